Background: an optimization exercise with open tools, aiming at small area and a short achievable clock period. Do not read the settings as production practice.
Where RTL was checked, it was by simulation tests only, not by an equivalence proof against the original.
Runs are listed by start time; runs that overlapped did not see each other's results, and the first one shown may already differ from the original design.
Not every run is shown, and edits may drop behaviour that the tests do not exercise.
No functional check of the RTL was part of runs 3 to 6, 12, 14, 16 to 18, 20, 23, 27, 31, 32, 34, 45 and 46.
No activity file was given, so power comes from the tool's default toggle rates.

==> design.v <==
module master_apb #(parameter ADDR_WIDTH=8, parameter DATA_WIDTH =8, parameter STATE=2 )(
input PCLK,
input PRESETn,
input [ADDR_WIDTH-1:0] apb_write_paddr,
input [DATA_WIDTH-1:0] apb_write_data,
input [ADDR_WIDTH-1:0] apb_read_paddr,
input READ_WRITE,
input PREADY,
input transfer,
input [DATA_WIDTH-1:0] PRDATA,
output PWRITE,
output reg PSEL,
output reg PENABLE,
output [ADDR_WIDTH-1:0] PADDR,
output reg[DATA_WIDTH-1:0] PWDATA,
output reg [DATA_WIDTH-1:0] apb_read_data_out
);
parameter IDLE=2'b00;
parameter SETUP=2'b01;
parameter ACCESS=2'b11;
reg [STATE-1:0] current_state,next_state;
wire [DATA_WIDTH-1:0] temp_read;
always @(posedge PCLK or negedge PRESETn)
begin
if(!PRESETn)
current_state<=IDLE;
else
current_state<=next_state;
end
always @(*)
begin
case (current_state)
IDLE: 
begin
if(transfer==1'b1)
next_state=SETUP;
else
next_state=IDLE;
end
SETUP:
begin
next_state=ACCESS;
end
ACCESS:
begin
if(PREADY==1'b1&&transfer==1'b1)
next_state=SETUP;
else if(PREADY==1'b1&&transfer==1'b0)
next_state=IDLE;
else
next_state=ACCESS;
end
default:
next_state=IDLE;
endcase
end
always@(*)
begin
PWDATA='b0;
case(current_state)
IDLE:
begin
PSEL=1'b0;
PENABLE=1'b0;
end
SETUP:
begin
PSEL=1'b1;
PENABLE=1'b0;
PWDATA=apb_write_data;
end
ACCESS:
begin
PSEL=1'b1;
PENABLE=1'b1;
PWDATA=apb_write_data;
end
default:
begin
PSEL=1'b0;
PENABLE=1'b0;
end
endcase
end
always @(posedge PCLK or negedge PRESETn)
begin
if(!PRESETn)
apb_read_data_out<='b0;
else if (current_state==ACCESS && PWRITE==1'b0)
apb_read_data_out<=PRDATA;
end
assign PWRITE=READ_WRITE;
assign PADDR= READ_WRITE?apb_write_paddr:apb_read_paddr;
endmodule
module RAM_slave #(parameter ADDRESS=8, parameter DATA=8, parameter LOCATION=64, parameter STATES=3)(
input PWRITE,PCLK,PRESETn,
input PSEL1,
input PENABLE,
input [ADDRESS-1:0] paddr,
input [DATA-1:0] pwdata,
output reg [DATA-1:0] prdata,
output reg PREADY
);
parameter IDLE=2'b00;
parameter TRANSFER=2'b01;
parameter WRITE=2'b11;
parameter READ=2'b10;
localparam AW=$clog2(LOCATION);
reg [STATES-1:0] current_state,next_state;
reg [DATA-1:0] memory [0:LOCATION-1];
integer i;
always @(posedge PCLK or negedge PRESETn )
begin
if(!PRESETn)
current_state<=IDLE;
else
current_state<=next_state;
end
always @(*)
begin
case (current_state)
IDLE: 
if(PSEL1==1'b1)
next_state=TRANSFER;
else 
next_state=IDLE;
TRANSFER:
next_state=IDLE;
default:
next_state=IDLE;
endcase
end
always @(*)
if(!PRESETn)
begin
prdata='b0;
PREADY=1'b0;
end
else
begin
    case(current_state)
    IDLE:
    begin
        prdata='b0;
        PREADY=1'b0;
    end
    TRANSFER:
    begin
        PREADY=1'b1;
	if(PWRITE==1'b0)
	if(paddr<LOCATION)
	prdata=memory[paddr[AW-1:0]];
	else
	prdata='b0;	
        else
	 prdata='b0;
    end
default:
begin
prdata='b0;
        PREADY=1'b0;
end
    endcase
end
always @(posedge PCLK or negedge PRESETn)
begin
if(!PRESETn)
begin
    for(i=0;i<LOCATION;i=i+1)
    memory[i]<='b0;
end
else if(current_state==TRANSFER&&PWRITE==1'b1&&paddr<LOCATION)
memory[paddr[AW-1:0]]<=pwdata;
end
endmodule
module apb_top #(parameter ADDRESS=8, parameter DATA =8, parameter LOCATION=64)(
input PCLK,PRESETn,transfer,READ_WRITE,
input [ADDRESS-1:0] apb_write_paddr,apb_read_paddr,
input [DATA-1:0] apb_write_data,
output [DATA-1:0] apb_read_data_out);
wire PWRITE;
wire PREADY;
wire PSEL1;
wire PENABLE;
wire [ADDRESS-1:0] paddr;
wire [DATA-1:0] pwdata,prdata;
master_apb #(.ADDR_WIDTH(ADDRESS),.DATA_WIDTH(DATA)) master(
.PCLK(PCLK),
.PRESETn(PRESETn),
.apb_write_paddr(apb_write_paddr),
.apb_write_data(apb_write_data),
.apb_read_paddr(apb_read_paddr),
.READ_WRITE(READ_WRITE),
.PREADY(PREADY),
.transfer(transfer),
.PRDATA(prdata),
.PWRITE(PWRITE),
.PSEL(PSEL1),
.PENABLE(PENABLE),
.PADDR(paddr),
.PWDATA(pwdata),
.apb_read_data_out(apb_read_data_out));
RAM_slave #(.ADDRESS(ADDRESS),.DATA(DATA), .LOCATION(LOCATION)) slave_dut (
.PWRITE(PWRITE),
.PCLK(PCLK),
.PRESETn(PRESETn),
.PSEL1(PSEL1),
.PENABLE(PENABLE),
.paddr(paddr),
.pwdata(pwdata),
.prdata(prdata),
.PREADY(PREADY)
);
endmodule
==> run.sh <==
#!/bin/bash
# synth_recipe.tcl (not shown) runs the flow's synth.tcl, then flattens the netlist and writes it again
# the make line also repeats each setting of config.mk as NAME=value (left out here)
make -C /OpenROAD-flow-scripts/flow DESIGN_CONFIG=/design/flow/config.mk WORK_HOME=/design/flow/orfs CLKGATE_MAP_FILE= SYNTH_SCRIPT=/design/flow/synth_recipe.tcl finish
==> config.mk <==
export PLATFORM = sky130hd
export DESIGN_NAME = apb_top
export DESIGN_NICKNAME = apb_top
export VERILOG_FILES = /design/flow/design.v
export SDC_FILE = /design/flow/constraint.sdc
export NUM_CORES = 4
export LEC_CHECK = 0
export CAP_MARGIN = 20
export CORE_MARGIN = 2
export CORE_UTILIZATION = 40
export PLACE_DENSITY = 0.6
export SLEW_MARGIN = 20
==> constraint.sdc <==
create_clock -name core_clock -period 5.0 [get_ports {PCLK}]
set_input_delay 1.0000 -clock core_clock [delete_from_list [all_inputs] [get_ports {PCLK}]]
set_output_delay 1.0000 -clock core_clock [all_outputs]
set_load 0.01 [all_outputs]
==> summary.txt, run 1 <==
outcome complete, no violations; CP max FO 23; synthesized area 0.02283 sq mm; FILL cells 5507; sequential share of the synthesized area 57.33%; Critical Path AT 4.96 ns; Leakage Power 11.09 nW; Least-Margin Pin Slew 1.149 ns; layout cell share with drive strength beyond 1 10.14%; num rows 87; cell family with most CP delay simple AND/OR/NAND/NOR gates; die width 242.9 um; synth top area cells dfrtp_1 57%, o21ai_0 12%, nand2_1 11%; largest net degree at the start of global routing 154; Clock Latency Late Sink 0.64 ns; Routed WL 103100 um; Max Cap Violations 0; IO Port Bufs 35; Initial Util 40.48%; Max Root-Sink Buffers 3; Worst path slowest cell clkdlybuf4s50_1; share of the synthesized area in the top cell type 57.33%; CP Capture Point master.apb_read_data_out[2]; Synth Register Bits 523; Fin. Hold Viols 0; post-route insts no fill 3253; grt ovf 0; Relative slew margins 23.43%; Worst path most repeated cell buf_4; htree depth 2; multi-input logic area 0.008944 sq mm; cell count of the worst reg-to-reg path 6; Max Slew Vio Count 0; GPL Wtd Cong 1.011; clock slew at the register clock pins of the worst setup and hold paths 0.06 ns; crit-path cells clkdlybuf4s50_1, buf_4, or3b_1, nand2_4, buf_12, buf_4, a22oi_1, o22ai_1, nor3_1, nand4_1, o41a_1; Critical path buffers and inverters 4; Post-Route Skew 0.01773 ns; Num CTS Buffers 57; Antenna Nets Post-Route 0; fmax 225.2 MHz; CTS tree yes; distinct cell type count after synthesis 67; CTS root buf clkbuf_16; final worst-path cycle share 88.80%; Pwr per Cell Area 378.0 mW/mm^2; drt wl/cell 31.70 um; Synth Instances 2427; reg-to-reg startpoint master.current_state[0]; first-pass detailed-route iteration total 6; Final #Nets 2479; DR iter-0 viols 2760; Area growth, synth to finish 15.45%; YS warnings 3; Post-Syn Area per Cell 9.405 sq um; via count 20340; RR Endpoint master.apb_read_data_out[5]; hold buffer count at cts 0; GR Util All Layers 35.05%; Crit. path cell count 11; Boundary Pins 36; die height 242.9 um; die area 0.05899 sq mm; dominant synthesized flop cell dfrtp_1; clock sinks 523; placed inst area 0.02442 sq mm; flip-flop and latch area 0.01309 sq mm; crit path time final 4.440 ns; Max VDD drop 0.5240 mV; count of final setup violators 0; setup bufs post-CTS 0; pre-CTS WS 0.07269 ns; Reg2Reg Setup Slack 1.50 ns; first-pass GRT wire length 147200 um; final instance area 0.02635 sq mm; CP startpoint kind input pin; placed insts 3147; initial antenna violation count 3; Critical Path End Type flop; CP startpoint READ_WRITE; DRC Markers 0; routed vias/inst 6.251; Resized cells post-CTS 0; critical path class in -> reg; DP Wirelength 71380 um; HP Class in -> async; number of synthesized flops with an enable pin 0; Yosys top cell by area dfrtp_1; RSZ-0062 raised after global routing false; setup TNS 0 ns; slack of the critical path 0.5602 ns; ys async rst share 100.0%; number of global-route vias before repair 19480; max incr delay on CP 0.63 ns; WP data required 5.52 ns; Core Area 0.05639 sq mm
## how the worst min path moves through the flow
stage	endpoint
after floorplan	master.current_state[0]
after global placement	slave_dut.memory[23][1]
after detailed placement	slave_dut.memory[0][4]
after CTS	slave_dut.memory[18][2]
after global routing	slave_dut.memory[18][2]
final	slave_dut.memory[18][2]
## registers in the layout, indices dropped and copies added, names as in the netlist
signal and count:
master.apb_read_data_out 8, slave_dut.current_state 1, master.current_state 2, slave_dut.memory 512
## layout make-up
cell class / count / area share, %
Sequential cell: 523 / 49.66
Multi-Input combinational cell: 1705 / 33.94
Clock buffer: 81 / 6.291
Timing Repair Buffer: 162 / 5.555
Tap cell: 756 / 3.589
Clock inverter: 21 / 0.9068
Inverter: 2 / 0.02849
Antenna cell: 3 / 0.02849
## stage by stage
step	total power [mW]	hold slack, ns	utilization [%]
finish	9.962	0.3418	46.74
global route	10.21	0.3771	46.72
CTS	9.944	0.3670	46.66
detailed placement	5.673	0.4680	43.30
global placement	5.659	0.4579	43.29
floorplan	4.977	0.4401	-
## metal layers
| metal | share of wire [%] | vias to the layer above | global-route usage, % | wire length [um] |
|---|---|---|---|---|
| li1 | - | 8731 | - | - |
| met1 | 40 | 10060 | 47.53 | 41730 |
| met4 | 6.8 | 2 | 19.88 | 6998 |
| met3 | 10 | 299 | 8.879 | 10410 |
| met2 | 43 | 1246 | 51.17 | 43970 |
| met5 | 0.017 | - | 0 | 18 |
## synth_stat cells, drive strengths merged, types with 3 or more instances
| master | n |
|---|---|
| a2111oi | 3 |
| a222oi | 12 |
| a21boi | 4 |
| a221o | 5 |
| a32o | 21 |
| a22oi | 127 |
| or3b | 7 |
| nand3b | 8 |
| and4 | 3 |
| clkbuf | 147 |
| nand4 | 32 |
| o211ai | 3 |
| a211oi | 3 |
| and3 | 10 |
| o21ai | 532 |
| and2 | 12 |
| a311oi | 6 |
| o2bb2ai | 7 |
| nor4 | 14 |
| o221ai | 5 |
| a32oi | 28 |
| or4 | 3 |
| nor2 | 28 |
| nor3 | 10 |
| o31a | 3 |
| nand3 | 57 |
| buf | 50 |
| a221oi | 8 |
| nand2 | 643 |
| a31oi | 3 |
| a22o | 23 |
| o21a | 3 |
| o22ai | 35 |
| dfrtp | 523 |
| a21oi | 24 |
| or3 | 4 |
## cells by family (layout without fill, tap and decap cells)
logic type	count (synthesis)	in the layout	synth area share (%)
buffers and inverters	199	266	3.645
other	0	3	0
AOI/OAI and AO/OA	868	868	23.38
DFF	523	523	57.33
and+or+nand+nor	837	837	15.64
## report_power, final
group | total (mW) | internal (mW) | switching, mW | leakage (nW)
Combinational | 1.15 | 0.191 | 0.954 | 2.87
Sequential | 4.50 | 4.36 | 0.138 | 7.28
Clock | 4.32 | 2.50 | 1.81 | 0.938
## placed cells by master (no fill, tap or decap), types with 28 or more instances in the layout
cell type,count
nand4_1,32
buf_4,114
o22ai_1,34
a22oi_1,125
a32oi_1,28
dfrtp_1,523
o21ai_0,528
clkbuf_16,58
clkdlybuf4s50_1,34
nand3_1,57
nand2_1,630
## worst register-to-register path: cells and delay by family, from the launching register on
family | cells | cell delay, ns
compound gates | 1 | 0.36
flops | 1 | 0.83
simple gates | 5 | 2.19
==> run 2: changes to the inputs <==
--- a/config.mk
+++ b/config.mk
@@ -9,4 +9,5 @@
 export CORE_MARGIN = 2
 export CORE_UTILIZATION = 40
 export PLACE_DENSITY = 0.6
+export SETUP_SLACK_MARGIN = 2.5
 export SLEW_MARGIN = 20
==> summary.txt, run 2 <==
post-route insts no fill 3426 (+5.3%); Max Slew Vio Count 0 (unchanged); Num CTS Buffers 57 (unchanged); num rows 87 (unchanged); critical path class in -> reg; CTS root buf clkbuf_16; Max VDD drop 0.3196 mV (-39%); sequential share of the synthesized area 57.33% (unchanged); drt wl/cell 33.71 um (+6.3%); Post-Syn Area per Cell 9.405 sq um (unchanged); RSZ-0062 raised after global routing true; first-pass GRT wire length 160900 um (+9.3%); dominant synthesized flop cell dfrtp_1; Relative slew margins 30.43% (+7.0 points); Critical Path AT 3.47 ns (-1.49 ns); Core Area 0.05639 sq mm (unchanged); Synth Register Bits 523 (unchanged); Largest Register slave_dut.memory; Boundary Pins 36 (unchanged); share of the synthesized area in the top cell type 57.33% (unchanged); Final #Nets 2655 (+7.1%); CP startpoint kind input pin; Post-Route Skew 0.02654 ns (+0.008802 ns); Least-Margin Pin Slew 1.044 ns (-0.1050 ns); largest net degree at the start of global routing 135 (-12%); GR Util All Layers 38.45% (+3.4 points); DP Wirelength 72850 um (+2.1%); layout cell share with drive strength beyond 1 26.11% (+16 points); most frequent cell after synthesis nand2_1; routed vias/inst 6.432 (+2.9%); crit path time final 2.947 ns (-1.493 ns); Area growth, synth to finish 33.52%; die width 242.9 um (unchanged); most frequent cells after synthesis 640 x nand2_1, 528 x o21ai_0, 523 x dfrtp_1, 146 x clkbuf_1, 125 x a22oi_1; first-pass detailed-route iteration total 8 (+2); clock sinks 523 (unchanged); fmax 339.4 MHz (+51%); HP Class in -> async; IO Port Bufs 35 (unchanged); GPL Wtd Cong 0.9973 (-1.3%); htree depth 2 (unchanged); Switching Fraction 29.55% (+0.39 points); die height 242.9 um (unchanged); Top Registers slave_dut.memory (512), master.apb_read_data_out (8), master.current_state (2); CTS tree yes; initial antenna violation count 5 (+2); Initial Util 40.48% (unchanged); CP startpoint apb_write_paddr[0]; Clock power frac 43.5% (+0.2 points); Power Internal 7.488 mW (+6.1%); clock slew at the register clock pins of the worst setup and hold paths 0.06 ns (about the same); grt ovf 0 (unchanged); DR iter-0 viols 3067 (+11%); die area 0.05899 sq mm (unchanged); sequential power share 42.3% (-2.9 points); final instance area 0.03048 sq mm (+16%); Pwr per Cell Area 348.7 mW/mm^2 (-7.7%); Synth Instances 2427 (unchanged); CP max FO 8 (-65%); synth top area cells dfrtp_1 57%, o21ai_0 12%, nand2_1 11%; Comb pwr share 14.2% (+2.7 points); reg-to-reg startpoint master.current_state[0]; Routed WL 115500 um (+12%); Leakage Power 13.01 nW (+17%); placed inst area 0.02470 sq mm (+1.2%); synthesized area 0.02283 sq mm (unchanged); WP data required 5.53 ns (about the same); commonest non-fill, non-tap cell in the layout nand2_1; most frequent cells in the layout 564 x nand2_1, 521 x dfrtp_1, 391 x o21ai_0; distinct cell type count after synthesis 67 (unchanged); number of global-route vias before repair 20720 (+6.3%); DRC Markers 0 (unchanged); Antenna Nets Post-Route 0 (unchanged); ys async rst share 100.0% (unchanged); Power Total 10.63 mW (+6.7%); final core occ 54.05% (+7.3 points); YS warnings 3 (unchanged); placed insts 3139 (-0.25%); outcome complete, no violations; final worst-path cycle share 58.94% (-30 points); Clock Latency Late Sink 0.65 ns (about the same); Max Root-Sink Buffers 3 (unchanged); number of synthesized flops with an enable pin 0 (unchanged); max reg flops 512 (unchanged); Critical Path End Type flop; Fin. Hold Viols 0 (unchanged); via count 22040 (+8.4%); switching power 3.141 mW (+8.1%); hold buffer count at cts 0 (unchanged); Max Cap Violations 0 (unchanged); count of final setup violators 0 (unchanged); Yosys top cell by area dfrtp_1
==> run 2: cells by family (layout without fill, tap and decap cells) <==
kind of cell           count (synthesis)  after routing  synth area share [%]
AO/OA/AOI/OAI                        868            870                 23.38
buffers and inverters                199            428                 3.645
flip-flops                           523            523                 57.33
AND/OR/NAND/NOR                      837            848                 15.64
other                                  0              1                     0
==> run 2: path summary, 6_finish.rpt <==
kind	depth (start not counted)	slack, ns	end
worst min-delay path	1	0.32	slave_dut.memory[57][3]
min in group core_clock	2	0.48	slave_dut.memory[27][7]
worst min register to register	2	0.48	slave_dut.memory[27][7]
worst max register to register	3	2.66	slave_dut.memory[32][5]
worst max-delay path	12	2.05	master.apb_read_data_out[3]
max in group asynchronous	3	3.01	slave_dut.memory[25][0]
==> run 2: per-stage QoR <==
step / setup TNS (ns) / hold slack, ns / setup slack, ns
CTS: 0 / 0.3555 / 2.131
global placement: -0.1622 / 0.4559 / -0.1460
global route: 0 / 0.3857 / 2.077
floorplan: 0 / 0.4401 / 2.072
detailed placement: -0.1739 / 0.4659 / -0.1688
finish: 0 / 0.3195 / 2.053
==> run 2: area by class of cell <==
cell class	count	area, sq um
Timing Repair Buffer	325	3298
Multi-Input combinational cell	1718	11130
Inverter	2	7.507
Sequential cell	523	13090
Fill cell	5100	25910
Clock buffer	77	1613
Clock inverter	24	391.6
Antenna cell	1	2.502
Tap cell	756	945.9
==> run 2: critical path, cell delays in order <==
cell and delay (ns):
buf_2 0.18, nand3b_1 0.19, buf_6 0.22, nand2_8 0.13, buf_4 0.22, buf_4 0.20, a21oi_1 0.16, nor2_1 0.08
a311oi_2 0.31, buf_4 0.21, nand4_1 0.12, o41a_1 0.43
==> run 2: per-layer routing <==
| metal | vias to the layer above | GRT usage [%] | wire length (um) | part of all wire [%] |
|---|---|---|---|---|
| met5 | - | 0 | 192 | 0.17 |
| met4 | 8 | 21.91 | 8710 | 7.5 |
| met3 | 438 | 13.21 | 14790 | 13 |
| met2 | 1562 | 54.52 | 47330 | 41 |
| met1 | 10860 | 51.18 | 44460 | 38 |
| li1 | 9172 | - | - | - |
==> run 2: power by group through the flow <==
stage	Sequential, mW	Combinational [mW]	Clock (mW)
floorplan	4.49	0.539	0
global placement	4.55	1.16	0
detailed placement	4.56	1.18	0
CTS	4.49	1.37	4.64
global route	4.50	1.54	4.84
finish	4.49	1.51	4.62
==> run 2: timing repair <==
item	4_1_cts	5_1_grt
setup buffers	112	52
setup endpoints to repair	528	350
endpoints found under the hold margin	0	0
gates cloned	15	6
resized for setup	360	162
pin swaps	76	79
==> run 3: changes to the inputs <==
==> design.v (replaced) <==
module master_apb #(parameter ADDR_WIDTH=8, parameter DATA_WIDTH =8)(
input PCLK,
input PRESETn,
input READ_WRITE,
input transfer,
input [DATA_WIDTH-1:0] PRDATA,
output reg PENABLE,
output reg [DATA_WIDTH-1:0] apb_read_data_out
);
reg setup_q;
always @(posedge PCLK or negedge PRESETn)
begin
if(!PRESETn)
begin
setup_q<=1'b0;
PENABLE<=1'b0;
end
else
begin
setup_q<=transfer&~setup_q;
PENABLE<=setup_q;
end
end
always @(posedge PCLK or negedge PRESETn)
begin
if(!PRESETn)
apb_read_data_out<='b0;
else if (PENABLE && !READ_WRITE)
apb_read_data_out<=PRDATA;
end
endmodule
module RAM_slave #(parameter ADDRESS=8, parameter DATA=8, parameter LOCATION=64)(
input PCLK,PRESETn,
input PENABLE,
input PWRITE,
input [ADDRESS-1:0] waddr,
input [ADDRESS-1:0] raddr,
input [DATA-1:0] pwdata,
output [DATA-1:0] prdata
);
localparam AW=$clog2(LOCATION);
reg [DATA-1:0] memory [0:LOCATION-1];
wire wr = PENABLE & PWRITE & (waddr < LOCATION);
genvar g;
generate
for (g=0; g<LOCATION; g=g+1) begin : loc
always @(posedge PCLK or negedge PRESETn)
begin
if(!PRESETn)
memory[g]<='b0;
else if(wr && waddr[AW-1:0]==g)
memory[g]<=pwdata;
end
end
endgenerate
assign prdata = (raddr < LOCATION) ? memory[raddr[AW-1:0]] : {DATA{1'b0}};
endmodule
module apb_top #(parameter ADDRESS=8, parameter DATA =8, parameter LOCATION=64)(
input PCLK,PRESETn,transfer,READ_WRITE,
input [ADDRESS-1:0] apb_write_paddr,apb_read_paddr,
input [DATA-1:0] apb_write_data,
output [DATA-1:0] apb_read_data_out);
wire PENABLE;
wire [DATA-1:0] prdata;
master_apb #(.ADDR_WIDTH(ADDRESS),.DATA_WIDTH(DATA)) master(
.PCLK(PCLK),
.PRESETn(PRESETn),
.READ_WRITE(READ_WRITE),
.transfer(transfer),
.PRDATA(prdata),
.PENABLE(PENABLE),
.apb_read_data_out(apb_read_data_out));
RAM_slave #(.ADDRESS(ADDRESS),.DATA(DATA), .LOCATION(LOCATION)) slave_dut (
.PCLK(PCLK),
.PRESETn(PRESETn),
.PENABLE(PENABLE),
.PWRITE(READ_WRITE),
.waddr(apb_write_paddr),
.raddr(apb_read_paddr),
.pwdata(apb_write_data),
.prdata(prdata)
);
endmodule
==> summary.txt, run 3 <==
die area 0.06184 sq mm (+4.8%); CTS tree yes; Clock power frac 47.2% (+3.7 points); GR Util All Layers 35.10% (-3.4 points); final instance area 0.03036 sq mm (-0.39%); number of synthesized flops with an enable pin 0 (unchanged); IO Port Bufs 35 (unchanged); ys async rst share 100.0% (unchanged); DP Wirelength 71570 um (-1.8%); via count 19210 (-13%); Power Internal 7.148 mW (-4.5%); Least-Margin Pin Slew 1.137 ns (+0.09380 ns); most frequent cells in the layout 515 x dfrtp_1, 488 x mux2_2, 153 x buf_4; Critical Path AT 3.14 ns (-0.33 ns); Max Slew Vio Count 0 (unchanged); Clock Latency Late Sink 0.64 ns (about the same); first-pass detailed-route iteration total 8 (unchanged); Leakage Power 14.87 nW (+14%); CP max FO 8 (unchanged); cell family with most CP delay simple AND/OR/NAND/NOR gates; switching power 2.347 mW (-25%); Boundary Pins 36 (unchanged); die width 248.7 um (+2.4%); Fin. Hold Viols 0 (unchanged); sequential power share 45.9% (+3.6 points); largest net degree at the start of global routing 101 (-25%); max incr delay on CP 0.38 ns (-0.05 ns); Initial Util 40.50% (about the same); Worst path most repeated cell buf_12; final worst-path cycle share 52.61% (-6.3 points); Num CTS Buffers 57 (unchanged); Synth Instances 1882 (-22%); FILL cells 5007 (-1.8%); synth top area cells dfrtp_1 55%, mux2_2 24%, nand3_1 2.8%; clock slew at the register clock pins of the worst setup and hold paths 0.07 ns (about the same); Largest Register slave_dut.memory; synthesized area 0.02395 sq mm (+4.9%); Area growth, synth to finish 26.78%; Routed WL 110200 um (-4.6%); DRC Markers 0 (unchanged); Max VDD drop 0.2755 mV (-14%); CTS root buf clkbuf_16; first-pass GRT wire length 152800 um (-5.1%); Critical Path End Type flop; outcome complete, no violations; sequential share of the synthesized area 54.55% (-2.8 points); CP startpoint kind input pin; Max Cap Violations 0 (unchanged); GPL Wtd Cong 1.012 (+1.5%); Worst path slowest cell nand4_1; Critical path buffers and inverters 6 (+1); die height 248.7 um (+2.4%); crit path time final 2.630 ns (-0.3165 ns); drt wl/cell 38.52 um (+14%); Max Root-Sink Buffers 3 (unchanged); count of final setup violators 0 (unchanged); DR iter-0 viols 2585 (-16%); grt ovf 0 (unchanged); Core Area 0.05913 sq mm (+4.9%); number of global-route vias before repair 18880 (-8.9%); distinct cell type count after synthesis 65 (-3.0%); Post-Route Skew 0.02945 ns (+0.002912 ns); share of the synthesized area in the top cell type 54.55% (-2.8 points); Switching Fraction 24.72% (-4.8 points); fmax 380.2 MHz (+12%); pre-CTS WS 0.2959 ns (+0.4647 ns); Comb pwr share 6.9% (-7.3 points); Relative slew margins 24.18% (-6.3 points); crit-path cells buf_12, buf_12, buf_12, buf_6, nand2_8, nor2_1, buf_4, a2111oi_4, buf_4, nand4_1, nor4_2, o21ai_1; Post-Syn Area per Cell 12.72 sq um (+35%); RSZ-0062 raised after global routing true; max reg flops 512 (unchanged); critical path class in -> reg; htree depth 2 (unchanged); slack of the critical path 2.370 ns (+0.3165 ns); placed inst area 0.02582 sq mm (+4.5%); most frequent cell after synthesis dfrtp_1; HP Class reg -> reg; num rows 89 (+2.3%); clock sinks 522 (-0.19%); routed vias/inst 6.713 (+4.4%); Pwr per Cell Area 312.8 mW/mm^2 (-10%); Yosys top cell by area dfrtp_1; WP data required 5.51 ns (-0.02 ns); dominant synthesized flop cell dfrtp_1; Final #Nets 2068 (-22%); Antenna Nets Post-Route 0 (unchanged); initial antenna violation count 3 (-2); Top Registers slave_dut.memory (512), master.apb_read_data_out (8); commonest non-fill, non-tap cell in the layout dfrtp_1; YS warnings 3 (unchanged); most frequent cells after synthesis 522 x dfrtp_1, 515 x mux2_2, 135 x nand3_1, 105 x clkbuf_1, 73 x a32oi_1; layout cell share with drive strength beyond 1 51.94% (+26 points); Synth Register Bits 522 (-0.19%)
## run 3: changes by cell type in the layout (fill, tap and decap cells not counted), moves of 20 or more
cell     before  now
a22oi_2      42   12
o21ai_0     391    9
mux2_4        0   27
mux2_2        0  488
and3_1        4   46
nand2_4      35   15
a22oi_1      84   33
nand2_1     564   32
a32oi_1      21   60
o21ai_1     134    3
nand3_4      24    1
buf_4       198  153
nand3_1      37  126
## run 3: layer usage
metal | GRT usage [%] | vias up | share of wire, %
met5 | 0 | - | 0.026
met4 | 22.65 | 4 | 8.2
met3 | 10.24 | 425 | 12
met2 | 50.59 | 1362 | 42
met1 | 46.16 | 10000 | 38
li1 | - | 7413 | -
## run 3: final timing paths
check	from	end	slack, ns	cells after the start
setup reg to reg	slave_dut.memory[30][1]	master.apb_read_data_out[1]	2.72	7
max in group asynchronous	PRESETn	slave_dut.memory[0][2]	3.28	2
hold reg to reg	master.setup_q	master.PENABLE	0.39	0
setup / recovery	apb_read_paddr[5]	master.apb_read_data_out[1]	2.37	12
min in group asynchronous	PRESETn	slave_dut.memory[7][5]	0.45	1
hold / removal	master.setup_q	master.PENABLE	0.39	0
## run 3: worst reg2reg max path: cells and delay by family (launching register included)
kind / cells / cell delay (ns)
multiplexers: 1 / 0.26
buffers and inverters: 1 / 0.17
AO/OA/AOI/OAI: 2 / 0.37
flip-flops: 1 / 0.39
AND/OR/NAND/NOR: 3 / 0.98
## run 3: cells by family (layout without fill, tap and decap cells)
logic type      count (synthesis)  count (layout)  synth area share, %
flops                         522             522                54.55
mux                           518             518                24.34
simple gates                  471             475                11.01
compound gates                210             210                7.138
buf+inv                       161             360                2.958
other cells                     0               3                    0
## run 3: stage by stage
step | hold slack [ns] | setup TNS (ns) | util (%) | total power, mW | std cells
2_1_floorplan | 0.3543 | 0 | - | 4.668 | 1882
3_3_place_gp | 0.3667 | -0.04636 | 43.66 | 4.951 | 2633
3_5_place_dp | 0.3845 | 0 | 43.67 | 4.960 | 2633
4_1_cts | 0.3934 | 0 | 49.99 | 9.476 | 2829
5_1_grt | 0.4040 | 0 | 51.33 | 9.727 | 2858
6_report | 0.3852 | 0 | 51.34 | 9.496 | 2861
## run 3: timing repair
action | CTS | global route
setup buffers | 85 | 28
hold buffers | 0 | 0
pin swaps | 33 | 36
gates resized for setup | 259 | 116
endpoints found under the setup margin | 514 | 304
gates cloned | 7 | 1
## run 3: final cells by class
type	count	area [sq um]	share of cell area (%)
multi-input cells	1203	11710	38.58
repair buffers	254	2623	8.639
clock buffers	82	1720	5.667
diodes	3	7.507	0.02473
flip-flops and latches	522	13070	43.06
inverters	2	7.507	0.02473
well taps	773	967.2	3.186
clock inverters	22	250.2	0.8243
## run 3: power by group through the flow
stage	registers, mW	logic (mW)	clock network [mW]
3_3_place_gp	4.43	0.522	0
5_1_grt	4.37	0.675	4.69
4_1_cts	4.36	0.613	4.51
2_1_floorplan	4.41	0.259	0
3_5_place_dp	4.43	0.529	0
6_report	4.36	0.652	4.48
==> run 4: changes to the inputs <==
--- a/design.v
+++ b/design.v
@@ -40,7 +40,21 @@
 );
 localparam AW=$clog2(LOCATION);
 reg [DATA-1:0] memory [0:LOCATION-1];
-wire wr = PENABLE & PWRITE & (waddr < LOCATION);
+reg wr_pend;
+reg [AW-1:0] wr_addr;
+reg [DATA-1:0] wr_data;
+always @(posedge PCLK or negedge PRESETn)
+begin
+if(!PRESETn)
+wr_pend<=1'b0;
+else
+wr_pend<=PENABLE & PWRITE & (waddr < LOCATION);
+end
+always @(posedge PCLK)
+begin
+wr_addr<=waddr[AW-1:0];
+wr_data<=pwdata;
+end
 genvar g;
 generate
 for (g=0; g<LOCATION; g=g+1) begin : loc
@@ -48,8 +62,8 @@
 begin
 if(!PRESETn)
 memory[g]<='b0;
-else if(wr && waddr[AW-1:0]==g)
-memory[g]<=pwdata;
+else if(wr_pend && wr_addr==g)
+memory[g]<=wr_data;
 end
 end
 endgenerate
==> summary.txt, run 4 <==
outcome complete, no violations; YS warnings 3 (unchanged); post-route insts no fill 2782 (-2.8%); Post-Route Skew 0.01969 ns (-0.009757 ns); placed insts 2600 (-1.3%); WHS Path Cells 0 (unchanged); grt ovf 0 (unchanged); number of synthesized flops with an enable pin 0 (unchanged); reg-to-reg startpoint slave_dut.wr_addr[1]; RSZ-0062 raised after global routing true; sequential power share 47.4% (+1.5 points); Clock power frac 46.5% (-0.7 points); first-pass detailed-route iteration total 6 (-2); Relative slew margins 21.72% (-2.5 points); Num CTS Buffers 58 (+1.8%); DR iter-0 viols 2450 (-5.2%); Clock Latency Late Sink 0.64 ns (about the same); sequential share of the synthesized area 56.09% (+1.5 points); crit path time final 2.621 ns (-0.009680 ns); cell count of the worst reg-to-reg path 4 (-3); routed vias/inst 6.644 (-1.0%); Worst path slowest cell or4_4; Boundary Pins 36 (unchanged); Critical Path AT 3.13 ns (about the same); CTS root buf clkbuf_16; most frequent cells in the layout 520 x dfrtp_1, 515 x mux2_2, 119 x buf_4; layout cell share with drive strength beyond 1 46.17% (-5.8 points); num rows 89 (unchanged); CTS tree yes; DRC Markers 0 (unchanged); htree depth 2 (unchanged); Switching Fraction 24.34% (-0.38 points); CP startpoint apb_read_paddr[1]; Routed WL 110400 um (+0.14%); die width 248.1 um (-0.23%); slack of the critical path 2.379 ns (+0.009680 ns); crit-path cells buf_12, buf_16, nand4b_1, nor2_4, a22oi_2, nand4_1, or4_4, o31a_1; Post-Syn Area per Cell 12.97 sq um (+1.9%); setup TNS 0 ns (unchanged); DP Wirelength 73670 um (+2.9%); most frequent cell after synthesis dfrtp_1; Fin. Hold Viols 0 (unchanged); Antenna Nets Post-Route 0 (unchanged); HP Class reg -> reg; number of global-route vias before repair 18230 (-3.5%); drt wl/cell 39.67 um (+3.0%); Synth Register Bits 537 (+2.9%); Area growth, synth to finish 21.61%; critical path class in -> reg; Top Registers slave_dut.memory (512), master.apb_read_data_out (8), slave_dut.wr_data (8); largest net degree at the start of global routing 92 (-8.9%); die area 0.06155 sq mm (-0.46%); Power Internal 7.195 mW (+0.66%); Final #Nets 1991 (-3.7%); die height 248.1 um (-0.23%); Core Area 0.05891 sq mm (-0.38%); Reg2Reg Setup Slack 2.44 ns (-0.28 ns); distinct cell type count after synthesis 56 (-14%); synth top area cells dfrtp_1 55%, mux2_2 24%, a22oi_1 3.0%; synthesized area 0.02383 sq mm (-0.47%); ys async rst share 97.39% (-2.6 points); commonest non-fill, non-tap cell in the layout dfrtp_1; CP startpoint kind input pin; share of the synthesized area in the top cell type 54.91% (+0.36 points); worst hold start master.setup_q; GR Util All Layers 36.30% (+1.2 points); Comb pwr share 6.1% (-0.8 points); most frequent cells after synthesis 523 x dfrtp_1, 515 x mux2_2, 97 x nand2_1, 94 x a22oi_1, 92 x clkbuf_1; worst hold margin 0.3625 ns (-0.02267 ns); max reg flops 512 (unchanged); Largest Register slave_dut.memory; Yosys top cell by area dfrtp_1; IO Port Bufs 35 (unchanged); via count 18480 (-3.8%); CP max FO 8 (unchanged); count of final setup violators 0 (unchanged); Pwr per Cell Area 328.1 mW/mm^2 (+4.9%); Least-Margin Pin Slew 1.173 ns (+0.03566 ns); Synth Instances 1838 (-2.3%); dominant synthesized flop cell dfrtp_1; GPL Wtd Cong 1.009 (-0.32%); first-pass GRT wire length 151900 um (-0.59%); Max VDD drop 0.2655 mV (-3.7%); initial antenna violation count 3 (unchanged); pre-CTS WS 0.3412 ns (+0.04529 ns); WP data required 5.51 ns (about the same); clock sinks 537 (+2.9%); final worst-path cycle share 52.41% (-0.19 points); Critical Path End Type flop; Max Slew Vio Count 0 (unchanged); Initial Util 40.46% (about the same); Max Root-Sink Buffers 3 (unchanged); fmax 381.6 MHz (+0.37%); switching power 2.314 mW (-1.4%); Leakage Power 14.00 nW (-5.9%); clock slew at the register clock pins of the worst setup and hold paths 0.06 ns (about the same); max incr delay on CP 0.49 ns (+0.11 ns); Max Cap Violations 0 (unchanged)
run 4: cell types whose count changed in the layout (fill, tap and decap cells not counted), moves of 10 or more:
cell / delta
a22oi_1: +48
a32o_1: -10
and3_1: -11
buf_12: -17
buf_4: -34
buf_6: -10
clkdlybuf4s50_1: +14
mux2_2: +27
mux2_4: -27
nand2_1: +51
nand2_4: -15
nand3_1: -46
nor2_1: +11
nor2_4: -10
run 4: worst paths after layout:
path                                               end
max in group asynchronous  master.apb_read_data_out[0]
hold / removal                          master.PENABLE
min in group asynchronous      slave_dut.memory[48][2]
setup / recovery           master.apb_read_data_out[3]
hold reg to reg                         master.PENABLE
setup reg to reg                slave_dut.memory[2][1]
run 4: through the flow:
step	utilization, %	power [mW]	area (sq um)
2_1_floorplan	-	4.751	23990
3_3_place_gp	43.24	5.045	25470
3_5_place_dp	43.27	5.054	25490
4_1_cts	48.81	9.521	28750
5_1_grt	49.20	9.747	28980
6_report	49.20	9.510	28980
run 4: layer usage:
metal	vias to the layer above	GRT usage (%)	routed length, um
met5	-	0	11
met3	297	7.283	10100
li1	7178	-	-
met2	1151	54.29	47770
met1	9855	49.19	44790
met4	2	20.97	7680
run 4: timing repair:
item	CTS	global route
gates cloned	9	0
pin swaps	44	23
endpoints found under the setup margin	126	61
setup buffers	58	9
hold buffers	0	0
gates resized for setup	196	38
run 4: cell type report:
class,instances,area (sq um)
diodes,1,2.502
repair buffers,194,2033
multi-input cells,1172,10670
clock inverters,21,221.5
clock buffers,84,1710
fillers,5145,29920
flip-flops and latches,537,13380
well taps,773,967.2
run 4: cell families (layout without fill, tap and decap cells):
logic type,count (synthesis),in the layout,synth area share [%]
multiplexers,520,520,24.54
other,0,1,0
AND/OR/NAND/NOR,423,424,9.481
AO/OA/AOI/OAI,228,228,7.623
flip-flops,537,537,56.09
buffers and inverters,130,299,2.263
run 4: critical path, delay by kind of cell:
family	cells	cell delay [ns]
buf+inv	2	0.27
compound gates	2	0.53
simple gates	4	1.30
run 4: power by group through the flow:
stage	Sequential [mW]	Combinational [mW]	Clock, mW
global route	4.51	0.602	4.64
finish	4.51	0.578	4.42
detailed placement	4.58	0.474	0
global placement	4.58	0.466	0
CTS	4.50	0.562	4.46
floorplan	4.54	0.211	0
==> run 5: changes to the inputs <==
--- a/config.mk
+++ b/config.mk
@@ -5,6 +5,7 @@
 export SDC_FILE = /design/flow/constraint.sdc
 export NUM_CORES = 4
 export LEC_CHECK = 0
+export ABC_CLOCK_PERIOD_IN_PS = 1500
 export CAP_MARGIN = 20
 export CORE_MARGIN = 2
 export CORE_UTILIZATION = 40
==> summary.txt, run 5 <==
outcome complete, no violations; Clock Latency Late Sink 0.64 ns (about the same); max reg flops 512 (unchanged); Least-Margin Pin Slew 1.173 ns (unchanged); Top Registers slave_dut.memory (512), master.apb_read_data_out (8), slave_dut.wr_data (8); htree depth 2 (unchanged); Core Area 0.05891 sq mm (unchanged); count of final setup violators 0 (unchanged); fmax 381.6 MHz (unchanged); Num CTS Buffers 58 (unchanged); cell count of the worst reg-to-reg path 4 (unchanged); hold buffer count at cts 0 (unchanged); Max Root-Sink Buffers 3 (unchanged); Pwr per Cell Area 328.1 mW/mm^2 (unchanged); distinct cell type count after synthesis 56 (unchanged); most frequent cells in the layout 520 x dfrtp_1, 515 x mux2_2, 119 x buf_4; GR Util All Layers 36.30% (unchanged); ys async rst share 97.39% (unchanged); max incr delay on CP 0.49 ns (about the same); reg-to-reg startpoint slave_dut.wr_addr[1]; first-pass GRT wire length 151900 um (unchanged); number of global-route vias before repair 18230 (unchanged); Switching Fraction 24.34% (unchanged); Metal-1 WL 44790 um (unchanged); CP startpoint kind input pin; routed vias/inst 6.644 (unchanged); RSZ-0062 raised after global routing true; Comb pwr share 6.1% (about the same); Max Slew Vio Count 0 (unchanged); IO Port Bufs 35 (unchanged); Routed WL 110400 um (unchanged); FILL cells 5145 (unchanged); Antenna Nets Post-Route 0 (unchanged); DR iter-0 viols 2450 (unchanged); synthesized area 0.02383 sq mm (unchanged); Yosys top cell by area dfrtp_1; Boundary Pins 36 (unchanged); Reg2Reg Setup Slack 2.44 ns (about the same); Clock power frac 46.5% (about the same); DRC Markers 0 (unchanged); dominant synthesized flop cell dfrtp_1; WHS Path Cells 0 (unchanged); initial antenna violation count 3 (unchanged); commonest non-fill, non-tap cell in the layout dfrtp_1; Initial Util 40.46% (unchanged); synth top area cells dfrtp_1 55%, mux2_2 24%, a22oi_1 3.0%; sequential share of the synthesized area 56.09% (unchanged); GPL Wtd Cong 1.009 (unchanged); CTS root buf clkbuf_16; Synth Register Bits 537 (unchanged); max layer used met5; RR Endpoint slave_dut.memory[2][1]; pre-CTS WS 0.3412 ns (unchanged); Synth Instances 1838 (unchanged); DP Wirelength 73670 um (unchanged); HP Class reg -> reg; sequential power share 47.4% (about the same); Worst path slowest cell or4_4; grt ovf 0 (unchanged); Worst Hold End master.PENABLE; Max Cap Violations 0 (unchanged); Post-Route Skew 0.01969 ns (unchanged); most frequent cell after synthesis dfrtp_1; Relative slew margins 21.72% (unchanged); final core occ 49.20% (unchanged); setup TNS 0 ns (unchanged); most frequent cells after synthesis 523 x dfrtp_1, 515 x mux2_2, 97 x nand2_1, 94 x a22oi_1, 92 x clkbuf_1; critical path class in -> reg; die area 0.06155 sq mm (unchanged); Max VDD drop 0.2655 mV (unchanged); crit-path cells buf_12, buf_16, nand4b_1, nor2_4, a22oi_2, nand4_1, or4_4, o31a_1; Largest Register slave_dut.memory; switching power 2.314 mW (unchanged); crit path time final 2.621 ns (unchanged); Power Internal 7.195 mW (unchanged); placed inst area 0.02549 sq mm (unchanged); via count 18480 (unchanged); Leakage Power 14.00 nW (unchanged); die width 248.1 um (unchanged); Fin. Hold Viols 0 (unchanged); drt wl/cell 39.67 um (unchanged); largest net degree at the start of global routing 92 (unchanged); clock sinks 537 (unchanged); number of synthesized flops with an enable pin 0 (unchanged); Post-Syn Area per Cell 12.97 sq um (unchanged); Area growth, synth to finish 21.61% (unchanged); Met3 Wirelength 10100 um (unchanged); share of the synthesized area in the top cell type 54.91% (unchanged); worst hold start master.setup_q; layout cell share with drive strength beyond 1 46.17% (unchanged); Critical Path End Type flop; slack of the critical path 2.379 ns (unchanged); CP max FO 8 (unchanged); Critical Path AT 3.13 ns (about the same); clock slew at the register clock pins of the worst setup and hold paths 0.06 ns (about the same); metal2 WL 47770 um (unchanged); CTS tree yes; die height 248.1 um (unchanged); final worst-path cycle share 52.41% (unchanged); Power Total 9.510 mW (unchanged); num rows 89 (unchanged); first-pass detailed-route iteration total 6 (unchanged); final instance area 0.02898 sq mm (unchanged); YS warnings 3 (unchanged); Final #Nets 1991 (unchanged); WP data required 5.51 ns (about the same)
[run 5: cell counts after synthesis]
No cell type changed its count.
[run 5: power by group through the flow]
stage | clock network [mW] | registers (mW) | logic [mW]
6_report | 4.42 | 4.51 | 0.578
5_1_grt | 4.64 | 4.51 | 0.602
4_1_cts | 4.46 | 4.50 | 0.562
3_5_place_dp | 0 | 4.58 | 0.474
3_3_place_gp | 0 | 4.58 | 0.466
2_1_floorplan | 0 | 4.54 | 0.211
[run 5: kinds of logic after synthesis]
kind of cell	after synthesis	synth area share [%]
multiplexers	520	24.54
AND/OR/NAND/NOR	423	9.481
buffers and inverters	130	2.263
AO/OA/AOI/OAI	228	7.623
flip-flops	537	56.09
[run 5: critical path: cells and delay by family]
family,cells,cell delay (ns)
compound gates,2,0.53
simple gates,4,1.30
buf+inv,2,0.27
[run 5: worst max-delay path by stage]
stage,from,endpoint,slack (ns)
floorplan,apb_read_paddr[3],master.apb_read_data_out[3],2.33
global placement,apb_read_paddr[5],master.apb_read_data_out[4],0.40
detailed placement,apb_read_paddr[5],master.apb_read_data_out[4],0.34
CTS,READ_WRITE,master.apb_read_data_out[4],2.38
global route,apb_read_paddr[1],master.apb_read_data_out[3],2.41
finish,apb_read_paddr[1],master.apb_read_data_out[3],2.38
[run 5: what timing repair did]
item	CTS	global route
setup endpoints to repair	126	61
buffers inserted	58	9
resized for setup	196	38
gates cloned	9	0
pin swaps	44	23
[run 5: metrics by stage]
stage               cells  hold WS [ns]
finish               2782        0.3625
global route         2781        0.3837
CTS                  2772        0.3644
detailed placement   2600        0.3656
global placement     2599        0.3622
floorplan            1838        0.3543
[run 5: layer usage]
metal	vias to the layer above	track usage, %
met1	9855	49.19
met4	2	20.97
met3	297	7.283
met5	-	0
li1	7178	-
met2	1151	54.29
[run 5: cell type report]
class	count	area (sq um)	share of cell area, %
Sequential cell	537	13380	46.17
Multi-Input combinational cell	1172	10670	36.81
Timing Repair Buffer	194	2033	7.015
Clock buffer	84	1710	5.901
Tap cell	773	967.2	3.337
Clock inverter	21	221.5	0.7641
Antenna cell	1	2.502	0.008634
==> run 6: changes to the inputs <==
--- a/config.mk
+++ b/config.mk
@@ -5,10 +5,9 @@
 export SDC_FILE = /design/flow/constraint.sdc
 export NUM_CORES = 4
 export LEC_CHECK = 0
-export ABC_CLOCK_PERIOD_IN_PS = 1500
 export CAP_MARGIN = 20
 export CORE_MARGIN = 2
 export CORE_UTILIZATION = 40
 export PLACE_DENSITY = 0.6
-export SETUP_SLACK_MARGIN = 2.5
+export SETUP_SLACK_MARGIN = 3.0
 export SLEW_MARGIN = 20
==> summary.txt, run 6 <==
CP startpoint apb_read_paddr[4]; max reg flops 512 (unchanged); Routed WL 105100 um (-4.8%); Area growth, synth to finish 23.76%; CP startpoint kind input pin; final worst-path cycle share 52.02% (-0.39 points); Antenna Nets Post-Route 0 (unchanged); fmax 384.5 MHz (+0.75%); Num CTS Buffers 57 (-1.7%); die height 248.1 um (unchanged); Max Root-Sink Buffers 3 (unchanged); Reg2Reg Setup Slack 2.97 ns (+0.53 ns); layout cell share with drive strength beyond 1 49.23% (+3.1 points); CP Capture Point master.apb_read_data_out[7]; Synth Instances 1838 (unchanged); Pwr per Cell Area 322.3 mW/mm^2 (-1.8%); Synth Register Bits 537 (unchanged); number of global-route vias before repair 18200 (-0.13%); Max VDD drop 0.3048 mV (+15%); grt ovf 0 (unchanged); Core Area 0.05891 sq mm (unchanged); clock slew at the register clock pins of the worst setup and hold paths 0.06 ns (about the same); Critical Path AT 3.09 ns (-0.04 ns); Yosys top cell by area dfrtp_1; FILL cells 5058 (-1.7%); die width 248.1 um (unchanged); largest net degree at the start of global routing 110 (+20%); Max Cap Violations 0 (unchanged); sequential power share 47.4% (about the same); GR Util All Layers 34.17% (-2.1 points); drt wl/cell 37.67 um (-5.0%); Relative slew margins 25.66% (+3.9 points); initial antenna violation count 3 (unchanged); DR iter-0 viols 2468 (+0.73%); first-pass detailed-route iteration total 6 (unchanged); commonest non-fill, non-tap cell in the layout dfrtp_1; dominant synthesized flop cell dfrtp_1; Fin. Hold Viols 0 (unchanged); synthesized area 0.02383 sq mm (unchanged); Boundary Pins 36 (unchanged); ys async rst share 97.39% (unchanged); Least-Margin Pin Slew 1.115 ns (-0.05781 ns); routed vias/inst 6.645 (about the same); RSZ-0062 raised after global routing true; DRC Markers 0 (unchanged); first-pass GRT wire length 144800 um (-4.7%); sequential share of the synthesized area 56.09% (unchanged); htree depth 2 (unchanged); Post-Route Skew 0.01913 ns (-0.0005544 ns); GPL Wtd Cong 1.041 (+3.1%); HP Class in -> async; Largest Register slave_dut.memory; pre-CTS WS 0.4912 ns (+0.1500 ns); Post-Syn Area per Cell 12.97 sq um (unchanged); reg-to-reg startpoint slave_dut.wr_addr[3]; RR Endpoint slave_dut.memory[61][7]; Switching Fraction 23.93% (-0.41 points); distinct cell type count after synthesis 56 (unchanged); Leakage Power 14.26 nW (+1.9%); crit path time final 2.601 ns (-0.01959 ns); num rows 89 (unchanged); count of final setup violators 0 (unchanged); DP Wirelength 67860 um (-7.9%); critical path class in -> reg; YS warnings 3 (unchanged); CP max FO 15 (+7); cell count of the worst reg-to-reg path 5 (+1); outcome complete, no violations; Clock power frac 46.7% (+0.2 points); die area 0.06155 sq mm (unchanged); Initial Util 40.46% (unchanged); Comb pwr share 5.9% (-0.2 points); most frequent cell after synthesis dfrtp_1; Max Slew Vio Count 0 (unchanged); via count 18540 (+0.31%); slack of the critical path 2.399 ns (+0.01959 ns); most frequent cells in the layout 518 x dfrtp_1, 515 x mux2_2, 103 x buf_4; CTS tree yes; Critical Path End Type flop; number of synthesized flops with an enable pin 0 (unchanged); synth top area cells dfrtp_1 55%, mux2_2 24%, a22oi_1 3.0%; setup TNS 0 ns (unchanged); Clock Latency Late Sink 0.63 ns (about the same); Final #Nets 1993 (+0.10%); share of the synthesized area in the top cell type 54.91% (unchanged); IO Port Bufs 35 (unchanged); switching power 2.274 mW (-1.7%); clock sinks 537 (unchanged); WP data required 5.49 ns (-0.02 ns); CTS root buf clkbuf_16; most frequent cells after synthesis 523 x dfrtp_1, 515 x mux2_2, 97 x nand2_1, 94 x a22oi_1, 92 x clkbuf_1; Power Internal 7.231 mW (+0.50%); Top Registers slave_dut.memory (512), master.apb_read_data_out (8), slave_dut.wr_data (8)
-- run 6: cell counts after synthesis --
Identical to the previous run, type by type.
-- run 6: cells by family (layout without fill, tap and decap cells) --
kind of cell	count (synthesis)	after routing	synth area share (%)
other cells	0	4	0
compound gates	228	228	7.623
simple gates	423	427	9.481
buf+inv	130	301	2.263
flops	537	537	56.09
mux	520	520	24.54
-- run 6: area by class of cell --
cell class | count | area (sq um) | area share (%)
sequential | 537 | 13400 | 45.42
antenna | 4 | 10.01 | 0.03394
clock buffer | 93 | 1774 | 6.015
tap | 773 | 967.2 | 3.279
timing repair buffer | 194 | 2128 | 7.216
multi-input combinational | 1175 | 11040 | 37.42
clock inverter | 14 | 182.7 | 0.6194
-- run 6: critical path, cell delays in order --
cell,delay [ns]
buf_12,0.10
buf_8,0.10
buf_4,0.11
nor2_4,0.04
buf_12,0.15
buf_4,0.22
and3_1,0.22
a2111o_1,0.44
nor4_2,0.38
and4b_1,0.26
o21ai_1,0.06
-- run 6: worst min path at each step --
stage / startpoint / depth (start not counted) / to / slack (ns)
final: PRESETn / 1 / master.setup_q / 0.39
after floorplan: master.setup_q / 0 / master.PENABLE / 0.35
after CTS: master.setup_q / 0 / master.PENABLE / 0.40
after global placement: master.setup_q / 0 / master.PENABLE / 0.38
after global routing: master.setup_q / 0 / master.PENABLE / 0.42
after detailed placement: master.setup_q / 0 / master.PENABLE / 0.38
-- run 6: power by group through the flow --
stage / Sequential (mW) / Clock [mW] / Combinational, mW
after floorplan: 4.54 / 0 / 0.213
after global placement: 4.57 / 0 / 0.458
after detailed placement: 4.57 / 0 / 0.466
after CTS: 4.50 / 4.47 / 0.532
after global routing: 4.51 / 4.67 / 0.586
final: 4.51 / 4.44 / 0.563
-- run 6: metrics by stage --
stage | hold slack, ns | cell area, sq um | power [mW] | util, % | instances
6_report | 0.3910 | 29490 | 9.506 | 50.07 | 2790
5_1_grt | 0.4216 | 29480 | 9.761 | 50.05 | 2786
4_1_cts | 0.4016 | 28810 | 9.496 | 48.90 | 2759
3_5_place_dp | 0.3836 | 25400 | 5.037 | 43.12 | 2586
3_3_place_gp | 0.3788 | 25380 | 5.029 | 43.09 | 2586
2_1_floorplan | 0.3543 | 24020 | 4.753 | - | 1838
-- run 6: routing by layer --
metal / track usage [%] / routed length [um] / share of wire [%]
met1: 44.67 / 40260 / 38
met2: 49.30 / 44290 / 42
met3: 11.05 / 12550 / 12
met4: 20.83 / 7979 / 7.6
met5: 0 / 10 / 0.0095
-- run 6: timing repair --
| item | in CTS | in global routing |
|---|---|---|
| endpoints found under the setup margin | 471 | 423 |
| hold endpoints to repair | 0 | 0 |
| pin swaps | 38 | 33 |
| gates resized for setup | 273 | 80 |
| buffers inserted | 62 | 25 |
| gates cloned | 4 | 2 |
| hold buffers | 0 | 0 |
==> run 7: changes to the inputs <==
--- a/design.v
+++ b/design.v
@@ -38,10 +38,9 @@
 input [DATA-1:0] pwdata,
 output [DATA-1:0] prdata
 );
-localparam AW=$clog2(LOCATION);
-reg [DATA-1:0] memory [0:LOCATION-1];
+reg [DATA-1:0] memory [0:63];
 reg wr_pend;
-reg [AW-1:0] wr_addr;
+reg [5:0] wr_addr;
 reg [DATA-1:0] wr_data;
 always @(posedge PCLK or negedge PRESETn)
 begin
@@ -52,22 +51,64 @@
 end
 always @(posedge PCLK)
 begin
-wr_addr<=waddr[AW-1:0];
+wr_addr<=waddr[5:0];
 wr_data<=pwdata;
 end
-genvar g;
+wire [7:0] w_row, w_bank;
+onehot8 w_row_dec (.en(wr_pend), .a(wr_addr[2:0]), .y(w_row));
+onehot8 w_bank_dec (.en(1'b1), .a(wr_addr[5:3]), .y(w_bank));
+wire [7:0] r_row, r_bank;
+onehot8 r_row_dec (.en(1'b1), .a(raddr[2:0]), .y(r_row));
+onehot8 r_bank_dec (.en(raddr[ADDRESS-1:6] == 0), .a(raddr[5:3]), .y(r_bank));
+genvar g, b;
 generate
-for (g=0; g<LOCATION; g=g+1) begin : loc
+for (g=0; g<64; g=g+1) begin : loc
+wire we = w_bank[g/8] & w_row[g%8];
+wire nwe = ~(w_bank[g/8] & w_row[g%8]);
+wire [DATA-1:0] d;
+for (b=0; b<DATA; b=b+1) begin : bc
+ram_bit_next nxt (.we(we), .nwe(nwe), .wd(wr_data[b]), .q(memory[g][b]), .d(d[b]));
+end
 always @(posedge PCLK or negedge PRESETn)
 begin
 if(!PRESETn)
 memory[g]<='b0;
-else if(wr_pend && wr_addr==g)
-memory[g]<=wr_data;
+else
+memory[g]<=d;
 end
 end
+for (b=0; b<DATA; b=b+1) begin : rbit
+wire [7:0] bank_data;
+for (g=0; g<8; g=g+1) begin : bank
+sel8 s (.sel(r_row), .d({memory[8*g+7][b], memory[8*g+6][b], memory[8*g+5][b], memory[8*g+4][b],
+                         memory[8*g+3][b], memory[8*g+2][b], memory[8*g+1][b], memory[8*g][b]}),
+        .y(bank_data[g]));
+end
+sel8 s (.sel(r_bank), .d(bank_data), .y(prdata[b]));
+end
 endgenerate
-assign prdata = (raddr < LOCATION) ? memory[raddr[AW-1:0]] : {DATA{1'b0}};
+endmodule
+module ram_bit_next (
+input we, nwe,
+input wd,
+input q,
+output d
+);
+assign d = (q & nwe) | (wd & we);
+endmodule
+module onehot8 (
+input en,
+input [2:0] a,
+output [7:0] y
+);
+assign y = en ? (8'b1 << a) : 8'b0;
+endmodule
+module sel8 (
+input [7:0] sel,
+input [7:0] d,
+output y
+);
+assign y = |(sel & d);
 endmodule
 module apb_top #(parameter ADDRESS=8, parameter DATA =8, parameter LOCATION=64)(
 input PCLK,PRESETn,transfer,READ_WRITE,
--- a/config.mk
+++ b/config.mk
@@ -8,6 +8,8 @@
 export CAP_MARGIN = 20
 export CORE_MARGIN = 2
 export CORE_UTILIZATION = 40
+export CTS_BUF_LIST = sky130_fd_sc_hd__clkbuf_4 sky130_fd_sc_hd__clkbuf_8
 export PLACE_DENSITY = 0.6
-export SETUP_SLACK_MARGIN = 3.0
+export SETUP_SLACK_MARGIN = 2.5
 export SLEW_MARGIN = 20
+export SYNTH_HIERARCHICAL = 1
==> summary.txt, run 7 <==
num rows 85 (-4.5%); Power Total 8.954 mW (-5.8%); main combinational cell family by area after synthesis compound AO/OA/AOI/OAI gates; share of the synthesized area in the top cell type 59.94% (+5.0 points); via count 17060 (-8.0%); CTS tree yes; ys async rst share 97.39% (unchanged); Least-Margin Pin Slew 1.081 ns (-0.03406 ns); die height 237.6 um (-4.2%); grt ovf 0 (unchanged); Max Root-Sink Buffers 3 (unchanged); Area growth, synth to finish 16.35%; flip-flop and latch area 0.01338 sq mm (-0.10%); YS warnings 10 (+7); Max VDD drop 0.1847 mV (-39%); Initial Util 40.49% (about the same); Final #Nets 1790 (-10%); Simple-Gate Fraction of Synth Area 6.894% (-2.6 points); Relative slew margins 27.93% (+2.3 points); Leakage Power 11.51 nW (-19%); Max Slew Vio Count 0 (unchanged); Synth Register Bits 537 (unchanged); number of synthesized flops with an enable pin 0 (unchanged); DRC Markers 0 (unchanged); Core Area 0.05392 sq mm (-8.5%); most frequent cells in the layout 519 x dfrtp_1, 512 x a22o_1, 269 x a22oi_1; final worst-path cycle share 51.10% (-0.92 points); Num CTS Buffers 90 (+58%); outcome complete, no violations; critical path class in -> reg; most frequent cell after synthesis dfrtp_1; final core occ 47.11% (-3.0 points); GPL Wtd Cong 0.8896 (-15%); CP max FO 35 (+20); post-route insts no fill 2523 (-9.6%); drt wl/cell 29.56 um (-22%); CP startpoint apb_read_paddr[1]; Max Cap Violations 0 (unchanged); Antenna Nets Post-Route 0 (unchanged); multi-input logic area 0.008559 sq mm (-22%); Post-Route Skew 0.03627 ns (+0.01713 ns); Clock Latency Late Sink 0.71 ns (+0.08 ns); Routed WL 74590 um (-29%); DP Wirelength 44160 um (-35%); CTS root buf clkbuf_8; DR iter-0 viols 2274 (-7.9%); dominant synthesized flop cell dfrtp_1; most frequent cells after synthesis 523 x dfrtp_1, 512 x a22o_1, 288 x a22oi_1, 72 x nand4_1; setup TNS 0 ns (unchanged); worst hold margin 0.3910 ns (-0.00004300 ns); distinct cell type count after synthesis 20 (-64%); XOR/XNOR share of the synthesized area 0% (unchanged); Top Registers slave_dut.memory (512), master.apb_read_data_out (8), slave_dut.wr_data (8); hold buffer count at cts 0 (unchanged); Yosys top cell by area dfrtp_1; adder-cell share of the synthesized area 0% (unchanged); HP Class reg -> reg; first-pass detailed-route iteration total 6 (unchanged); GR Util All Layers 26.44% (-7.7 points); clock slew at the register clock pins of the worst setup and hold paths 0.06 ns (about the same); FILL cells 4770 (-5.7%); die width 237.6 um (-4.2%); count of final setup violators 0 (unchanged); synthesized area 0.02183 sq mm (-8.4%); ANT cells 0 (-4); fmax 391.4 MHz (+1.8%); max reg flops 512 (unchanged); Synth Instances 1599 (-13%); largest net degree at the start of global routing 120 (+9.1%); Largest Register slave_dut.memory; initial antenna violation count 1 (-2); multiplexer share of the synthesized area 0.5501% (-24 points); Critical Path AT 3.13 ns (+0.04 ns); Pwr per Cell Area 352.5 mW/mm^2 (+9.4%); crit path time final 2.555 ns (-0.04591 ns); clock sinks 537 (unchanged); reg-to-reg startpoint slave_dut.wr_addr[1]; Boundary Pins 36 (unchanged); worst hold start master.setup_q; WP data required 5.57 ns (+0.08 ns); RSZ-0062 raised after global routing false; IO Port Bufs 35 (unchanged); compound-gate portion of the synthesized area 30.44% (+23 points); layout cell share with drive strength beyond 1 14.45% (-35 points); placed insts 2352 (-9.0%); synth top area cells dfrtp_1 60%, a22o_1 21%, a22oi_1 9.9%; Fin. Hold Viols 0 (unchanged); CP startpoint kind input pin; Post-Syn Area per Cell 13.66 sq um (+5.3%); commonest non-fill, non-tap cell in the layout dfrtp_1; Critical Path End Type flop; die area 0.05647 sq mm (-8.3%); number of global-route vias before repair 16880 (-7.3%); routed vias/inst 6.761 (+1.7%); htree depth 3 (+1); first-pass GRT wire length 112000 um (-23%); sequential share of the synthesized area 61.22% (+5.1 points)
==> run 7: cell types whose count changed in the layout (fill, tap and decap cells not counted), moves of 31 or more <==
| cell | delta |
|---|---|
| a32oi_1 | -66 |
| and2_1 | +62 |
| nor2_4 | -32 |
| nand2_2 | -31 |
| mux2_2 | -515 |
| buf_4 | -79 |
| clkbuf_4 | +31 |
| clkbuf_8 | +95 |
| and3_1 | -37 |
| a22o_1 | +506 |
| clkbuf_16 | -60 |
| nand3_1 | -80 |
| a22oi_1 | +186 |
| nand4_1 | +31 |
==> run 7: what timing repair did <==
| item | in CTS | in global routing |
|---|---|---|
| gates resized for setup | 55 | 10 |
| setup endpoints to repair | 16 | 7 |
| pin swaps | 8 | 3 |
| buffers inserted | 5 | 3 |
| cloned | 5 | 1 |
==> run 7: cells by family after synthesis <==
family,after synthesis
mux,8
buf+inv,17
other cells,1
flops,537
compound gates,800
simple gates,236
==> run 7: final cells by class <==
cell class	count	area share (%)
flip-flops and latches	537	52.68
multi-input cells	1066	33.69
clock buffers	143	6.984
well taps	696	3.428
repair buffers	67	2.694
clock inverters	14	0.5221
==> run 7: through the flow <==
step / setup WS [ns] / area [sq um]
2_1_floorplan: 1.641 / 21900
3_3_place_gp: 0.9771 / 23210
3_5_place_dp: 0.9418 / 23210
4_1_cts: 2.492 / 25300
5_1_grt: 2.496 / 25400
6_report: 2.445 / 25400
==> run 7: where the power goes <==
group          switching (mW)  leakage [nW]  internal, mW
clock network            1.84          1.01          2.30
logic                   0.246          3.09        0.0898
registers              0.0754          7.40          4.40
==> run 7: modules after synthesis (local to each module, per instance), a selection <==
module | times used | cells inside | flops+latches | cell area (sq um)
ram_bit_next | 512 | 1 | 0 | 8.758
onehot8 | 4 | 8 | 0 | 95.09
sel8 | 72 | 5 | 0 | 36.28
==> run 7: worst max-delay path, cell delays in order <==
cell and delay [ns]:
buf_4 0.24, and4b_4 0.34, buf_4 0.30, a22oi_1 0.26, nand4_1 0.16, a22oi_1 0.39
nand4_1 0.14, mux2_4 0.27
==> run 7: final timing paths <==
check | to | slack, ns | depth (start not counted)
setup / recovery | master.apb_read_data_out[4] | 2.44 | 8
hold / removal | master.PENABLE | 0.39 | 0
setup reg to reg | slave_dut.memory[2][5] | 2.72 | 3
hold reg to reg | master.PENABLE | 0.39 | 0
max in group asynchronous | slave_dut.memory[27][0] | 3.46 | 2
min in group asynchronous | slave_dut.memory[19][0] | 0.40 | 1
==> run 7: metal layers <==
metal	global-route usage, %	part of all wire [%]	up-vias
li1	-	-	7067
met1	38.04	43	8945
met2	38.45	44	888
met3	6.678	8.9	157
met4	10.14	3.7	0
met5	0	0	-
==> run 8: changes to the inputs <==
--- a/config.mk
+++ b/config.mk
@@ -8,7 +8,6 @@
 export CAP_MARGIN = 20
 export CORE_MARGIN = 2
 export CORE_UTILIZATION = 40
-export CTS_BUF_LIST = sky130_fd_sc_hd__clkbuf_4 sky130_fd_sc_hd__clkbuf_8
 export PLACE_DENSITY = 0.6
 export SETUP_SLACK_MARGIN = 2.5
 export SLEW_MARGIN = 20
==> summary.txt, run 8 <==
Core Area 0.05392 sq mm (unchanged); number of synthesized flops with an enable pin 0 (unchanged); Antenna Nets Post-Route 0 (unchanged); htree depth 2 (-1); GPL Wtd Cong 0.8896 (unchanged); most frequent cells after synthesis 523 x dfrtp_1, 512 x a22o_1, 288 x a22oi_1, 72 x nand4_1; routed vias/inst 6.799 (+0.57%); Post-Route Skew 0.03655 ns (+0.0002777 ns); Num CTS Buffers 57 (-37%); Max Cap Violations 0 (unchanged); grt ovf 0 (unchanged); Routed WL 73890 um (-0.95%); synthesized area 0.02183 sq mm (unchanged); setup TNS 0 ns (unchanged); Relative slew margins 28.13% (+0.21 points); Least-Margin Pin Slew 1.078 ns (-0.003100 ns); sequential power share 47.7% (-2.2 points); outcome complete, no violations; Most Used Layer, Global Route met2; GR Util All Layers 26.10% (-0.34 points); XOR/XNOR share of the synthesized area 0% (unchanged); sequential share of the synthesized area 61.22% (unchanged); met3 global-route usage 5.296% (-1.4 points); Initial Util 40.49% (unchanged); ys async rst share 97.39% (unchanged); Max Root-Sink Buffers 3 (unchanged); Final #Nets 1759 (-1.7%); ANT cells 0 (unchanged); HP Class reg -> reg; DRC Markers 0 (unchanged); Area growth, synth to finish 17.37%; multiplexer share of the synthesized area 0.5501% (unchanged); YS warnings 10 (unchanged); fmax 395.5 MHz (+1.0%); most frequent cells in the layout 519 x dfrtp_1, 512 x a22o_1, 256 x a22oi_1; CP max FO 48 (+37%); DR iter-0 viols 2339 (+2.9%); Synth Instances 1599 (unchanged); layout cell share with drive strength beyond 1 12.21% (-2.2 points); Largest Register slave_dut.memory; initial antenna violation count 1 (unchanged); flip-flop and latch area 0.01338 sq mm (unchanged); Boundary Pins 36 (unchanged); synth top area cells dfrtp_1 60%, a22o_1 21%, a22oi_1 9.9%; die width 237.6 um (unchanged); cell count of the worst reg-to-reg path 3 (unchanged); final worst-path cycle share 50.57% (-0.53 points); grt met2 use 38.35% (-0.098 points); CP Capture Point master.apb_read_data_out[1]; most frequent cell after synthesis dfrtp_1; first-pass GRT wire length 110800 um (-1.1%); CP startpoint kind input pin; Post-Syn Area per Cell 13.66 sq um (unchanged); M1 GR Usage 38.01% (about the same); switching power 2.129 mW (-1.6%); drt wl/cell 29.88 um (+1.1%); number of global-route vias before repair 16550 (-1.9%); adder-cell share of the synthesized area 0% (unchanged); via count 16810 (-1.4%); dominant synthesized flop cell dfrtp_1; worst hold margin 0.3903 ns (-0.0006730 ns); CTS tree yes; critical path class in -> reg; multi-input logic area 0.008625 sq mm (+0.76%); largest net degree at the start of global routing 120 (unchanged); Reg2Reg Setup Slack 2.72 ns (about the same); num rows 85 (unchanged); clock sinks 537 (unchanged); Clock Latency Late Sink 0.63 ns (-0.08 ns); Simple-Gate Fraction of Synth Area 6.894% (unchanged); WP data required 5.52 ns (-0.05 ns); main combinational cell family by area after synthesis compound AO/OA/AOI/OAI gates; die area 0.05647 sq mm (unchanged); Max Slew Vio Count 0 (unchanged); Fin. Hold Viols 0 (unchanged); Yosys top cell by area dfrtp_1; DP Wirelength 44160 um (unchanged); distinct cell type count after synthesis 20 (unchanged); reg-to-reg startpoint slave_dut.wr_addr[1]; FILL cells 4691 (-1.7%); CP startpoint apb_read_paddr[2]; Top Registers slave_dut.memory (512), master.apb_read_data_out (8), slave_dut.wr_data (8); first-pass detailed-route iteration total 6 (unchanged); crit path time final 2.529 ns (-0.02642 ns); Pwr per Cell Area 365.9 mW/mm^2 (+3.8%); Critical Path AT 3.05 ns (-0.08 ns); count of final setup violators 0 (unchanged); max reg flops 512 (unchanged); RSZ-0062 raised after global routing false; Clock power frac 48.7% (+2.4 points); die height 237.6 um (unchanged); Critical Path End Type flop; CTS root buf clkbuf_16; commonest non-fill, non-tap cell in the layout dfrtp_1; WHS Path Cells 0 (unchanged); share of the synthesized area in the top cell type 59.94% (unchanged); Comb pwr share 3.6% (-0.2 points); clock slew at the register clock pins of the worst setup and hold paths 0.06 ns (about the same); Switching Fraction 22.70% (-1.5 points); compound-gate portion of the synthesized area 30.44% (unchanged); Power Internal 7.247 mW (+6.7%); IO Port Bufs 35 (unchanged); Max VDD drop 0.3219 mV (+74%); RR Endpoint slave_dut.memory[2][5]; Synth Register Bits 537 (unchanged); Leakage Power 11.53 nW (+0.21%)
-- run 8: cell count changes in the layout (fill, tap and decap cells not counted), moves of 4 or more --
cell,delta
clkbuf_8,-97
clkbuf_1,+10
bufinv_16,+7
a22oi_1,-13
clkbuf_16,+58
clkinv_2,+4
clkbuf_4,-31
a22oi_2,+13
buf_6,+4
-- run 8: metrics by stage --
step / worst slack, ns / std cells / util, % / power, mW / cell area (sq um)
2_1_floorplan: 1.641 / 1614 / - / 4.628 / 21900
3_3_place_gp: 0.9771 / 2352 / 43.04 / 4.857 / 23210
3_5_place_dp: 0.9418 / 2352 / 43.04 / 4.864 / 23210
4_1_cts: 2.491 / 2470 / 47.32 / 9.432 / 25520
5_1_grt: 2.488 / 2473 / 47.53 / 9.647 / 25630
6_report: 2.471 / 2473 / 47.53 / 9.376 / 25630
-- run 8: metal layers --
layer | vias up | share of wire, %
li1 | 6985 | -
met3 | 164 | 8.1
met1 | 8778 | 44
met5 | - | 0
met2 | 887 | 44
met4 | 0 | 4.0
-- run 8: per-module statistics from Yosys (local to each module, per instance), a selection --
module | area, sq um | flops+latches | cells inside
onehot8 | 95.09 | 0 | 8
sel8 | 36.28 | 0 | 5
ram_bit_next | 8.758 | 0 | 1
-- run 8: final cells by class --
| class | instances | area share (%) |
|---|---|---|
| clock inverter | 22 | 1.338 |
| sequential | 537 | 52.22 |
| multi-input combinational | 1066 | 33.65 |
| clock buffer | 83 | 6.616 |
| timing repair buffer | 69 | 2.773 |
| tap | 696 | 3.398 |
-- run 8: cells by family after synthesis --
group	after synthesis
AO/OA/AOI/OAI	800
buffers and inverters	17
flip-flops	537
multiplexers	8
other	1
AND/OR/NAND/NOR	236
-- run 8: worst max-delay path, stage by stage --
cell	delay (ns)
buf_6	0.18
and4b_4	0.25
buf_6	0.22
a22oi_2	0.30
nand4_1	0.23
a22oi_2	0.38
nand4_1	0.14
mux2_4	0.27
-- run 8: worst min-delay path by stage --
stage | start | end | slack (ns)
2_1_floorplan | master.setup_q | master.PENABLE | 0.35
3_3_place_gp | master.setup_q | master.PENABLE | 0.37
3_5_place_dp | master.setup_q | master.PENABLE | 0.38
4_1_cts | master.setup_q | master.PENABLE | 0.40
5_1_grt | master.setup_q | master.PENABLE | 0.41
6_report | master.setup_q | master.PENABLE | 0.39
-- run 8: repair_timing --
item                       4_1_cts  5_1_grt
hold buffers                     0        0
resized for setup               62       17
buffers inserted                 7        3
cloned                           6        0
pin swaps                        7        3
setup endpoints to repair       16        8
-- run 8: power by group through the flow --
stage	clock [mW]	combinational, mW	sequential, mW
6_report	4.57	0.339	4.47
5_1_grt	4.81	0.366	4.47
2_1_floorplan	0	0.0926	4.54
3_3_place_gp	0	0.312	4.55
4_1_cts	4.63	0.336	4.47
3_5_place_dp	0	0.318	4.55
==> run 9: changes to the inputs <==
--- a/config.mk
+++ b/config.mk
@@ -9,6 +9,6 @@
 export CORE_MARGIN = 2
 export CORE_UTILIZATION = 40
 export PLACE_DENSITY = 0.6
-export SETUP_SLACK_MARGIN = 2.5
+export SETUP_SLACK_MARGIN = 2.8
 export SLEW_MARGIN = 20
 export SYNTH_HIERARCHICAL = 1
==> summary.txt, run 9 <==
htree depth 2 (unchanged); most frequent cells after synthesis 523 x dfrtp_1, 512 x a22o_1, 288 x a22oi_1, 72 x nand4_1; CP startpoint kind input pin; initial antenna violation count 1 (unchanged); Synth Register Bits 537 (unchanged); cell count of the worst reg-to-reg path 3 (unchanged); first-pass detailed-route iteration total 5 (-1); dominant synthesized flop cell dfrtp_1; number of synthesized flops with an enable pin 0 (unchanged); Worst Hold End master.PENABLE; Max Slew Vio Count 0 (unchanged); CTS tree yes; Critical Path AT 2.87 ns (-0.18 ns); Boundary Pins 36 (unchanged); Final #Nets 1800 (+2.3%); max reg flops 512 (unchanged); HP Class reg -> reg; fmax 426.0 MHz (+7.7%); crit path time final 2.347 ns (-0.1814 ns); Antenna Nets Post-Route 0 (unchanged); synth top area cells dfrtp_1 60%, a22o_1 21%, a22oi_1 9.9%; via count 17390 (+3.4%); GR Util All Layers 27.86% (+1.8 points); Post-Route Skew 0.03563 ns (-0.0009135 ns); setup TNS 0 ns (unchanged); Max VDD drop 0.3232 mV (+0.40%); Reg2Reg Setup Slack 2.86 ns (+0.14 ns); Clock Latency Late Sink 0.64 ns (about the same); share of the synthesized area in the top cell type 59.94% (unchanged); sequential share of the synthesized area 61.22% (unchanged); most frequent cell after synthesis dfrtp_1; DR iter-0 viols 2340 (+0.043%); outcome complete, no violations; WP data required 5.53 ns (about the same); die area 0.05647 sq mm (unchanged); DRC Markers 0 (unchanged); Leakage Power 11.92 nW (+3.4%); Synth Instances 1599 (unchanged); number of global-route vias before repair 17020 (+2.8%); Pwr per Cell Area 352.3 mW/mm^2 (-3.7%); Max Root-Sink Buffers 3 (unchanged); synthesized area 0.02183 sq mm (unchanged); Post-Syn Area per Cell 13.66 sq um (unchanged); Fin. Hold Viols 0 (unchanged); ANT cells 0 (unchanged); reg-to-reg startpoint slave_dut.wr_addr[4]; clock slew at the register clock pins of the worst setup and hold paths 0.07 ns (about the same); drt wl/cell 31.39 um (+5.1%); Yosys top cell by area dfrtp_1; IO Port Bufs 35 (unchanged); ys async rst share 97.39% (unchanged); YS warnings 10 (unchanged); CTS root buf clkbuf_16; placed inst area 0.02321 sq mm (unchanged); Core Area 0.05392 sq mm (unchanged); Max Cap Violations 0 (unchanged); clock sinks 537 (unchanged); layout cell share with drive strength beyond 1 18.26% (+6.1 points); Largest Register slave_dut.memory; RSZ-0062 raised after global routing true; RR Endpoint slave_dut.memory[16][5]; commonest non-fill, non-tap cell in the layout dfrtp_1; Initial Util 40.49% (unchanged); num rows 85 (unchanged); slack of the critical path 2.653 ns (+0.1814 ns); Routed WL 78910 um (+6.8%); die width 237.6 um (unchanged); grt ovf 0 (unchanged); Least-Margin Pin Slew 1.097 ns (+0.01936 ns); critical path class in -> reg; die height 237.6 um (unchanged); WHS Path Cells 0 (unchanged); final worst-path cycle share 46.95% (-3.6 points); largest net degree at the start of global routing 120 (unchanged); Relative slew margins 26.84% (-1.3 points); count of final setup violators 0 (unchanged); most frequent cells in the layout 519 x dfrtp_1, 512 x a22o_1, 195 x a22oi_1; pre-CTS WS 0.9418 ns (unchanged); Num CTS Buffers 57 (unchanged); final instance area 0.02686 sq mm (+4.8%); DP Wirelength 44160 um (unchanged); CP max FO 6 (-88%); GPL Wtd Cong 0.8896 (unchanged); Top Registers slave_dut.memory (512), master.apb_read_data_out (8), slave_dut.wr_data (8); worst hold start master.setup_q; FILL cells 4568 (-2.6%); first-pass GRT wire length 117300 um (+5.9%); distinct cell type count after synthesis 20 (unchanged); Critical Path End Type flop; Area growth, synth to finish 23.03%; routed vias/inst 6.916 (+1.7%)
==> run 9: Yosys stat by module, one instance, submodules excluded, excerpt <==
module        cells  area (sq um)
ram_bit_next      1         8.758
onehot8           8         95.09
sel8              5         36.28
==> run 9: cells by family after synthesis <==
logic type | after synthesis | synth area share [%]
compound gates | 800 | 30.44
buf+inv | 17 | 0.8767
flops | 537 | 61.22
mux | 8 | 0.5501
other cells | 1 | 0.01717
simple gates | 236 | 6.894
==> run 9: stage by stage <==
| stage | hold WS, ns | utilization (%) | instances | power (mW) |
|---|---|---|---|---|
| after floorplan | 0.3543 | - | 1614 | 4.628 |
| after global placement | 0.3666 | 43.04 | 2352 | 4.857 |
| after detailed placement | 0.3839 | 43.04 | 2352 | 4.864 |
| after CTS | 0.3959 | 49.56 | 2509 | 9.503 |
| after global routing | 0.4129 | 49.82 | 2514 | 9.722 |
| final | 0.3908 | 49.82 | 2514 | 9.463 |
==> run 9: area by class of cell <==
type / instances / area [sq um] / share of cell area (%)
clock inverters: 22 / 342.8 / 1.276
well taps: 696 / 870.8 / 3.242
repair buffers: 109 / 1608 / 5.985
clock buffers: 83 / 1695 / 6.311
multi-input cells: 1067 / 8964 / 33.37
flip-flops and latches: 537 / 13380 / 49.82
==> run 9: routing by layer <==
metal | part of all wire, % | vias up | global-route usage [%]
li1 | - | 7075 | -
met1 | 42 | 9115 | 39.90
met2 | 44 | 1017 | 41.44
met3 | 9.9 | 177 | 6.074
met4 | 4.1 | 2 | 10.75
met5 | 0.014 | - | 0
==> run 9: worst max-delay path: stages <==
cell and delay, ns:
buf_16 0.10, and4b_4 0.24, buf_12 0.17, buf_16 0.16, a22oi_2 0.21, nand4_1 0.20
a22oi_2 0.35, nand4_1 0.15, mux2_4 0.27
==> run 9: repair_timing <==
item,4_1_cts,5_1_grt
gates cloned,23,1
pin swaps,59,24
resized for setup,206,22
endpoints found under the setup margin,145,97
buffers inserted,29,4
hold buffers,0,0
==> run 9: power breakdown <==
part / total (mW) / internal, mW / switching [mW]
Sequential: 4.47 / 4.39 / 0.0771
Clock: 4.58 / 2.76 / 1.81
Combinational: 0.414 / 0.138 / 0.276
Total: 9.46 / 7.29 / 2.17
==> run 9: how the worst max path moves through the flow <==
| stage | startpoint | endpoint |
|---|---|---|
| 6_report | apb_read_paddr[2] | master.apb_read_data_out[5] |
| 4_1_cts | apb_read_paddr[1] | master.apb_read_data_out[5] |
| 2_1_floorplan | apb_read_paddr[0] | master.apb_read_data_out[0] |
| 3_3_place_gp | apb_read_paddr[2] | master.apb_read_data_out[1] |
| 5_1_grt | apb_read_paddr[1] | master.apb_read_data_out[5] |
| 3_5_place_dp | apb_read_paddr[2] | master.apb_read_data_out[1] |
==> run 10: changes to the inputs <==
--- a/config.mk
+++ b/config.mk
@@ -9,6 +9,6 @@
 export CORE_MARGIN = 2
 export CORE_UTILIZATION = 40
 export PLACE_DENSITY = 0.6
-export SETUP_SLACK_MARGIN = 2.8
+export SETUP_SLACK_MARGIN = 3.2
 export SLEW_MARGIN = 20
 export SYNTH_HIERARCHICAL = 1
==> summary.txt, run 10 <==
Max Root-Sink Buffers 3 (unchanged); layout cell share with drive strength beyond 1 17.33% (-0.93 points); GPL Wtd Cong 0.8896 (unchanged); Fin. Hold Viols 0 (unchanged); Routed WL 75650 um (-4.1%); FILL cells 4589 (+0.46%); commonest non-fill, non-tap cell in the layout dfrtp_1; distinct cell type count after synthesis 20 (unchanged); DRC Markers 0 (unchanged); switching power 2.148 mW (-0.95%); reg-to-reg startpoint slave_dut.wr_addr[2]; max incr delay on CP 0.34 ns (about the same); GR Util All Layers 26.76% (-1.1 points); initial antenna violation count 0 (-1); outcome complete, no violations; first-pass GRT wire length 113600 um (-3.2%); synthesized area 0.02183 sq mm (unchanged); Area growth, synth to finish 21.34%; most frequent cells in the layout 519 x dfrtp_1, 512 x a22o_1, 209 x a22oi_1; Clock power frac 48.6% (+0.2 points); largest net degree at the start of global routing 120 (unchanged); setup TNS 0 ns (unchanged); Post-Syn Area per Cell 13.66 sq um (unchanged); CTS tree yes; htree depth 2 (unchanged); Synth Instances 1599 (unchanged); die area 0.05647 sq mm (unchanged); ys async rst share 97.39% (unchanged); CP startpoint apb_read_paddr[1]; DP Wirelength 44160 um (unchanged); Worst path slowest cell a22oi_2; IO Port Bufs 35 (unchanged); Critical Path AT 2.90 ns (+0.03 ns); Power Internal 7.271 mW (-0.32%); crit-path cells buf_16, and4b_4, buf_16, a22oi_2, nand4_1, a22oi_2, nand4_1, mux2_4; Max Slew Vio Count 0 (unchanged); routed vias/inst 6.845 (-1.0%); Least-Margin Pin Slew 1.059 ns (-0.03821 ns); share of the synthesized area in the top cell type 59.94% (unchanged); dominant synthesized flop cell dfrtp_1; clock slew at the register clock pins of the worst setup and hold paths 0.06 ns (about the same); number of global-route vias before repair 16810 (-1.2%); Boundary Pins 36 (unchanged); Max Cap Violations 0 (unchanged); Synth Register Bits 537 (unchanged); Critical Path End Type flop; Power Total 9.419 mW (-0.46%); max reg flops 512 (unchanged); fmax 420.5 MHz (-1.3%); sequential power share 47.5% (+0.2 points); Final #Nets 1788 (-0.67%); sequential share of the synthesized area 61.22% (unchanged); critical path class in -> reg; synth top area cells dfrtp_1 60%, a22o_1 21%, a22oi_1 9.9%; YS warnings 10 (unchanged); final instance area 0.02649 sq mm (-1.4%); most frequent cells after synthesis 523 x dfrtp_1, 512 x a22o_1, 288 x a22oi_1, 72 x nand4_1; count of final setup violators 0 (unchanged); Top Registers slave_dut.memory (512), master.apb_read_data_out (8), slave_dut.wr_data (8); CP Capture Point master.apb_read_data_out[5]; clock sinks 537 (unchanged); Max VDD drop 0.3220 mV (-0.39%); RSZ-0062 raised after global routing true; HP Class in -> async; cell count of the worst reg-to-reg path 3 (unchanged); Largest Register slave_dut.memory; Reg2Reg Setup Slack 3.19 ns (+0.33 ns); Num CTS Buffers 57 (unchanged); number of synthesized flops with an enable pin 0 (unchanged); CTS root buf clkbuf_16; Initial Util 40.49% (unchanged); num rows 85 (unchanged); crit path time final 2.378 ns (+0.03090 ns); placed inst area 0.02321 sq mm (unchanged); Comb pwr share 4.0% (-0.4 points); CP max FO 12 (+6); WP data required 5.52 ns (about the same); die width 237.6 um (unchanged); first-pass detailed-route iteration total 6 (+1); Core Area 0.05392 sq mm (unchanged); Leakage Power 11.77 nW (-1.3%); drt wl/cell 30.21 um (-3.8%); final core occ 49.14% (-0.68 points); RR Endpoint slave_dut.memory[13][3]; Yosys top cell by area dfrtp_1; Antenna Nets Post-Route 0 (unchanged); via count 17140 (-1.4%); Pwr per Cell Area 355.5 mW/mm^2 (+0.92%); DR iter-0 viols 2518 (+7.6%); most frequent cell after synthesis dfrtp_1; Switching Fraction 22.80% (-0.11 points); grt ovf 0 (unchanged); die height 237.6 um (unchanged); CP startpoint kind input pin; Clock Latency Late Sink 0.63 ns (about the same); Relative slew margins 29.39% (+2.5 points); Post-Route Skew 0.03278 ns (-0.002855 ns); final worst-path cycle share 47.56% (+0.62 points)
## run 10: cell counts after synthesis
No cell type changed its count.
## run 10: power groups by stage
stage,combinational (mW),sequential [mW],clock [mW]
after detailed placement,0.318,4.55,0
after global placement,0.312,4.55,0
after global routing,0.402,4.47,4.81
after CTS,0.371,4.47,4.63
final,0.375,4.47,4.57
after floorplan,0.0926,4.54,0
## run 10: worst min-delay path by stage
| stage | end | slack (ns) | depth (start not counted) |
|---|---|---|---|
| 2_1_floorplan | master.PENABLE | 0.35 | 0 |
| 3_3_place_gp | master.PENABLE | 0.37 | 0 |
| 3_5_place_dp | master.PENABLE | 0.38 | 0 |
| 4_1_cts | master.PENABLE | 0.40 | 0 |
| 5_1_grt | slave_dut.memory[19][0] | 0.40 | 1 |
| 6_report | slave_dut.memory[19][0] | 0.34 | 1 |
## run 10: timing repair
action	CTS	global route
gates cloned	12	0
endpoints found under the setup margin	528	341
pin swaps	42	23
buffers inserted	24	9
hold buffers	0	0
resized for setup	198	23
## run 10: cell families (layout without fill, tap and decap cells)
family / Yosys count / in the layout / synth area share, %
other: 1 / 18 / 0.01717
flip-flops: 537 / 537 / 61.22
multiplexers: 8 / 8 / 0.5501
buffers and inverters: 17 / 202 / 0.8767
AND/OR/NAND/NOR: 236 / 243 / 6.894
AO/OA/AOI/OAI: 800 / 800 / 30.44
## run 10: critical path, delay by kind of cell
kind | cells | cell delay, ns
and+or+nand+nor | 3 | 0.68
AOI/OAI and AO/OA | 2 | 0.57
buffers and inverters | 2 | 0.33
muxes | 1 | 0.27
## run 10: stage by stage
stage                     hold slack (ns)  instances  worst slack (ns)
after floorplan                    0.3543       1614             1.641
after global placement             0.3666       2352            0.9771
after detailed placement           0.3839       2352            0.9418
after CTS                          0.3959       2493             2.707
after global routing               0.4002       2502             2.639
final                              0.3374       2504             2.622
## run 10: routing by layer
layer	part of all wire, %	global-route usage (%)	vias up
met3	8.1	5.145	153
met1	44	38.69	8991
li1	-	-	7052
met4	3.5	10.04	0
met2	45	40.03	944
met5	0	0	-
## run 10: modules after synthesis (local to each module, per instance), a selection
module	cells inside	cell area, sq um	flops+latches
sel8	5	36.28	0
ram_bit_next	1	8.758	0
onehot8	8	95.09	0
## run 10: final cells by class
| class | instances | area (sq um) | area share [%] |
|---|---|---|---|
| Clock inverter | 22 | 342.8 | 1.294 |
| Tap cell | 696 | 870.8 | 3.287 |
| Multi-Input combinational cell | 1067 | 8926 | 33.69 |
| Clock buffer | 83 | 1695 | 6.399 |
| Timing Repair Buffer | 97 | 1255 | 4.737 |
| Antenna cell | 2 | 5.005 | 0.01889 |
| Sequential cell | 537 | 13400 | 50.57 |
==> run 11: changes to the inputs <==
--- a/config.mk
+++ b/config.mk
@@ -8,7 +8,9 @@
 export CAP_MARGIN = 20
 export CORE_MARGIN = 2
 export CORE_UTILIZATION = 40
+export CTS_CLUSTER_DIAMETER = 100
+export CTS_CLUSTER_SIZE = 30
 export PLACE_DENSITY = 0.6
-export SETUP_SLACK_MARGIN = 3.2
+export SETUP_SLACK_MARGIN = 2.8
 export SLEW_MARGIN = 20
 export SYNTH_HIERARCHICAL = 1
==> summary.txt, run 11 <==
outcome complete, no violations; Clock power frac 32.4% (-16 points); Top Registers slave_dut.memory (512), master.apb_read_data_out (8), slave_dut.wr_data (8); RSZ-0062 raised after global routing true; Max Root-Sink Buffers 3 (unchanged); CP max FO 6 (-6); Post-Route Skew 0.02727 ns (-0.005511 ns); CP startpoint kind input pin; YS warnings 10 (unchanged); Area growth, synth to finish 15.61%; CTS root buf clkbuf_16; most frequent cells after synthesis 523 x dfrtp_1, 512 x a22o_1, 288 x a22oi_1, 72 x nand4_1; IO Port Bufs 35 (unchanged); Pwr per Cell Area 284.4 mW/mm^2 (-20%); number of synthesized flops with an enable pin 0 (unchanged); critical path class in -> reg; layout cell share with drive strength beyond 1 14.74% (-2.6 points); DP Wirelength 44160 um (unchanged); cell family with most CP delay compound AO/OA/AOI/OAI gates; final core occ 46.82% (-2.3 points); share of the synthesized area in the top cell type 59.94% (unchanged); worst hold margin 0.4012 ns (+0.06384 ns); clock slew at the register clock pins of the worst setup and hold paths 0.11 ns (+0.05 ns); DR iter-0 viols 2411 (-4.2%); drt wl/cell 31.01 um (+2.6%); DRC Markers 0 (unchanged); setup TNS 0 ns (unchanged); Critical path buffers and inverters 4 (+2); htree depth 1 (-1); grt ovf 0 (unchanged); Comb pwr share 5.4% (+1.4 points); die width 237.6 um (unchanged); Critical Path End Type flop; die area 0.05647 sq mm (unchanged); distinct cell type count after synthesis 20 (unchanged); sequential power share 62.2% (+15 points); CTS tree yes; Switching Fraction 24.83% (+2.0 points); metal2 WL 33370 um (-1.0%); Critical Path AT 2.90 ns (about the same); most frequent cells in the layout 519 x dfrtp_1, 512 x a22o_1, 196 x a22oi_1; initial antenna violation count 1 (+1); number of global-route vias before repair 16340 (-2.8%); cell count of the worst reg-to-reg path 3 (unchanged); via count 16950 (-1.1%); Power Internal 5.397 mW (-26%); Final #Nets 1757 (-1.7%); first-pass GRT wire length 112800 um (-0.73%); switching power 1.783 mW (-17%); ys async rst share 97.39% (unchanged); Fin. Hold Viols 0 (unchanged); count of final setup violators 0 (unchanged); synth top area cells dfrtp_1 60%, a22o_1 21%, a22oi_1 9.9%; synthesized area 0.02183 sq mm (unchanged); Metal-1 WL 33500 um (+1.1%); Initial Util 40.49% (unchanged); commonest non-fill, non-tap cell in the layout dfrtp_1; Clock Latency Late Sink 0.60 ns (-0.03 ns); largest net degree at the start of global routing 120 (unchanged); Largest Register slave_dut.memory; Relative slew margins 27.71% (-1.7 points); Routed WL 75470 um (-0.24%); crit path time final 2.420 ns (+0.04166 ns); final worst-path cycle share 48.40% (+0.83 points); dominant synthesized flop cell dfrtp_1; fmax 413.2 MHz (-1.7%); Post-Syn Area per Cell 13.66 sq um (unchanged); HP Class reg -> reg; max incr delay on CP 0.29 ns (-0.05 ns); Leakage Power 11.13 nW (-5.4%); Synth Instances 1599 (unchanged); WP data required 5.48 ns (-0.04 ns); num rows 85 (unchanged); first-pass detailed-route iteration total 5 (-1); Max Slew Vio Count 0 (unchanged); Yosys top cell by area dfrtp_1; Boundary Pins 36 (unchanged); routed vias/inst 6.963 (+1.7%); GR Util All Layers 26.49% (-0.27 points); most frequent cell after synthesis dfrtp_1; Antenna Nets Post-Route 0 (unchanged); Synth Register Bits 537 (unchanged); clock sinks 537 (unchanged); max layer used met4; Core Area 0.05392 sq mm (unchanged); Max Cap Violations 0 (unchanged); max reg flops 512 (unchanged); Num CTS Buffers 23 (-60%); Worst path slowest cell a22oi_2; sequential share of the synthesized area 61.22% (unchanged); WHS Path Cells 0; Max VDD drop 0.2147 mV (-33%); die height 237.6 um (unchanged); Least-Margin Pin Slew 1.084 ns (+0.02523 ns); Crit. path cell count 10 (+2); crit-path cells buf_16, and4b_4, buf_12, buf_12, buf_16, a22oi_2, nand4_1, a22oi_2, nand4_1, mux2_4; Met3 Wirelength 5930 um (-3.3%); GPL Wtd Cong 0.8896 (unchanged)
run 11: cell families after synthesis:
group | synth area share, %
compound gates | 30.44
flops | 61.22
simple gates | 6.894
buf+inv | 0.8767
mux | 0.5501
other cells | 0.01717
run 11: per-layer routing:
| metal | vias to the layer above | track usage, % |
|---|---|---|
| li1 | 6941 | - |
| met1 | 9026 | 39.79 |
| met2 | 851 | 40.27 |
| met3 | 130 | 3.437 |
| met4 | 0 | 7.604 |
| met5 | - | 0 |
run 11: worst reg2reg max path: cells and delay by family (launching register included):
family	cells	cell delay, ns
flip-flops	1	0.52
AO/OA/AOI/OAI	1	0.31
AND/OR/NAND/NOR	2	1.19
run 11: Yosys stat by module (local to each module, per instance), excerpt:
module	times used	cell area, sq um	cells inside	flops+latches
onehot8	4	95.09	8	0
ram_bit_next	512	8.758	1	0
sel8	72	36.28	5	0
run 11: per-stage QoR:
| stage | area (sq um) | worst slack [ns] | std cells | total power, mW |
|---|---|---|---|---|
| 6_report | 25240 | 2.580 | 2434 | 7.180 |
| 2_1_floorplan | 21900 | 1.641 | 1614 | 4.628 |
| 5_1_grt | 25240 | 2.586 | 2433 | 7.392 |
| 3_5_place_dp | 23210 | 0.9418 | 2352 | 4.864 |
| 3_3_place_gp | 23210 | 0.9771 | 2352 | 4.857 |
| 4_1_cts | 25040 | 2.641 | 2428 | 7.195 |
run 11: power groups by stage:
stage	registers, mW	clock network (mW)	logic (mW)
after floorplan	4.54	0	0.0926
after global placement	4.55	0	0.312
after detailed placement	4.55	0	0.318
after CTS	4.46	2.35	0.380
after global routing	4.47	2.50	0.417
final	4.47	2.32	0.390
run 11: repair_timing:
item | 4_1_cts | 5_1_grt
hold buffers | 0 | 0
endpoints found under the hold margin | 0 | 0
buffers inserted | 27 | 3
resized for setup | 196 | 25
cloned | 16 | 2
pin swaps | 56 | 24
endpoints found under the setup margin | 175 | 126
run 11: worst paths after layout:
kind / from / end / slack [ns]
hold reg to reg: master.setup_q / master.PENABLE / 0.40
hold / removal: master.setup_q / master.PENABLE / 0.40
min in group asynchronous: PRESETn / slave_dut.memory[19][0] / 0.45
max in group asynchronous: PRESETn / slave_dut.memory[58][6] / 3.36
setup / recovery: apb_read_paddr[1] / master.apb_read_data_out[4] / 2.58
setup reg to reg: slave_dut.wr_addr[5] / slave_dut.memory[2][2] / 2.89
run 11: final cells by class:
cell class,count,area [sq um]
diodes,1,2.502
multi-input cells,1066,8947
flip-flops and latches,537,13380
clock inverters,6,81.33
fillers,4743,28680
well taps,696,870.8
repair buffers,101,1368
clock buffers,27,590.6
==> run 12: changes to the inputs <==
--- a/design.v
+++ b/design.v
@@ -39,26 +39,18 @@
 output [DATA-1:0] prdata
 );
 reg [DATA-1:0] memory [0:63];
-reg wr_pend;
-reg [5:0] wr_addr;
-reg [DATA-1:0] wr_data;
-always @(posedge PCLK or negedge PRESETn)
-begin
-if(!PRESETn)
-wr_pend<=1'b0;
-else
-wr_pend<=PENABLE & PWRITE & (waddr < LOCATION);
+wire wr = PENABLE & PWRITE & (waddr < LOCATION);
+wire [7:0] w_row, w_bank;
+onehot8 w_row_dec (.en(wr), .a(waddr[2:0]), .y(w_row));
+onehot8 w_bank_dec (.en(1'b1), .a(waddr[5:3]), .y(w_bank));
+wire [7:0] r_row [0:DATA/2-1];
+wire [7:0] r_bank;
+genvar k;
+generate
+for (k=0; k<DATA/2; k=k+1) begin : rdec
+onehot8 r_row_dec (.en(1'b1), .a(raddr[2:0]), .y(r_row[k]));
 end
-always @(posedge PCLK)
-begin
-wr_addr<=waddr[5:0];
-wr_data<=pwdata;
-end
-wire [7:0] w_row, w_bank;
-onehot8 w_row_dec (.en(wr_pend), .a(wr_addr[2:0]), .y(w_row));
-onehot8 w_bank_dec (.en(1'b1), .a(wr_addr[5:3]), .y(w_bank));
-wire [7:0] r_row, r_bank;
-onehot8 r_row_dec (.en(1'b1), .a(raddr[2:0]), .y(r_row));
+endgenerate
 onehot8 r_bank_dec (.en(raddr[ADDRESS-1:6] == 0), .a(raddr[5:3]), .y(r_bank));
 genvar g, b;
 generate
@@ -67,7 +59,7 @@
 wire nwe = ~(w_bank[g/8] & w_row[g%8]);
 wire [DATA-1:0] d;
 for (b=0; b<DATA; b=b+1) begin : bc
-ram_bit_next nxt (.we(we), .nwe(nwe), .wd(wr_data[b]), .q(memory[g][b]), .d(d[b]));
+ram_bit_next nxt (.we(we), .nwe(nwe), .wd(pwdata[b]), .q(memory[g][b]), .d(d[b]));
 end
 always @(posedge PCLK or negedge PRESETn)
 begin
@@ -80,7 +72,7 @@
 for (b=0; b<DATA; b=b+1) begin : rbit
 wire [7:0] bank_data;
 for (g=0; g<8; g=g+1) begin : bank
-sel8 s (.sel(r_row), .d({memory[8*g+7][b], memory[8*g+6][b], memory[8*g+5][b], memory[8*g+4][b],
+sel8 s (.sel(r_row[b/2]), .d({memory[8*g+7][b], memory[8*g+6][b], memory[8*g+5][b], memory[8*g+4][b],
                          memory[8*g+3][b], memory[8*g+2][b], memory[8*g+1][b], memory[8*g][b]}),
         .y(bank_data[g]));
 end
--- a/config.mk
+++ b/config.mk
@@ -8,8 +8,6 @@
 export CAP_MARGIN = 20
 export CORE_MARGIN = 2
 export CORE_UTILIZATION = 40
-export CTS_CLUSTER_DIAMETER = 100
-export CTS_CLUSTER_SIZE = 30
 export PLACE_DENSITY = 0.6
 export SETUP_SLACK_MARGIN = 2.8
 export SLEW_MARGIN = 20
==> summary.txt, run 12 <==
Relative slew margins 22.83% (-4.9 points); XOR/XNOR share of the synthesized area 0% (unchanged); Simple-Gate Fraction of Synth Area 8.208% (+1.3 points); Core Area 0.05392 sq mm (unchanged); most frequent cell after synthesis dfrtp_1; Synth Instances 1608 (+0.56%); Area growth, synth to finish 26.38%; multiplexer share of the synthesized area 0.5506% (about the same); first-pass GRT wire length 128100 um (+14%); synth top area cells dfrtp_1 60%, a22o_1 21%, a22oi_1 9.9%; Leakage Power 12.53 nW (+13%); flip-flop and latch area 0.01307 sq mm (-2.4%); final worst-path cycle share 48.12% (-0.28 points); distinct cell type count after synthesis 19 (-5.0%); RSZ-0062 raised after global routing true; clock sinks 522 (-2.8%); DRC Markers 0 (unchanged); compound-gate portion of the synthesized area 30.47% (about the same); Boundary Pins 36 (unchanged); multi-input logic area 0.009733 sq mm (+8.8%); Clock Latency Late Sink 0.63 ns (+0.03 ns); largest net degree at the start of global routing 102 (-15%); hold buffer count at cts 0 (unchanged); dominant synthesized flop cell dfrtp_1; most frequent cells in the layout 519 x dfrtp_1, 512 x a22o_1, 202 x a22oi_1; Post-Route Skew 0.01975 ns (-0.007515 ns); commonest non-fill, non-tap cell in the layout dfrtp_1; drt wl/cell 34.20 um (+10%); Post-Syn Area per Cell 13.57 sq um (-0.65%); crit path time final 2.406 ns (-0.01407 ns); DR iter-0 viols 2623 (+8.8%); routed vias/inst 7.097 (+1.9%); via count 18460 (+8.9%); Critical Path AT 2.91 ns (about the same); CTS tree yes; CP startpoint kind input pin; synthesized area 0.02181 sq mm (about the same); HP Class reg -> reg; grt ovf 0 (unchanged); die width 237.5 um (about the same); number of synthesized flops with an enable pin 0 (unchanged); CTS root buf clkbuf_16; setup TNS 0 ns (unchanged); share of the synthesized area in the top cell type 59.88% (about the same); Final #Nets 1888 (+7.5%); Initial Util 40.46% (about the same); initial antenna violation count 5 (+4); main combinational cell family by area after synthesis compound AO/OA/AOI/OAI gates; WP data required 5.51 ns (+0.03 ns); critical path class in -> reg; Least-Margin Pin Slew 1.157 ns (+0.07311 ns); GR Util All Layers 30.98% (+4.5 points); Max Root-Sink Buffers 3 (unchanged); fmax 415.7 MHz (+0.59%); outcome complete, no violations; IO Port Bufs 35 (unchanged); layout cell share with drive strength beyond 1 25.59% (+11 points); most frequent cells after synthesis 522 x dfrtp_1, 512 x a22o_1, 288 x a22oi_1, 72 x nand4_1; DP Wirelength 49660 um (+12%); Antenna Nets Post-Route 0 (unchanged); die height 237.5 um (about the same); Pwr per Cell Area 321.6 mW/mm^2 (+13%); placed insts 2388 (+1.5%); Max Slew Vio Count 0 (unchanged); clock slew at the register clock pins of the worst setup and hold paths 0.06 ns (-0.05 ns); max reg flops 512 (unchanged); Largest Register slave_dut.memory; num rows 85 (unchanged); FILL cells 4560 (-3.9%); Top Registers slave_dut.memory (512), master.apb_read_data_out (8); YS warnings 10 (unchanged); sequential share of the synthesized area 59.88% (-1.3 points); number of global-route vias before repair 18130 (+11%); count of final setup violators 0 (unchanged); CP max FO 36 (+30); Routed WL 88960 um (+18%); Synth Register Bits 522 (-2.8%); Max Cap Violations 0 (unchanged); ys async rst share 100.0% (+2.6 points); Max VDD drop 0.2559 mV (+19%); post-route insts no fill 2601 (+6.9%); adder-cell share of the synthesized area 0% (unchanged); Critical Path End Type flop; Yosys top cell by area dfrtp_1; Num CTS Buffers 54 (+130%); die area 0.05642 sq mm (about the same); first-pass detailed-route iteration total 6 (+1); GPL Wtd Cong 0.8782 (-1.3%); htree depth 2 (+1); Fin. Hold Viols 0 (unchanged)
## run 12: cell count changes in the layout (fill, tap and decap cells not counted), sizes merged, moves of 3 or more
cell / previous run / this run
and4b: 14 / 23
and4bb: 16 / 26
clkbuf: 29 / 87
nor4b: 4 / 7
dlygate4sd2: 3 / 6
conb: 16 / 40
clkinv: 4 / 10
buf: 76 / 152
clkdlybuf4s50: 20 / 3
and4: 4 / 7
dlymetal6s2s: 0 / 3
dfxtp: 14 / 0
## run 12: cell families after synthesis
| family | after synthesis |
|---|---|
| flops | 522 |
| mux | 8 |
| other cells | 1 |
| simple gates | 260 |
| compound gates | 800 |
| buf+inv | 17 |
## run 12: final cells by class
class | count | share of cell area [%]
multi-input cells | 1115 | 35.30
clock inverters | 14 | 0.3812
clock buffers | 85 | 5.909
flip-flops and latches | 522 | 47.40
well taps | 696 | 3.159
diodes | 2 | 0.01815
repair buffers | 167 | 7.833
## run 12: where the power goes
group,leakage [nW],internal (mW),switching [mW]
clock,0.860,2.28,1.75
sequential,7.27,4.27,0.0307
combinational,4.40,0.157,0.378
total,12.5,6.70,2.16
## run 12: routing by layer
metal / vias up / global-route usage [%] / share of wire, %
li1: 7289 / - / -
met1: 9698 / 43.75 / 41
met2: 1226 / 44.85 / 43
met3: 243 / 8.245 / 11
met4: 4 / 13.59 / 4.7
met5: - / 0 / 0.030
## run 12: through the flow
step	setup slack, ns	power [mW]	utilization (%)	hold WS, ns	area [sq um]
CTS	2.649	8.842	50.39	0.3866	27170
floorplan	2.700	4.476	-	0.3543	22210
finish	2.594	8.866	51.13	0.3811	27570
detailed placement	0.6420	4.791	43.52	0.3677	23470
global placement	0.7616	4.782	43.52	0.3622	23470
global route	2.584	9.074	51.12	0.4094	27570
## run 12: worst max-delay path, stage by stage
cell and delay [ns]:
buf_16 0.16, buf_8 0.16, and4bb_4 0.28, a22oi_1 0.19, nand4_1 0.22, a22oi_2 0.39
nand4_1 0.20, mux2_4 0.29
## run 12: worst paths after layout
path	startpoint	to	cells after the start	slack [ns]
max	apb_read_paddr[2]	master.apb_read_data_out[5]	8	2.59
min	master.setup_q	master.PENABLE	0	0.38
max reg2reg	master.PENABLE	slave_dut.memory[4][6]	8	3.10
min reg2reg	master.setup_q	master.PENABLE	0	0.38
max in group asynchronous	PRESETn	master.apb_read_data_out[6]	2	3.39
min in group asynchronous	PRESETn	slave_dut.memory[16][6]	1	0.43
## run 12: repair_timing
| item | 4_1_cts | 5_1_grt |
|---|---|---|
| setup endpoints to repair | 528 | 350 |
| setup buffers | 85 | 14 |
| cloned | 11 | 2 |
| resized for setup | 253 | 52 |
| pin swaps | 72 | 35 |
## run 12: Yosys stat by module (local to each module, per instance), a selection
| module | cells inside | cell area [sq um] |
|---|---|---|
| ram_bit_next | 1 | 8.758 |
| sel8 | 5 | 36.28 |
| onehot8 | 8 | 95.09 |
==> run 13: changes to the inputs <==
--- a/design.v
+++ b/design.v
@@ -39,18 +39,26 @@
 output [DATA-1:0] prdata
 );
 reg [DATA-1:0] memory [0:63];
-wire wr = PENABLE & PWRITE & (waddr < LOCATION);
+reg wr_pend;
+reg [5:0] wr_addr;
+reg [DATA-1:0] wr_data;
+always @(posedge PCLK or negedge PRESETn)
+begin
+if(!PRESETn)
+wr_pend<=1'b0;
+else
+wr_pend<=PENABLE & PWRITE & (waddr < LOCATION);
+end
+always @(posedge PCLK)
+begin
+wr_addr<=waddr[5:0];
+wr_data<=pwdata;
+end
 wire [7:0] w_row, w_bank;
-onehot8 w_row_dec (.en(wr), .a(waddr[2:0]), .y(w_row));
-onehot8 w_bank_dec (.en(1'b1), .a(waddr[5:3]), .y(w_bank));
-wire [7:0] r_row [0:DATA/2-1];
-wire [7:0] r_bank;
-genvar k;
-generate
-for (k=0; k<DATA/2; k=k+1) begin : rdec
-onehot8 r_row_dec (.en(1'b1), .a(raddr[2:0]), .y(r_row[k]));
-end
-endgenerate
+onehot8 w_row_dec (.en(wr_pend), .a(wr_addr[2:0]), .y(w_row));
+onehot8 w_bank_dec (.en(1'b1), .a(wr_addr[5:3]), .y(w_bank));
+wire [7:0] r_row, r_bank;
+onehot8 r_row_dec (.en(1'b1), .a(raddr[2:0]), .y(r_row));
 onehot8 r_bank_dec (.en(raddr[ADDRESS-1:6] == 0), .a(raddr[5:3]), .y(r_bank));
 genvar g, b;
 generate
@@ -59,7 +67,7 @@
 wire nwe = ~(w_bank[g/8] & w_row[g%8]);
 wire [DATA-1:0] d;
 for (b=0; b<DATA; b=b+1) begin : bc
-ram_bit_next nxt (.we(we), .nwe(nwe), .wd(pwdata[b]), .q(memory[g][b]), .d(d[b]));
+ram_bit_next nxt (.we(we), .nwe(nwe), .wd(wr_data[b]), .q(memory[g][b]), .d(d[b]));
 end
 always @(posedge PCLK or negedge PRESETn)
 begin
@@ -72,7 +80,7 @@
 for (b=0; b<DATA; b=b+1) begin : rbit
 wire [7:0] bank_data;
 for (g=0; g<8; g=g+1) begin : bank
-sel8 s (.sel(r_row[b/2]), .d({memory[8*g+7][b], memory[8*g+6][b], memory[8*g+5][b], memory[8*g+4][b],
+sel8 s (.sel(r_row), .d({memory[8*g+7][b], memory[8*g+6][b], memory[8*g+5][b], memory[8*g+4][b],
                          memory[8*g+3][b], memory[8*g+2][b], memory[8*g+1][b], memory[8*g][b]}),
         .y(bank_data[g]));
 end
==> flow/run.sh (new file) <==
#!/bin/bash
# The standard layout (standard.sh, synthesis unchanged) with three changes
# to how the layout is made:
#  - the resizer may pick any size of a cell, not only cells of the same footprint
#  - ports are buffered with buf_2 instead of the delay buffer buffer_ports picks
#  - larger clock-sink clusters and no CTS dummy loads
# Each tool's output stays in orfs/logs/; make's output goes to standard.log.
set -e
bash standard.sh \
  MATCH_CELL_FOOTPRINT=0 \
  "BUFFER_PORTS_ARGS=-buffer_cell sky130_fd_sc_hd__buf_2" \
  "CTS_ARGS=-sink_clustering_enable -repair_clock_nets -sink_clustering_size 25 -sink_clustering_max_diameter 100 -dont_use_dummy_load" \
  finish > standard.log 2>&1
==> standard.sh (new file) <==
#!/bin/bash
# synth_recipe.tcl (not shown) runs the flow's synth.tcl, then flattens the netlist and writes it again
# the make line also repeats each setting of config.mk as NAME=value (left out here)
make -C /OpenROAD-flow-scripts/flow DESIGN_CONFIG=/design/flow/config.mk WORK_HOME=/design/flow/orfs CLKGATE_MAP_FILE= SYNTH_SCRIPT=/design/flow/synth_recipe.tcl "${@:-finish}"
removed: run.sh
==> summary.txt, run 13 <==
num rows 85 (unchanged); Critical Path AT 2.89 ns (-0.02 ns); CP startpoint kind input pin; clock slew at the register clock pins of the worst setup and hold paths 0.10 ns (+0.04 ns); Critical Path End Type flop; Synth Register Bits 537 (+2.9%); Pwr per Cell Area 284.3 mW/mm^2 (-12%); Top Registers slave_dut.memory (512), master.apb_read_data_out (8), slave_dut.wr_data (8); Max Root-Sink Buffers 3 (unchanged); GPL Wtd Cong 0.9163 (+4.3%); Initial Util 40.49% (about the same); IO Port Bufs 35 (unchanged); Least-Margin Pin Slew 1.182 ns (+0.02433 ns); count of final setup violators 0 (unchanged); worst hold start master.setup_q; first-pass GRT wire length 116500 um (-9.0%); grt ovf 0 (unchanged); FILL cells 4757 (+4.3%); critical path class in -> reg; max reg flops 512 (unchanged); Num CTS Buffers 25 (-54%); DP Wirelength 44460 um (-10%); XOR/XNOR share of the synthesized area 0% (unchanged); Power Total 7.116 mW (-20%); YS warnings 10 (unchanged); adder-cell share of the synthesized area 0% (unchanged); DR iter-0 viols 2489 (-5.1%); main combinational cell family by area after synthesis compound AO/OA/AOI/OAI gates; first-pass detailed-route iteration total 6 (unchanged); number of synthesized flops with an enable pin 0 (unchanged); multiplexer share of the synthesized area 0.5501% (about the same); CTS tree yes; Clock Latency Late Sink 0.59 ns (-0.04 ns); most frequent cells in the layout 522 x dfrtp_1, 512 x a22o_1, 192 x a22oi_1; compound-gate portion of the synthesized area 30.44% (about the same); fmax 415.8 MHz (about the same); crit path time final 2.405 ns (-0.0006700 ns); Core Area 0.05392 sq mm (unchanged); Post-Route Skew 0.05278 ns (+0.03303 ns); htree depth 1 (-1); layout cell share with drive strength beyond 1 15.83% (-9.8 points); flip-flop and latch area 0.01338 sq mm (+2.4%); die height 237.6 um (about the same); DRC Markers 0 (unchanged); Max VDD drop 0.2580 mV (+0.81%); reg-to-reg startpoint slave_dut.wr_addr[2]; Simple-Gate Fraction of Synth Area 6.894% (-1.3 points); GR Util All Layers 27.41% (-3.6 points); dominant synthesized flop cell dfrtp_1; commonest non-fill, non-tap cell in the layout dfrtp_1; HP Class reg -> reg; distinct cell type count after synthesis 20 (+1); synthesized area 0.02183 sq mm (about the same); final instance area 0.02503 sq mm (-9.2%); Relative slew margins 21.21% (-1.6 points); Max Slew Vio Count 0 (unchanged); die area 0.05647 sq mm (about the same); multi-input logic area 0.009047 sq mm (-7.0%); Antenna Nets Post-Route 0 (unchanged); synth top area cells dfrtp_1 60%, a22o_1 21%, a22oi_1 9.9%; die width 237.6 um (about the same); Area growth, synth to finish 14.64%; CP max FO 6 (-83%); RSZ-0062 raised after global routing true; setup TNS 0 ns (unchanged); routed vias/inst 7.052 (-0.63%); Leakage Power 11.10 nW (-11%); number of global-route vias before repair 16890 (-6.8%); ys async rst share 97.39% (-2.6 points); CP startpoint apb_read_paddr[1]; drt wl/cell 32.16 um (-6.0%); Final #Nets 1761 (-6.7%); WP data required 5.48 ns (-0.03 ns); Post-Syn Area per Cell 13.66 sq um (+0.66%); most frequent cells after synthesis 523 x dfrtp_1, 512 x a22o_1, 288 x a22oi_1, 72 x nand4_1; Routed WL 78080 um (-12%); clock sinks 537 (+2.9%); placed inst area 0.02302 sq mm (-1.9%); Largest Register slave_dut.memory; Boundary Pins 36 (unchanged); most frequent cell after synthesis dfrtp_1; sequential share of the synthesized area 61.22% (+1.3 points); Max Cap Violations 0 (unchanged); share of the synthesized area in the top cell type 59.94% (about the same); CTS root buf clkbuf_16; Yosys top cell by area dfrtp_1; worst hold margin 0.3994 ns (+0.01838 ns); initial antenna violation count 2 (-3); largest net degree at the start of global routing 117 (+15%); outcome complete, no violations; final core occ 46.42% (-4.7 points); Synth Instances 1599 (-0.56%); via count 17120 (-7.2%); final worst-path cycle share 48.10% (about the same); Fin. Hold Viols 0 (unchanged)
## run 13: cell count changes in the layout (fill, tap and decap cells not counted), sizes merged, moves of 3 or more
cell           change
and4bb             -7
dlygate4sd2        -6
dlymetal6s2s       -3
buf               -66
clkbuf            -52
conb              -24
clkinv            -10
clkdlybuf4s50      -3
nor4b              -3
dfxtp             +14
and4b              -6
## run 13: modules after synthesis, one instance, submodules excluded, excerpt
module	cell area [sq um]	cells inside	flops+latches	times used
onehot8	95.09	8	0	4
ram_bit_next	8.758	1	0	512
sel8	36.28	5	0	72
## run 13: cells by family after synthesis
group,Yosys count
AND/OR/NAND/NOR,236
multiplexers,8
buffers and inverters,17
flip-flops,537
other,1
AO/OA/AOI/OAI,800
## run 13: final cells by class
class,instances,share of cell area [%]
sequential,537,53.45
clock buffer,25,2.499
timing repair buffer,96,4.414
tap,696,3.479
antenna,1,0.009997
multi-input combinational,1073,36.15
## run 13: report_power, final
group | internal (mW) | switching, mW
Combinational | 0.113 | 0.275
Clock | 0.897 | 1.37
Sequential | 4.39 | 0.0776
## run 13: final timing paths
| check | endpoint | slack [ns] | cells past startpoint |
|---|---|---|---|
| max in group asynchronous | slave_dut.memory[60][2] | 3.27 | 2 |
| min in group asynchronous | slave_dut.memory[18][5] | 0.45 | 1 |
| worst max-delay path | master.apb_read_data_out[3] | 2.59 | 8 |
| worst min-delay path | master.PENABLE | 0.40 | 0 |
| worst min register to register | master.PENABLE | 0.40 | 0 |
| worst max register to register | slave_dut.memory[20][0] | 2.85 | 3 |
## run 13: per-stage QoR
stage,worst slack (ns),cells
final,2.595,2428
after global placement,1.365,2351
after floorplan,1.641,1614
after detailed placement,1.308,2351
after global routing,2.653,2428
after CTS,2.702,2420
## run 13: worst max-delay path, cell delays in order
cell and delay (ns):
buf_16 0.13, and4b_4 0.29, clkbuf_16 0.20, a22oi_1 0.20, nand4_1 0.14, a22oi_1 0.47, nand4_1 0.16, mux2_4 0.28
## run 13: what timing repair did
action                     in CTS  in global routing
hold buffers                    0                  0
pin swaps                      55                 43
gates cloned                   27                  2
gates resized for setup       141                 24
setup endpoints to repair     208                 97
setup buffers                  17                  5
## run 13: layer usage
metal / GRT usage, % / share of wire, % / vias to the layer above
li1: - / - / 6964
met1: 40.55 / 44 / 9090
met2: 41.07 / 44 / 924
met3: 5.551 / 8.7 / 143
met4: 7.338 / 3.2 / 2
met5: 0 / 0.017 / -
==> run 14: changes to the inputs <==
==> design.v (replaced) <==
module master_apb (
input PCLK,
input PRESETn,
input transfer,
output reg PENABLE
);
reg setup_q;
always @(posedge PCLK or negedge PRESETn)
begin
if(!PRESETn)
begin
setup_q<=1'b0;
PENABLE<=1'b0;
end
else
begin
setup_q<=transfer&~setup_q;
PENABLE<=setup_q;
end
end
endmodule
module RAM_slave #(parameter ADDRESS=8, parameter DATA=8, parameter LOCATION=64)(
input PCLK,PRESETn,
input PENABLE,
input PWRITE,
input [ADDRESS-1:0] waddr,
input [ADDRESS-1:0] raddr,
input [DATA-1:0] pwdata,
output reg [DATA-1:0] rdata
);
reg [DATA-1:0] memory [0:63];
reg wr_pend;
reg [5:0] wr_addr;
reg [DATA-1:0] wr_data_n;   
always @(posedge PCLK or negedge PRESETn)
begin
if(!PRESETn)
wr_pend<=1'b0;
else
wr_pend<=PENABLE & PWRITE & (waddr < LOCATION);
end
always @(posedge PCLK)
begin
wr_addr<=waddr[5:0];
wr_data_n<=~pwdata;
end
wire [7:0] w_row, w_bank;
onehot8 w_row_dec (.en(wr_pend), .a(wr_addr[2:0]), .y(w_row));
dec8 w_bank_dec (.a(wr_addr[5:3]), .y(w_bank));
wire rd = PENABLE & ~PWRITE;
wire [7:0] r_row [0:DATA/2-1];
wire [7:0] r_bank;
onehot8 r_bank_dec (.en(rd & (raddr < LOCATION)), .a(raddr[5:3]), .y(r_bank));
genvar g, b;
generate
for (b=0; b<DATA/2; b=b+1) begin : rdec
dec8 r_row_dec (.a(raddr[2:0]), .y(r_row[b]));
end
for (g=0; g<64; g=g+1) begin : loc
wire nwe = ~(w_bank[g/8] & w_row[g%8]);
wire [DATA-1:0] d;
for (b=0; b<DATA; b=b+1) begin : bc
ram_bit_next nxt (.nwe(nwe), .wd_n(wr_data_n[b]), .q(memory[g][b]), .d(d[b]));
end
always @(posedge PCLK or negedge PRESETn)
begin
if(!PRESETn)
memory[g]<='b0;
else
memory[g]<=d;
end
end
for (b=0; b<DATA; b=b+1) begin : rbit
wire [7:0] bank_data;
wire rnext;
for (g=0; g<8; g=g+1) begin : bank
sel8 s (.sel(r_row[b/2]), .d({memory[8*g+7][b], memory[8*g+6][b], memory[8*g+5][b], memory[8*g+4][b],
                         memory[8*g+3][b], memory[8*g+2][b], memory[8*g+1][b], memory[8*g][b]}),
        .y(bank_data[g]));
end
sel8_hold s (.sel(r_bank), .d(bank_data), .hold(~rd), .q(rdata[b]), .y(rnext));
always @(posedge PCLK or negedge PRESETn)
begin
if(!PRESETn)
rdata[b]<=1'b0;
else
rdata[b]<=rnext;
end
end
endgenerate
endmodule
module ram_bit_next (
input nwe,
input wd_n,
input q,
output d
);
assign d = ~((wd_n | nwe) & ~(q & nwe));
endmodule
module onehot8 (
input en,
input [2:0] a,
output [7:0] y
);
assign y = en ? (8'b1 << a) : 8'b0;
endmodule
module dec8 (
input [2:0] a,
output [7:0] y
);
assign y = 8'b1 << a;
endmodule
module sel8 (
input [7:0] sel,
input [7:0] d,
output y
);
assign y = |(sel & d);
endmodule
module sel8_hold (
input [7:0] sel,
input [7:0] d,
input hold,
input q,
output y
);
assign y = |(sel & d) | (hold & q);
endmodule
module apb_top #(parameter ADDRESS=8, parameter DATA =8, parameter LOCATION=64)(
input PCLK,PRESETn,transfer,READ_WRITE,
input [ADDRESS-1:0] apb_write_paddr,apb_read_paddr,
input [DATA-1:0] apb_write_data,
output [DATA-1:0] apb_read_data_out);
wire PENABLE;
master_apb master(
.PCLK(PCLK),
.PRESETn(PRESETn),
.transfer(transfer),
.PENABLE(PENABLE));
RAM_slave #(.ADDRESS(ADDRESS),.DATA(DATA), .LOCATION(LOCATION)) slave_dut (
.PCLK(PCLK),
.PRESETn(PRESETn),
.PENABLE(PENABLE),
.PWRITE(READ_WRITE),
.waddr(apb_write_paddr),
.raddr(apb_read_paddr),
.pwdata(apb_write_data),
.rdata(apb_read_data_out)
);
endmodule
==> summary.txt, run 14 <==
FILL cells 4970 (+4.5%); WP data required 5.42 ns (-0.06 ns); CTS root buf clkbuf_16; first-pass GRT wire length 112500 um (-3.5%); share of the synthesized area in the top cell type 60.99% (+1.1 points); cell family with most CP delay simple AND/OR/NAND/NOR gates; Fin. Hold Viols 0 (unchanged); max reg flops 512 (unchanged); Max Slew Vio Count 0 (unchanged); crit-path cells nor3b_2, nand2_1, nand2_1, o21ai_1; Leakage Power 10.48 nW (-5.6%); Largest Register slave_dut.memory; YS warnings 10 (unchanged); Critical Path AT 2.91 ns (+0.02 ns); Final #Nets 2222 (+26%); initial antenna violation count 2 (unchanged); Routed WL 77090 um (-1.3%); outcome complete, no violations; largest net degree at the start of global routing 118 (+0.85%); layout cell share with drive strength beyond 1 11.31% (-4.5 points); commonest non-fill, non-tap cell in the layout nand2_1; GR Util All Layers 27.06% (-0.35 points); RR Endpoint slave_dut.memory[33][3]; IO Port Bufs 35 (unchanged); final core occ 46.20% (-0.22 points); Critical path buffers and inverters 0 (-2); CP startpoint kind flop; slack of the critical path 2.501 ns (-0.09402 ns); routed vias/inst 6.160 (-13%); final instance area 0.02437 sq mm (-2.6%); most frequent cell after synthesis nand2_1; Boundary Pins 36 (unchanged); critical path class reg -> reg; Top Registers slave_dut.memory (512), slave_dut.rdata (8), slave_dut.wr_data_n (8); reg-to-reg startpoint slave_dut.wr_addr[5]; ys async rst share 97.39% (unchanged); grt ovf 0 (unchanged); dominant synthesized flop cell dfrtp_1; distinct cell type count after synthesis 24 (+20%); Synth Register Bits 537 (unchanged); Worst path slowest cell dfxtp_1; Worst path most repeated cell nand2_1; clock slew at the register clock pins of the worst setup and hold paths 0.10 ns (about the same); crit path time final 2.499 ns (+0.09402 ns); DRC Markers 0 (unchanged); number of synthesized flops with an enable pin 0 (unchanged); Critical Path End Type flop; Antenna Nets Post-Route 0 (unchanged); pre-CTS WS 1.557 ns (+0.2486 ns); GPL Wtd Cong 0.9621 (+5.0%); DR iter-0 viols 2290 (-8.0%); DP Wirelength 48860 um (+9.9%); Initial Util 40.67% (+0.18 points); number of global-route vias before repair 16550 (-2.0%); setup TNS 0 ns (unchanged); Num CTS Buffers 25 (unchanged); CP startpoint slave_dut.wr_addr[5]; Relative slew margins 37.00% (+16 points); Clock Latency Late Sink 0.60 ns (about the same); synthesized area 0.02146 sq mm (-1.7%); htree depth 1 (unchanged); RSZ-0062 raised after global routing true; die width 235.6 um (-0.85%); Synth Instances 2069 (+29%); count of final setup violators 0 (unchanged); Max VDD drop 0.2647 mV (+2.6%); die area 0.05551 sq mm (-1.7%); ANT cells 0 (-1); CTS tree yes; fmax 400.1 MHz (-3.8%); clock sinks 537 (unchanged); drt wl/cell 26.77 um (-17%); die height 235.6 um (-0.85%); final worst-path cycle share 49.98% (+1.9 points); Yosys top cell by area dfrtp_1; max incr delay on CP 0.72 ns (+0.25 ns); Pwr per Cell Area 298.0 mW/mm^2 (+4.8%); most frequent cells in the layout 561 x nand2_1, 519 x dfrtp_1, 512 x o21ai_1; CP max FO 16 (+10); first-pass detailed-route iteration total 6 (unchanged); Reg2Reg Setup Slack 2.50 ns (-0.35 ns); sequential share of the synthesized area 62.30% (+1.1 points); num rows 84 (-1.2%); via count 17740 (+3.6%); placed inst area 0.02286 sq mm (-0.68%); Max Cap Violations 0 (unchanged); HP Class in -> async; Area growth, synth to finish 13.59%; Least-Margin Pin Slew 0.9450 ns (-0.2368 ns); Post-Route Skew 0.04895 ns (-0.003838 ns); Post-Syn Area per Cell 10.37 sq um (-24%); synth top area cells dfrtp_1 61%, o21ai_1 12%, nand2_1 10%; Max Root-Sink Buffers 3 (unchanged); Core Area 0.05276 sq mm (-2.2%); cell count of the worst reg-to-reg path 4 (+1); most frequent cells after synthesis 576 x nand2_1, 523 x dfrtp_1, 512 x o21ai_1, 264 x a22oi_1, 64 x nand4_1
run 14: changes by cell type in the layout (fill, tap and decap cells not counted), sizes merged, moves of 16 or more:
cell / previous run / this run
and3b: 0 / 17
o21ai: 0 / 512
and2: 64 / 0
a22o: 512 / 8
nand2: 64 / 576
conb: 16 / 0
buf: 86 / 107
a22oi: 288 / 264
run 14: area by class of cell:
cell class                 count  area [sq um]  area share, %
inverter                       8         30.03         0.1232
sequential                   537         13380          54.90
multi-input combinational   1510          8404          34.48
tap                          688         860.8          3.532
timing repair buffer         112          1071          4.394
clock buffer                  25         625.6          2.567
run 14: metrics by stage:
step	power [mW]	hold slack [ns]	instances
final	7.263	0.3418	2880
after global routing	7.501	0.3722	2880
after CTS	7.261	0.3437	2854
after detailed placement	5.006	0.4757	2809
after global placement	4.993	0.4669	2806
after floorplan	4.713	0.4091	2069
run 14: per-module statistics from Yosys (local to each module, per instance), a selection:
module	cells inside	copies in the design
onehot8	8	2
dec8	8	5
master_apb	3	1
ram_bit_next	2	512
sel8	5	64
sel8_hold	5	8
run 14: cell families (layout without fill, tap and decap cells):
group	Yosys count	in the layout	synth area share, %
buf+inv	24	145	0.5131
compound gates	800	800	22.44
flops	537	537	62.30
simple gates	708	710	14.75
run 14: layer usage:
metal / vias up / GRT usage, % / share of wire [%]
met5: - / 0 / 0.029
met2: 951 / 38.45 / 42
met4: 4 / 11.45 / 4.5
met3: 175 / 5.417 / 10
li1: 7956 / - / -
met1: 8655 / 40.14 / 43
run 14: worst reg2reg max path, delay by kind of cell (launching register included):
kind | cells | cell delay (ns)
simple gates | 3 | 1.50
compound gates | 1 | 0.09
flops | 1 | 0.72
run 14: timing repair:
| item | 4_1_cts | 5_1_grt |
|---|---|---|
| pin swaps | 8 | 21 |
| endpoints found under the setup margin | 236 | 315 |
| resized for setup | 61 | 50 |
| hold buffers | 0 | 0 |
| gates cloned | 1 | 6 |
| setup buffers | 19 | 20 |
run 14: worst max-delay path by stage:
stage	slack, ns	depth (start not counted)	to
4_1_cts	2.67	4	slave_dut.memory[19][3]
5_1_grt	2.46	4	slave_dut.memory[19][6]
3_5_place_dp	1.56	6	slave_dut.rdata[1]
6_report	2.50	4	slave_dut.memory[33][3]
3_3_place_gp	1.39	7	slave_dut.rdata[7]
2_1_floorplan	2.83	6	slave_dut.rdata[0]
run 14: report_power, final:
part | total, mW | internal [mW] | switching [mW] | leakage [nW]
clock | 2.27 | 0.897 | 1.37 | 0.308
sequential | 4.49 | 4.42 | 0.0703 | 7.39
combinational | 0.500 | 0.130 | 0.370 | 2.78
==> run 15: changes to the inputs <==
==> design.v (replaced) <==
module master_apb #(parameter ADDR_WIDTH=8, parameter DATA_WIDTH =8)(
input PCLK,
input PRESETn,
input READ_WRITE,
input transfer,
input [DATA_WIDTH-1:0] PRDATA,
output reg PENABLE,
output reg [DATA_WIDTH-1:0] apb_read_data_out
);
reg setup_q;
always @(posedge PCLK or negedge PRESETn)
begin
if(!PRESETn)
begin
setup_q<=1'b0;
PENABLE<=1'b0;
end
else
begin
setup_q<=transfer&~setup_q;
PENABLE<=setup_q;
end
end
always @(posedge PCLK or negedge PRESETn)
begin
if(!PRESETn)
apb_read_data_out<='b0;
else if (PENABLE && !READ_WRITE)
apb_read_data_out<=PRDATA;
end
endmodule
module RAM_slave #(parameter ADDRESS=8, parameter DATA=8, parameter LOCATION=64)(
input PCLK,PRESETn,
input PENABLE,
input PWRITE,
input [ADDRESS-1:0] waddr,
input [ADDRESS-1:0] raddr,
input [DATA-1:0] pwdata,
output [DATA-1:0] prdata
);
reg [DATA-1:0] memory [0:63];
reg wr_pend;
reg [5:0] wr_addr;
reg [DATA-1:0] wr_data_n;   
always @(posedge PCLK or negedge PRESETn)
begin
if(!PRESETn)
wr_pend<=1'b0;
else
wr_pend<=PENABLE & PWRITE & (waddr < LOCATION);
end
always @(posedge PCLK)
begin
wr_addr<=waddr[5:0];
wr_data_n<=~pwdata;
end
wire [7:0] w_row, w_bank;
onehot8 w_row_dec (.en(wr_pend), .a(wr_addr[2:0]), .y(w_row));
dec8 w_bank_dec (.a(wr_addr[5:3]), .y(w_bank));
wire [7:0] r_row, r_bank;
dec8 r_row_dec (.a(raddr[2:0]), .y(r_row));
onehot8 r_bank_dec (.en(raddr[ADDRESS-1:6] == 0), .a(raddr[5:3]), .y(r_bank));
genvar g, b;
generate
for (g=0; g<64; g=g+1) begin : loc
wire nwe = ~(w_bank[g/8] & w_row[g%8]);
wire [DATA-1:0] d;
for (b=0; b<DATA; b=b+1) begin : bc
ram_bit_next nxt (.nwe(nwe), .wd_n(wr_data_n[b]), .q(memory[g][b]), .d(d[b]));
end
always @(posedge PCLK or negedge PRESETn)
begin
if(!PRESETn)
memory[g]<='b0;
else
memory[g]<=d;
end
end
for (b=0; b<DATA; b=b+1) begin : rbit
wire [7:0] bank_data;
for (g=0; g<8; g=g+1) begin : bank
sel8 s (.sel(r_row), .d({memory[8*g+7][b], memory[8*g+6][b], memory[8*g+5][b], memory[8*g+4][b],
                         memory[8*g+3][b], memory[8*g+2][b], memory[8*g+1][b], memory[8*g][b]}),
        .y(bank_data[g]));
end
sel8 s (.sel(r_bank), .d(bank_data), .y(prdata[b]));
end
endgenerate
endmodule
module ram_bit_next (
input nwe,
input wd_n,
input q,
output d
);
assign d = ~((wd_n | nwe) & ~(q & nwe));
endmodule
module onehot8 (
input en,
input [2:0] a,
output [7:0] y
);
assign y = en ? (8'b1 << a) : 8'b0;
endmodule
module dec8 (
input [2:0] a,
output [7:0] y
);
assign y = 8'b1 << a;
endmodule
module sel8 (
input [7:0] sel,
input [7:0] d,
output y
);
assign y = |(sel & d);
endmodule
module apb_top #(parameter ADDRESS=8, parameter DATA =8, parameter LOCATION=64)(
input PCLK,PRESETn,transfer,READ_WRITE,
input [ADDRESS-1:0] apb_write_paddr,apb_read_paddr,
input [DATA-1:0] apb_write_data,
output [DATA-1:0] apb_read_data_out);
wire PENABLE;
wire [DATA-1:0] prdata;
master_apb #(.ADDR_WIDTH(ADDRESS),.DATA_WIDTH(DATA)) master(
.PCLK(PCLK),
.PRESETn(PRESETn),
.READ_WRITE(READ_WRITE),
.transfer(transfer),
.PRDATA(prdata),
.PENABLE(PENABLE),
.apb_read_data_out(apb_read_data_out));
RAM_slave #(.ADDRESS(ADDRESS),.DATA(DATA), .LOCATION(LOCATION)) slave_dut (
.PCLK(PCLK),
.PRESETn(PRESETn),
.PENABLE(PENABLE),
.PWRITE(READ_WRITE),
.waddr(apb_write_paddr),
.raddr(apb_read_paddr),
.pwdata(apb_write_data),
.prdata(prdata)
);
endmodule
==> summary.txt, run 15 <==
outcome complete, no violations; Fin. Hold Viols 0 (unchanged); first-pass detailed-route iteration total 6 (unchanged); Reg2Reg Setup Slack 2.83 ns (+0.33 ns); worst hold margin 0.4104 ns (+0.06867 ns); Top Registers slave_dut.memory (512), master.apb_read_data_out (8), slave_dut.wr_data_n (8); Area growth, synth to finish 15.53%; placed insts 2784 (-0.89%); post-route insts no fill 2863 (-0.59%); most frequent cells in the layout 570 x nand2_1, 522 x dfrtp_1, 512 x o21ai_1; Initial Util 40.46% (-0.21 points); worst hold start master.setup_q; pre-CTS WS 1.425 ns (-0.1314 ns); max reg flops 512 (unchanged); initial antenna violation count 3 (+1); max incr delay on CP 0.38 ns (-0.34 ns); num rows 84 (unchanged); Routed WL 73090 um (-5.2%); final worst-path cycle share 48.08% (-1.9 points); share of the synthesized area in the top cell type 61.44% (+0.44 points); Largest Register slave_dut.memory; CTS tree yes; Post-Syn Area per Cell 10.37 sq um (about the same); count of final setup violators 0 (unchanged); via count 17400 (-1.9%); IO Port Bufs 35 (unchanged); CP Capture Point master.apb_read_data_out[7]; Num CTS Buffers 25 (unchanged); slack of the critical path 2.596 ns (+0.09514 ns); clock sinks 537 (unchanged); sequential share of the synthesized area 62.75% (+0.45 points); critical path class in -> reg; most frequent cell after synthesis nand2_1; Post-Route Skew 0.02096 ns (-0.02799 ns); GR Util All Layers 26.10% (-0.96 points); first-pass GRT wire length 109700 um (-2.5%); RSZ-0062 raised after global routing true; crit-path cells buf_16, nor3b_4, buf_12, clkbuf_16, a22oi_2, nand4_1, a22oi_2, nand4_1, mux2_4; die height 234.8 um (-0.36%); fmax 416.0 MHz (+4.0%); placed inst area 0.02260 sq mm (-1.1%); final instance area 0.02461 sq mm (+0.97%); Antenna Nets Post-Route 0 (unchanged); ys async rst share 97.39% (unchanged); synthesized area 0.02130 sq mm (-0.72%); htree depth 1 (unchanged); drt wl/cell 25.53 um (-4.6%); Least-Margin Pin Slew 0.9490 ns (+0.003977 ns); routed vias/inst 6.078 (-1.3%); CTS root buf clkbuf_16; DP Wirelength 38580 um (-21%); Critical Path End Type flop; distinct cell type count after synthesis 23 (-4.2%); DR iter-0 viols 2287 (-0.13%); Core Area 0.05266 sq mm (-0.20%); final core occ 46.74% (+0.54 points); Worst path slowest cell a22oi_2; number of global-route vias before repair 16360 (-1.1%); cell count of the worst reg-to-reg path 4 (unchanged); DRC Markers 0 (unchanged); layout cell share with drive strength beyond 1 12.46% (+1.1 points); Synth Instances 2054 (-0.72%); crit path time final 2.404 ns (-0.09514 ns); Critical Path AT 2.89 ns (-0.02 ns); setup TNS 0 ns (unchanged); Synth Register Bits 537 (unchanged); number of synthesized flops with an enable pin 0 (unchanged); Leakage Power 10.42 nW (-0.52%); Max VDD drop 0.2289 mV (-14%); YS warnings 10 (unchanged); reg-to-reg startpoint slave_dut.wr_addr[1]; Clock Latency Late Sink 0.59 ns (about the same); CP max FO 8 (-8); dominant synthesized flop cell dfrtp_1; largest net degree at the start of global routing 114 (-3.4%); Relative slew margins 36.73% (-0.27 points); WP data required 5.48 ns (+0.06 ns); clock slew at the register clock pins of the worst setup and hold paths 0.10 ns (about the same); ANT cells 0 (unchanged); hold buffer count at cts 0 (unchanged); die width 234.8 um (-0.36%); CP startpoint kind input pin; Yosys top cell by area dfrtp_1; Max Slew Vio Count 0 (unchanged); Boundary Pins 36 (unchanged); Power Total 7.232 mW (-0.43%); Max Root-Sink Buffers 3 (unchanged); Pwr per Cell Area 293.8 mW/mm^2 (-1.4%); Final #Nets 2205 (-0.77%); commonest non-fill, non-tap cell in the layout nand2_1; HP Class reg -> reg; die area 0.05512 sq mm (-0.71%); most frequent cells after synthesis 576 x nand2_1, 523 x dfrtp_1, 512 x o21ai_1, 288 x a22oi_1, 72 x nand4_1; CP startpoint apb_read_paddr[0]; RR Endpoint slave_dut.memory[50][3]; grt ovf 0 (unchanged); Max Cap Violations 0 (unchanged); GPL Wtd Cong 0.8441 (-12%); synth top area cells dfrtp_1 61%, o21ai_1 12%, a22oi_1 10%
==> run 15: changes by cell type after synthesis, sizes merged, moves of 3 or more <==
cell,previous run,this run
a22oi,264,288
and3b,15,6
nor3b,15,6
a221oi,8,0
a222oi,8,0
a22o,8,0
mux2,0,8
nand3,8,0
nand4,64,72
and3,5,2
nor3,5,2
==> run 15: logic make-up (layout without fill, tap and decap cells) <==
group	Yosys count	after routing	synth area share, %
simple gates	684	698	13.94
flops	537	537	62.75
compound gates	800	800	22.18
mux	8	8	0.5639
buf+inv	25	132	0.5697
==> run 15: how the worst min path moves through the flow <==
stage                     end  slack, ns  depth (start not counted)
3_5_place_dp   master.PENABLE       0.38                          0
5_1_grt        master.PENABLE       0.42                          0
2_1_floorplan  master.PENABLE       0.35                          0
4_1_cts        master.PENABLE       0.41                          0
3_3_place_gp   master.PENABLE       0.37                          0
6_report       master.PENABLE       0.41                          0
==> run 15: report_power, final <==
part	internal, mW	switching (mW)
registers	4.42	0.0576
logic	0.137	0.373
clock network	0.896	1.34
total	5.46	1.77
==> run 15: final cells by class <==
type	count	area, sq um
Fill cell	4876	28040
Sequential cell	537	13380
Multi-Input combinational cell	1506	8491
Timing Repair Buffer	99	1225
Tap cell	688	860.8
Clock buffer	25	625.6
Inverter	8	30.03
==> run 15: what timing repair did <==
item | CTS | global route
gates cloned | 25 | 2
setup endpoints to repair | 331 | 159
buffers inserted | 20 | 7
pin swaps | 52 | 18
resized for setup | 148 | 24
==> run 15: Yosys stat by module (local to each module, per instance), a selection <==
module | area, sq um | cells inside | flip-flops and latches | times used
onehot8 | 95.09 | 8 | 0 | 2
dec8 | 65.06 | 8 | 0 | 2
sel8 | 36.28 | 5 | 0 | 72
ram_bit_next | 8.758 | 2 | 0 | 512
==> run 15: worst max-delay path: cells and delay by family <==
family	cells	cell delay, ns
buf+inv	3	0.46
simple gates	3	0.53
mux	1	0.28
compound gates	2	0.59
==> run 15: routing by layer <==
| layer | part of all wire (%) | routed length, um | vias to the layer above | GRT usage, % |
|---|---|---|---|---|
| met5 | 0.047 | 34 | - | 0 |
| met4 | 3.6 | 2626 | 6 | 8.688 |
| met3 | 7.4 | 5419 | 136 | 3.607 |
| met2 | 45 | 32900 | 758 | 39.69 |
| met1 | 44 | 32110 | 8637 | 38.57 |
| li1 | - | - | 7865 | - |
==> run 16: changes to the inputs <==
==> design.v (replaced) <==
module master_apb (
input PCLK,
input PRESETn,
input transfer,
output reg PENABLE
);
reg setup_q;
always @(posedge PCLK or negedge PRESETn)
begin
if(!PRESETn)
begin
setup_q<=1'b0;
PENABLE<=1'b0;
end
else
begin
setup_q<=transfer&~setup_q;
PENABLE<=setup_q;
end
end
endmodule
module RAM_slave #(parameter ADDRESS=8, parameter DATA=8, parameter LOCATION=64)(
input PCLK,PRESETn,
input PENABLE,
input PWRITE,
input [ADDRESS-1:0] waddr,
input [ADDRESS-1:0] raddr,
input [DATA-1:0] pwdata,
output reg [DATA-1:0] rdata
);
reg [DATA-1:0] memory [0:63];
reg wr_pend;
reg [5:0] wr_addr;
reg [DATA-1:0] wr_data_n;   
always @(posedge PCLK or negedge PRESETn)
begin
if(!PRESETn)
wr_pend<=1'b0;
else
wr_pend<=PENABLE & PWRITE & (waddr < LOCATION);
end
always @(posedge PCLK)
begin
wr_addr<=waddr[5:0];
wr_data_n<=~pwdata;
end
wire [7:0] w_row, w_bank;
onehot8 w_row_dec (.en(wr_pend), .a(wr_addr[2:0]), .y(w_row));
dec8 w_bank_dec (.a(wr_addr[5:3]), .y(w_bank));
wire rd = PENABLE & ~PWRITE;
wire [7:0] r_row [0:DATA/2-1];
wire [7:0] r_bank;
onehot8 r_bank_dec (.en(rd & (raddr < LOCATION)), .a(raddr[5:3]), .y(r_bank));
genvar g, b;
generate
for (b=0; b<DATA/2; b=b+1) begin : rdec
dec8 r_row_dec (.a(raddr[2:0]), .y(r_row[b]));
end
for (g=0; g<64; g=g+1) begin : loc
wire [DATA-1:0] d;
ram_row_next #(.DATA(DATA)) nxt (.bank(w_bank[g/8]), .row(w_row[g%8]), .wd_n(wr_data_n), .q(memory[g]), .d(d));
always @(posedge PCLK or negedge PRESETn)
begin
if(!PRESETn)
memory[g]<='b0;
else
memory[g]<=d;
end
end
for (b=0; b<DATA; b=b+1) begin : rbit
wire [7:0] bank_data;
wire rnext;
for (g=0; g<8; g=g+1) begin : bank
sel8 s (.sel(r_row[b/2]), .d({memory[8*g+7][b], memory[8*g+6][b], memory[8*g+5][b], memory[8*g+4][b],
                         memory[8*g+3][b], memory[8*g+2][b], memory[8*g+1][b], memory[8*g][b]}),
        .y(bank_data[g]));
end
sel8_hold s (.sel(r_bank), .d(bank_data), .hold(~rd), .q(rdata[b]), .y(rnext));
always @(posedge PCLK or negedge PRESETn)
begin
if(!PRESETn)
rdata[b]<=1'b0;
else
rdata[b]<=rnext;
end
end
endgenerate
endmodule
module ram_row_next #(parameter DATA=8)(
input bank, row,
input [DATA-1:0] wd_n,
input [DATA-1:0] q,
output [DATA-1:0] d
);
wire nwe = ~(bank & row);
genvar b;
generate
for (b=0; b<DATA; b=b+1) begin : bc
ram_bit_next nxt (.nwe(nwe), .wd_n(wd_n[b]), .q(q[b]), .d(d[b]));
end
endgenerate
endmodule
module ram_bit_next (
input nwe,
input wd_n,
input q,
output d
);
assign d = ~((wd_n | nwe) & ~(q & nwe));
endmodule
module onehot8 (
input en,
input [2:0] a,
output [7:0] y
);
assign y = en ? (8'b1 << a) : 8'b0;
endmodule
module dec8 (
input [2:0] a,
output [7:0] y
);
assign y = 8'b1 << a;
endmodule
module sel8 (
input [7:0] sel,
input [7:0] d,
output y
);
assign y = |(sel & d);
endmodule
module sel8_hold (
input [7:0] sel,
input [7:0] d,
input hold,
input q,
output y
);
assign y = |(sel & d) | (hold & q);
endmodule
module apb_top #(parameter ADDRESS=8, parameter DATA =8, parameter LOCATION=64)(
input PCLK,PRESETn,transfer,READ_WRITE,
input [ADDRESS-1:0] apb_write_paddr,apb_read_paddr,
input [DATA-1:0] apb_write_data,
output [DATA-1:0] apb_read_data_out);
wire PENABLE;
master_apb master(
.PCLK(PCLK),
.PRESETn(PRESETn),
.transfer(transfer),
.PENABLE(PENABLE));
RAM_slave #(.ADDRESS(ADDRESS),.DATA(DATA), .LOCATION(LOCATION)) slave_dut (
.PCLK(PCLK),
.PRESETn(PRESETn),
.PENABLE(PENABLE),
.PWRITE(READ_WRITE),
.waddr(apb_write_paddr),
.raddr(apb_read_paddr),
.pwdata(apb_write_data),
.rdata(apb_read_data_out)
);
endmodule
--- a/config.mk
+++ b/config.mk
@@ -9,6 +9,6 @@
 export CORE_MARGIN = 2
 export CORE_UTILIZATION = 40
 export PLACE_DENSITY = 0.6
-export SETUP_SLACK_MARGIN = 2.8
+export SETUP_SLACK_MARGIN = 3.0
 export SLEW_MARGIN = 20
 export SYNTH_HIERARCHICAL = 1
==> summary.txt, run 16 <==
outcome complete, no violations; clock sinks 537 (unchanged); Reg2Reg Setup Slack 3.01 ns (+0.18 ns); Pwr per Cell Area 287.1 mW/mm^2 (-2.3%); final instance area 0.02540 sq mm (+3.2%); sequential share of the synthesized area 62.53% (-0.22 points); Core Area 0.05266 sq mm (unchanged); initial antenna violation count 4 (+1); post-route insts no fill 2938 (+2.6%); distinct cell type count after synthesis 23 (unchanged); Post-Route Skew 0.03868 ns (+0.01773 ns); Yosys top cell by area dfrtp_1; cell count of the worst reg-to-reg path 4 (unchanged); die height 235.2 um (+0.17%); YS warnings 10 (unchanged); GPL Wtd Cong 0.9144 (+8.3%); Power Total 7.291 mW (+0.82%); most frequent cells after synthesis 576 x nand2_1, 523 x dfrtp_1, 512 x o21ai_1, 264 x a22oi_1, 64 x nand4_1; critical path class in -> reg; Boundary Pins 36 (unchanged); die width 235.2 um (+0.17%); layout cell share with drive strength beyond 1 17.98% (+5.5 points); reg-to-reg startpoint slave_dut.wr_pend; GR Util All Layers 27.51% (+1.4 points); number of synthesized flops with an enable pin 0 (unchanged); DP Wirelength 47820 um (+24%); most frequent cells in the layout 516 x dfrtp_1, 512 x nand2_1, 512 x o21ai_1; Max Slew Vio Count 0 (unchanged); RSZ-0062 raised after global routing true; Max Cap Violations 0 (unchanged); most frequent cell after synthesis nand2_1; largest net degree at the start of global routing 119 (+4.4%); Fin. Hold Viols 0 (unchanged); RR Endpoint slave_dut.memory[9][1]; Area growth, synth to finish 18.80%; Antenna Nets Post-Route 0 (unchanged); placed inst area 0.02282 sq mm (+0.99%); htree depth 1 (unchanged); Critical Path AT 2.75 ns (-0.14 ns); Largest Register slave_dut.memory; CTS tree yes; setup TNS 0 ns (unchanged); num rows 84 (unchanged); final core occ 48.23% (+1.5 points); DRC Markers 0 (unchanged); Relative slew margins 39.69% (+3.0 points); share of the synthesized area in the top cell type 61.22% (-0.22 points); first-pass detailed-route iteration total 6 (unchanged); commonest non-fill, non-tap cell in the layout dfrtp_1; max reg flops 512 (unchanged); ys async rst share 97.39% (unchanged); Initial Util 40.60% (+0.14 points); die area 0.05531 sq mm (+0.35%); dominant synthesized flop cell dfrtp_1; Worst path slowest cell nand4_1; HP Class in -> async; max incr delay on CP 0.53 ns (+0.15 ns); fmax 436.8 MHz (+5.0%); IO Port Bufs 35 (unchanged); Least-Margin Pin Slew 0.9047 ns (-0.04436 ns); Leakage Power 10.87 nW (+4.3%); Routed WL 77080 um (+5.5%); WP data required 5.46 ns (-0.02 ns); clock slew at the register clock pins of the worst setup and hold paths 0.10 ns (about the same); crit path time final 2.290 ns (-0.1145 ns); slack of the critical path 2.710 ns (+0.1145 ns); final worst-path cycle share 45.79% (-2.3 points); placed insts 2802 (+0.65%); Max Root-Sink Buffers 3 (unchanged); CTS root buf clkbuf_16; Top Registers slave_dut.memory (512), slave_dut.rdata (8), slave_dut.wr_data_n (8); Synth Register Bits 537 (unchanged); number of global-route vias before repair 17420 (+6.5%); crit-path cells clkbuf_16, nor3b_2, buf_6, a22oi_2, nand4_1, a221oi_2, nand3_1; Clock Latency Late Sink 0.59 ns (about the same); pre-CTS WS 1.402 ns (-0.02373 ns); synthesized area 0.02138 sq mm (+0.35%); Final #Nets 2277 (+3.3%); Critical Path End Type flop; count of final setup violators 0 (unchanged); via count 17900 (+2.9%); drt wl/cell 26.23 um (+2.8%); Max VDD drop 0.2442 mV (+6.7%); Num CTS Buffers 25 (unchanged); routed vias/inst 6.093 (+0.24%); CP startpoint kind input pin; DR iter-0 viols 1924 (-16%); grt ovf 0 (unchanged); Post-Syn Area per Cell 10.41 sq um (+0.40%); worst hold margin 0.3510 ns (-0.05949 ns); CP max FO 7 (-1); synth top area cells dfrtp_1 61%, o21ai_1 12%, nand2_1 10%; Synth Instances 2053 (-0.049%); first-pass GRT wire length 115200 um (+5.0%)
run 16: cell count changes in the layout (fill, tap and decap cells not counted), moves of 8 or more:
| cell | delta |
|---|---|
| a22oi_2 | -15 |
| a22oi_1 | -9 |
| nand2_1 | -58 |
| nand3_1 | +8 |
| buf_4 | +63 |
| buf_6 | +15 |
| nand4_1 | -8 |
| nand2_2 | +58 |
| mux2_4 | -8 |
| a222oi_1 | +8 |
run 16: area by class of cell:
cell class / count / area [sq um]
Antenna cell: 3 / 7.507
Clock buffer: 25 / 625.6
Fill cell: 4772 / 27260
Inverter: 8 / 30.03
Multi-Input combinational cell: 1511 / 8793
Sequential cell: 537 / 13390
Tap cell: 688 / 860.8
Timing Repair Buffer: 166 / 1689
run 16: worst max-delay path, delay by kind of cell:
family / cells / cell delay [ns]
AO/OA/AOI/OAI: 2 / 0.61
AND/OR/NAND/NOR: 3 / 0.82
buffers and inverters: 2 / 0.30
run 16: report_power, final:
group | switching [mW] | total (mW) | internal, mW
logic | 0.383 | 0.550 | 0.167
clock network | 1.35 | 2.25 | 0.897
registers | 0.0661 | 4.49 | 4.42
total | 1.80 | 7.29 | 5.49
run 16: cells by family (layout without fill, tap and decap cells):
group                  after synthesis  in the layout  synth area share, %
DFF                                537            537                62.53
AOI/OAI and AO/OA                  800            800                22.52
other                                0              3                    0
buffers and inverters                8            199               0.1405
and+or+nand+nor                    708            711                14.81
run 16: routing by layer:
layer	global-route usage (%)	routed length (um)
met4	11.37	3668
met2	40.04	32880
met5	0	8
met1	37.81	31920
met3	9.017	8594
run 16: repair_timing:
| action | 4_1_cts | 5_1_grt |
|---|---|---|
| endpoints found under the setup margin | 368 | 405 |
| pin swaps | 51 | 49 |
| cloned | 9 | 2 |
| hold buffers | 0 | 0 |
| setup buffers | 87 | 10 |
| resized for setup | 152 | 73 |
run 16: Yosys stat by module (local to each module, per instance), a selection:
module / cell area [sq um] / flops+latches / copies in the design
sel8_hold: 46.29 / 0 / 8
sel8: 36.28 / 0 / 64
master_apb: 63.81 / 2 / 1
ram_bit_next: 8.758 / 0 / 512
dec8: 65.06 / 0 / 5
onehot8: 95.09 / 0 / 2
run 16: worst max-delay path by stage:
stage | start | endpoint | slack, ns | cells after the start
detailed placement | apb_read_paddr[2] | slave_dut.rdata[0] | 1.40 | 6
finish | apb_read_paddr[2] | slave_dut.rdata[1] | 2.71 | 7
floorplan | apb_read_paddr[0] | slave_dut.rdata[0] | 2.85 | 6
global placement | apb_read_paddr[1] | slave_dut.rdata[2] | 1.46 | 6
CTS | slave_dut.rdata[0] | apb_read_data_out[0] | 2.74 | 1
global route | apb_read_paddr[1] | slave_dut.rdata[0] | 2.73 | 7
==> run 17: changes to the inputs <==
--- a/config.mk
+++ b/config.mk
@@ -9,6 +9,6 @@
 export CORE_MARGIN = 2
 export CORE_UTILIZATION = 40
 export PLACE_DENSITY = 0.6
-export SETUP_SLACK_MARGIN = 3.0
+export SETUP_SLACK_MARGIN = 2.8
 export SLEW_MARGIN = 20
 export SYNTH_HIERARCHICAL = 1
==> summary.txt, run 17 <==
outcome complete, no violations; Worst path slowest cell dfxtp_1; routed vias/inst 6.041 (-0.84%); die width 235.2 um (unchanged); Clock Latency Late Sink 0.60 ns (about the same); compound-gate portion of the synthesized area 22.52% (unchanged); Initial Util 40.60% (unchanged); sequential share of the synthesized area 62.53% (unchanged); Critical Path AT 2.73 ns (-0.02 ns); die height 235.2 um (unchanged); Pwr per Cell Area 295.2 mW/mm^2 (+2.8%); clock sinks 537 (unchanged); placed inst area 0.02282 sq mm (about the same); FILL cells 4918 (+3.1%); HP Class in -> async; Critical path buffers and inverters 0 (-2); number of synthesized flops with an enable pin 0 (unchanged); Core Area 0.05266 sq mm (unchanged); Top Registers slave_dut.memory (512), slave_dut.rdata (8), slave_dut.wr_data_n (8); Worst path most repeated cell nand2_1; first-pass detailed-route iteration total 6 (unchanged); Critical Path End Type flop; Max Cap Violations 0 (unchanged); YS warnings 10 (unchanged); most frequent cells in the layout 560 x nand2_1, 519 x dfrtp_1, 512 x o21ai_1; cell family with most CP delay simple AND/OR/NAND/NOR gates; crit path time final 2.301 ns (+0.01119 ns); Leakage Power 10.44 nW (-4.0%); layout cell share with drive strength beyond 1 11.05% (-6.9 points); count of final setup violators 0 (unchanged); fmax 434.7 MHz (-0.49%); initial antenna violation count 1 (-3); RSZ-0062 raised after global routing true; Simple-Gate Fraction of Synth Area 14.81% (unchanged); final instance area 0.02444 sq mm (-3.8%); DR iter-0 viols 1945 (+1.1%); final core occ 46.41% (-1.8 points); synth top area cells dfrtp_1 61%, o21ai_1 12%, nand2_1 10%; flip-flop and latch area 0.01338 sq mm (about the same); critical path class reg -> reg; Fin. Hold Viols 0 (unchanged); final worst-path cycle share 46.01% (+0.22 points); num rows 84 (unchanged); DP Wirelength 45500 um (-4.8%); adder-cell share of the synthesized area 0% (unchanged); commonest non-fill, non-tap cell in the layout nand2_1; WP data required 5.43 ns (-0.03 ns); GR Util All Layers 25.58% (-1.9 points); multi-input logic area 0.008396 sq mm (-4.5%); main combinational cell family by area after synthesis compound AO/OA/AOI/OAI gates; Largest Register slave_dut.memory; Synth Register Bits 537 (unchanged); Max Slew Vio Count 0 (unchanged); ys async rst share 97.39% (unchanged); Relative slew margins 39.12% (-0.57 points); Final #Nets 2211 (-2.9%); setup TNS 0 ns (unchanged); Yosys top cell by area dfrtp_1; dominant synthesized flop cell dfrtp_1; share of the synthesized area in the top cell type 61.22% (unchanged); Post-Syn Area per Cell 10.41 sq um (unchanged); most frequent cells after synthesis 576 x nand2_1, 523 x dfrtp_1, 512 x o21ai_1, 264 x a22oi_1, 64 x nand4_1; first-pass GRT wire length 107500 um (-6.6%); CTS tree yes; Synth Instances 2053 (unchanged); crit-path cells nor3b_2, nand2_1, nand2_1, o21ai_1; largest net degree at the start of global routing 129 (+8.4%); multiplexer share of the synthesized area 0% (unchanged); drt wl/cell 25.00 um (-4.7%); CTS root buf clkbuf_16; synthesized area 0.02138 sq mm (unchanged); XOR/XNOR share of the synthesized area 0% (unchanged); Post-Route Skew 0.02991 ns (-0.008773 ns); Least-Margin Pin Slew 0.9132 ns (+0.008583 ns); via count 17330 (-3.2%); Routed WL 71740 um (-6.9%); IO Port Bufs 35 (unchanged); clock slew at the register clock pins of the worst setup and hold paths 0.10 ns (about the same); Power Total 7.215 mW (-1.0%); htree depth 1 (unchanged); Num CTS Buffers 25 (unchanged); Area growth, synth to finish 14.30%; die area 0.05531 sq mm (unchanged); number of global-route vias before repair 16570 (-4.9%); most frequent cell after synthesis nand2_1; max incr delay on CP 0.69 ns (+0.16 ns); DRC Markers 0 (unchanged); GPL Wtd Cong 0.8581 (-6.2%); Max VDD drop 0.2197 mV (-10%); Boundary Pins 36 (unchanged); grt ovf 0 (unchanged); Antenna Nets Post-Route 0 (unchanged); CP startpoint kind flop; max reg flops 512 (unchanged); distinct cell type count after synthesis 23 (unchanged); Max Root-Sink Buffers 3 (unchanged); CP max FO 16 (+9); ANT cells 0 (-3)
-- run 17: cell counts after synthesis --
Identical to the previous run, type by type.
-- run 17: routing by layer --
| metal | up-vias | routed length [um] | GRT usage (%) |
|---|---|---|---|
| met4 | 0 | 2556 | 9.014 |
| met5 | - | 0 | 0 |
| met3 | 122 | 6086 | 4.796 |
| met1 | 8633 | 31610 | 37.15 |
| met2 | 677 | 31490 | 38.38 |
| li1 | 7901 | - | - |
-- run 17: cells by family after synthesis --
family | count (synthesis)
AOI/OAI and AO/OA | 800
buffers and inverters | 8
DFF | 537
and+or+nand+nor | 708
-- run 17: what timing repair did --
item / CTS / global route
hold buffers: 0 / 0
pin swaps: 4 / 14
endpoints found under the setup margin: 236 / 185
resized for setup: 68 / 43
cloned: 0 / 5
buffers inserted: 9 / 20
-- run 17: metrics by stage --
step / hold slack [ns] / worst slack, ns / cells
6_report: 0.3282 / 2.699 / 2869
5_1_grt: 0.3289 / 2.646 / 2869
4_1_cts: 0.4482 / 2.713 / 2843
3_5_place_dp: 0.4258 / 1.657 / 2809
3_3_place_gp: 0.4172 / 1.513 / 2808
2_1_floorplan: 0.4091 / 2.830 / 2053
-- run 17: power by group --
part / internal (mW) / switching [mW]
combinational: 0.130 / 0.352
sequential: 4.42 / 0.0604
clock: 0.897 / 1.35
total: 5.45 / 1.76
-- run 17: per-module statistics from Yosys (local to each module, per instance), a selection --
module | cells | copies in the design
sel8_hold | 5 | 8
ram_bit_next | 2 | 512
dec8 | 8 | 5
sel8 | 5 | 64
master_apb | 3 | 1
onehot8 | 8 | 2
-- run 17: area by class of cell --
type,count,area share [%]
flip-flops and latches,537,54.77
multi-input cells,1508,34.36
repair buffers,103,4.670
well taps,688,3.523
clock buffers,25,2.560
inverters,8,0.1229
-- run 17: path summary, 6_finish.rpt --
kind | cells after the start | from | endpoint | slack [ns]
worst max-delay path | 4 | slave_dut.wr_addr[5] | slave_dut.memory[36][6] | 2.70
worst min-delay path | 1 | PRESETn | slave_dut.memory[23][0] | 0.33
worst max register to register | 4 | slave_dut.wr_addr[5] | slave_dut.memory[36][6] | 2.70
worst min register to register | 0 | master.setup_q | master.PENABLE | 0.45
max in group asynchronous | 3 | PRESETn | slave_dut.memory[62][4] | 3.45
min in group core_clock | 0 | master.setup_q | master.PENABLE | 0.45
==> run 18: changes to the inputs <==
--- a/config.mk
+++ b/config.mk
@@ -12,3 +12,4 @@
 export SETUP_SLACK_MARGIN = 2.8
 export SLEW_MARGIN = 20
 export SYNTH_HIERARCHICAL = 1
+export TNS_END_PERCENT = 10
==> summary.txt, run 18 <==
outcome complete, no violations; CP max FO 16 (unchanged); Area growth, synth to finish 11.73%; most frequent cells in the layout 571 x nand2_1, 523 x dfrtp_1, 512 x o21ai_1; count of final setup violators 0 (unchanged); share of the synthesized area in the top cell type 61.22% (unchanged); GPL Wtd Cong 0.8581 (unchanged); DR iter-0 viols 1988 (+2.2%); Clock Latency Late Sink 0.59 ns (about the same); compound-gate portion of the synthesized area 22.52% (unchanged); Yosys top cell by area dfrtp_1; fmax 425.8 MHz (-2.0%); first-pass GRT wire length 107500 um (about the same); Simple-Gate Fraction of Synth Area 14.81% (unchanged); Max Cap Violations 0 (unchanged); Antenna Nets Post-Route 0 (unchanged); YS warnings 10 (unchanged); IO Port Bufs 35 (unchanged); Leakage Power 10.22 nW (-2.0%); Synth Register Bits 537 (unchanged); cell count of the worst reg-to-reg path 4 (unchanged); Reg2Reg Setup Slack 2.65 ns (-0.05 ns); max reg flops 512 (unchanged); DP Wirelength 45500 um (unchanged); Critical Path End Type flop; drt wl/cell 24.99 um (about the same); Max VDD drop 0.2207 mV (+0.46%); Synth Instances 2053 (unchanged); via count 17290 (-0.27%); initial antenna violation count 1 (unchanged); die height 235.2 um (unchanged); Pwr per Cell Area 300.7 mW/mm^2 (+1.9%); synth top area cells dfrtp_1 61%, o21ai_1 12%, nand2_1 10%; die area 0.05531 sq mm (unchanged); Largest Register slave_dut.memory; clock slew at the register clock pins of the worst setup and hold paths 0.10 ns (about the same); crit path time final 2.348 ns (+0.04770 ns); Routed WL 71080 um (-0.92%); RSZ-0062 raised after global routing true; HP Class in -> async; Least-Margin Pin Slew 0.9069 ns (-0.006365 ns); CP startpoint kind flop; Boundary Pins 36 (unchanged); Initial Util 40.60% (unchanged); layout cell share with drive strength beyond 1 8.720% (-2.3 points); dominant synthesized flop cell dfrtp_1; Fin. Hold Viols 0 (unchanged); most frequent cell after synthesis nand2_1; routed vias/inst 6.078 (+0.61%); Core Area 0.05266 sq mm (unchanged); Relative slew margins 39.54% (+0.42 points); Num CTS Buffers 25 (unchanged); CTS root buf clkbuf_16; XOR/XNOR share of the synthesized area 0% (unchanged); ANT cells 0 (unchanged); ys async rst share 97.39% (unchanged); final worst-path cycle share 46.97% (+0.95 points); clock sinks 537 (unchanged); reg-to-reg startpoint slave_dut.wr_addr[2]; synthesized area 0.02138 sq mm (unchanged); critical path class reg -> reg; multiplexer share of the synthesized area 0% (unchanged); most frequent cells after synthesis 576 x nand2_1, 523 x dfrtp_1, 512 x o21ai_1, 264 x a22oi_1, 64 x nand4_1; CTS tree yes; number of global-route vias before repair 16570 (+0.012%); Post-Syn Area per Cell 10.41 sq um (unchanged); Critical Path AT 2.77 ns (+0.04 ns); sequential share of the synthesized area 62.53% (unchanged); largest net degree at the start of global routing 129 (unchanged); first-pass detailed-route iteration total 9 (+3); adder-cell share of the synthesized area 0% (unchanged); distinct cell type count after synthesis 23 (unchanged); die width 235.2 um (unchanged); Final #Nets 2186 (-1.1%); main combinational cell family by area after synthesis compound AO/OA/AOI/OAI gates; grt ovf 0 (unchanged); RR Endpoint slave_dut.memory[4][0]; num rows 84 (unchanged); htree depth 1 (unchanged); number of synthesized flops with an enable pin 0 (unchanged); commonest non-fill, non-tap cell in the layout nand2_1; Top Registers slave_dut.memory (512), slave_dut.rdata (8), slave_dut.wr_data_n (8); Post-Route Skew 0.02606 ns (-0.003849 ns); DRC Markers 0 (unchanged); final core occ 45.36% (-1.0 points); setup TNS 0 ns (unchanged); WP data required 5.42 ns (about the same); Max Root-Sink Buffers 3 (unchanged); GR Util All Layers 25.58% (unchanged); Max Slew Vio Count 0 (unchanged)
## run 18: cell families after synthesis
kind of cell / count (synthesis)
flops: 537
compound gates: 800
simple gates: 708
buf+inv: 8
## run 18: what timing repair did
item,in CTS,in global routing
hold buffers,0,0
cloned,0,0
pin swaps,4,2
endpoints found under the setup margin,236,218
buffers inserted,9,0
resized for setup,57,7
## run 18: worst max-delay path, stage by stage, from the launching register on
cell	delay, ns
dfxtp_1	0.52
and4bb_1	0.66
nand2_1	0.68
nand2_1	0.23
o21ai_1	0.09
## run 18: worst max-delay path by stage
stage | from | end | slack (ns)
after global routing | apb_read_paddr[1] | slave_dut.rdata[3] | 2.64
after global placement | apb_read_paddr[1] | slave_dut.rdata[6] | 1.51
after detailed placement | apb_read_paddr[2] | slave_dut.rdata[3] | 1.66
after floorplan | apb_read_paddr[1] | slave_dut.rdata[0] | 2.83
after CTS | slave_dut.wr_addr[4] | slave_dut.memory[19][5] | 2.59
final | slave_dut.wr_addr[2] | slave_dut.memory[4][0] | 2.65
## run 18: modules after synthesis (local to each module, per instance), excerpt
| module | times used | flops+latches |
|---|---|---|
| ram_bit_next | 512 | 0 |
| onehot8 | 2 | 0 |
| sel8_hold | 8 | 0 |
| dec8 | 5 | 0 |
| sel8 | 64 | 0 |
| master_apb | 1 | 2 |
## run 18: power breakdown
group / leakage, nW / switching (mW) / internal, mW
Clock: 0.308 / 1.35 / 0.897
Sequential: 7.39 / 0.0597 / 4.42
Combinational: 2.52 / 0.345 / 0.104
## run 18: through the flow
stage / setup WS [ns] / instances / total power, mW / cell area [sq um] / hold WS [ns]
finish: 2.652 / 2844 / 7.183 / 23890 / 0.3236
global route: 2.636 / 2844 / 7.449 / 23890 / 0.3293
CTS: 2.587 / 2843 / 7.230 / 23830 / 0.4482
floorplan: 2.830 / 2053 / 4.711 / 21470 / 0.4091
global placement: 1.513 / 2808 / 4.975 / 22800 / 0.4172
detailed placement: 1.657 / 2809 / 4.988 / 22820 / 0.4258
## run 18: area by class of cell
class | count | area (sq um)
Fill cell | 4984 | 28770
Multi-Input combinational cell | 1508 | 8294
Tap cell | 688 | 860.8
Clock buffer | 25 | 625.6
Sequential cell | 537 | 13380
Timing Repair Buffer | 78 | 698.2
Inverter | 8 | 30.03
## run 18: layer usage
metal  up-vias  GRT usage, %  routed length, um
met4         0         9.110               2812
met2       727         38.32              30960
met3       142         4.784               6009
met1      8572         37.17              31300
li1       7845             -                  -
met5         -             0                  0
==> run 19: changes to the inputs <==
--- a/design.v
+++ b/design.v
@@ -29,24 +29,23 @@
 output reg [DATA-1:0] rdata
 );
 reg [DATA-1:0] memory [0:63];
-reg wr_pend;
-reg [5:0] wr_addr;
+reg [7:0] w_row, w_bank;    
 reg [DATA-1:0] wr_data_n;   
+wire [7:0] w_row_d, w_bank_d;
+onehot8 w_row_dec (.en(PENABLE & PWRITE & (waddr < LOCATION)), .a(waddr[2:0]), .y(w_row_d));
+dec8 w_bank_dec (.a(waddr[5:3]), .y(w_bank_d));
 always @(posedge PCLK or negedge PRESETn)
 begin
 if(!PRESETn)
-wr_pend<=1'b0;
+w_row<=8'b0;
 else
-wr_pend<=PENABLE & PWRITE & (waddr < LOCATION);
+w_row<=w_row_d;
 end
 always @(posedge PCLK)
 begin
-wr_addr<=waddr[5:0];
+w_bank<=w_bank_d;
 wr_data_n<=~pwdata;
 end
-wire [7:0] w_row, w_bank;
-onehot8 w_row_dec (.en(wr_pend), .a(wr_addr[2:0]), .y(w_row));
-dec8 w_bank_dec (.a(wr_addr[5:3]), .y(w_bank));
 wire rd = PENABLE & ~PWRITE;
 wire [7:0] r_row [0:DATA/2-1];
 wire [7:0] r_bank;
--- a/config.mk
+++ b/config.mk
@@ -12,4 +12,3 @@
 export SETUP_SLACK_MARGIN = 2.8
 export SLEW_MARGIN = 20
 export SYNTH_HIERARCHICAL = 1
-export TNS_END_PERCENT = 10
==> summary.txt, run 19 <==
outcome complete, no violations; CTS tree yes; HP Class in -> async; Area growth, synth to finish 10.96%; ys async rst share 97.07% (-0.32 points); layout cell share with drive strength beyond 1 8.194% (-0.53 points); number of global-route vias before repair 16540 (-0.19%); commonest non-fill, non-tap cell in the layout nand2_1; CP max FO 33 (+17); CP startpoint kind input pin; Fin. Hold Viols 0 (unchanged); count of final setup violators 0 (unchanged); Max Slew Vio Count 0 (unchanged); placed inst area 0.02301 sq mm (+0.83%); htree depth 1 (unchanged); most frequent cells in the layout 576 x nand2_1, 525 x dfrtp_1, 512 x o21ai_1; first-pass GRT wire length 107800 um (+0.28%); Synth Register Bits 546 (+1.7%); Relative slew margins 37.23% (-2.3 points); Worst path slowest cell a22oi_1; dominant synthesized flop cell dfrtp_1; largest net degree at the start of global routing 145 (+12%); Post-Route Skew 0.02350 ns (-0.002560 ns); clock slew at the register clock pins of the worst setup and hold paths 0.10 ns (about the same); Post-Syn Area per Cell 10.47 sq um (+0.57%); YS warnings 10 (unchanged); Final #Nets 2190 (+0.18%); Antenna Nets Post-Route 0 (unchanged); GPL Wtd Cong 0.8987 (+4.7%); fmax 444.3 MHz (+4.4%); grt ovf 0 (unchanged); crit-path cells buf_12, and3b_1, a22oi_1, nand4_1, a221oi_2, nand3_1; Routed WL 71050 um (about the same); RSZ-0062 raised after global routing true; final instance area 0.02396 sq mm (+0.30%); DR iter-0 viols 1974 (-0.70%); via count 17250 (-0.22%); max reg flops 512 (unchanged); sequential share of the synthesized area 62.90% (+0.37 points); Power Total 7.249 mW (+0.92%); DRC Markers 0 (unchanged); die height 236.3 um (+0.49%); CTS root buf clkbuf_16; synth top area cells dfrtp_1 61%, o21ai_1 12%, nand2_1 10%; distinct cell type count after synthesis 23 (unchanged); num rows 85 (+1.2%); Largest Register slave_dut.memory; Boundary Pins 36 (unchanged); clock sinks 546 (+1.7%); Synth Instances 2062 (+0.44%); DP Wirelength 47370 um (+4.1%); final worst-path cycle share 45.01% (-2.0 points); max incr delay on CP 0.48 ns (-0.20 ns); IO Port Bufs 35 (unchanged); Critical Path End Type flop; GR Util All Layers 25.56% (about the same); Least-Margin Pin Slew 0.9393 ns (+0.03244 ns); die width 236.3 um (+0.49%); setup TNS 0 ns (unchanged); Clock Latency Late Sink 0.59 ns (about the same); most frequent cells after synthesis 576 x nand2_1, 530 x dfrtp_1, 512 x o21ai_1, 264 x a22oi_1, 64 x nand4_1; WP data required 5.44 ns (+0.02 ns); Critical Path AT 2.69 ns (-0.08 ns); initial antenna violation count 1 (unchanged); die area 0.05586 sq mm (+0.99%); first-pass detailed-route iteration total 8 (-1); drt wl/cell 24.87 um (-0.49%); hold buffer count at cts 0 (unchanged); Core Area 0.05360 sq mm (+1.8%); Yosys top cell by area dfrtp_1; routed vias/inst 6.037 (-0.67%); most frequent cell after synthesis nand2_1; Max Cap Violations 0 (unchanged); Pwr per Cell Area 302.6 mW/mm^2 (+0.61%); Leakage Power 10.25 nW (+0.31%); crit path time final 2.251 ns (-0.09790 ns); synthesized area 0.02159 sq mm (+1.0%); critical path class in -> reg; Initial Util 40.28% (-0.31 points); number of synthesized flops with an enable pin 0 (unchanged); Max Root-Sink Buffers 3 (unchanged); FILL cells 5122 (+2.8%); Num CTS Buffers 25 (unchanged); share of the synthesized area in the top cell type 61.42% (+0.20 points); Max VDD drop 0.2514 mV (+14%)
[run 19: cell count changes after synthesis]
cell	previous run	this run
dfrtp_1	523	530
dfxtp_1	14	16
[run 19: per-layer routing]
layer / wire, um / vias to the layer above / part of all wire [%] / GRT usage (%)
met3: 6515 / 113 / 9.2 / 6.331
met2: 30980 / 746 / 44 / 38.30
li1: - / 7878 / - / -
met4: 2058 / 0 / 2.9 / 6.406
met5: 0 / - / 0 / 0
met1: 31500 / 8511 / 44 / 37.22
[run 19: layout make-up]
type                    instances  area [sq um]  share of cell area [%]
well taps                     696         870.8                   3.635
flip-flops and latches        546         13600                   56.76
clock buffers                  25         625.6                   2.611
diodes                          1         2.502                 0.01044
inverters                       8         30.03                  0.1253
multi-input cells            1509          8227                   34.34
repair buffers                 72         604.3                   2.522
[run 19: final timing paths]
| check | from | to | slack (ns) | cells after the start |
|---|---|---|---|---|
| max reg2reg | master.PENABLE | slave_dut.rdata[1] | 3.04 | 4 |
| min | PRESETn | slave_dut.memory[54][0] | 0.40 | 1 |
| max | apb_read_paddr[0] | slave_dut.rdata[1] | 2.75 | 6 |
| max in group asynchronous | PRESETn | slave_dut.memory[35][3] | 3.36 | 2 |
| min in group core_clock | master.setup_q | master.PENABLE | 0.46 | 0 |
| min reg2reg | master.setup_q | master.PENABLE | 0.46 | 0 |
[run 19: where the power goes]
part / leakage, nW / internal (mW) / total [mW] / switching, mW
Sequential: 7.50 / 4.50 / 4.56 / 0.0604
Combinational: 2.45 / 0.0961 / 0.418 / 0.322
Clock: 0.308 / 0.898 / 2.27 / 1.38
Total: 10.3 / 5.49 / 7.25 / 1.76
[run 19: modules after synthesis, one instance, submodules excluded, a selection]
module / cells inside / times used
dec8: 8 / 5
master_apb: 3 / 1
onehot8: 8 / 2
ram_bit_next: 2 / 512
sel8: 5 / 64
sel8_hold: 5 / 8
[run 19: repair_timing]
action	4_1_cts	5_1_grt
buffers inserted	7	0
gates resized for setup	43	19
hold endpoints to repair	0	0
cloned	1	0
endpoints found under the setup margin	13	15
pin swaps	3	5
[run 19: kinds of logic (layout without fill, tap and decap cells)]
| group | after synthesis | after routing | synth area share [%] |
|---|---|---|---|
| buffers and inverters | 8 | 105 | 0.1391 |
| other | 0 | 1 | 0 |
| AND/OR/NAND/NOR | 708 | 709 | 14.66 |
| AO/OA/AOI/OAI | 800 | 800 | 22.30 |
| flip-flops | 546 | 546 | 62.90 |
[run 19: critical path, delay by kind of cell]
kind	cells	cell delay (ns)
buffers and inverters	1	0.18
and+or+nand+nor	3	0.69
AOI/OAI and AO/OA	2	0.81
[run 19: metrics by stage]
step,setup WS (ns),instances,utilization [%],hold WS [ns]
2_1_floorplan,2.830,2062,-,0.4091
3_3_place_gp,1.724,2823,42.93,0.4157
3_5_place_dp,1.704,2823,42.93,0.4377
4_1_cts,2.765,2856,44.51,0.3968
5_1_grt,2.750,2856,44.69,0.4181
6_report,2.750,2857,44.70,0.3997
==> run 20: changes to the inputs <==
--- a/design.v
+++ b/design.v
@@ -29,23 +29,10 @@
 output reg [DATA-1:0] rdata
 );
 reg [DATA-1:0] memory [0:63];
-reg [7:0] w_row, w_bank;    
-reg [DATA-1:0] wr_data_n;   
-wire [7:0] w_row_d, w_bank_d;
-onehot8 w_row_dec (.en(PENABLE & PWRITE & (waddr < LOCATION)), .a(waddr[2:0]), .y(w_row_d));
-dec8 w_bank_dec (.a(waddr[5:3]), .y(w_bank_d));
-always @(posedge PCLK or negedge PRESETn)
-begin
-if(!PRESETn)
-w_row<=8'b0;
-else
-w_row<=w_row_d;
-end
-always @(posedge PCLK)
-begin
-w_bank<=w_bank_d;
-wr_data_n<=~pwdata;
-end
+wire [DATA-1:0] wd_n = ~pwdata;   
+wire [7:0] w_row, w_bank;
+onehot8 w_row_dec (.en(PENABLE & PWRITE & (waddr < LOCATION)), .a(waddr[2:0]), .y(w_row));
+dec8 w_bank_dec (.a(waddr[5:3]), .y(w_bank));
 wire rd = PENABLE & ~PWRITE;
 wire [7:0] r_row [0:DATA/2-1];
 wire [7:0] r_bank;
@@ -57,7 +44,7 @@
 end
 for (g=0; g<64; g=g+1) begin : loc
 wire [DATA-1:0] d;
-ram_row_next #(.DATA(DATA)) nxt (.bank(w_bank[g/8]), .row(w_row[g%8]), .wd_n(wr_data_n), .q(memory[g]), .d(d));
+ram_row_next #(.DATA(DATA)) nxt (.bank(w_bank[g/8]), .row(w_row[g%8]), .wd_n(wd_n), .q(memory[g]), .d(d));
 always @(posedge PCLK or negedge PRESETn)
 begin
 if(!PRESETn)
--- a/config.mk
+++ b/config.mk
@@ -12,3 +12,4 @@
 export SETUP_SLACK_MARGIN = 2.8
 export SLEW_MARGIN = 20
 export SYNTH_HIERARCHICAL = 1
+export TNS_END_PERCENT = 10
==> summary.txt, run 20 <==
first-pass detailed-route iteration total 6 (-2); slack of the critical path 2.598 ns (-0.1516 ns); clock sinks 522 (-4.4%); number of global-route vias before repair 16380 (-0.97%); WHS Path Cells 1; layout cell share with drive strength beyond 1 13.12% (+4.9 points); initial antenna violation count 0 (-1); max incr delay on CP 0.50 ns (+0.02 ns); setup TNS 0 ns (unchanged); sequential power share 61.4% (-1.5 points); synth top area cells dfrtp_1 62%, o21ai_1 12%, nand2_1 10%; share of the synthesized area in the top cell type 61.99% (+0.57 points); Post-Route Skew 0.04562 ns (+0.02212 ns); Power Total 7.078 mW (-2.4%); Post-Syn Area per Cell 10.34 sq um (-1.3%); num rows 84 (-1.2%); CP max FO 16 (-52%); Core Area 0.05234 sq mm (-2.4%); routed vias/inst 6.020 (-0.28%); ys async rst share 100.0% (+2.9 points); Largest Register slave_dut.memory; outcome complete, no violations; DR iter-0 viols 2257 (+14%); Switching Fraction 24.81% (+0.54 points); final worst-path cycle share 48.04% (+3.0 points); IO Port Bufs 35 (unchanged); dominant synthesized flop cell dfrtp_1; clock slew at the register clock pins of the worst setup and hold paths 0.10 ns (about the same); most frequent cells in the layout 527 x nand2_1, 522 x dfrtp_1, 512 x o21ai_1; Initial Util 40.26% (about the same); DRC Markers 0 (unchanged); Area growth, synth to finish 14.52%; CP startpoint kind input pin; CTS tree yes; WP data required 5.46 ns (+0.02 ns); Max Cap Violations 0 (unchanged); critical path class in -> reg; Critical path buffers and inverters 1 (unchanged); Top Registers slave_dut.memory (512), slave_dut.rdata (8); Relative slew margins 33.92% (-3.3 points); Max Slew Vio Count 0 (unchanged); crit path time final 2.402 ns (+0.1516 ns); Clock power frac 31.5% (about the same); ANT cells 0 (-1); CP startpoint apb_write_paddr[7]; reg-to-reg startpoint master.PENABLE; CTS root buf clkbuf_16; via count 17220 (-0.17%); hold buffer count at cts 0 (unchanged); distinct cell type count after synthesis 22 (-4.3%); pre-CTS WS 1.481 ns (-0.2236 ns); Pwr per Cell Area 293.3 mW/mm^2 (-3.1%); commonest non-fill, non-tap cell in the layout nand2_1; Comb pwr share 7.1% (+1.3 points); die height 233.5 um (-1.2%); Routed WL 72520 um (+2.1%); fmax 416.3 MHz (-6.3%); first-pass GRT wire length 107500 um (-0.31%); RSZ-0062 raised after global routing true; Worst path slowest cell and4bb_2; Worst Hold End master.setup_q; sequential share of the synthesized area 61.99% (-0.92 points); Antenna Nets Post-Route 0 (unchanged); count of final setup violators 0 (unchanged); drt wl/cell 25.36 um (+2.0%); GR Util All Layers 26.48% (+0.92 points); Max Root-Sink Buffers 3 (unchanged); Power Internal 5.322 mW (-3.1%); Synth Instances 2038 (-1.2%); Yosys top cell by area dfrtp_1; Leakage Power 10.34 nW (+0.82%); final instance area 0.02413 sq mm (+0.72%); placed inst area 0.02252 sq mm (-2.1%); Critical Path AT 2.86 ns (+0.17 ns); DP Wirelength 45620 um (-3.7%); YS warnings 10 (unchanged); HP Class reg -> reg; die area 0.05453 sq mm (-2.4%); number of synthesized flops with an enable pin 0 (unchanged); die width 233.5 um (-1.2%); htree depth 1 (unchanged); Clock Latency Late Sink 0.60 ns (about the same); Num CTS Buffers 25 (unchanged); Max VDD drop 0.2313 mV (-8.0%); Final #Nets 2202 (+0.55%); cell count of the worst reg-to-reg path 5 (+1); Synth Register Bits 522 (-4.4%); max reg flops 512 (unchanged); RR Endpoint slave_dut.memory[9][7]; Critical Path End Type flop; Least-Margin Pin Slew 0.9912 ns (+0.05191 ns); Boundary Pins 36 (unchanged); most frequent cell after synthesis nand2_1; switching power 1.756 mW (-0.18%); Reg2Reg Setup Slack 2.80 ns (-0.24 ns); cell family with most CP delay simple AND/OR/NAND/NOR gates; worst hold start master.setup_q; synthesized area 0.02107 sq mm (-2.4%); Fin. Hold Viols 0 (unchanged); crit-path cells buf_2, and4bb_2, and4bb_2, nand2_1, nand2_1, o21ai_1; grt ovf 0 (unchanged); most frequent cells after synthesis 576 x nand2_1, 522 x dfrtp_1, 512 x o21ai_1, 264 x a22oi_1, 64 x nand4_1; GPL Wtd Cong 0.8726 (-2.9%); largest net degree at the start of global routing 117 (-19%)
## run 20: changes by cell type after synthesis, sizes merged
| cell | before | now |
|---|---|---|
| dfxtp | 16 | 0 |
| dfrtp | 530 | 522 |
## run 20: kinds of logic (layout without fill, tap and decap cells)
group                  after synthesis  in the layout  share of synthesized area, %
AO/OA/AOI/OAI                      800            800                         22.85
AND/OR/NAND/NOR                    708            710                         15.02
flip-flops                         522            522                         61.99
buffers and inverters                8            140                        0.1425
## run 20: worst max-delay path by stage
stage | end | slack (ns) | depth (start not counted)
after floorplan | slave_dut.memory[16][0] | 2.60 | 5
after global placement | slave_dut.memory[48][3] | 1.52 | 6
after detailed placement | slave_dut.memory[48][2] | 1.48 | 6
after CTS | slave_dut.memory[17][7] | 2.68 | 6
after global routing | slave_dut.memory[53][7] | 2.59 | 6
final | slave_dut.memory[9][7] | 2.60 | 6
## run 20: cell type report
type / count / area, sq um
multi-input combinational: 1510 / 8514
clock buffer: 25 / 625.6
tap: 688 / 860.8
fill: 4924 / 28210
timing repair buffer: 107 / 1039
inverter: 8 / 30.03
sequential: 522 / 13060
## run 20: metrics by stage
| step | hold slack, ns | instances | util, % |
|---|---|---|---|
| floorplan | 0.4091 | 2038 | - |
| global placement | 0.4286 | 2794 | 43.02 |
| detailed placement | 0.4354 | 2794 | 43.02 |
| CTS | 0.4803 | 2832 | 44.99 |
| global route | 0.4987 | 2860 | 46.11 |
| finish | 0.4763 | 2860 | 46.11 |
## run 20: metal layers
layer	vias up	part of all wire [%]	GRT usage, %
met2	679	44	39.77
met1	8517	44	38.62
met4	0	3.1	9.731
li1	7886	-	-
met3	136	8.1	4.272
met5	-	0	0
## run 20: modules after synthesis, one instance, submodules excluded, a selection
module	cell area (sq um)	cells
dec8	65.06	8
onehot8	95.09	8
ram_bit_next	8.758	2
master_apb	63.81	3
sel8	36.28	5
sel8_hold	46.29	5
## run 20: what timing repair did
action / in CTS / in global routing
endpoints found under the setup margin: 525 / 462
setup buffers: 11 / 24
cloned: 2 / 4
gates resized for setup: 84 / 64
pin swaps: 11 / 26
## run 20: power by group through the flow
stage	clock network (mW)	registers, mW	logic, mW
finish	2.23	4.35	0.504
global route	2.41	4.36	0.545
CTS	2.28	4.34	0.464
detailed placement	0	4.43	0.439
global placement	0	4.42	0.428
floorplan	0	4.41	0.168
==> run 21: changes to the inputs <==
--- a/design.v
+++ b/design.v
@@ -29,10 +29,23 @@
 output reg [DATA-1:0] rdata
 );
 reg [DATA-1:0] memory [0:63];
-wire [DATA-1:0] wd_n = ~pwdata;   
-wire [7:0] w_row, w_bank;
-onehot8 w_row_dec (.en(PENABLE & PWRITE & (waddr < LOCATION)), .a(waddr[2:0]), .y(w_row));
-dec8 w_bank_dec (.a(waddr[5:3]), .y(w_bank));
+reg [7:0] w_row, w_bank;    
+reg [DATA-1:0] wr_data_n;   
+wire [7:0] w_row_d, w_bank_d;
+onehot8 w_row_dec (.en(PENABLE & PWRITE & (waddr < LOCATION)), .a(waddr[2:0]), .y(w_row_d));
+dec8 w_bank_dec (.a(waddr[5:3]), .y(w_bank_d));
+always @(posedge PCLK or negedge PRESETn)
+begin
+if(!PRESETn)
+w_row<=8'b0;
+else
+w_row<=w_row_d;
+end
+always @(posedge PCLK)
+begin
+w_bank<=w_bank_d;
+wr_data_n<=~pwdata;
+end
 wire rd = PENABLE & ~PWRITE;
 wire [7:0] r_row [0:DATA/2-1];
 wire [7:0] r_bank;
@@ -44,7 +57,7 @@
 end
 for (g=0; g<64; g=g+1) begin : loc
 wire [DATA-1:0] d;
-ram_row_next #(.DATA(DATA)) nxt (.bank(w_bank[g/8]), .row(w_row[g%8]), .wd_n(wd_n), .q(memory[g]), .d(d));
+ram_row_next #(.DATA(DATA)) nxt (.bank(w_bank[g/8]), .row(w_row[g%8]), .wd_n(wr_data_n), .q(memory[g]), .d(d));
 always @(posedge PCLK or negedge PRESETn)
 begin
 if(!PRESETn)
==> summary.txt, run 21 <==
ANT cells 0 (unchanged); switching power 1.759 mW (+0.20%); die area 0.05586 sq mm (+2.4%); number of synthesized flops with an enable pin 0 (unchanged); worst hold margin 0.3990 ns (-0.07732 ns); Critical Path AT 2.72 ns (-0.14 ns); RR Endpoint slave_dut.rdata[3]; die height 236.3 um (+1.2%); Max Cap Violations 0 (unchanged); critical path class in -> reg; Switching Fraction 24.28% (-0.53 points); layout cell share with drive strength beyond 1 7.885% (-5.2 points); IO Port Bufs 35 (unchanged); multiplexer share of the synthesized area 0% (unchanged); count of final setup violators 0 (unchanged); Post-Route Skew 0.01964 ns (-0.02598 ns); YS warnings 10 (unchanged); Relative slew margins 37.76% (+3.8 points); Area growth, synth to finish 10.48%; Comb pwr share 5.7% (-1.4 points); Antenna Nets Post-Route 0 (unchanged); compound-gate portion of the synthesized area 22.30% (-0.55 points); Max Slew Vio Count 0 (unchanged); share of the synthesized area in the top cell type 61.42% (-0.57 points); ys async rst share 97.07% (-2.9 points); synthesized area 0.02159 sq mm (+2.5%); Boundary Pins 36 (unchanged); Least-Margin Pin Slew 0.9314 ns (-0.05988 ns); sequential power share 62.9% (+1.5 points); Largest Register slave_dut.memory; CP max FO 32 (+16); CTS root buf clkbuf_16; crit path time final 2.254 ns (-0.1479 ns); clock slew at the register clock pins of the worst setup and hold paths 0.10 ns (about the same); reg-to-reg startpoint master.PENABLE; initial antenna violation count 1 (+1); number of global-route vias before repair 16470 (+0.57%); DR iter-0 viols 1861 (-18%); Initial Util 40.28% (about the same); WP data required 5.46 ns (about the same); Max VDD drop 0.2512 mV (+8.6%); most frequent cells after synthesis 576 x nand2_1, 530 x dfrtp_1, 512 x o21ai_1, 264 x a22oi_1, 64 x nand4_1; synth top area cells dfrtp_1 61%, o21ai_1 12%, nand2_1 10%; Clock Latency Late Sink 0.59 ns (about the same); Num CTS Buffers 25 (unchanged); DRC Markers 0 (unchanged); drt wl/cell 24.84 um (-2.0%); Routed WL 70850 um (-2.3%); via count 17220 (-0.017%); GPL Wtd Cong 0.8987 (+3.0%); most frequent cells in the layout 576 x nand2_1, 525 x dfrtp_1, 512 x o21ai_1; die width 236.3 um (+1.2%); outcome complete, no violations; dominant synthesized flop cell dfrtp_1; Synth Register Bits 546 (+4.6%); CTS tree yes; GR Util All Layers 25.50% (-0.98 points); hold buffer count at cts 0 (unchanged); htree depth 1 (unchanged); first-pass detailed-route iteration total 7 (+1); fmax 443.6 MHz (+6.6%); Power Total 7.246 mW (+2.4%); DP Wirelength 47370 um (+3.9%); CP startpoint kind input pin; commonest non-fill, non-tap cell in the layout nand2_1; Synth Instances 2062 (+1.2%); Leakage Power 10.22 nW (-1.1%); Power Internal 5.487 mW (+3.1%); XOR/XNOR share of the synthesized area 0% (unchanged); Core Area 0.05360 sq mm (+2.4%); adder-cell share of the synthesized area 0% (unchanged); Clock power frac 31.4% (about the same); RSZ-0062 raised after global routing true; Pwr per Cell Area 303.8 mW/mm^2 (+3.6%); sequential share of the synthesized area 62.90% (+0.92 points); Final #Nets 2186 (-0.73%); distinct cell type count after synthesis 23 (+4.5%); Post-Syn Area per Cell 10.47 sq um (+1.3%); clock sinks 546 (+4.6%); grt ovf 0 (unchanged); largest net degree at the start of global routing 145 (+24%); main combinational cell family by area after synthesis compound AO/OA/AOI/OAI gates; Fin. Hold Viols 0 (unchanged); most frequent cell after synthesis nand2_1; Max Root-Sink Buffers 3 (unchanged); HP Class in -> async; Simple-Gate Fraction of Synth Area 14.66% (-0.36 points); setup TNS 0 ns (unchanged); Reg2Reg Setup Slack 2.99 ns (+0.19 ns); cell count of the worst reg-to-reg path 5 (unchanged); first-pass GRT wire length 107600 um (+0.10%); Critical Path End Type flop; num rows 85 (+1.2%); final worst-path cycle share 45.08% (-3.0 points); Yosys top cell by area dfrtp_1; max reg flops 512 (unchanged); routed vias/inst 6.036 (+0.26%)
[run 21: changes by cell type in the layout (fill, tap and decap cells not counted), sizes merged]
cell	change
dfxtp	+16
clkbuf	-3
dfrtp	+8
buf	-35
and3b	-2
[run 21: what timing repair did]
item / in CTS / in global routing
buffers inserted: 1 / 3
endpoints found under the setup margin: 13 / 15
resized for setup: 25 / 24
pin swaps: 1 / 5
[run 21: cell type report]
| type | instances | area, sq um |
|---|---|---|
| multi-input cells | 1508 | 8190 |
| clock buffers | 25 | 625.6 |
| repair buffers | 69 | 539.3 |
| fillers | 5147 | 29750 |
| inverters | 8 | 30.03 |
| flip-flops and latches | 546 | 13600 |
| well taps | 696 | 870.8 |
[run 21: power by group through the flow]
stage	registers (mW)	clock network [mW]	logic, mW
final	4.56	2.28	0.413
after global routing	4.57	2.48	0.457
after CTS	4.55	2.33	0.410
after detailed placement	4.64	0	0.404
after global placement	4.64	0	0.391
after floorplan	4.66	0	0.123
[run 21: layer usage]
layer  GRT usage [%]  vias up  share of wire, %
met5               0        -                 0
met4           6.176        0               2.6
met3           6.027       95               9.3
met2           38.35      723                44
met1           37.29     8518                44
li1                -     7879                 -
[run 21: cells by family after synthesis]
kind of cell           after synthesis
flip-flops                         546
AND/OR/NAND/NOR                    708
AO/OA/AOI/OAI                      800
buffers and inverters                8
[run 21: worst max path at each step]
stage,start,to,slack [ns]
final,apb_read_paddr[2],slave_dut.rdata[2],2.75
after global placement,apb_read_paddr[1],slave_dut.rdata[4],1.72
after floorplan,apb_read_paddr[1],slave_dut.rdata[0],2.83
after global routing,slave_dut.rdata[7],apb_read_data_out[7],2.75
after CTS,apb_read_paddr[1],slave_dut.rdata[1],2.72
after detailed placement,apb_read_paddr[1],slave_dut.rdata[4],1.70
[run 21: Yosys stat by module (local to each module, per instance), a selection]
module	flops+latches	copies in the design
onehot8	0	2
dec8	0	5
master_apb	2	1
sel8_hold	0	8
sel8	0	64
ram_bit_next	0	512
[run 21: metrics by stage]
step,area [sq um],setup slack [ns],util (%),cells
2_1_floorplan,21680,2.830,-,2062
3_3_place_gp,23010,1.724,42.93,2823
3_5_place_dp,23010,1.704,42.93,2823
4_1_cts,23730,2.725,44.28,2849
5_1_grt,23860,2.750,44.51,2852
6_report,23860,2.746,44.51,2852
[run 21: critical path, cell delays in order]
cell      delay, ns
buf_8          0.16
and3_2         0.44
a22oi_1        0.25
nand4_1        0.12
a22o_1         0.29
a221oi_2       0.31
nand3_1        0.12
==> run 22: changes to the inputs <==
--- a/config.mk
+++ b/config.mk
@@ -10,6 +10,6 @@
 export CORE_UTILIZATION = 40
 export PLACE_DENSITY = 0.6
 export SETUP_SLACK_MARGIN = 2.8
-export SLEW_MARGIN = 20
+export SLEW_MARGIN = 75
 export SYNTH_HIERARCHICAL = 1
 export TNS_END_PERCENT = 10
==> summary.txt, run 22 <==
outcome complete, no violations; largest net degree at the start of global routing 47 (-68%); sequential power share 62.1% (-0.8 points); most frequent cells after synthesis 576 x nand2_1, 530 x dfrtp_1, 512 x o21ai_1, 264 x a22oi_1, 64 x nand4_1; first-pass GRT wire length 109200 um (+1.5%); commonest non-fill, non-tap cell in the layout dfrtp_1; Fin. Hold Viols 0 (unchanged); Synth Instances 2062 (unchanged); Max Slew Vio Count 0 (unchanged); Boundary Pins 36 (unchanged); first-pass detailed-route iteration total 6 (-1); YS warnings 10 (unchanged); crit-path cells buf_6; initial antenna violation count 2 (+1); Crit. path cell count 1 (-6); flip-flop and latch area 0.01366 sq mm (+0.43%); Core Area 0.05360 sq mm (unchanged); CTS tree yes; CP startpoint kind flop; Antenna Nets Post-Route 0 (unchanged); distinct cell type count after synthesis 23 (unchanged); Worst path slowest cell dfrtp_2; Comb pwr share 6.6% (+0.9 points); Relative slew margins 73.27% (+36 points); GR Util All Layers 25.98% (+0.48 points); Area growth, synth to finish 16.68%; Critical Path End Type primary output; via count 17380 (+0.98%); Routed WL 72090 um (+1.8%); DP Wirelength 50120 um (+5.8%); FILL cells 4955 (-3.7%); ys async rst share 97.07% (unchanged); die area 0.05586 sq mm (unchanged); ANT cells 0 (unchanged); Max Cap Violations 0 (unchanged); layout cell share with drive strength beyond 1 13.19% (+5.3 points); max reg flops 512 (unchanged); routed vias/inst 6.005 (-0.52%); die width 236.3 um (unchanged); critical path class reg -> out; cell family with most CP delay flip-flops; switching power 1.786 mW (+1.5%); setup TNS 0 ns (unchanged); synth top area cells dfrtp_1 61%, o21ai_1 12%, nand2_1 10%; Pwr per Cell Area 292.0 mW/mm^2 (-3.9%); Num CTS Buffers 26 (+4.0%); drt wl/cell 24.90 um (+0.24%); num rows 85 (unchanged); fmax 445.8 MHz (+0.49%); Final #Nets 2229 (+2.0%); Largest Register slave_dut.memory; GPL Wtd Cong 0.8987 (unchanged); share of the synthesized area in the top cell type 61.42% (unchanged); crit path time final 2.243 ns (-0.01100 ns); dominant synthesized flop cell dfrtp_1; number of global-route vias before repair 16730 (+1.6%); synthesized area 0.02159 sq mm (unchanged); Yosys top cell by area dfrtp_1; Initial Util 40.28% (unchanged); CTS root buf clkbuf_16; sequential share of the synthesized area 62.90% (unchanged); most frequent cell after synthesis nand2_1; Power Internal 5.570 mW (+1.5%); final worst-path cycle share 44.86% (-0.22 points); count of final setup violators 0 (unchanged); IO Port Bufs 35 (unchanged); Max Root-Sink Buffers 3 (unchanged); DR iter-0 viols 1967 (+5.7%); RSZ-0062 raised after global routing true; clock slew at the register clock pins of the worst setup and hold paths 0.10 ns (about the same); Critical path buffers and inverters 1 (unchanged); number of synthesized flops with an enable pin 0 (unchanged); multi-input logic area 0.008711 sq mm (+6.4%); Critical Path AT 1.24 ns (-1.48 ns); CP max FO 2 (-94%); HP Class in -> async; WP data required 4.00 ns (-1.46 ns); Max VDD drop 0.2505 mV (-0.26%); Clock Latency Late Sink 0.60 ns (about the same); Switching Fraction 24.28% (about the same); die height 236.3 um (unchanged); Post-Syn Area per Cell 10.47 sq um (unchanged); most frequent cells in the layout 518 x dfrtp_1, 512 x nand2_1, 512 x o21ai_1; Least-Margin Pin Slew 0.4009 ns (-0.5305 ns); Synth Register Bits 546 (unchanged); grt ovf 0 (unchanged); DRC Markers 0 (unchanged); cell count of the worst reg-to-reg path 8 (+3); htree depth 1 (unchanged); Post-Route Skew 0.03280 ns (+0.01316 ns); clock sinks 546 (unchanged); max incr delay on CP 0.49 ns (+0.05 ns); Leakage Power 11.50 nW (+13%); Power Total 7.356 mW (+1.5%); Clock power frac 31.4% (about the same); worst hold margin 0.2276 ns (-0.1715 ns)
[run 22: power by group through the flow]
stage	Combinational (mW)	Sequential [mW]	Clock [mW]
3_5_place_dp	0.475	4.65	0
3_3_place_gp	0.391	4.64	0
4_1_cts	0.476	4.56	2.36
2_1_floorplan	0.123	4.66	0
6_report	0.482	4.57	2.31
5_1_grt	0.529	4.58	2.53
[run 22: per-layer routing]
metal	vias to the layer above	track usage [%]	routed length, um
met5	-	0	13
met4	2	7.576	2222
met3	108	7.408	6917
met2	748	38.59	31630
met1	8554	37.06	31310
li1	7972	-	-
[run 22: per-module statistics from Yosys, one instance, submodules excluded, excerpt]
module | times used | flip-flops and latches
onehot8 | 2 | 0
master_apb | 1 | 2
sel8 | 64 | 0
sel8_hold | 8 | 0
dec8 | 5 | 0
ram_bit_next | 512 | 0
[run 22: timing repair]
item / in CTS / in global routing
gates resized for setup: 7 / 18
pin swaps: 0 / 3
hold buffers: 0 / 0
hold endpoints to repair: 0 / 0
endpoints found under the setup margin: 12 / 15
setup buffers: 0 / 2
[run 22: kinds of logic after synthesis]
logic type | Yosys count | synth area share, %
simple gates | 708 | 14.66
buf+inv | 8 | 0.1391
compound gates | 800 | 22.30
flops | 546 | 62.90
[run 22: layout make-up]
| type | instances | share of cell area, % |
|---|---|---|
| sequential | 546 | 54.21 |
| multi-input combinational | 1508 | 34.57 |
| timing repair buffer | 111 | 5.060 |
| tap | 696 | 3.456 |
| clock buffer | 26 | 2.582 |
| inverter | 8 | 0.1192 |
[run 22: path summary, 6_finish.rpt]
check | end | from | slack, ns
max in group asynchronous | slave_dut.memory[13][4] | PRESETn | 3.27
worst min register to register | master.PENABLE | master.setup_q | 0.45
min in group core_clock | master.PENABLE | master.setup_q | 0.45
worst max register to register | slave_dut.rdata[1] | master.PENABLE | 3.01
worst max-delay path | apb_read_data_out[7] | slave_dut.rdata[7] | 2.76
worst min-delay path | slave_dut.memory[50][0] | PRESETn | 0.23
[run 22: per-stage QoR]
step | std cells | worst slack [ns] | cell area, sq um | util, %
6_report | 2895 | 2.757 | 25200 | 47.01
5_1_grt | 2895 | 2.750 | 25200 | 47.01
4_1_cts | 2886 | 2.754 | 24970 | 46.58
3_5_place_dp | 2860 | 2.057 | 24290 | 45.32
3_3_place_gp | 2823 | 1.724 | 23010 | 42.93
2_1_floorplan | 2062 | 2.830 | 21680 | -
==> run 23: changes to the inputs <==
--- a/design.v
+++ b/design.v
@@ -29,23 +29,10 @@
 output reg [DATA-1:0] rdata
 );
 reg [DATA-1:0] memory [0:63];
-reg [7:0] w_row, w_bank;    
-reg [DATA-1:0] wr_data_n;   
-wire [7:0] w_row_d, w_bank_d;
-onehot8 w_row_dec (.en(PENABLE & PWRITE & (waddr < LOCATION)), .a(waddr[2:0]), .y(w_row_d));
-dec8 w_bank_dec (.a(waddr[5:3]), .y(w_bank_d));
-always @(posedge PCLK or negedge PRESETn)
-begin
-if(!PRESETn)
-w_row<=8'b0;
-else
-w_row<=w_row_d;
-end
-always @(posedge PCLK)
-begin
-w_bank<=w_bank_d;
-wr_data_n<=~pwdata;
-end
+wire [DATA-1:0] wd_n = ~pwdata;   
+wire [7:0] w_row, w_bank;
+onehot8 w_row_dec (.en(PENABLE & PWRITE & (waddr < LOCATION)), .a(waddr[2:0]), .y(w_row));
+dec8 w_bank_dec (.a(waddr[5:3]), .y(w_bank));
 wire rd = PENABLE & ~PWRITE;
 wire [7:0] r_row [0:DATA/2-1];
 wire [7:0] r_bank;
@@ -57,7 +44,7 @@
 end
 for (g=0; g<64; g=g+1) begin : loc
 wire [DATA-1:0] d;
-ram_row_next #(.DATA(DATA)) nxt (.bank(w_bank[g/8]), .row(w_row[g%8]), .wd_n(wr_data_n), .q(memory[g]), .d(d));
+ram_row_next #(.DATA(DATA)) nxt (.bank(w_bank[g/8]), .row(w_row[g%8]), .wd_n(wd_n), .q(memory[g]), .d(d));
 always @(posedge PCLK or negedge PRESETn)
 begin
 if(!PRESETn)
==> summary.txt, run 23 <==
Post-Route Skew 0.02769 ns (-0.005111 ns); YS warnings 10 (unchanged); Num CTS Buffers 25 (-3.8%); Final #Nets 2271 (+1.9%); Post-Syn Area per Cell 10.34 sq um (-1.3%); Critical Path End Type flop; Power Internal 5.371 mW (-3.6%); share of the synthesized area in the top cell type 61.99% (+0.57 points); switching power 1.756 mW (-1.7%); Antenna Nets Post-Route 0 (unchanged); flip-flop and latch area 0.01306 sq mm (-4.4%); Largest Register slave_dut.memory; GPL Wtd Cong 0.8726 (-2.9%); fmax 443.3 MHz (-0.56%); dominant synthesized flop cell dfrtp_1; XOR/XNOR share of the synthesized area 0% (unchanged); Max Slew Vio Count 0 (unchanged); Synth Instances 2038 (-1.2%); Simple-Gate Fraction of Synth Area 15.02% (+0.36 points); distinct cell type count after synthesis 22 (-4.3%); number of global-route vias before repair 16800 (+0.41%); Relative slew margins 73.48% (+0.21 points); DRC Markers 0 (unchanged); Top Registers slave_dut.memory (512), slave_dut.rdata (8); Pwr per Cell Area 281.5 mW/mm^2 (-3.6%); count of final setup violators 0 (unchanged); most frequent cell after synthesis nand2_1; most frequent cells after synthesis 576 x nand2_1, 522 x dfrtp_1, 512 x o21ai_1, 264 x a22oi_1, 64 x nand4_1; Routed WL 72800 um (+0.99%); drt wl/cell 24.86 um (-0.19%); die width 233.5 um (-1.2%); CP startpoint kind input pin; Worst path most repeated cell buf_2; number of synthesized flops with an enable pin 0 (unchanged); GR Util All Layers 26.73% (+0.74 points); hold buffer count at cts 0 (unchanged); grt ovf 0 (unchanged); Clock power frac 31.0% (-0.4 points); Max Root-Sink Buffers 3 (unchanged); Critical path buffers and inverters 4 (+3); Area growth, synth to finish 20.16%; sequential share of the synthesized area 61.99% (-0.92 points); synth top area cells dfrtp_1 62%, o21ai_1 12%, nand2_1 10%; ys async rst share 100.0% (+2.9 points); CTS root buf clkbuf_16; max reg flops 512 (unchanged); RSZ-0062 raised after global routing true; Max VDD drop 0.2230 mV (-11%); DP Wirelength 48910 um (-2.4%); Comb pwr share 8.0% (+1.4 points); WP data required 5.46 ns (+1.46 ns); via count 17710 (+1.9%); die area 0.05453 sq mm (-2.4%); adder-cell share of the synthesized area 0% (unchanged); HP Class in -> async; most frequent cells in the layout 522 x dfrtp_1, 512 x nand2_1, 512 x o21ai_1; IO Port Bufs 35 (unchanged); Synth Register Bits 522 (-4.4%); sequential power share 61.0% (-1.1 points); Core Area 0.05234 sq mm (-2.4%); commonest non-fill, non-tap cell in the layout dfrtp_1; final worst-path cycle share 45.12% (+0.25 points); max incr delay on CP 0.46 ns (-0.03 ns); final core occ 48.38% (+1.4 points); initial antenna violation count 0 (-2); compound-gate portion of the synthesized area 22.85% (+0.55 points); crit path time final 2.256 ns (+0.01256 ns); crit-path cells buf_16, nor3b_4, buf_6, a22oi_1, buf_2, nand4_1, a222oi_1, buf_2, nand3_1; Initial Util 40.26% (about the same); CP max FO 14 (+12); clock sinks 522 (-4.4%); routed vias/inst 6.047 (+0.70%); htree depth 1 (unchanged); outcome complete, no violations; largest net degree at the start of global routing 59 (+26%); Worst path slowest cell a222oi_1; synthesized area 0.02107 sq mm (-2.4%); Boundary Pins 36 (unchanged); multiplexer share of the synthesized area 0% (unchanged); FILL cells 4828 (-2.6%); clock slew at the register clock pins of the worst setup and hold paths 0.10 ns (about the same); CTS tree yes; Critical Path AT 2.71 ns (+1.47 ns); Leakage Power 11.55 nW (+0.40%); Clock Latency Late Sink 0.58 ns (-0.02 ns); Yosys top cell by area dfrtp_1; ANT cells 0 (unchanged); critical path class in -> reg; Fin. Hold Viols 0 (unchanged); Least-Margin Pin Slew 0.3978 ns (-0.003082 ns); Switching Fraction 24.64% (+0.36 points); die height 233.5 um (-1.2%); first-pass detailed-route iteration total 9 (+3); cell family with most CP delay buffers and inverters; Max Cap Violations 0 (unchanged); main combinational cell family by area after synthesis compound AO/OA/AOI/OAI gates; DR iter-0 viols 2185 (+11%); first-pass GRT wire length 109100 um (about the same); setup TNS 0 ns (unchanged); num rows 84 (-1.2%); layout cell share with drive strength beyond 1 15.84% (+2.7 points); multi-input logic area 0.008891 sq mm (+2.1%)
-- run 23: cell types whose count changed after synthesis, sizes merged --
cell | previous run | this run
dfxtp | 16 | 0
dfrtp | 530 | 522
-- run 23: cells by family (layout without fill, tap and decap cells) --
family / Yosys count / after routing
AOI/OAI and AO/OA: 800 / 800
buffers and inverters: 8 / 209
DFF: 522 / 522
and+or+nand+nor: 708 / 710
-- run 23: per-stage QoR --
stage               worst slack, ns  hold WS, ns  total power, mW  area (sq um)  cells
floorplan                     2.605       0.4091            4.583         21170   2038
global placement              1.523       0.4286            4.853         22520   2794
detailed placement            1.504       0.4251            4.948         23860   2869
CTS                           2.779       0.2031            7.162         24820   2907
global route                  2.729       0.2108            7.370         25320   2929
finish                        2.744       0.2229            7.127         25320   2929
-- run 23: repair_timing --
item                       4_1_cts  5_1_grt
setup buffers                    9        9
resized for setup               62       50
pin swaps                       14       25
setup endpoints to repair       98       96
gates cloned                     4        1
-- run 23: power groups by stage --
stage / Clock (mW) / Sequential [mW] / Combinational [mW]
after floorplan: 0 / 4.41 / 0.168
after global placement: 0 / 4.42 / 0.428
after detailed placement: 0 / 4.43 / 0.521
after CTS: 2.27 / 4.34 / 0.542
after global routing: 2.40 / 4.36 / 0.612
final: 2.21 / 4.35 / 0.571
-- run 23: worst paths after layout --
path	to	startpoint	slack, ns	cells past startpoint
min	slave_dut.memory[17][5]	PRESETn	0.22	1
min in group core_clock	master.PENABLE	master.setup_q	0.45	0
min reg2reg	master.PENABLE	master.setup_q	0.45	0
max	slave_dut.rdata[0]	apb_read_paddr[2]	2.74	9
max reg2reg	slave_dut.rdata[4]	master.PENABLE	2.93	9
max in group asynchronous	slave_dut.memory[44][2]	PRESETn	3.29	7
-- run 23: metal layers --
layer | vias up | share of wire (%) | wire length, um | GRT usage, %
met5 | - | 0 | 0 | 0
met4 | 0 | 2.8 | 2065 | 8.703
met3 | 129 | 8.2 | 5939 | 4.309
met2 | 800 | 45 | 32880 | 40.71
met1 | 8760 | 44 | 31910 | 38.95
li1 | 8022 | - | - | -
-- run 23: area by class of cell --
cell class	count	area share, %
multi-input cells	1510	35.11
well taps	688	3.400
repair buffers	176	7.239
inverters	8	0.1878
clock buffers	25	2.471
flip-flops and latches	522	51.59
-- run 23: Yosys stat by module, one instance, submodules excluded, excerpt --
| module | copies in the design | area [sq um] | cells inside |
|---|---|---|---|
| ram_bit_next | 512 | 8.758 | 2 |
| sel8 | 64 | 36.28 | 5 |
| sel8_hold | 8 | 46.29 | 5 |
| onehot8 | 2 | 95.09 | 8 |
| master_apb | 1 | 63.81 | 3 |
| dec8 | 5 | 65.06 | 8 |
==> run 24: changes to the inputs <==
--- a/design.v
+++ b/design.v
@@ -29,10 +29,23 @@
 output reg [DATA-1:0] rdata
 );
 reg [DATA-1:0] memory [0:63];
-wire [DATA-1:0] wd_n = ~pwdata;   
-wire [7:0] w_row, w_bank;
-onehot8 w_row_dec (.en(PENABLE & PWRITE & (waddr < LOCATION)), .a(waddr[2:0]), .y(w_row));
-dec8 w_bank_dec (.a(waddr[5:3]), .y(w_bank));
+reg [7:0] w_row, w_bank;    
+reg [DATA-1:0] wr_data_n;   
+wire [7:0] w_row_d, w_bank_d;
+onehot8 w_row_dec (.en(PENABLE & PWRITE & (waddr < LOCATION)), .a(waddr[2:0]), .y(w_row_d));
+dec8 w_bank_dec (.a(waddr[5:3]), .y(w_bank_d));
+always @(posedge PCLK or negedge PRESETn)
+begin
+if(!PRESETn)
+w_row<=8'b0;
+else
+w_row<=w_row_d;
+end
+always @(posedge PCLK)
+begin
+w_bank<=w_bank_d;
+wr_data_n<=~pwdata;
+end
 wire rd = PENABLE & ~PWRITE;
 wire [7:0] r_row [0:DATA/2-1];
 wire [7:0] r_bank;
@@ -44,7 +57,7 @@
 end
 for (g=0; g<64; g=g+1) begin : loc
 wire [DATA-1:0] d;
-ram_row_next #(.DATA(DATA)) nxt (.bank(w_bank[g/8]), .row(w_row[g%8]), .wd_n(wd_n), .q(memory[g]), .d(d));
+ram_row_next #(.DATA(DATA)) nxt (.bank(w_bank[g/8]), .row(w_row[g%8]), .wd_n(wr_data_n), .q(memory[g]), .d(d));
 always @(posedge PCLK or negedge PRESETn)
 begin
 if(!PRESETn)
--- a/config.mk
+++ b/config.mk
@@ -9,7 +9,7 @@
 export CORE_MARGIN = 2
 export CORE_UTILIZATION = 40
 export PLACE_DENSITY = 0.6
-export SETUP_SLACK_MARGIN = 2.8
-export SLEW_MARGIN = 75
+export SETUP_SLACK_MARGIN = 3.0
+export SLEW_MARGIN = 20
 export SYNTH_HIERARCHICAL = 1
 export TNS_END_PERCENT = 10
==> summary.txt, run 24 <==
outcome complete, no violations; DP Wirelength 48820 um (-0.19%); slack of the critical path 2.728 ns (-0.01592 ns); clock slew at the register clock pins of the worst setup and hold paths 0.10 ns (about the same); Num CTS Buffers 26 (+4.0%); Area growth, synth to finish 13.62%; Leakage Power 10.56 nW (-8.6%); first-pass detailed-route iteration total 7 (-2); CTS root buf clkbuf_16; commonest non-fill, non-tap cell in the layout nand2_1; sequential share of the synthesized area 62.90% (+0.92 points); YS warnings 10 (unchanged); DRC Markers 0 (unchanged); synthesized area 0.02159 sq mm (+2.5%); via count 17810 (+0.53%); max incr delay on CP 0.43 ns (-0.03 ns); placed inst area 0.02306 sq mm (-3.3%); Max Cap Violations 0 (unchanged); Power Total 7.386 mW (+3.6%); crit-path cells buf_16, nor3b_4, buf_6, buf_12, a22oi_1, nand4_1, a222oi_1, nand3_1; HP Class reg -> reg; most frequent cells after synthesis 576 x nand2_1, 530 x dfrtp_1, 512 x o21ai_1, 264 x a22oi_1, 64 x nand4_1; Antenna Nets Post-Route 0 (unchanged); Critical Path AT 2.73 ns (+0.02 ns); WP data required 5.46 ns (about the same); IO Port Bufs 35 (unchanged); cell family with most CP delay simple AND/OR/NAND/NOR gates; Critical Path End Type flop; Max Slew Vio Count 0 (unchanged); initial antenna violation count 2 (+2); die width 236.3 um (+1.2%); worst hold margin 0.4460 ns (+0.2232 ns); Pwr per Cell Area 301.1 mW/mm^2 (+7.0%); Synth Register Bits 546 (+4.6%); die height 236.3 um (+1.2%); Largest Register slave_dut.memory; DR iter-0 viols 2308 (+5.6%); CTS tree yes; layout cell share with drive strength beyond 1 10.47% (-5.4 points); final worst-path cycle share 45.43% (+0.32 points); htree depth 1 (unchanged); crit path time final 2.272 ns (+0.01592 ns); distinct cell type count after synthesis 23 (+4.5%); final instance area 0.02453 sq mm (-3.1%); Relative slew margins 38.57% (-35 points); routed vias/inst 6.155 (+1.8%); most frequent cells in the layout 576 x nand2_1, 525 x dfrtp_1, 512 x o21ai_1; Core Area 0.05360 sq mm (+2.4%); synth top area cells dfrtp_1 61%, o21ai_1 12%, nand2_1 10%; Least-Margin Pin Slew 0.9214 ns (+0.5236 ns); number of global-route vias before repair 16670 (-0.80%); critical path class in -> reg; count of final setup violators 0 (unchanged); drt wl/cell 26.57 um (+6.9%); Initial Util 40.28% (about the same); number of synthesized flops with an enable pin 0 (unchanged); first-pass GRT wire length 111900 um (+2.6%); Max VDD drop 0.2384 mV (+6.9%); Max Root-Sink Buffers 3 (unchanged); Synth Instances 2062 (+1.2%); Yosys top cell by area dfrtp_1; num rows 85 (+1.2%); CP startpoint kind input pin; setup TNS 0 ns (unchanged); ANT cells 0 (unchanged); GR Util All Layers 26.89% (+0.16 points); share of the synthesized area in the top cell type 61.42% (-0.57 points); Post-Syn Area per Cell 10.47 sq um (+1.3%); most frequent cell after synthesis nand2_1; largest net degree at the start of global routing 113 (+92%); Worst path slowest cell a222oi_1; Critical path buffers and inverters 3 (-1); fmax 440.2 MHz (-0.70%); Fin. Hold Viols 0 (unchanged); Routed WL 76870 um (+5.6%); die area 0.05586 sq mm (+2.4%); hold buffer count at cts 0 (unchanged); dominant synthesized flop cell dfrtp_1; max reg flops 512 (unchanged); CP max FO 17 (+3); Post-Route Skew 0.03652 ns (+0.008835 ns); pre-CTS WS 1.474 ns (-0.02955 ns); Clock Latency Late Sink 0.60 ns (+0.02 ns); Final #Nets 2227 (-1.9%); RSZ-0062 raised after global routing true; grt ovf 0 (unchanged); Boundary Pins 36 (unchanged); ys async rst share 97.07% (-2.9 points); clock sinks 546 (+4.6%); GPL Wtd Cong 0.9293 (+6.5%)
## run 24: Yosys stat by module, one instance, submodules excluded, a selection
module,flip-flops and latches,copies in the design
dec8,0,5
master_apb,2,1
onehot8,0,2
ram_bit_next,0,512
sel8,0,64
sel8_hold,0,8
## run 24: cells by family (layout without fill, tap and decap cells)
kind of cell	count (synthesis)	after routing	synth area share (%)
flip-flops	546	546	62.90
AND/OR/NAND/NOR	708	711	14.66
AO/OA/AOI/OAI	800	800	22.30
buffers and inverters	8	140	0.1391
## run 24: repair_timing
item | CTS | global route
setup buffers | 18 | 23
pin swaps | 2 | 21
setup endpoints to repair | 16 | 37
gates resized for setup | 32 | 49
gates cloned | 0 | 6
## run 24: final timing paths
path	from	endpoint	slack [ns]	depth (start not counted)
max in group asynchronous	PRESETn	slave_dut.memory[30][6]	3.31	2
worst min-delay path	master.setup_q	master.PENABLE	0.45	0
worst max-delay path	apb_read_paddr[2]	slave_dut.rdata[1]	2.73	8
worst min register to register	master.setup_q	master.PENABLE	0.45	0
worst max register to register	slave_dut.w_row[4]	slave_dut.memory[20][6]	2.93	3
min in group asynchronous	PRESETn	slave_dut.memory[61][0]	0.46	1
## run 24: area by class of cell
| class | count | area [sq um] |
|---|---|---|
| Fill cell | 5091 | 29070 |
| Clock buffer | 26 | 650.6 |
| Inverter | 8 | 30.03 |
| Tap cell | 696 | 870.8 |
| Timing Repair Buffer | 106 | 1021 |
| Sequential cell | 546 | 13600 |
| Multi-Input combinational cell | 1511 | 8362 |
## run 24: power by group
group          internal (mW)  switching, mW  total (mW)
Sequential              4.50         0.0635        4.56
Clock                  0.931           1.40        2.33
Combinational          0.127          0.368       0.495
Total                   5.55           1.83        7.39
## run 24: metrics by stage
step,cells,utilization [%]
6_report,2893,45.77
5_1_grt,2893,45.77
4_1_cts,2864,44.85
3_5_place_dp,2820,43.03
3_3_place_gp,2819,42.99
2_1_floorplan,2062,-
## run 24: routing by layer
metal / vias to the layer above / share of wire [%] / track usage [%]
met2: 895 / 43 / 40.15
li1: 7964 / - / -
met5: - / 0.030 / 0
met1: 8774 / 43 / 38.77
met4: 4 / 4.3 / 10.51
met3: 168 / 9.1 / 5.114
==> run 25: changes to the inputs <==
--- a/config.mk
+++ b/config.mk
@@ -9,7 +9,7 @@
 export CORE_MARGIN = 2
 export CORE_UTILIZATION = 40
 export PLACE_DENSITY = 0.6
-export SETUP_SLACK_MARGIN = 3.0
+export SETUP_SLACK_MARGIN = 2.6
 export SLEW_MARGIN = 20
 export SYNTH_HIERARCHICAL = 1
 export TNS_END_PERCENT = 10
==> summary.txt, run 25 <==
outcome complete, no violations; DR iter-0 viols 2301 (-0.30%); Relative slew margins 37.40% (-1.2 points); Initial Util 40.28% (unchanged); FILL cells 5142 (+1.0%); DP Wirelength 49930 um (+2.3%); Fin. Hold Viols 0 (unchanged); synth top area cells dfrtp_1 61%, o21ai_1 12%, nand2_1 10%; IO Port Bufs 35 (unchanged); most frequent cells in the layout 576 x nand2_1, 530 x dfrtp_1, 512 x o21ai_1; dominant synthesized flop cell dfrtp_1; cell count of the worst reg-to-reg path 4 (+1); Pwr per Cell Area 307.0 mW/mm^2 (+2.0%); layout cell share with drive strength beyond 1 7.678% (-2.8 points); Area growth, synth to finish 10.77%; GPL Wtd Cong 0.9945 (+7.0%); Switching Fraction 24.78% (about the same); num rows 85 (unchanged); placed inst area 0.02305 sq mm (about the same); DRC Markers 0 (unchanged); ANT cells 0 (unchanged); commonest non-fill, non-tap cell in the layout nand2_1; routed vias/inst 6.189 (+0.55%); sequential share of the synthesized area 62.90% (unchanged); Boundary Pins 36 (unchanged); htree depth 1 (unchanged); Reg2Reg Setup Slack 2.75 ns (-0.18 ns); Final #Nets 2192 (-1.6%); Critical Path End Type flop; drt wl/cell 26.68 um (+0.40%); largest net degree at the start of global routing 131 (+16%); Least-Margin Pin Slew 0.9390 ns (+0.01758 ns); switching power 1.820 mW (-0.67%); first-pass GRT wire length 112800 um (+0.76%); Yosys top cell by area dfrtp_1; ys async rst share 97.07% (unchanged); setup TNS 0 ns (unchanged); Max Root-Sink Buffers 3 (unchanged); Leakage Power 10.31 nW (-2.3%); Clock Latency Late Sink 0.62 ns (+0.02 ns); synthesized area 0.02159 sq mm (unchanged); via count 17690 (-0.66%); RSZ-0062 raised after global routing true; final instance area 0.02392 sq mm (-2.5%); Max Cap Violations 0 (unchanged); pre-CTS WS 1.345 ns (-0.1295 ns); Clock power frac 31.7% (about the same); reg-to-reg startpoint master.PENABLE; sequential power share 62.2% (+0.5 points); HP Class in -> async; GR Util All Layers 27.21% (+0.32 points); Post-Route Skew 0.02935 ns (-0.007171 ns); Antenna Nets Post-Route 0 (unchanged); number of global-route vias before repair 16560 (-0.64%); Power Total 7.342 mW (-0.60%); grt ovf 0 (unchanged); Worst path slowest cell a222oi_1; die width 236.3 um (unchanged); Power Internal 5.523 mW (-0.58%); CTS root buf clkbuf_16; CP max FO 32 (+15); Synth Instances 2062 (unchanged); die area 0.05586 sq mm (unchanged); share of the synthesized area in the top cell type 61.42% (unchanged); Critical path buffers and inverters 1 (-2); die height 236.3 um (unchanged); clock sinks 546 (unchanged); clock slew at the register clock pins of the worst setup and hold paths 0.10 ns (about the same); Max VDD drop 0.2694 mV (+13%); Num CTS Buffers 26 (unchanged); CP startpoint kind input pin; Comb pwr share 6.1% (-0.6 points); placed insts 2825 (+0.18%); number of synthesized flops with an enable pin 0 (unchanged); CTS tree yes; Max Slew Vio Count 0 (unchanged); final worst-path cycle share 49.71% (+4.3 points); worst hold margin 0.3323 ns (-0.1137 ns); WP data required 5.46 ns (about the same); cell family with most CP delay compound AO/OA/AOI/OAI gates; Post-Syn Area per Cell 10.47 sq um (unchanged); Core Area 0.05360 sq mm (unchanged); distinct cell type count after synthesis 23 (unchanged); initial antenna violation count 0 (-2); count of final setup violators 0 (unchanged); max incr delay on CP 0.53 ns (+0.10 ns); hold buffer count at cts 0 (unchanged); Critical Path AT 2.95 ns (+0.22 ns); slack of the critical path 2.514 ns (-0.2140 ns); final core occ 44.62% (-1.1 points); Largest Register slave_dut.memory; most frequent cells after synthesis 576 x nand2_1, 530 x dfrtp_1, 512 x o21ai_1, 264 x a22oi_1, 64 x nand4_1; YS warnings 10 (unchanged); post-route insts no fill 2858 (-1.2%); RR Endpoint slave_dut.rdata[2]; max reg flops 512 (unchanged); crit path time final 2.486 ns (+0.2140 ns); first-pass detailed-route iteration total 6 (-1); Synth Register Bits 546 (unchanged); fmax 402.3 MHz (-8.6%); critical path class in -> reg; most frequent cell after synthesis nand2_1; crit-path cells buf_8, and3b_4, a22oi_1, nand4_1, a222oi_1, nand3_1; Routed WL 76250 um (-0.81%)
## run 25: worst max-delay path by stage
| stage | start | end | slack [ns] | cells after the start |
|---|---|---|---|---|
| after floorplan | apb_read_paddr[1] | slave_dut.rdata[2] | 2.45 | 6 |
| after global placement | apb_read_paddr[2] | slave_dut.rdata[4] | 1.31 | 7 |
| after detailed placement | apb_read_paddr[0] | slave_dut.rdata[0] | 1.34 | 8 |
| after CTS | apb_read_paddr[2] | slave_dut.rdata[0] | 2.58 | 8 |
| after global routing | apb_read_paddr[0] | slave_dut.rdata[2] | 2.59 | 7 |
| final | apb_read_paddr[2] | slave_dut.rdata[1] | 2.51 | 6 |
## run 25: logic make-up after synthesis
| family | share of synthesized area [%] |
|---|---|
| compound gates | 22.30 |
| simple gates | 14.66 |
| flops | 62.90 |
| buf+inv | 0.1391 |
## run 25: final cells by class
type	count	area (sq um)	area share, %
clock buffer	26	650.6	2.720
inverter	8	30.03	0.1255
tap	696	870.8	3.641
sequential	546	13590	56.83
timing repair buffer	74	585.6	2.448
multi-input combinational	1508	8189	34.24
## run 25: Yosys stat by module (local to each module, per instance), a selection
module        flip-flops and latches  area [sq um]
sel8                               0         36.28
dec8                               0         65.06
onehot8                            0         95.09
master_apb                         2         63.81
sel8_hold                          0         46.29
ram_bit_next                       0         8.758
## run 25: repair_timing
action                                  CTS  global route
gates resized for setup                  26             8
pin swaps                                 1             3
endpoints found under the setup margin    8             8
setup buffers                             2             5
## run 25: metal layers
layer	routed length, um	up-vias	global-route usage (%)
met3	9042	154	9.912
met4	2793	2	8.439
met2	31830	942	38.92
met1	32510	8693	38.38
li1	-	7896	-
met5	77	-	1.039
## run 25: power groups by stage
stage / Clock, mW / Combinational [mW] / Sequential [mW]
finish: 2.33 / 0.450 / 4.57
global route: 2.54 / 0.488 / 4.57
CTS: 2.37 / 0.439 / 4.56
floorplan: 0 / 0.122 / 4.66
detailed placement: 0 / 0.430 / 4.65
global placement: 0 / 0.412 / 4.65
==> run 26: changes to the inputs <==
--- a/config.mk
+++ b/config.mk
@@ -7,9 +7,9 @@
 export LEC_CHECK = 0
 export CAP_MARGIN = 20
 export CORE_MARGIN = 2
-export CORE_UTILIZATION = 40
-export PLACE_DENSITY = 0.6
-export SETUP_SLACK_MARGIN = 2.6
+export CORE_UTILIZATION = 60
+export PLACE_DENSITY = 0.75
+export SETUP_SLACK_MARGIN = 2.8
 export SLEW_MARGIN = 20
 export SYNTH_HIERARCHICAL = 1
 export TNS_END_PERCENT = 10
==> summary.txt, run 26 <==
CP max FO 8 (-75%); Antenna Nets Post-Route 0 (unchanged); placed insts 2587 (-8.4%); crit path time final 2.275 ns (-0.2105 ns); RR Endpoint slave_dut.rdata[6]; Most Used Layer, Global Route met1; Area growth, synth to finish 10.40%; share of the synthesized area in the top cell type 61.42% (unchanged); most frequent cells after synthesis 576 x nand2_1, 530 x dfrtp_1, 512 x o21ai_1, 264 x a22oi_1, 64 x nand4_1; most frequent cell after synthesis nand2_1; Largest Register slave_dut.memory; Crit. path cell count 6 (unchanged); CTS tree yes; met3 global-route usage 12.73% (+2.8 points); distinct cell type count after synthesis 23 (unchanged); ys async rst share 97.07% (unchanged); Relative slew margins 37.78% (+0.38 points); GR Util All Layers 37.71% (+11 points); Post-Syn Area per Cell 10.47 sq um (unchanged); Final #Nets 2209 (+0.78%); Max Slew Vio Count 0 (unchanged); fmax 439.5 MHz (+9.3%); routed vias/inst 6.871 (+11%); YS warnings 10 (unchanged); cell count of the worst reg-to-reg path 5 (+1); Num CTS Buffers 25 (-3.8%); number of synthesized flops with an enable pin 0 (unchanged); first-pass GRT wire length 107100 um (-5.0%); via count 18140 (+2.6%); num rows 69 (-19%); htree depth 1 (unchanged); Initial Util 60.86% (+21 points); dominant synthesized flop cell dfrtp_1; Fin. Hold Viols 0 (unchanged); DR iter-0 viols 2523 (+9.6%); Core Area 0.03548 sq mm (-34%); Leakage Power 10.41 nW (+1.0%); crit-path cells buf_2, nor4b_4, and4_2, a22o_1, a221oi_2, nand3_1; Routed WL 71190 um (-6.6%); max incr delay on CP 0.61 ns (+0.08 ns); Least-Margin Pin Slew 0.9333 ns (-0.005677 ns); Max VDD drop 0.3856 mV (+43%); Clock Latency Late Sink 0.58 ns (-0.04 ns); Max Root-Sink Buffers 3 (unchanged); hold buffer count at cts 0 (unchanged); synthesized area 0.02159 sq mm (unchanged); largest net degree at the start of global routing 113 (-14%); WP data required 5.51 ns (+0.05 ns); clock slew at the register clock pins of the worst setup and hold paths 0.10 ns (about the same); die height 193.7 um (-18%); CP Capture Point slave_dut.rdata[6]; CP startpoint kind input pin; Post-Route Skew 0.01576 ns (-0.01359 ns); FILL cells 2685 (-48%); die width 193.7 um (-18%); clock sinks 546 (unchanged); final core occ 67.18% (+23 points); critical path class in -> reg; outcome complete, no violations; Pwr per Cell Area 304.7 mW/mm^2 (-0.73%); Yosys top cell by area dfrtp_1; Max Cap Violations 0 (unchanged); Boundary Pins 36 (unchanged); Critical Path AT 2.79 ns (-0.16 ns); Synth Instances 2062 (unchanged); die area 0.03752 sq mm (-33%); max reg flops 512 (unchanged); Critical Path End Type flop; Critical path buffers and inverters 1 (unchanged); IO Port Bufs 35 (unchanged); setup TNS 0 ns (unchanged); first-pass detailed-route iteration total 8 (+2); reg-to-reg startpoint master.PENABLE; GPL Wtd Cong 0.9798 (-1.5%); drt wl/cell 26.96 um (+1.1%); count of final setup violators 0 (unchanged); commonest non-fill, non-tap cell in the layout nand2_1; sequential share of the synthesized area 62.90% (unchanged); DRC Markers 0 (unchanged); CP startpoint READ_WRITE; initial antenna violation count 1 (+1); ANT cells 0 (unchanged); post-route insts no fill 2640 (-7.6%); M1 GR Usage 55.29% (+17 points); Synth Register Bits 546 (unchanged); final worst-path cycle share 45.50% (-4.2 points); most frequent cells in the layout 576 x nand2_1, 528 x dfrtp_1, 512 x o21ai_1; CTS root buf clkbuf_16; HP Class reg -> reg; grt met2 use 53.41% (+14 points); number of global-route vias before repair 16990 (+2.6%); synth top area cells dfrtp_1 61%, o21ai_1 12%, nand2_1 10%; DP Wirelength 45940 um (-8.0%); layout cell share with drive strength beyond 1 8.582% (+0.90 points); Reg2Reg Setup Slack 2.77 ns (+0.02 ns); cell family with most CP delay simple AND/OR/NAND/NOR gates; Worst path slowest cell nor4b_4; grt ovf 0 (unchanged); RSZ-0062 raised after global routing true
==> run 26: cell counts after synthesis <==
No cell type changed its count.
==> run 26: cells by family (layout without fill, tap and decap cells) <==
| kind of cell | after synthesis | count (layout) | share of synthesized area, % |
|---|---|---|---|
| buffers and inverters | 8 | 123 | 0.1391 |
| AOI/OAI and AO/OA | 800 | 800 | 22.30 |
| DFF | 546 | 546 | 62.90 |
| and+or+nand+nor | 708 | 710 | 14.66 |
==> run 26: worst reg2reg max path: stages, from the launching register on <==
cell and delay [ns]:
dfrtp_1 0.57, nor4b_4 0.59, and4_2 0.54, a22o_1 0.27, a221oi_2 0.07, nand3_1 0.12
==> run 26: cell type report <==
class	count	area (sq um)	share of cell area (%)
multi-input combinational	1510	8223	34.49
tap	461	576.8	2.420
timing repair buffer	90	788.3	3.307
sequential	546	13600	57.03
inverter	8	30.03	0.1260
clock buffer	25	625.6	2.624
==> run 26: layer usage <==
layer	up-vias	part of all wire (%)
met2	1253	42
li1	7897	-
met5	-	0
met1	8801	39
met4	0	3.9
met3	188	15
==> run 26: how the worst min path moves through the flow <==
| stage | start | endpoint | slack, ns | cells past startpoint |
|---|---|---|---|---|
| CTS | master.setup_q | master.PENABLE | 0.45 | 0 |
| global route | master.setup_q | master.PENABLE | 0.47 | 0 |
| detailed placement | master.setup_q | master.PENABLE | 0.42 | 0 |
| global placement | master.setup_q | master.PENABLE | 0.42 | 0 |
| floorplan | master.setup_q | master.PENABLE | 0.41 | 0 |
| finish | master.setup_q | master.PENABLE | 0.45 | 0 |
==> run 26: report_power, final <==
group | leakage, nW | internal (mW) | total, mW | switching (mW)
clock | 0.308 | 0.896 | 2.24 | 1.34
combinational | 2.60 | 0.111 | 0.457 | 0.346
sequential | 7.50 | 4.50 | 4.57 | 0.0724
total | 10.4 | 5.50 | 7.26 | 1.76
==> run 26: Yosys stat by module (local to each module, per instance), a selection <==
module        cells  copies in the design  flops+latches  area [sq um]
onehot8           8                     2              0         95.09
sel8_hold         5                     8              0         46.29
dec8              8                     5              0         65.06
sel8              5                    64              0         36.28
ram_bit_next      2                   512              0         8.758
master_apb        3                     1              2         63.81
==> run 26: timing repair <==
action / CTS / global route
buffers inserted: 10 / 14
cloned: 0 / 4
resized for setup: 39 / 12
pin swaps: 2 / 11
endpoints found under the setup margin: 9 / 13
==> run 26: stage by stage <==
| step | total power [mW] | hold WS, ns | setup WS (ns) | instance area (sq um) |
|---|---|---|---|---|
| 2_1_floorplan | 4.782 | 0.4091 | 2.830 | 21680 |
| 3_3_place_gp | 5.042 | 0.4205 | 1.569 | 22720 |
| 3_5_place_dp | 5.060 | 0.4236 | 1.527 | 22740 |
| 4_1_cts | 7.241 | 0.4492 | 2.789 | 23590 |
| 5_1_grt | 7.473 | 0.4671 | 2.775 | 23840 |
| 6_report | 7.264 | 0.4453 | 2.725 | 23840 |
==> run 27: changes to the inputs <==
--- a/design.v
+++ b/design.v
@@ -74,7 +74,9 @@
                          memory[8*g+3][b], memory[8*g+2][b], memory[8*g+1][b], memory[8*g][b]}),
         .y(bank_data[g]));
 end
-sel8_hold s (.sel(r_bank), .d(bank_data), .hold(~rd), .q(rdata[b]), .y(rnext));
+wire rsel;
+sel8 s (.sel(r_bank), .d(bank_data), .y(rsel));
+or_hold h (.a(rsel), .hold(~rd), .q(rdata[b]), .y(rnext));
 always @(posedge PCLK or negedge PRESETn)
 begin
 if(!PRESETn)
@@ -127,14 +129,13 @@
 );
 assign y = |(sel & d);
 endmodule
-module sel8_hold (
-input [7:0] sel,
-input [7:0] d,
+module or_hold (
+input a,
 input hold,
 input q,
 output y
 );
-assign y = |(sel & d) | (hold & q);
+assign y = a | (hold & q);
 endmodule
 module apb_top #(parameter ADDRESS=8, parameter DATA =8, parameter LOCATION=64)(
 input PCLK,PRESETn,transfer,READ_WRITE,
--- a/config.mk
+++ b/config.mk
@@ -7,8 +7,8 @@
 export LEC_CHECK = 0
 export CAP_MARGIN = 20
 export CORE_MARGIN = 2
-export CORE_UTILIZATION = 60
-export PLACE_DENSITY = 0.75
+export CORE_UTILIZATION = 40
+export PLACE_DENSITY = 0.6
 export SETUP_SLACK_MARGIN = 2.8
 export SLEW_MARGIN = 20
 export SYNTH_HIERARCHICAL = 1
==> summary.txt, run 27 <==
outcome complete, no violations; routed vias/inst 6.019 (-12%); count of final setup violators 0 (unchanged); crit path time final 2.265 ns (-0.01033 ns); Max Root-Sink Buffers 3 (unchanged); Least-Margin Pin Slew 0.9294 ns (-0.003924 ns); crit-path cells buf_12, nor3b_4, buf_12, a22oi_1, nand4_1, a22oi_2, nand4_1, a21o_1; distinct cell type count after synthesis 20 (-13%); Final #Nets 2206 (-0.14%); XOR/XNOR share of the synthesized area 0% (unchanged); max incr delay on CP 0.38 ns (-0.23 ns); initial antenna violation count 0 (-1); Max Cap Violations 0 (unchanged); worst hold margin 0.3852 ns (-0.06005 ns); Post-Route Skew 0.09151 ns (+0.07575 ns); Yosys top cell by area dfrtp_1; most frequent cells in the layout 576 x nand2_1, 528 x dfrtp_1, 512 x o21ai_1; first-pass detailed-route iteration total 7 (-1); slack of the critical path 2.735 ns (+0.01033 ns); num rows 85 (+23%); Synth Instances 2070 (+0.39%); critical path class in -> reg; most frequent cell after synthesis nand2_1; cell family with most CP delay compound AO/OA/AOI/OAI gates; reg-to-reg startpoint slave_dut.w_row[2]; CTS root buf clkbuf_16; IO Port Bufs 35 (unchanged); main combinational cell family by area after synthesis compound AO/OA/AOI/OAI gates; die height 236.2 um (+22%); Boundary Pins 36 (unchanged); via count 17290 (-4.7%); DR iter-0 viols 2233 (-11%); CP startpoint apb_read_paddr[2]; Synth Register Bits 546 (unchanged); compound-gate portion of the synthesized area 22.18% (-0.12 points); Fin. Hold Viols 0 (unchanged); fmax 441.5 MHz (+0.46%); commonest non-fill, non-tap cell in the layout nand2_1; placed insts 2831 (+9.4%); CTS tree yes; max reg flops 512 (unchanged); Area growth, synth to finish 11.84%; synthesized area 0.02157 sq mm (about the same); CP max FO 32 (+24); Max Slew Vio Count 0 (unchanged); clock slew at the register clock pins of the worst setup and hold paths 0.10 ns (about the same); drt wl/cell 25.58 um (-5.1%); Initial Util 40.25% (-21 points); Critical Path AT 2.74 ns (-0.05 ns); post-route insts no fill 2872 (+8.8%); Worst path slowest cell a22oi_1; ANT cells 0 (unchanged); Critical path buffers and inverters 2 (+1); Relative slew margins 38.04% (+0.26 points); Core Area 0.05360 sq mm (+51%); GR Util All Layers 26.42% (-11 points); WP data required 5.48 ns (-0.03 ns); Post-Syn Area per Cell 10.42 sq um (-0.48%); Critical Path End Type flop; GPL Wtd Cong 0.9110 (-7.0%); number of global-route vias before repair 16300 (-4.1%); setup TNS 0 ns (unchanged); pre-CTS WS 1.295 ns (-0.2314 ns); dominant synthesized flop cell dfrtp_1; layout cell share with drive strength beyond 1 9.007% (+0.43 points); Max VDD drop 0.2685 mV (-30%); grt ovf 0 (unchanged); first-pass GRT wire length 110300 um (+3.0%); multiplexer share of the synthesized area 0% (unchanged); Antenna Nets Post-Route 0 (unchanged); adder-cell share of the synthesized area 0% (unchanged); sequential share of the synthesized area 62.96% (about the same); number of synthesized flops with an enable pin 0 (unchanged); clock sinks 546 (unchanged); Leakage Power 10.37 nW (-0.41%); DP Wirelength 47760 um (+4.0%); Largest Register slave_dut.memory; Simple-Gate Fraction of Synth Area 14.72% (+0.060 points); most frequent cells after synthesis 576 x nand2_1, 530 x dfrtp_1, 512 x o21ai_1, 288 x a22oi_1, 72 x nand4_1; Pwr per Cell Area 302.9 mW/mm^2 (-0.59%); Num CTS Buffers 26 (+4.0%); htree depth 1 (unchanged); YS warnings 10 (unchanged); HP Class in -> async; synth top area cells dfrtp_1 61%, o21ai_1 12%, a22oi_1 10%; largest net degree at the start of global routing 116 (+2.7%); RSZ-0062 raised after global routing true; CP startpoint kind input pin; DRC Markers 0 (unchanged); Clock Latency Late Sink 0.62 ns (+0.04 ns); share of the synthesized area in the top cell type 61.48% (about the same); die area 0.05581 sq mm (+49%); final worst-path cycle share 45.30% (-0.21 points); Routed WL 73460 um (+3.2%); die width 236.2 um (+22%); ys async rst share 97.07% (unchanged)
-- run 27: cell count changes after synthesis, sizes merged --
cell	delta
a221oi	-8
a21o	+8
a22o	-8
a22oi	+24
nand4	+8
nand3	-8
a222oi	-8
-- run 27: layout make-up --
type / instances / area, sq um
fill: 5116 / 29470
clock buffer: 26 / 650.6
sequential: 546 / 13600
inverter: 8 / 30.03
tap: 696 / 870.8
timing repair buffer: 80 / 663.1
multi-input combinational: 1516 / 8317
-- run 27: timing repair --
action,CTS,global route
hold endpoints to repair,0,0
setup endpoints to repair,15,15
buffers inserted,7,8
gates cloned,0,0
hold buffers,0,0
resized for setup,53,21
pin swaps,4,6
-- run 27: cell families (layout without fill, tap and decap cells) --
| family | after synthesis | after routing |
|---|---|---|
| AO/OA/AOI/OAI | 808 | 808 |
| buffers and inverters | 8 | 114 |
| flip-flops | 546 | 546 |
| AND/OR/NAND/NOR | 708 | 708 |
-- run 27: per-stage QoR --
step | util [%] | total power [mW] | area (sq um)
CTS | 44.73 | 7.356 | 23980
global placement | 42.87 | 5.048 | 22980
floorplan | - | 4.782 | 21670
finish | 45.01 | 7.308 | 24130
detailed placement | 42.99 | 5.064 | 23040
global route | 45.01 | 7.551 | 24130
-- run 27: path summary, 6_finish.rpt --
check,end,slack [ns],cells past startpoint
worst min register to register,master.PENABLE,0.45,0
min in group core_clock,master.PENABLE,0.45,0
worst max register to register,slave_dut.memory[26][6],2.98,3
max in group asynchronous,slave_dut.memory[5][6],3.36,2
worst min-delay path,slave_dut.memory[56][1],0.39,1
worst max-delay path,slave_dut.rdata[2],2.74,8
-- run 27: report_power, final --
part           internal, mW  switching, mW
Sequential             4.50         0.0601
Clock                 0.929           1.38
Combinational         0.103          0.344
Total                  5.53           1.78
-- run 27: per-layer routing --
layer	vias to the layer above	share of wire, %	track usage (%)
met4	0	3.8	9.513
met3	132	7.8	3.792
met1	8493	44	38.90
met2	743	44	39.91
li1	7920	-	-
met5	-	0	0
-- run 27: modules after synthesis (local to each module, per instance), a selection --
module / cells inside / flops+latches / times used / area [sq um]
dec8: 8 / 0 / 5 / 65.06
onehot8: 8 / 0 / 2 / 95.09
ram_bit_next: 2 / 0 / 512 / 8.758
or_hold: 1 / 0 / 8 / 7.507
sel8: 5 / 0 / 72 / 36.28
master_apb: 3 / 2 / 1 / 63.81
==> run 28: changes to the inputs <==
--- a/design.v
+++ b/design.v
@@ -74,9 +74,7 @@
                          memory[8*g+3][b], memory[8*g+2][b], memory[8*g+1][b], memory[8*g][b]}),
         .y(bank_data[g]));
 end
-wire rsel;
-sel8 s (.sel(r_bank), .d(bank_data), .y(rsel));
-or_hold h (.a(rsel), .hold(~rd), .q(rdata[b]), .y(rnext));
+sel8_hold s (.sel(r_bank), .d(bank_data), .hold(~rd), .q(rdata[b]), .y(rnext));
 always @(posedge PCLK or negedge PRESETn)
 begin
 if(!PRESETn)
@@ -129,13 +127,14 @@
 );
 assign y = |(sel & d);
 endmodule
-module or_hold (
-input a,
+module sel8_hold (
+input [7:0] sel,
+input [7:0] d,
 input hold,
 input q,
 output y
 );
-assign y = a | (hold & q);
+assign y = |(sel & d) | (hold & q);
 endmodule
 module apb_top #(parameter ADDRESS=8, parameter DATA =8, parameter LOCATION=64)(
 input PCLK,PRESETn,transfer,READ_WRITE,
--- a/config.mk
+++ b/config.mk
@@ -8,7 +8,7 @@
 export CAP_MARGIN = 20
 export CORE_MARGIN = 2
 export CORE_UTILIZATION = 40
-export PLACE_DENSITY = 0.6
+export PLACE_DENSITY = 0.7
 export SETUP_SLACK_MARGIN = 2.8
 export SLEW_MARGIN = 20
 export SYNTH_HIERARCHICAL = 1
==> summary.txt, run 28 <==
Final #Nets 2229 (+1.0%); initial antenna violation count 1 (+1); fmax 422.6 MHz (-4.3%); IO Port Bufs 35 (unchanged); Area growth, synth to finish 13.08%; share of the synthesized area in the top cell type 61.42% (about the same); crit-path cells clkbuf_16, and3b_1, a22oi_1, nand4_1, a222oi_1, nand3_1; final worst-path cycle share 47.33% (+2.0 points); Boundary Pins 36 (unchanged); DRC Markers 0 (unchanged); layout cell share with drive strength beyond 1 9.868% (+0.86 points); RR Endpoint slave_dut.memory[54][3]; Core Area 0.05360 sq mm (unchanged); Max VDD drop 0.2336 mV (-13%); worst hold start master.setup_q; Pwr per Cell Area 298.7 mW/mm^2 (-1.4%); Leakage Power 10.55 nW (+1.7%); Clock Latency Late Sink 0.59 ns (-0.03 ns); synthesized area 0.02159 sq mm (about the same); dominant synthesized flop cell dfrtp_1; Initial Util 40.28% (about the same); RSZ-0062 raised after global routing true; Post-Syn Area per Cell 10.47 sq um (+0.48%); die area 0.05586 sq mm (about the same); WP data required 5.43 ns (-0.05 ns); die width 236.3 um (about the same); Critical Path End Type flop; GR Util All Layers 25.67% (-0.76 points); num rows 85 (unchanged); Post-Route Skew 0.03503 ns (-0.05648 ns); Max Cap Violations 0 (unchanged); CTS tree yes; synth top area cells dfrtp_1 61%, o21ai_1 12%, nand2_1 10%; Least-Margin Pin Slew 0.8887 ns (-0.04069 ns); Antenna Nets Post-Route 0 (unchanged); commonest non-fill, non-tap cell in the layout nand2_1; CTS root buf clkbuf_16; die height 236.3 um (about the same); ys async rst share 97.07% (unchanged); routed vias/inst 6.244 (+3.7%); outcome complete, no violations; first-pass detailed-route iteration total 8 (+1); sequential share of the synthesized area 62.90% (about the same); count of final setup violators 0 (unchanged); critical path class in -> reg; GPL Wtd Cong 0.9460 (+3.8%); drt wl/cell 25.06 um (-2.0%); reg-to-reg startpoint slave_dut.w_row[6]; distinct cell type count after synthesis 23 (+15%); most frequent cells in the layout 576 x nand2_1, 530 x dfrtp_1, 512 x o21ai_1; Synth Instances 2062 (-0.39%); WHS Path Cells 0; grt ovf 0 (unchanged); max incr delay on CP 0.58 ns (+0.20 ns); Synth Register Bits 546 (unchanged); Num CTS Buffers 25 (-3.8%); Critical Path AT 2.79 ns (+0.05 ns); placed inst area 0.02302 sq mm (about the same); CP startpoint kind input pin; Max Slew Vio Count 0 (unchanged); YS warnings 10 (unchanged); Relative slew margins 40.76% (+2.7 points); setup TNS 0 ns (unchanged); most frequent cells after synthesis 576 x nand2_1, 530 x dfrtp_1, 512 x o21ai_1, 264 x a22oi_1, 64 x nand4_1; Critical path buffers and inverters 1 (-1); hold buffer count at cts 0 (unchanged); largest net degree at the start of global routing 102 (-12%); CP max FO 17 (-47%); Routed WL 72560 um (-1.2%); clock sinks 546 (unchanged); via count 18080 (+4.6%); DR iter-0 viols 2424 (+8.6%); htree depth 1 (unchanged); clock slew at the register clock pins of the worst setup and hold paths 0.10 ns (about the same); worst hold margin 0.4455 ns (+0.06029 ns); cell count of the worst reg-to-reg path 3 (unchanged); Fin. Hold Viols 0 (unchanged); final instance area 0.02442 sq mm (+1.2%); crit path time final 2.366 ns (+0.1014 ns); most frequent cell after synthesis nand2_1; DP Wirelength 45940 um (-3.8%); HP Class reg -> reg; CP startpoint apb_read_paddr[2]; max reg flops 512 (unchanged); cell family with most CP delay compound AO/OA/AOI/OAI gates; Yosys top cell by area dfrtp_1; Worst path slowest cell a222oi_1; Reg2Reg Setup Slack 2.90 ns (-0.08 ns); number of global-route vias before repair 16970 (+4.1%); Worst Hold End master.PENABLE; first-pass GRT wire length 109200 um (-1.0%); Largest Register slave_dut.memory; ANT cells 0 (unchanged); Max Root-Sink Buffers 3 (unchanged); number of synthesized flops with an enable pin 0 (unchanged)
## run 28: through the flow
step	total power, mW	cells	utilization [%]	setup slack (ns)
2_1_floorplan	4.782	2062	-	2.830
3_3_place_gp	5.036	2819	42.90	1.495
3_5_place_dp	5.054	2819	42.96	1.489
4_1_cts	7.292	2873	45.01	2.758
5_1_grt	7.531	2895	45.56	2.696
6_report	7.294	2895	45.56	2.634
## run 28: cell families after synthesis
kind of cell,count (synthesis),share of synthesized area [%]
buffers and inverters,8,0.1391
DFF,546,62.90
and+or+nand+nor,708,14.66
AOI/OAI and AO/OA,800,22.30
## run 28: timing repair
item	4_1_cts	5_1_grt
buffers inserted	23	18
gates resized for setup	45	19
hold endpoints to repair	0	0
pin swaps	8	20
cloned	6	4
endpoints found under the setup margin	10	14
## run 28: report_power, final
| part | total (mW) | switching, mW | internal [mW] |
|---|---|---|---|
| clock | 2.25 | 1.36 | 0.897 |
| sequential | 4.56 | 0.0611 | 4.50 |
| combinational | 0.484 | 0.357 | 0.128 |
## run 28: worst max-delay path by stage
| stage | end | slack [ns] | cells past startpoint |
|---|---|---|---|
| after detailed placement | slave_dut.rdata[0] | 1.49 | 6 |
| final | slave_dut.rdata[1] | 2.63 | 6 |
| after CTS | slave_dut.rdata[1] | 2.76 | 7 |
| after global placement | slave_dut.rdata[6] | 1.50 | 7 |
| after floorplan | slave_dut.rdata[0] | 2.83 | 6 |
| after global routing | slave_dut.rdata[2] | 2.70 | 8 |
## run 28: routing by layer
layer  GRT usage (%)  part of all wire, %  vias to the layer above
met2           37.70                   43                     1050
met1           36.28                   41                     8881
met5               0                0.018                        -
li1                -                    -                     7947
met3           6.752                   12                      196
met4           10.13                  4.6                        2
## run 28: final cells by class
class                      instances  area (sq um)
fill                            4985         29180
inverter                           8         30.03
timing repair buffer             109          1021
tap                              696         870.8
clock buffer                      25         625.6
multi-input combinational       1511          8278
sequential                       546         13590
## run 28: modules after synthesis (local to each module, per instance), excerpt
| module | cells inside | copies in the design |
|---|---|---|
| onehot8 | 8 | 2 |
| dec8 | 8 | 5 |
| master_apb | 3 | 1 |
| sel8_hold | 5 | 8 |
| sel8 | 5 | 64 |
| ram_bit_next | 2 | 512 |
==> run 29: changes to the inputs <==
--- a/config.mk
+++ b/config.mk
@@ -8,7 +8,7 @@
 export CAP_MARGIN = 20
 export CORE_MARGIN = 2
 export CORE_UTILIZATION = 40
-export PLACE_DENSITY = 0.7
+export PLACE_DENSITY = 0.5
 export SETUP_SLACK_MARGIN = 2.8
 export SLEW_MARGIN = 20
 export SYNTH_HIERARCHICAL = 1
==> summary.txt, run 29 <==
DR iter-0 viols 1804 (-26%); synthesized area 0.02159 sq mm (unchanged); Initial Util 40.28% (unchanged); max reg flops 512 (unchanged); clock slew at the register clock pins of the worst setup and hold paths 0.10 ns (about the same); first-pass GRT wire length 113100 um (+3.6%); critical path class in -> reg; most frequent cells in the layout 576 x nand2_1, 529 x dfrtp_1, 512 x o21ai_1; num rows 85 (unchanged); CP startpoint apb_read_paddr[0]; DRC Markers 0 (unchanged); outcome complete, no violations; Relative slew margins 38.64% (-2.1 points); initial antenna violation count 1 (unchanged); Final #Nets 2211 (-0.81%); HP Class in -> async; Routed WL 76310 um (+5.2%); Least-Margin Pin Slew 0.9204 ns (+0.03175 ns); GR Util All Layers 27.31% (+1.6 points); placed insts 2821 (+0.071%); Max Cap Violations 0 (unchanged); htree depth 1 (unchanged); Boundary Pins 36 (unchanged); final core occ 45.29% (-0.26 points); Critical path buffers and inverters 2 (+1); grt ovf 0 (unchanged); setup TNS 0 ns (unchanged); routed vias/inst 5.916 (-5.3%); YS warnings 10 (unchanged); crit path time final 2.287 ns (-0.07934 ns); GPL Wtd Cong 0.8524 (-9.9%); synth top area cells dfrtp_1 61%, o21ai_1 12%, nand2_1 10%; most frequent cells after synthesis 576 x nand2_1, 530 x dfrtp_1, 512 x o21ai_1, 264 x a22oi_1, 64 x nand4_1; Max Root-Sink Buffers 3 (unchanged); Max VDD drop 0.2527 mV (+8.2%); Worst path slowest cell a222oi_1; CP startpoint kind input pin; hold buffer count at cts 0 (unchanged); Yosys top cell by area dfrtp_1; CP max FO 33 (+16); Num CTS Buffers 26 (+4.0%); commonest non-fill, non-tap cell in the layout nand2_1; CTS root buf clkbuf_16; post-route insts no fill 2877 (-0.62%); Core Area 0.05360 sq mm (unchanged); Leakage Power 10.45 nW (-0.91%); Max Slew Vio Count 0 (unchanged); final instance area 0.02428 sq mm (-0.58%); Pwr per Cell Area 302.5 mW/mm^2 (+1.3%); number of synthesized flops with an enable pin 0 (unchanged); Fin. Hold Viols 0 (unchanged); Area growth, synth to finish 12.43%; WP data required 5.45 ns (+0.02 ns); share of the synthesized area in the top cell type 61.42% (unchanged); layout cell share with drive strength beyond 1 8.941% (-0.93 points); RSZ-0062 raised after global routing true; Largest Register slave_dut.memory; dominant synthesized flop cell dfrtp_1; final worst-path cycle share 45.74% (-1.6 points); placed inst area 0.02307 sq mm (+0.18%); die width 236.3 um (unchanged); most frequent cell after synthesis nand2_1; max incr delay on CP 0.61 ns (+0.03 ns); cell family with most CP delay compound AO/OA/AOI/OAI gates; fmax 437.3 MHz (+3.5%); Synth Register Bits 546 (unchanged); IO Port Bufs 35 (unchanged); crit-path cells buf_16, nor3b_2, buf_6, a22oi_1, nand4_1, a222oi_1, nand3_1; DP Wirelength 51170 um (+11%); ANT cells 0 (unchanged); reg-to-reg startpoint master.PENABLE; Synth Instances 2062 (unchanged); Power Total 7.343 mW (+0.68%); ys async rst share 97.07% (unchanged); die area 0.05586 sq mm (unchanged); Post-Syn Area per Cell 10.47 sq um (unchanged); sequential share of the synthesized area 62.90% (unchanged); via count 17020 (-5.8%); drt wl/cell 26.52 um (+5.8%); count of final setup violators 0 (unchanged); Clock Latency Late Sink 0.60 ns (about the same); die height 236.3 um (unchanged); Post-Route Skew 0.02234 ns (-0.01269 ns); Critical Path End Type flop; first-pass detailed-route iteration total 6 (-2); number of global-route vias before repair 16260 (-4.2%); clock sinks 546 (unchanged); Antenna Nets Post-Route 0 (unchanged); Critical Path AT 2.74 ns (-0.05 ns); CTS tree yes; distinct cell type count after synthesis 23 (unchanged); largest net degree at the start of global routing 98 (-3.9%)
## run 29: kinds of logic after synthesis
kind of cell           count (synthesis)  synth area share [%]
DFF                                  546                 62.90
buffers and inverters                  8                0.1391
and+or+nand+nor                      708                 14.66
AOI/OAI and AO/OA                    800                 22.30
## run 29: worst paths after layout
check | end | slack [ns] | cells past startpoint
min in group core_clock | slave_dut.memory[50][1] | 0.49 | 2
max in group asynchronous | slave_dut.memory[56][1] | 3.42 | 2
hold reg to reg | slave_dut.memory[50][1] | 0.49 | 2
hold / removal | slave_dut.memory[6][3] | 0.44 | 1
setup / recovery | slave_dut.rdata[5] | 2.71 | 7
setup reg to reg | slave_dut.rdata[7] | 2.96 | 5
## run 29: per-module statistics from Yosys, one instance, submodules excluded, a selection
module	flops+latches	cells	times used	area (sq um)
onehot8	0	8	2	95.09
dec8	0	8	5	65.06
master_apb	2	3	1	63.81
sel8_hold	0	5	8	46.29
sel8	0	5	64	36.28
ram_bit_next	0	2	512	8.758
## run 29: where the power goes
group | total, mW | switching, mW | internal (mW)
Clock | 2.33 | 1.40 | 0.931
Sequential | 4.56 | 0.0648 | 4.50
Combinational | 0.456 | 0.341 | 0.115
Total | 7.34 | 1.80 | 5.54
## run 29: area by class of cell
| class | instances | area [sq um] |
|---|---|---|
| Sequential cell | 546 | 13590 |
| Timing Repair Buffer | 92 | 863.3 |
| Fill cell | 5213 | 29320 |
| Inverter | 8 | 30.03 |
| Tap cell | 696 | 870.8 |
| Clock buffer | 26 | 650.6 |
| Multi-Input combinational cell | 1509 | 8268 |
## run 29: per-layer routing
| layer | vias to the layer above | GRT usage [%] | routed length (um) | part of all wire, % |
|---|---|---|---|---|
| li1 | 7930 | - | - | - |
| met1 | 8490 | 41.79 | 35880 | 47 |
| met2 | 515 | 41.15 | 33710 | 44 |
| met3 | 85 | 4.272 | 5117 | 6.7 |
| met4 | 0 | 5.351 | 1606 | 2.1 |
| met5 | - | 0 | 0 | 0 |
## run 29: timing repair
action	CTS	global route
pin swaps	7	10
buffers inserted	10	17
resized for setup	43	15
setup endpoints to repair	14	15
cloned	0	3
## run 29: stage by stage
stage / setup slack, ns / hold slack, ns
floorplan: 2.830 / 0.4091
finish: 2.713 / 0.4366
global route: 2.714 / 0.4965
global placement: 1.327 / 0.4663
detailed placement: 1.395 / 0.4751
CTS: 2.729 / 0.4844
==> run 30: changes to the inputs <==
--- a/flow/run.sh
+++ b/flow/run.sh
@@ -10,4 +10,5 @@
   MATCH_CELL_FOOTPRINT=0 \
   "BUFFER_PORTS_ARGS=-buffer_cell sky130_fd_sc_hd__buf_2" \
   "CTS_ARGS=-sink_clustering_enable -repair_clock_nets -sink_clustering_size 25 -sink_clustering_max_diameter 100 -dont_use_dummy_load" \
+  "SETUP_MOVE_SEQUENCE=sizeup,swap,buffer,clone,split" \
   finish > standard.log 2>&1
--- a/config.mk
+++ b/config.mk
@@ -8,7 +8,7 @@
 export CAP_MARGIN = 20
 export CORE_MARGIN = 2
 export CORE_UTILIZATION = 40
-export PLACE_DENSITY = 0.5
+export PLACE_DENSITY = 0.6
 export SETUP_SLACK_MARGIN = 2.8
 export SLEW_MARGIN = 20
 export SYNTH_HIERARCHICAL = 1
==> summary.txt, run 30 <==
die area 0.05586 sq mm (unchanged); met3 global-route usage 6.027% (+1.8 points); FILL cells 5147 (-1.3%); M1 GR Usage 37.29% (-4.5 points); Final #Nets 2186 (-1.1%); hold buffer count at cts 0 (unchanged); htree depth 1 (unchanged); HP Class in -> async; synthesized area 0.02159 sq mm (unchanged); synth top area cells dfrtp_1 61%, o21ai_1 12%, nand2_1 10%; Num CTS Buffers 25 (-3.8%); Most Used Layer, Global Route met2; crit path time final 2.254 ns (-0.03271 ns); DP Wirelength 47370 um (-7.4%); count of final setup violators 0 (unchanged); Clock Latency Late Sink 0.59 ns (about the same); Leakage Power 10.22 nW (-2.2%); Fin. Hold Viols 0 (unchanged); CTS root buf clkbuf_16; IO Port Bufs 35 (unchanged); number of synthesized flops with an enable pin 0 (unchanged); Least-Margin Pin Slew 0.9314 ns (+0.01094 ns); Post-Syn Area per Cell 10.47 sq um (unchanged); num rows 85 (unchanged); Max VDD drop 0.2512 mV (-0.58%); Critical Path AT 2.72 ns (-0.02 ns); max reg flops 512 (unchanged); compound-gate portion of the synthesized area 22.30% (unchanged); number of global-route vias before repair 16470 (+1.3%); sequential power share 62.9% (+0.8 points); CP startpoint apb_read_paddr[2]; DR iter-0 viols 1861 (+3.2%); GPL Wtd Cong 0.8987 (+5.4%); most frequent cells in the layout 576 x nand2_1, 525 x dfrtp_1, 512 x o21ai_1; via count 17220 (+1.1%); Max Cap Violations 0 (unchanged); Switching Fraction 24.28% (-0.26 points); Yosys top cell by area dfrtp_1; die height 236.3 um (unchanged); switching power 1.759 mW (-2.4%); Max Slew Vio Count 0 (unchanged); WP data required 5.46 ns (about the same); Critical Path End Type flop; DRC Markers 0 (unchanged); first-pass detailed-route iteration total 7 (+1); RSZ-0062 raised after global routing true; most frequent cell after synthesis nand2_1; clock slew at the register clock pins of the worst setup and hold paths 0.10 ns (about the same); die width 236.3 um (unchanged); largest net degree at the start of global routing 145 (+48%); Max Root-Sink Buffers 3 (unchanged); critical path class in -> reg; Routed WL 70850 um (-7.2%); CTS tree yes; ANT cells 0 (unchanged); Core Area 0.05360 sq mm (unchanged); CP max FO 32 (-3.0%); most frequent cells after synthesis 576 x nand2_1, 530 x dfrtp_1, 512 x o21ai_1, 264 x a22oi_1, 64 x nand4_1; CP startpoint kind input pin; Area growth, synth to finish 10.48%; Largest Register slave_dut.memory; commonest non-fill, non-tap cell in the layout nand2_1; XOR/XNOR share of the synthesized area 0% (unchanged); ys async rst share 97.07% (unchanged); drt wl/cell 24.84 um (-6.3%); grt met2 use 38.35% (-2.8 points); first-pass GRT wire length 107600 um (-4.8%); dominant synthesized flop cell dfrtp_1; YS warnings 10 (unchanged); multi-input logic area 0.008190 sq mm (-0.94%); layout cell share with drive strength beyond 1 7.885% (-1.1 points); Comb pwr share 5.7% (-0.5 points); routed vias/inst 6.036 (+2.0%); flip-flop and latch area 0.01360 sq mm (about the same); final instance area 0.02386 sq mm (-1.7%); outcome complete, no violations; grt ovf 0 (unchanged); Pwr per Cell Area 303.8 mW/mm^2 (+0.42%); reg-to-reg startpoint master.PENABLE; clock sinks 546 (unchanged); setup TNS 0 ns (unchanged); share of the synthesized area in the top cell type 61.42% (unchanged); multiplexer share of the synthesized area 0% (unchanged); Post-Route Skew 0.01964 ns (-0.002703 ns); initial antenna violation count 1 (unchanged); Relative slew margins 37.76% (-0.88 points); Clock power frac 31.4% (-0.3 points); Synth Register Bits 546 (unchanged); distinct cell type count after synthesis 23 (unchanged); Initial Util 40.28% (unchanged); sequential share of the synthesized area 62.90% (unchanged); main combinational cell family by area after synthesis compound AO/OA/AOI/OAI gates; Boundary Pins 36 (unchanged); Power Internal 5.487 mW (-0.99%); placed inst area 0.02301 sq mm (-0.24%); GR Util All Layers 25.50% (-1.8 points); Synth Instances 2062 (unchanged); adder-cell share of the synthesized area 0% (unchanged); final worst-path cycle share 45.08% (-0.65 points); Simple-Gate Fraction of Synth Area 14.66% (unchanged); Antenna Nets Post-Route 0 (unchanged); fmax 443.6 MHz (+1.5%)
## run 30: cell types whose count changed in the layout (fill, tap and decap cells not counted), sizes merged
| cell | previous run | this run |
|---|---|---|
| clkbuf | 28 | 25 |
| and3b | 16 | 15 |
| buf | 90 | 69 |
## run 30: power groups by stage
stage | logic, mW | registers, mW | clock network [mW]
3_5_place_dp | 0.404 | 4.64 | 0
2_1_floorplan | 0.123 | 4.66 | 0
4_1_cts | 0.410 | 4.55 | 2.33
5_1_grt | 0.457 | 4.57 | 2.48
3_3_place_gp | 0.391 | 4.64 | 0
6_report | 0.413 | 4.56 | 2.28
## run 30: cells by family (layout without fill, tap and decap cells)
logic type             count (synthesis)  in the layout
AO/OA/AOI/OAI                        800            800
buffers and inverters                  8            102
flip-flops                           546            546
AND/OR/NAND/NOR                      708            708
## run 30: stage by stage
stage	worst slack [ns]	hold slack, ns	power, mW	utilization (%)	instances
2_1_floorplan	2.830	0.4091	4.782	-	2062
4_1_cts	2.725	0.3968	7.295	44.28	2849
6_report	2.746	0.3990	7.246	44.51	2852
3_3_place_gp	1.724	0.4157	5.030	42.93	2823
5_1_grt	2.750	0.4190	7.506	44.51	2852
3_5_place_dp	1.704	0.4377	5.044	42.93	2823
## run 30: routing by layer
metal	up-vias	part of all wire (%)
met5	-	0
met4	0	2.6
met3	95	9.3
met2	723	44
met1	8518	44
li1	7879	-
## run 30: worst paths after layout
path | depth (start not counted) | end | slack (ns)
worst min-delay path | 1 | slave_dut.memory[54][0] | 0.40
min in group core_clock | 0 | master.PENABLE | 0.45
max in group asynchronous | 2 | slave_dut.memory[38][4] | 3.35
worst max-delay path | 7 | slave_dut.rdata[2] | 2.75
worst min register to register | 0 | master.PENABLE | 0.45
worst max register to register | 5 | slave_dut.rdata[3] | 2.99
## run 30: timing repair
item,4_1_cts,5_1_grt
resized for setup,25,24
pin swaps,1,5
setup buffers,1,3
endpoints found under the setup margin,13,15
## run 30: area by class of cell
| class | count | share of cell area, % |
|---|---|---|
| Multi-Input combinational cell | 1508 | 34.33 |
| Tap cell | 696 | 3.650 |
| Inverter | 8 | 0.1259 |
| Clock buffer | 25 | 2.622 |
| Sequential cell | 546 | 57.01 |
| Timing Repair Buffer | 69 | 2.261 |
## run 30: modules after synthesis (local to each module, per instance), a selection
module / cells inside / cell area (sq um)
onehot8: 8 / 95.09
dec8: 8 / 65.06
master_apb: 3 / 63.81
sel8_hold: 5 / 46.29
sel8: 5 / 36.28
ram_bit_next: 2 / 8.758
## run 30: worst max-delay path: stages
cell,delay (ns)
buf_8,0.16
and3_2,0.44
a22oi_1,0.25
nand4_1,0.12
a22o_1,0.29
a221oi_2,0.31
nand3_1,0.12
==> run 31: changes to the inputs <==
--- a/design.v
+++ b/design.v
@@ -47,12 +47,12 @@
 wr_data_n<=~pwdata;
 end
 wire rd = PENABLE & ~PWRITE;
-wire [7:0] r_row [0:DATA/2-1];
+wire [7:0] r_row [0:DATA-1];
 wire [7:0] r_bank;
 onehot8 r_bank_dec (.en(rd & (raddr < LOCATION)), .a(raddr[5:3]), .y(r_bank));
 genvar g, b;
 generate
-for (b=0; b<DATA/2; b=b+1) begin : rdec
+for (b=0; b<DATA; b=b+1) begin : rdec
 dec8 r_row_dec (.a(raddr[2:0]), .y(r_row[b]));
 end
 for (g=0; g<64; g=g+1) begin : loc
@@ -70,7 +70,7 @@
 wire [7:0] bank_data;
 wire rnext;
 for (g=0; g<8; g=g+1) begin : bank
-sel8 s (.sel(r_row[b/2]), .d({memory[8*g+7][b], memory[8*g+6][b], memory[8*g+5][b], memory[8*g+4][b],
+sel8 s (.sel(r_row[b]), .d({memory[8*g+7][b], memory[8*g+6][b], memory[8*g+5][b], memory[8*g+4][b],
                          memory[8*g+3][b], memory[8*g+2][b], memory[8*g+1][b], memory[8*g][b]}),
         .y(bank_data[g]));
 end
--- a/flow/run.sh
+++ b/flow/run.sh
@@ -10,5 +10,4 @@
   MATCH_CELL_FOOTPRINT=0 \
   "BUFFER_PORTS_ARGS=-buffer_cell sky130_fd_sc_hd__buf_2" \
   "CTS_ARGS=-sink_clustering_enable -repair_clock_nets -sink_clustering_size 25 -sink_clustering_max_diameter 100 -dont_use_dummy_load" \
-  "SETUP_MOVE_SEQUENCE=sizeup,swap,buffer,clone,split" \
   finish > standard.log 2>&1
==> summary.txt, run 31 <==
outcome complete, no violations; Max Cap Violations 0 (unchanged); final core occ 45.87% (+1.4 points); Largest Register slave_dut.memory; FILL cells 5047 (-1.9%); Num CTS Buffers 26 (+4.0%); synth top area cells dfrtp_1 61%, o21ai_1 12%, nand2_1 9.9%; CTS tree yes; Relative slew margins 31.43% (-6.3 points); synthesized area 0.02185 sq mm (+1.2%); first-pass GRT wire length 124800 um (+16%); worst hold margin 0.4290 ns (+0.02996 ns); most frequent cell after synthesis nand2_1; CP startpoint kind input pin; RSZ-0062 raised after global routing true; die height 237.7 um (+0.59%); drt wl/cell 29.78 um (+20%); Post-Route Skew 0.05066 ns (+0.03102 ns); first-pass detailed-route iteration total 8 (+1); CP max FO 8 (-75%); htree depth 1 (unchanged); HP Class in -> async; Synth Register Bits 546 (unchanged); Worst path most repeated cell nor4b_4; Core Area 0.05392 sq mm (+0.60%); via count 18270 (+6.1%); Post-Syn Area per Cell 10.44 sq um (-0.34%); Max Root-Sink Buffers 3 (unchanged); count of final setup violators 0 (unchanged); share of the synthesized area in the top cell type 60.69% (-0.73 points); dominant synthesized flop cell dfrtp_1; CTS root buf clkbuf_16; Clock Latency Late Sink 0.62 ns (+0.03 ns); Worst path slowest cell nor4b_4; cell family with most CP delay simple AND/OR/NAND/NOR gates; clock slew at the register clock pins of the worst setup and hold paths 0.10 ns (about the same); critical path class in -> reg; Max VDD drop 0.2440 mV (-2.9%); Critical path buffers and inverters 1 (unchanged); clock sinks 546 (unchanged); Leakage Power 10.57 nW (+3.4%); number of global-route vias before repair 17140 (+4.1%); crit-path cells buf_2, nor4b_4, nor4b_4, a222oi_1, nand3_1; WP data required 5.51 ns (+0.05 ns); initial antenna violation count 1 (unchanged); largest net degree at the start of global routing 98 (-32%); hold buffer count at cts 0 (unchanged); setup TNS 0 ns (unchanged); Critical Path End Type flop; Synth Instances 2094 (+1.6%); slack of the critical path 2.670 ns (-0.07550 ns); YS warnings 10 (unchanged); Reg2Reg Setup Slack 2.94 ns (-0.05 ns); GR Util All Layers 30.60% (+5.1 points); GPL Wtd Cong 1.047 (+17%); grt ovf 0 (unchanged); fmax 429.2 MHz (-3.2%); Pwr per Cell Area 299.9 mW/mm^2 (-1.3%); ys async rst share 97.07% (unchanged); Yosys top cell by area dfrtp_1; Boundary Pins 36 (unchanged); Antenna Nets Post-Route 0 (unchanged); Routed WL 86570 um (+22%); IO Port Bufs 35 (unchanged); final worst-path cycle share 46.59% (+1.5 points); distinct cell type count after synthesis 23 (unchanged); number of synthesized flops with an enable pin 0 (unchanged); DP Wirelength 60960 um (+29%); die area 0.05652 sq mm (+1.2%); Fin. Hold Viols 0 (unchanged); Area growth, synth to finish 13.18%; most frequent cells after synthesis 576 x nand2_1, 530 x dfrtp_1, 512 x o21ai_1, 264 x a22oi_1, 64 x nand4_1; DR iter-0 viols 2368 (+27%); Critical Path AT 2.84 ns (+0.12 ns); num rows 85 (unchanged); layout cell share with drive strength beyond 1 12.04% (+4.2 points); Max Slew Vio Count 0 (unchanged); Least-Margin Pin Slew 1.021 ns (+0.08930 ns); crit path time final 2.330 ns (+0.07550 ns); DRC Markers 0 (unchanged); max reg flops 512 (unchanged); sequential share of the synthesized area 62.16% (-0.75 points); most frequent cells in the layout 576 x nand2_1, 529 x dfrtp_1, 512 x o21ai_1; Final #Nets 2240 (+2.5%); routed vias/inst 6.283 (+4.1%); max incr delay on CP 0.70 ns (+0.26 ns); commonest non-fill, non-tap cell in the layout nand2_1; Initial Util 40.53% (+0.24 points); pre-CTS WS 1.337 ns (-0.3673 ns); die width 237.7 um (+0.59%)
==> run 31: changes by cell type in the layout (fill, tap and decap cells not counted), moves of 5 or more <==
cell / delta
a22oi_1: -62
a22oi_2: +62
and3_2: +5
and3b_2: +17
and3b_4: -5
buf_4: +11
clkbuf_16: +7
nor3b_1: +12
==> run 31: worst paths after layout <==
check                                        from                 endpoint  cells after the start
max in group asynchronous                 PRESETn  slave_dut.memory[34][0]                      2
worst min register to register     master.setup_q           master.PENABLE                      0
worst max-delay path            apb_read_paddr[6]       slave_dut.rdata[0]                      5
min in group core_clock            master.setup_q           master.PENABLE                      0
worst min-delay path                      PRESETn   slave_dut.memory[4][5]                      1
worst max register to register     master.PENABLE       slave_dut.rdata[0]                      4
==> run 31: cell type report <==
| type | instances | area (sq um) | share of cell area, % |
|---|---|---|---|
| timing repair buffer | 90 | 857.1 | 3.465 |
| multi-input combinational | 1540 | 8728 | 35.29 |
| sequential | 546 | 13590 | 54.96 |
| antenna | 1 | 2.502 | 0.01012 |
| inverter | 8 | 30.03 | 0.1214 |
| clock buffer | 26 | 650.6 | 2.631 |
| tap | 696 | 870.8 | 3.521 |
==> run 31: metrics by stage <==
step	instance area, sq um	total power [mW]	std cells
CTS	24430	7.435	2893
global placement	23230	5.083	2858
floorplan	21860	4.788	2094
global route	24730	7.678	2906
finish	24730	7.418	2907
detailed placement	23330	5.099	2864
==> run 31: per-module statistics from Yosys, one instance, submodules excluded, excerpt <==
module        cell area, sq um  cells inside  flops+latches  copies in the design
sel8                     36.28             5              0                    64
ram_bit_next             8.758             2              0                   512
master_apb               63.81             3              2                     1
onehot8                  95.09             8              0                     2
sel8_hold                46.29             5              0                     8
dec8                     65.06             8              0                     9
==> run 31: report_power, final <==
part	internal [mW]	switching, mW	total [mW]	leakage [nW]
Clock	0.931	1.41	2.35	0.320
Sequential	4.50	0.0756	4.57	7.51
Combinational	0.125	0.376	0.501	2.74
==> run 31: logic make-up after synthesis <==
family,after synthesis,synth area share [%]
AOI/OAI and AO/OA,800,22.03
and+or+nand+nor,740,15.68
DFF,546,62.16
buffers and inverters,8,0.1374
==> run 31: layer usage <==
metal / up-vias / track usage (%) / part of all wire, %
met5: - / 0 / 0
met4: 0 / 17.80 / 7.4
met3: 226 / 4.947 / 8.9
met2: 952 / 46.04 / 44
met1: 9030 / 42.06 / 40
li1: 8057 / - / -
==> run 31: what timing repair did <==
action                     4_1_cts  5_1_grt
cloned                           2        4
setup endpoints to repair       14       15
pin swaps                        8       19
buffers inserted                 1        9
hold endpoints to repair         0        0
gates resized for setup         89       31
==> run 32: changes to the inputs <==
--- a/flow/run.sh
+++ b/flow/run.sh
@@ -9,5 +9,5 @@
 bash standard.sh \
   MATCH_CELL_FOOTPRINT=0 \
   "BUFFER_PORTS_ARGS=-buffer_cell sky130_fd_sc_hd__buf_2" \
-  "CTS_ARGS=-sink_clustering_enable -repair_clock_nets -sink_clustering_size 25 -sink_clustering_max_diameter 100 -dont_use_dummy_load" \
+  "CTS_ARGS=-sink_clustering_enable -repair_clock_nets -sink_clustering_size 30 -sink_clustering_max_diameter 100 -dont_use_dummy_load" \
   finish > standard.log 2>&1
==> summary.txt, run 32 <==
Power Internal 5.490 mW (-1.1%); grt ovf 0 (unchanged); placed inst area 0.02333 sq mm (unchanged); count of final setup violators 0 (unchanged); flip-flop and latch area 0.01359 sq mm (unchanged); drt wl/cell 29.91 um (+0.44%); synth top area cells dfrtp_1 61%, o21ai_1 12%, nand2_1 9.9%; synthesized area 0.02185 sq mm (unchanged); clock sinks 546 (unchanged); DR iter-0 viols 2359 (-0.38%); DRC Markers 0 (unchanged); Boundary Pins 36 (unchanged); CTS tree yes; initial antenna violation count 1 (unchanged); fmax 433.3 MHz (+0.95%); Least-Margin Pin Slew 0.9675 ns (-0.05315 ns); Clock power frac 30.8% (-0.8 points); final core occ 45.94% (+0.070 points); Comb pwr share 6.9% (about the same); slack of the critical path 2.692 ns (+0.02195 ns); Routed WL 86800 um (+0.27%); first-pass GRT wire length 125800 um (+0.84%); dominant synthesized flop cell dfrtp_1; crit path time final 2.308 ns (-0.02195 ns); Synth Instances 2094 (unchanged); Critical Path End Type flop; Max VDD drop 0.2321 mV (-4.9%); Critical Path AT 2.84 ns (about the same); Relative slew margins 35.50% (+4.1 points); distinct cell type count after synthesis 23 (unchanged); sequential share of the synthesized area 62.16% (unchanged); Synth Register Bits 546 (unchanged); Post-Syn Area per Cell 10.44 sq um (unchanged); sequential power share 62.3% (+0.7 points); critical path class in -> reg; RSZ-0062 raised after global routing true; die area 0.05652 sq mm (unchanged); pre-CTS WS 1.337 ns (unchanged); Area growth, synth to finish 13.35%; first-pass detailed-route iteration total 6 (-2); post-route insts no fill 2902 (-0.17%); Fin. Hold Viols 0 (unchanged); DP Wirelength 60960 um (unchanged); Num CTS Buffers 24 (-7.7%); YS warnings 10 (unchanged); most frequent cells after synthesis 576 x nand2_1, 530 x dfrtp_1, 512 x o21ai_1, 264 x a22oi_1, 64 x nand4_1; final instance area 0.02477 sq mm (+0.15%); Core Area 0.05392 sq mm (unchanged); number of global-route vias before repair 17260 (+0.66%); die height 237.7 um (unchanged); Post-Route Skew 0.06047 ns (+0.009809 ns); layout cell share with drive strength beyond 1 12.28% (+0.25 points); clock slew at the register clock pins of the worst setup and hold paths 0.12 ns (+0.02 ns); Switching Fraction 25.25% (+0.11 points); switching power 1.855 mW (-0.57%); Yosys top cell by area dfrtp_1; Clock Latency Late Sink 0.61 ns (about the same); Max Slew Vio Count 0 (unchanged); outcome complete, no violations; CTS root buf clkbuf_16; WP data required 5.53 ns (+0.02 ns); FILL cells 5032 (-0.30%); commonest non-fill, non-tap cell in the layout nand2_1; setup TNS 0 ns (unchanged); Largest Register slave_dut.memory; Antenna Nets Post-Route 0 (unchanged); hold buffer count at cts 0 (unchanged); via count 18160 (-0.56%); share of the synthesized area in the top cell type 60.69% (unchanged); HP Class in -> async; Max Root-Sink Buffers 3 (unchanged); die width 237.7 um (unchanged); placed insts 2864 (unchanged); htree depth 1 (unchanged); num rows 85 (unchanged); ys async rst share 97.07% (unchanged); Pwr per Cell Area 296.5 mW/mm^2 (-1.1%); multi-input logic area 0.008796 sq mm (+0.77%); CP max FO 8 (unchanged); IO Port Bufs 35 (unchanged); largest net degree at the start of global routing 98 (unchanged); max reg flops 512 (unchanged); most frequent cells in the layout 576 x nand2_1, 529 x dfrtp_1, 512 x o21ai_1; Max Cap Violations 0 (unchanged); routed vias/inst 6.258 (-0.39%); number of synthesized flops with an enable pin 0 (unchanged); Final #Nets 2236 (-0.18%); ANT cells 0 (-1); Initial Util 40.53% (unchanged); final worst-path cycle share 46.16% (-0.44 points); Leakage Power 10.55 nW (-0.18%); GR Util All Layers 30.78% (+0.18 points); most frequent cell after synthesis nand2_1; GPL Wtd Cong 1.047 (unchanged); CP startpoint kind input pin
run 32: worst max-delay path, stage by stage:
cell and delay, ns:
buf_2 0.19, nor4b_4 0.58, and4_2 0.55, a22o_1 0.31, a221oi_2 0.08, nand3_1 0.10
run 32: power groups by stage:
stage               clock network, mW  logic (mW)  registers [mW]
floorplan                           0       0.129            4.66
CTS                              2.30       0.486            4.57
global route                     2.46       0.546            4.58
global placement                    0       0.432            4.65
finish                           2.26       0.507            4.57
detailed placement                  0       0.447            4.65
run 32: cell type report:
cell class                      instances  share of cell area, %
Sequential cell                       546                  54.88
Multi-Input combinational cell       1540                  35.51
Timing Repair Buffer                   88                  3.551
Tap cell                              696                  3.515
Clock buffer                           24                  2.424
Inverter                                8                 0.1212
run 32: what timing repair did:
item / CTS / global route
cloned: 5 / 3
setup endpoints to repair: 12 / 13
resized for setup: 104 / 29
buffers inserted: 3 / 3
pin swaps: 13 / 19
run 32: per-module statistics from Yosys, one instance, submodules excluded, excerpt:
module | flops+latches | area [sq um] | cells inside
dec8 | 0 | 65.06 | 8
master_apb | 2 | 63.81 | 3
onehot8 | 0 | 95.09 | 8
ram_bit_next | 0 | 8.758 | 2
sel8 | 0 | 36.28 | 5
sel8_hold | 0 | 46.29 | 5
run 32: path summary, 6_finish.rpt:
path / from / end / slack [ns] / cells after the start
worst max-delay path: apb_read_paddr[6] / slave_dut.rdata[5] / 2.69 / 6
worst min-delay path: PRESETn / slave_dut.memory[3][2] / 0.41 / 1
worst max register to register: master.PENABLE / slave_dut.rdata[5] / 2.97 / 5
worst min register to register: master.setup_q / master.PENABLE / 0.48 / 0
max in group asynchronous: PRESETn / slave_dut.memory[34][2] / 3.40 / 2
min in group core_clock: master.setup_q / master.PENABLE / 0.48 / 0
run 32: cell families after synthesis:
group           share of synthesized area, %
buf+inv                               0.1374
flops                                  62.16
compound gates                         22.03
simple gates                           15.68
run 32: per-stage QoR:
| step | total power [mW] | hold slack, ns |
|---|---|---|
| after floorplan | 4.788 | 0.4091 |
| after global placement | 5.083 | 0.4179 |
| after detailed placement | 5.099 | 0.4335 |
| after CTS | 7.354 | 0.4628 |
| after global routing | 7.584 | 0.4847 |
| final | 7.345 | 0.4144 |
run 32: per-layer routing:
layer | vias to the layer above | GRT usage, % | wire [um]
met3 | 221 | 5.237 | 7454
met4 | 0 | 18.64 | 6271
met1 | 8950 | 41.75 | 35000
li1 | 8055 | - | -
met2 | 936 | 46.40 | 38080
met5 | - | 0 | 0
==> run 33: changes to the inputs <==
--- a/design.v
+++ b/design.v
@@ -47,12 +47,12 @@
 wr_data_n<=~pwdata;
 end
 wire rd = PENABLE & ~PWRITE;
-wire [7:0] r_row [0:DATA-1];
+wire [7:0] r_row [0:DATA/2-1];
 wire [7:0] r_bank;
 onehot8 r_bank_dec (.en(rd & (raddr < LOCATION)), .a(raddr[5:3]), .y(r_bank));
 genvar g, b;
 generate
-for (b=0; b<DATA; b=b+1) begin : rdec
+for (b=0; b<DATA/2; b=b+1) begin : rdec
 dec8 r_row_dec (.a(raddr[2:0]), .y(r_row[b]));
 end
 for (g=0; g<64; g=g+1) begin : loc
@@ -70,7 +70,7 @@
 wire [7:0] bank_data;
 wire rnext;
 for (g=0; g<8; g=g+1) begin : bank
-sel8 s (.sel(r_row[b]), .d({memory[8*g+7][b], memory[8*g+6][b], memory[8*g+5][b], memory[8*g+4][b],
+sel8 s (.sel(r_row[b/2]), .d({memory[8*g+7][b], memory[8*g+6][b], memory[8*g+5][b], memory[8*g+4][b],
                          memory[8*g+3][b], memory[8*g+2][b], memory[8*g+1][b], memory[8*g][b]}),
         .y(bank_data[g]));
 end
==> summary.txt, run 33 <==
cell count of the worst reg-to-reg path 5 (unchanged); Critical Path End Type primary output; clock slew at the register clock pins of the worst setup and hold paths 0.12 ns (about the same); fmax 445.6 MHz (+2.8%); Crit. path cell count 1 (-5); CTS root buf clkbuf_16; Critical Path AT 1.24 ns (-1.60 ns); multi-input logic area 0.008172 sq mm (-7.1%); RSZ-0062 raised after global routing true; htree depth 1 (unchanged); distinct cell type count after synthesis 23 (unchanged); YS warnings 10 (unchanged); DR iter-0 viols 1953 (-17%); Post-Route Skew 0.04654 ns (-0.01392 ns); Area growth, synth to finish 10.20%; layout cell share with drive strength beyond 1 7.614% (-4.7 points); share of the synthesized area in the top cell type 61.42% (+0.73 points); critical path class reg -> out; Max VDD drop 0.2289 mV (-1.4%); Yosys top cell by area dfrtp_1; first-pass GRT wire length 107300 um (-15%); synthesized area 0.02159 sq mm (-1.2%); synth top area cells dfrtp_1 61%, o21ai_1 12%, nand2_1 10%; Power Total 7.203 mW (-1.9%); crit-path cells buf_6; DRC Markers 0 (unchanged); Clock Latency Late Sink 0.60 ns (about the same); most frequent cells after synthesis 576 x nand2_1, 530 x dfrtp_1, 512 x o21ai_1, 264 x a22oi_1, 64 x nand4_1; pre-CTS WS 1.704 ns (+0.3673 ns); Synth Register Bits 546 (unchanged); crit path time final 2.244 ns (-0.06381 ns); flip-flop and latch area 0.01360 sq mm (about the same); CP startpoint slave_dut.rdata[7]; number of synthesized flops with an enable pin 0 (unchanged); Fin. Hold Viols 0 (unchanged); num rows 85 (unchanged); dominant synthesized flop cell dfrtp_1; Post-Syn Area per Cell 10.47 sq um (+0.34%); Relative slew margins 36.98% (+1.5 points); clock sinks 546 (unchanged); ANT cells 0 (unchanged); count of final setup violators 0 (unchanged); Worst path slowest cell dfrtp_2; CP startpoint kind flop; most frequent cells in the layout 576 x nand2_1, 526 x dfrtp_1, 512 x o21ai_1; FILL cells 5137 (+2.1%); drt wl/cell 24.81 um (-17%); hold buffer count at cts 0 (unchanged); max incr delay on CP 0.49 ns (-0.09 ns); Boundary Pins 36 (unchanged); outcome complete, no violations; placed inst area 0.02301 sq mm (-1.4%); HP Class in -> async; routed vias/inst 6.010 (-4.0%); most frequent cell after synthesis nand2_1; worst hold margin 0.3920 ns (-0.02239 ns); die height 236.3 um (-0.59%); die area 0.05586 sq mm (-1.2%); Initial Util 40.28% (-0.24 points); sequential share of the synthesized area 62.90% (+0.75 points); max reg flops 512 (unchanged); Largest Register slave_dut.memory; largest net degree at the start of global routing 145 (+48%); commonest non-fill, non-tap cell in the layout nand2_1; final worst-path cycle share 44.88% (-1.3 points); Num CTS Buffers 24 (unchanged); Least-Margin Pin Slew 0.9430 ns (-0.02455 ns); initial antenna violation count 1 (unchanged); CP max FO 2 (-6); Max Root-Sink Buffers 3 (unchanged); Pwr per Cell Area 302.7 mW/mm^2 (+2.1%); Core Area 0.05360 sq mm (-0.59%); Synth Instances 2062 (-1.5%); Critical path buffers and inverters 1 (unchanged); IO Port Bufs 35 (unchanged); DP Wirelength 47370 um (-22%); number of global-route vias before repair 16380 (-5.1%); setup TNS 0 ns (unchanged); final instance area 0.02380 sq mm (-3.9%); Max Slew Vio Count 0 (unchanged); ys async rst share 97.07% (unchanged); Leakage Power 10.20 nW (-3.3%); GR Util All Layers 25.44% (-5.3 points); Final #Nets 2184 (-2.3%); GPL Wtd Cong 0.8987 (-14%); grt ovf 0 (unchanged); Antenna Nets Post-Route 0 (unchanged); slack of the critical path 2.756 ns (+0.06381 ns); WP data required 4.00 ns (-1.53 ns); Max Cap Violations 0 (unchanged); reg-to-reg startpoint master.PENABLE; cell family with most CP delay flip-flops; first-pass detailed-route iteration total 8 (+2); die width 236.3 um (-0.59%); CTS tree yes; Routed WL 70720 um (-19%); via count 17130 (-5.7%)
-- run 33: routing by layer --
layer	part of all wire (%)	global-route usage [%]	vias up
li1	-	-	7862
met1	44	37.29	8476
met2	44	38.15	688
met3	9.4	6.097	103
met4	2.4	6.022	0
met5	0	0	-
-- run 33: timing repair --
| action | in CTS | in global routing |
|---|---|---|
| pin swaps | 1 | 3 |
| buffers inserted | 1 | 2 |
| endpoints found under the setup margin | 15 | 16 |
| gates resized for setup | 26 | 16 |
-- run 33: cells by family (layout without fill, tap and decap cells) --
| family | count (synthesis) | in the layout | synth area share, % |
|---|---|---|---|
| simple gates | 708 | 708 | 14.66 |
| buf+inv | 8 | 100 | 0.1391 |
| flops | 546 | 546 | 62.90 |
| compound gates | 800 | 800 | 22.30 |
-- run 33: path summary, 6_finish.rpt --
path | to | slack, ns
hold reg to reg | master.PENABLE | 0.46
setup reg to reg | slave_dut.rdata[3] | 3.03
setup / recovery | apb_read_data_out[7] | 2.76
hold / removal | slave_dut.w_row[7] | 0.39
max in group asynchronous | slave_dut.memory[62][3] | 3.32
min in group core_clock | master.PENABLE | 0.46
-- run 33: Yosys stat by module, one instance, submodules excluded, a selection --
module / area (sq um) / times used / cells / flip-flops and latches
sel8: 36.28 / 64 / 5 / 0
master_apb: 63.81 / 1 / 3 / 2
sel8_hold: 46.29 / 8 / 5 / 0
ram_bit_next: 8.758 / 512 / 2 / 0
onehot8: 95.09 / 2 / 8 / 0
dec8: 65.06 / 5 / 8 / 0
-- run 33: area by class of cell --
cell class / count / share of cell area [%]
Sequential cell: 546 / 57.14
Multi-Input combinational cell: 1508 / 34.34
Tap cell: 696 / 3.659
Clock buffer: 24 / 2.524
Timing Repair Buffer: 68 / 2.208
Inverter: 8 / 0.1262
-- run 33: report_power, final --
group / switching, mW / internal [mW] / leakage [nW]
Combinational: 0.321 / 0.0908 / 2.41
Clock: 1.37 / 0.865 / 0.296
Sequential: 0.0598 / 4.50 / 7.50
-- run 33: through the flow --
stage	utilization, %	instances
2_1_floorplan	-	2062
3_3_place_gp	42.93	2823
3_5_place_dp	42.93	2823
4_1_cts	44.23	2848
5_1_grt	44.40	2850
6_report	44.40	2850
==> run 34: changes to the inputs <==
--- a/design.v
+++ b/design.v
@@ -74,7 +74,9 @@
                          memory[8*g+3][b], memory[8*g+2][b], memory[8*g+1][b], memory[8*g][b]}),
         .y(bank_data[g]));
 end
-sel8_hold s (.sel(r_bank), .d(bank_data), .hold(~rd), .q(rdata[b]), .y(rnext));
+wire rsel;
+sel8 s (.sel(r_bank), .d(bank_data), .y(rsel));
+or_hold h (.a(rsel), .hold(~rd), .q(rdata[b]), .y(rnext));
 always @(posedge PCLK or negedge PRESETn)
 begin
 if(!PRESETn)
@@ -127,14 +129,13 @@
 );
 assign y = |(sel & d);
 endmodule
-module sel8_hold (
-input [7:0] sel,
-input [7:0] d,
+module or_hold (
+input a,
 input hold,
 input q,
 output y
 );
-assign y = |(sel & d) | (hold & q);
+assign y = a | (hold & q);
 endmodule
 module apb_top #(parameter ADDRESS=8, parameter DATA =8, parameter LOCATION=64)(
 input PCLK,PRESETn,transfer,READ_WRITE,
==> summary.txt, run 34 <==
cell family with most CP delay compound AO/OA/AOI/OAI gates; synthesized area 0.02157 sq mm (about the same); Max VDD drop 0.2666 mV (+16%); most frequent cells in the layout 576 x nand2_1, 529 x dfrtp_1, 512 x o21ai_1; HP Class in -> async; commonest non-fill, non-tap cell in the layout nand2_1; Routed WL 73630 um (+4.1%); most frequent cell after synthesis nand2_1; GR Util All Layers 26.43% (+0.99 points); Boundary Pins 36 (unchanged); DR iter-0 viols 2126 (+8.9%); GPL Wtd Cong 0.9110 (+1.4%); sequential share of the synthesized area 62.96% (about the same); Relative slew margins 37.87% (+0.89 points); Pwr per Cell Area 298.9 mW/mm^2 (-1.3%); most frequent cells after synthesis 576 x nand2_1, 530 x dfrtp_1, 512 x o21ai_1, 288 x a22oi_1, 72 x nand4_1; first-pass GRT wire length 110200 um (+2.7%); Critical path buffers and inverters 2 (+1); IO Port Bufs 35 (unchanged); Leakage Power 10.33 nW (+1.3%); Post-Syn Area per Cell 10.42 sq um (-0.48%); Yosys top cell by area dfrtp_1; layout cell share with drive strength beyond 1 8.748% (+1.1 points); max reg flops 512 (unchanged); initial antenna violation count 0 (-1); CTS tree yes; hold buffer count at cts 0 (unchanged); Clock Latency Late Sink 0.60 ns (about the same); die width 236.2 um (about the same); Initial Util 40.25% (about the same); FILL cells 5097 (-0.78%); YS warnings 10 (unchanged); RSZ-0062 raised after global routing true; Synth Register Bits 546 (unchanged); reg-to-reg startpoint slave_dut.w_row[2]; Reg2Reg Setup Slack 2.95 ns (-0.08 ns); setup TNS 0 ns (unchanged); DP Wirelength 47760 um (+0.81%); Area growth, synth to finish 11.49%; num rows 85 (unchanged); distinct cell type count after synthesis 20 (-13%); htree depth 1 (unchanged); Least-Margin Pin Slew 0.9319 ns (-0.01108 ns); share of the synthesized area in the top cell type 61.48% (about the same); first-pass detailed-route iteration total 6 (-2); routed vias/inst 6.037 (+0.45%); grt ovf 0 (unchanged); Max Slew Vio Count 0 (unchanged); clock slew at the register clock pins of the worst setup and hold paths 0.11 ns (about the same); Num CTS Buffers 23 (-4.2%); Critical Path AT 2.75 ns (+1.51 ns); die height 236.2 um (about the same); dominant synthesized flop cell dfrtp_1; CTS root buf clkbuf_16; final worst-path cycle share 45.71% (+0.83 points); clock sinks 546 (unchanged); ys async rst share 97.07% (unchanged); RR Endpoint slave_dut.memory[26][4]; max incr delay on CP 0.40 ns (-0.09 ns); fmax 437.6 MHz (-1.8%); critical path class in -> reg; crit-path cells buf_12, nor3b_4, buf_12, a22oi_1, nand4_1, a22oi_2, nand4_1, a21o_1; multi-input logic area 0.008312 sq mm (+1.7%); slack of the critical path 2.715 ns (-0.04132 ns); Max Cap Violations 0 (unchanged); number of global-route vias before repair 16280 (-0.62%); drt wl/cell 25.66 um (+3.4%); Core Area 0.05360 sq mm (unchanged); Max Root-Sink Buffers 3 (unchanged); CP startpoint kind input pin; CP max FO 32 (+30); die area 0.05581 sq mm (about the same); Largest Register slave_dut.memory; DRC Markers 0 (unchanged); Power Total 7.189 mW (-0.20%); synth top area cells dfrtp_1 61%, o21ai_1 12%, a22oi_1 10%; crit path time final 2.285 ns (+0.04132 ns); count of final setup violators 0 (unchanged); flip-flop and latch area 0.01359 sq mm (about the same); worst hold margin 0.4009 ns (+0.008894 ns); cell count of the worst reg-to-reg path 3 (-2); largest net degree at the start of global routing 116 (-20%); Worst path slowest cell a22oi_1; via count 17330 (+1.2%); Antenna Nets Post-Route 0 (unchanged); Synth Instances 2070 (+0.39%); Fin. Hold Viols 0 (unchanged); Post-Route Skew 0.06009 ns (+0.01355 ns); outcome complete, no violations; Final #Nets 2202 (+0.82%); Critical Path End Type flop; pre-CTS WS 1.295 ns (-0.4089 ns); number of synthesized flops with an enable pin 0 (unchanged); WP data required 5.46 ns (+1.46 ns)
[run 34: cell count changes in the layout (fill, tap and decap cells not counted), moves of 8 or more]
cell | before | now
a22oi_2 | 3 | 29
a21o_1 | 0 | 8
a222oi_1 | 8 | 0
a22o_1 | 8 | 0
nand3_1 | 8 | 0
nand4_1 | 64 | 72
[run 34: where the power goes]
group,internal (mW),switching (mW),total [mW],leakage [nW]
clock network,0.832,1.35,2.18,0.283
logic,0.103,0.345,0.448,2.54
registers,4.50,0.0596,4.56,7.51
[run 34: final cells by class]
class	count	area share, %
Multi-Input combinational cell	1516	34.56
Sequential cell	546	56.52
Tap cell	696	3.621
Timing Repair Buffer	79	2.762
Antenna cell	2	0.02081
Clock buffer	23	2.393
Inverter	8	0.1249
[run 34: per-module statistics from Yosys (local to each module, per instance), excerpt]
module,times used,flip-flops and latches,cells inside
master_apb,1,2,3
ram_bit_next,512,0,2
sel8,72,0,5
dec8,5,0,8
or_hold,8,0,1
onehot8,2,0,8
[run 34: logic make-up after synthesis]
group,Yosys count,synth area share (%)
buffers and inverters,8,0.1392
AOI/OAI and AO/OA,808,22.18
and+or+nand+nor,708,14.72
DFF,546,62.96
[run 34: metrics by stage]
| step | std cells | area (sq um) | utilization [%] |
|---|---|---|---|
| finish | 2870 | 24050 | 44.87 |
| detailed placement | 2831 | 23040 | 42.99 |
| global route | 2868 | 24050 | 44.86 |
| global placement | 2828 | 22980 | 42.87 |
| CTS | 2862 | 23940 | 44.66 |
| floorplan | 2070 | 21670 | - |
[run 34: repair_timing]
action,4_1_cts,5_1_grt
gates resized for setup,59,12
endpoints found under the hold margin,0,0
setup endpoints to repair,12,14
pin swaps,5,3
buffers inserted,8,6
[run 34: worst max-delay path by stage]
stage,start,end,slack (ns),cells after the start
after floorplan,apb_read_paddr[1],slave_dut.rdata[0],2.84,6
after global placement,apb_read_paddr[2],slave_dut.rdata[0],1.16,7
after detailed placement,apb_read_paddr[2],slave_dut.rdata[3],1.30,8
after CTS,slave_dut.rdata[7],apb_read_data_out[7],2.73,1
after global routing,slave_dut.rdata[7],apb_read_data_out[7],2.74,1
final,apb_read_paddr[2],slave_dut.rdata[2],2.71,8
[run 34: routing by layer]
| layer | vias to the layer above | track usage, % | wire, um |
|---|---|---|---|
| met4 | 0 | 10.11 | 3035 |
| li1 | 7888 | - | - |
| met3 | 122 | 3.523 | 5850 |
| met1 | 8551 | 38.94 | 32330 |
| met5 | - | 0 | 0 |
| met2 | 766 | 39.83 | 32420 |
==> run 35: changes to the inputs <==
--- a/design.v
+++ b/design.v
@@ -74,9 +74,7 @@
                          memory[8*g+3][b], memory[8*g+2][b], memory[8*g+1][b], memory[8*g][b]}),
         .y(bank_data[g]));
 end
-wire rsel;
-sel8 s (.sel(r_bank), .d(bank_data), .y(rsel));
-or_hold h (.a(rsel), .hold(~rd), .q(rdata[b]), .y(rnext));
+sel8_hold s (.sel(r_bank), .d(bank_data), .hold(~rd), .q(rdata[b]), .y(rnext));
 always @(posedge PCLK or negedge PRESETn)
 begin
 if(!PRESETn)
@@ -129,13 +127,14 @@
 );
 assign y = |(sel & d);
 endmodule
-module or_hold (
-input a,
+module sel8_hold (
+input [7:0] sel,
+input [7:0] d,
 input hold,
 input q,
 output y
 );
-assign y = a | (hold & q);
+assign y = |(sel & d) | (hold & q);
 endmodule
 module apb_top #(parameter ADDRESS=8, parameter DATA =8, parameter LOCATION=64)(
 input PCLK,PRESETn,transfer,READ_WRITE,
--- a/config.mk
+++ b/config.mk
@@ -9,7 +9,7 @@
 export CORE_MARGIN = 2
 export CORE_UTILIZATION = 40
 export PLACE_DENSITY = 0.6
-export SETUP_SLACK_MARGIN = 2.8
+export SETUP_SLACK_MARGIN = 2.75
 export SLEW_MARGIN = 20
 export SYNTH_HIERARCHICAL = 1
 export TNS_END_PERCENT = 10
==> summary.txt, run 35 <==
via count 17130 (-1.2%); most frequent cells after synthesis 576 x nand2_1, 530 x dfrtp_1, 512 x o21ai_1, 264 x a22oi_1, 64 x nand4_1; Synth Instances 2062 (-0.39%); largest net degree at the start of global routing 145 (+25%); crit path time final 2.343 ns (+0.05726 ns); Num CTS Buffers 24 (+4.3%); DRC Markers 0 (unchanged); cell family with most CP delay flip-flops; GR Util All Layers 25.44% (-0.99 points); synth top area cells dfrtp_1 61%, o21ai_1 12%, nand2_1 10%; distinct cell type count after synthesis 23 (+15%); Final #Nets 2182 (-0.91%); reg-to-reg startpoint master.PENABLE; Max VDD drop 0.2290 mV (-14%); Critical Path AT 1.34 ns (-1.41 ns); final worst-path cycle share 46.85% (+1.1 points); outcome complete, no violations; layout cell share with drive strength beyond 1 7.249% (-1.5 points); Post-Syn Area per Cell 10.47 sq um (+0.48%); die area 0.05586 sq mm (about the same); DR iter-0 viols 2065 (-2.9%); critical path class reg -> out; CTS root buf clkbuf_16; placed inst area 0.02301 sq mm (-0.13%); GPL Wtd Cong 0.8987 (-1.4%); die width 236.3 um (about the same); post-route insts no fill 2848 (-0.77%); Core Area 0.05360 sq mm (unchanged); Post-Route Skew 0.04411 ns (-0.01598 ns); Critical path buffers and inverters 1 (-1); Pwr per Cell Area 303.8 mW/mm^2 (+1.6%); grt ovf 0 (unchanged); setup TNS 0 ns (unchanged); count of final setup violators 0 (unchanged); Worst path slowest cell dfrtp_1; CP startpoint kind flop; first-pass detailed-route iteration total 5 (-1); Initial Util 40.28% (about the same); commonest non-fill, non-tap cell in the layout nand2_1; number of synthesized flops with an enable pin 0 (unchanged); crit-path cells buf_2; most frequent cells in the layout 576 x nand2_1, 530 x dfrtp_1, 512 x o21ai_1; Boundary Pins 36 (unchanged); sequential share of the synthesized area 62.90% (about the same); Leakage Power 10.19 nW (-1.4%); CP startpoint slave_dut.rdata[7]; Max Root-Sink Buffers 3 (unchanged); Routed WL 70670 um (-4.0%); worst hold margin 0.3918 ns (-0.009080 ns); most frequent cell after synthesis nand2_1; placed insts 2823 (-0.28%); routed vias/inst 6.013 (-0.40%); CTS tree yes; share of the synthesized area in the top cell type 61.42% (about the same); HP Class in -> async; ys async rst share 97.07% (unchanged); Clock Latency Late Sink 0.60 ns (about the same); initial antenna violation count 1 (+1); RSZ-0062 raised after global routing true; num rows 85 (unchanged); Max Slew Vio Count 0 (unchanged); clock slew at the register clock pins of the worst setup and hold paths 0.12 ns (about the same); Area growth, synth to finish 9.839%; Synth Register Bits 546 (unchanged); cell count of the worst reg-to-reg path 5 (+2); max reg flops 512 (unchanged); die height 236.3 um (about the same); ANT cells 0 (-2); fmax 426.9 MHz (-2.4%); Relative slew margins 38.15% (+0.28 points); CP max FO 2 (-94%); Antenna Nets Post-Route 0 (unchanged); Fin. Hold Viols 0 (unchanged); Max Cap Violations 0 (unchanged); max incr delay on CP 0.53 ns (+0.13 ns); final instance area 0.02372 sq mm (-1.4%); WP data required 4.00 ns (-1.46 ns); IO Port Bufs 35 (unchanged); Yosys top cell by area dfrtp_1; htree depth 1 (unchanged); YS warnings 10 (unchanged); clock sinks 546 (unchanged); RR Endpoint slave_dut.rdata[3]; dominant synthesized flop cell dfrtp_1; first-pass GRT wire length 107300 um (-2.6%); drt wl/cell 24.81 um (-3.3%); Least-Margin Pin Slew 0.9255 ns (-0.006416 ns); DP Wirelength 47370 um (-0.80%); number of global-route vias before repair 16380 (+0.62%); Reg2Reg Setup Slack 2.98 ns (+0.03 ns); Critical Path End Type primary output; Largest Register slave_dut.memory; synthesized area 0.02159 sq mm (about the same)
[run 35: final cells by class]
| cell class | count | area (sq um) |
|---|---|---|
| multi-input cells | 1508 | 8137 |
| fillers | 5150 | 29880 |
| clock buffers | 24 | 600.6 |
| inverters | 8 | 30.03 |
| repair buffers | 66 | 486.7 |
| flip-flops and latches | 546 | 13590 |
| well taps | 696 | 870.8 |
[run 35: repair_timing]
action | in CTS | in global routing
hold buffers | 0 | 0
pin swaps | 1 | 0
endpoints found under the setup margin | 12 | 13
gates resized for setup | 23 | 4
cloned | 0 | 0
buffers inserted | 1 | 0
[run 35: kinds of logic (layout without fill, tap and decap cells)]
logic type             after synthesis  count (layout)  synth area share (%)
AO/OA/AOI/OAI                      800             800                 22.30
buffers and inverters                8              98                0.1391
flip-flops                         546             546                 62.90
AND/OR/NAND/NOR                    708             708                 14.66
[run 35: through the flow]
step                worst slack (ns)  utilization [%]  total power, mW
detailed placement             1.704            42.93            5.044
finish                         2.657            44.25            7.205
global route                   2.651            44.25            7.460
global placement               1.724            42.93            5.030
floorplan                      2.830                -            4.782
CTS                            2.694            44.22            7.235
[run 35: worst max-delay path by stage]
stage | cells past startpoint | end
2_1_floorplan | 6 | slave_dut.rdata[0]
3_3_place_gp | 7 | slave_dut.rdata[4]
3_5_place_dp | 7 | slave_dut.rdata[4]
4_1_cts | 1 | apb_read_data_out[7]
5_1_grt | 1 | apb_read_data_out[7]
6_report | 1 | apb_read_data_out[7]
[run 35: report_power, final]
part | internal [mW] | switching [mW] | leakage (nW)
registers | 4.50 | 0.0596 | 7.51
clock network | 0.865 | 1.38 | 0.296
logic | 0.0880 | 0.319 | 2.39
[run 35: routing by layer]
metal  track usage [%]  wire [um]  vias to the layer above
li1                  -          -                     7872
met1             37.29      31280                     8443
met2             38.15      30930                      726
met3             6.097       6852                       85
met4             6.022       1607                        0
met5                 0          0                        -
[run 35: modules after synthesis, one instance, submodules excluded, a selection]
module,area [sq um],flops+latches,cells,times used
onehot8,95.09,0,8,2
dec8,65.06,0,8,5
master_apb,63.81,2,3,1
sel8_hold,46.29,0,5,8
sel8,36.28,0,5,64
ram_bit_next,8.758,0,2,512
==> run 36: changes to the inputs <==
--- a/config.mk
+++ b/config.mk
@@ -9,7 +9,7 @@
 export CORE_MARGIN = 2
 export CORE_UTILIZATION = 40
 export PLACE_DENSITY = 0.6
-export SETUP_SLACK_MARGIN = 2.75
+export SETUP_SLACK_MARGIN = 2.9
 export SLEW_MARGIN = 20
 export SYNTH_HIERARCHICAL = 1
 export TNS_END_PERCENT = 10
==> summary.txt, run 36 <==
outcome complete, no violations; crit path time final 2.245 ns (-0.09753 ns); Leakage Power 10.36 nW (+1.7%); Least-Margin Pin Slew 0.9163 ns (-0.009121 ns); HP Class reg -> reg; Initial Util 40.28% (unchanged); final instance area 0.02410 sq mm (+1.6%); Max VDD drop 0.2347 mV (+2.5%); CTS root buf clkbuf_16; Clock Latency Late Sink 0.61 ns (about the same); first-pass detailed-route iteration total 6 (+1); sequential share of the synthesized area 62.90% (unchanged); Post-Route Skew 0.05710 ns (+0.01299 ns); Routed WL 74910 um (+6.0%); final worst-path cycle share 44.90% (-2.0 points); most frequent cell after synthesis nand2_1; Post-Syn Area per Cell 10.47 sq um (unchanged); Core Area 0.05360 sq mm (unchanged); most frequent cells after synthesis 576 x nand2_1, 530 x dfrtp_1, 512 x o21ai_1, 264 x a22oi_1, 64 x nand4_1; share of the synthesized area in the top cell type 61.42% (unchanged); max incr delay on CP 0.48 ns (-0.05 ns); clock sinks 546 (unchanged); GPL Wtd Cong 0.9293 (+3.4%); Critical Path End Type primary output; Boundary Pins 36 (unchanged); number of synthesized flops with an enable pin 0 (unchanged); final core occ 44.96% (+0.72 points); DP Wirelength 48820 um (+3.0%); Final #Nets 2201 (+0.87%); ys async rst share 97.07% (unchanged); Largest Register slave_dut.memory; Max Cap Violations 0 (unchanged); CP max FO 2 (unchanged); CP startpoint kind flop; YS warnings 10 (unchanged); fmax 445.4 MHz (+4.3%); Fin. Hold Viols 0 (unchanged); Synth Instances 2062 (unchanged); initial antenna violation count 1 (unchanged); Pwr per Cell Area 300.1 mW/mm^2 (-1.2%); CTS tree yes; RSZ-0062 raised after global routing true; dominant synthesized flop cell dfrtp_1; via count 17500 (+2.2%); Max Slew Vio Count 0 (unchanged); layout cell share with drive strength beyond 1 8.660% (+1.4 points); num rows 85 (unchanged); Yosys top cell by area dfrtp_1; setup TNS 0 ns (unchanged); Area growth, synth to finish 11.62%; Antenna Nets Post-Route 0 (unchanged); ANT cells 0 (unchanged); clock slew at the register clock pins of the worst setup and hold paths 0.12 ns (about the same); GR Util All Layers 26.84% (+1.4 points); IO Port Bufs 35 (unchanged); placed inst area 0.02306 sq mm (+0.23%); count of final setup violators 0 (unchanged); Critical path buffers and inverters 1 (unchanged); max reg flops 512 (unchanged); most frequent cells in the layout 576 x nand2_1, 527 x dfrtp_1, 512 x o21ai_1; die width 236.3 um (unchanged); Num CTS Buffers 23 (-4.2%); Critical Path AT 1.24 ns (-0.10 ns); WP data required 4.00 ns (about the same); drt wl/cell 26.13 um (+5.3%); critical path class reg -> out; grt ovf 0 (unchanged); Max Root-Sink Buffers 3 (unchanged); die area 0.05586 sq mm (unchanged); DR iter-0 viols 2280 (+10%); DRC Markers 0 (unchanged); number of global-route vias before repair 16740 (+2.2%); distinct cell type count after synthesis 23 (unchanged); cell family with most CP delay flip-flops; Relative slew margins 38.91% (+0.76 points); crit-path cells buf_2; Synth Register Bits 546 (unchanged); commonest non-fill, non-tap cell in the layout nand2_1; Power Total 7.234 mW (+0.40%); routed vias/inst 6.104 (+1.5%); die height 236.3 um (unchanged); first-pass GRT wire length 111800 um (+4.1%); synthesized area 0.02159 sq mm (unchanged); Worst path slowest cell dfrtp_2; largest net degree at the start of global routing 113 (-22%); synth top area cells dfrtp_1 61%, o21ai_1 12%, nand2_1 10%; htree depth 1 (unchanged)
==> run 36: cell counts after synthesis <==
Identical to the previous run, type by type.
==> run 36: what timing repair did <==
item | 4_1_cts | 5_1_grt
gates resized for setup | 31 | 26
pin swaps | 2 | 6
hold buffers | 0 | 0
endpoints found under the setup margin | 16 | 16
endpoints found under the hold margin | 0 | 0
setup buffers | 18 | 6
==> run 36: Yosys stat by module, one instance, submodules excluded, excerpt <==
module	cells inside	times used
sel8_hold	5	8
sel8	5	64
ram_bit_next	2	512
master_apb	3	1
dec8	8	5
onehot8	8	2
==> run 36: cell families (layout without fill, tap and decap cells) <==
family | count (synthesis) | in the layout | synth area share (%)
AO/OA/AOI/OAI | 800 | 800 | 22.30
AND/OR/NAND/NOR | 708 | 708 | 14.66
buffers and inverters | 8 | 117 | 0.1391
flip-flops | 546 | 546 | 62.90
==> run 36: final timing paths <==
path | start | end | slack, ns | cells after the start
min in group asynchronous | PRESETn | slave_dut.memory[56][4] | 0.46 | 1
worst min register to register | master.setup_q | master.PENABLE | 0.45 | 0
worst min-delay path | master.setup_q | master.PENABLE | 0.45 | 0
max in group asynchronous | PRESETn | slave_dut.memory[31][6] | 3.31 | 2
worst max register to register | slave_dut.w_row[4] | slave_dut.memory[44][4] | 2.91 | 3
worst max-delay path | slave_dut.rdata[7] | apb_read_data_out[7] | 2.76 | 1
==> run 36: per-layer routing <==
metal | vias to the layer above | routed length (um) | share of wire (%) | global-route usage (%)
met5 | - | 14 | 0.019 | 0
met2 | 851 | 32640 | 44 | 40.05
met4 | 2 | 3148 | 4.2 | 9.973
met1 | 8591 | 32560 | 43 | 38.99
met3 | 151 | 6549 | 8.7 | 5.020
li1 | 7904 | - | - | -
==> run 36: layout make-up <==
class / count / area [sq um]
multi-input cells: 1508 / 8253
inverters: 8 / 30.03
fillers: 5134 / 29500
well taps: 696 / 870.8
repair buffers: 86 / 775.7
flip-flops and latches: 546 / 13600
clock buffers: 23 / 575.6
==> run 36: stage by stage <==
step | setup slack [ns] | hold WS [ns] | instances
finish | 2.755 | 0.4497 | 2867
global route | 2.747 | 0.4699 | 2867
CTS | 2.739 | 0.4504 | 2861
detailed placement | 1.474 | 0.4188 | 2820
global placement | 1.372 | 0.4219 | 2819
floorplan | 2.849 | 0.4091 | 2062
==> run 36: power breakdown <==
group	switching, mW	leakage, nW	internal, mW	total [mW]
logic	0.355	2.57	0.111	0.466
clock network	1.38	0.283	0.832	2.21
registers	0.0630	7.50	4.50	4.56
total	1.79	10.4	5.44	7.23
==> run 37: changes to the inputs <==
--- a/flow/run.sh
+++ b/flow/run.sh
@@ -9,5 +9,5 @@
 bash standard.sh \
   MATCH_CELL_FOOTPRINT=0 \
   "BUFFER_PORTS_ARGS=-buffer_cell sky130_fd_sc_hd__buf_2" \
-  "CTS_ARGS=-sink_clustering_enable -repair_clock_nets -sink_clustering_size 30 -sink_clustering_max_diameter 100 -dont_use_dummy_load" \
+  "CTS_ARGS=-sink_clustering_enable -repair_clock_nets -sink_clustering_size 30 -sink_clustering_max_diameter 60 -dont_use_dummy_load" \
   finish > standard.log 2>&1
--- a/config.mk
+++ b/config.mk
@@ -9,7 +9,7 @@
 export CORE_MARGIN = 2
 export CORE_UTILIZATION = 40
 export PLACE_DENSITY = 0.6
-export SETUP_SLACK_MARGIN = 2.9
+export SETUP_SLACK_MARGIN = 2.8
 export SLEW_MARGIN = 20
 export SYNTH_HIERARCHICAL = 1
 export TNS_END_PERCENT = 10
==> summary.txt, run 37 <==
Synth Register Bits 546 (unchanged); post-route insts no fill 2872 (+0.17%); first-pass GRT wire length 108000 um (-3.4%); die height 236.3 um (unchanged); GR Util All Layers 25.75% (-1.1 points); most frequent cell after synthesis nand2_1; Simple-Gate Fraction of Synth Area 14.66% (unchanged); die width 236.3 um (unchanged); share of the synthesized area in the top cell type 61.42% (unchanged); largest net degree at the start of global routing 145 (+28%); max reg flops 512 (unchanged); max incr delay on CP 0.31 ns (-0.17 ns); hold buffer count at cts 0 (unchanged); reg-to-reg startpoint master.PENABLE; num rows 85 (unchanged); clock slew at the register clock pins of the worst setup and hold paths 0.10 ns (-0.02 ns); CTS tree yes; worst hold margin 0.4092 ns (-0.04051 ns); count of final setup violators 0 (unchanged); synth top area cells dfrtp_1 61%, o21ai_1 12%, nand2_1 10%; Critical path buffers and inverters 2 (+1); DR iter-0 viols 1821 (-20%); Boundary Pins 36 (unchanged); YS warnings 10 (unchanged); crit path time final 2.229 ns (-0.01582 ns); CP startpoint kind input pin; final core occ 45.34% (+0.38 points); distinct cell type count after synthesis 23 (unchanged); grt ovf 0 (unchanged); dominant synthesized flop cell dfrtp_1; CP Capture Point slave_dut.rdata[1]; Post-Syn Area per Cell 10.47 sq um (unchanged); Critical Path End Type flop; Routed WL 71260 um (-4.9%); CP max FO 33 (+31); Initial Util 40.28% (unchanged); multi-input logic area 0.008215 sq mm (-0.45%); crit-path cells buf_12, and3b_4, buf_4, a22oi_1, nand4_1, a22o_1, a221oi_2, nand3_1; flip-flop and latch area 0.01360 sq mm (about the same); Core Area 0.05360 sq mm (unchanged); fmax 448.6 MHz (+0.71%); Max Root-Sink Buffers 3 (unchanged); most frequent cells after synthesis 576 x nand2_1, 530 x dfrtp_1, 512 x o21ai_1, 264 x a22oi_1, 64 x nand4_1; HP Class in -> async; Area growth, synth to finish 12.55%; setup TNS 0 ns (unchanged); placed insts 2823 (+0.11%); first-pass detailed-route iteration total 6 (unchanged); Reg2Reg Setup Slack 3.06 ns (+0.15 ns); XOR/XNOR share of the synthesized area 0% (unchanged); htree depth 2 (+1); WP data required 5.42 ns (+1.42 ns); routed vias/inst 6.020 (-1.4%); Largest Register slave_dut.memory; cell count of the worst reg-to-reg path 4 (+1); main combinational cell family by area after synthesis compound AO/OA/AOI/OAI gates; Post-Route Skew 0.07373 ns (+0.01663 ns); Antenna Nets Post-Route 0 (unchanged); Max Cap Violations 0 (unchanged); clock sinks 546 (unchanged); compound-gate portion of the synthesized area 22.30% (unchanged); drt wl/cell 24.81 um (-5.0%); adder-cell share of the synthesized area 0% (unchanged); DRC Markers 0 (unchanged); number of synthesized flops with an enable pin 0 (unchanged); final worst-path cycle share 44.58% (-0.32 points); Relative slew margins 36.91% (-2.0 points); most frequent cells in the layout 576 x nand2_1, 525 x dfrtp_1, 512 x o21ai_1; Crit. path cell count 8 (+7); DP Wirelength 47370 um (-3.0%); outcome complete, no violations; number of global-route vias before repair 16560 (-1.0%); commonest non-fill, non-tap cell in the layout nand2_1; FILL cells 5092 (-0.82%); Clock Latency Late Sink 0.60 ns (about the same); die area 0.05586 sq mm (unchanged); Fin. Hold Viols 0 (unchanged); Least-Margin Pin Slew 0.9440 ns (+0.02768 ns); initial antenna violation count 2 (+1); Yosys top cell by area dfrtp_1; synthesized area 0.02159 sq mm (unchanged); Synth Instances 2062 (unchanged); CP startpoint apb_read_paddr[1]; Max VDD drop 0.2137 mV (-8.9%); critical path class in -> reg; Critical Path AT 2.65 ns (+1.41 ns); pre-CTS WS 1.704 ns (+0.2300 ns); Worst path slowest cell and3b_4; ys async rst share 97.07% (unchanged); via count 17290 (-1.2%); multiplexer share of the synthesized area 0% (unchanged); IO Port Bufs 35 (unchanged); layout cell share with drive strength beyond 1 8.828% (+0.17 points); CTS root buf clkbuf_16; GPL Wtd Cong 0.8987 (-3.3%); Pwr per Cell Area 324.8 mW/mm^2 (+8.2%); Leakage Power 10.44 nW (+0.73%); slack of the critical path 2.771 ns (+0.01582 ns); RR Endpoint slave_dut.rdata[1]; cell family with most CP delay compound AO/OA/AOI/OAI gates; Final #Nets 2205 (+0.18%); Num CTS Buffers 40 (+74%); RSZ-0062 raised after global routing true; sequential share of the synthesized area 62.90% (unchanged); Max Slew Vio Count 0 (unchanged)
## run 37: Yosys stat by module, one instance, submodules excluded, excerpt
module        cells  area [sq um]
sel8_hold         5         46.29
sel8              5         36.28
dec8              8         65.06
onehot8           8         95.09
ram_bit_next      2         8.758
master_apb        3         63.81
## run 37: power breakdown
part | switching (mW) | internal (mW)
sequential | 0.0599 | 4.50
combinational | 0.323 | 0.0958
clock | 1.50 | 1.42
total | 1.88 | 6.01
## run 37: final cells by class
| cell class | count | share of cell area, % |
|---|---|---|
| clock buffers | 40 | 4.119 |
| multi-input cells | 1509 | 33.80 |
| diodes | 1 | 0.01030 |
| inverters | 8 | 0.1236 |
| repair buffers | 72 | 2.404 |
| well taps | 696 | 3.583 |
| flip-flops and latches | 546 | 55.96 |
## run 37: worst min-delay path by stage
stage / start / endpoint / cells past startpoint
floorplan: master.setup_q / master.PENABLE / 0
global placement: master.setup_q / master.PENABLE / 0
detailed placement: master.setup_q / master.PENABLE / 0
CTS: PRESETn / slave_dut.memory[6][7] / 1
global route: PRESETn / slave_dut.w_row[7] / 1
finish: PRESETn / slave_dut.w_row[7] / 1
## run 37: routing by layer
metal | up-vias | track usage, % | routed length, um
met5 | - | 0 | 0
met4 | 0 | 8.113 | 2138
met3 | 116 | 5.933 | 6604
met2 | 745 | 37.99 | 30950
met1 | 8519 | 37.63 | 31570
li1 | 7910 | - | -
## run 37: logic make-up (layout without fill, tap and decap cells)
kind of cell,Yosys count,count (layout)
compound gates,800,800
simple gates,708,709
flops,546,546
other cells,0,1
buf+inv,8,120
## run 37: what timing repair did
item,4_1_cts,5_1_grt
pin swaps,1,5
resized for setup,25,31
setup endpoints to repair,13,15
setup buffers,1,6
cloned,0,1
## run 37: stage by stage
| stage | power [mW] | instance area [sq um] |
|---|---|---|
| after global placement | 5.030 | 23010 |
| after global routing | 8.168 | 24300 |
| after floorplan | 4.782 | 21680 |
| after detailed placement | 5.044 | 23010 |
| after CTS | 7.940 | 24110 |
| final | 7.895 | 24300 |
==> run 38: changes to the inputs <==
--- a/flow/run.sh
+++ b/flow/run.sh
@@ -9,5 +9,5 @@
 bash standard.sh \
   MATCH_CELL_FOOTPRINT=0 \
   "BUFFER_PORTS_ARGS=-buffer_cell sky130_fd_sc_hd__buf_2" \
-  "CTS_ARGS=-sink_clustering_enable -repair_clock_nets -sink_clustering_size 30 -sink_clustering_max_diameter 60 -dont_use_dummy_load" \
+  "CTS_ARGS=-sink_clustering_enable -repair_clock_nets -sink_clustering_size 30 -sink_clustering_max_diameter 150 -dont_use_dummy_load" \
   finish > standard.log 2>&1
==> summary.txt, run 38 <==
GPL Wtd Cong 0.8987 (unchanged); number of global-route vias before repair 16360 (-1.2%); Largest Register slave_dut.memory; first-pass detailed-route iteration total 6 (unchanged); Fin. Hold Viols 0 (unchanged); YS warnings 10 (unchanged); Power Internal 5.389 mW (-10%); most frequent cell after synthesis nand2_1; via count 17120 (-0.98%); switching power 1.737 mW (-7.8%); setup TNS 0 ns (unchanged); IO Port Bufs 35 (unchanged); Post-Syn Area per Cell 10.47 sq um (unchanged); Area growth, synth to finish 10.17%; count of final setup violators 0 (unchanged); Leakage Power 10.20 nW (-2.3%); multiplexer share of the synthesized area 0% (unchanged); htree depth 1 (-1); routed vias/inst 6.007 (-0.21%); cell count of the worst reg-to-reg path 4 (unchanged); adder-cell share of the synthesized area 0% (unchanged); fmax 448.4 MHz (about the same); DR iter-0 viols 2017 (+11%); CP Capture Point apb_read_data_out[7]; critical path class reg -> out; Core Area 0.05360 sq mm (unchanged); initial antenna violation count 1 (-1); ys async rst share 97.07% (unchanged); CP startpoint kind flop; reg-to-reg startpoint master.PENABLE; Comb pwr share 5.8% (+0.5 points); Critical Path AT 1.23 ns (-1.42 ns); Max Root-Sink Buffers 3 (unchanged); dominant synthesized flop cell dfrtp_1; sequential power share 64.0% (+6.3 points); Max Cap Violations 0 (unchanged); GR Util All Layers 25.40% (-0.35 points); Synth Instances 2062 (unchanged); Clock power frac 30.2% (-6.8 points); Initial Util 40.28% (unchanged); crit path time final 2.230 ns (+0.001170 ns); worst hold margin 0.3913 ns (-0.01785 ns); Antenna Nets Post-Route 0 (unchanged); final worst-path cycle share 44.61% (about the same); die width 236.3 um (unchanged); Least-Margin Pin Slew 0.9343 ns (-0.009716 ns); CTS root buf clkbuf_16; hold buffer count at cts 0 (unchanged); Max Slew Vio Count 0 (unchanged); RR Endpoint slave_dut.rdata[0]; CTS tree yes; slack of the critical path 2.770 ns (-0.001170 ns); Clock Latency Late Sink 0.59 ns (about the same); share of the synthesized area in the top cell type 61.42% (unchanged); WP data required 4.00 ns (-1.42 ns); die height 236.3 um (unchanged); cell family with most CP delay flip-flops; XOR/XNOR share of the synthesized area 0% (unchanged); Synth Register Bits 546 (unchanged); synthesized area 0.02159 sq mm (unchanged); main combinational cell family by area after synthesis compound AO/OA/AOI/OAI gates; most frequent cells after synthesis 576 x nand2_1, 530 x dfrtp_1, 512 x o21ai_1, 264 x a22oi_1, 64 x nand4_1; grt ovf 0 (unchanged); sequential share of the synthesized area 62.90% (unchanged); most frequent cells in the layout 576 x nand2_1, 526 x dfrtp_1, 512 x o21ai_1; CP startpoint slave_dut.rdata[7]; distinct cell type count after synthesis 23 (unchanged); compound-gate portion of the synthesized area 22.30% (unchanged); Critical Path End Type primary output; Relative slew margins 37.56% (+0.65 points); outcome complete, no violations; Max VDD drop 0.2237 mV (+4.7%); RSZ-0062 raised after global routing true; commonest non-fill, non-tap cell in the layout nand2_1; CP max FO 2 (-94%); first-pass GRT wire length 107000 um (-0.89%); Yosys top cell by area dfrtp_1; Post-Route Skew 0.05548 ns (-0.01825 ns); DRC Markers 0 (unchanged); ANT cells 0 (-1); DP Wirelength 47370 um (unchanged); number of synthesized flops with an enable pin 0 (unchanged); FILL cells 5145 (+1.0%); crit-path cells buf_6; Critical path buffers and inverters 1 (-1); max reg flops 512 (unchanged); drt wl/cell 24.73 um (-0.34%); Switching Fraction 24.37% (+0.50 points); synth top area cells dfrtp_1 61%, o21ai_1 12%, nand2_1 10%; Reg2Reg Setup Slack 3.04 ns (-0.02 ns); Simple-Gate Fraction of Synth Area 14.66% (unchanged); Routed WL 70480 um (-1.1%); Boundary Pins 36 (unchanged); Final #Nets 2184 (-0.95%); Worst path slowest cell dfrtp_2; num rows 85 (unchanged); max incr delay on CP 0.49 ns (+0.18 ns); clock sinks 546 (unchanged); clock slew at the register clock pins of the worst setup and hold paths 0.11 ns (about the same); layout cell share with drive strength beyond 1 7.753% (-1.1 points); Crit. path cell count 1 (-7); pre-CTS WS 1.704 ns (unchanged); HP Class in -> async; Pwr per Cell Area 299.6 mW/mm^2 (-7.8%); Num CTS Buffers 22 (-45%); die area 0.05586 sq mm (unchanged); largest net degree at the start of global routing 145 (unchanged)
==> run 38: area by class of cell <==
type                    count  area [sq um]  area share (%)
clock buffers              22         550.5           2.314
inverters                   8         30.03          0.1262
multi-input cells        1508          8183           34.40
flip-flops and latches    546         13600           57.16
well taps                 696         870.8           3.661
repair buffers             70         556.8           2.341
==> run 38: per-layer routing <==
| metal | GRT usage (%) | vias to the layer above | part of all wire, % |
|---|---|---|---|
| met5 | 0 | - | 0 |
| met4 | 6.272 | 0 | 2.9 |
| met3 | 6.343 | 102 | 9.3 |
| met2 | 38.00 | 682 | 44 |
| met1 | 37.03 | 8473 | 44 |
| li1 | - | 7864 | - |
==> run 38: repair_timing <==
action	CTS	global route
buffers inserted	1	4
pin swaps	2	5
gates resized for setup	32	18
setup endpoints to repair	13	15
==> run 38: worst min path at each step <==
stage,cells past startpoint,slack [ns],endpoint,from
after CTS,1,0.40,slave_dut.memory[50][0],PRESETn
after detailed placement,0,0.44,master.PENABLE,master.setup_q
final,1,0.39,slave_dut.memory[54][0],PRESETn
after floorplan,0,0.41,master.PENABLE,master.setup_q
after global placement,0,0.42,master.PENABLE,master.setup_q
after global routing,1,0.41,slave_dut.memory[54][1],PRESETn
==> run 38: cells by family (layout without fill, tap and decap cells) <==
kind of cell | Yosys count | in the layout
AOI/OAI and AO/OA | 800 | 800
and+or+nand+nor | 708 | 708
DFF | 546 | 546
buffers and inverters | 8 | 100
==> run 38: worst reg2reg max path, cell delays in order, from the launching register on <==
cell	delay, ns
dfrtp_1	0.38
nor4b_4	0.44
and4bb_1	0.65
a222oi_1	0.29
nand3_1	0.14
==> run 38: through the flow <==
stage          power [mW]  instances  cell area (sq um)  util, %
2_1_floorplan       4.782       2062              21680        -
3_3_place_gp        5.030       2823              23010    42.93
3_5_place_dp        5.044       2823              23010    42.93
4_1_cts             7.169       2846              23690    44.19
5_1_grt             7.389       2850              23790    44.38
6_report            7.126       2850              23790    44.38
==> run 38: per-module statistics from Yosys (local to each module, per instance), a selection <==
module        cell area [sq um]  times used  cells inside  flip-flops and latches
dec8                      65.06           5             8                       0
sel8_hold                 46.29           8             5                       0
sel8                      36.28          64             5                       0
master_apb                63.81           1             3                       2
onehot8                   95.09           2             8                       0
ram_bit_next              8.758         512             2                       0
==> run 38: power groups by stage <==
stage	clock [mW]	combinational [mW]	sequential, mW
after floorplan	0	0.123	4.66
after global placement	0	0.391	4.64
after detailed placement	0	0.404	4.64
after CTS	2.20	0.411	4.55
after global routing	2.36	0.458	4.57
final	2.16	0.413	4.56
==> run 39: changes to the inputs <==
--- a/flow/run.sh
+++ b/flow/run.sh
@@ -9,5 +9,5 @@
 bash standard.sh \
   MATCH_CELL_FOOTPRINT=0 \
   "BUFFER_PORTS_ARGS=-buffer_cell sky130_fd_sc_hd__buf_2" \
-  "CTS_ARGS=-sink_clustering_enable -repair_clock_nets -sink_clustering_size 30 -sink_clustering_max_diameter 150 -dont_use_dummy_load" \
+  "CTS_ARGS=-sink_clustering_enable -repair_clock_nets -sink_clustering_size 30 -sink_clustering_max_diameter 100 -dont_use_dummy_load" \
   finish > standard.log 2>&1
--- a/config.mk
+++ b/config.mk
@@ -8,6 +8,7 @@
 export CAP_MARGIN = 20
 export CORE_MARGIN = 2
 export CORE_UTILIZATION = 40
+export GPL_ROUTABILITY_DRIVEN = 0
 export PLACE_DENSITY = 0.6
 export SETUP_SLACK_MARGIN = 2.8
 export SLEW_MARGIN = 20
==> summary.txt, run 39 <==
outcome complete, no violations; cell family with most CP delay flip-flops; clock slew at the register clock pins of the worst setup and hold paths 0.12 ns (about the same); FILL cells 5137 (-0.16%); YS warnings 10 (unchanged); Core Area 0.05360 sq mm (unchanged); clock sinks 546 (unchanged); Clock Latency Late Sink 0.60 ns (about the same); first-pass GRT wire length 107300 um (+0.29%); Crit. path cell count 1 (unchanged); synthesized area 0.02159 sq mm (unchanged); final worst-path cycle share 44.88% (+0.27 points); cell count of the worst reg-to-reg path 5 (+1); Max VDD drop 0.2289 mV (+2.3%); Critical Path AT 1.24 ns (about the same); Critical path buffers and inverters 1 (unchanged); Post-Route Skew 0.04654 ns (-0.008936 ns); sequential share of the synthesized area 62.90% (unchanged); Routed WL 70720 um (+0.35%); Antenna Nets Post-Route 0 (unchanged); most frequent cells in the layout 576 x nand2_1, 526 x dfrtp_1, 512 x o21ai_1; count of final setup violators 0 (unchanged); crit-path cells buf_6; most frequent cell after synthesis nand2_1; Num CTS Buffers 24 (+9.1%); die height 236.3 um (unchanged); share of the synthesized area in the top cell type 61.42% (unchanged); DR iter-0 viols 1953 (-3.2%); Synth Instances 2062 (unchanged); IO Port Bufs 35 (unchanged); CP max FO 2 (unchanged); HP Class in -> async; grt ovf 0 (unchanged); Max Cap Violations 0 (unchanged); fmax 445.6 MHz (-0.61%); Boundary Pins 36 (unchanged); critical path class reg -> out; max reg flops 512 (unchanged); initial antenna violation count 1 (unchanged); Relative slew margins 36.98% (-0.58 points); Post-Syn Area per Cell 10.47 sq um (unchanged); Largest Register slave_dut.memory; synth top area cells dfrtp_1 61%, o21ai_1 12%, nand2_1 10%; distinct cell type count after synthesis 23 (unchanged); final core occ 44.40% (about the same); die width 236.3 um (unchanged); Fin. Hold Viols 0 (unchanged); multi-input logic area 0.008172 sq mm (-0.14%); CP startpoint kind flop; die area 0.05586 sq mm (unchanged); DP Wirelength 47370 um (unchanged); num rows 85 (unchanged); CTS root buf clkbuf_16; Max Root-Sink Buffers 3 (unchanged); max incr delay on CP 0.49 ns (about the same); largest net degree at the start of global routing 145 (unchanged); CTS tree yes; DRC Markers 0 (unchanged); drt wl/cell 24.81 um (+0.35%); Initial Util 40.28% (unchanged); Leakage Power 10.20 nW (about the same); flip-flop and latch area 0.01360 sq mm (unchanged); number of global-route vias before repair 16380 (+0.12%); Synth Register Bits 546 (unchanged); layout cell share with drive strength beyond 1 7.614% (-0.14 points); htree depth 1 (unchanged); Pwr per Cell Area 302.7 mW/mm^2 (+1.0%); WP data required 4.00 ns (about the same); most frequent cells after synthesis 576 x nand2_1, 530 x dfrtp_1, 512 x o21ai_1, 264 x a22oi_1, 64 x nand4_1; Least-Margin Pin Slew 0.9430 ns (+0.008656 ns); Worst path slowest cell dfrtp_2; via count 17130 (+0.047%); ys async rst share 97.07% (unchanged); Yosys top cell by area dfrtp_1; dominant synthesized flop cell dfrtp_1; Max Slew Vio Count 0 (unchanged); placed inst area 0.02301 sq mm (unchanged); commonest non-fill, non-tap cell in the layout nand2_1; RSZ-0062 raised after global routing true; Area growth, synth to finish 10.20% (about the same); Final #Nets 2184 (unchanged); setup TNS 0 ns (unchanged); first-pass detailed-route iteration total 8 (+2); crit path time final 2.244 ns (+0.01360 ns); Critical Path End Type primary output; routed vias/inst 6.010 (about the same); GR Util All Layers 25.44% (+0.041 points); ANT cells 0 (unchanged); number of synthesized flops with an enable pin 0 (unchanged); final instance area 0.02380 sq mm (about the same)
## run 39: logic make-up after synthesis
kind of cell    after synthesis  share of synthesized area, %
compound gates              800                         22.30
buf+inv                       8                        0.1391
flops                       546                         62.90
simple gates                708                         14.66
## run 39: report_power, final
part           switching (mW)  leakage [nW]  internal [mW]
Sequential             0.0598          7.50           4.50
Combinational           0.321          2.41         0.0908
Clock                    1.37         0.296          0.865
## run 39: final cells by class
class	instances	area share [%]
tap	696	3.659
clock buffer	24	2.524
timing repair buffer	68	2.208
inverter	8	0.1262
sequential	546	57.14
multi-input combinational	1508	34.34
## run 39: what timing repair did
action                                  in CTS  in global routing
gates resized for setup                     26                 16
hold buffers                                 0                  0
pin swaps                                    1                  3
setup buffers                                1                  2
endpoints found under the setup margin      15                 16
## run 39: worst reg2reg max path, cell delays in order (launching register included)
cell	delay [ns]
dfrtp_1	0.39
nor4b_4	0.42
and4bb_2	0.58
a22o_1	0.35
a221oi_2	0.07
nand3_1	0.11
## run 39: modules after synthesis, one instance, submodules excluded, a selection
module	flip-flops and latches	cells inside	area, sq um
dec8	0	8	65.06
onehot8	0	8	95.09
sel8	0	5	36.28
master_apb	2	3	63.81
ram_bit_next	0	2	8.758
sel8_hold	0	5	46.29
## run 39: worst paths after layout
check | start | to | slack, ns
min in group core_clock | master.setup_q | master.PENABLE | 0.46
min | PRESETn | slave_dut.w_row[7] | 0.39
min reg2reg | master.setup_q | master.PENABLE | 0.46
max reg2reg | master.PENABLE | slave_dut.rdata[3] | 3.03
max | slave_dut.rdata[7] | apb_read_data_out[7] | 2.76
max in group asynchronous | PRESETn | slave_dut.memory[62][3] | 3.32
## run 39: stage by stage
step | worst slack (ns) | hold WS [ns] | cells | total power, mW
global route | 2.732 | 0.4104 | 2850 | 7.464
detailed placement | 1.704 | 0.4377 | 2823 | 5.044
global placement | 1.724 | 0.4157 | 2823 | 5.030
finish | 2.756 | 0.3920 | 2850 | 7.203
floorplan | 2.830 | 0.4091 | 2062 | 4.782
CTS | 2.735 | 0.3958 | 2848 | 7.236
## run 39: routing by layer
layer | global-route usage, % | wire length, um
met5 | 0 | 0
met4 | 6.022 | 1723
met3 | 6.097 | 6641
met2 | 38.15 | 30890
met1 | 37.29 | 31470
==> run 40: changes to the inputs <==
--- a/config.mk
+++ b/config.mk
@@ -8,7 +8,7 @@
 export CAP_MARGIN = 20
 export CORE_MARGIN = 2
 export CORE_UTILIZATION = 40
-export GPL_ROUTABILITY_DRIVEN = 0
+export GPL_TIMING_DRIVEN = 0
 export PLACE_DENSITY = 0.6
 export SETUP_SLACK_MARGIN = 2.8
 export SLEW_MARGIN = 20
==> summary.txt, run 40 <==
synthesized area 0.02159 sq mm (unchanged); Largest Register slave_dut.memory; die height 236.3 um (unchanged); dominant synthesized flop cell dfrtp_1; max reg flops 512 (unchanged); hold buffer count at cts 0 (unchanged); via count 17520 (+2.3%); placed insts 2825 (+0.071%); first-pass detailed-route iteration total 6 (-2); DRC Markers 0 (unchanged); drt wl/cell 24.80 um (about the same); CTS root buf clkbuf_16; post-route insts no fill 2903 (+1.9%); IO Port Bufs 35 (unchanged); Max Cap Violations 0 (unchanged); Num CTS Buffers 22 (-8.3%); htree depth 1 (unchanged); share of the synthesized area in the top cell type 61.42% (unchanged); YS warnings 10 (unchanged); Core Area 0.05360 sq mm (unchanged); DR iter-0 viols 2352 (+20%); crit path time final 2.403 ns (+0.1593 ns); setup TNS 0 ns (unchanged); num rows 85 (unchanged); Least-Margin Pin Slew 0.8010 ns (-0.1420 ns); Max Root-Sink Buffers 3 (unchanged); number of global-route vias before repair 16940 (+3.4%); DP Wirelength 46190 um (-2.5%); Final #Nets 2237 (+2.4%); Synth Instances 2062 (unchanged); Antenna Nets Post-Route 0 (unchanged); routed vias/inst 6.034 (+0.39%); Critical Path AT 2.82 ns (+1.58 ns); outcome complete, no violations; GR Util All Layers 25.73% (+0.29 points); ys async rst share 97.07% (unchanged); crit-path cells buf_16, and3b_4, buf_4, a22oi_1, nand4_1, a221oi_2, nand3_1; HP Class in -> async; cell family with most CP delay compound AO/OA/AOI/OAI gates; Critical path buffers and inverters 2 (+1); critical path class in -> reg; die area 0.05586 sq mm (unchanged); Relative slew margins 46.60% (+9.6 points); Yosys top cell by area dfrtp_1; Worst path slowest cell a22oi_1; largest net degree at the start of global routing 99 (-32%); distinct cell type count after synthesis 23 (unchanged); WP data required 5.42 ns (+1.42 ns); ANT cells 0 (unchanged); clock slew at the register clock pins of the worst setup and hold paths 0.12 ns (about the same); fmax 416.1 MHz (-6.6%); die width 236.3 um (unchanged); synth top area cells dfrtp_1 61%, o21ai_1 12%, nand2_1 10%; Leakage Power 10.72 nW (+5.1%); CP max FO 10 (+8); most frequent cells in the layout 576 x nand2_1, 530 x dfrtp_1, 512 x o21ai_1; Routed WL 72000 um (+1.8%); Synth Register Bits 546 (unchanged); final worst-path cycle share 48.06% (+3.2 points); Initial Util 40.28% (unchanged); FILL cells 4874 (-5.1%); most frequent cells after synthesis 576 x nand2_1, 530 x dfrtp_1, 512 x o21ai_1, 264 x a22oi_1, 64 x nand4_1; CP startpoint kind input pin; Max VDD drop 0.2261 mV (-1.2%); RSZ-0062 raised after global routing true; Post-Route Skew 0.05650 ns (+0.009954 ns); Fin. Hold Viols 0 (unchanged); count of final setup violators 0 (unchanged); Boundary Pins 36 (unchanged); GPL Wtd Cong 0.8858; commonest non-fill, non-tap cell in the layout nand2_1; initial antenna violation count 2 (+1); max incr delay on CP 0.41 ns (-0.08 ns); Pwr per Cell Area 289.4 mW/mm^2 (-4.4%); Clock Latency Late Sink 0.58 ns (-0.02 ns); Post-Syn Area per Cell 10.47 sq um (unchanged); Area growth, synth to finish 15.42%; Max Slew Vio Count 0 (unchanged); first-pass GRT wire length 107600 um (+0.28%); grt ovf 0 (unchanged); most frequent cell after synthesis nand2_1; clock sinks 546 (unchanged); number of synthesized flops with an enable pin 0 (unchanged); Critical Path End Type flop; layout cell share with drive strength beyond 1 10.69% (+3.1 points); CTS tree yes; sequential share of the synthesized area 62.90% (unchanged)
## run 40: cell counts after synthesis
No cell type changed its count.
## run 40: routing by layer
metal	GRT usage [%]	part of all wire [%]
met1	37.26	44
met2	37.87	43
met3	5.547	8.9
met4	9.762	3.6
met5	0	0
## run 40: worst reg2reg max path, cell delays in order, from the launching register on
cell      delay [ns]
dfrtp_1         0.39
nor4b_4         0.47
and4bb_1        0.58
a22o_1          0.37
a221oi_2        0.07
nand3_1         0.10
## run 40: final timing paths
path | startpoint | endpoint | slack (ns) | cells after the start
min in group core_clock | master.setup_q | master.PENABLE | 0.45 | 0
worst max register to register | master.PENABLE | slave_dut.rdata[1] | 2.95 | 5
worst min-delay path | PRESETn | slave_dut.memory[20][0] | 0.43 | 1
max in group asynchronous | PRESETn | slave_dut.memory[7][2] | 3.21 | 3
worst max-delay path | apb_read_paddr[1] | slave_dut.rdata[2] | 2.60 | 7
worst min register to register | master.setup_q | master.PENABLE | 0.45 | 0
## run 40: metrics by stage
stage	setup WS [ns]	utilization [%]	total power [mW]	instance area, sq um	hold WS [ns]
6_report	2.597	46.50	7.213	24920	0.4340
3_5_place_dp	1.185	43.87	5.108	23510	0.4187
2_1_floorplan	2.830	-	4.782	21680	0.4091
3_3_place_gp	-7.433	42.40	5.029	22730	0.4189
4_1_cts	2.658	46.00	7.256	24660	0.4453
5_1_grt	2.630	46.50	7.472	24920	0.4664
## run 40: Yosys stat by module (local to each module, per instance), excerpt
module        flip-flops and latches  cell area [sq um]  times used
onehot8                            0              95.09           2
master_apb                         2              63.81           1
dec8                               0              65.06           5
sel8_hold                          0              46.29           8
ram_bit_next                       0              8.758         512
sel8                               0              36.28          64
## run 40: report_power, final
| group | switching, mW | internal, mW |
|---|---|---|
| registers | 0.0784 | 4.50 |
| clock network | 1.32 | 0.798 |
| logic | 0.355 | 0.163 |
## run 40: layout make-up
class / instances / area [sq um] / area share, %
clock buffer: 22 / 550.5 / 2.209
inverter: 8 / 30.03 / 0.1205
multi-input combinational: 1508 / 8358 / 33.54
sequential: 546 / 13610 / 54.62
tap: 696 / 870.8 / 3.494
timing repair buffer: 123 / 1500 / 6.019
## run 40: logic make-up (layout without fill, tap and decap cells)
group / count (synthesis) / count (layout) / synth area share, %
AO/OA/AOI/OAI: 800 / 800 / 22.30
buffers and inverters: 8 / 153 / 0.1391
AND/OR/NAND/NOR: 708 / 708 / 14.66
flip-flops: 546 / 546 / 62.90
## run 40: repair_timing
item                                    4_1_cts  5_1_grt
resized for setup                            46       20
cloned                                        6        0
pin swaps                                    22       45
setup buffers                                31       19
endpoints found under the hold margin         0        0
endpoints found under the setup margin        8        8
==> run 41: changes to the inputs <==
--- a/config.mk
+++ b/config.mk
@@ -8,9 +8,8 @@
 export CAP_MARGIN = 20
 export CORE_MARGIN = 2
 export CORE_UTILIZATION = 40
-export GPL_TIMING_DRIVEN = 0
 export PLACE_DENSITY = 0.6
 export SETUP_SLACK_MARGIN = 2.8
 export SLEW_MARGIN = 20
 export SYNTH_HIERARCHICAL = 1
-export TNS_END_PERCENT = 10
+export TNS_END_PERCENT = 30
==> summary.txt, run 41 <==
number of global-route vias before repair 16440 (-2.9%); placed insts 2823 (-0.071%); Synth Instances 2062 (unchanged); Reg2Reg Setup Slack 3.04 ns (+0.09 ns); distinct cell type count after synthesis 23 (unchanged); Num CTS Buffers 24 (+9.1%); Area growth, synth to finish 10.64%; most frequent cell after synthesis nand2_1; Yosys top cell by area dfrtp_1; Max Slew Vio Count 0 (unchanged); Antenna Nets Post-Route 0 (unchanged); Worst path slowest cell dfrtp_2; Post-Syn Area per Cell 10.47 sq um (unchanged); Core Area 0.05360 sq mm (unchanged); grt ovf 0 (unchanged); max incr delay on CP 0.50 ns (+0.09 ns); die area 0.05586 sq mm (unchanged); RSZ-0062 raised after global routing true; Boundary Pins 36 (unchanged); Routed WL 70940 um (-1.5%); Initial Util 40.28% (unchanged); routed vias/inst 6.035 (about the same); Clock Latency Late Sink 0.60 ns (+0.02 ns); CTS tree yes; YS warnings 10 (unchanged); Max Cap Violations 0 (unchanged); Post-Route Skew 0.05130 ns (-0.005195 ns); final worst-path cycle share 45.23% (-2.8 points); sequential share of the synthesized area 62.90% (unchanged); ys async rst share 97.07% (unchanged); max reg flops 512 (unchanged); htree depth 1 (unchanged); Pwr per Cell Area 302.3 mW/mm^2 (+4.4%); cell count of the worst reg-to-reg path 4 (-1); Leakage Power 10.24 nW (-4.5%); layout cell share with drive strength beyond 1 7.920% (-2.8 points); Max VDD drop 0.2323 mV (+2.8%); share of the synthesized area in the top cell type 61.42% (unchanged); fmax 442.2 MHz (+6.3%); largest net degree at the start of global routing 145 (+46%); synth top area cells dfrtp_1 61%, o21ai_1 12%, nand2_1 10%; GR Util All Layers 25.49% (-0.25 points); IO Port Bufs 35 (unchanged); die width 236.3 um (unchanged); hold buffer count at cts 0 (unchanged); clock slew at the register clock pins of the worst setup and hold paths 0.12 ns (about the same); DRC Markers 0 (unchanged); final core occ 44.57% (-1.9 points); synthesized area 0.02159 sq mm (unchanged); most frequent cells in the layout 576 x nand2_1, 526 x dfrtp_1, 512 x o21ai_1; Final #Nets 2189 (-2.1%); number of synthesized flops with an enable pin 0 (unchanged); WP data required 4.00 ns (-1.42 ns); crit path time final 2.261 ns (-0.1418 ns); GPL Wtd Cong 0.8987 (+1.5%); Crit. path cell count 1 (-6); crit-path cells buf_6; setup TNS 0 ns (unchanged); drt wl/cell 24.85 um (+0.20%); CP max FO 2 (-8); Max Root-Sink Buffers 3 (unchanged); Critical path buffers and inverters 1 (-1); CTS root buf clkbuf_16; HP Class in -> async; initial antenna violation count 1 (-1); Critical Path End Type primary output; commonest non-fill, non-tap cell in the layout nand2_1; outcome complete, no violations; via count 17230 (-1.6%); Power Total 7.222 mW (+0.12%); Largest Register slave_dut.memory; Fin. Hold Viols 0 (unchanged); dominant synthesized flop cell dfrtp_1; count of final setup violators 0 (unchanged); Critical Path AT 1.26 ns (-1.56 ns); first-pass GRT wire length 107500 um (-0.12%); CP startpoint kind flop; DP Wirelength 47370 um (+2.6%); num rows 85 (unchanged); cell family with most CP delay flip-flops; die height 236.3 um (unchanged); post-route insts no fill 2855 (-1.7%); Least-Margin Pin Slew 0.9364 ns (+0.1355 ns); Synth Register Bits 546 (unchanged); Relative slew margins 37.42% (-9.2 points); ANT cells 0 (unchanged); most frequent cells after synthesis 576 x nand2_1, 530 x dfrtp_1, 512 x o21ai_1, 264 x a22oi_1, 64 x nand4_1; critical path class reg -> out; DR iter-0 viols 2068 (-12%); clock sinks 546 (unchanged); first-pass detailed-route iteration total 8 (+2)
==> run 41: cell counts after synthesis <==
Identical to the previous run, type by type.
==> run 41: worst paths after layout <==
check | from | end
setup / recovery | slave_dut.rdata[7] | apb_read_data_out[7]
hold / removal | PRESETn | slave_dut.w_row[7]
setup reg to reg | master.PENABLE | slave_dut.rdata[1]
hold reg to reg | master.setup_q | master.PENABLE
max in group asynchronous | PRESETn | slave_dut.memory[62][3]
min in group core_clock | master.setup_q | master.PENABLE
==> run 41: per-layer routing <==
layer / GRT usage (%) / vias up / share of wire (%)
met1: 37.15 / 8537 / 44
li1: - / 7889 / -
met4: 5.965 / 0 / 2.2
met2: 38.44 / 712 / 44
met3: 6.179 / 91 / 9.7
met5: 0 / - / 0
==> run 41: metrics by stage <==
stage | hold WS (ns) | instance area [sq um] | worst slack, ns
2_1_floorplan | 0.4091 | 21680 | 2.830
3_3_place_gp | 0.4157 | 23010 | 1.724
3_5_place_dp | 0.4377 | 23010 | 1.704
4_1_cts | 0.3958 | 23800 | 2.737
5_1_grt | 0.4105 | 23890 | 2.732
6_report | 0.3839 | 23890 | 2.739
==> run 41: area by class of cell <==
type	count	area, sq um
fill	5124	29710
sequential	546	13600
multi-input combinational	1509	8199
tap	696	870.8
clock buffer	24	600.6
timing repair buffer	72	591.8
inverter	8	30.03
==> run 41: cells by family (layout without fill, tap and decap cells) <==
logic type | after synthesis | in the layout | share of synthesized area (%)
buffers and inverters | 8 | 104 | 0.1391
DFF | 546 | 546 | 62.90
AOI/OAI and AO/OA | 800 | 800 | 22.30
and+or+nand+nor | 708 | 709 | 14.66
==> run 41: power breakdown <==
group	internal, mW	switching, mW	leakage [nW]
clock network	0.865	1.38	0.296
registers	4.50	0.0599	7.50
logic	0.0956	0.323	2.44
==> run 41: timing repair <==
| action | 4_1_cts | 5_1_grt |
|---|---|---|
| setup buffers | 7 | 0 |
| cloned | 0 | 1 |
| endpoints found under the setup margin | 15 | 16 |
| gates resized for setup | 34 | 20 |
| pin swaps | 2 | 5 |
==> run 41: per-module statistics from Yosys, one instance, submodules excluded, a selection <==
module,flops+latches,copies in the design
sel8_hold,0,8
dec8,0,5
onehot8,0,2
sel8,0,64
ram_bit_next,0,512
master_apb,2,1
==> run 42: changes to the inputs <==
--- a/config.mk
+++ b/config.mk
@@ -12,4 +12,4 @@
 export SETUP_SLACK_MARGIN = 2.8
 export SLEW_MARGIN = 20
 export SYNTH_HIERARCHICAL = 1
-export TNS_END_PERCENT = 30
+export TNS_END_PERCENT = 0
==> summary.txt, run 42 <==
outcome complete, no violations; max reg flops 512 (unchanged); share of the synthesized area in the top cell type 61.42% (unchanged); slack of the critical path 2.756 ns (+0.01742 ns); Critical path buffers and inverters 1 (unchanged); GPL Wtd Cong 0.8987 (unchanged); max incr delay on CP 0.49 ns (about the same); ANT cells 0 (unchanged); CP startpoint slave_dut.rdata[7]; largest net degree at the start of global routing 145 (unchanged); Routed WL 70720 um (-0.32%); most frequent cell after synthesis nand2_1; synth top area cells dfrtp_1 61%, o21ai_1 12%, nand2_1 10%; reg-to-reg startpoint master.PENABLE; final instance area 0.02380 sq mm (-0.39%); hold buffer count at cts 0 (unchanged); clock sinks 546 (unchanged); Num CTS Buffers 24 (unchanged); initial antenna violation count 1 (unchanged); setup TNS 0 ns (unchanged); crit-path cells buf_6; sequential share of the synthesized area 62.90% (unchanged); first-pass GRT wire length 107300 um (-0.16%); die height 236.3 um (unchanged); routed vias/inst 6.010 (-0.41%); Yosys top cell by area dfrtp_1; commonest non-fill, non-tap cell in the layout nand2_1; DR iter-0 viols 1953 (-5.6%); CTS root buf clkbuf_16; fmax 445.6 MHz (+0.78%); DP Wirelength 47370 um (unchanged); Max Cap Violations 0 (unchanged); Pwr per Cell Area 302.7 mW/mm^2 (+0.13%); YS warnings 10 (unchanged); synthesized area 0.02159 sq mm (unchanged); post-route insts no fill 2850 (-0.18%); grt ovf 0 (unchanged); Area growth, synth to finish 10.20%; number of synthesized flops with an enable pin 0 (unchanged); adder-cell share of the synthesized area 0% (unchanged); Synth Register Bits 546 (unchanged); crit path time final 2.244 ns (-0.01742 ns); Initial Util 40.28% (unchanged); Antenna Nets Post-Route 0 (unchanged); final worst-path cycle share 44.88% (-0.35 points); pre-CTS WS 1.704 ns (unchanged); die width 236.3 um (unchanged); Max VDD drop 0.2289 mV (-1.5%); Clock Latency Late Sink 0.60 ns (about the same); DRC Markers 0 (unchanged); die area 0.05586 sq mm (unchanged); Largest Register slave_dut.memory; FILL cells 5137 (+0.25%); clock slew at the register clock pins of the worst setup and hold paths 0.12 ns (about the same); Relative slew margins 36.98% (-0.44 points); Critical Path End Type primary output; RSZ-0062 raised after global routing true; first-pass detailed-route iteration total 8 (unchanged); Fin. Hold Viols 0 (unchanged); Max Slew Vio Count 0 (unchanged); Post-Syn Area per Cell 10.47 sq um (unchanged); via count 17130 (-0.58%); htree depth 1 (unchanged); main combinational cell family by area after synthesis compound AO/OA/AOI/OAI gates; distinct cell type count after synthesis 23 (unchanged); CTS tree yes; placed inst area 0.02301 sq mm (unchanged); HP Class in -> async; IO Port Bufs 35 (unchanged); num rows 85 (unchanged); Final #Nets 2184 (-0.23%); WP data required 4.00 ns (about the same); CP startpoint kind flop; CP max FO 2 (unchanged); most frequent cells after synthesis 576 x nand2_1, 530 x dfrtp_1, 512 x o21ai_1, 264 x a22oi_1, 64 x nand4_1; multiplexer share of the synthesized area 0% (unchanged); Post-Route Skew 0.04654 ns (-0.004759 ns); drt wl/cell 24.81 um (-0.14%); Critical Path AT 1.24 ns (-0.02 ns); critical path class reg -> out; compound-gate portion of the synthesized area 22.30% (unchanged); dominant synthesized flop cell dfrtp_1; cell family with most CP delay flip-flops; Least-Margin Pin Slew 0.9430 ns (+0.006516 ns); Boundary Pins 36 (unchanged); Core Area 0.05360 sq mm (unchanged); Leakage Power 10.20 nW (-0.38%); Max Root-Sink Buffers 3 (unchanged); ys async rst share 97.07% (unchanged); XOR/XNOR share of the synthesized area 0% (unchanged); count of final setup violators 0 (unchanged); layout cell share with drive strength beyond 1 7.614% (-0.31 points); Simple-Gate Fraction of Synth Area 14.66% (unchanged); Worst path slowest cell dfrtp_2; placed insts 2823 (unchanged); number of global-route vias before repair 16380 (-0.38%); GR Util All Layers 25.44% (-0.046 points); Synth Instances 2062 (unchanged); most frequent cells in the layout 576 x nand2_1, 526 x dfrtp_1, 512 x o21ai_1
-- run 42: per-module statistics from Yosys (local to each module, per instance), excerpt --
module,times used,cells inside,area (sq um),flops+latches
dec8,5,8,65.06,0
master_apb,1,3,63.81,2
onehot8,2,8,95.09,0
ram_bit_next,512,2,8.758,0
sel8,64,5,36.28,0
sel8_hold,8,5,46.29,0
-- run 42: through the flow --
step	util, %	hold slack (ns)	power (mW)
CTS	44.23	0.3958	7.236
global route	44.40	0.4104	7.464
floorplan	-	0.4091	4.782
detailed placement	42.93	0.4377	5.044
global placement	42.93	0.4157	5.030
finish	44.40	0.3920	7.203
-- run 42: cells by family after synthesis --
logic type,Yosys count
compound gates,800
simple gates,708
flops,546
buf+inv,8
-- run 42: metal layers --
| metal | wire, um | GRT usage, % | up-vias |
|---|---|---|---|
| met2 | 30890 | 38.15 | 688 |
| met4 | 1723 | 6.022 | 0 |
| met1 | 31470 | 37.29 | 8476 |
| li1 | - | - | 7862 |
| met5 | 0 | 0 | - |
| met3 | 6641 | 6.097 | 103 |
-- run 42: worst paths after layout --
| path | cells past startpoint | slack (ns) | to |
|---|---|---|---|
| setup / recovery | 1 | 2.76 | apb_read_data_out[7] |
| hold / removal | 1 | 0.39 | slave_dut.w_row[7] |
| setup reg to reg | 5 | 3.03 | slave_dut.rdata[3] |
| hold reg to reg | 0 | 0.46 | master.PENABLE |
| max in group asynchronous | 2 | 3.32 | slave_dut.memory[62][3] |
| min in group core_clock | 0 | 0.46 | master.PENABLE |
-- run 42: report_power, final --
part / internal, mW / total [mW] / switching, mW / leakage [nW]
Clock: 0.865 / 2.23 / 1.37 / 0.296
Combinational: 0.0908 / 0.412 / 0.321 / 2.41
Sequential: 4.50 / 4.56 / 0.0598 / 7.50
Total: 5.45 / 7.20 / 1.75 / 10.2
-- run 42: layout make-up --
cell class | count | area [sq um] | share of cell area, %
repair buffers | 68 | 525.5 | 2.208
flip-flops and latches | 546 | 13600 | 57.14
clock buffers | 24 | 600.6 | 2.524
inverters | 8 | 30.03 | 0.1262
well taps | 696 | 870.8 | 3.659
multi-input cells | 1508 | 8172 | 34.34
-- run 42: repair_timing --
action,CTS,global route
endpoints found under the setup margin,15,16
pin swaps,1,3
resized for setup,26,16
buffers inserted,1,2
==> run 43: changes to the inputs <==
--- a/flow/run.sh
+++ b/flow/run.sh
@@ -9,5 +9,5 @@
 bash standard.sh \
   MATCH_CELL_FOOTPRINT=0 \
   "BUFFER_PORTS_ARGS=-buffer_cell sky130_fd_sc_hd__buf_2" \
-  "CTS_ARGS=-sink_clustering_enable -repair_clock_nets -sink_clustering_size 30 -sink_clustering_max_diameter 100 -dont_use_dummy_load" \
+  "CTS_ARGS=-sink_clustering_enable -repair_clock_nets -sink_clustering_size 20 -sink_clustering_max_diameter 100 -dont_use_dummy_load" \
   finish > standard.log 2>&1
--- a/config.mk
+++ b/config.mk
@@ -12,4 +12,4 @@
 export SETUP_SLACK_MARGIN = 2.8
 export SLEW_MARGIN = 20
 export SYNTH_HIERARCHICAL = 1
-export TNS_END_PERCENT = 0
+export TNS_END_PERCENT = 10
==> summary.txt, run 43 <==
outcome complete, no violations; sequential share of the synthesized area 62.90% (unchanged); Max Root-Sink Buffers 3 (unchanged); Final #Nets 2189 (+0.23%); crit-path cells buf_2; Critical Path AT 1.25 ns (about the same); FILL cells 5135 (-0.039%); synthesized area 0.02159 sq mm (unchanged); clock slew at the register clock pins of the worst setup and hold paths 0.08 ns (-0.04 ns); count of final setup violators 0 (unchanged); Least-Margin Pin Slew 0.9523 ns (+0.009370 ns); GPL Wtd Cong 0.8987 (unchanged); Clock Latency Late Sink 0.63 ns (+0.03 ns); critical path class reg -> out; Synth Register Bits 546 (unchanged); setup TNS 0 ns (unchanged); DRC Markers 0 (unchanged); max incr delay on CP 0.47 ns (-0.02 ns); die area 0.05586 sq mm (unchanged); distinct cell type count after synthesis 23 (unchanged); layout cell share with drive strength beyond 1 7.781% (+0.17 points); CTS root buf clkbuf_16; placed insts 2823 (unchanged); crit path time final 2.251 ns (+0.007020 ns); Yosys top cell by area dfrtp_1; Power Total 7.494 mW (+4.0%); Post-Syn Area per Cell 10.47 sq um (unchanged); most frequent cell after synthesis nand2_1; HP Class in -> async; IO Port Bufs 35 (unchanged); max reg flops 512 (unchanged); Area growth, synth to finish 10.82%; die height 236.3 um (unchanged); via count 17200 (+0.41%); Initial Util 40.28% (unchanged); Relative slew margins 36.36% (-0.63 points); share of the synthesized area in the top cell type 61.42% (unchanged); final instance area 0.02393 sq mm (+0.56%); ys async rst share 97.07% (unchanged); largest net degree at the start of global routing 145 (unchanged); RR Endpoint slave_dut.rdata[3]; synth top area cells dfrtp_1 61%, o21ai_1 12%, nand2_1 10%; number of synthesized flops with an enable pin 0 (unchanged); Routed WL 70980 um (+0.37%); slack of the critical path 2.749 ns (-0.007020 ns); Critical Path End Type primary output; DR iter-0 viols 1864 (-4.6%); WP data required 4.00 ns (about the same); flip-flop and latch area 0.01360 sq mm (about the same); cell family with most CP delay flip-flops; reg-to-reg startpoint master.PENABLE; commonest non-fill, non-tap cell in the layout nand2_1; worst hold margin 0.3757 ns (-0.01629 ns); routed vias/inst 6.024 (+0.23%); drt wl/cell 24.86 um (+0.19%); CP startpoint kind flop; num rows 85 (unchanged); first-pass GRT wire length 107700 um (+0.31%); Antenna Nets Post-Route 0 (unchanged); Synth Instances 2062 (unchanged); pre-CTS WS 1.704 ns (unchanged); Worst path slowest cell dfrtp_2; DP Wirelength 47370 um (unchanged); Max Slew Vio Count 0 (unchanged); placed inst area 0.02301 sq mm (unchanged); initial antenna violation count 1 (unchanged); most frequent cells after synthesis 576 x nand2_1, 530 x dfrtp_1, 512 x o21ai_1, 264 x a22oi_1, 64 x nand4_1; multi-input logic area 0.008147 sq mm (-0.31%); Critical path buffers and inverters 1 (unchanged); grt ovf 0 (unchanged); GR Util All Layers 25.56% (+0.12 points); die width 236.3 um (unchanged); Max Cap Violations 0 (unchanged); post-route insts no fill 2855 (+0.18%); clock sinks 546 (unchanged); htree depth 1 (unchanged); Post-Route Skew 0.04759 ns (+0.001047 ns); final worst-path cycle share 45.02% (+0.14 points); Largest Register slave_dut.memory; Leakage Power 10.28 nW (+0.73%); Boundary Pins 36 (unchanged); most frequent cells in the layout 576 x nand2_1, 525 x dfrtp_1, 512 x o21ai_1; final core occ 44.64% (+0.25 points); RSZ-0062 raised after global routing true; Pwr per Cell Area 313.2 mW/mm^2 (+3.5%); number of global-route vias before repair 16540 (+0.99%); first-pass detailed-route iteration total 5 (-3); cell count of the worst reg-to-reg path 5 (unchanged); ANT cells 0 (unchanged); Max VDD drop 0.2593 mV (+13%); CP max FO 2 (unchanged); Num CTS Buffers 31 (+29%); Core Area 0.05360 sq mm (unchanged); Reg2Reg Setup Slack 2.98 ns (-0.05 ns); Fin. Hold Viols 0 (unchanged); fmax 444.3 MHz (-0.31%); hold buffer count at cts 0 (unchanged); YS warnings 10 (unchanged); dominant synthesized flop cell dfrtp_1; CTS tree yes
[run 43: cell counts after synthesis]
Identical to the previous run, type by type.
[run 43: what timing repair did]
item                                    CTS  global route
endpoints found under the setup margin   16            16
pin swaps                                 1             1
resized for setup                        29             9
setup buffers                             1             0
[run 43: modules after synthesis (local to each module, per instance), a selection]
module	cells inside	flops+latches	area, sq um	times used
onehot8	8	0	95.09	2
dec8	8	0	65.06	5
master_apb	3	2	63.81	1
sel8_hold	5	0	46.29	8
sel8	5	0	36.28	64
ram_bit_next	2	0	8.758	512
[run 43: cell families after synthesis]
kind of cell | Yosys count | share of synthesized area, %
buffers and inverters | 8 | 0.1391
and+or+nand+nor | 708 | 14.66
AOI/OAI and AO/OA | 800 | 22.30
DFF | 546 | 62.90
[run 43: worst max-delay path by stage]
stage               slack, ns              endpoint  cells after the start                from
floorplan                2.83    slave_dut.rdata[0]                      6   apb_read_paddr[1]
global placement         1.72    slave_dut.rdata[4]                      7   apb_read_paddr[1]
detailed placement       1.70    slave_dut.rdata[4]                      7   apb_read_paddr[1]
CTS                      2.73  apb_read_data_out[7]                      1  slave_dut.rdata[7]
global route             2.72  apb_read_data_out[7]                      1  slave_dut.rdata[7]
finish                   2.75  apb_read_data_out[6]                      1  slave_dut.rdata[6]
[run 43: layout make-up]
cell class / count / area share [%]
clock buffer: 31 / 3.242
inverter: 8 / 0.1255
multi-input combinational: 1508 / 34.04
sequential: 546 / 56.83
tap: 696 / 3.639
timing repair buffer: 66 / 2.118
[run 43: per-layer routing]
layer	vias up	track usage (%)	wire length, um
met1	8481	36.92	31250
met4	0	6.962	2088
met3	109	6.671	6637
met5	-	0	0
met2	730	38.12	31000
li1	7879	-	-
[run 43: report_power, final]
part | internal [mW] | switching, mW
registers | 4.50 | 0.0597
logic | 0.0894 | 0.320
clock network | 1.09 | 1.43
==> run 44: changes to the inputs <==
--- a/flow/run.sh
+++ b/flow/run.sh
@@ -9,5 +9,5 @@
 bash standard.sh \
   MATCH_CELL_FOOTPRINT=0 \
   "BUFFER_PORTS_ARGS=-buffer_cell sky130_fd_sc_hd__buf_2" \
-  "CTS_ARGS=-sink_clustering_enable -repair_clock_nets -sink_clustering_size 20 -sink_clustering_max_diameter 100 -dont_use_dummy_load" \
+  "CTS_ARGS=-sink_clustering_enable -repair_clock_nets -sink_clustering_size 30 -sink_clustering_max_diameter 100 -dont_use_dummy_load -buf_list {sky130_fd_sc_hd__clkbuf_8 sky130_fd_sc_hd__clkbuf_16}" \
   finish > standard.log 2>&1
==> summary.txt, run 44 <==
dominant synthesized flop cell dfrtp_1; multi-input logic area 0.008172 sq mm (+0.31%); clock slew at the register clock pins of the worst setup and hold paths 0.12 ns (+0.04 ns); setup TNS 0 ns (unchanged); cell family with most CP delay flip-flops; critical path class reg -> out; WP data required 4.00 ns (about the same); hold buffer count at cts 0 (unchanged); Synth Instances 2062 (unchanged); flip-flop and latch area 0.01360 sq mm (about the same); layout cell share with drive strength beyond 1 7.614% (-0.17 points); Critical Path End Type primary output; first-pass detailed-route iteration total 8 (+3); FILL cells 5137 (+0.039%); Pwr per Cell Area 302.7 mW/mm^2 (-3.4%); Critical path buffers and inverters 1 (unchanged); Post-Route Skew 0.04654 ns (-0.001047 ns); share of the synthesized area in the top cell type 61.42% (unchanged); Boundary Pins 36 (unchanged); Relative slew margins 36.98% (+0.63 points); Largest Register slave_dut.memory; Antenna Nets Post-Route 0 (unchanged); Max VDD drop 0.2289 mV (-12%); crit path time final 2.244 ns (-0.007020 ns); die width 236.3 um (unchanged); Initial Util 40.28% (unchanged); Max Root-Sink Buffers 3 (unchanged); reg-to-reg startpoint master.PENABLE; GR Util All Layers 25.44% (-0.12 points); via count 17130 (-0.41%); GPL Wtd Cong 0.8987 (unchanged); outcome complete, no violations; max reg flops 512 (unchanged); post-route insts no fill 2850 (-0.18%); Num CTS Buffers 24 (-23%); CP startpoint slave_dut.rdata[7]; fmax 445.6 MHz (+0.31%); most frequent cells in the layout 576 x nand2_1, 526 x dfrtp_1, 512 x o21ai_1; placed inst area 0.02301 sq mm (unchanged); Clock Latency Late Sink 0.60 ns (-0.03 ns); Routed WL 70720 um (-0.36%); count of final setup violators 0 (unchanged); CTS root buf clkbuf_16; clock sinks 546 (unchanged); Synth Register Bits 546 (unchanged); initial antenna violation count 1 (unchanged); Least-Margin Pin Slew 0.9430 ns (-0.009370 ns); ANT cells 0 (unchanged); worst hold margin 0.3920 ns (+0.01629 ns); final instance area 0.02380 sq mm (-0.55%); Final #Nets 2184 (-0.23%); synthesized area 0.02159 sq mm (unchanged); synth top area cells dfrtp_1 61%, o21ai_1 12%, nand2_1 10%; num rows 85 (unchanged); Area growth, synth to finish 10.20%; most frequent cells after synthesis 576 x nand2_1, 530 x dfrtp_1, 512 x o21ai_1, 264 x a22oi_1, 64 x nand4_1; commonest non-fill, non-tap cell in the layout nand2_1; number of global-route vias before repair 16380 (-0.98%); distinct cell type count after synthesis 23 (unchanged); number of synthesized flops with an enable pin 0 (unchanged); CP max FO 2 (unchanged); most frequent cell after synthesis nand2_1; Yosys top cell by area dfrtp_1; RSZ-0062 raised after global routing true; final worst-path cycle share 44.88% (-0.14 points); sequential share of the synthesized area 62.90% (unchanged); cell count of the worst reg-to-reg path 5 (unchanged); Reg2Reg Setup Slack 3.03 ns (+0.05 ns); CTS tree yes; die area 0.05586 sq mm (unchanged); die height 236.3 um (unchanged); ys async rst share 97.07% (unchanged); DR iter-0 viols 1953 (+4.8%); max incr delay on CP 0.49 ns (+0.02 ns); htree depth 1 (unchanged); HP Class in -> async; routed vias/inst 6.010 (-0.23%); crit-path cells buf_6; IO Port Bufs 35 (unchanged); placed insts 2823 (unchanged); grt ovf 0 (unchanged); largest net degree at the start of global routing 145 (unchanged); Max Cap Violations 0 (unchanged); drt wl/cell 24.81 um (-0.19%); Worst path slowest cell dfrtp_2; YS warnings 10 (unchanged); Core Area 0.05360 sq mm (unchanged); Critical Path AT 1.24 ns (about the same); CP startpoint kind flop; RR Endpoint slave_dut.rdata[3]; first-pass GRT wire length 107300 um (-0.31%); Post-Syn Area per Cell 10.47 sq um (unchanged); Fin. Hold Viols 0 (unchanged); Leakage Power 10.20 nW (-0.72%); DP Wirelength 47370 um (unchanged); Max Slew Vio Count 0 (unchanged); DRC Markers 0 (unchanged)
## run 44: stage by stage
stage | utilization, % | worst slack (ns) | power [mW]
CTS | 44.23 | 2.735 | 7.236
floorplan | - | 2.830 | 4.782
detailed placement | 42.93 | 1.704 | 5.044
global placement | 42.93 | 1.724 | 5.030
finish | 44.40 | 2.756 | 7.203
global route | 44.40 | 2.732 | 7.464
## run 44: report_power, final
group,switching (mW),total [mW],internal [mW],leakage [nW]
Clock,1.37,2.23,0.865,0.296
Combinational,0.321,0.412,0.0908,2.41
Sequential,0.0598,4.56,4.50,7.50
Total,1.75,7.20,5.45,10.2
## run 44: per-module statistics from Yosys (local to each module, per instance), a selection
module,cells inside,times used,cell area (sq um)
ram_bit_next,2,512,8.758
master_apb,3,1,63.81
sel8_hold,5,8,46.29
dec8,8,5,65.06
sel8,5,64,36.28
onehot8,8,2,95.09
## run 44: layout make-up
type / instances / share of cell area [%]
Clock buffer: 24 / 2.524
Timing Repair Buffer: 68 / 2.208
Sequential cell: 546 / 57.14
Multi-Input combinational cell: 1508 / 34.34
Tap cell: 696 / 3.659
Inverter: 8 / 0.1262
## run 44: worst max-delay path by stage
stage / end / slack, ns / cells after the start
2_1_floorplan: slave_dut.rdata[0] / 2.83 / 6
3_3_place_gp: slave_dut.rdata[4] / 1.72 / 7
3_5_place_dp: slave_dut.rdata[4] / 1.70 / 7
4_1_cts: slave_dut.rdata[1] / 2.74 / 6
5_1_grt: apb_read_data_out[7] / 2.73 / 1
6_report: apb_read_data_out[7] / 2.76 / 1
## run 44: kinds of logic (layout without fill, tap and decap cells)
family | Yosys count | in the layout | share of synthesized area [%]
AO/OA/AOI/OAI | 800 | 800 | 22.30
AND/OR/NAND/NOR | 708 | 708 | 14.66
flip-flops | 546 | 546 | 62.90
buffers and inverters | 8 | 100 | 0.1391
## run 44: worst register-to-register path, cell delays in order (launching register included)
cell	delay (ns)
dfrtp_1	0.39
nor4b_4	0.42
and4bb_2	0.58
a22o_1	0.35
a221oi_2	0.07
nand3_1	0.11
## run 44: timing repair
| action | CTS | global route |
|---|---|---|
| setup endpoints to repair | 15 | 16 |
| pin swaps | 1 | 3 |
| setup buffers | 1 | 2 |
| resized for setup | 26 | 16 |
## run 44: per-layer routing
layer  vias up  wire length (um)  global-route usage (%)
met2       688             30890                   38.15
met4         0              1723                   6.022
met1      8476             31470                   37.29
li1       7862                 -                       -
met5         -                 0                       0
met3       103              6641                   6.097
==> run 45: changes to the inputs <==
--- a/design.v
+++ b/design.v
@@ -74,7 +74,9 @@
                          memory[8*g+3][b], memory[8*g+2][b], memory[8*g+1][b], memory[8*g][b]}),
         .y(bank_data[g]));
 end
-sel8_hold s (.sel(r_bank), .d(bank_data), .hold(~rd), .q(rdata[b]), .y(rnext));
+wire rsel;
+sel8 s (.sel(r_bank), .d(bank_data), .y(rsel));
+or_hold h (.a(rsel), .hold(~rd), .q(rdata[b]), .y(rnext));
 always @(posedge PCLK or negedge PRESETn)
 begin
 if(!PRESETn)
@@ -127,14 +129,13 @@
 );
 assign y = |(sel & d);
 endmodule
-module sel8_hold (
-input [7:0] sel,
-input [7:0] d,
+module or_hold (
+input a,
 input hold,
 input q,
 output y
 );
-assign y = |(sel & d) | (hold & q);
+assign y = a | (hold & q);
 endmodule
 module apb_top #(parameter ADDRESS=8, parameter DATA =8, parameter LOCATION=64)(
 input PCLK,PRESETn,transfer,READ_WRITE,
--- a/flow/run.sh
+++ b/flow/run.sh
@@ -9,5 +9,5 @@
 bash standard.sh \
   MATCH_CELL_FOOTPRINT=0 \
   "BUFFER_PORTS_ARGS=-buffer_cell sky130_fd_sc_hd__buf_2" \
-  "CTS_ARGS=-sink_clustering_enable -repair_clock_nets -sink_clustering_size 30 -sink_clustering_max_diameter 100 -dont_use_dummy_load -buf_list {sky130_fd_sc_hd__clkbuf_8 sky130_fd_sc_hd__clkbuf_16}" \
+  "CTS_ARGS=-sink_clustering_enable -repair_clock_nets -sink_clustering_size 30 -sink_clustering_max_diameter 150 -dont_use_dummy_load" \
   finish > standard.log 2>&1
==> summary.txt, run 45 <==
hold buffer count at cts 0 (unchanged); drt wl/cell 25.83 um (+4.1%); synthesized area 0.02157 sq mm (about the same); multi-input logic area 0.008363 sq mm (+2.3%); setup TNS 0 ns (unchanged); Max Cap Violations 0 (unchanged); RSZ-0062 raised after global routing true; DR iter-0 viols 2253 (+15%); CP max FO 16 (+14); first-pass GRT wire length 110000 um (+2.5%); most frequent cells after synthesis 576 x nand2_1, 530 x dfrtp_1, 512 x o21ai_1, 288 x a22oi_1, 72 x nand4_1; GR Util All Layers 26.38% (+0.94 points); commonest non-fill, non-tap cell in the layout nand2_1; ANT cells 0 (unchanged); Synth Register Bits 546 (unchanged); GPL Wtd Cong 0.9110 (+1.4%); most frequent cells in the layout 576 x nand2_1, 528 x dfrtp_1, 512 x o21ai_1; largest net degree at the start of global routing 116 (-20%); Routed WL 74310 um (+5.1%); Initial Util 40.25% (about the same); initial antenna violation count 0 (-1); count of final setup violators 0 (unchanged); FILL cells 5092 (-0.88%); WP data required 5.49 ns (+1.49 ns); Final #Nets 2211 (+1.2%); Least-Margin Pin Slew 0.9361 ns (-0.006870 ns); DP Wirelength 47760 um (+0.81%); num rows 85 (unchanged); Max VDD drop 0.2467 mV (+7.8%); CTS root buf clkbuf_16; fmax 452.1 MHz (+1.5%); DRC Markers 0 (unchanged); Relative slew margins 37.59% (+0.61 points); Leakage Power 10.42 nW (+2.1%); number of global-route vias before repair 16230 (-0.93%); Antenna Nets Post-Route 0 (unchanged); CP startpoint kind input pin; Clock Latency Late Sink 0.59 ns (about the same); distinct cell type count after synthesis 20 (-13%); number of synthesized flops with an enable pin 0 (unchanged); HP Class in -> async; Max Slew Vio Count 0 (unchanged); post-route insts no fill 2877 (+0.95%); CTS tree yes; clock sinks 546 (unchanged); synth top area cells dfrtp_1 61%, o21ai_1 12%, a22oi_1 10%; Num CTS Buffers 22 (-8.3%); layout cell share with drive strength beyond 1 9.399% (+1.8 points); Fin. Hold Viols 0 (unchanged); Yosys top cell by area dfrtp_1; Critical Path AT 2.70 ns (+1.46 ns); Max Root-Sink Buffers 3 (unchanged); Core Area 0.05360 sq mm (unchanged); IO Port Bufs 35 (unchanged); via count 17360 (+1.3%); clock slew at the register clock pins of the worst setup and hold paths 0.12 ns (about the same); die area 0.05581 sq mm (about the same); slack of the critical path 2.788 ns (+0.03224 ns); Post-Syn Area per Cell 10.42 sq um (-0.48%); share of the synthesized area in the top cell type 61.48% (about the same); critical path class in -> reg; M1 GR Usage 38.87% (+1.6 points); Synth Instances 2070 (+0.39%); routed vias/inst 6.033 (+0.38%); dominant synthesized flop cell dfrtp_1; ys async rst share 97.07% (unchanged); Pwr per Cell Area 295.6 mW/mm^2 (-2.3%); final worst-path cycle share 44.23% (-0.64 points); most frequent cell after synthesis nand2_1; Boundary Pins 36 (unchanged); pre-CTS WS 1.295 ns (-0.4089 ns); met3 global-route usage 3.663% (-2.4 points); YS warnings 10 (unchanged); sequential share of the synthesized area 62.96% (about the same); grt met2 use 40.03% (+1.9 points); first-pass detailed-route iteration total 5 (-3); grt ovf 0 (unchanged); max reg flops 512 (unchanged); Most Used Layer, Global Route met2; placed insts 2831 (+0.28%); die width 236.2 um (about the same); flip-flop and latch area 0.01360 sq mm (about the same); Largest Register slave_dut.memory; outcome complete, no violations; die height 236.2 um (about the same); htree depth 1 (unchanged); Critical Path End Type flop; Post-Route Skew 0.05623 ns (+0.009684 ns); Area growth, synth to finish 12.35%; crit path time final 2.212 ns (-0.03224 ns)
run 45: path summary, 6_finish.rpt:
check | from | endpoint | slack, ns | cells past startpoint
max in group asynchronous | PRESETn | slave_dut.rdata[4] | 3.38 | 2
min reg2reg | master.setup_q | master.PENABLE | 0.45 | 0
min | PRESETn | slave_dut.memory[58][1] | 0.40 | 1
max reg2reg | slave_dut.w_row[2] | slave_dut.memory[18][2] | 3.02 | 3
max | apb_read_paddr[2] | slave_dut.rdata[2] | 2.79 | 8
min in group core_clock | master.setup_q | master.PENABLE | 0.45 | 0
run 45: area by class of cell:
| cell class | instances | area share (%) |
|---|---|---|
| flip-flops and latches | 546 | 56.09 |
| multi-input cells | 1517 | 34.50 |
| well taps | 696 | 3.593 |
| repair buffers | 88 | 3.417 |
| clock buffers | 22 | 2.271 |
| inverters | 8 | 0.1239 |
run 45: metrics by stage:
step	power [mW]	hold slack, ns	util (%)	area, sq um
finish	7.166	0.4042	45.22	24240
global route	7.397	0.4243	45.22	24240
CTS	7.191	0.4168	44.61	23910
detailed placement	5.064	0.4262	42.99	23040
global placement	5.048	0.4186	42.87	22980
floorplan	4.782	0.4091	-	21670
run 45: worst max-delay path, stage by stage:
cell and delay, ns:
clkbuf_16 0.16, nor3b_4 0.19, buf_12 0.15, a22oi_1 0.39
nand4_1 0.19, a22oi_2 0.30, nand4_1 0.14, a21o_1 0.17
run 45: logic make-up (layout without fill, tap and decap cells):
family,count (synthesis),count (layout),synth area share [%]
AOI/OAI and AO/OA,808,808,22.18
DFF,546,546,62.96
buffers and inverters,8,118,0.1392
and+or+nand+nor,708,709,14.72
run 45: report_power, final:
part | total (mW) | switching (mW) | internal [mW]
Sequential | 4.56 | 0.0601 | 4.50
Combinational | 0.464 | 0.350 | 0.114
Clock | 2.14 | 1.35 | 0.798
run 45: modules after synthesis, one instance, submodules excluded, excerpt:
module,flip-flops and latches,cell area [sq um],copies in the design,cells inside
onehot8,0,95.09,2,8
ram_bit_next,0,8.758,512,2
dec8,0,65.06,5,8
master_apb,2,63.81,1,3
or_hold,0,7.507,8,1
sel8,0,36.28,72,5
run 45: per-layer routing:
layer  part of all wire, %  up-vias
met2                    45      772
met5                     0        -
li1                      -     7924
met4                   3.4        0
met1                    44     8541
met3                   8.0      120
run 45: timing repair:
item,4_1_cts,5_1_grt
endpoints found under the setup margin,13,14
pin swaps,4,13
buffers inserted,6,14
cloned,0,4
gates resized for setup,62,26
==> run 46: changes to the inputs <==
--- a/flow/run.sh
+++ b/flow/run.sh
@@ -9,5 +9,5 @@
 bash standard.sh \
   MATCH_CELL_FOOTPRINT=0 \
   "BUFFER_PORTS_ARGS=-buffer_cell sky130_fd_sc_hd__buf_2" \
-  "CTS_ARGS=-sink_clustering_enable -repair_clock_nets -sink_clustering_size 30 -sink_clustering_max_diameter 150 -dont_use_dummy_load" \
+  "CTS_ARGS=-sink_clustering_enable -repair_clock_nets -sink_clustering_size 30 -sink_clustering_max_diameter 100 -dont_use_dummy_load" \
   finish > standard.log 2>&1
--- a/config.mk
+++ b/config.mk
@@ -9,7 +9,7 @@
 export CORE_MARGIN = 2
 export CORE_UTILIZATION = 40
 export PLACE_DENSITY = 0.6
-export SETUP_SLACK_MARGIN = 2.8
+export SETUP_SLACK_MARGIN = 2.9
 export SLEW_MARGIN = 20
 export SYNTH_HIERARCHICAL = 1
 export TNS_END_PERCENT = 10
==> summary.txt, run 46 <==
DP Wirelength 46090 um (-3.5%); RSZ-0062 raised after global routing true; Critical Path AT 1.23 ns (-1.47 ns); outcome complete, no violations; die area 0.05581 sq mm (unchanged); metal2 WL 33170 um (+0.27%); XOR/XNOR share of the synthesized area 0% (unchanged); die height 236.2 um (unchanged); multiplexer share of the synthesized area 0% (unchanged); pre-CTS WS 1.397 ns (+0.1015 ns); Least-Margin Pin Slew 0.8835 ns (-0.05258 ns); max layer used met4; Num CTS Buffers 22 (unchanged); Largest Register slave_dut.memory; adder-cell share of the synthesized area 0% (unchanged); Max Root-Sink Buffers 3 (unchanged); ys async rst share 97.07% (unchanged); CP Capture Point apb_read_data_out[0]; crit path time final 2.226 ns (+0.01451 ns); YS warnings 10 (unchanged); Final #Nets 2230 (+0.86%); Critical Path End Type primary output; Worst path slowest cell dfrtp_2; Met3 Wirelength 7062 um (+19%); synthesized area 0.02157 sq mm (unchanged); most frequent cells in the layout 576 x nand2_1, 525 x dfrtp_1, 512 x o21ai_1; HP Class in -> async; Fin. Hold Viols 0 (unchanged); Simple-Gate Fraction of Synth Area 14.72% (unchanged); largest net degree at the start of global routing 105 (-9.5%); final worst-path cycle share 44.52% (+0.29 points); Post-Syn Area per Cell 10.42 sq um (unchanged); die width 236.2 um (unchanged); synth top area cells dfrtp_1 61%, o21ai_1 12%, a22oi_1 10%; most frequent cell after synthesis nand2_1; initial antenna violation count 1 (+1); DR iter-0 viols 2333 (+3.6%); Boundary Pins 36 (unchanged); IO Port Bufs 35 (unchanged); crit-path cells buf_6; max reg flops 512 (unchanged); layout cell share with drive strength beyond 1 9.636% (+0.24 points); cell count of the worst reg-to-reg path 5 (+2); Routed WL 76460 um (+2.9%); first-pass GRT wire length 110700 um (+0.61%); clock sinks 546 (unchanged); first-pass detailed-route iteration total 6 (+1); Area growth, synth to finish 13.21%; num rows 85 (unchanged); Synth Instances 2070 (unchanged); commonest non-fill, non-tap cell in the layout nand2_1; Synth Register Bits 546 (unchanged); drt wl/cell 26.40 um (+2.2%); slack of the critical path 2.774 ns (-0.01451 ns); via count 17670 (+1.8%); worst hold margin 0.4513 ns (+0.04714 ns); Clock Latency Late Sink 0.59 ns (about the same); WP data required 4.00 ns (-1.49 ns); Core Area 0.05360 sq mm (unchanged); routed vias/inst 6.103 (+1.2%); fmax 449.2 MHz (-0.65%); htree depth 1 (unchanged); GPL Wtd Cong 0.8861 (-2.7%); Max VDD drop 0.2580 mV (+4.6%); Critical path buffers and inverters 1 (-1); Power Total 7.215 mW (+0.69%); CP startpoint slave_dut.rdata[0]; most frequent cells after synthesis 576 x nand2_1, 530 x dfrtp_1, 512 x o21ai_1, 288 x a22oi_1, 72 x nand4_1; critical path class reg -> out; main combinational cell family by area after synthesis compound AO/OA/AOI/OAI gates; distinct cell type count after synthesis 20 (unchanged); Crit. path cell count 1 (-7); number of global-route vias before repair 16610 (+2.3%); reg-to-reg startpoint master.PENABLE; GR Util All Layers 26.56% (+0.18 points); CTS tree yes; clock slew at the register clock pins of the worst setup and hold paths 0.12 ns (about the same); final core occ 45.56% (+0.35 points); FILL cells 5086 (-0.12%); Antenna Nets Post-Route 0 (unchanged); ANT cells 0 (unchanged); Reg2Reg Setup Slack 2.96 ns (-0.06 ns); Initial Util 40.25% (unchanged); Relative slew margins 41.10% (+3.5 points); share of the synthesized area in the top cell type 61.48% (unchanged); sequential share of the synthesized area 62.96% (unchanged); Leakage Power 10.53 nW (+1.1%); grt ovf 0 (unchanged); Pwr per Cell Area 295.4 mW/mm^2 (about the same); RR Endpoint slave_dut.rdata[3]; Max Cap Violations 0 (unchanged); number of synthesized flops with an enable pin 0 (unchanged); Metal-1 WL 32650 um (-0.32%); Yosys top cell by area dfrtp_1; Post-Route Skew 0.02991 ns (-0.02632 ns); dominant synthesized flop cell dfrtp_1; CP max FO 2 (-14); count of final setup violators 0 (unchanged); Max Slew Vio Count 0 (unchanged); compound-gate portion of the synthesized area 22.18% (unchanged); cell family with most CP delay flip-flops; max incr delay on CP 0.49 ns (+0.10 ns); setup TNS 0 ns (unchanged); DRC Markers 0 (unchanged); CTS root buf clkbuf_16; CP startpoint kind flop
[run 46: what timing repair did]
item,CTS,global route
hold buffers,0,0
setup buffers,30,8
cloned,3,6
pin swaps,10,12
endpoints found under the setup margin,16,16
resized for setup,51,24
[run 46: cell families (layout without fill, tap and decap cells)]
group           Yosys count  after routing
compound gates          808            808
simple gates            708            714
flops                   546            546
buf+inv                   8            132
[run 46: worst min-delay path by stage]
| stage | startpoint | end | cells past startpoint |
|---|---|---|---|
| floorplan | master.setup_q | master.PENABLE | 0 |
| CTS | master.setup_q | master.PENABLE | 0 |
| global placement | master.setup_q | master.PENABLE | 0 |
| finish | PRESETn | slave_dut.memory[55][3] | 1 |
| detailed placement | master.setup_q | master.PENABLE | 0 |
| global route | master.setup_q | master.PENABLE | 0 |
[run 46: final cells by class]
class | count | area, sq um | area share, %
sequential | 546 | 13600 | 55.68
multi-input combinational | 1522 | 8371 | 34.27
timing repair buffer | 102 | 1002 | 4.103
tap | 696 | 870.8 | 3.566
clock buffer | 22 | 550.5 | 2.254
inverter | 8 | 30.03 | 0.1230
[run 46: report_power, final]
group          internal, mW  switching, mW
clock network         0.798           1.35
logic                 0.129          0.379
registers              4.50         0.0596
total                  5.42           1.79
[run 46: routing by layer]
| metal | track usage [%] | up-vias |
|---|---|---|
| li1 | - | 7960 |
| met1 | 38.62 | 8701 |
| met2 | 39.57 | 832 |
| met3 | 4.260 | 180 |
| met4 | 11.14 | 0 |
| met5 | 0 | - |
[run 46: per-stage QoR]
step                      std cells  instance area [sq um]
final                          2896                  24420
after floorplan                2070                  21770
after CTS                      2882                  24170
after global placement         2825                  23070
after global routing           2896                  24420
after detailed placement       2827                  23090
[run 46: Yosys stat by module, one instance, submodules excluded, a selection]
module | times used | cells | flip-flops and latches | cell area, sq um
onehot8 | 2 | 8 | 0 | 95.09
ram_bit_next | 512 | 2 | 0 | 8.758
master_apb | 1 | 3 | 2 | 63.81
or_hold | 8 | 1 | 0 | 7.507
sel8 | 72 | 5 | 0 | 36.28
dec8 | 5 | 8 | 0 | 65.06
[run 46: worst register-to-register path: stages (launching register included)]
cell and delay (ns):
dfrtp_1 0.51, nor4b_4 0.45, and4bb_1 0.56, a22oi_1 0.24, nand4_1 0.13, a21o_1 0.09

## afterwards: timing with drivers on the ports
The results above use ideal ports. As a check the final layouts listed here were re-extracted and re-timed, cells and wires unchanged. Step 1 assumes that a clkbuf_16 drives the clock port and a buf_2 every other input. Step 2 also shifts input and output timing later by t, the mid clock arrival at the registers, as if the neighbouring blocks saw the same clock. Three values: no drivers, after step 1, after step 2; two values: the first two.
| run | t, ns | setup slack, ns | worst setup path at the end | cell pins on the clock port's net |
|---|---|---|---|---|
| run 1 | 0.693 | 0.560 / 0.585 / -0.108 | input to register | 1 |
| run 2 | 0.705 | 2.053 / 2.057 / 1.352 | input to register | 1 |
| run 3 | 0.686 | 2.370 / 2.378 / 1.692 | input to register | 1 |
| run 4 | 0.687 | 2.379 / 2.307 / 1.620 | input to register | 1 |
| run 5 | 0.687 | 2.379 / 2.307 / 1.620 | input to register | 1 |
| run 6 | 0.690 | 2.399 / 2.398 / 1.708 | input to register | 1 |
| run 7 | 0.740 | 2.445 / 2.471 / 1.730 | input to register | 1 |
| run 8 | 0.671 | 2.471 / 2.484 / 1.812 | input to register | 1 |
| run 9 | 0.676 | 2.653 / 2.547 / 1.871 | input to register | 1 |
| run 10 | 0.672 | 2.622 / 2.599 / 1.927 | input to register | 1 |
| run 11 | 0.640 | 2.580 / 2.518 / 1.878 | input to register | 1 |
| run 12 | 0.675 | 2.594 / 2.507 / 1.832 | input to register | 1 |
| run 13 | 0.629 | 2.595 / 2.442 / 1.813 | input to register | 1 |
| run 14 | 0.633 | 2.501 / 2.501 / 1.925 | input to register | 1 |
| run 15 | 0.631 | 2.596 / 2.512 / 1.881 | input to register | 1 |
| run 16 | 0.629 | 2.710 / 2.532 / 1.903 | input to register | 1 |
| run 17 | 0.636 | 2.699 / 2.691 / 2.055 | input to register | 1 |
| run 18 | 0.633 | 2.652 / 2.652 / 2.057 | input to register | 1 |
| run 19 | 0.639 | 2.750 / 2.709 / 2.089 | input to register | 1 |
| run 20 | 0.635 | 2.598 / 2.549 / 1.914 | input to register | 1 |
| run 21 | 0.635 | 2.746 / 2.720 / 2.106 | input to register | 1 |
| run 22 | 0.643 | 2.757 / 2.698 / 2.136 | input to register | 1 |
| run 23 | 0.632 | 2.744 / 2.663 / 2.031 | input to register | 1 |
| run 24 | 0.639 | 2.728 / 2.636 / 1.996 | input to register | 1 |
| run 25 | 0.657 | 2.514 / 2.515 / 1.858 | input to register | 1 |
| run 26 | 0.630 | 2.725 / 2.657 / 2.027 | input to register | 1 |
| run 27 | 0.624 | 2.735 / 2.699 / 2.116 | input to register | 1 |
| run 28 | 0.643 | 2.634 / 2.473 / 1.830 | input to register | 1 |
| run 29 | 0.643 | 2.713 / 2.530 / 1.886 | input to register | 1 |
| run 30 | 0.635 | 2.746 / 2.720 / 2.106 | input to register | 1 |
| run 31 | 0.651 | 2.670 / 2.525 / 1.874 | input to register | 1 |
| run 32 | 0.641 | 2.692 / 2.651 / 2.011 | input to register | 1 |
| run 33 | 0.640 | 2.756 / 2.694 / 2.141 | input to register | 1 |
| run 34 | 0.625 | 2.715 / 2.717 / 2.096 | input to register | 1 |
| run 35 | 0.643 | 2.657 / 2.596 / 2.085 | input to register | 1 |
| run 36 | 0.633 | 2.755 / 2.702 / 2.078 | input to register | 1 |
| run 37 | 0.623 | 2.771 / 2.729 / 2.137 | input to register | 1 |
| run 38 | 0.621 | 2.770 / 2.710 / 2.153 | input to register | 1 |
| run 39 | 0.640 | 2.756 / 2.694 / 2.141 | input to register | 1 |
| run 40 | 0.611 | 2.597 / 2.457 / 1.847 | input to register | 1 |
| run 41 | 0.641 | 2.739 / 2.681 / 2.134 | input to register | 1 |
| run 42 | 0.640 | 2.756 / 2.694 / 2.141 | input to register | 1 |
| run 43 | 0.661 | 2.749 / 2.692 / 2.097 | input to register | 1 |
| run 44 | 0.640 | 2.756 / 2.694 / 2.141 | input to register | 1 |
| run 45 | 0.614 | 2.788 / 2.695 / 2.081 | input to register | 1 |
| run 46 | 0.633 | 2.774 / 2.697 / 2.064 | input to register | 1 |
Met with ideal ports but missed after step 2: setup timing in run 1. The setup slack of run 29, which loses most, moves by -0.183 ns with the drivers and by -0.827 ns with both steps.
